Background: an optimization exercise with open tools, aiming at a short achievable clock period and few clock cycles. Do not read the settings as production practice.
Function was checked by simulation only, so behaviour that the tests miss may differ from the original.
Order is by start time. A run may have started before the one above it ended, and the first run may already hold edits.
Some runs may be left out. An edit can pass the tests and still lose a function that they never use.

==> flow/design.v <==
`timescale 1ns/1ps
module AND_GATE( Input_1,
                 Input_2,
                 Result);
   parameter BubblesMask = 1;
   input  Input_1;
   input  Input_2;
   output Result;
   wire s_real_input_1;
   wire s_real_input_2;
   wire[1:0] s_signal_invert_mask;
   assign s_signal_invert_mask = BubblesMask;
   assign s_real_input_1 = (s_signal_invert_mask[0]) ? ~Input_1: Input_1;
   assign s_real_input_2 = (s_signal_invert_mask[1]) ? ~Input_2: Input_2;
   assign Result = s_real_input_1 &
                   s_real_input_2;
endmodule
`timescale 1ns/1ps
module AND_GATE_10_INPUTS( Input_1,
                           Input_10,
                           Input_2,
                           Input_3,
                           Input_4,
                           Input_5,
                           Input_6,
                           Input_7,
                           Input_8,
                           Input_9,
                           Result);
   parameter BubblesMask = 1;
   input  Input_1;
   input  Input_10;
   input  Input_2;
   input  Input_3;
   input  Input_4;
   input  Input_5;
   input  Input_6;
   input  Input_7;
   input  Input_8;
   input  Input_9;
   output Result;
   wire s_real_input_1;
   wire s_real_input_10;
   wire s_real_input_2;
   wire s_real_input_3;
   wire s_real_input_4;
   wire s_real_input_5;
   wire s_real_input_6;
   wire s_real_input_7;
   wire s_real_input_8;
   wire s_real_input_9;
   wire[9:0] s_signal_invert_mask;
   assign s_signal_invert_mask = BubblesMask;
   assign s_real_input_1 = (s_signal_invert_mask[0]) ? ~Input_1: Input_1;
   assign s_real_input_2 = (s_signal_invert_mask[1]) ? ~Input_2: Input_2;
   assign s_real_input_3 = (s_signal_invert_mask[2]) ? ~Input_3: Input_3;
   assign s_real_input_4 = (s_signal_invert_mask[3]) ? ~Input_4: Input_4;
   assign s_real_input_5 = (s_signal_invert_mask[4]) ? ~Input_5: Input_5;
   assign s_real_input_6 = (s_signal_invert_mask[5]) ? ~Input_6: Input_6;
   assign s_real_input_7 = (s_signal_invert_mask[6]) ? ~Input_7: Input_7;
   assign s_real_input_8 = (s_signal_invert_mask[7]) ? ~Input_8: Input_8;
   assign s_real_input_9 = (s_signal_invert_mask[8]) ? ~Input_9: Input_9;
   assign s_real_input_10 = (s_signal_invert_mask[9]) ? ~Input_10: Input_10;
   assign Result = s_real_input_1 &
                   s_real_input_2 &
                   s_real_input_3 &
                   s_real_input_4 &
                   s_real_input_5 &
                   s_real_input_6 &
                   s_real_input_7 &
                   s_real_input_8 &
                   s_real_input_9 &
                   s_real_input_10;
endmodule
`timescale 1ns/1ps
module AND_GATE_5_INPUTS( Input_1,
                          Input_2,
                          Input_3,
                          Input_4,
                          Input_5,
                          Result);
   parameter BubblesMask = 1;
   input  Input_1;
   input  Input_2;
   input  Input_3;
   input  Input_4;
   input  Input_5;
   output Result;
   wire s_real_input_1;
   wire s_real_input_2;
   wire s_real_input_3;
   wire s_real_input_4;
   wire s_real_input_5;
   wire[4:0] s_signal_invert_mask;
   assign s_signal_invert_mask = BubblesMask;
   assign s_real_input_1 = (s_signal_invert_mask[0]) ? ~Input_1: Input_1;
   assign s_real_input_2 = (s_signal_invert_mask[1]) ? ~Input_2: Input_2;
   assign s_real_input_3 = (s_signal_invert_mask[2]) ? ~Input_3: Input_3;
   assign s_real_input_4 = (s_signal_invert_mask[3]) ? ~Input_4: Input_4;
   assign s_real_input_5 = (s_signal_invert_mask[4]) ? ~Input_5: Input_5;
   assign Result = s_real_input_1 &
                   s_real_input_2 &
                   s_real_input_3 &
                   s_real_input_4 &
                   s_real_input_5;
endmodule
`timescale 1ns/1ps
module AND_GATE_6_INPUTS( Input_1,
                          Input_2,
                          Input_3,
                          Input_4,
                          Input_5,
                          Input_6,
                          Result);
   parameter BubblesMask = 1;
   input  Input_1;
   input  Input_2;
   input  Input_3;
   input  Input_4;
   input  Input_5;
   input  Input_6;
   output Result;
   wire s_real_input_1;
   wire s_real_input_2;
   wire s_real_input_3;
   wire s_real_input_4;
   wire s_real_input_5;
   wire s_real_input_6;
   wire[5:0] s_signal_invert_mask;
   assign s_signal_invert_mask = BubblesMask;
   assign s_real_input_1 = (s_signal_invert_mask[0]) ? ~Input_1: Input_1;
   assign s_real_input_2 = (s_signal_invert_mask[1]) ? ~Input_2: Input_2;
   assign s_real_input_3 = (s_signal_invert_mask[2]) ? ~Input_3: Input_3;
   assign s_real_input_4 = (s_signal_invert_mask[3]) ? ~Input_4: Input_4;
   assign s_real_input_5 = (s_signal_invert_mask[4]) ? ~Input_5: Input_5;
   assign s_real_input_6 = (s_signal_invert_mask[5]) ? ~Input_6: Input_6;
   assign Result = s_real_input_1 &
                   s_real_input_2 &
                   s_real_input_3 &
                   s_real_input_4 &
                   s_real_input_5 &
                   s_real_input_6;
endmodule
`timescale 1ns/1ps
module AND_GATE_7_INPUTS( Input_1,
                          Input_2,
                          Input_3,
                          Input_4,
                          Input_5,
                          Input_6,
                          Input_7,
                          Result);
   parameter BubblesMask = 1;
   input  Input_1;
   input  Input_2;
   input  Input_3;
   input  Input_4;
   input  Input_5;
   input  Input_6;
   input  Input_7;
   output Result;
   wire s_real_input_1;
   wire s_real_input_2;
   wire s_real_input_3;
   wire s_real_input_4;
   wire s_real_input_5;
   wire s_real_input_6;
   wire s_real_input_7;
   wire[6:0] s_signal_invert_mask;
   assign s_signal_invert_mask = BubblesMask;
   assign s_real_input_1 = (s_signal_invert_mask[0]) ? ~Input_1: Input_1;
   assign s_real_input_2 = (s_signal_invert_mask[1]) ? ~Input_2: Input_2;
   assign s_real_input_3 = (s_signal_invert_mask[2]) ? ~Input_3: Input_3;
   assign s_real_input_4 = (s_signal_invert_mask[3]) ? ~Input_4: Input_4;
   assign s_real_input_5 = (s_signal_invert_mask[4]) ? ~Input_5: Input_5;
   assign s_real_input_6 = (s_signal_invert_mask[5]) ? ~Input_6: Input_6;
   assign s_real_input_7 = (s_signal_invert_mask[6]) ? ~Input_7: Input_7;
   assign Result = s_real_input_1 &
                   s_real_input_2 &
                   s_real_input_3 &
                   s_real_input_4 &
                   s_real_input_5 &
                   s_real_input_6 &
                   s_real_input_7;
endmodule
`timescale 1ns/1ps
module AND_GATE_8_INPUTS( Input_1,
                          Input_2,
                          Input_3,
                          Input_4,
                          Input_5,
                          Input_6,
                          Input_7,
                          Input_8,
                          Result);
   parameter BubblesMask = 1;
   input  Input_1;
   input  Input_2;
   input  Input_3;
   input  Input_4;
   input  Input_5;
   input  Input_6;
   input  Input_7;
   input  Input_8;
   output Result;
   wire s_real_input_1;
   wire s_real_input_2;
   wire s_real_input_3;
   wire s_real_input_4;
   wire s_real_input_5;
   wire s_real_input_6;
   wire s_real_input_7;
   wire s_real_input_8;
   wire[7:0] s_signal_invert_mask;
   assign s_signal_invert_mask = BubblesMask;
   assign s_real_input_1 = (s_signal_invert_mask[0]) ? ~Input_1: Input_1;
   assign s_real_input_2 = (s_signal_invert_mask[1]) ? ~Input_2: Input_2;
   assign s_real_input_3 = (s_signal_invert_mask[2]) ? ~Input_3: Input_3;
   assign s_real_input_4 = (s_signal_invert_mask[3]) ? ~Input_4: Input_4;
   assign s_real_input_5 = (s_signal_invert_mask[4]) ? ~Input_5: Input_5;
   assign s_real_input_6 = (s_signal_invert_mask[5]) ? ~Input_6: Input_6;
   assign s_real_input_7 = (s_signal_invert_mask[6]) ? ~Input_7: Input_7;
   assign s_real_input_8 = (s_signal_invert_mask[7]) ? ~Input_8: Input_8;
   assign Result = s_real_input_1 &
                   s_real_input_2 &
                   s_real_input_3 &
                   s_real_input_4 &
                   s_real_input_5 &
                   s_real_input_6 &
                   s_real_input_7 &
                   s_real_input_8;
endmodule
`timescale 1ns/1ps
module AND_GATE_BUS( Input_1,
                     Input_2,
                     Result);
   parameter BubblesMask = 1;
   parameter NrOfBits = 1;
   input[NrOfBits-1:0]  Input_1;
   input[NrOfBits-1:0]  Input_2;
   output[NrOfBits-1:0] Result;
   wire[NrOfBits-1:0] s_real_input_1;
   wire[NrOfBits-1:0] s_real_input_2;
   wire[1:0] s_signal_invert_mask;
   assign s_signal_invert_mask = BubblesMask;
   assign s_real_input_1 = (s_signal_invert_mask[0]) ? ~Input_1: Input_1;
   assign s_real_input_2 = (s_signal_invert_mask[1]) ? ~Input_2: Input_2;
   assign Result = s_real_input_1 &
                   s_real_input_2;
endmodule
`timescale 1ns/1ps
module Adder( CarryIn,
              DataA,
              DataB,
              CarryOut,
              Result);
   parameter ExtendedBits = 1;
   parameter NrOfBits = 1;
   input  CarryIn;
   input[NrOfBits-1:0]  DataA;
   input[NrOfBits-1:0]  DataB;
   output CarryOut;
   output[NrOfBits-1:0] Result;
   wire[ExtendedBits-1:0] s_extended_dataA;
   wire[ExtendedBits-1:0] s_extended_dataB;
   wire[ExtendedBits-1:0] s_sum_result;
    assign   {CarryOut,Result} = DataA + DataB + CarryIn;
endmodule
`timescale 1ns/1ps
module Bit_Extender_12_32_SIGN( imm_in,
                                imm_out);
   input[11:0]  imm_in;
   output reg [31:0] imm_out;
	always @(*) begin
		imm_out = {{(20){imm_in[11]}}, imm_in};
	end
endmodule
`timescale 1ns/1ps
module Bit_Extender_20_32_SIGN( imm_in,
                                imm_out);
   input[19:0]  imm_in;
   output reg [31:0] imm_out;
	always @(*) begin
		imm_out = {{(12){imm_in[19]}}, imm_in};
	end
endmodule
`timescale 1ns/1ps
module Comparator( DataA,
                   DataB,
                   A_EQ_B,
                   A_GT_B,
                   A_LT_B);
   parameter TwosComplement = 1;
   parameter NrOfBits = 1;
   input[NrOfBits-1:0]  DataA;
   input[NrOfBits-1:0]  DataB;
   output A_EQ_B;
   output A_GT_B;
   output A_LT_B;
   wire s_signed_greater;
   wire s_signed_less;
   wire s_unsigned_greater;
   wire s_unsigned_less;
   assign s_signed_less      = ($signed(DataA) < $signed(DataB));
   assign s_unsigned_less    = (DataA < DataB);
   assign s_signed_greater   = ($signed(DataA) > $signed(DataB));
   assign s_unsigned_greater = (DataA > DataB);
   assign A_EQ_B = (DataA == DataB);
   assign A_GT_B = (TwosComplement==1) ? s_signed_greater : s_unsigned_greater;
   assign A_LT_B = (TwosComplement==1) ? s_signed_less : s_unsigned_less;
endmodule
`timescale 1ns/1ps
module Multiplexer_16( Enable,
                       MuxIn_0,
                       MuxIn_1,
                       MuxIn_10,
                       MuxIn_11,
                       MuxIn_12,
                       MuxIn_13,
                       MuxIn_14,
                       MuxIn_15,
                       MuxIn_2,
                       MuxIn_3,
                       MuxIn_4,
                       MuxIn_5,
                       MuxIn_6,
                       MuxIn_7,
                       MuxIn_8,
                       MuxIn_9,
                       Sel,
                       MuxOut);
   input  Enable;
   input  MuxIn_0;
   input  MuxIn_1;
   input  MuxIn_10;
   input  MuxIn_11;
   input  MuxIn_12;
   input  MuxIn_13;
   input  MuxIn_14;
   input  MuxIn_15;
   input  MuxIn_2;
   input  MuxIn_3;
   input  MuxIn_4;
   input  MuxIn_5;
   input  MuxIn_6;
   input  MuxIn_7;
   input  MuxIn_8;
   input  MuxIn_9;
   input[3:0]  Sel;
   output MuxOut;
   reg s_selected_vector;
   assign MuxOut = s_selected_vector;
   always @(*)
   begin
      if (~Enable) s_selected_vector <= 0;
      else case (Sel)
         4'b0000:
            s_selected_vector <= MuxIn_0;
         4'b0001:
            s_selected_vector <= MuxIn_1;
         4'b0010:
            s_selected_vector <= MuxIn_2;
         4'b0011:
            s_selected_vector <= MuxIn_3;
         4'b0100:
            s_selected_vector <= MuxIn_4;
         4'b0101:
            s_selected_vector <= MuxIn_5;
         4'b0110:
            s_selected_vector <= MuxIn_6;
         4'b0111:
            s_selected_vector <= MuxIn_7;
         4'b1000:
            s_selected_vector <= MuxIn_8;
         4'b1001:
            s_selected_vector <= MuxIn_9;
         4'b1010:
            s_selected_vector <= MuxIn_10;
         4'b1011:
            s_selected_vector <= MuxIn_11;
         4'b1100:
            s_selected_vector <= MuxIn_12;
         4'b1101:
            s_selected_vector <= MuxIn_13;
         4'b1110:
            s_selected_vector <= MuxIn_14;
         default:
            s_selected_vector <= MuxIn_15;
      endcase
   end
endmodule
`timescale 1ns/1ps
module Multiplexer_bus_16( Enable,
                           MuxIn_0,
                           MuxIn_1,
                           MuxIn_10,
                           MuxIn_11,
                           MuxIn_12,
                           MuxIn_13,
                           MuxIn_14,
                           MuxIn_15,
                           MuxIn_2,
                           MuxIn_3,
                           MuxIn_4,
                           MuxIn_5,
                           MuxIn_6,
                           MuxIn_7,
                           MuxIn_8,
                           MuxIn_9,
                           Sel,
                           MuxOut);
   parameter NrOfBits = 1;
   input  Enable;
   input[NrOfBits-1:0]  MuxIn_0;
   input[NrOfBits-1:0]  MuxIn_1;
   input[NrOfBits-1:0]  MuxIn_10;
   input[NrOfBits-1:0]  MuxIn_11;
   input[NrOfBits-1:0]  MuxIn_12;
   input[NrOfBits-1:0]  MuxIn_13;
   input[NrOfBits-1:0]  MuxIn_14;
   input[NrOfBits-1:0]  MuxIn_15;
   input[NrOfBits-1:0]  MuxIn_2;
   input[NrOfBits-1:0]  MuxIn_3;
   input[NrOfBits-1:0]  MuxIn_4;
   input[NrOfBits-1:0]  MuxIn_5;
   input[NrOfBits-1:0]  MuxIn_6;
   input[NrOfBits-1:0]  MuxIn_7;
   input[NrOfBits-1:0]  MuxIn_8;
   input[NrOfBits-1:0]  MuxIn_9;
   input[3:0]  Sel;
   output[NrOfBits-1:0] MuxOut;
   reg[NrOfBits-1:0] s_selected_vector;
   assign MuxOut = s_selected_vector;
   always @(*)
   begin
      if (~Enable) s_selected_vector <= 0;
      else case (Sel)
         4'b0000:
            s_selected_vector <= MuxIn_0;
         4'b0001:
            s_selected_vector <= MuxIn_1;
         4'b0010:
            s_selected_vector <= MuxIn_2;
         4'b0011:
            s_selected_vector <= MuxIn_3;
         4'b0100:
            s_selected_vector <= MuxIn_4;
         4'b0101:
            s_selected_vector <= MuxIn_5;
         4'b0110:
            s_selected_vector <= MuxIn_6;
         4'b0111:
            s_selected_vector <= MuxIn_7;
         4'b1000:
            s_selected_vector <= MuxIn_8;
         4'b1001:
            s_selected_vector <= MuxIn_9;
         4'b1010:
            s_selected_vector <= MuxIn_10;
         4'b1011:
            s_selected_vector <= MuxIn_11;
         4'b1100:
            s_selected_vector <= MuxIn_12;
         4'b1101:
            s_selected_vector <= MuxIn_13;
         4'b1110:
            s_selected_vector <= MuxIn_14;
         default:
            s_selected_vector <= MuxIn_15;
      endcase
   end
endmodule
`timescale 1ns/1ps
module Multiplexer_bus_2( Enable,
                          MuxIn_0,
                          MuxIn_1,
                          Sel,
                          MuxOut);
   parameter NrOfBits = 1;
   input  Enable;
   input[NrOfBits-1:0]  MuxIn_0;
   input[NrOfBits-1:0]  MuxIn_1;
   input  Sel;
   output[NrOfBits-1:0] MuxOut;
   reg[NrOfBits-1:0] s_selected_vector;
   assign MuxOut = s_selected_vector;
   always @(*)
   begin
      if (~Enable) s_selected_vector <= 0;
      else case (Sel)
         1'b0:
            s_selected_vector <= MuxIn_0;
         default:
            s_selected_vector <= MuxIn_1;
      endcase
   end
endmodule
`timescale 1ns/1ps
module Multiplexer_bus_4( Enable,
                          MuxIn_0,
                          MuxIn_1,
                          MuxIn_2,
                          MuxIn_3,
                          Sel,
                          MuxOut);
   parameter NrOfBits = 1;
   input  Enable;
   input[NrOfBits-1:0]  MuxIn_0;
   input[NrOfBits-1:0]  MuxIn_1;
   input[NrOfBits-1:0]  MuxIn_2;
   input[NrOfBits-1:0]  MuxIn_3;
   input[1:0]  Sel;
   output[NrOfBits-1:0] MuxOut;
   reg[NrOfBits-1:0] s_selected_vector;
   assign MuxOut = s_selected_vector;
   always @(*)
   begin
      if (~Enable) s_selected_vector <= 0;
      else case (Sel)
         2'b00:
            s_selected_vector <= MuxIn_0;
         2'b01:
            s_selected_vector <= MuxIn_1;
         2'b10:
            s_selected_vector <= MuxIn_2;
         default:
            s_selected_vector <= MuxIn_3;
      endcase
   end
endmodule
`timescale 1ns/1ps
module NOR_GATE_BUS( Input_1,
                     Input_2,
                     Result);
   parameter BubblesMask = 1;
   parameter NrOfBits = 1;
   input[NrOfBits-1:0]  Input_1;
   input[NrOfBits-1:0]  Input_2;
   output[NrOfBits-1:0] Result;
   wire[NrOfBits-1:0] s_real_input_1;
   wire[NrOfBits-1:0] s_real_input_2;
   wire[1:0] s_signal_invert_mask;
   assign s_signal_invert_mask = BubblesMask;
   assign s_real_input_1 = (s_signal_invert_mask[0]) ? ~Input_1: Input_1;
   assign s_real_input_2 = (s_signal_invert_mask[1]) ? ~Input_2: Input_2;
   assign Result = ~(s_real_input_1 |
                     s_real_input_2);
endmodule
`timescale 1ns/1ps
module NOT_GATE( Input_1,
                 Result);
   input  Input_1;
   output Result;
   assign Result = ~(Input_1);
endmodule
`timescale 1ns/1ps
module OR_GATE( Input_1,
                Input_2,
                Result);
   parameter BubblesMask = 1;
   input  Input_1;
   input  Input_2;
   output Result;
   wire s_real_input_1;
   wire s_real_input_2;
   wire[1:0] s_signal_invert_mask;
   assign s_signal_invert_mask = BubblesMask;
   assign s_real_input_1 = (s_signal_invert_mask[0]) ? ~Input_1: Input_1;
   assign s_real_input_2 = (s_signal_invert_mask[1]) ? ~Input_2: Input_2;
   assign Result = s_real_input_1 |
                   s_real_input_2;
endmodule
`timescale 1ns/1ps
module OR_GATE_11_INPUTS( Input_1,
                          Input_10,
                          Input_11,
                          Input_2,
                          Input_3,
                          Input_4,
                          Input_5,
                          Input_6,
                          Input_7,
                          Input_8,
                          Input_9,
                          Result);
   parameter BubblesMask = 1;
   input  Input_1;
   input  Input_10;
   input  Input_11;
   input  Input_2;
   input  Input_3;
   input  Input_4;
   input  Input_5;
   input  Input_6;
   input  Input_7;
   input  Input_8;
   input  Input_9;
   output Result;
   wire s_real_input_1;
   wire s_real_input_10;
   wire s_real_input_11;
   wire s_real_input_2;
   wire s_real_input_3;
   wire s_real_input_4;
   wire s_real_input_5;
   wire s_real_input_6;
   wire s_real_input_7;
   wire s_real_input_8;
   wire s_real_input_9;
   wire[10:0] s_signal_invert_mask;
   assign s_signal_invert_mask = BubblesMask;
   assign s_real_input_1 = (s_signal_invert_mask[0]) ? ~Input_1: Input_1;
   assign s_real_input_2 = (s_signal_invert_mask[1]) ? ~Input_2: Input_2;
   assign s_real_input_3 = (s_signal_invert_mask[2]) ? ~Input_3: Input_3;
   assign s_real_input_4 = (s_signal_invert_mask[3]) ? ~Input_4: Input_4;
   assign s_real_input_5 = (s_signal_invert_mask[4]) ? ~Input_5: Input_5;
   assign s_real_input_6 = (s_signal_invert_mask[5]) ? ~Input_6: Input_6;
   assign s_real_input_7 = (s_signal_invert_mask[6]) ? ~Input_7: Input_7;
   assign s_real_input_8 = (s_signal_invert_mask[7]) ? ~Input_8: Input_8;
   assign s_real_input_9 = (s_signal_invert_mask[8]) ? ~Input_9: Input_9;
   assign s_real_input_10 = (s_signal_invert_mask[9]) ? ~Input_10: Input_10;
   assign s_real_input_11 = (s_signal_invert_mask[10]) ? ~Input_11: Input_11;
   assign Result = s_real_input_1 |
                   s_real_input_2 |
                   s_real_input_3 |
                   s_real_input_4 |
                   s_real_input_5 |
                   s_real_input_6 |
                   s_real_input_7 |
                   s_real_input_8 |
                   s_real_input_9 |
                   s_real_input_10 |
                   s_real_input_11;
endmodule
`timescale 1ns/1ps
module OR_GATE_15_INPUTS( Input_1,
                          Input_10,
                          Input_11,
                          Input_12,
                          Input_13,
                          Input_14,
                          Input_15,
                          Input_2,
                          Input_3,
                          Input_4,
                          Input_5,
                          Input_6,
                          Input_7,
                          Input_8,
                          Input_9,
                          Result);
   parameter BubblesMask = 1;
   input  Input_1;
   input  Input_10;
   input  Input_11;
   input  Input_12;
   input  Input_13;
   input  Input_14;
   input  Input_15;
   input  Input_2;
   input  Input_3;
   input  Input_4;
   input  Input_5;
   input  Input_6;
   input  Input_7;
   input  Input_8;
   input  Input_9;
   output Result;
   wire s_real_input_1;
   wire s_real_input_10;
   wire s_real_input_11;
   wire s_real_input_12;
   wire s_real_input_13;
   wire s_real_input_14;
   wire s_real_input_15;
   wire s_real_input_2;
   wire s_real_input_3;
   wire s_real_input_4;
   wire s_real_input_5;
   wire s_real_input_6;
   wire s_real_input_7;
   wire s_real_input_8;
   wire s_real_input_9;
   wire[14:0] s_signal_invert_mask;
   assign s_signal_invert_mask = BubblesMask;
   assign s_real_input_1 = (s_signal_invert_mask[0]) ? ~Input_1: Input_1;
   assign s_real_input_2 = (s_signal_invert_mask[1]) ? ~Input_2: Input_2;
   assign s_real_input_3 = (s_signal_invert_mask[2]) ? ~Input_3: Input_3;
   assign s_real_input_4 = (s_signal_invert_mask[3]) ? ~Input_4: Input_4;
   assign s_real_input_5 = (s_signal_invert_mask[4]) ? ~Input_5: Input_5;
   assign s_real_input_6 = (s_signal_invert_mask[5]) ? ~Input_6: Input_6;
   assign s_real_input_7 = (s_signal_invert_mask[6]) ? ~Input_7: Input_7;
   assign s_real_input_8 = (s_signal_invert_mask[7]) ? ~Input_8: Input_8;
   assign s_real_input_9 = (s_signal_invert_mask[8]) ? ~Input_9: Input_9;
   assign s_real_input_10 = (s_signal_invert_mask[9]) ? ~Input_10: Input_10;
   assign s_real_input_11 = (s_signal_invert_mask[10]) ? ~Input_11: Input_11;
   assign s_real_input_12 = (s_signal_invert_mask[11]) ? ~Input_12: Input_12;
   assign s_real_input_13 = (s_signal_invert_mask[12]) ? ~Input_13: Input_13;
   assign s_real_input_14 = (s_signal_invert_mask[13]) ? ~Input_14: Input_14;
   assign s_real_input_15 = (s_signal_invert_mask[14]) ? ~Input_15: Input_15;
   assign Result = s_real_input_1 |
                   s_real_input_2 |
                   s_real_input_3 |
                   s_real_input_4 |
                   s_real_input_5 |
                   s_real_input_6 |
                   s_real_input_7 |
                   s_real_input_8 |
                   s_real_input_9 |
                   s_real_input_10 |
                   s_real_input_11 |
                   s_real_input_12 |
                   s_real_input_13 |
                   s_real_input_14 |
                   s_real_input_15;
endmodule
`timescale 1ns/1ps
module OR_GATE_20_INPUTS( Input_1,
                          Input_10,
                          Input_11,
                          Input_12,
                          Input_13,
                          Input_14,
                          Input_15,
                          Input_16,
                          Input_17,
                          Input_18,
                          Input_19,
                          Input_2,
                          Input_20,
                          Input_3,
                          Input_4,
                          Input_5,
                          Input_6,
                          Input_7,
                          Input_8,
                          Input_9,
                          Result);
   parameter BubblesMask = 1;
   input  Input_1;
   input  Input_10;
   input  Input_11;
   input  Input_12;
   input  Input_13;
   input  Input_14;
   input  Input_15;
   input  Input_16;
   input  Input_17;
   input  Input_18;
   input  Input_19;
   input  Input_2;
   input  Input_20;
   input  Input_3;
   input  Input_4;
   input  Input_5;
   input  Input_6;
   input  Input_7;
   input  Input_8;
   input  Input_9;
   output Result;
   wire s_real_input_1;
   wire s_real_input_10;
   wire s_real_input_11;
   wire s_real_input_12;
   wire s_real_input_13;
   wire s_real_input_14;
   wire s_real_input_15;
   wire s_real_input_16;
   wire s_real_input_17;
   wire s_real_input_18;
   wire s_real_input_19;
   wire s_real_input_2;
   wire s_real_input_20;
   wire s_real_input_3;
   wire s_real_input_4;
   wire s_real_input_5;
   wire s_real_input_6;
   wire s_real_input_7;
   wire s_real_input_8;
   wire s_real_input_9;
   wire[19:0] s_signal_invert_mask;
   assign s_signal_invert_mask = BubblesMask;
   assign s_real_input_1 = (s_signal_invert_mask[0]) ? ~Input_1: Input_1;
   assign s_real_input_2 = (s_signal_invert_mask[1]) ? ~Input_2: Input_2;
   assign s_real_input_3 = (s_signal_invert_mask[2]) ? ~Input_3: Input_3;
   assign s_real_input_4 = (s_signal_invert_mask[3]) ? ~Input_4: Input_4;
   assign s_real_input_5 = (s_signal_invert_mask[4]) ? ~Input_5: Input_5;
   assign s_real_input_6 = (s_signal_invert_mask[5]) ? ~Input_6: Input_6;
   assign s_real_input_7 = (s_signal_invert_mask[6]) ? ~Input_7: Input_7;
   assign s_real_input_8 = (s_signal_invert_mask[7]) ? ~Input_8: Input_8;
   assign s_real_input_9 = (s_signal_invert_mask[8]) ? ~Input_9: Input_9;
   assign s_real_input_10 = (s_signal_invert_mask[9]) ? ~Input_10: Input_10;
   assign s_real_input_11 = (s_signal_invert_mask[10]) ? ~Input_11: Input_11;
   assign s_real_input_12 = (s_signal_invert_mask[11]) ? ~Input_12: Input_12;
   assign s_real_input_13 = (s_signal_invert_mask[12]) ? ~Input_13: Input_13;
   assign s_real_input_14 = (s_signal_invert_mask[13]) ? ~Input_14: Input_14;
   assign s_real_input_15 = (s_signal_invert_mask[14]) ? ~Input_15: Input_15;
   assign s_real_input_16 = (s_signal_invert_mask[15]) ? ~Input_16: Input_16;
   assign s_real_input_17 = (s_signal_invert_mask[16]) ? ~Input_17: Input_17;
   assign s_real_input_18 = (s_signal_invert_mask[17]) ? ~Input_18: Input_18;
   assign s_real_input_19 = (s_signal_invert_mask[18]) ? ~Input_19: Input_19;
   assign s_real_input_20 = (s_signal_invert_mask[19]) ? ~Input_20: Input_20;
   assign Result = s_real_input_1 |
                   s_real_input_2 |
                   s_real_input_3 |
                   s_real_input_4 |
                   s_real_input_5 |
                   s_real_input_6 |
                   s_real_input_7 |
                   s_real_input_8 |
                   s_real_input_9 |
                   s_real_input_10 |
                   s_real_input_11 |
                   s_real_input_12 |
                   s_real_input_13 |
                   s_real_input_14 |
                   s_real_input_15 |
                   s_real_input_16 |
                   s_real_input_17 |
                   s_real_input_18 |
                   s_real_input_19 |
                   s_real_input_20;
endmodule
`timescale 1ns/1ps
module OR_GATE_8_INPUTS( Input_1,
                         Input_2,
                         Input_3,
                         Input_4,
                         Input_5,
                         Input_6,
                         Input_7,
                         Input_8,
                         Result);
   parameter BubblesMask = 1;
   input  Input_1;
   input  Input_2;
   input  Input_3;
   input  Input_4;
   input  Input_5;
   input  Input_6;
   input  Input_7;
   input  Input_8;
   output Result;
   wire s_real_input_1;
   wire s_real_input_2;
   wire s_real_input_3;
   wire s_real_input_4;
   wire s_real_input_5;
   wire s_real_input_6;
   wire s_real_input_7;
   wire s_real_input_8;
   wire[7:0] s_signal_invert_mask;
   assign s_signal_invert_mask = BubblesMask;
   assign s_real_input_1 = (s_signal_invert_mask[0]) ? ~Input_1: Input_1;
   assign s_real_input_2 = (s_signal_invert_mask[1]) ? ~Input_2: Input_2;
   assign s_real_input_3 = (s_signal_invert_mask[2]) ? ~Input_3: Input_3;
   assign s_real_input_4 = (s_signal_invert_mask[3]) ? ~Input_4: Input_4;
   assign s_real_input_5 = (s_signal_invert_mask[4]) ? ~Input_5: Input_5;
   assign s_real_input_6 = (s_signal_invert_mask[5]) ? ~Input_6: Input_6;
   assign s_real_input_7 = (s_signal_invert_mask[6]) ? ~Input_7: Input_7;
   assign s_real_input_8 = (s_signal_invert_mask[7]) ? ~Input_8: Input_8;
   assign Result = s_real_input_1 |
                   s_real_input_2 |
                   s_real_input_3 |
                   s_real_input_4 |
                   s_real_input_5 |
                   s_real_input_6 |
                   s_real_input_7 |
                   s_real_input_8;
endmodule
`timescale 1ns/1ps
module OR_GATE_9_INPUTS( Input_1,
                         Input_2,
                         Input_3,
                         Input_4,
                         Input_5,
                         Input_6,
                         Input_7,
                         Input_8,
                         Input_9,
                         Result);
   parameter BubblesMask = 1;
   input  Input_1;
   input  Input_2;
   input  Input_3;
   input  Input_4;
   input  Input_5;
   input  Input_6;
   input  Input_7;
   input  Input_8;
   input  Input_9;
   output Result;
   wire s_real_input_1;
   wire s_real_input_2;
   wire s_real_input_3;
   wire s_real_input_4;
   wire s_real_input_5;
   wire s_real_input_6;
   wire s_real_input_7;
   wire s_real_input_8;
   wire s_real_input_9;
   wire[8:0] s_signal_invert_mask;
   assign s_signal_invert_mask = BubblesMask;
   assign s_real_input_1 = (s_signal_invert_mask[0]) ? ~Input_1: Input_1;
   assign s_real_input_2 = (s_signal_invert_mask[1]) ? ~Input_2: Input_2;
   assign s_real_input_3 = (s_signal_invert_mask[2]) ? ~Input_3: Input_3;
   assign s_real_input_4 = (s_signal_invert_mask[3]) ? ~Input_4: Input_4;
   assign s_real_input_5 = (s_signal_invert_mask[4]) ? ~Input_5: Input_5;
   assign s_real_input_6 = (s_signal_invert_mask[5]) ? ~Input_6: Input_6;
   assign s_real_input_7 = (s_signal_invert_mask[6]) ? ~Input_7: Input_7;
   assign s_real_input_8 = (s_signal_invert_mask[7]) ? ~Input_8: Input_8;
   assign s_real_input_9 = (s_signal_invert_mask[8]) ? ~Input_9: Input_9;
   assign Result = s_real_input_1 |
                   s_real_input_2 |
                   s_real_input_3 |
                   s_real_input_4 |
                   s_real_input_5 |
                   s_real_input_6 |
                   s_real_input_7 |
                   s_real_input_8 |
                   s_real_input_9;
endmodule
`timescale 1ns/1ps
module OR_GATE_BUS( Input_1,
                    Input_2,
                    Result);
   parameter BubblesMask = 1;
   parameter NrOfBits = 1;
   input[NrOfBits-1:0]  Input_1;
   input[NrOfBits-1:0]  Input_2;
   output[NrOfBits-1:0] Result;
   wire[NrOfBits-1:0] s_real_input_1;
   wire[NrOfBits-1:0] s_real_input_2;
   wire[1:0] s_signal_invert_mask;
   assign s_signal_invert_mask = BubblesMask;
   assign s_real_input_1 = (s_signal_invert_mask[0]) ? ~Input_1: Input_1;
   assign s_real_input_2 = (s_signal_invert_mask[1]) ? ~Input_2: Input_2;
   assign Result = s_real_input_1 |
                   s_real_input_2;
endmodule
`timescale 1ns/1ps
module Priority_Encoder( enable,
                         input_vector,
                         Address,
                         EnableOut,
                         GroupSelect);
   parameter NrOfInputBits = 1;
   parameter NrOfSelectBits = 1;
   input  enable;
   input[NrOfInputBits-1:0]  input_vector;
   output[NrOfSelectBits-1:0] Address;
   output EnableOut;
   output GroupSelect;
   wire[4:0] s_address;
   wire s_in_is_zero;
   wire[32:0] v_select_1_vector;
   wire[15:0] v_select_2_vector;
   wire[7:0] v_select_3_vector;
   wire[3:0] v_select_4_vector;
   assign GroupSelect = ~s_in_is_zero&enable;
   assign EnableOut = s_in_is_zero&enable;
   assign Address = (~enable) ? 0 : s_address[NrOfSelectBits-1:0];
   assign s_in_is_zero = (input_vector == 0) ? 1'b1 : 1'b0;
   assign v_select_1_vector[32:NrOfInputBits] = 0;
   assign v_select_1_vector[NrOfInputBits-1:0] = input_vector;
   assign s_address[4] = (v_select_1_vector[31:16] == 0) ? 1'b0 : 1'b1;
   assign v_select_2_vector = (v_select_1_vector[31:16] == 0) ? v_select_1_vector[15:0] : v_select_1_vector[31:16];
   assign s_address[3] = (v_select_2_vector[15:8] == 0) ? 1'b0 : 1'b1;
   assign v_select_3_vector = (v_select_2_vector[15:8] == 0) ? v_select_2_vector[7:0] : v_select_2_vector[15:8];
   assign s_address[2] = (v_select_3_vector[7:4] == 0) ? 1'b0 : 1'b1;
   assign v_select_4_vector = (v_select_3_vector[7:4] == 0) ? v_select_3_vector[3:0] : v_select_2_vector[7:4];
   assign s_address[1] = (v_select_4_vector[3:2] == 0) ? 1'b0 : 1'b1;
   assign s_address[0] = (v_select_4_vector[3:2] == 0) ? v_select_4_vector[1] : v_select_4_vector[3];
endmodule
`timescale 1ns/1ps
module Shifter_32_bit( DataA,
                       ShiftAmount,
                       Result);
   parameter ShifterMode = 1;
   input[31:0]  DataA;
   input[4:0]  ShiftAmount;
   output reg [31:0] Result;
   always @* begin
       case(ShifterMode)
	       0: Result = DataA << ShiftAmount;
		   1: Result = DataA;
		   2: Result = DataA >> ShiftAmount;
		   3: Result = $signed(DataA) >>> ShiftAmount;
		   4: Result = DataA;
		   default: Result = DataA;
	   endcase
   end
endmodule
`timescale 1ns/1ps
module Subtractor( BorrowIn,
                   DataA,
                   DataB,
                   BorrowOut,
                   Result);
   parameter ExtendedBits = 1;
   parameter NrOfBits = 1;
   input  BorrowIn;
   input[NrOfBits-1:0]  DataA;
   input[NrOfBits-1:0]  DataB;
   output BorrowOut;
   output[NrOfBits-1:0] Result;
   wire s_carry;
   wire[ExtendedBits-1:0] s_extended_dataA;
   wire[ExtendedBits-1:0] s_extended_dataB;
   wire[NrOfBits-1:0] s_inverted_dataB;
   wire[ExtendedBits-1:0] s_sum_result;
   assign   {s_carry,Result} = DataA + ~(DataB) + ~(BorrowIn) + 2;
   assign   BorrowOut = ~s_carry;
endmodule
`timescale 1ns/1ps
module XOR_GATE_BUS( Input_1,
                     Input_2,
                     Result);
   parameter BubblesMask = 1;
   parameter NrOfBits = 1;
   input[NrOfBits-1:0]  Input_1;
   input[NrOfBits-1:0]  Input_2;
   output[NrOfBits-1:0] Result;
   wire[NrOfBits-1:0] s_real_input_1;
   wire[NrOfBits-1:0] s_real_input_2;
   wire[1:0] s_signal_invert_mask;
   assign s_signal_invert_mask = BubblesMask;
   assign s_real_input_1 = (s_signal_invert_mask[0]) ? ~Input_1: Input_1;
   assign s_real_input_2 = (s_signal_invert_mask[1]) ? ~Input_2: Input_2;
   genvar n;
   generate
      for (n = 0 ; n < NrOfBits ; n = n + 1)
         begin: gen_bit
            assign Result[n] = s_real_input_1[n]^
                               s_real_input_2[n];
         end
   endgenerate
endmodule
`timescale 1ns/1ps
module CPU( clk,
            rst,
            go,
            imem_addr,
            imem_rdata,
            dmem_addr,
            dmem_wdata,
            dmem_we,
            dmem_rdata,
            led,
            halted);
   input  clk;
   input  rst;
   input  go;
   input[31:0]  imem_rdata;
   input[31:0]  dmem_rdata;
   output[9:0]  imem_addr;
   output[9:0]  dmem_addr;
   output[31:0] dmem_wdata;
   output       dmem_we;
   output[31:0] led;
   output       halted;
   wire[4:0] s_LOGISIM_BUS_100;
   wire[4:0] s_LOGISIM_BUS_101;
   wire[31:0] s_LOGISIM_BUS_102;
   wire[31:0] s_LOGISIM_BUS_104;
   wire[31:0] s_LOGISIM_BUS_105;
   wire[31:0] s_LOGISIM_BUS_106;
   wire[31:0] s_LOGISIM_BUS_109;
   wire[31:0] s_LOGISIM_BUS_11;
   wire[3:0] s_LOGISIM_BUS_111;
   wire[11:0] s_LOGISIM_BUS_113;
   wire[31:0] s_LOGISIM_BUS_115;
   wire[4:0] s_LOGISIM_BUS_119;
   wire[4:0] s_LOGISIM_BUS_120;
   wire[31:0] s_LOGISIM_BUS_121;
   wire[31:0] s_LOGISIM_BUS_122;
   wire[2:0] s_LOGISIM_BUS_17;
   wire[31:0] s_LOGISIM_BUS_2;
   wire[7:0] s_LOGISIM_BUS_20;
   wire[31:0] s_LOGISIM_BUS_22;
   wire[3:0] s_LOGISIM_BUS_23;
   wire[6:0] s_LOGISIM_BUS_24;
   wire[7:0] s_LOGISIM_BUS_26;
   wire[31:0] s_LOGISIM_BUS_27;
   wire[15:0] s_LOGISIM_BUS_28;
   wire[31:0] s_LOGISIM_BUS_3;
   wire[4:0] s_LOGISIM_BUS_30;
   wire[11:0] s_LOGISIM_BUS_31;
   wire[31:0] s_LOGISIM_BUS_34;
   wire[31:0] s_LOGISIM_BUS_35;
   wire[4:0] s_LOGISIM_BUS_36;
   wire[1:0] s_LOGISIM_BUS_37;
   wire[31:0] s_LOGISIM_BUS_38;
   wire[31:0] s_LOGISIM_BUS_39;
   wire[31:0] s_LOGISIM_BUS_40;
   wire[31:0] s_LOGISIM_BUS_41;
   wire[31:0] s_LOGISIM_BUS_42;
   wire[31:0] s_LOGISIM_BUS_44;
   wire[19:0] s_LOGISIM_BUS_52;
   wire[31:0] s_LOGISIM_BUS_53;
   wire[4:0] s_LOGISIM_BUS_60;
   wire[9:0] s_LOGISIM_BUS_64;
   wire[5:0] s_LOGISIM_BUS_65;
   wire[7:0] s_LOGISIM_BUS_69;
   wire[31:0] s_LOGISIM_BUS_70;
   wire[31:0] s_LOGISIM_BUS_76;
   wire[31:0] s_LOGISIM_BUS_77;
   wire[4:0] s_LOGISIM_BUS_78;
   wire[31:0] s_LOGISIM_BUS_83;
   wire[4:0] s_LOGISIM_BUS_84;
   wire[31:0] s_LOGISIM_BUS_85;
   wire[31:0] s_LOGISIM_BUS_86;
   wire[31:0] s_LOGISIM_BUS_87;
   wire[11:0] s_LOGISIM_BUS_90;
   wire[31:0] s_LOGISIM_BUS_94;
   wire[15:0] s_LOGISIM_BUS_99;
   wire s_LOGISIM_NET_0;
   wire s_LOGISIM_NET_1;
   wire s_LOGISIM_NET_103;
   wire s_LOGISIM_NET_107;
   wire s_LOGISIM_NET_108;
   wire s_LOGISIM_NET_112;
   wire s_LOGISIM_NET_116;
   wire s_LOGISIM_NET_118;
   wire s_LOGISIM_NET_12;
   wire s_LOGISIM_NET_15;
   wire s_LOGISIM_NET_16;
   wire s_LOGISIM_NET_18;
   wire s_LOGISIM_NET_19;
   wire s_LOGISIM_NET_21;
   wire s_LOGISIM_NET_25;
   wire s_LOGISIM_NET_32;
   wire s_LOGISIM_NET_33;
   wire s_LOGISIM_NET_4;
   wire s_LOGISIM_NET_45;
   wire s_LOGISIM_NET_46;
   wire s_LOGISIM_NET_49;
   wire s_LOGISIM_NET_5;
   wire s_LOGISIM_NET_50;
   wire s_LOGISIM_NET_51;
   wire s_LOGISIM_NET_55;
   wire s_LOGISIM_NET_56;
   wire s_LOGISIM_NET_57;
   wire s_LOGISIM_NET_58;
   wire s_LOGISIM_NET_6;
   wire s_LOGISIM_NET_61;
   wire s_LOGISIM_NET_62;
   wire s_LOGISIM_NET_66;
   wire s_LOGISIM_NET_67;
   wire s_LOGISIM_NET_68;
   wire s_LOGISIM_NET_7;
   wire s_LOGISIM_NET_71;
   wire s_LOGISIM_NET_72;
   wire s_LOGISIM_NET_74;
   wire s_LOGISIM_NET_75;
   wire s_LOGISIM_NET_8;
   wire s_LOGISIM_NET_80;
   wire s_LOGISIM_NET_82;
   wire s_LOGISIM_NET_88;
   wire s_LOGISIM_NET_89;
   wire s_LOGISIM_NET_9;
   wire s_LOGISIM_NET_91;
   wire s_LOGISIM_NET_93;
   wire s_LOGISIM_NET_95;
   wire s_LOGISIM_NET_96;
   wire s_LOGISIM_NET_97;
   wire s_LOGISIM_NET_98;
   assign s_LOGISIM_BUS_17[0]                = s_LOGISIM_BUS_2[12];
   assign s_LOGISIM_BUS_30[0]                = s_LOGISIM_BUS_17[0];
   assign s_LOGISIM_BUS_17[1]                = s_LOGISIM_BUS_2[13];
   assign s_LOGISIM_BUS_30[1]                = s_LOGISIM_BUS_17[1];
   assign s_LOGISIM_BUS_17[2]                = s_LOGISIM_BUS_2[14];
   assign s_LOGISIM_BUS_30[2]                = s_LOGISIM_BUS_17[2];
   assign s_LOGISIM_NET_18                   = s_LOGISIM_BUS_2[25];
   assign s_LOGISIM_BUS_30[3]                = s_LOGISIM_NET_18;
   assign s_LOGISIM_NET_19                   = s_LOGISIM_BUS_2[30];
   assign s_LOGISIM_BUS_30[4]                = s_LOGISIM_NET_19;
   assign s_LOGISIM_BUS_20[0]                = s_LOGISIM_BUS_2[12];
   assign s_LOGISIM_BUS_52[11]               = s_LOGISIM_BUS_20[0];
   assign s_LOGISIM_BUS_20[1]                = s_LOGISIM_BUS_2[13];
   assign s_LOGISIM_BUS_52[12]               = s_LOGISIM_BUS_20[1];
   assign s_LOGISIM_BUS_20[2]                = s_LOGISIM_BUS_2[14];
   assign s_LOGISIM_BUS_52[13]               = s_LOGISIM_BUS_20[2];
   assign s_LOGISIM_BUS_20[3]                = s_LOGISIM_BUS_2[15];
   assign s_LOGISIM_BUS_52[14]               = s_LOGISIM_BUS_20[3];
   assign s_LOGISIM_BUS_20[4]                = s_LOGISIM_BUS_2[16];
   assign s_LOGISIM_BUS_52[15]               = s_LOGISIM_BUS_20[4];
   assign s_LOGISIM_BUS_20[5]                = s_LOGISIM_BUS_2[17];
   assign s_LOGISIM_BUS_52[16]               = s_LOGISIM_BUS_20[5];
   assign s_LOGISIM_BUS_20[6]                = s_LOGISIM_BUS_2[18];
   assign s_LOGISIM_BUS_52[17]               = s_LOGISIM_BUS_20[6];
   assign s_LOGISIM_BUS_20[7]                = s_LOGISIM_BUS_2[19];
   assign s_LOGISIM_BUS_52[18]               = s_LOGISIM_BUS_20[7];
   assign s_LOGISIM_BUS_24[0]                = s_LOGISIM_BUS_2[25];
   assign s_LOGISIM_BUS_31[5]                = s_LOGISIM_BUS_24[0];
   assign s_LOGISIM_BUS_24[1]                = s_LOGISIM_BUS_2[26];
   assign s_LOGISIM_BUS_31[6]                = s_LOGISIM_BUS_24[1];
   assign s_LOGISIM_BUS_24[2]                = s_LOGISIM_BUS_2[27];
   assign s_LOGISIM_BUS_31[7]                = s_LOGISIM_BUS_24[2];
   assign s_LOGISIM_BUS_24[3]                = s_LOGISIM_BUS_2[28];
   assign s_LOGISIM_BUS_31[8]                = s_LOGISIM_BUS_24[3];
   assign s_LOGISIM_BUS_24[4]                = s_LOGISIM_BUS_2[29];
   assign s_LOGISIM_BUS_31[9]                = s_LOGISIM_BUS_24[4];
   assign s_LOGISIM_BUS_24[5]                = s_LOGISIM_BUS_2[30];
   assign s_LOGISIM_BUS_31[10]               = s_LOGISIM_BUS_24[5];
   assign s_LOGISIM_BUS_24[6]                = s_LOGISIM_BUS_2[31];
   assign s_LOGISIM_BUS_31[11]               = s_LOGISIM_BUS_24[6];
   assign s_LOGISIM_NET_56                   = s_LOGISIM_BUS_2[7];
   assign s_LOGISIM_BUS_90[10]               = s_LOGISIM_NET_56;
   assign s_LOGISIM_BUS_64[0]                = s_LOGISIM_BUS_2[21];
   assign s_LOGISIM_BUS_52[0]                = s_LOGISIM_BUS_64[0];
   assign s_LOGISIM_BUS_64[1]                = s_LOGISIM_BUS_2[22];
   assign s_LOGISIM_BUS_52[1]                = s_LOGISIM_BUS_64[1];
   assign s_LOGISIM_BUS_64[2]                = s_LOGISIM_BUS_2[23];
   assign s_LOGISIM_BUS_52[2]                = s_LOGISIM_BUS_64[2];
   assign s_LOGISIM_BUS_64[3]                = s_LOGISIM_BUS_2[24];
   assign s_LOGISIM_BUS_52[3]                = s_LOGISIM_BUS_64[3];
   assign s_LOGISIM_BUS_64[4]                = s_LOGISIM_BUS_2[25];
   assign s_LOGISIM_BUS_52[4]                = s_LOGISIM_BUS_64[4];
   assign s_LOGISIM_BUS_64[5]                = s_LOGISIM_BUS_2[26];
   assign s_LOGISIM_BUS_52[5]                = s_LOGISIM_BUS_64[5];
   assign s_LOGISIM_BUS_64[6]                = s_LOGISIM_BUS_2[27];
   assign s_LOGISIM_BUS_52[6]                = s_LOGISIM_BUS_64[6];
   assign s_LOGISIM_BUS_64[7]                = s_LOGISIM_BUS_2[28];
   assign s_LOGISIM_BUS_52[7]                = s_LOGISIM_BUS_64[7];
   assign s_LOGISIM_BUS_64[8]                = s_LOGISIM_BUS_2[29];
   assign s_LOGISIM_BUS_52[8]                = s_LOGISIM_BUS_64[8];
   assign s_LOGISIM_BUS_64[9]                = s_LOGISIM_BUS_2[30];
   assign s_LOGISIM_BUS_52[9]                = s_LOGISIM_BUS_64[9];
   assign s_LOGISIM_BUS_65[0]                = s_LOGISIM_BUS_2[25];
   assign s_LOGISIM_BUS_90[4]                = s_LOGISIM_BUS_65[0];
   assign s_LOGISIM_BUS_65[1]                = s_LOGISIM_BUS_2[26];
   assign s_LOGISIM_BUS_90[5]                = s_LOGISIM_BUS_65[1];
   assign s_LOGISIM_BUS_65[2]                = s_LOGISIM_BUS_2[27];
   assign s_LOGISIM_BUS_90[6]                = s_LOGISIM_BUS_65[2];
   assign s_LOGISIM_BUS_65[3]                = s_LOGISIM_BUS_2[28];
   assign s_LOGISIM_BUS_90[7]                = s_LOGISIM_BUS_65[3];
   assign s_LOGISIM_BUS_65[4]                = s_LOGISIM_BUS_2[29];
   assign s_LOGISIM_BUS_90[8]                = s_LOGISIM_BUS_65[4];
   assign s_LOGISIM_BUS_65[5]                = s_LOGISIM_BUS_2[30];
   assign s_LOGISIM_BUS_90[9]                = s_LOGISIM_BUS_65[5];
   assign s_LOGISIM_NET_80                   = s_LOGISIM_BUS_2[31];
   assign s_LOGISIM_BUS_52[19]               = s_LOGISIM_NET_80;
   assign s_LOGISIM_NET_91                   = s_LOGISIM_BUS_2[31];
   assign s_LOGISIM_BUS_90[11]               = s_LOGISIM_NET_91;
   assign s_LOGISIM_NET_97                   = s_LOGISIM_BUS_2[20];
   assign s_LOGISIM_BUS_52[10]               = s_LOGISIM_NET_97;
   assign s_LOGISIM_BUS_101[0]               = s_LOGISIM_BUS_2[7];
   assign s_LOGISIM_BUS_31[0]                = s_LOGISIM_BUS_101[0];
   assign s_LOGISIM_BUS_101[1]               = s_LOGISIM_BUS_2[8];
   assign s_LOGISIM_BUS_31[1]                = s_LOGISIM_BUS_101[1];
   assign s_LOGISIM_BUS_101[2]               = s_LOGISIM_BUS_2[9];
   assign s_LOGISIM_BUS_31[2]                = s_LOGISIM_BUS_101[2];
   assign s_LOGISIM_BUS_101[3]               = s_LOGISIM_BUS_2[10];
   assign s_LOGISIM_BUS_31[3]                = s_LOGISIM_BUS_101[3];
   assign s_LOGISIM_BUS_101[4]               = s_LOGISIM_BUS_2[11];
   assign s_LOGISIM_BUS_31[4]                = s_LOGISIM_BUS_101[4];
   assign s_LOGISIM_BUS_111[0]               = s_LOGISIM_BUS_2[8];
   assign s_LOGISIM_BUS_90[0]                = s_LOGISIM_BUS_111[0];
   assign s_LOGISIM_BUS_111[1]               = s_LOGISIM_BUS_2[9];
   assign s_LOGISIM_BUS_90[1]                = s_LOGISIM_BUS_111[1];
   assign s_LOGISIM_BUS_111[2]               = s_LOGISIM_BUS_2[10];
   assign s_LOGISIM_BUS_90[2]                = s_LOGISIM_BUS_111[2];
   assign s_LOGISIM_BUS_111[3]               = s_LOGISIM_BUS_2[11];
   assign s_LOGISIM_BUS_90[3]                = s_LOGISIM_BUS_111[3];
   assign s_LOGISIM_NET_112                  = clk;
   assign s_LOGISIM_NET_107                  = rst;
   assign s_LOGISIM_NET_108                  = go;
   assign led                                = s_LOGISIM_BUS_122[31:0];
   assign halted                             = s_LOGISIM_NET_89;
   assign s_LOGISIM_BUS_53[31:0] = 32'd65535;
   assign s_LOGISIM_BUS_60[4:0] = 5'd10;
   assign s_LOGISIM_NET_62 = 1'd0;
   assign s_LOGISIM_NET_118 = 1'd1;
   assign s_LOGISIM_BUS_119[4:0] = 5'd17;
   assign s_LOGISIM_BUS_83[31:0] = 32'd4;
   assign s_LOGISIM_BUS_77[31:0] = 32'hfffffffe;
   assign s_LOGISIM_NET_61 = 1'd0;
   assign s_LOGISIM_NET_45 = 1'd0;
   assign s_LOGISIM_BUS_99[15:0] = 16'd0;
   assign s_LOGISIM_NET_5 = 1'd1;
   assign s_LOGISIM_NET_6 = 1'd1;
   assign s_LOGISIM_NET_33 = 1'd0;
   assign s_LOGISIM_BUS_100[4:0] = 5'd16;
   assign s_LOGISIM_NET_7 = 1'd0;
   assign s_LOGISIM_BUS_84[4:0] = 5'd1;
   assign s_LOGISIM_NET_4 = 1'd0;
   assign s_LOGISIM_BUS_105[31:0] = 32'd0;
   assign s_LOGISIM_BUS_35[31:0] = 32'd34;
   assign s_LOGISIM_NET_66 = 1'd1;
   assign s_LOGISIM_NET_1 = 1'd0;
   assign s_LOGISIM_BUS_36[4:0] = 5'd1;
   Priority_Encoder #(.NrOfInputBits(4),
                      .NrOfSelectBits(2))
      PRIENC_1 (.Address(s_LOGISIM_BUS_37[1:0]),
                .EnableOut(),
                .GroupSelect(),
                .enable(s_LOGISIM_NET_66),
                .input_vector({s_LOGISIM_NET_50,
                               s_LOGISIM_NET_25,
                               s_LOGISIM_NET_72,
                               s_LOGISIM_NET_5}));
   NOT_GATE      GATE_1 (.Input_1(s_LOGISIM_NET_89),
                         .Result(s_LOGISIM_NET_71));
   Bit_Extender_12_32_SIGN      BitExtender_1 (.imm_in(s_LOGISIM_BUS_90[11:0]),
                                               .imm_out(s_LOGISIM_BUS_106[31:0]));
   OR_GATE #(.BubblesMask(0))
      GATE_2 (.Input_1(s_LOGISIM_NET_25),
              .Input_2(s_LOGISIM_NET_50),
              .Result(s_LOGISIM_NET_68));
   Bit_Extender_20_32_SIGN      BitExtender_2 (.imm_in(s_LOGISIM_BUS_52[19:0]),
                                               .imm_out(s_LOGISIM_BUS_76[31:0]));
   AND_GATE #(.BubblesMask(0))
      GATE_3 (.Input_1(s_LOGISIM_NET_75),
              .Input_2(s_LOGISIM_NET_95),
              .Result(s_LOGISIM_NET_15));
   Adder #(.ExtendedBits(33),
           .NrOfBits(32))
      ADDER2C_1 (.CarryIn(s_LOGISIM_NET_61),
                 .CarryOut(),
                 .DataA(s_LOGISIM_BUS_109[31:0]),
                 .DataB(s_LOGISIM_BUS_83[31:0]),
                 .Result(s_LOGISIM_BUS_3[31:0]));
   OR_GATE #(.BubblesMask(0))
      GATE_4 (.Input_1(s_LOGISIM_NET_108),
              .Input_2(s_LOGISIM_NET_98),
              .Result(s_LOGISIM_NET_93));
   Multiplexer_bus_2 #(.NrOfBits(5))
      MUX_1 (.Enable(1'b1),
             .MuxIn_0(s_LOGISIM_BUS_2[19:15]),
             .MuxIn_1(s_LOGISIM_BUS_119[4:0]),
             .MuxOut(s_LOGISIM_BUS_78[4:0]),
             .Sel(s_LOGISIM_NET_32));
   OR_GATE #(.BubblesMask(0))
      GATE_5 (.Input_1(s_LOGISIM_NET_16),
              .Input_2(s_LOGISIM_NET_15),
              .Result(s_LOGISIM_NET_72));
   Multiplexer_bus_2 #(.NrOfBits(32))
      MUX_2 (.Enable(1'b1),
             .MuxIn_0(s_LOGISIM_BUS_105[31:0]),
             .MuxIn_1(s_LOGISIM_BUS_27[31:0]),
             .MuxOut(s_LOGISIM_BUS_38[31:0]),
             .Sel(s_LOGISIM_NET_96));
   AND_GATE_BUS #(.BubblesMask(0),
                  .NrOfBits(32))
      GATE_6 (.Input_1(s_LOGISIM_BUS_104[31:0]),
              .Input_2(s_LOGISIM_BUS_77[31:0]),
              .Result(s_LOGISIM_BUS_102[31:0]));
   REGISTER_FLIP_FLOP #(.ActiveLevel(1),
                        .NrOfBits(32))
      REGISTER_FILE_1 (.Clock(s_LOGISIM_NET_112),
                       .ClockEnable(s_LOGISIM_NET_96),
                       .D(s_LOGISIM_BUS_38[31:0]),
                       .Q(s_LOGISIM_BUS_122[31:0]),
                       .Reset(s_LOGISIM_NET_107),
                       .Tick(1'b1),
                       .cs(s_LOGISIM_NET_1),
                       .pre(s_LOGISIM_NET_1));
   Multiplexer_bus_2 #(.NrOfBits(32))
      MUX_3 (.Enable(1'b1),
             .MuxIn_0(s_LOGISIM_BUS_85[31:0]),
             .MuxIn_1(s_LOGISIM_BUS_34[31:0]),
             .MuxOut(s_LOGISIM_BUS_41[31:0]),
             .Sel(s_LOGISIM_NET_103));
   Comparator #(.NrOfBits(32),
                .TwosComplement(1))
      Comparator_1 (.A_EQ_B(s_LOGISIM_NET_9),
                    .A_GT_B(),
                    .A_LT_B(),
                    .DataA(s_LOGISIM_BUS_35[31:0]),
                    .DataB(s_LOGISIM_BUS_86[31:0]));
   OR_GATE #(.BubblesMask(0))
      GATE_7 (.Input_1(s_LOGISIM_NET_108),
              .Input_2(s_LOGISIM_NET_71),
              .Result(s_LOGISIM_NET_46));
   Multiplexer_bus_2 #(.NrOfBits(32))
      MUX_4 (.Enable(1'b1),
             .MuxIn_0(s_LOGISIM_BUS_104[31:0]),
             .MuxIn_1(s_LOGISIM_BUS_94[31:0]),
             .MuxOut(s_LOGISIM_BUS_85[31:0]),
             .Sel(s_LOGISIM_NET_74));
   Multiplexer_bus_4 #(.NrOfBits(32))
      MUX_5 (.Enable(1'b1),
             .MuxIn_0(s_LOGISIM_BUS_3[31:0]),
             .MuxIn_1(s_LOGISIM_BUS_40[31:0]),
             .MuxIn_2(s_LOGISIM_BUS_44[31:0]),
             .MuxIn_3(s_LOGISIM_BUS_102[31:0]),
             .MuxOut(s_LOGISIM_BUS_42[31:0]),
             .Sel(s_LOGISIM_BUS_37[1:0]));
   NOT_GATE      GATE_8 (.Input_1(s_LOGISIM_NET_12),
                         .Result(s_LOGISIM_NET_116));
   AND_GATE #(.BubblesMask(0))
      GATE_9 (.Input_1(s_LOGISIM_NET_12),
              .Input_2(s_LOGISIM_NET_49),
              .Result(s_LOGISIM_NET_0));
   Multiplexer_bus_2 #(.NrOfBits(12))
      MUX_6 (.Enable(1'b1),
             .MuxIn_0(s_LOGISIM_BUS_2[31:20]),
             .MuxIn_1(s_LOGISIM_BUS_31[11:0]),
             .MuxOut(s_LOGISIM_BUS_113[11:0]),
             .Sel(s_LOGISIM_NET_67));
   Adder #(.ExtendedBits(33),
           .NrOfBits(32))
      ADDER2C_2 (.CarryIn(s_LOGISIM_NET_62),
                 .CarryOut(),
                 .DataA(s_LOGISIM_BUS_22[31:0]),
                 .DataB(s_LOGISIM_BUS_109[31:0]),
                 .Result(s_LOGISIM_BUS_44[31:0]));
   Adder #(.ExtendedBits(33),
           .NrOfBits(32))
      ADDER2C_3 (.CarryIn(s_LOGISIM_NET_45),
                 .CarryOut(),
                 .DataA(s_LOGISIM_BUS_11[31:0]),
                 .DataB(s_LOGISIM_BUS_109[31:0]),
                 .Result(s_LOGISIM_BUS_40[31:0]));
   Multiplexer_bus_2 #(.NrOfBits(5))
      MUX_7 (.Enable(1'b1),
             .MuxIn_0(s_LOGISIM_BUS_2[24:20]),
             .MuxIn_1(s_LOGISIM_BUS_60[4:0]),
             .MuxOut(s_LOGISIM_BUS_120[4:0]),
             .Sel(s_LOGISIM_NET_32));
   assign dmem_addr                          = s_LOGISIM_BUS_104[11:2];
   assign dmem_wdata                         = s_LOGISIM_BUS_27[31:0];
   assign dmem_we                            = s_LOGISIM_NET_58;
   assign s_LOGISIM_BUS_94[31:0]             = dmem_rdata;
   Shifter_32_bit #(.ShifterMode(2))
      Shifter_1 (.DataA(s_LOGISIM_BUS_85[31:0]),
                 .Result(s_LOGISIM_BUS_70[31:0]),
                 .ShiftAmount(s_LOGISIM_BUS_100[4:0]));
   Shifter_32_bit #(.ShifterMode(0))
      Shifter_2 (.DataA(s_LOGISIM_BUS_76[31:0]),
                 .Result(s_LOGISIM_BUS_22[31:0]),
                 .ShiftAmount(s_LOGISIM_BUS_36[4:0]));
   AND_GATE #(.BubblesMask(0))
      GATE_10 (.Input_1(s_LOGISIM_NET_32),
               .Input_2(s_LOGISIM_NET_9),
               .Result(s_LOGISIM_NET_96));
   AND_GATE #(.BubblesMask(0))
      GATE_11 (.Input_1(s_LOGISIM_NET_32),
               .Input_2(s_LOGISIM_NET_21),
               .Result(s_LOGISIM_NET_89));
   Multiplexer_bus_2 #(.NrOfBits(32))
      MUX_8 (.Enable(1'b1),
             .MuxIn_0(s_LOGISIM_BUS_85[31:0]),
             .MuxIn_1(s_LOGISIM_BUS_70[31:0]),
             .MuxOut(s_LOGISIM_BUS_115[31:0]),
             .Sel(s_LOGISIM_BUS_104[1]));
   Shifter_32_bit #(.ShifterMode(0))
      Shifter_3 (.DataA(s_LOGISIM_BUS_106[31:0]),
                 .Result(s_LOGISIM_BUS_11[31:0]),
                 .ShiftAmount(s_LOGISIM_BUS_84[4:0]));
   AND_GATE_BUS #(.BubblesMask(0),
                  .NrOfBits(32))
      GATE_12 (.Input_1(s_LOGISIM_BUS_115[31:0]),
               .Input_2(s_LOGISIM_BUS_53[31:0]),
               .Result(s_LOGISIM_BUS_34[31:0]));
   assign imem_addr                          = s_LOGISIM_BUS_109[11:2];
   assign s_LOGISIM_BUS_2[31:0]              = imem_rdata;
   NOT_GATE      GATE_13 (.Input_1(s_LOGISIM_NET_89),
                          .Result(s_LOGISIM_NET_98));
   OR_GATE #(.BubblesMask(0))
      GATE_14 (.Input_1(s_LOGISIM_NET_0),
               .Input_2(s_LOGISIM_NET_88),
               .Result(s_LOGISIM_NET_16));
   AND_GATE #(.BubblesMask(0))
      GATE_15 (.Input_1(s_LOGISIM_NET_116),
               .Input_2(s_LOGISIM_NET_55),
               .Result(s_LOGISIM_NET_88));
   NOT_GATE      GATE_16 (.Input_1(s_LOGISIM_NET_8),
                          .Result(s_LOGISIM_NET_75));
   Multiplexer_bus_2 #(.NrOfBits(32))
      MUX_9 (.Enable(1'b1),
             .MuxIn_0(s_LOGISIM_BUS_41[31:0]),
             .MuxIn_1(s_LOGISIM_BUS_3[31:0]),
             .MuxOut(s_LOGISIM_BUS_121[31:0]),
             .Sel(s_LOGISIM_NET_68));
   NOT_GATE      GATE_17 (.Input_1(s_LOGISIM_NET_58),
                          .Result(s_LOGISIM_NET_82));
   Multiplexer_bus_2 #(.NrOfBits(32))
      MUX_10 (.Enable(1'b1),
              .MuxIn_0(s_LOGISIM_BUS_27[31:0]),
              .MuxIn_1(s_LOGISIM_BUS_39[31:0]),
              .MuxOut(s_LOGISIM_BUS_87[31:0]),
              .Sel(s_LOGISIM_NET_51));
   REGISTER_FLIP_FLOP_PC #(.ActiveLevel(1),
                           .NrOfBits(32))
      REGISTER_FILE_2 (.Clock(s_LOGISIM_NET_112),
                       .ClockEnable(s_LOGISIM_NET_93),
                       .D(s_LOGISIM_BUS_42[31:0]),
                       .Q(s_LOGISIM_BUS_109[31:0]),
                       .Reset(s_LOGISIM_NET_107),
                       .Tick(1'b1),
                       .cs(s_LOGISIM_NET_33),
                       .pre(s_LOGISIM_NET_33));
   Bit_Extender_12_32_SIGN      BitExtender_3 (.imm_in(s_LOGISIM_BUS_113[11:0]),
                                               .imm_out(s_LOGISIM_BUS_39[31:0]));
   NOT_GATE      GATE_18 (.Input_1(s_LOGISIM_NET_9),
                          .Result(s_LOGISIM_NET_21));
   controller      controller_1 (.ALU_OP(s_LOGISIM_BUS_23[3:0]),
                                 .ALU_SRC(s_LOGISIM_NET_51),
                                 .Beq(s_LOGISIM_NET_49),
                                 .Bne(s_LOGISIM_NET_55),
                                 .CSR(),
                                 .Funct(s_LOGISIM_BUS_30[4:0]),
                                 .IR21(s_LOGISIM_BUS_2[21]),
                                 .JAL(s_LOGISIM_NET_25),
                                 .Jalr(s_LOGISIM_NET_50),
                                 .MemToReg(s_LOGISIM_NET_74),
                                 .MemWrite(s_LOGISIM_NET_58),
                                 .OP(s_LOGISIM_BUS_2[6:2]),
                                 .RegWrite(s_LOGISIM_NET_8),
                                 .S_type(s_LOGISIM_NET_67),
                                 .ecall(s_LOGISIM_NET_32),
                                 .half(s_LOGISIM_NET_103),
                                 .uret(s_LOGISIM_NET_57));
   alu      alu_1 (.AluOP(s_LOGISIM_BUS_23[3:0]),
                   .Equal(s_LOGISIM_NET_12),
                   .LESS(s_LOGISIM_NET_95),
                   .NOTLESS(),
                   .Result(s_LOGISIM_BUS_104[31:0]),
                   .Result_2(),
                   .X(s_LOGISIM_BUS_86[31:0]),
                   .Y(s_LOGISIM_BUS_87[31:0]));
   regifile      regifile_1 (.Clk(s_LOGISIM_NET_112),
                             .Din(s_LOGISIM_BUS_121[31:0]),
                             .R1(s_LOGISIM_BUS_86[31:0]),
                             .R1Adr(s_LOGISIM_BUS_78[4:0]),
                             .R2(s_LOGISIM_BUS_27[31:0]),
                             .R2Adr(s_LOGISIM_BUS_120[4:0]),
                             .WAdr(s_LOGISIM_BUS_2[11:7]),
                             .WE(s_LOGISIM_NET_8));
endmodule
`timescale 1ns/1ps
module controller( Funct,
                   IR21,
                   OP,
                   ALU_OP,
                   ALU_SRC,
                   Beq,
                   Bne,
                   CSR,
                   JAL,
                   Jalr,
                   MemToReg,
                   MemWrite,
                   RegWrite,
                   S_type,
                   ecall,
                   half,
                   uret);
   input[4:0]  Funct;
   input  IR21;
   input[4:0]  OP;
   output[3:0] ALU_OP;
   output ALU_SRC;
   output Beq;
   output Bne;
   output CSR;
   output JAL;
   output Jalr;
   output MemToReg;
   output MemWrite;
   output RegWrite;
   output S_type;
   output ecall;
   output half;
   output uret;
   wire[3:0] s_LOGISIM_BUS_31;
   wire[4:0] s_LOGISIM_BUS_32;
   wire[4:0] s_LOGISIM_BUS_35;
   wire s_LOGISIM_NET_10;
   wire s_LOGISIM_NET_11;
   wire s_LOGISIM_NET_12;
   wire s_LOGISIM_NET_13;
   wire s_LOGISIM_NET_16;
   wire s_LOGISIM_NET_17;
   wire s_LOGISIM_NET_18;
   wire s_LOGISIM_NET_19;
   wire s_LOGISIM_NET_20;
   wire s_LOGISIM_NET_33;
   wire s_LOGISIM_NET_34;
   wire s_LOGISIM_NET_36;
   wire s_LOGISIM_NET_39;
   wire s_LOGISIM_NET_40;
   wire s_LOGISIM_NET_41;
   assign s_LOGISIM_BUS_35[4:0]              = OP;
   assign s_LOGISIM_BUS_32[4:0]              = Funct;
   assign s_LOGISIM_NET_39                   = IR21;
   assign MemWrite                           = s_LOGISIM_NET_17;
   assign ALU_SRC                            = s_LOGISIM_NET_19;
   assign ALU_OP                             = s_LOGISIM_BUS_31[3:0];
   assign S_type                             = s_LOGISIM_NET_11;
   assign RegWrite                           = s_LOGISIM_NET_34;
   assign MemToReg                           = s_LOGISIM_NET_41;
   assign ecall                              = s_LOGISIM_NET_13;
   assign Beq                                = s_LOGISIM_NET_40;
   assign half                               = s_LOGISIM_NET_20;
   assign Bne                                = s_LOGISIM_NET_18;
   assign CSR                                = s_LOGISIM_NET_10;
   assign Jalr                               = s_LOGISIM_NET_33;
   assign uret                               = s_LOGISIM_NET_36;
   assign JAL                                = s_LOGISIM_NET_16;
   AND_GATE #(.BubblesMask(1))
      GATE_1 (.Input_1(s_LOGISIM_NET_39),
              .Input_2(s_LOGISIM_NET_12),
              .Result(s_LOGISIM_NET_13));
   AND_GATE #(.BubblesMask(0))
      GATE_2 (.Input_1(s_LOGISIM_NET_39),
              .Input_2(s_LOGISIM_NET_12),
              .Result(s_LOGISIM_NET_36));
   controlcompute      controlcompute_1 (.F12(s_LOGISIM_BUS_32[0]),
                                         .F13(s_LOGISIM_BUS_32[1]),
                                         .F14(s_LOGISIM_BUS_32[2]),
                                         .F25(s_LOGISIM_BUS_32[3]),
                                         .F30(s_LOGISIM_BUS_32[4]),
                                         .OP2(s_LOGISIM_BUS_35[0]),
                                         .OP3(s_LOGISIM_BUS_35[1]),
                                         .OP4(s_LOGISIM_BUS_35[2]),
                                         .OP5(s_LOGISIM_BUS_35[3]),
                                         .OP6(s_LOGISIM_BUS_35[4]),
                                         .S0(s_LOGISIM_BUS_31[0]),
                                         .S1(s_LOGISIM_BUS_31[1]),
                                         .S2(s_LOGISIM_BUS_31[2]),
                                         .S3(s_LOGISIM_BUS_31[3]));
   controlsignal      controlsignal_1 (.ALU_SRC(s_LOGISIM_NET_19),
                                       .BEQ(s_LOGISIM_NET_40),
                                       .BNE(s_LOGISIM_NET_18),
                                       .CSR(s_LOGISIM_NET_10),
                                       .F12(s_LOGISIM_BUS_32[0]),
                                       .F13(s_LOGISIM_BUS_32[1]),
                                       .F14(s_LOGISIM_BUS_32[2]),
                                       .F25(s_LOGISIM_BUS_32[3]),
                                       .F30(s_LOGISIM_BUS_32[4]),
                                       .JAL(s_LOGISIM_NET_16),
                                       .JALR(s_LOGISIM_NET_33),
                                       .MemToReg(s_LOGISIM_NET_41),
                                       .MemWrite(s_LOGISIM_NET_17),
                                       .OP2(s_LOGISIM_BUS_35[0]),
                                       .OP3(s_LOGISIM_BUS_35[1]),
                                       .OP4(s_LOGISIM_BUS_35[2]),
                                       .OP5(s_LOGISIM_BUS_35[3]),
                                       .OP6(s_LOGISIM_BUS_35[4]),
                                       .RegWrite(s_LOGISIM_NET_34),
                                       .S_Type(s_LOGISIM_NET_11),
                                       .ecall(s_LOGISIM_NET_12),
                                       .half(s_LOGISIM_NET_20));
endmodule
`timescale 1ns/1ps
module controlsignal( F12,
                      F13,
                      F14,
                      F25,
                      F30,
                      OP2,
                      OP3,
                      OP4,
                      OP5,
                      OP6,
                      ALU_SRC,
                      BEQ,
                      BNE,
                      CSR,
                      JAL,
                      JALR,
                      MemToReg,
                      MemWrite,
                      RegWrite,
                      S_Type,
                      ecall,
                      half);
   input  F12;
   input  F13;
   input  F14;
   input  F25;
   input  F30;
   input  OP2;
   input  OP3;
   input  OP4;
   input  OP5;
   input  OP6;
   output ALU_SRC;
   output BEQ;
   output BNE;
   output CSR;
   output JAL;
   output JALR;
   output MemToReg;
   output MemWrite;
   output RegWrite;
   output S_Type;
   output ecall;
   output half;
   wire s_LOGISIM_NET_0;
   wire s_LOGISIM_NET_1;
   wire s_LOGISIM_NET_10;
   wire s_LOGISIM_NET_100;
   wire s_LOGISIM_NET_101;
   wire s_LOGISIM_NET_102;
   wire s_LOGISIM_NET_103;
   wire s_LOGISIM_NET_104;
   wire s_LOGISIM_NET_105;
   wire s_LOGISIM_NET_106;
   wire s_LOGISIM_NET_107;
   wire s_LOGISIM_NET_108;
   wire s_LOGISIM_NET_109;
   wire s_LOGISIM_NET_11;
   wire s_LOGISIM_NET_110;
   wire s_LOGISIM_NET_111;
   wire s_LOGISIM_NET_112;
   wire s_LOGISIM_NET_113;
   wire s_LOGISIM_NET_114;
   wire s_LOGISIM_NET_115;
   wire s_LOGISIM_NET_116;
   wire s_LOGISIM_NET_117;
   wire s_LOGISIM_NET_118;
   wire s_LOGISIM_NET_119;
   wire s_LOGISIM_NET_12;
   wire s_LOGISIM_NET_120;
   wire s_LOGISIM_NET_121;
   wire s_LOGISIM_NET_122;
   wire s_LOGISIM_NET_123;
   wire s_LOGISIM_NET_124;
   wire s_LOGISIM_NET_125;
   wire s_LOGISIM_NET_126;
   wire s_LOGISIM_NET_127;
   wire s_LOGISIM_NET_128;
   wire s_LOGISIM_NET_129;
   wire s_LOGISIM_NET_13;
   wire s_LOGISIM_NET_130;
   wire s_LOGISIM_NET_131;
   wire s_LOGISIM_NET_132;
   wire s_LOGISIM_NET_133;
   wire s_LOGISIM_NET_134;
   wire s_LOGISIM_NET_135;
   wire s_LOGISIM_NET_136;
   wire s_LOGISIM_NET_137;
   wire s_LOGISIM_NET_138;
   wire s_LOGISIM_NET_139;
   wire s_LOGISIM_NET_14;
   wire s_LOGISIM_NET_140;
   wire s_LOGISIM_NET_141;
   wire s_LOGISIM_NET_142;
   wire s_LOGISIM_NET_143;
   wire s_LOGISIM_NET_144;
   wire s_LOGISIM_NET_145;
   wire s_LOGISIM_NET_146;
   wire s_LOGISIM_NET_147;
   wire s_LOGISIM_NET_148;
   wire s_LOGISIM_NET_149;
   wire s_LOGISIM_NET_15;
   wire s_LOGISIM_NET_150;
   wire s_LOGISIM_NET_151;
   wire s_LOGISIM_NET_152;
   wire s_LOGISIM_NET_153;
   wire s_LOGISIM_NET_154;
   wire s_LOGISIM_NET_155;
   wire s_LOGISIM_NET_156;
   wire s_LOGISIM_NET_157;
   wire s_LOGISIM_NET_158;
   wire s_LOGISIM_NET_159;
   wire s_LOGISIM_NET_16;
   wire s_LOGISIM_NET_160;
   wire s_LOGISIM_NET_161;
   wire s_LOGISIM_NET_162;
   wire s_LOGISIM_NET_163;
   wire s_LOGISIM_NET_164;
   wire s_LOGISIM_NET_165;
   wire s_LOGISIM_NET_166;
   wire s_LOGISIM_NET_167;
   wire s_LOGISIM_NET_168;
   wire s_LOGISIM_NET_169;
   wire s_LOGISIM_NET_17;
   wire s_LOGISIM_NET_170;
   wire s_LOGISIM_NET_171;
   wire s_LOGISIM_NET_172;
   wire s_LOGISIM_NET_173;
   wire s_LOGISIM_NET_174;
   wire s_LOGISIM_NET_175;
   wire s_LOGISIM_NET_176;
   wire s_LOGISIM_NET_177;
   wire s_LOGISIM_NET_178;
   wire s_LOGISIM_NET_179;
   wire s_LOGISIM_NET_18;
   wire s_LOGISIM_NET_180;
   wire s_LOGISIM_NET_181;
   wire s_LOGISIM_NET_182;
   wire s_LOGISIM_NET_183;
   wire s_LOGISIM_NET_184;
   wire s_LOGISIM_NET_185;
   wire s_LOGISIM_NET_186;
   wire s_LOGISIM_NET_187;
   wire s_LOGISIM_NET_188;
   wire s_LOGISIM_NET_189;
   wire s_LOGISIM_NET_19;
   wire s_LOGISIM_NET_190;
   wire s_LOGISIM_NET_191;
   wire s_LOGISIM_NET_192;
   wire s_LOGISIM_NET_193;
   wire s_LOGISIM_NET_194;
   wire s_LOGISIM_NET_195;
   wire s_LOGISIM_NET_196;
   wire s_LOGISIM_NET_197;
   wire s_LOGISIM_NET_198;
   wire s_LOGISIM_NET_199;
   wire s_LOGISIM_NET_2;
   wire s_LOGISIM_NET_20;
   wire s_LOGISIM_NET_200;
   wire s_LOGISIM_NET_201;
   wire s_LOGISIM_NET_202;
   wire s_LOGISIM_NET_203;
   wire s_LOGISIM_NET_204;
   wire s_LOGISIM_NET_205;
   wire s_LOGISIM_NET_206;
   wire s_LOGISIM_NET_207;
   wire s_LOGISIM_NET_208;
   wire s_LOGISIM_NET_209;
   wire s_LOGISIM_NET_21;
   wire s_LOGISIM_NET_210;
   wire s_LOGISIM_NET_211;
   wire s_LOGISIM_NET_212;
   wire s_LOGISIM_NET_213;
   wire s_LOGISIM_NET_214;
   wire s_LOGISIM_NET_215;
   wire s_LOGISIM_NET_216;
   wire s_LOGISIM_NET_217;
   wire s_LOGISIM_NET_218;
   wire s_LOGISIM_NET_219;
   wire s_LOGISIM_NET_22;
   wire s_LOGISIM_NET_220;
   wire s_LOGISIM_NET_221;
   wire s_LOGISIM_NET_222;
   wire s_LOGISIM_NET_223;
   wire s_LOGISIM_NET_224;
   wire s_LOGISIM_NET_225;
   wire s_LOGISIM_NET_226;
   wire s_LOGISIM_NET_227;
   wire s_LOGISIM_NET_228;
   wire s_LOGISIM_NET_229;
   wire s_LOGISIM_NET_23;
   wire s_LOGISIM_NET_230;
   wire s_LOGISIM_NET_231;
   wire s_LOGISIM_NET_232;
   wire s_LOGISIM_NET_233;
   wire s_LOGISIM_NET_234;
   wire s_LOGISIM_NET_235;
   wire s_LOGISIM_NET_236;
   wire s_LOGISIM_NET_237;
   wire s_LOGISIM_NET_238;
   wire s_LOGISIM_NET_239;
   wire s_LOGISIM_NET_24;
   wire s_LOGISIM_NET_240;
   wire s_LOGISIM_NET_241;
   wire s_LOGISIM_NET_242;
   wire s_LOGISIM_NET_243;
   wire s_LOGISIM_NET_244;
   wire s_LOGISIM_NET_245;
   wire s_LOGISIM_NET_246;
   wire s_LOGISIM_NET_247;
   wire s_LOGISIM_NET_248;
   wire s_LOGISIM_NET_249;
   wire s_LOGISIM_NET_25;
   wire s_LOGISIM_NET_250;
   wire s_LOGISIM_NET_251;
   wire s_LOGISIM_NET_252;
   wire s_LOGISIM_NET_253;
   wire s_LOGISIM_NET_254;
   wire s_LOGISIM_NET_255;
   wire s_LOGISIM_NET_256;
   wire s_LOGISIM_NET_257;
   wire s_LOGISIM_NET_258;
   wire s_LOGISIM_NET_259;
   wire s_LOGISIM_NET_26;
   wire s_LOGISIM_NET_260;
   wire s_LOGISIM_NET_261;
   wire s_LOGISIM_NET_262;
   wire s_LOGISIM_NET_263;
   wire s_LOGISIM_NET_264;
   wire s_LOGISIM_NET_265;
   wire s_LOGISIM_NET_266;
   wire s_LOGISIM_NET_267;
   wire s_LOGISIM_NET_27;
   wire s_LOGISIM_NET_28;
   wire s_LOGISIM_NET_29;
   wire s_LOGISIM_NET_3;
   wire s_LOGISIM_NET_30;
   wire s_LOGISIM_NET_31;
   wire s_LOGISIM_NET_32;
   wire s_LOGISIM_NET_33;
   wire s_LOGISIM_NET_34;
   wire s_LOGISIM_NET_35;
   wire s_LOGISIM_NET_36;
   wire s_LOGISIM_NET_37;
   wire s_LOGISIM_NET_38;
   wire s_LOGISIM_NET_39;
   wire s_LOGISIM_NET_4;
   wire s_LOGISIM_NET_40;
   wire s_LOGISIM_NET_41;
   wire s_LOGISIM_NET_42;
   wire s_LOGISIM_NET_43;
   wire s_LOGISIM_NET_44;
   wire s_LOGISIM_NET_45;
   wire s_LOGISIM_NET_46;
   wire s_LOGISIM_NET_47;
   wire s_LOGISIM_NET_48;
   wire s_LOGISIM_NET_49;
   wire s_LOGISIM_NET_5;
   wire s_LOGISIM_NET_50;
   wire s_LOGISIM_NET_51;
   wire s_LOGISIM_NET_52;
   wire s_LOGISIM_NET_53;
   wire s_LOGISIM_NET_54;
   wire s_LOGISIM_NET_55;
   wire s_LOGISIM_NET_56;
   wire s_LOGISIM_NET_57;
   wire s_LOGISIM_NET_58;
   wire s_LOGISIM_NET_59;
   wire s_LOGISIM_NET_6;
   wire s_LOGISIM_NET_60;
   wire s_LOGISIM_NET_61;
   wire s_LOGISIM_NET_62;
   wire s_LOGISIM_NET_63;
   wire s_LOGISIM_NET_64;
   wire s_LOGISIM_NET_65;
   wire s_LOGISIM_NET_66;
   wire s_LOGISIM_NET_67;
   wire s_LOGISIM_NET_68;
   wire s_LOGISIM_NET_69;
   wire s_LOGISIM_NET_7;
   wire s_LOGISIM_NET_70;
   wire s_LOGISIM_NET_71;
   wire s_LOGISIM_NET_72;
   wire s_LOGISIM_NET_73;
   wire s_LOGISIM_NET_74;
   wire s_LOGISIM_NET_75;
   wire s_LOGISIM_NET_76;
   wire s_LOGISIM_NET_77;
   wire s_LOGISIM_NET_78;
   wire s_LOGISIM_NET_79;
   wire s_LOGISIM_NET_8;
   wire s_LOGISIM_NET_80;
   wire s_LOGISIM_NET_81;
   wire s_LOGISIM_NET_82;
   wire s_LOGISIM_NET_83;
   wire s_LOGISIM_NET_84;
   wire s_LOGISIM_NET_85;
   wire s_LOGISIM_NET_86;
   wire s_LOGISIM_NET_87;
   wire s_LOGISIM_NET_88;
   wire s_LOGISIM_NET_89;
   wire s_LOGISIM_NET_9;
   wire s_LOGISIM_NET_90;
   wire s_LOGISIM_NET_91;
   wire s_LOGISIM_NET_92;
   wire s_LOGISIM_NET_93;
   wire s_LOGISIM_NET_94;
   wire s_LOGISIM_NET_95;
   wire s_LOGISIM_NET_96;
   wire s_LOGISIM_NET_97;
   wire s_LOGISIM_NET_98;
   wire s_LOGISIM_NET_99;
   assign s_LOGISIM_NET_35                   = F30;
   assign s_LOGISIM_NET_1                    = OP3;
   assign s_LOGISIM_NET_13                   = F14;
   assign s_LOGISIM_NET_2                    = OP6;
   assign s_LOGISIM_NET_12                   = F12;
   assign s_LOGISIM_NET_28                   = F13;
   assign s_LOGISIM_NET_14                   = OP5;
   assign s_LOGISIM_NET_7                    = OP2;
   assign s_LOGISIM_NET_29                   = F25;
   assign s_LOGISIM_NET_18                   = OP4;
   assign RegWrite                           = s_LOGISIM_NET_250;
   assign half                               = s_LOGISIM_NET_251;
   assign MemWrite                           = s_LOGISIM_NET_122;
   assign ecall                              = s_LOGISIM_NET_260;
   assign JAL                                = s_LOGISIM_NET_266;
   assign JALR                               = s_LOGISIM_NET_113;
   assign S_Type                             = s_LOGISIM_NET_88;
   assign BEQ                                = s_LOGISIM_NET_137;
   assign BNE                                = s_LOGISIM_NET_226;
   assign CSR                                = s_LOGISIM_NET_223;
   assign ALU_SRC                            = s_LOGISIM_NET_143;
   assign MemToReg                           = s_LOGISIM_NET_198;
   AND_GATE_10_INPUTS #(.BubblesMask(0))
      GATE_1 (.Input_1(s_LOGISIM_NET_224),
              .Input_10(s_LOGISIM_NET_44),
              .Input_2(s_LOGISIM_NET_126),
              .Input_3(s_LOGISIM_NET_104),
              .Input_4(s_LOGISIM_NET_28),
              .Input_5(s_LOGISIM_NET_12),
              .Input_6(s_LOGISIM_NET_229),
              .Input_7(s_LOGISIM_NET_14),
              .Input_8(s_LOGISIM_NET_18),
              .Input_9(s_LOGISIM_NET_37),
              .Result(s_LOGISIM_NET_134));
   NOT_GATE      GATE_2 (.Input_1(s_LOGISIM_NET_14),
                         .Result(s_LOGISIM_NET_98));
   AND_GATE_10_INPUTS #(.BubblesMask(0))
      GATE_3 (.Input_1(s_LOGISIM_NET_35),
              .Input_10(s_LOGISIM_NET_147),
              .Input_2(s_LOGISIM_NET_105),
              .Input_3(s_LOGISIM_NET_13),
              .Input_4(s_LOGISIM_NET_70),
              .Input_5(s_LOGISIM_NET_12),
              .Input_6(s_LOGISIM_NET_218),
              .Input_7(s_LOGISIM_NET_115),
              .Input_8(s_LOGISIM_NET_18),
              .Input_9(s_LOGISIM_NET_84),
              .Result(s_LOGISIM_NET_82));
   NOT_GATE      GATE_4 (.Input_1(s_LOGISIM_NET_2),
                         .Result(s_LOGISIM_NET_218));
   NOT_GATE      GATE_5 (.Input_1(s_LOGISIM_NET_13),
                         .Result(s_LOGISIM_NET_75));
   NOT_GATE      GATE_6 (.Input_1(s_LOGISIM_NET_1),
                         .Result(s_LOGISIM_NET_19));
   AND_GATE_8_INPUTS #(.BubblesMask(0))
      GATE_7 (.Input_1(s_LOGISIM_NET_111),
              .Input_2(s_LOGISIM_NET_16),
              .Input_3(s_LOGISIM_NET_171),
              .Input_4(s_LOGISIM_NET_205),
              .Input_5(s_LOGISIM_NET_71),
              .Input_6(s_LOGISIM_NET_186),
              .Input_7(s_LOGISIM_NET_28),
              .Input_8(s_LOGISIM_NET_191),
              .Result(s_LOGISIM_NET_130));
   AND_GATE_8_INPUTS #(.BubblesMask(0))
      GATE_8 (.Input_1(s_LOGISIM_NET_162),
              .Input_2(s_LOGISIM_NET_28),
              .Input_3(s_LOGISIM_NET_125),
              .Input_4(s_LOGISIM_NET_164),
              .Input_5(s_LOGISIM_NET_5),
              .Input_6(s_LOGISIM_NET_140),
              .Input_7(s_LOGISIM_NET_141),
              .Input_8(s_LOGISIM_NET_150),
              .Result(s_LOGISIM_NET_121));
   NOT_GATE      GATE_9 (.Input_1(s_LOGISIM_NET_2),
                         .Result(s_LOGISIM_NET_45));
   NOT_GATE      GATE_10 (.Input_1(s_LOGISIM_NET_35),
                          .Result(s_LOGISIM_NET_80));
   NOT_GATE      GATE_11 (.Input_1(s_LOGISIM_NET_12),
                          .Result(s_LOGISIM_NET_263));
   NOT_GATE      GATE_12 (.Input_1(s_LOGISIM_NET_2),
                          .Result(s_LOGISIM_NET_229));
   NOT_GATE      GATE_13 (.Input_1(s_LOGISIM_NET_12),
                          .Result(s_LOGISIM_NET_179));
   NOT_GATE      GATE_14 (.Input_1(s_LOGISIM_NET_1),
                          .Result(s_LOGISIM_NET_91));
   NOT_GATE      GATE_15 (.Input_1(s_LOGISIM_NET_1),
                          .Result(s_LOGISIM_NET_234));
   NOT_GATE      GATE_16 (.Input_1(s_LOGISIM_NET_7),
                          .Result(s_LOGISIM_NET_127));
   OR_GATE #(.BubblesMask(0))
      GATE_17 (.Input_1(s_LOGISIM_NET_130),
               .Input_2(s_LOGISIM_NET_227),
               .Result(s_LOGISIM_NET_198));
   NOT_GATE      GATE_18 (.Input_1(s_LOGISIM_NET_1),
                          .Result(s_LOGISIM_NET_116));
   NOT_GATE      GATE_19 (.Input_1(s_LOGISIM_NET_13),
                          .Result(s_LOGISIM_NET_104));
   NOT_GATE      GATE_20 (.Input_1(s_LOGISIM_NET_7),
                          .Result(s_LOGISIM_NET_73));
   NOT_GATE      GATE_21 (.Input_1(s_LOGISIM_NET_29),
                          .Result(s_LOGISIM_NET_149));
   OR_GATE_8_INPUTS #(.BubblesMask(0))
      GATE_22 (.Input_1(s_LOGISIM_NET_123),
               .Input_2(s_LOGISIM_NET_101),
               .Input_3(s_LOGISIM_NET_157),
               .Input_4(s_LOGISIM_NET_118),
               .Input_5(s_LOGISIM_NET_51),
               .Input_6(s_LOGISIM_NET_159),
               .Input_7(s_LOGISIM_NET_221),
               .Input_8(s_LOGISIM_NET_230),
               .Result(s_LOGISIM_NET_143));
   NOT_GATE      GATE_23 (.Input_1(s_LOGISIM_NET_7),
                          .Result(s_LOGISIM_NET_61));
   NOT_GATE      GATE_24 (.Input_1(s_LOGISIM_NET_18),
                          .Result(s_LOGISIM_NET_254));
   NOT_GATE      GATE_25 (.Input_1(s_LOGISIM_NET_13),
                          .Result(s_LOGISIM_NET_39));
   NOT_GATE      GATE_26 (.Input_1(s_LOGISIM_NET_12),
                          .Result(s_LOGISIM_NET_125));
   NOT_GATE      GATE_27 (.Input_1(s_LOGISIM_NET_7),
                          .Result(s_LOGISIM_NET_150));
   NOT_GATE      GATE_28 (.Input_1(s_LOGISIM_NET_12),
                          .Result(s_LOGISIM_NET_180));
   NOT_GATE      GATE_29 (.Input_1(s_LOGISIM_NET_28),
                          .Result(s_LOGISIM_NET_188));
   NOT_GATE      GATE_30 (.Input_1(s_LOGISIM_NET_7),
                          .Result(s_LOGISIM_NET_94));
   NOT_GATE      GATE_31 (.Input_1(s_LOGISIM_NET_12),
                          .Result(s_LOGISIM_NET_187));
   NOT_GATE      GATE_32 (.Input_1(s_LOGISIM_NET_12),
                          .Result(s_LOGISIM_NET_66));
   NOT_GATE      GATE_33 (.Input_1(s_LOGISIM_NET_13),
                          .Result(s_LOGISIM_NET_245));
   NOT_GATE      GATE_34 (.Input_1(s_LOGISIM_NET_12),
                          .Result(s_LOGISIM_NET_62));
   NOT_GATE      GATE_35 (.Input_1(s_LOGISIM_NET_12),
                          .Result(s_LOGISIM_NET_237));
   NOT_GATE      GATE_36 (.Input_1(s_LOGISIM_NET_1),
                          .Result(s_LOGISIM_NET_216));
   NOT_GATE      GATE_37 (.Input_1(s_LOGISIM_NET_7),
                          .Result(s_LOGISIM_NET_41));
   NOT_GATE      GATE_38 (.Input_1(s_LOGISIM_NET_2),
                          .Result(s_LOGISIM_NET_38));
   NOT_GATE      GATE_39 (.Input_1(s_LOGISIM_NET_1),
                          .Result(s_LOGISIM_NET_65));
   AND_GATE_8_INPUTS #(.BubblesMask(0))
      GATE_40 (.Input_1(s_LOGISIM_NET_13),
               .Input_2(s_LOGISIM_NET_28),
               .Input_3(s_LOGISIM_NET_12),
               .Input_4(s_LOGISIM_NET_262),
               .Input_5(s_LOGISIM_NET_232),
               .Input_6(s_LOGISIM_NET_18),
               .Input_7(s_LOGISIM_NET_144),
               .Input_8(s_LOGISIM_NET_81),
               .Result(s_LOGISIM_NET_6));
   NOT_GATE      GATE_41 (.Input_1(s_LOGISIM_NET_18),
                          .Result(s_LOGISIM_NET_17));
   NOT_GATE      GATE_42 (.Input_1(s_LOGISIM_NET_14),
                          .Result(s_LOGISIM_NET_21));
   AND_GATE_6_INPUTS #(.BubblesMask(0))
      GATE_43 (.Input_1(s_LOGISIM_NET_102),
               .Input_2(s_LOGISIM_NET_106),
               .Input_3(s_LOGISIM_NET_18),
               .Input_4(s_LOGISIM_NET_231),
               .Input_5(s_LOGISIM_NET_185),
               .Input_6(s_LOGISIM_NET_114),
               .Result(s_LOGISIM_NET_157));
   NOT_GATE      GATE_44 (.Input_1(s_LOGISIM_NET_2),
                          .Result(s_LOGISIM_NET_214));
   NOT_GATE      GATE_45 (.Input_1(s_LOGISIM_NET_7),
                          .Result(s_LOGISIM_NET_96));
   NOT_GATE      GATE_46 (.Input_1(s_LOGISIM_NET_7),
                          .Result(s_LOGISIM_NET_152));
   NOT_GATE      GATE_47 (.Input_1(s_LOGISIM_NET_1),
                          .Result(s_LOGISIM_NET_87));
   NOT_GATE      GATE_48 (.Input_1(s_LOGISIM_NET_18),
                          .Result(s_LOGISIM_NET_240));
   AND_GATE_7_INPUTS #(.BubblesMask(0))
      GATE_49 (.Input_1(s_LOGISIM_NET_74),
               .Input_2(s_LOGISIM_NET_145),
               .Input_3(s_LOGISIM_NET_18),
               .Input_4(s_LOGISIM_NET_220),
               .Input_5(s_LOGISIM_NET_38),
               .Input_6(s_LOGISIM_NET_13),
               .Input_7(s_LOGISIM_NET_156),
               .Result(s_LOGISIM_NET_51));
   AND_GATE_7_INPUTS #(.BubblesMask(0))
      GATE_50 (.Input_1(s_LOGISIM_NET_61),
               .Input_2(s_LOGISIM_NET_202),
               .Input_3(s_LOGISIM_NET_17),
               .Input_4(s_LOGISIM_NET_256),
               .Input_5(s_LOGISIM_NET_173),
               .Input_6(s_LOGISIM_NET_28),
               .Input_7(s_LOGISIM_NET_23),
               .Result(s_LOGISIM_NET_123));
   AND_GATE_10_INPUTS #(.BubblesMask(0))
      GATE_51 (.Input_1(s_LOGISIM_NET_107),
               .Input_10(s_LOGISIM_NET_49),
               .Input_2(s_LOGISIM_NET_72),
               .Input_3(s_LOGISIM_NET_75),
               .Input_4(s_LOGISIM_NET_28),
               .Input_5(s_LOGISIM_NET_241),
               .Input_6(s_LOGISIM_NET_117),
               .Input_7(s_LOGISIM_NET_14),
               .Input_8(s_LOGISIM_NET_18),
               .Input_9(s_LOGISIM_NET_210),
               .Result(s_LOGISIM_NET_155));
   AND_GATE_8_INPUTS #(.BubblesMask(0))
      GATE_52 (.Input_1(s_LOGISIM_NET_189),
               .Input_2(s_LOGISIM_NET_56),
               .Input_3(s_LOGISIM_NET_18),
               .Input_4(s_LOGISIM_NET_193),
               .Input_5(s_LOGISIM_NET_54),
               .Input_6(s_LOGISIM_NET_170),
               .Input_7(s_LOGISIM_NET_172),
               .Input_8(s_LOGISIM_NET_182),
               .Result(s_LOGISIM_NET_118));
   NOT_GATE      GATE_53 (.Input_1(s_LOGISIM_NET_35),
                          .Result(s_LOGISIM_NET_181));
   NOT_GATE      GATE_54 (.Input_1(s_LOGISIM_NET_13),
                          .Result(s_LOGISIM_NET_95));
   NOT_GATE      GATE_55 (.Input_1(s_LOGISIM_NET_13),
                          .Result(s_LOGISIM_NET_204));
   NOT_GATE      GATE_56 (.Input_1(s_LOGISIM_NET_2),
                          .Result(s_LOGISIM_NET_117));
   NOT_GATE      GATE_57 (.Input_1(s_LOGISIM_NET_2),
                          .Result(s_LOGISIM_NET_225));
   NOT_GATE      GATE_58 (.Input_1(s_LOGISIM_NET_2),
                          .Result(s_LOGISIM_NET_31));
   NOT_GATE      GATE_59 (.Input_1(s_LOGISIM_NET_14),
                          .Result(s_LOGISIM_NET_153));
   NOT_GATE      GATE_60 (.Input_1(s_LOGISIM_NET_1),
                          .Result(s_LOGISIM_NET_146));
   NOT_GATE      GATE_61 (.Input_1(s_LOGISIM_NET_2),
                          .Result(s_LOGISIM_NET_83));
   NOT_GATE      GATE_62 (.Input_1(s_LOGISIM_NET_14),
                          .Result(s_LOGISIM_NET_165));
   NOT_GATE      GATE_63 (.Input_1(s_LOGISIM_NET_1),
                          .Result(s_LOGISIM_NET_141));
   NOT_GATE      GATE_64 (.Input_1(s_LOGISIM_NET_18),
                          .Result(s_LOGISIM_NET_252));
   NOT_GATE      GATE_65 (.Input_1(s_LOGISIM_NET_35),
                          .Result(s_LOGISIM_NET_93));
   AND_GATE_8_INPUTS #(.BubblesMask(0))
      GATE_66 (.Input_1(s_LOGISIM_NET_7),
               .Input_2(s_LOGISIM_NET_59),
               .Input_3(s_LOGISIM_NET_211),
               .Input_4(s_LOGISIM_NET_14),
               .Input_5(s_LOGISIM_NET_2),
               .Input_6(s_LOGISIM_NET_62),
               .Input_7(s_LOGISIM_NET_103),
               .Input_8(s_LOGISIM_NET_219),
               .Result(s_LOGISIM_NET_230));
   NOT_GATE      GATE_67 (.Input_1(s_LOGISIM_NET_2),
                          .Result(s_LOGISIM_NET_33));
   NOT_GATE      GATE_68 (.Input_1(s_LOGISIM_NET_28),
                          .Result(s_LOGISIM_NET_63));
   NOT_GATE      GATE_69 (.Input_1(s_LOGISIM_NET_2),
                          .Result(s_LOGISIM_NET_92));
   AND_GATE_10_INPUTS #(.BubblesMask(0))
      GATE_70 (.Input_1(s_LOGISIM_NET_32),
               .Input_10(s_LOGISIM_NET_167),
               .Input_2(s_LOGISIM_NET_183),
               .Input_3(s_LOGISIM_NET_13),
               .Input_4(s_LOGISIM_NET_243),
               .Input_5(s_LOGISIM_NET_12),
               .Input_6(s_LOGISIM_NET_45),
               .Input_7(s_LOGISIM_NET_153),
               .Input_8(s_LOGISIM_NET_18),
               .Input_9(s_LOGISIM_NET_228),
               .Result(s_LOGISIM_NET_26));
   NOT_GATE      GATE_71 (.Input_1(s_LOGISIM_NET_1),
                          .Result(s_LOGISIM_NET_128));
   NOT_GATE      GATE_72 (.Input_1(s_LOGISIM_NET_2),
                          .Result(s_LOGISIM_NET_163));
   NOT_GATE      GATE_73 (.Input_1(s_LOGISIM_NET_18),
                          .Result(s_LOGISIM_NET_248));
   AND_GATE_5_INPUTS #(.BubblesMask(0))
      GATE_74 (.Input_1(s_LOGISIM_NET_7),
               .Input_2(s_LOGISIM_NET_1),
               .Input_3(s_LOGISIM_NET_258),
               .Input_4(s_LOGISIM_NET_14),
               .Input_5(s_LOGISIM_NET_2),
               .Result(s_LOGISIM_NET_266));
   NOT_GATE      GATE_75 (.Input_1(s_LOGISIM_NET_1),
                          .Result(s_LOGISIM_NET_202));
   NOT_GATE      GATE_76 (.Input_1(s_LOGISIM_NET_28),
                          .Result(s_LOGISIM_NET_244));
   NOT_GATE      GATE_77 (.Input_1(s_LOGISIM_NET_7),
                          .Result(s_LOGISIM_NET_215));
   AND_GATE_8_INPUTS #(.BubblesMask(0))
      GATE_78 (.Input_1(s_LOGISIM_NET_41),
               .Input_2(s_LOGISIM_NET_216),
               .Input_3(s_LOGISIM_NET_55),
               .Input_4(s_LOGISIM_NET_48),
               .Input_5(s_LOGISIM_NET_11),
               .Input_6(s_LOGISIM_NET_12),
               .Input_7(s_LOGISIM_NET_15),
               .Input_8(s_LOGISIM_NET_13),
               .Result(s_LOGISIM_NET_101));
   NOT_GATE      GATE_79 (.Input_1(s_LOGISIM_NET_1),
                          .Result(s_LOGISIM_NET_210));
   NOT_GATE      GATE_80 (.Input_1(s_LOGISIM_NET_14),
                          .Result(s_LOGISIM_NET_259));
   NOT_GATE      GATE_81 (.Input_1(s_LOGISIM_NET_28),
                          .Result(s_LOGISIM_NET_79));
   AND_GATE_10_INPUTS #(.BubblesMask(0))
      GATE_82 (.Input_1(s_LOGISIM_NET_99),
               .Input_10(s_LOGISIM_NET_68),
               .Input_2(s_LOGISIM_NET_151),
               .Input_3(s_LOGISIM_NET_200),
               .Input_4(s_LOGISIM_NET_9),
               .Input_5(s_LOGISIM_NET_12),
               .Input_6(s_LOGISIM_NET_163),
               .Input_7(s_LOGISIM_NET_21),
               .Input_8(s_LOGISIM_NET_18),
               .Input_9(s_LOGISIM_NET_128),
               .Result(s_LOGISIM_NET_138));
   NOT_GATE      GATE_83 (.Input_1(s_LOGISIM_NET_1),
                          .Result(s_LOGISIM_NET_37));
   NOT_GATE      GATE_84 (.Input_1(s_LOGISIM_NET_29),
                          .Result(s_LOGISIM_NET_105));
   NOT_GATE      GATE_85 (.Input_1(s_LOGISIM_NET_14),
                          .Result(s_LOGISIM_NET_231));
   NOT_GATE      GATE_86 (.Input_1(s_LOGISIM_NET_1),
                          .Result(s_LOGISIM_NET_249));
   NOT_GATE      GATE_87 (.Input_1(s_LOGISIM_NET_2),
                          .Result(s_LOGISIM_NET_256));
   NOT_GATE      GATE_88 (.Input_1(s_LOGISIM_NET_7),
                          .Result(s_LOGISIM_NET_69));
   NOT_GATE      GATE_89 (.Input_1(s_LOGISIM_NET_1),
                          .Result(s_LOGISIM_NET_175));
   NOT_GATE      GATE_90 (.Input_1(s_LOGISIM_NET_14),
                          .Result(s_LOGISIM_NET_193));
   NOT_GATE      GATE_91 (.Input_1(s_LOGISIM_NET_7),
                          .Result(s_LOGISIM_NET_86));
   NOT_GATE      GATE_92 (.Input_1(s_LOGISIM_NET_1),
                          .Result(s_LOGISIM_NET_78));
   NOT_GATE      GATE_93 (.Input_1(s_LOGISIM_NET_12),
                          .Result(s_LOGISIM_NET_169));
   NOT_GATE      GATE_94 (.Input_1(s_LOGISIM_NET_12),
                          .Result(s_LOGISIM_NET_236));
   NOT_GATE      GATE_95 (.Input_1(s_LOGISIM_NET_2),
                          .Result(s_LOGISIM_NET_11));
   NOT_GATE      GATE_96 (.Input_1(s_LOGISIM_NET_1),
                          .Result(s_LOGISIM_NET_195));
   NOT_GATE      GATE_97 (.Input_1(s_LOGISIM_NET_2),
                          .Result(s_LOGISIM_NET_246));
   NOT_GATE      GATE_98 (.Input_1(s_LOGISIM_NET_7),
                          .Result(s_LOGISIM_NET_100));
   NOT_GATE      GATE_99 (.Input_1(s_LOGISIM_NET_29),
                          .Result(s_LOGISIM_NET_34));
   NOT_GATE      GATE_100 (.Input_1(s_LOGISIM_NET_2),
                           .Result(s_LOGISIM_NET_54));
   NOT_GATE      GATE_101 (.Input_1(s_LOGISIM_NET_18),
                           .Result(s_LOGISIM_NET_176));
   NOT_GATE      GATE_102 (.Input_1(s_LOGISIM_NET_7),
                           .Result(s_LOGISIM_NET_111));
   NOT_GATE      GATE_103 (.Input_1(s_LOGISIM_NET_28),
                           .Result(s_LOGISIM_NET_119));
   NOT_GATE      GATE_104 (.Input_1(s_LOGISIM_NET_1),
                           .Result(s_LOGISIM_NET_59));
   NOT_GATE      GATE_105 (.Input_1(s_LOGISIM_NET_1),
                           .Result(s_LOGISIM_NET_108));
   NOT_GATE      GATE_106 (.Input_1(s_LOGISIM_NET_7),
                           .Result(s_LOGISIM_NET_76));
   NOT_GATE      GATE_107 (.Input_1(s_LOGISIM_NET_1),
                           .Result(s_LOGISIM_NET_106));
   NOT_GATE      GATE_108 (.Input_1(s_LOGISIM_NET_12),
                           .Result(s_LOGISIM_NET_142));
   AND_GATE_8_INPUTS #(.BubblesMask(0))
      GATE_109 (.Input_1(s_LOGISIM_NET_13),
                .Input_2(s_LOGISIM_NET_28),
                .Input_3(s_LOGISIM_NET_237),
                .Input_4(s_LOGISIM_NET_246),
                .Input_5(s_LOGISIM_NET_194),
                .Input_6(s_LOGISIM_NET_18),
                .Input_7(s_LOGISIM_NET_65),
                .Input_8(s_LOGISIM_NET_242),
                .Result(s_LOGISIM_NET_239));
   NOT_GATE      GATE_110 (.Input_1(s_LOGISIM_NET_35),
                           .Result(s_LOGISIM_NET_32));
   NOT_GATE      GATE_111 (.Input_1(s_LOGISIM_NET_7),
                           .Result(s_LOGISIM_NET_43));
   NOT_GATE      GATE_112 (.Input_1(s_LOGISIM_NET_14),
                           .Result(s_LOGISIM_NET_194));
   NOT_GATE      GATE_113 (.Input_1(s_LOGISIM_NET_28),
                           .Result(s_LOGISIM_NET_15));
   NOT_GATE      GATE_114 (.Input_1(s_LOGISIM_NET_12),
                           .Result(s_LOGISIM_NET_173));
   AND_GATE_8_INPUTS #(.BubblesMask(0))
      GATE_115 (.Input_1(s_LOGISIM_NET_27),
                .Input_2(s_LOGISIM_NET_28),
                .Input_3(s_LOGISIM_NET_261),
                .Input_4(s_LOGISIM_NET_265),
                .Input_5(s_LOGISIM_NET_238),
                .Input_6(s_LOGISIM_NET_18),
                .Input_7(s_LOGISIM_NET_175),
                .Input_8(s_LOGISIM_NET_110),
                .Result(s_LOGISIM_NET_207));
   NOT_GATE      GATE_116 (.Input_1(s_LOGISIM_NET_7),
                           .Result(s_LOGISIM_NET_0));
   NOT_GATE      GATE_117 (.Input_1(s_LOGISIM_NET_2),
                           .Result(s_LOGISIM_NET_24));
   NOT_GATE      GATE_118 (.Input_1(s_LOGISIM_NET_35),
                           .Result(s_LOGISIM_NET_182));
   NOT_GATE      GATE_119 (.Input_1(s_LOGISIM_NET_14),
                           .Result(s_LOGISIM_NET_52));
   NOT_GATE      GATE_120 (.Input_1(s_LOGISIM_NET_1),
                           .Result(s_LOGISIM_NET_233));
   NOT_GATE      GATE_121 (.Input_1(s_LOGISIM_NET_18),
                           .Result(s_LOGISIM_NET_140));
   NOT_GATE      GATE_122 (.Input_1(s_LOGISIM_NET_2),
                           .Result(s_LOGISIM_NET_164));
   NOT_GATE      GATE_123 (.Input_1(s_LOGISIM_NET_29),
                           .Result(s_LOGISIM_NET_72));
   NOT_GATE      GATE_124 (.Input_1(s_LOGISIM_NET_2),
                           .Result(s_LOGISIM_NET_267));
   NOT_GATE      GATE_125 (.Input_1(s_LOGISIM_NET_35),
                           .Result(s_LOGISIM_NET_148));
   NOT_GATE      GATE_126 (.Input_1(s_LOGISIM_NET_18),
                           .Result(s_LOGISIM_NET_124));
   AND_GATE_8_INPUTS #(.BubblesMask(0))
      GATE_127 (.Input_1(s_LOGISIM_NET_13),
                .Input_2(s_LOGISIM_NET_213),
                .Input_3(s_LOGISIM_NET_12),
                .Input_4(s_LOGISIM_NET_267),
                .Input_5(s_LOGISIM_NET_247),
                .Input_6(s_LOGISIM_NET_176),
                .Input_7(s_LOGISIM_NET_203),
                .Input_8(s_LOGISIM_NET_127),
                .Result(s_LOGISIM_NET_40));
   AND_GATE_8_INPUTS #(.BubblesMask(0))
      GATE_128 (.Input_1(s_LOGISIM_NET_13),
                .Input_2(s_LOGISIM_NET_119),
                .Input_3(s_LOGISIM_NET_253),
                .Input_4(s_LOGISIM_NET_257),
                .Input_5(s_LOGISIM_NET_222),
                .Input_6(s_LOGISIM_NET_18),
                .Input_7(s_LOGISIM_NET_116),
                .Input_8(s_LOGISIM_NET_43),
                .Result(s_LOGISIM_NET_57));
   AND_GATE_8_INPUTS #(.BubblesMask(0))
      GATE_129 (.Input_1(s_LOGISIM_NET_86),
                .Input_2(s_LOGISIM_NET_133),
                .Input_3(s_LOGISIM_NET_254),
                .Input_4(s_LOGISIM_NET_259),
                .Input_5(s_LOGISIM_NET_225),
                .Input_6(s_LOGISIM_NET_12),
                .Input_7(s_LOGISIM_NET_129),
                .Input_8(s_LOGISIM_NET_13),
                .Result(s_LOGISIM_NET_227));
   NOT_GATE      GATE_130 (.Input_1(s_LOGISIM_NET_14),
                           .Result(s_LOGISIM_NET_5));
   AND_GATE_8_INPUTS #(.BubblesMask(0))
      GATE_131 (.Input_1(s_LOGISIM_NET_135),
                .Input_2(s_LOGISIM_NET_146),
                .Input_3(s_LOGISIM_NET_252),
                .Input_4(s_LOGISIM_NET_14),
                .Input_5(s_LOGISIM_NET_83),
                .Input_6(s_LOGISIM_NET_187),
                .Input_7(s_LOGISIM_NET_28),
                .Input_8(s_LOGISIM_NET_42),
                .Result(s_LOGISIM_NET_122));
   AND_GATE_7_INPUTS #(.BubblesMask(0))
      GATE_132 (.Input_1(s_LOGISIM_NET_76),
                .Input_2(s_LOGISIM_NET_233),
                .Input_3(s_LOGISIM_NET_18),
                .Input_4(s_LOGISIM_NET_14),
                .Input_5(s_LOGISIM_NET_2),
                .Input_6(s_LOGISIM_NET_28),
                .Input_7(s_LOGISIM_NET_13),
                .Result(s_LOGISIM_NET_223));
   NOT_GATE      GATE_133 (.Input_1(s_LOGISIM_NET_28),
                           .Result(s_LOGISIM_NET_129));
   NOT_GATE      GATE_134 (.Input_1(s_LOGISIM_NET_13),
                           .Result(s_LOGISIM_NET_64));
   NOT_GATE      GATE_135 (.Input_1(s_LOGISIM_NET_1),
                           .Result(s_LOGISIM_NET_145));
   NOT_GATE      GATE_136 (.Input_1(s_LOGISIM_NET_28),
                           .Result(s_LOGISIM_NET_139));
   NOT_GATE      GATE_137 (.Input_1(s_LOGISIM_NET_18),
                           .Result(s_LOGISIM_NET_55));
   NOT_GATE      GATE_138 (.Input_1(s_LOGISIM_NET_35),
                           .Result(s_LOGISIM_NET_99));
   NOT_GATE      GATE_139 (.Input_1(s_LOGISIM_NET_29),
                           .Result(s_LOGISIM_NET_172));
   NOT_GATE      GATE_140 (.Input_1(s_LOGISIM_NET_28),
                           .Result(s_LOGISIM_NET_103));
   NOT_GATE      GATE_141 (.Input_1(s_LOGISIM_NET_18),
                           .Result(s_LOGISIM_NET_184));
   NOT_GATE      GATE_142 (.Input_1(s_LOGISIM_NET_13),
                           .Result(s_LOGISIM_NET_53));
   NOT_GATE      GATE_143 (.Input_1(s_LOGISIM_NET_7),
                           .Result(s_LOGISIM_NET_147));
   NOT_GATE      GATE_144 (.Input_1(s_LOGISIM_NET_28),
                           .Result(s_LOGISIM_NET_70));
   NOT_GATE      GATE_145 (.Input_1(s_LOGISIM_NET_18),
                           .Result(s_LOGISIM_NET_171));
   NOT_GATE      GATE_146 (.Input_1(s_LOGISIM_NET_7),
                           .Result(s_LOGISIM_NET_81));
   NOT_GATE      GATE_147 (.Input_1(s_LOGISIM_NET_13),
                           .Result(s_LOGISIM_NET_209));
   NOT_GATE      GATE_148 (.Input_1(s_LOGISIM_NET_2),
                           .Result(s_LOGISIM_NET_265));
   NOT_GATE      GATE_149 (.Input_1(s_LOGISIM_NET_18),
                           .Result(s_LOGISIM_NET_36));
   NOT_GATE      GATE_150 (.Input_1(s_LOGISIM_NET_12),
                           .Result(s_LOGISIM_NET_186));
   NOT_GATE      GATE_151 (.Input_1(s_LOGISIM_NET_28),
                           .Result(s_LOGISIM_NET_50));
   NOT_GATE      GATE_152 (.Input_1(s_LOGISIM_NET_28),
                           .Result(s_LOGISIM_NET_132));
   AND_GATE_7_INPUTS #(.BubblesMask(0))
      GATE_153 (.Input_1(s_LOGISIM_NET_215),
                .Input_2(s_LOGISIM_NET_67),
                .Input_3(s_LOGISIM_NET_18),
                .Input_4(s_LOGISIM_NET_98),
                .Input_5(s_LOGISIM_NET_24),
                .Input_6(s_LOGISIM_NET_28),
                .Input_7(s_LOGISIM_NET_13),
                .Result(s_LOGISIM_NET_159));
   NOT_GATE      GATE_154 (.Input_1(s_LOGISIM_NET_2),
                           .Result(s_LOGISIM_NET_264));
   NOT_GATE      GATE_155 (.Input_1(s_LOGISIM_NET_14),
                           .Result(s_LOGISIM_NET_48));
   NOT_GATE      GATE_156 (.Input_1(s_LOGISIM_NET_1),
                           .Result(s_LOGISIM_NET_85));
   NOT_GATE      GATE_157 (.Input_1(s_LOGISIM_NET_12),
                           .Result(s_LOGISIM_NET_241));
   NOT_GATE      GATE_158 (.Input_1(s_LOGISIM_NET_14),
                           .Result(s_LOGISIM_NET_220));
   NOT_GATE      GATE_159 (.Input_1(s_LOGISIM_NET_7),
                           .Result(s_LOGISIM_NET_68));
   AND_GATE_8_INPUTS #(.BubblesMask(0))
      GATE_160 (.Input_1(s_LOGISIM_NET_47),
                .Input_2(s_LOGISIM_NET_234),
                .Input_3(s_LOGISIM_NET_36),
                .Input_4(s_LOGISIM_NET_14),
                .Input_5(s_LOGISIM_NET_2),
                .Input_6(s_LOGISIM_NET_12),
                .Input_7(s_LOGISIM_NET_50),
                .Input_8(s_LOGISIM_NET_53),
                .Result(s_LOGISIM_NET_226));
   AND_GATE_8_INPUTS #(.BubblesMask(0))
      GATE_161 (.Input_1(s_LOGISIM_NET_69),
                .Input_2(s_LOGISIM_NET_249),
                .Input_3(s_LOGISIM_NET_124),
                .Input_4(s_LOGISIM_NET_165),
                .Input_5(s_LOGISIM_NET_4),
                .Input_6(s_LOGISIM_NET_12),
                .Input_7(s_LOGISIM_NET_139),
                .Input_8(s_LOGISIM_NET_13),
                .Result(s_LOGISIM_NET_251));
   NOT_GATE      GATE_162 (.Input_1(s_LOGISIM_NET_28),
                           .Result(s_LOGISIM_NET_77));
   NOT_GATE      GATE_163 (.Input_1(s_LOGISIM_NET_29),
                           .Result(s_LOGISIM_NET_156));
   NOT_GATE      GATE_164 (.Input_1(s_LOGISIM_NET_1),
                           .Result(s_LOGISIM_NET_196));
   NOT_GATE      GATE_165 (.Input_1(s_LOGISIM_NET_7),
                           .Result(s_LOGISIM_NET_44));
   NOT_GATE      GATE_166 (.Input_1(s_LOGISIM_NET_7),
                           .Result(s_LOGISIM_NET_3));
   NOT_GATE      GATE_167 (.Input_1(s_LOGISIM_NET_18),
                           .Result(s_LOGISIM_NET_211));
   NOT_GATE      GATE_168 (.Input_1(s_LOGISIM_NET_7),
                           .Result(s_LOGISIM_NET_47));
   AND_GATE_10_INPUTS #(.BubblesMask(0))
      GATE_169 (.Input_1(s_LOGISIM_NET_35),
                .Input_10(s_LOGISIM_NET_94),
                .Input_2(s_LOGISIM_NET_174),
                .Input_3(s_LOGISIM_NET_235),
                .Input_4(s_LOGISIM_NET_79),
                .Input_5(s_LOGISIM_NET_179),
                .Input_6(s_LOGISIM_NET_31),
                .Input_7(s_LOGISIM_NET_14),
                .Input_8(s_LOGISIM_NET_18),
                .Input_9(s_LOGISIM_NET_87),
                .Result(s_LOGISIM_NET_60));
   NOT_GATE      GATE_170 (.Input_1(s_LOGISIM_NET_28),
                           .Result(s_LOGISIM_NET_212));
   NOT_GATE      GATE_171 (.Input_1(s_LOGISIM_NET_18),
                           .Result(s_LOGISIM_NET_258));
   AND_GATE_10_INPUTS #(.BubblesMask(0))
      GATE_172 (.Input_1(s_LOGISIM_NET_217),
                .Input_10(s_LOGISIM_NET_96),
                .Input_2(s_LOGISIM_NET_149),
                .Input_3(s_LOGISIM_NET_13),
                .Input_4(s_LOGISIM_NET_77),
                .Input_5(s_LOGISIM_NET_180),
                .Input_6(s_LOGISIM_NET_33),
                .Input_7(s_LOGISIM_NET_14),
                .Input_8(s_LOGISIM_NET_18),
                .Input_9(s_LOGISIM_NET_85),
                .Result(s_LOGISIM_NET_58));
   NOT_GATE      GATE_173 (.Input_1(s_LOGISIM_NET_14),
                           .Result(s_LOGISIM_NET_222));
   NOT_GATE      GATE_174 (.Input_1(s_LOGISIM_NET_28),
                           .Result(s_LOGISIM_NET_213));
   NOT_GATE      GATE_175 (.Input_1(s_LOGISIM_NET_7),
                           .Result(s_LOGISIM_NET_189));
   NOT_GATE      GATE_176 (.Input_1(s_LOGISIM_NET_29),
                           .Result(s_LOGISIM_NET_8));
   AND_GATE_10_INPUTS #(.BubblesMask(0))
      GATE_177 (.Input_1(s_LOGISIM_NET_80),
                .Input_10(s_LOGISIM_NET_0),
                .Input_2(s_LOGISIM_NET_120),
                .Input_3(s_LOGISIM_NET_39),
                .Input_4(s_LOGISIM_NET_188),
                .Input_5(s_LOGISIM_NET_236),
                .Input_6(s_LOGISIM_NET_92),
                .Input_7(s_LOGISIM_NET_14),
                .Input_8(s_LOGISIM_NET_18),
                .Input_9(s_LOGISIM_NET_196),
                .Result(s_LOGISIM_NET_25));
   NOT_GATE      GATE_178 (.Input_1(s_LOGISIM_NET_2),
                           .Result(s_LOGISIM_NET_257));
   NOT_GATE      GATE_179 (.Input_1(s_LOGISIM_NET_7),
                           .Result(s_LOGISIM_NET_166));
   NOT_GATE      GATE_180 (.Input_1(s_LOGISIM_NET_13),
                           .Result(s_LOGISIM_NET_162));
   NOT_GATE      GATE_181 (.Input_1(s_LOGISIM_NET_12),
                           .Result(s_LOGISIM_NET_253));
   AND_GATE_8_INPUTS #(.BubblesMask(0))
      GATE_182 (.Input_1(s_LOGISIM_NET_112),
                .Input_2(s_LOGISIM_NET_154),
                .Input_3(s_LOGISIM_NET_18),
                .Input_4(s_LOGISIM_NET_14),
                .Input_5(s_LOGISIM_NET_2),
                .Input_6(s_LOGISIM_NET_197),
                .Input_7(s_LOGISIM_NET_63),
                .Input_8(s_LOGISIM_NET_204),
                .Result(s_LOGISIM_NET_260));
   NOT_GATE      GATE_183 (.Input_1(s_LOGISIM_NET_1),
                           .Result(s_LOGISIM_NET_56));
   NOT_GATE      GATE_184 (.Input_1(s_LOGISIM_NET_14),
                           .Result(s_LOGISIM_NET_247));
   AND_GATE_8_INPUTS #(.BubblesMask(0))
      GATE_185 (.Input_1(s_LOGISIM_NET_209),
                .Input_2(s_LOGISIM_NET_212),
                .Input_3(s_LOGISIM_NET_66),
                .Input_4(s_LOGISIM_NET_2),
                .Input_5(s_LOGISIM_NET_14),
                .Input_6(s_LOGISIM_NET_22),
                .Input_7(s_LOGISIM_NET_201),
                .Input_8(s_LOGISIM_NET_7),
                .Result(s_LOGISIM_NET_190));
   NOT_GATE      GATE_186 (.Input_1(s_LOGISIM_NET_12),
                           .Result(s_LOGISIM_NET_199));
   NOT_GATE      GATE_187 (.Input_1(s_LOGISIM_NET_29),
                           .Result(s_LOGISIM_NET_120));
   AND_GATE_8_INPUTS #(.BubblesMask(0))
      GATE_188 (.Input_1(s_LOGISIM_NET_152),
                .Input_2(s_LOGISIM_NET_161),
                .Input_3(s_LOGISIM_NET_10),
                .Input_4(s_LOGISIM_NET_14),
                .Input_5(s_LOGISIM_NET_2),
                .Input_6(s_LOGISIM_NET_199),
                .Input_7(s_LOGISIM_NET_132),
                .Input_8(s_LOGISIM_NET_64),
                .Result(s_LOGISIM_NET_137));
   NOT_GATE      GATE_189 (.Input_1(s_LOGISIM_NET_28),
                           .Result(s_LOGISIM_NET_170));
   NOT_GATE      GATE_190 (.Input_1(s_LOGISIM_NET_1),
                           .Result(s_LOGISIM_NET_131));
   AND_GATE_8_INPUTS #(.BubblesMask(0))
      GATE_191 (.Input_1(s_LOGISIM_NET_100),
                .Input_2(s_LOGISIM_NET_108),
                .Input_3(s_LOGISIM_NET_240),
                .Input_4(s_LOGISIM_NET_14),
                .Input_5(s_LOGISIM_NET_30),
                .Input_6(s_LOGISIM_NET_142),
                .Input_7(s_LOGISIM_NET_28),
                .Input_8(s_LOGISIM_NET_245),
                .Result(s_LOGISIM_NET_88));
   NOT_GATE      GATE_192 (.Input_1(s_LOGISIM_NET_1),
                           .Result(s_LOGISIM_NET_203));
   NOT_GATE      GATE_193 (.Input_1(s_LOGISIM_NET_13),
                           .Result(s_LOGISIM_NET_20));
   AND_GATE_8_INPUTS #(.BubblesMask(0))
      GATE_194 (.Input_1(s_LOGISIM_NET_95),
                .Input_2(s_LOGISIM_NET_255),
                .Input_3(s_LOGISIM_NET_158),
                .Input_4(s_LOGISIM_NET_192),
                .Input_5(s_LOGISIM_NET_52),
                .Input_6(s_LOGISIM_NET_18),
                .Input_7(s_LOGISIM_NET_19),
                .Input_8(s_LOGISIM_NET_178),
                .Result(s_LOGISIM_NET_206));
   NOT_GATE      GATE_195 (.Input_1(s_LOGISIM_NET_29),
                           .Result(s_LOGISIM_NET_174));
   AND_GATE_10_INPUTS #(.BubblesMask(0))
      GATE_196 (.Input_1(s_LOGISIM_NET_181),
                .Input_10(s_LOGISIM_NET_166),
                .Input_2(s_LOGISIM_NET_89),
                .Input_3(s_LOGISIM_NET_13),
                .Input_4(s_LOGISIM_NET_28),
                .Input_5(s_LOGISIM_NET_263),
                .Input_6(s_LOGISIM_NET_214),
                .Input_7(s_LOGISIM_NET_14),
                .Input_8(s_LOGISIM_NET_18),
                .Input_9(s_LOGISIM_NET_91),
                .Result(s_LOGISIM_NET_168));
   AND_GATE_10_INPUTS #(.BubblesMask(0))
      GATE_197 (.Input_1(s_LOGISIM_NET_93),
                .Input_10(s_LOGISIM_NET_208),
                .Input_2(s_LOGISIM_NET_8),
                .Input_3(s_LOGISIM_NET_13),
                .Input_4(s_LOGISIM_NET_28),
                .Input_5(s_LOGISIM_NET_12),
                .Input_6(s_LOGISIM_NET_264),
                .Input_7(s_LOGISIM_NET_14),
                .Input_8(s_LOGISIM_NET_18),
                .Input_9(s_LOGISIM_NET_136),
                .Result(s_LOGISIM_NET_97));
   OR_GATE_20_INPUTS #(.BubblesMask(0))
      GATE_198 (.Input_1(s_LOGISIM_NET_25),
                .Input_10(s_LOGISIM_NET_57),
                .Input_11(s_LOGISIM_NET_207),
                .Input_12(s_LOGISIM_NET_138),
                .Input_13(s_LOGISIM_NET_26),
                .Input_14(s_LOGISIM_NET_82),
                .Input_15(s_LOGISIM_NET_121),
                .Input_16(s_LOGISIM_NET_160),
                .Input_17(s_LOGISIM_NET_190),
                .Input_18(s_LOGISIM_NET_177),
                .Input_19(s_LOGISIM_NET_58),
                .Input_2(s_LOGISIM_NET_60),
                .Input_20(s_LOGISIM_NET_40),
                .Input_3(s_LOGISIM_NET_97),
                .Input_4(s_LOGISIM_NET_168),
                .Input_5(s_LOGISIM_NET_155),
                .Input_6(s_LOGISIM_NET_134),
                .Input_7(s_LOGISIM_NET_206),
                .Input_8(s_LOGISIM_NET_6),
                .Input_9(s_LOGISIM_NET_239),
                .Result(s_LOGISIM_NET_250));
   NOT_GATE      GATE_199 (.Input_1(s_LOGISIM_NET_7),
                           .Result(s_LOGISIM_NET_74));
   NOT_GATE      GATE_200 (.Input_1(s_LOGISIM_NET_2),
                           .Result(s_LOGISIM_NET_4));
   NOT_GATE      GATE_201 (.Input_1(s_LOGISIM_NET_1),
                           .Result(s_LOGISIM_NET_201));
   NOT_GATE      GATE_202 (.Input_1(s_LOGISIM_NET_12),
                           .Result(s_LOGISIM_NET_261));
   NOT_GATE      GATE_203 (.Input_1(s_LOGISIM_NET_7),
                           .Result(s_LOGISIM_NET_242));
   NOT_GATE      GATE_204 (.Input_1(s_LOGISIM_NET_28),
                           .Result(s_LOGISIM_NET_109));
   NOT_GATE      GATE_205 (.Input_1(s_LOGISIM_NET_12),
                           .Result(s_LOGISIM_NET_158));
   NOT_GATE      GATE_206 (.Input_1(s_LOGISIM_NET_1),
                           .Result(s_LOGISIM_NET_16));
   NOT_GATE      GATE_207 (.Input_1(s_LOGISIM_NET_12),
                           .Result(s_LOGISIM_NET_197));
   AND_GATE_10_INPUTS #(.BubblesMask(0))
      GATE_208 (.Input_1(s_LOGISIM_NET_148),
                .Input_10(s_LOGISIM_NET_3),
                .Input_2(s_LOGISIM_NET_34),
                .Input_3(s_LOGISIM_NET_90),
                .Input_4(s_LOGISIM_NET_244),
                .Input_5(s_LOGISIM_NET_12),
                .Input_6(s_LOGISIM_NET_46),
                .Input_7(s_LOGISIM_NET_14),
                .Input_8(s_LOGISIM_NET_18),
                .Input_9(s_LOGISIM_NET_195),
                .Result(s_LOGISIM_NET_177));
   AND_GATE_5_INPUTS #(.BubblesMask(0))
      GATE_209 (.Input_1(s_LOGISIM_NET_2),
                .Input_2(s_LOGISIM_NET_14),
                .Input_3(s_LOGISIM_NET_184),
                .Input_4(s_LOGISIM_NET_1),
                .Input_5(s_LOGISIM_NET_7),
                .Result(s_LOGISIM_NET_160));
   AND_GATE_7_INPUTS #(.BubblesMask(0))
      GATE_210 (.Input_1(s_LOGISIM_NET_73),
                .Input_2(s_LOGISIM_NET_78),
                .Input_3(s_LOGISIM_NET_18),
                .Input_4(s_LOGISIM_NET_14),
                .Input_5(s_LOGISIM_NET_2),
                .Input_6(s_LOGISIM_NET_28),
                .Input_7(s_LOGISIM_NET_13),
                .Result(s_LOGISIM_NET_221));
   NOT_GATE      GATE_211 (.Input_1(s_LOGISIM_NET_7),
                           .Result(s_LOGISIM_NET_112));
   NOT_GATE      GATE_212 (.Input_1(s_LOGISIM_NET_2),
                           .Result(s_LOGISIM_NET_71));
   NOT_GATE      GATE_213 (.Input_1(s_LOGISIM_NET_28),
                           .Result(s_LOGISIM_NET_9));
   NOT_GATE      GATE_214 (.Input_1(s_LOGISIM_NET_7),
                           .Result(s_LOGISIM_NET_102));
   NOT_GATE      GATE_215 (.Input_1(s_LOGISIM_NET_13),
                           .Result(s_LOGISIM_NET_191));
   NOT_GATE      GATE_216 (.Input_1(s_LOGISIM_NET_12),
                           .Result(s_LOGISIM_NET_114));
   NOT_GATE      GATE_217 (.Input_1(s_LOGISIM_NET_2),
                           .Result(s_LOGISIM_NET_262));
   NOT_GATE      GATE_218 (.Input_1(s_LOGISIM_NET_7),
                           .Result(s_LOGISIM_NET_110));
   NOT_GATE      GATE_219 (.Input_1(s_LOGISIM_NET_7),
                           .Result(s_LOGISIM_NET_49));
   NOT_GATE      GATE_220 (.Input_1(s_LOGISIM_NET_1),
                           .Result(s_LOGISIM_NET_67));
   NOT_GATE      GATE_221 (.Input_1(s_LOGISIM_NET_28),
                           .Result(s_LOGISIM_NET_255));
   NOT_GATE      GATE_222 (.Input_1(s_LOGISIM_NET_1),
                           .Result(s_LOGISIM_NET_136));
   NOT_GATE      GATE_223 (.Input_1(s_LOGISIM_NET_29),
                           .Result(s_LOGISIM_NET_126));
   NOT_GATE      GATE_224 (.Input_1(s_LOGISIM_NET_7),
                           .Result(s_LOGISIM_NET_208));
   NOT_GATE      GATE_225 (.Input_1(s_LOGISIM_NET_18),
                           .Result(s_LOGISIM_NET_22));
   NOT_GATE      GATE_226 (.Input_1(s_LOGISIM_NET_1),
                           .Result(s_LOGISIM_NET_161));
   NOT_GATE      GATE_227 (.Input_1(s_LOGISIM_NET_13),
                           .Result(s_LOGISIM_NET_235));
   NOT_GATE      GATE_228 (.Input_1(s_LOGISIM_NET_13),
                           .Result(s_LOGISIM_NET_27));
   NOT_GATE      GATE_229 (.Input_1(s_LOGISIM_NET_28),
                           .Result(s_LOGISIM_NET_243));
   NOT_GATE      GATE_230 (.Input_1(s_LOGISIM_NET_35),
                           .Result(s_LOGISIM_NET_224));
   NOT_GATE      GATE_231 (.Input_1(s_LOGISIM_NET_13),
                           .Result(s_LOGISIM_NET_23));
   NOT_GATE      GATE_232 (.Input_1(s_LOGISIM_NET_13),
                           .Result(s_LOGISIM_NET_200));
   NOT_GATE      GATE_233 (.Input_1(s_LOGISIM_NET_7),
                           .Result(s_LOGISIM_NET_135));
   NOT_GATE      GATE_234 (.Input_1(s_LOGISIM_NET_35),
                           .Result(s_LOGISIM_NET_217));
   NOT_GATE      GATE_235 (.Input_1(s_LOGISIM_NET_29),
                           .Result(s_LOGISIM_NET_151));
   NOT_GATE      GATE_236 (.Input_1(s_LOGISIM_NET_1),
                           .Result(s_LOGISIM_NET_84));
   NOT_GATE      GATE_237 (.Input_1(s_LOGISIM_NET_14),
                           .Result(s_LOGISIM_NET_238));
   NOT_GATE      GATE_238 (.Input_1(s_LOGISIM_NET_18),
                           .Result(s_LOGISIM_NET_10));
   NOT_GATE      GATE_239 (.Input_1(s_LOGISIM_NET_1),
                           .Result(s_LOGISIM_NET_133));
   NOT_GATE      GATE_240 (.Input_1(s_LOGISIM_NET_1),
                           .Result(s_LOGISIM_NET_154));
   NOT_GATE      GATE_241 (.Input_1(s_LOGISIM_NET_14),
                           .Result(s_LOGISIM_NET_115));
   NOT_GATE      GATE_242 (.Input_1(s_LOGISIM_NET_14),
                           .Result(s_LOGISIM_NET_205));
   NOT_GATE      GATE_243 (.Input_1(s_LOGISIM_NET_35),
                           .Result(s_LOGISIM_NET_107));
   NOT_GATE      GATE_244 (.Input_1(s_LOGISIM_NET_1),
                           .Result(s_LOGISIM_NET_228));
   AND_GATE_8_INPUTS #(.BubblesMask(0))
      GATE_245 (.Input_1(s_LOGISIM_NET_7),
                .Input_2(s_LOGISIM_NET_131),
                .Input_3(s_LOGISIM_NET_248),
                .Input_4(s_LOGISIM_NET_14),
                .Input_5(s_LOGISIM_NET_2),
                .Input_6(s_LOGISIM_NET_169),
                .Input_7(s_LOGISIM_NET_109),
                .Input_8(s_LOGISIM_NET_20),
                .Result(s_LOGISIM_NET_113));
   NOT_GATE      GATE_246 (.Input_1(s_LOGISIM_NET_2),
                           .Result(s_LOGISIM_NET_30));
   NOT_GATE      GATE_247 (.Input_1(s_LOGISIM_NET_7),
                           .Result(s_LOGISIM_NET_178));
   NOT_GATE      GATE_248 (.Input_1(s_LOGISIM_NET_2),
                           .Result(s_LOGISIM_NET_185));
   NOT_GATE      GATE_249 (.Input_1(s_LOGISIM_NET_1),
                           .Result(s_LOGISIM_NET_144));
   NOT_GATE      GATE_250 (.Input_1(s_LOGISIM_NET_7),
                           .Result(s_LOGISIM_NET_167));
   NOT_GATE      GATE_251 (.Input_1(s_LOGISIM_NET_14),
                           .Result(s_LOGISIM_NET_232));
   NOT_GATE      GATE_252 (.Input_1(s_LOGISIM_NET_13),
                           .Result(s_LOGISIM_NET_42));
   NOT_GATE      GATE_253 (.Input_1(s_LOGISIM_NET_29),
                           .Result(s_LOGISIM_NET_183));
   NOT_GATE      GATE_254 (.Input_1(s_LOGISIM_NET_2),
                           .Result(s_LOGISIM_NET_192));
   NOT_GATE      GATE_255 (.Input_1(s_LOGISIM_NET_13),
                           .Result(s_LOGISIM_NET_219));
   NOT_GATE      GATE_256 (.Input_1(s_LOGISIM_NET_13),
                           .Result(s_LOGISIM_NET_90));
   NOT_GATE      GATE_257 (.Input_1(s_LOGISIM_NET_2),
                           .Result(s_LOGISIM_NET_46));
   NOT_GATE      GATE_258 (.Input_1(s_LOGISIM_NET_29),
                           .Result(s_LOGISIM_NET_89));
endmodule
`timescale 1ns/1ps
module controlcompute( F12,
                       F13,
                       F14,
                       F25,
                       F30,
                       OP2,
                       OP3,
                       OP4,
                       OP5,
                       OP6,
                       S0,
                       S1,
                       S2,
                       S3);
   input  F12;
   input  F13;
   input  F14;
   input  F25;
   input  F30;
   input  OP2;
   input  OP3;
   input  OP4;
   input  OP5;
   input  OP6;
   output S0;
   output S1;
   output S2;
   output S3;
   wire s_LOGISIM_NET_0;
   wire s_LOGISIM_NET_1;
   wire s_LOGISIM_NET_10;
   wire s_LOGISIM_NET_100;
   wire s_LOGISIM_NET_101;
   wire s_LOGISIM_NET_102;
   wire s_LOGISIM_NET_103;
   wire s_LOGISIM_NET_104;
   wire s_LOGISIM_NET_105;
   wire s_LOGISIM_NET_106;
   wire s_LOGISIM_NET_107;
   wire s_LOGISIM_NET_108;
   wire s_LOGISIM_NET_109;
   wire s_LOGISIM_NET_11;
   wire s_LOGISIM_NET_110;
   wire s_LOGISIM_NET_111;
   wire s_LOGISIM_NET_112;
   wire s_LOGISIM_NET_113;
   wire s_LOGISIM_NET_114;
   wire s_LOGISIM_NET_115;
   wire s_LOGISIM_NET_116;
   wire s_LOGISIM_NET_117;
   wire s_LOGISIM_NET_118;
   wire s_LOGISIM_NET_119;
   wire s_LOGISIM_NET_12;
   wire s_LOGISIM_NET_120;
   wire s_LOGISIM_NET_121;
   wire s_LOGISIM_NET_122;
   wire s_LOGISIM_NET_123;
   wire s_LOGISIM_NET_124;
   wire s_LOGISIM_NET_125;
   wire s_LOGISIM_NET_126;
   wire s_LOGISIM_NET_127;
   wire s_LOGISIM_NET_128;
   wire s_LOGISIM_NET_129;
   wire s_LOGISIM_NET_13;
   wire s_LOGISIM_NET_130;
   wire s_LOGISIM_NET_131;
   wire s_LOGISIM_NET_132;
   wire s_LOGISIM_NET_133;
   wire s_LOGISIM_NET_134;
   wire s_LOGISIM_NET_135;
   wire s_LOGISIM_NET_136;
   wire s_LOGISIM_NET_137;
   wire s_LOGISIM_NET_138;
   wire s_LOGISIM_NET_139;
   wire s_LOGISIM_NET_14;
   wire s_LOGISIM_NET_140;
   wire s_LOGISIM_NET_141;
   wire s_LOGISIM_NET_142;
   wire s_LOGISIM_NET_143;
   wire s_LOGISIM_NET_144;
   wire s_LOGISIM_NET_145;
   wire s_LOGISIM_NET_146;
   wire s_LOGISIM_NET_147;
   wire s_LOGISIM_NET_148;
   wire s_LOGISIM_NET_149;
   wire s_LOGISIM_NET_15;
   wire s_LOGISIM_NET_150;
   wire s_LOGISIM_NET_151;
   wire s_LOGISIM_NET_152;
   wire s_LOGISIM_NET_153;
   wire s_LOGISIM_NET_154;
   wire s_LOGISIM_NET_155;
   wire s_LOGISIM_NET_156;
   wire s_LOGISIM_NET_157;
   wire s_LOGISIM_NET_158;
   wire s_LOGISIM_NET_159;
   wire s_LOGISIM_NET_16;
   wire s_LOGISIM_NET_160;
   wire s_LOGISIM_NET_161;
   wire s_LOGISIM_NET_162;
   wire s_LOGISIM_NET_163;
   wire s_LOGISIM_NET_164;
   wire s_LOGISIM_NET_165;
   wire s_LOGISIM_NET_166;
   wire s_LOGISIM_NET_167;
   wire s_LOGISIM_NET_168;
   wire s_LOGISIM_NET_169;
   wire s_LOGISIM_NET_17;
   wire s_LOGISIM_NET_170;
   wire s_LOGISIM_NET_171;
   wire s_LOGISIM_NET_172;
   wire s_LOGISIM_NET_173;
   wire s_LOGISIM_NET_174;
   wire s_LOGISIM_NET_175;
   wire s_LOGISIM_NET_176;
   wire s_LOGISIM_NET_177;
   wire s_LOGISIM_NET_178;
   wire s_LOGISIM_NET_179;
   wire s_LOGISIM_NET_18;
   wire s_LOGISIM_NET_180;
   wire s_LOGISIM_NET_181;
   wire s_LOGISIM_NET_182;
   wire s_LOGISIM_NET_183;
   wire s_LOGISIM_NET_184;
   wire s_LOGISIM_NET_185;
   wire s_LOGISIM_NET_186;
   wire s_LOGISIM_NET_187;
   wire s_LOGISIM_NET_188;
   wire s_LOGISIM_NET_189;
   wire s_LOGISIM_NET_19;
   wire s_LOGISIM_NET_190;
   wire s_LOGISIM_NET_191;
   wire s_LOGISIM_NET_192;
   wire s_LOGISIM_NET_193;
   wire s_LOGISIM_NET_194;
   wire s_LOGISIM_NET_195;
   wire s_LOGISIM_NET_196;
   wire s_LOGISIM_NET_197;
   wire s_LOGISIM_NET_198;
   wire s_LOGISIM_NET_199;
   wire s_LOGISIM_NET_2;
   wire s_LOGISIM_NET_20;
   wire s_LOGISIM_NET_200;
   wire s_LOGISIM_NET_201;
   wire s_LOGISIM_NET_202;
   wire s_LOGISIM_NET_203;
   wire s_LOGISIM_NET_204;
   wire s_LOGISIM_NET_205;
   wire s_LOGISIM_NET_206;
   wire s_LOGISIM_NET_207;
   wire s_LOGISIM_NET_208;
   wire s_LOGISIM_NET_209;
   wire s_LOGISIM_NET_21;
   wire s_LOGISIM_NET_210;
   wire s_LOGISIM_NET_211;
   wire s_LOGISIM_NET_212;
   wire s_LOGISIM_NET_213;
   wire s_LOGISIM_NET_214;
   wire s_LOGISIM_NET_215;
   wire s_LOGISIM_NET_216;
   wire s_LOGISIM_NET_217;
   wire s_LOGISIM_NET_218;
   wire s_LOGISIM_NET_219;
   wire s_LOGISIM_NET_22;
   wire s_LOGISIM_NET_220;
   wire s_LOGISIM_NET_221;
   wire s_LOGISIM_NET_222;
   wire s_LOGISIM_NET_223;
   wire s_LOGISIM_NET_224;
   wire s_LOGISIM_NET_225;
   wire s_LOGISIM_NET_226;
   wire s_LOGISIM_NET_227;
   wire s_LOGISIM_NET_228;
   wire s_LOGISIM_NET_229;
   wire s_LOGISIM_NET_23;
   wire s_LOGISIM_NET_230;
   wire s_LOGISIM_NET_231;
   wire s_LOGISIM_NET_232;
   wire s_LOGISIM_NET_233;
   wire s_LOGISIM_NET_234;
   wire s_LOGISIM_NET_235;
   wire s_LOGISIM_NET_236;
   wire s_LOGISIM_NET_237;
   wire s_LOGISIM_NET_238;
   wire s_LOGISIM_NET_239;
   wire s_LOGISIM_NET_24;
   wire s_LOGISIM_NET_240;
   wire s_LOGISIM_NET_241;
   wire s_LOGISIM_NET_242;
   wire s_LOGISIM_NET_243;
   wire s_LOGISIM_NET_244;
   wire s_LOGISIM_NET_245;
   wire s_LOGISIM_NET_246;
   wire s_LOGISIM_NET_247;
   wire s_LOGISIM_NET_248;
   wire s_LOGISIM_NET_249;
   wire s_LOGISIM_NET_25;
   wire s_LOGISIM_NET_250;
   wire s_LOGISIM_NET_251;
   wire s_LOGISIM_NET_252;
   wire s_LOGISIM_NET_253;
   wire s_LOGISIM_NET_254;
   wire s_LOGISIM_NET_255;
   wire s_LOGISIM_NET_256;
   wire s_LOGISIM_NET_257;
   wire s_LOGISIM_NET_258;
   wire s_LOGISIM_NET_259;
   wire s_LOGISIM_NET_26;
   wire s_LOGISIM_NET_260;
   wire s_LOGISIM_NET_261;
   wire s_LOGISIM_NET_262;
   wire s_LOGISIM_NET_263;
   wire s_LOGISIM_NET_264;
   wire s_LOGISIM_NET_265;
   wire s_LOGISIM_NET_266;
   wire s_LOGISIM_NET_267;
   wire s_LOGISIM_NET_268;
   wire s_LOGISIM_NET_269;
   wire s_LOGISIM_NET_27;
   wire s_LOGISIM_NET_270;
   wire s_LOGISIM_NET_271;
   wire s_LOGISIM_NET_272;
   wire s_LOGISIM_NET_273;
   wire s_LOGISIM_NET_274;
   wire s_LOGISIM_NET_275;
   wire s_LOGISIM_NET_276;
   wire s_LOGISIM_NET_277;
   wire s_LOGISIM_NET_278;
   wire s_LOGISIM_NET_279;
   wire s_LOGISIM_NET_28;
   wire s_LOGISIM_NET_280;
   wire s_LOGISIM_NET_281;
   wire s_LOGISIM_NET_282;
   wire s_LOGISIM_NET_283;
   wire s_LOGISIM_NET_284;
   wire s_LOGISIM_NET_285;
   wire s_LOGISIM_NET_286;
   wire s_LOGISIM_NET_287;
   wire s_LOGISIM_NET_288;
   wire s_LOGISIM_NET_289;
   wire s_LOGISIM_NET_29;
   wire s_LOGISIM_NET_290;
   wire s_LOGISIM_NET_291;
   wire s_LOGISIM_NET_292;
   wire s_LOGISIM_NET_293;
   wire s_LOGISIM_NET_294;
   wire s_LOGISIM_NET_295;
   wire s_LOGISIM_NET_296;
   wire s_LOGISIM_NET_297;
   wire s_LOGISIM_NET_298;
   wire s_LOGISIM_NET_299;
   wire s_LOGISIM_NET_3;
   wire s_LOGISIM_NET_30;
   wire s_LOGISIM_NET_300;
   wire s_LOGISIM_NET_31;
   wire s_LOGISIM_NET_32;
   wire s_LOGISIM_NET_33;
   wire s_LOGISIM_NET_34;
   wire s_LOGISIM_NET_35;
   wire s_LOGISIM_NET_36;
   wire s_LOGISIM_NET_37;
   wire s_LOGISIM_NET_38;
   wire s_LOGISIM_NET_39;
   wire s_LOGISIM_NET_4;
   wire s_LOGISIM_NET_40;
   wire s_LOGISIM_NET_41;
   wire s_LOGISIM_NET_42;
   wire s_LOGISIM_NET_43;
   wire s_LOGISIM_NET_44;
   wire s_LOGISIM_NET_45;
   wire s_LOGISIM_NET_46;
   wire s_LOGISIM_NET_47;
   wire s_LOGISIM_NET_48;
   wire s_LOGISIM_NET_49;
   wire s_LOGISIM_NET_5;
   wire s_LOGISIM_NET_50;
   wire s_LOGISIM_NET_51;
   wire s_LOGISIM_NET_52;
   wire s_LOGISIM_NET_53;
   wire s_LOGISIM_NET_54;
   wire s_LOGISIM_NET_55;
   wire s_LOGISIM_NET_56;
   wire s_LOGISIM_NET_57;
   wire s_LOGISIM_NET_58;
   wire s_LOGISIM_NET_59;
   wire s_LOGISIM_NET_6;
   wire s_LOGISIM_NET_60;
   wire s_LOGISIM_NET_61;
   wire s_LOGISIM_NET_62;
   wire s_LOGISIM_NET_63;
   wire s_LOGISIM_NET_64;
   wire s_LOGISIM_NET_65;
   wire s_LOGISIM_NET_66;
   wire s_LOGISIM_NET_67;
   wire s_LOGISIM_NET_68;
   wire s_LOGISIM_NET_69;
   wire s_LOGISIM_NET_7;
   wire s_LOGISIM_NET_70;
   wire s_LOGISIM_NET_71;
   wire s_LOGISIM_NET_72;
   wire s_LOGISIM_NET_73;
   wire s_LOGISIM_NET_74;
   wire s_LOGISIM_NET_75;
   wire s_LOGISIM_NET_76;
   wire s_LOGISIM_NET_77;
   wire s_LOGISIM_NET_78;
   wire s_LOGISIM_NET_79;
   wire s_LOGISIM_NET_8;
   wire s_LOGISIM_NET_80;
   wire s_LOGISIM_NET_81;
   wire s_LOGISIM_NET_82;
   wire s_LOGISIM_NET_83;
   wire s_LOGISIM_NET_84;
   wire s_LOGISIM_NET_85;
   wire s_LOGISIM_NET_86;
   wire s_LOGISIM_NET_87;
   wire s_LOGISIM_NET_88;
   wire s_LOGISIM_NET_89;
   wire s_LOGISIM_NET_9;
   wire s_LOGISIM_NET_90;
   wire s_LOGISIM_NET_91;
   wire s_LOGISIM_NET_92;
   wire s_LOGISIM_NET_93;
   wire s_LOGISIM_NET_94;
   wire s_LOGISIM_NET_95;
   wire s_LOGISIM_NET_96;
   wire s_LOGISIM_NET_97;
   wire s_LOGISIM_NET_98;
   wire s_LOGISIM_NET_99;
   assign s_LOGISIM_NET_16                   = OP5;
   assign s_LOGISIM_NET_13                   = F12;
   assign s_LOGISIM_NET_6                    = F14;
   assign s_LOGISIM_NET_2                    = OP3;
   assign s_LOGISIM_NET_4                    = OP2;
   assign s_LOGISIM_NET_12                   = OP4;
   assign s_LOGISIM_NET_15                   = OP6;
   assign s_LOGISIM_NET_5                    = F30;
   assign s_LOGISIM_NET_20                   = F13;
   assign s_LOGISIM_NET_9                    = F25;
   assign S3                                 = s_LOGISIM_NET_291;
   assign S2                                 = s_LOGISIM_NET_219;
   assign S1                                 = s_LOGISIM_NET_285;
   assign S0                                 = s_LOGISIM_NET_234;
   NOT_GATE      GATE_1 (.Input_1(s_LOGISIM_NET_2),
                         .Result(s_LOGISIM_NET_122));
   NOT_GATE      GATE_2 (.Input_1(s_LOGISIM_NET_20),
                         .Result(s_LOGISIM_NET_135));
   NOT_GATE      GATE_3 (.Input_1(s_LOGISIM_NET_16),
                         .Result(s_LOGISIM_NET_276));
   NOT_GATE      GATE_4 (.Input_1(s_LOGISIM_NET_2),
                         .Result(s_LOGISIM_NET_77));
   AND_GATE_10_INPUTS #(.BubblesMask(0))
      GATE_5 (.Input_1(s_LOGISIM_NET_246),
              .Input_10(s_LOGISIM_NET_273),
              .Input_2(s_LOGISIM_NET_203),
              .Input_3(s_LOGISIM_NET_6),
              .Input_4(s_LOGISIM_NET_20),
              .Input_5(s_LOGISIM_NET_13),
              .Input_6(s_LOGISIM_NET_184),
              .Input_7(s_LOGISIM_NET_16),
              .Input_8(s_LOGISIM_NET_12),
              .Input_9(s_LOGISIM_NET_43),
              .Result(s_LOGISIM_NET_260));
   NOT_GATE      GATE_6 (.Input_1(s_LOGISIM_NET_6),
                         .Result(s_LOGISIM_NET_28));
   NOT_GATE      GATE_7 (.Input_1(s_LOGISIM_NET_12),
                         .Result(s_LOGISIM_NET_154));
   AND_GATE_8_INPUTS #(.BubblesMask(0))
      GATE_8 (.Input_1(s_LOGISIM_NET_150),
              .Input_2(s_LOGISIM_NET_193),
              .Input_3(s_LOGISIM_NET_46),
              .Input_4(s_LOGISIM_NET_73),
              .Input_5(s_LOGISIM_NET_276),
              .Input_6(s_LOGISIM_NET_12),
              .Input_7(s_LOGISIM_NET_221),
              .Input_8(s_LOGISIM_NET_59),
              .Result(s_LOGISIM_NET_100));
   NOT_GATE      GATE_9 (.Input_1(s_LOGISIM_NET_15),
                         .Result(s_LOGISIM_NET_0));
   NOT_GATE      GATE_10 (.Input_1(s_LOGISIM_NET_20),
                          .Result(s_LOGISIM_NET_228));
   NOT_GATE      GATE_11 (.Input_1(s_LOGISIM_NET_4),
                          .Result(s_LOGISIM_NET_41));
   NOT_GATE      GATE_12 (.Input_1(s_LOGISIM_NET_2),
                          .Result(s_LOGISIM_NET_54));
   NOT_GATE      GATE_13 (.Input_1(s_LOGISIM_NET_15),
                          .Result(s_LOGISIM_NET_136));
   NOT_GATE      GATE_14 (.Input_1(s_LOGISIM_NET_16),
                          .Result(s_LOGISIM_NET_83));
   NOT_GATE      GATE_15 (.Input_1(s_LOGISIM_NET_13),
                          .Result(s_LOGISIM_NET_178));
   NOT_GATE      GATE_16 (.Input_1(s_LOGISIM_NET_15),
                          .Result(s_LOGISIM_NET_251));
   NOT_GATE      GATE_17 (.Input_1(s_LOGISIM_NET_9),
                          .Result(s_LOGISIM_NET_74));
   NOT_GATE      GATE_18 (.Input_1(s_LOGISIM_NET_20),
                          .Result(s_LOGISIM_NET_96));
   NOT_GATE      GATE_19 (.Input_1(s_LOGISIM_NET_4),
                          .Result(s_LOGISIM_NET_67));
   NOT_GATE      GATE_20 (.Input_1(s_LOGISIM_NET_9),
                          .Result(s_LOGISIM_NET_261));
   NOT_GATE      GATE_21 (.Input_1(s_LOGISIM_NET_13),
                          .Result(s_LOGISIM_NET_226));
   NOT_GATE      GATE_22 (.Input_1(s_LOGISIM_NET_6),
                          .Result(s_LOGISIM_NET_150));
   NOT_GATE      GATE_23 (.Input_1(s_LOGISIM_NET_2),
                          .Result(s_LOGISIM_NET_101));
   NOT_GATE      GATE_24 (.Input_1(s_LOGISIM_NET_15),
                          .Result(s_LOGISIM_NET_271));
   NOT_GATE      GATE_25 (.Input_1(s_LOGISIM_NET_2),
                          .Result(s_LOGISIM_NET_8));
   NOT_GATE      GATE_26 (.Input_1(s_LOGISIM_NET_4),
                          .Result(s_LOGISIM_NET_84));
   NOT_GATE      GATE_27 (.Input_1(s_LOGISIM_NET_15),
                          .Result(s_LOGISIM_NET_282));
   NOT_GATE      GATE_28 (.Input_1(s_LOGISIM_NET_4),
                          .Result(s_LOGISIM_NET_22));
   AND_GATE_10_INPUTS #(.BubblesMask(0))
      GATE_29 (.Input_1(s_LOGISIM_NET_5),
               .Input_10(s_LOGISIM_NET_89),
               .Input_2(s_LOGISIM_NET_148),
               .Input_3(s_LOGISIM_NET_39),
               .Input_4(s_LOGISIM_NET_213),
               .Input_5(s_LOGISIM_NET_226),
               .Input_6(s_LOGISIM_NET_134),
               .Input_7(s_LOGISIM_NET_16),
               .Input_8(s_LOGISIM_NET_12),
               .Input_9(s_LOGISIM_NET_190),
               .Result(s_LOGISIM_NET_30));
   NOT_GATE      GATE_30 (.Input_1(s_LOGISIM_NET_2),
                          .Result(s_LOGISIM_NET_174));
   NOT_GATE      GATE_31 (.Input_1(s_LOGISIM_NET_15),
                          .Result(s_LOGISIM_NET_134));
   NOT_GATE      GATE_32 (.Input_1(s_LOGISIM_NET_20),
                          .Result(s_LOGISIM_NET_193));
   AND_GATE_8_INPUTS #(.BubblesMask(0))
      GATE_33 (.Input_1(s_LOGISIM_NET_182),
               .Input_2(s_LOGISIM_NET_20),
               .Input_3(s_LOGISIM_NET_145),
               .Input_4(s_LOGISIM_NET_167),
               .Input_5(s_LOGISIM_NET_83),
               .Input_6(s_LOGISIM_NET_153),
               .Input_7(s_LOGISIM_NET_289),
               .Input_8(s_LOGISIM_NET_41),
               .Result(s_LOGISIM_NET_123));
   NOT_GATE      GATE_34 (.Input_1(s_LOGISIM_NET_4),
                          .Result(s_LOGISIM_NET_250));
   NOT_GATE      GATE_35 (.Input_1(s_LOGISIM_NET_2),
                          .Result(s_LOGISIM_NET_126));
   NOT_GATE      GATE_36 (.Input_1(s_LOGISIM_NET_16),
                          .Result(s_LOGISIM_NET_239));
   NOT_GATE      GATE_37 (.Input_1(s_LOGISIM_NET_9),
                          .Result(s_LOGISIM_NET_164));
   NOT_GATE      GATE_38 (.Input_1(s_LOGISIM_NET_15),
                          .Result(s_LOGISIM_NET_196));
   AND_GATE_8_INPUTS #(.BubblesMask(0))
      GATE_39 (.Input_1(s_LOGISIM_NET_6),
               .Input_2(s_LOGISIM_NET_20),
               .Input_3(s_LOGISIM_NET_13),
               .Input_4(s_LOGISIM_NET_15),
               .Input_5(s_LOGISIM_NET_16),
               .Input_6(s_LOGISIM_NET_12),
               .Input_7(s_LOGISIM_NET_215),
               .Input_8(s_LOGISIM_NET_131),
               .Result(s_LOGISIM_NET_85));
   NOT_GATE      GATE_40 (.Input_1(s_LOGISIM_NET_5),
                          .Result(s_LOGISIM_NET_50));
   AND_GATE_8_INPUTS #(.BubblesMask(0))
      GATE_41 (.Input_1(s_LOGISIM_NET_6),
               .Input_2(s_LOGISIM_NET_119),
               .Input_3(s_LOGISIM_NET_13),
               .Input_4(s_LOGISIM_NET_196),
               .Input_5(s_LOGISIM_NET_115),
               .Input_6(s_LOGISIM_NET_180),
               .Input_7(s_LOGISIM_NET_29),
               .Input_8(s_LOGISIM_NET_84),
               .Result(s_LOGISIM_NET_243));
   NOT_GATE      GATE_42 (.Input_1(s_LOGISIM_NET_2),
                          .Result(s_LOGISIM_NET_29));
   NOT_GATE      GATE_43 (.Input_1(s_LOGISIM_NET_16),
                          .Result(s_LOGISIM_NET_115));
   NOT_GATE      GATE_44 (.Input_1(s_LOGISIM_NET_20),
                          .Result(s_LOGISIM_NET_79));
   NOT_GATE      GATE_45 (.Input_1(s_LOGISIM_NET_4),
                          .Result(s_LOGISIM_NET_116));
   NOT_GATE      GATE_46 (.Input_1(s_LOGISIM_NET_15),
                          .Result(s_LOGISIM_NET_156));
   NOT_GATE      GATE_47 (.Input_1(s_LOGISIM_NET_6),
                          .Result(s_LOGISIM_NET_42));
   NOT_GATE      GATE_48 (.Input_1(s_LOGISIM_NET_4),
                          .Result(s_LOGISIM_NET_268));
   NOT_GATE      GATE_49 (.Input_1(s_LOGISIM_NET_2),
                          .Result(s_LOGISIM_NET_190));
   NOT_GATE      GATE_50 (.Input_1(s_LOGISIM_NET_12),
                          .Result(s_LOGISIM_NET_253));
   NOT_GATE      GATE_51 (.Input_1(s_LOGISIM_NET_4),
                          .Result(s_LOGISIM_NET_34));
   NOT_GATE      GATE_52 (.Input_1(s_LOGISIM_NET_13),
                          .Result(s_LOGISIM_NET_145));
   NOT_GATE      GATE_53 (.Input_1(s_LOGISIM_NET_4),
                          .Result(s_LOGISIM_NET_205));
   NOT_GATE      GATE_54 (.Input_1(s_LOGISIM_NET_20),
                          .Result(s_LOGISIM_NET_119));
   NOT_GATE      GATE_55 (.Input_1(s_LOGISIM_NET_4),
                          .Result(s_LOGISIM_NET_127));
   NOT_GATE      GATE_56 (.Input_1(s_LOGISIM_NET_15),
                          .Result(s_LOGISIM_NET_267));
   NOT_GATE      GATE_57 (.Input_1(s_LOGISIM_NET_13),
                          .Result(s_LOGISIM_NET_207));
   NOT_GATE      GATE_58 (.Input_1(s_LOGISIM_NET_13),
                          .Result(s_LOGISIM_NET_280));
   NOT_GATE      GATE_59 (.Input_1(s_LOGISIM_NET_4),
                          .Result(s_LOGISIM_NET_62));
   AND_GATE_10_INPUTS #(.BubblesMask(0))
      GATE_60 (.Input_1(s_LOGISIM_NET_21),
               .Input_10(s_LOGISIM_NET_205),
               .Input_2(s_LOGISIM_NET_117),
               .Input_3(s_LOGISIM_NET_121),
               .Input_4(s_LOGISIM_NET_20),
               .Input_5(s_LOGISIM_NET_297),
               .Input_6(s_LOGISIM_NET_202),
               .Input_7(s_LOGISIM_NET_16),
               .Input_8(s_LOGISIM_NET_12),
               .Input_9(s_LOGISIM_NET_54),
               .Result(s_LOGISIM_NET_155));
   NOT_GATE      GATE_61 (.Input_1(s_LOGISIM_NET_6),
                          .Result(s_LOGISIM_NET_199));
   NOT_GATE      GATE_62 (.Input_1(s_LOGISIM_NET_20),
                          .Result(s_LOGISIM_NET_247));
   AND_GATE_10_INPUTS #(.BubblesMask(0))
      GATE_63 (.Input_1(s_LOGISIM_NET_165),
               .Input_10(s_LOGISIM_NET_37),
               .Input_2(s_LOGISIM_NET_249),
               .Input_3(s_LOGISIM_NET_6),
               .Input_4(s_LOGISIM_NET_247),
               .Input_5(s_LOGISIM_NET_259),
               .Input_6(s_LOGISIM_NET_172),
               .Input_7(s_LOGISIM_NET_16),
               .Input_8(s_LOGISIM_NET_12),
               .Input_9(s_LOGISIM_NET_217),
               .Result(s_LOGISIM_NET_26));
   NOT_GATE      GATE_64 (.Input_1(s_LOGISIM_NET_13),
                          .Result(s_LOGISIM_NET_53));
   NOT_GATE      GATE_65 (.Input_1(s_LOGISIM_NET_20),
                          .Result(s_LOGISIM_NET_225));
   NOT_GATE      GATE_66 (.Input_1(s_LOGISIM_NET_13),
                          .Result(s_LOGISIM_NET_224));
   AND_GATE_10_INPUTS #(.BubblesMask(0))
      GATE_67 (.Input_1(s_LOGISIM_NET_149),
               .Input_10(s_LOGISIM_NET_258),
               .Input_2(s_LOGISIM_NET_93),
               .Input_3(s_LOGISIM_NET_188),
               .Input_4(s_LOGISIM_NET_20),
               .Input_5(s_LOGISIM_NET_13),
               .Input_6(s_LOGISIM_NET_156),
               .Input_7(s_LOGISIM_NET_16),
               .Input_8(s_LOGISIM_NET_12),
               .Input_9(s_LOGISIM_NET_139),
               .Result(s_LOGISIM_NET_236));
   NOT_GATE      GATE_68 (.Input_1(s_LOGISIM_NET_6),
                          .Result(s_LOGISIM_NET_151));
   NOT_GATE      GATE_69 (.Input_1(s_LOGISIM_NET_9),
                          .Result(s_LOGISIM_NET_125));
   NOT_GATE      GATE_70 (.Input_1(s_LOGISIM_NET_13),
                          .Result(s_LOGISIM_NET_262));
   NOT_GATE      GATE_71 (.Input_1(s_LOGISIM_NET_15),
                          .Result(s_LOGISIM_NET_210));
   NOT_GATE      GATE_72 (.Input_1(s_LOGISIM_NET_2),
                          .Result(s_LOGISIM_NET_233));
   NOT_GATE      GATE_73 (.Input_1(s_LOGISIM_NET_2),
                          .Result(s_LOGISIM_NET_181));
   NOT_GATE      GATE_74 (.Input_1(s_LOGISIM_NET_5),
                          .Result(s_LOGISIM_NET_21));
   NOT_GATE      GATE_75 (.Input_1(s_LOGISIM_NET_6),
                          .Result(s_LOGISIM_NET_216));
   NOT_GATE      GATE_76 (.Input_1(s_LOGISIM_NET_9),
                          .Result(s_LOGISIM_NET_117));
   OR_GATE_9_INPUTS #(.BubblesMask(0))
      GATE_77 (.Input_1(s_LOGISIM_NET_87),
               .Input_2(s_LOGISIM_NET_152),
               .Input_3(s_LOGISIM_NET_236),
               .Input_4(s_LOGISIM_NET_186),
               .Input_5(s_LOGISIM_NET_286),
               .Input_6(s_LOGISIM_NET_99),
               .Input_7(s_LOGISIM_NET_177),
               .Input_8(s_LOGISIM_NET_7),
               .Input_9(s_LOGISIM_NET_283),
               .Result(s_LOGISIM_NET_291));
   NOT_GATE      GATE_78 (.Input_1(s_LOGISIM_NET_15),
                          .Result(s_LOGISIM_NET_160));
   NOT_GATE      GATE_79 (.Input_1(s_LOGISIM_NET_15),
                          .Result(s_LOGISIM_NET_140));
   NOT_GATE      GATE_80 (.Input_1(s_LOGISIM_NET_16),
                          .Result(s_LOGISIM_NET_275));
   NOT_GATE      GATE_81 (.Input_1(s_LOGISIM_NET_9),
                          .Result(s_LOGISIM_NET_61));
   NOT_GATE      GATE_82 (.Input_1(s_LOGISIM_NET_16),
                          .Result(s_LOGISIM_NET_118));
   NOT_GATE      GATE_83 (.Input_1(s_LOGISIM_NET_4),
                          .Result(s_LOGISIM_NET_89));
   NOT_GATE      GATE_84 (.Input_1(s_LOGISIM_NET_4),
                          .Result(s_LOGISIM_NET_49));
   NOT_GATE      GATE_85 (.Input_1(s_LOGISIM_NET_5),
                          .Result(s_LOGISIM_NET_48));
   NOT_GATE      GATE_86 (.Input_1(s_LOGISIM_NET_4),
                          .Result(s_LOGISIM_NET_76));
   OR_GATE_8_INPUTS #(.BubblesMask(0))
      GATE_87 (.Input_1(s_LOGISIM_NET_30),
               .Input_2(s_LOGISIM_NET_256),
               .Input_3(s_LOGISIM_NET_133),
               .Input_4(s_LOGISIM_NET_110),
               .Input_5(s_LOGISIM_NET_17),
               .Input_6(s_LOGISIM_NET_278),
               .Input_7(s_LOGISIM_NET_85),
               .Input_8(s_LOGISIM_NET_284),
               .Result(s_LOGISIM_NET_285));
   NOT_GATE      GATE_88 (.Input_1(s_LOGISIM_NET_20),
                          .Result(s_LOGISIM_NET_105));
   NOT_GATE      GATE_89 (.Input_1(s_LOGISIM_NET_13),
                          .Result(s_LOGISIM_NET_235));
   NOT_GATE      GATE_90 (.Input_1(s_LOGISIM_NET_9),
                          .Result(s_LOGISIM_NET_70));
   NOT_GATE      GATE_91 (.Input_1(s_LOGISIM_NET_5),
                          .Result(s_LOGISIM_NET_146));
   NOT_GATE      GATE_92 (.Input_1(s_LOGISIM_NET_2),
                          .Result(s_LOGISIM_NET_23));
   NOT_GATE      GATE_93 (.Input_1(s_LOGISIM_NET_4),
                          .Result(s_LOGISIM_NET_95));
   AND_GATE_8_INPUTS #(.BubblesMask(0))
      GATE_94 (.Input_1(s_LOGISIM_NET_199),
               .Input_2(s_LOGISIM_NET_105),
               .Input_3(s_LOGISIM_NET_224),
               .Input_4(s_LOGISIM_NET_245),
               .Input_5(s_LOGISIM_NET_179),
               .Input_6(s_LOGISIM_NET_12),
               .Input_7(s_LOGISIM_NET_102),
               .Input_8(s_LOGISIM_NET_62),
               .Result(s_LOGISIM_NET_78));
   AND_GATE_8_INPUTS #(.BubblesMask(0))
      GATE_95 (.Input_1(s_LOGISIM_NET_6),
               .Input_2(s_LOGISIM_NET_96),
               .Input_3(s_LOGISIM_NET_211),
               .Input_4(s_LOGISIM_NET_296),
               .Input_5(s_LOGISIM_NET_214),
               .Input_6(s_LOGISIM_NET_12),
               .Input_7(s_LOGISIM_NET_143),
               .Input_8(s_LOGISIM_NET_31),
               .Result(s_LOGISIM_NET_33));
   NOT_GATE      GATE_96 (.Input_1(s_LOGISIM_NET_13),
                          .Result(s_LOGISIM_NET_46));
   NOT_GATE      GATE_97 (.Input_1(s_LOGISIM_NET_2),
                          .Result(s_LOGISIM_NET_27));
   NOT_GATE      GATE_98 (.Input_1(s_LOGISIM_NET_5),
                          .Result(s_LOGISIM_NET_149));
   NOT_GATE      GATE_99 (.Input_1(s_LOGISIM_NET_9),
                          .Result(s_LOGISIM_NET_93));
   NOT_GATE      GATE_100 (.Input_1(s_LOGISIM_NET_2),
                           .Result(s_LOGISIM_NET_158));
   NOT_GATE      GATE_101 (.Input_1(s_LOGISIM_NET_15),
                           .Result(s_LOGISIM_NET_184));
   NOT_GATE      GATE_102 (.Input_1(s_LOGISIM_NET_13),
                           .Result(s_LOGISIM_NET_297));
   NOT_GATE      GATE_103 (.Input_1(s_LOGISIM_NET_2),
                           .Result(s_LOGISIM_NET_130));
   NOT_GATE      GATE_104 (.Input_1(s_LOGISIM_NET_4),
                           .Result(s_LOGISIM_NET_120));
   NOT_GATE      GATE_105 (.Input_1(s_LOGISIM_NET_13),
                           .Result(s_LOGISIM_NET_161));
   NOT_GATE      GATE_106 (.Input_1(s_LOGISIM_NET_6),
                           .Result(s_LOGISIM_NET_97));
   NOT_GATE      GATE_107 (.Input_1(s_LOGISIM_NET_15),
                           .Result(s_LOGISIM_NET_202));
   NOT_GATE      GATE_108 (.Input_1(s_LOGISIM_NET_6),
                           .Result(s_LOGISIM_NET_57));
   AND_GATE_8_INPUTS #(.BubblesMask(0))
      GATE_109 (.Input_1(s_LOGISIM_NET_6),
                .Input_2(s_LOGISIM_NET_20),
                .Input_3(s_LOGISIM_NET_183),
                .Input_4(s_LOGISIM_NET_293),
                .Input_5(s_LOGISIM_NET_185),
                .Input_6(s_LOGISIM_NET_12),
                .Input_7(s_LOGISIM_NET_109),
                .Input_8(s_LOGISIM_NET_254),
                .Result(s_LOGISIM_NET_186));
   NOT_GATE      GATE_110 (.Input_1(s_LOGISIM_NET_20),
                           .Result(s_LOGISIM_NET_82));
   NOT_GATE      GATE_111 (.Input_1(s_LOGISIM_NET_9),
                           .Result(s_LOGISIM_NET_141));
   NOT_GATE      GATE_112 (.Input_1(s_LOGISIM_NET_15),
                           .Result(s_LOGISIM_NET_167));
   NOT_GATE      GATE_113 (.Input_1(s_LOGISIM_NET_4),
                           .Result(s_LOGISIM_NET_1));
   NOT_GATE      GATE_114 (.Input_1(s_LOGISIM_NET_2),
                           .Result(s_LOGISIM_NET_212));
   NOT_GATE      GATE_115 (.Input_1(s_LOGISIM_NET_5),
                           .Result(s_LOGISIM_NET_206));
   AND_GATE_10_INPUTS #(.BubblesMask(0))
      GATE_116 (.Input_1(s_LOGISIM_NET_206),
                .Input_10(s_LOGISIM_NET_250),
                .Input_2(s_LOGISIM_NET_159),
                .Input_3(s_LOGISIM_NET_6),
                .Input_4(s_LOGISIM_NET_20),
                .Input_5(s_LOGISIM_NET_13),
                .Input_6(s_LOGISIM_NET_140),
                .Input_7(s_LOGISIM_NET_16),
                .Input_8(s_LOGISIM_NET_12),
                .Input_9(s_LOGISIM_NET_122),
                .Result(s_LOGISIM_NET_256));
   NOT_GATE      GATE_117 (.Input_1(s_LOGISIM_NET_12),
                           .Result(s_LOGISIM_NET_163));
   NOT_GATE      GATE_118 (.Input_1(s_LOGISIM_NET_9),
                           .Result(s_LOGISIM_NET_14));
   NOT_GATE      GATE_119 (.Input_1(s_LOGISIM_NET_6),
                           .Result(s_LOGISIM_NET_182));
   NOT_GATE      GATE_120 (.Input_1(s_LOGISIM_NET_9),
                           .Result(s_LOGISIM_NET_203));
   NOT_GATE      GATE_121 (.Input_1(s_LOGISIM_NET_4),
                           .Result(s_LOGISIM_NET_56));
   NOT_GATE      GATE_122 (.Input_1(s_LOGISIM_NET_20),
                           .Result(s_LOGISIM_NET_103));
   NOT_GATE      GATE_123 (.Input_1(s_LOGISIM_NET_12),
                           .Result(s_LOGISIM_NET_281));
   NOT_GATE      GATE_124 (.Input_1(s_LOGISIM_NET_9),
                           .Result(s_LOGISIM_NET_159));
   NOT_GATE      GATE_125 (.Input_1(s_LOGISIM_NET_13),
                           .Result(s_LOGISIM_NET_231));
   OR_GATE_11_INPUTS #(.BubblesMask(0))
      GATE_126 (.Input_1(s_LOGISIM_NET_35),
                .Input_10(s_LOGISIM_NET_51),
                .Input_11(s_LOGISIM_NET_129),
                .Input_2(s_LOGISIM_NET_240),
                .Input_3(s_LOGISIM_NET_64),
                .Input_4(s_LOGISIM_NET_288),
                .Input_5(s_LOGISIM_NET_78),
                .Input_6(s_LOGISIM_NET_60),
                .Input_7(s_LOGISIM_NET_123),
                .Input_8(s_LOGISIM_NET_168),
                .Input_9(s_LOGISIM_NET_269),
                .Result(s_LOGISIM_NET_219));
   NOT_GATE      GATE_127 (.Input_1(s_LOGISIM_NET_4),
                           .Result(s_LOGISIM_NET_274));
   AND_GATE_8_INPUTS #(.BubblesMask(0))
      GATE_128 (.Input_1(s_LOGISIM_NET_6),
                .Input_2(s_LOGISIM_NET_20),
                .Input_3(s_LOGISIM_NET_161),
                .Input_4(s_LOGISIM_NET_15),
                .Input_5(s_LOGISIM_NET_16),
                .Input_6(s_LOGISIM_NET_12),
                .Input_7(s_LOGISIM_NET_248),
                .Input_8(s_LOGISIM_NET_169),
                .Result(s_LOGISIM_NET_177));
   NOT_GATE      GATE_129 (.Input_1(s_LOGISIM_NET_15),
                           .Result(s_LOGISIM_NET_252));
   NOT_GATE      GATE_130 (.Input_1(s_LOGISIM_NET_16),
                           .Result(s_LOGISIM_NET_185));
   NOT_GATE      GATE_131 (.Input_1(s_LOGISIM_NET_15),
                           .Result(s_LOGISIM_NET_73));
   NOT_GATE      GATE_132 (.Input_1(s_LOGISIM_NET_4),
                           .Result(s_LOGISIM_NET_69));
   AND_GATE_8_INPUTS #(.BubblesMask(0))
      GATE_133 (.Input_1(s_LOGISIM_NET_6),
                .Input_2(s_LOGISIM_NET_191),
                .Input_3(s_LOGISIM_NET_66),
                .Input_4(s_LOGISIM_NET_15),
                .Input_5(s_LOGISIM_NET_16),
                .Input_6(s_LOGISIM_NET_266),
                .Input_7(s_LOGISIM_NET_23),
                .Input_8(s_LOGISIM_NET_116),
                .Result(s_LOGISIM_NET_284));
   AND_GATE_10_INPUTS #(.BubblesMask(0))
      GATE_134 (.Input_1(s_LOGISIM_NET_124),
                .Input_10(s_LOGISIM_NET_90),
                .Input_2(s_LOGISIM_NET_270),
                .Input_3(s_LOGISIM_NET_6),
                .Input_4(s_LOGISIM_NET_20),
                .Input_5(s_LOGISIM_NET_227),
                .Input_6(s_LOGISIM_NET_136),
                .Input_7(s_LOGISIM_NET_16),
                .Input_8(s_LOGISIM_NET_12),
                .Input_9(s_LOGISIM_NET_189),
                .Result(s_LOGISIM_NET_87));
   NOT_GATE      GATE_135 (.Input_1(s_LOGISIM_NET_4),
                           .Result(s_LOGISIM_NET_169));
   NOT_GATE      GATE_136 (.Input_1(s_LOGISIM_NET_4),
                           .Result(s_LOGISIM_NET_107));
   NOT_GATE      GATE_137 (.Input_1(s_LOGISIM_NET_4),
                           .Result(s_LOGISIM_NET_58));
   NOT_GATE      GATE_138 (.Input_1(s_LOGISIM_NET_13),
                           .Result(s_LOGISIM_NET_232));
   NOT_GATE      GATE_139 (.Input_1(s_LOGISIM_NET_5),
                           .Result(s_LOGISIM_NET_165));
   NOT_GATE      GATE_140 (.Input_1(s_LOGISIM_NET_15),
                           .Result(s_LOGISIM_NET_298));
   NOT_GATE      GATE_141 (.Input_1(s_LOGISIM_NET_13),
                           .Result(s_LOGISIM_NET_265));
   NOT_GATE      GATE_142 (.Input_1(s_LOGISIM_NET_2),
                           .Result(s_LOGISIM_NET_175));
   NOT_GATE      GATE_143 (.Input_1(s_LOGISIM_NET_9),
                           .Result(s_LOGISIM_NET_148));
   NOT_GATE      GATE_144 (.Input_1(s_LOGISIM_NET_6),
                           .Result(s_LOGISIM_NET_162));
   NOT_GATE      GATE_145 (.Input_1(s_LOGISIM_NET_20),
                           .Result(s_LOGISIM_NET_255));
   NOT_GATE      GATE_146 (.Input_1(s_LOGISIM_NET_15),
                           .Result(s_LOGISIM_NET_218));
   NOT_GATE      GATE_147 (.Input_1(s_LOGISIM_NET_6),
                           .Result(s_LOGISIM_NET_98));
   AND_GATE_10_INPUTS #(.BubblesMask(0))
      GATE_148 (.Input_1(s_LOGISIM_NET_204),
                .Input_10(s_LOGISIM_NET_95),
                .Input_2(s_LOGISIM_NET_70),
                .Input_3(s_LOGISIM_NET_6),
                .Input_4(s_LOGISIM_NET_24),
                .Input_5(s_LOGISIM_NET_280),
                .Input_6(s_LOGISIM_NET_210),
                .Input_7(s_LOGISIM_NET_16),
                .Input_8(s_LOGISIM_NET_12),
                .Input_9(s_LOGISIM_NET_257),
                .Result(s_LOGISIM_NET_7));
   NOT_GATE      GATE_149 (.Input_1(s_LOGISIM_NET_20),
                           .Result(s_LOGISIM_NET_132));
   NOT_GATE      GATE_150 (.Input_1(s_LOGISIM_NET_16),
                           .Result(s_LOGISIM_NET_187));
   NOT_GATE      GATE_151 (.Input_1(s_LOGISIM_NET_4),
                           .Result(s_LOGISIM_NET_80));
   NOT_GATE      GATE_152 (.Input_1(s_LOGISIM_NET_12),
                           .Result(s_LOGISIM_NET_266));
   NOT_GATE      GATE_153 (.Input_1(s_LOGISIM_NET_5),
                           .Result(s_LOGISIM_NET_104));
   NOT_GATE      GATE_154 (.Input_1(s_LOGISIM_NET_13),
                           .Result(s_LOGISIM_NET_106));
   NOT_GATE      GATE_155 (.Input_1(s_LOGISIM_NET_15),
                           .Result(s_LOGISIM_NET_294));
   NOT_GATE      GATE_156 (.Input_1(s_LOGISIM_NET_15),
                           .Result(s_LOGISIM_NET_55));
   NOT_GATE      GATE_157 (.Input_1(s_LOGISIM_NET_13),
                           .Result(s_LOGISIM_NET_211));
   NOT_GATE      GATE_158 (.Input_1(s_LOGISIM_NET_16),
                           .Result(s_LOGISIM_NET_3));
   NOT_GATE      GATE_159 (.Input_1(s_LOGISIM_NET_2),
                           .Result(s_LOGISIM_NET_173));
   AND_GATE_8_INPUTS #(.BubblesMask(0))
      GATE_160 (.Input_1(s_LOGISIM_NET_42),
                .Input_2(s_LOGISIM_NET_20),
                .Input_3(s_LOGISIM_NET_138),
                .Input_4(s_LOGISIM_NET_290),
                .Input_5(s_LOGISIM_NET_142),
                .Input_6(s_LOGISIM_NET_25),
                .Input_7(s_LOGISIM_NET_144),
                .Input_8(s_LOGISIM_NET_268),
                .Result(s_LOGISIM_NET_195));
   NOT_GATE      GATE_161 (.Input_1(s_LOGISIM_NET_15),
                           .Result(s_LOGISIM_NET_176));
   NOT_GATE      GATE_162 (.Input_1(s_LOGISIM_NET_2),
                           .Result(s_LOGISIM_NET_111));
   NOT_GATE      GATE_163 (.Input_1(s_LOGISIM_NET_6),
                           .Result(s_LOGISIM_NET_39));
   NOT_GATE      GATE_164 (.Input_1(s_LOGISIM_NET_13),
                           .Result(s_LOGISIM_NET_38));
   NOT_GATE      GATE_165 (.Input_1(s_LOGISIM_NET_20),
                           .Result(s_LOGISIM_NET_10));
   NOT_GATE      GATE_166 (.Input_1(s_LOGISIM_NET_4),
                           .Result(s_LOGISIM_NET_18));
   NOT_GATE      GATE_167 (.Input_1(s_LOGISIM_NET_2),
                           .Result(s_LOGISIM_NET_223));
   AND_GATE_8_INPUTS #(.BubblesMask(0))
      GATE_168 (.Input_1(s_LOGISIM_NET_11),
                .Input_2(s_LOGISIM_NET_20),
                .Input_3(s_LOGISIM_NET_235),
                .Input_4(s_LOGISIM_NET_298),
                .Input_5(s_LOGISIM_NET_239),
                .Input_6(s_LOGISIM_NET_12),
                .Input_7(s_LOGISIM_NET_173),
                .Input_8(s_LOGISIM_NET_68),
                .Result(s_LOGISIM_NET_99));
   NOT_GATE      GATE_169 (.Input_1(s_LOGISIM_NET_4),
                           .Result(s_LOGISIM_NET_258));
   NOT_GATE      GATE_170 (.Input_1(s_LOGISIM_NET_12),
                           .Result(s_LOGISIM_NET_63));
   NOT_GATE      GATE_171 (.Input_1(s_LOGISIM_NET_4),
                           .Result(s_LOGISIM_NET_71));
   NOT_GATE      GATE_172 (.Input_1(s_LOGISIM_NET_4),
                           .Result(s_LOGISIM_NET_131));
   NOT_GATE      GATE_173 (.Input_1(s_LOGISIM_NET_15),
                           .Result(s_LOGISIM_NET_290));
   AND_GATE_8_INPUTS #(.BubblesMask(0))
      GATE_174 (.Input_1(s_LOGISIM_NET_57),
                .Input_2(s_LOGISIM_NET_198),
                .Input_3(s_LOGISIM_NET_53),
                .Input_4(s_LOGISIM_NET_15),
                .Input_5(s_LOGISIM_NET_16),
                .Input_6(s_LOGISIM_NET_63),
                .Input_7(s_LOGISIM_NET_233),
                .Input_8(s_LOGISIM_NET_4),
                .Result(s_LOGISIM_NET_114));
   NOT_GATE      GATE_175 (.Input_1(s_LOGISIM_NET_16),
                           .Result(s_LOGISIM_NET_157));
   NOT_GATE      GATE_176 (.Input_1(s_LOGISIM_NET_16),
                           .Result(s_LOGISIM_NET_208));
   NOT_GATE      GATE_177 (.Input_1(s_LOGISIM_NET_15),
                           .Result(s_LOGISIM_NET_293));
   AND_GATE_8_INPUTS #(.BubblesMask(0))
      GATE_178 (.Input_1(s_LOGISIM_NET_6),
                .Input_2(s_LOGISIM_NET_20),
                .Input_3(s_LOGISIM_NET_13),
                .Input_4(s_LOGISIM_NET_200),
                .Input_5(s_LOGISIM_NET_128),
                .Input_6(s_LOGISIM_NET_12),
                .Input_7(s_LOGISIM_NET_36),
                .Input_8(s_LOGISIM_NET_194),
                .Result(s_LOGISIM_NET_222));
   NOT_GATE      GATE_179 (.Input_1(s_LOGISIM_NET_16),
                           .Result(s_LOGISIM_NET_128));
   NOT_GATE      GATE_180 (.Input_1(s_LOGISIM_NET_4),
                           .Result(s_LOGISIM_NET_197));
   AND_GATE_8_INPUTS #(.BubblesMask(0))
      GATE_181 (.Input_1(s_LOGISIM_NET_264),
                .Input_2(s_LOGISIM_NET_20),
                .Input_3(s_LOGISIM_NET_232),
                .Input_4(s_LOGISIM_NET_252),
                .Input_5(s_LOGISIM_NET_16),
                .Input_6(s_LOGISIM_NET_241),
                .Input_7(s_LOGISIM_NET_111),
                .Input_8(s_LOGISIM_NET_76),
                .Result(s_LOGISIM_NET_192));
   NOT_GATE      GATE_182 (.Input_1(s_LOGISIM_NET_2),
                           .Result(s_LOGISIM_NET_215));
   AND_GATE_10_INPUTS #(.BubblesMask(0))
      GATE_183 (.Input_1(s_LOGISIM_NET_50),
                .Input_10(s_LOGISIM_NET_274),
                .Input_2(s_LOGISIM_NET_141),
                .Input_3(s_LOGISIM_NET_216),
                .Input_4(s_LOGISIM_NET_82),
                .Input_5(s_LOGISIM_NET_106),
                .Input_6(s_LOGISIM_NET_0),
                .Input_7(s_LOGISIM_NET_16),
                .Input_8(s_LOGISIM_NET_12),
                .Input_9(s_LOGISIM_NET_44),
                .Result(s_LOGISIM_NET_35));
   AND_GATE_8_INPUTS #(.BubblesMask(0))
      GATE_184 (.Input_1(s_LOGISIM_NET_6),
                .Input_2(s_LOGISIM_NET_170),
                .Input_3(s_LOGISIM_NET_38),
                .Input_4(s_LOGISIM_NET_15),
                .Input_5(s_LOGISIM_NET_16),
                .Input_6(s_LOGISIM_NET_253),
                .Input_7(s_LOGISIM_NET_137),
                .Input_8(s_LOGISIM_NET_91),
                .Result(s_LOGISIM_NET_283));
   NOT_GATE      GATE_185 (.Input_1(s_LOGISIM_NET_4),
                           .Result(s_LOGISIM_NET_37));
   NOT_GATE      GATE_186 (.Input_1(s_LOGISIM_NET_2),
                           .Result(s_LOGISIM_NET_248));
   NOT_GATE      GATE_187 (.Input_1(s_LOGISIM_NET_16),
                           .Result(s_LOGISIM_NET_214));
   NOT_GATE      GATE_188 (.Input_1(s_LOGISIM_NET_2),
                           .Result(s_LOGISIM_NET_137));
   NOT_GATE      GATE_189 (.Input_1(s_LOGISIM_NET_2),
                           .Result(s_LOGISIM_NET_108));
   NOT_GATE      GATE_190 (.Input_1(s_LOGISIM_NET_4),
                           .Result(s_LOGISIM_NET_166));
   AND_GATE_8_INPUTS #(.BubblesMask(0))
      GATE_191 (.Input_1(s_LOGISIM_NET_6),
                .Input_2(s_LOGISIM_NET_20),
                .Input_3(s_LOGISIM_NET_13),
                .Input_4(s_LOGISIM_NET_15),
                .Input_5(s_LOGISIM_NET_16),
                .Input_6(s_LOGISIM_NET_12),
                .Input_7(s_LOGISIM_NET_209),
                .Input_8(s_LOGISIM_NET_120),
                .Result(s_LOGISIM_NET_201));
   NOT_GATE      GATE_192 (.Input_1(s_LOGISIM_NET_6),
                           .Result(s_LOGISIM_NET_121));
   AND_GATE_10_INPUTS #(.BubblesMask(0))
      GATE_193 (.Input_1(s_LOGISIM_NET_48),
                .Input_10(s_LOGISIM_NET_1),
                .Input_2(s_LOGISIM_NET_164),
                .Input_3(s_LOGISIM_NET_52),
                .Input_4(s_LOGISIM_NET_20),
                .Input_5(s_LOGISIM_NET_178),
                .Input_6(s_LOGISIM_NET_55),
                .Input_7(s_LOGISIM_NET_16),
                .Input_8(s_LOGISIM_NET_12),
                .Input_9(s_LOGISIM_NET_130),
                .Result(s_LOGISIM_NET_152));
   NOT_GATE      GATE_194 (.Input_1(s_LOGISIM_NET_4),
                           .Result(s_LOGISIM_NET_194));
   NOT_GATE      GATE_195 (.Input_1(s_LOGISIM_NET_13),
                           .Result(s_LOGISIM_NET_183));
   AND_GATE_10_INPUTS #(.BubblesMask(0))
      GATE_196 (.Input_1(s_LOGISIM_NET_5),
                .Input_10(s_LOGISIM_NET_237),
                .Input_2(s_LOGISIM_NET_74),
                .Input_3(s_LOGISIM_NET_162),
                .Input_4(s_LOGISIM_NET_225),
                .Input_5(s_LOGISIM_NET_32),
                .Input_6(s_LOGISIM_NET_229),
                .Input_7(s_LOGISIM_NET_16),
                .Input_8(s_LOGISIM_NET_12),
                .Input_9(s_LOGISIM_NET_101),
                .Result(s_LOGISIM_NET_240));
   NOT_GATE      GATE_197 (.Input_1(s_LOGISIM_NET_9),
                           .Result(s_LOGISIM_NET_230));
   NOT_GATE      GATE_198 (.Input_1(s_LOGISIM_NET_15),
                           .Result(s_LOGISIM_NET_229));
   NOT_GATE      GATE_199 (.Input_1(s_LOGISIM_NET_4),
                           .Result(s_LOGISIM_NET_68));
   NOT_GATE      GATE_200 (.Input_1(s_LOGISIM_NET_13),
                           .Result(s_LOGISIM_NET_66));
   OR_GATE_15_INPUTS #(.BubblesMask(0))
      GATE_201 (.Input_1(s_LOGISIM_NET_147),
                .Input_10(s_LOGISIM_NET_192),
                .Input_11(s_LOGISIM_NET_114),
                .Input_12(s_LOGISIM_NET_201),
                .Input_13(s_LOGISIM_NET_26),
                .Input_14(s_LOGISIM_NET_243),
                .Input_15(s_LOGISIM_NET_40),
                .Input_2(s_LOGISIM_NET_260),
                .Input_3(s_LOGISIM_NET_155),
                .Input_4(s_LOGISIM_NET_100),
                .Input_5(s_LOGISIM_NET_222),
                .Input_6(s_LOGISIM_NET_33),
                .Input_7(s_LOGISIM_NET_88),
                .Input_8(s_LOGISIM_NET_272),
                .Input_9(s_LOGISIM_NET_195),
                .Result(s_LOGISIM_NET_234));
   NOT_GATE      GATE_202 (.Input_1(s_LOGISIM_NET_2),
                           .Result(s_LOGISIM_NET_36));
   AND_GATE_10_INPUTS #(.BubblesMask(0))
      GATE_203 (.Input_1(s_LOGISIM_NET_19),
                .Input_10(s_LOGISIM_NET_166),
                .Input_2(s_LOGISIM_NET_61),
                .Input_3(s_LOGISIM_NET_65),
                .Input_4(s_LOGISIM_NET_20),
                .Input_5(s_LOGISIM_NET_295),
                .Input_6(s_LOGISIM_NET_160),
                .Input_7(s_LOGISIM_NET_16),
                .Input_8(s_LOGISIM_NET_12),
                .Input_9(s_LOGISIM_NET_158),
                .Result(s_LOGISIM_NET_133));
   NOT_GATE      GATE_204 (.Input_1(s_LOGISIM_NET_16),
                           .Result(s_LOGISIM_NET_142));
   NOT_GATE      GATE_205 (.Input_1(s_LOGISIM_NET_6),
                           .Result(s_LOGISIM_NET_11));
   AND_GATE_8_INPUTS #(.BubblesMask(0))
      GATE_206 (.Input_1(s_LOGISIM_NET_6),
                .Input_2(s_LOGISIM_NET_79),
                .Input_3(s_LOGISIM_NET_207),
                .Input_4(s_LOGISIM_NET_218),
                .Input_5(s_LOGISIM_NET_157),
                .Input_6(s_LOGISIM_NET_12),
                .Input_7(s_LOGISIM_NET_81),
                .Input_8(s_LOGISIM_NET_34),
                .Result(s_LOGISIM_NET_286));
   NOT_GATE      GATE_207 (.Input_1(s_LOGISIM_NET_2),
                           .Result(s_LOGISIM_NET_43));
   NOT_GATE      GATE_208 (.Input_1(s_LOGISIM_NET_4),
                           .Result(s_LOGISIM_NET_254));
   AND_GATE_8_INPUTS #(.BubblesMask(0))
      GATE_209 (.Input_1(s_LOGISIM_NET_6),
                .Input_2(s_LOGISIM_NET_132),
                .Input_3(s_LOGISIM_NET_262),
                .Input_4(s_LOGISIM_NET_15),
                .Input_5(s_LOGISIM_NET_16),
                .Input_6(s_LOGISIM_NET_154),
                .Input_7(s_LOGISIM_NET_175),
                .Input_8(s_LOGISIM_NET_69),
                .Result(s_LOGISIM_NET_40));
   NOT_GATE      GATE_210 (.Input_1(s_LOGISIM_NET_6),
                           .Result(s_LOGISIM_NET_86));
   NOT_GATE      GATE_211 (.Input_1(s_LOGISIM_NET_5),
                           .Result(s_LOGISIM_NET_246));
   NOT_GATE      GATE_212 (.Input_1(s_LOGISIM_NET_20),
                           .Result(s_LOGISIM_NET_170));
   NOT_GATE      GATE_213 (.Input_1(s_LOGISIM_NET_2),
                           .Result(s_LOGISIM_NET_139));
   NOT_GATE      GATE_214 (.Input_1(s_LOGISIM_NET_5),
                           .Result(s_LOGISIM_NET_45));
   NOT_GATE      GATE_215 (.Input_1(s_LOGISIM_NET_13),
                           .Result(s_LOGISIM_NET_244));
   AND_GATE_10_INPUTS #(.BubblesMask(0))
      GATE_216 (.Input_1(s_LOGISIM_NET_171),
                .Input_10(s_LOGISIM_NET_49),
                .Input_2(s_LOGISIM_NET_14),
                .Input_3(s_LOGISIM_NET_97),
                .Input_4(s_LOGISIM_NET_255),
                .Input_5(s_LOGISIM_NET_265),
                .Input_6(s_LOGISIM_NET_176),
                .Input_7(s_LOGISIM_NET_16),
                .Input_8(s_LOGISIM_NET_12),
                .Input_9(s_LOGISIM_NET_220),
                .Result(s_LOGISIM_NET_147));
   NOT_GATE      GATE_217 (.Input_1(s_LOGISIM_NET_5),
                           .Result(s_LOGISIM_NET_124));
   NOT_GATE      GATE_218 (.Input_1(s_LOGISIM_NET_15),
                           .Result(s_LOGISIM_NET_200));
   NOT_GATE      GATE_219 (.Input_1(s_LOGISIM_NET_2),
                           .Result(s_LOGISIM_NET_109));
   NOT_GATE      GATE_220 (.Input_1(s_LOGISIM_NET_5),
                           .Result(s_LOGISIM_NET_171));
   NOT_GATE      GATE_221 (.Input_1(s_LOGISIM_NET_2),
                           .Result(s_LOGISIM_NET_189));
   NOT_GATE      GATE_222 (.Input_1(s_LOGISIM_NET_6),
                           .Result(s_LOGISIM_NET_188));
   NOT_GATE      GATE_223 (.Input_1(s_LOGISIM_NET_4),
                           .Result(s_LOGISIM_NET_31));
   NOT_GATE      GATE_224 (.Input_1(s_LOGISIM_NET_15),
                           .Result(s_LOGISIM_NET_299));
   NOT_GATE      GATE_225 (.Input_1(s_LOGISIM_NET_13),
                           .Result(s_LOGISIM_NET_138));
   NOT_GATE      GATE_226 (.Input_1(s_LOGISIM_NET_6),
                           .Result(s_LOGISIM_NET_65));
   NOT_GATE      GATE_227 (.Input_1(s_LOGISIM_NET_2),
                           .Result(s_LOGISIM_NET_113));
   NOT_GATE      GATE_228 (.Input_1(s_LOGISIM_NET_6),
                           .Result(s_LOGISIM_NET_52));
   AND_GATE_8_INPUTS #(.BubblesMask(0))
      GATE_229 (.Input_1(s_LOGISIM_NET_6),
                .Input_2(s_LOGISIM_NET_20),
                .Input_3(s_LOGISIM_NET_13),
                .Input_4(s_LOGISIM_NET_15),
                .Input_5(s_LOGISIM_NET_16),
                .Input_6(s_LOGISIM_NET_12),
                .Input_7(s_LOGISIM_NET_126),
                .Input_8(s_LOGISIM_NET_127),
                .Result(s_LOGISIM_NET_51));
   NOT_GATE      GATE_230 (.Input_1(s_LOGISIM_NET_4),
                           .Result(s_LOGISIM_NET_273));
   NOT_GATE      GATE_231 (.Input_1(s_LOGISIM_NET_2),
                           .Result(s_LOGISIM_NET_221));
   NOT_GATE      GATE_232 (.Input_1(s_LOGISIM_NET_20),
                           .Result(s_LOGISIM_NET_213));
   NOT_GATE      GATE_233 (.Input_1(s_LOGISIM_NET_15),
                           .Result(s_LOGISIM_NET_72));
   NOT_GATE      GATE_234 (.Input_1(s_LOGISIM_NET_15),
                           .Result(s_LOGISIM_NET_245));
   NOT_GATE      GATE_235 (.Input_1(s_LOGISIM_NET_2),
                           .Result(s_LOGISIM_NET_289));
   AND_GATE_8_INPUTS #(.BubblesMask(0))
      GATE_236 (.Input_1(s_LOGISIM_NET_86),
                .Input_2(s_LOGISIM_NET_10),
                .Input_3(s_LOGISIM_NET_112),
                .Input_4(s_LOGISIM_NET_15),
                .Input_5(s_LOGISIM_NET_16),
                .Input_6(s_LOGISIM_NET_281),
                .Input_7(s_LOGISIM_NET_77),
                .Input_8(s_LOGISIM_NET_4),
                .Result(s_LOGISIM_NET_269));
   NOT_GATE      GATE_237 (.Input_1(s_LOGISIM_NET_16),
                           .Result(s_LOGISIM_NET_238));
   NOT_GATE      GATE_238 (.Input_1(s_LOGISIM_NET_2),
                           .Result(s_LOGISIM_NET_209));
   NOT_GATE      GATE_239 (.Input_1(s_LOGISIM_NET_13),
                           .Result(s_LOGISIM_NET_227));
   NOT_GATE      GATE_240 (.Input_1(s_LOGISIM_NET_9),
                           .Result(s_LOGISIM_NET_270));
   NOT_GATE      GATE_241 (.Input_1(s_LOGISIM_NET_13),
                           .Result(s_LOGISIM_NET_295));
   NOT_GATE      GATE_242 (.Input_1(s_LOGISIM_NET_15),
                           .Result(s_LOGISIM_NET_287));
   NOT_GATE      GATE_243 (.Input_1(s_LOGISIM_NET_2),
                           .Result(s_LOGISIM_NET_44));
   NOT_GATE      GATE_244 (.Input_1(s_LOGISIM_NET_2),
                           .Result(s_LOGISIM_NET_143));
   NOT_GATE      GATE_245 (.Input_1(s_LOGISIM_NET_13),
                           .Result(s_LOGISIM_NET_32));
   NOT_GATE      GATE_246 (.Input_1(s_LOGISIM_NET_4),
                           .Result(s_LOGISIM_NET_90));
   AND_GATE_8_INPUTS #(.BubblesMask(0))
      GATE_247 (.Input_1(s_LOGISIM_NET_98),
                .Input_2(s_LOGISIM_NET_20),
                .Input_3(s_LOGISIM_NET_47),
                .Input_4(s_LOGISIM_NET_72),
                .Input_5(s_LOGISIM_NET_275),
                .Input_6(s_LOGISIM_NET_12),
                .Input_7(s_LOGISIM_NET_223),
                .Input_8(s_LOGISIM_NET_58),
                .Result(s_LOGISIM_NET_17));
   NOT_GATE      GATE_248 (.Input_1(s_LOGISIM_NET_15),
                           .Result(s_LOGISIM_NET_172));
   AND_GATE_8_INPUTS #(.BubblesMask(0))
      GATE_249 (.Input_1(s_LOGISIM_NET_263),
                .Input_2(s_LOGISIM_NET_20),
                .Input_3(s_LOGISIM_NET_231),
                .Input_4(s_LOGISIM_NET_251),
                .Input_5(s_LOGISIM_NET_187),
                .Input_6(s_LOGISIM_NET_12),
                .Input_7(s_LOGISIM_NET_113),
                .Input_8(s_LOGISIM_NET_75),
                .Result(s_LOGISIM_NET_88));
   NOT_GATE      GATE_250 (.Input_1(s_LOGISIM_NET_9),
                           .Result(s_LOGISIM_NET_249));
   NOT_GATE      GATE_251 (.Input_1(s_LOGISIM_NET_15),
                           .Result(s_LOGISIM_NET_296));
   NOT_GATE      GATE_252 (.Input_1(s_LOGISIM_NET_6),
                           .Result(s_LOGISIM_NET_264));
   NOT_GATE      GATE_253 (.Input_1(s_LOGISIM_NET_16),
                           .Result(s_LOGISIM_NET_279));
   NOT_GATE      GATE_254 (.Input_1(s_LOGISIM_NET_4),
                           .Result(s_LOGISIM_NET_237));
   NOT_GATE      GATE_255 (.Input_1(s_LOGISIM_NET_15),
                           .Result(s_LOGISIM_NET_300));
   NOT_GATE      GATE_256 (.Input_1(s_LOGISIM_NET_2),
                           .Result(s_LOGISIM_NET_102));
   NOT_GATE      GATE_257 (.Input_1(s_LOGISIM_NET_2),
                           .Result(s_LOGISIM_NET_220));
   AND_GATE_10_INPUTS #(.BubblesMask(0))
      GATE_258 (.Input_1(s_LOGISIM_NET_146),
                .Input_10(s_LOGISIM_NET_18),
                .Input_2(s_LOGISIM_NET_261),
                .Input_3(s_LOGISIM_NET_6),
                .Input_4(s_LOGISIM_NET_228),
                .Input_5(s_LOGISIM_NET_13),
                .Input_6(s_LOGISIM_NET_282),
                .Input_7(s_LOGISIM_NET_208),
                .Input_8(s_LOGISIM_NET_12),
                .Input_9(s_LOGISIM_NET_212),
                .Result(s_LOGISIM_NET_278));
   NOT_GATE      GATE_259 (.Input_1(s_LOGISIM_NET_20),
                           .Result(s_LOGISIM_NET_191));
   NOT_GATE      GATE_260 (.Input_1(s_LOGISIM_NET_6),
                           .Result(s_LOGISIM_NET_263));
   AND_GATE_8_INPUTS #(.BubblesMask(0))
      GATE_261 (.Input_1(s_LOGISIM_NET_6),
                .Input_2(s_LOGISIM_NET_135),
                .Input_3(s_LOGISIM_NET_13),
                .Input_4(s_LOGISIM_NET_299),
                .Input_5(s_LOGISIM_NET_238),
                .Input_6(s_LOGISIM_NET_94),
                .Input_7(s_LOGISIM_NET_242),
                .Input_8(s_LOGISIM_NET_67),
                .Result(s_LOGISIM_NET_129));
   NOT_GATE      GATE_262 (.Input_1(s_LOGISIM_NET_4),
                           .Result(s_LOGISIM_NET_91));
   NOT_GATE      GATE_263 (.Input_1(s_LOGISIM_NET_5),
                           .Result(s_LOGISIM_NET_19));
   NOT_GATE      GATE_264 (.Input_1(s_LOGISIM_NET_2),
                           .Result(s_LOGISIM_NET_81));
   NOT_GATE      GATE_265 (.Input_1(s_LOGISIM_NET_13),
                           .Result(s_LOGISIM_NET_112));
   NOT_GATE      GATE_266 (.Input_1(s_LOGISIM_NET_2),
                           .Result(s_LOGISIM_NET_144));
   AND_GATE_10_INPUTS #(.BubblesMask(0))
      GATE_267 (.Input_1(s_LOGISIM_NET_104),
                .Input_10(s_LOGISIM_NET_22),
                .Input_2(s_LOGISIM_NET_230),
                .Input_3(s_LOGISIM_NET_151),
                .Input_4(s_LOGISIM_NET_20),
                .Input_5(s_LOGISIM_NET_13),
                .Input_6(s_LOGISIM_NET_271),
                .Input_7(s_LOGISIM_NET_16),
                .Input_8(s_LOGISIM_NET_12),
                .Input_9(s_LOGISIM_NET_174),
                .Result(s_LOGISIM_NET_288));
   NOT_GATE      GATE_268 (.Input_1(s_LOGISIM_NET_20),
                           .Result(s_LOGISIM_NET_198));
   NOT_GATE      GATE_269 (.Input_1(s_LOGISIM_NET_5),
                           .Result(s_LOGISIM_NET_204));
   NOT_GATE      GATE_270 (.Input_1(s_LOGISIM_NET_16),
                           .Result(s_LOGISIM_NET_179));
   NOT_GATE      GATE_271 (.Input_1(s_LOGISIM_NET_9),
                           .Result(s_LOGISIM_NET_92));
   NOT_GATE      GATE_272 (.Input_1(s_LOGISIM_NET_13),
                           .Result(s_LOGISIM_NET_47));
   NOT_GATE      GATE_273 (.Input_1(s_LOGISIM_NET_12),
                           .Result(s_LOGISIM_NET_153));
   NOT_GATE      GATE_274 (.Input_1(s_LOGISIM_NET_12),
                           .Result(s_LOGISIM_NET_180));
   NOT_GATE      GATE_275 (.Input_1(s_LOGISIM_NET_2),
                           .Result(s_LOGISIM_NET_257));
   NOT_GATE      GATE_276 (.Input_1(s_LOGISIM_NET_4),
                           .Result(s_LOGISIM_NET_59));
   NOT_GATE      GATE_277 (.Input_1(s_LOGISIM_NET_12),
                           .Result(s_LOGISIM_NET_241));
   AND_GATE_10_INPUTS #(.BubblesMask(0))
      GATE_278 (.Input_1(s_LOGISIM_NET_5),
                .Input_10(s_LOGISIM_NET_71),
                .Input_2(s_LOGISIM_NET_125),
                .Input_3(s_LOGISIM_NET_6),
                .Input_4(s_LOGISIM_NET_103),
                .Input_5(s_LOGISIM_NET_13),
                .Input_6(s_LOGISIM_NET_294),
                .Input_7(s_LOGISIM_NET_279),
                .Input_8(s_LOGISIM_NET_12),
                .Input_9(s_LOGISIM_NET_108),
                .Result(s_LOGISIM_NET_272));
   NOT_GATE      GATE_279 (.Input_1(s_LOGISIM_NET_20),
                           .Result(s_LOGISIM_NET_24));
   AND_GATE_10_INPUTS #(.BubblesMask(0))
      GATE_280 (.Input_1(s_LOGISIM_NET_45),
                .Input_10(s_LOGISIM_NET_56),
                .Input_2(s_LOGISIM_NET_92),
                .Input_3(s_LOGISIM_NET_6),
                .Input_4(s_LOGISIM_NET_20),
                .Input_5(s_LOGISIM_NET_13),
                .Input_6(s_LOGISIM_NET_292),
                .Input_7(s_LOGISIM_NET_16),
                .Input_8(s_LOGISIM_NET_12),
                .Input_9(s_LOGISIM_NET_277),
                .Result(s_LOGISIM_NET_64));
   NOT_GATE      GATE_281 (.Input_1(s_LOGISIM_NET_12),
                           .Result(s_LOGISIM_NET_94));
   NOT_GATE      GATE_282 (.Input_1(s_LOGISIM_NET_2),
                           .Result(s_LOGISIM_NET_242));
   NOT_GATE      GATE_283 (.Input_1(s_LOGISIM_NET_13),
                           .Result(s_LOGISIM_NET_259));
   NOT_GATE      GATE_284 (.Input_1(s_LOGISIM_NET_12),
                           .Result(s_LOGISIM_NET_25));
   NOT_GATE      GATE_285 (.Input_1(s_LOGISIM_NET_2),
                           .Result(s_LOGISIM_NET_217));
   NOT_GATE      GATE_286 (.Input_1(s_LOGISIM_NET_15),
                           .Result(s_LOGISIM_NET_292));
   AND_GATE_8_INPUTS #(.BubblesMask(0))
      GATE_287 (.Input_1(s_LOGISIM_NET_28),
                .Input_2(s_LOGISIM_NET_20),
                .Input_3(s_LOGISIM_NET_244),
                .Input_4(s_LOGISIM_NET_300),
                .Input_5(s_LOGISIM_NET_16),
                .Input_6(s_LOGISIM_NET_163),
                .Input_7(s_LOGISIM_NET_181),
                .Input_8(s_LOGISIM_NET_80),
                .Result(s_LOGISIM_NET_168));
   AND_GATE_8_INPUTS #(.BubblesMask(0))
      GATE_288 (.Input_1(s_LOGISIM_NET_6),
                .Input_2(s_LOGISIM_NET_20),
                .Input_3(s_LOGISIM_NET_13),
                .Input_4(s_LOGISIM_NET_287),
                .Input_5(s_LOGISIM_NET_118),
                .Input_6(s_LOGISIM_NET_12),
                .Input_7(s_LOGISIM_NET_27),
                .Input_8(s_LOGISIM_NET_197),
                .Result(s_LOGISIM_NET_60));
   AND_GATE_8_INPUTS #(.BubblesMask(0))
      GATE_289 (.Input_1(s_LOGISIM_NET_6),
                .Input_2(s_LOGISIM_NET_20),
                .Input_3(s_LOGISIM_NET_13),
                .Input_4(s_LOGISIM_NET_267),
                .Input_5(s_LOGISIM_NET_3),
                .Input_6(s_LOGISIM_NET_12),
                .Input_7(s_LOGISIM_NET_8),
                .Input_8(s_LOGISIM_NET_107),
                .Result(s_LOGISIM_NET_110));
   NOT_GATE      GATE_290 (.Input_1(s_LOGISIM_NET_4),
                           .Result(s_LOGISIM_NET_75));
   NOT_GATE      GATE_291 (.Input_1(s_LOGISIM_NET_2),
                           .Result(s_LOGISIM_NET_277));
endmodule
`timescale 1ns/1ps
module alu( AluOP,
            X,
            Y,
            Equal,
            LESS,
            NOTLESS,
            Result,
            Result_2);
   input[3:0]  AluOP;
   input[31:0]  X;
   input[31:0]  Y;
   output Equal;
   output LESS;
   output NOTLESS;
   output[31:0] Result;
   output[31:0] Result_2;
   wire[31:0] s_LOGISIM_BUS_0;
   wire[31:0] s_LOGISIM_BUS_1;
   wire[31:0] s_LOGISIM_BUS_10;
   wire[31:0] s_LOGISIM_BUS_11;
   wire[31:0] s_LOGISIM_BUS_12;
   wire[31:0] s_LOGISIM_BUS_13;
   wire[31:0] s_LOGISIM_BUS_16;
   wire[31:0] s_LOGISIM_BUS_17;
   wire[31:0] s_LOGISIM_BUS_18;
   wire[31:0] s_LOGISIM_BUS_2;
   wire[31:0] s_LOGISIM_BUS_20;
   wire[31:0] s_LOGISIM_BUS_24;
   wire[31:0] s_LOGISIM_BUS_26;
   wire[3:0] s_LOGISIM_BUS_27;
   wire[31:0] s_LOGISIM_BUS_6;
   wire[31:0] s_LOGISIM_BUS_7;
   wire[31:0] s_LOGISIM_BUS_8;
   wire[31:0] s_LOGISIM_BUS_9;
   wire s_LOGISIM_NET_15;
   wire s_LOGISIM_NET_22;
   wire s_LOGISIM_NET_23;
   wire s_LOGISIM_NET_25;
   wire s_LOGISIM_NET_3;
   assign s_LOGISIM_BUS_26[31:0]             = X;
   assign s_LOGISIM_BUS_24[31:0]             = Y;
   assign s_LOGISIM_BUS_27[3:0]              = AluOP;
   assign Result                             = s_LOGISIM_BUS_18[31:0];
   assign LESS                               = s_LOGISIM_NET_25;
   assign Equal                              = s_LOGISIM_NET_22;
   assign Result_2                           = s_LOGISIM_BUS_17[31:0];
   assign NOTLESS                            = s_LOGISIM_NET_23;
   assign s_LOGISIM_BUS_1[31:0] = 32'd0;
   assign s_LOGISIM_NET_3 = 1'd0;
   assign s_LOGISIM_BUS_16[31:1] = 31'd0;
   assign s_LOGISIM_BUS_2[31:0] = 32'd0;
   assign s_LOGISIM_NET_15 = 1'd0;
   assign s_LOGISIM_BUS_7[31:1] = 31'd0;
   Subtractor #(.ExtendedBits(33),
                .NrOfBits(32))
      SUBTRACTOR2C_1 (.BorrowIn(s_LOGISIM_NET_15),
                      .BorrowOut(),
                      .DataA(s_LOGISIM_BUS_26[31:0]),
                      .DataB(s_LOGISIM_BUS_24[31:0]),
                      .Result(s_LOGISIM_BUS_9[31:0]));
   NOR_GATE_BUS #(.BubblesMask(0),
                  .NrOfBits(32))
      GATE_1 (.Input_1(s_LOGISIM_BUS_26[31:0]),
              .Input_2(s_LOGISIM_BUS_24[31:0]),
              .Result(s_LOGISIM_BUS_13[31:0]));
   Adder #(.ExtendedBits(33),
           .NrOfBits(32))
      ADDER2C_1 (.CarryIn(s_LOGISIM_NET_15),
                 .CarryOut(),
                 .DataA(s_LOGISIM_BUS_26[31:0]),
                 .DataB(s_LOGISIM_BUS_24[31:0]),
                 .Result(s_LOGISIM_BUS_8[31:0]));
   OR_GATE_BUS #(.BubblesMask(0),
                 .NrOfBits(32))
      GATE_2 (.Input_1(s_LOGISIM_BUS_26[31:0]),
              .Input_2(s_LOGISIM_BUS_24[31:0]),
              .Result(s_LOGISIM_BUS_11[31:0]));
   Shifter_32_bit #(.ShifterMode(0))
      Shifter_1 (.DataA(s_LOGISIM_BUS_26[31:0]),
                 .Result(s_LOGISIM_BUS_20[31:0]),
                 .ShiftAmount(s_LOGISIM_BUS_24[4:0]));
   Multiplexer_16      MUX_1 (.Enable(1'b1),
                              .MuxIn_0(s_LOGISIM_NET_3),
                              .MuxIn_1(s_LOGISIM_NET_3),
                              .MuxIn_10(s_LOGISIM_NET_3),
                              .MuxIn_11(s_LOGISIM_BUS_7[0]),
                              .MuxIn_12(s_LOGISIM_BUS_16[0]),
                              .MuxIn_13(s_LOGISIM_NET_3),
                              .MuxIn_14(s_LOGISIM_NET_3),
                              .MuxIn_15(s_LOGISIM_NET_3),
                              .MuxIn_2(s_LOGISIM_NET_3),
                              .MuxIn_3(s_LOGISIM_NET_3),
                              .MuxIn_4(s_LOGISIM_NET_3),
                              .MuxIn_5(s_LOGISIM_NET_3),
                              .MuxIn_6(s_LOGISIM_NET_3),
                              .MuxIn_7(s_LOGISIM_NET_3),
                              .MuxIn_8(s_LOGISIM_NET_3),
                              .MuxIn_9(s_LOGISIM_NET_3),
                              .MuxOut(s_LOGISIM_NET_25),
                              .Sel(s_LOGISIM_BUS_27[3:0]));
   XOR_GATE_BUS #(.BubblesMask(0),
                  .NrOfBits(32))
      GATE_3 (.Input_1(s_LOGISIM_BUS_26[31:0]),
              .Input_2(s_LOGISIM_BUS_24[31:0]),
              .Result(s_LOGISIM_BUS_12[31:0]));
   Shifter_32_bit #(.ShifterMode(2))
      Shifter_2 (.DataA(s_LOGISIM_BUS_26[31:0]),
                 .Result(s_LOGISIM_BUS_0[31:0]),
                 .ShiftAmount(s_LOGISIM_BUS_24[4:0]));
   Comparator #(.NrOfBits(32),
                .TwosComplement(1))
      Comparator_1 (.A_EQ_B(s_LOGISIM_NET_22),
                    .A_GT_B(),
                    .A_LT_B(s_LOGISIM_BUS_7[0]),
                    .DataA(s_LOGISIM_BUS_26[31:0]),
                    .DataB(s_LOGISIM_BUS_24[31:0]));
   Multiplexer_bus_16 #(.NrOfBits(32))
      MUX_2 (.Enable(1'b1),
             .MuxIn_0(s_LOGISIM_BUS_1[31:0]),
             .MuxIn_1(s_LOGISIM_BUS_1[31:0]),
             .MuxIn_10(s_LOGISIM_BUS_1[31:0]),
             .MuxIn_11(s_LOGISIM_BUS_1[31:0]),
             .MuxIn_12(s_LOGISIM_BUS_1[31:0]),
             .MuxIn_13(s_LOGISIM_BUS_1[31:0]),
             .MuxIn_14(s_LOGISIM_BUS_1[31:0]),
             .MuxIn_15(s_LOGISIM_BUS_1[31:0]),
             .MuxIn_2(s_LOGISIM_BUS_1[31:0]),
             .MuxIn_3(s_LOGISIM_BUS_1[31:0]),
             .MuxIn_4(s_LOGISIM_BUS_1[31:0]),
             .MuxIn_5(s_LOGISIM_BUS_1[31:0]),
             .MuxIn_6(s_LOGISIM_BUS_1[31:0]),
             .MuxIn_7(s_LOGISIM_BUS_1[31:0]),
             .MuxIn_8(s_LOGISIM_BUS_1[31:0]),
             .MuxIn_9(s_LOGISIM_BUS_1[31:0]),
             .MuxOut(s_LOGISIM_BUS_17[31:0]),
             .Sel(s_LOGISIM_BUS_27[3:0]));
   Multiplexer_bus_16 #(.NrOfBits(32))
      MUX_3 (.Enable(1'b1),
             .MuxIn_0(s_LOGISIM_BUS_20[31:0]),
             .MuxIn_1(s_LOGISIM_BUS_10[31:0]),
             .MuxIn_10(s_LOGISIM_BUS_13[31:0]),
             .MuxIn_11(s_LOGISIM_BUS_7[31:0]),
             .MuxIn_12(s_LOGISIM_BUS_16[31:0]),
             .MuxIn_13(s_LOGISIM_BUS_2[31:0]),
             .MuxIn_14(s_LOGISIM_BUS_2[31:0]),
             .MuxIn_15(s_LOGISIM_BUS_2[31:0]),
             .MuxIn_2(s_LOGISIM_BUS_0[31:0]),
             .MuxIn_3(s_LOGISIM_BUS_2[31:0]),
             .MuxIn_4(s_LOGISIM_BUS_2[31:0]),
             .MuxIn_5(s_LOGISIM_BUS_8[31:0]),
             .MuxIn_6(s_LOGISIM_BUS_9[31:0]),
             .MuxIn_7(s_LOGISIM_BUS_6[31:0]),
             .MuxIn_8(s_LOGISIM_BUS_11[31:0]),
             .MuxIn_9(s_LOGISIM_BUS_12[31:0]),
             .MuxOut(s_LOGISIM_BUS_18[31:0]),
             .Sel(s_LOGISIM_BUS_27[3:0]));
   Comparator #(.NrOfBits(32),
                .TwosComplement(0))
      Comparator_2 (.A_EQ_B(),
                    .A_GT_B(),
                    .A_LT_B(s_LOGISIM_BUS_16[0]),
                    .DataA(s_LOGISIM_BUS_26[31:0]),
                    .DataB(s_LOGISIM_BUS_24[31:0]));
   Shifter_32_bit #(.ShifterMode(3))
      Shifter_3 (.DataA(s_LOGISIM_BUS_26[31:0]),
                 .Result(s_LOGISIM_BUS_10[31:0]),
                 .ShiftAmount(s_LOGISIM_BUS_24[4:0]));
   NOT_GATE      GATE_4 (.Input_1(s_LOGISIM_NET_25),
                         .Result(s_LOGISIM_NET_23));
   AND_GATE_BUS #(.BubblesMask(0),
                  .NrOfBits(32))
      GATE_5 (.Input_1(s_LOGISIM_BUS_26[31:0]),
              .Input_2(s_LOGISIM_BUS_24[31:0]),
              .Result(s_LOGISIM_BUS_6[31:0]));
endmodule
`timescale 1ns/1ps
module regifile( Clk,
                 Din,
                 LOGISIM_CLOCK_TREE_0,
                 R1Adr,
                 R2Adr,
                 WAdr,
                 WE,
                 R1,
                 R2);
   input  Clk;
   input[31:0]  Din;
   input[4:0]  LOGISIM_CLOCK_TREE_0;
   input[4:0]  R1Adr;
   input[4:0]  R2Adr;
   input[4:0]  WAdr;
   input  WE;
   output[31:0] R1;
   output[31:0] R2;
    reg [31:0]register[31:0];
    assign R1=register[R1Adr];
    assign R2=register[R2Adr];
    always@(negedge Clk)
    begin
        if(WE==1)
            register[WAdr]<=Din;
        register[0]<=0;
    end
endmodule
`timescale 1ns/1ps
module REGISTER_FLIP_FLOP( Clock,
                           ClockEnable,
                           D,
                           Reset,
                           Tick,
                           cs,
                           pre,
                           Q);
   parameter ActiveLevel = 1;
   parameter NrOfBits = 1;
   input  Clock;
   input  ClockEnable;
   input[NrOfBits-1:0]  D;
   input  Reset;
   input  Tick;
   input  cs;
   input  pre;
   output[NrOfBits-1:0] Q;
   reg[NrOfBits-1:0] s_state_reg;
   assign Q = s_state_reg;
   always @(posedge Clock or posedge Reset)
   begin
      if (Reset) s_state_reg <= 0;
      else if (ClockEnable&Tick) s_state_reg <= D;
   end
endmodule
`timescale 1ns/1ps
module REGISTER_FLIP_FLOP_PC( Clock,
                              ClockEnable,
                              D,
                              Reset,
                              Tick,
                              cs,
                              pre,
                              Q);
   parameter ActiveLevel = 1;
   parameter NrOfBits = 1;
   input  Clock;
   input  ClockEnable;
   input[NrOfBits-1:0]  D;
   input  Reset;
   input  Tick;
   input  cs;
   input  pre;
   output[NrOfBits-1:0] Q;
   reg[NrOfBits-1:0] s_state_reg;
   assign Q = s_state_reg;
   always @(posedge Clock or posedge Reset)
   begin
      if (Reset) s_state_reg <= 0;
      else if (ClockEnable&Tick) s_state_reg <= D;
   end
endmodule
==> flow/run.sh <==
#!/bin/bash
# synth_recipe.tcl (not shown) runs the flow's synth.tcl, then flattens the netlist and writes it again
# the make line also repeats each setting of config.mk as NAME=value (left out here)
make -C /OpenROAD-flow-scripts/flow DESIGN_CONFIG=/design/flow/config.mk WORK_HOME=/design/flow/orfs CLKGATE_MAP_FILE= SYNTH_SCRIPT=/design/flow/synth_recipe.tcl finish
==> flow/config.mk <==
export PLATFORM = sky130hd
export DESIGN_NAME = CPU
export DESIGN_NICKNAME = CPU
export VERILOG_FILES = /design/flow/design.v
export SDC_FILE = /design/flow/constraint.sdc
export NUM_CORES = 4
export LEC_CHECK = 0
export CAP_MARGIN = 20
export CORE_MARGIN = 2
export CORE_UTILIZATION = 40
export SLEW_MARGIN = 20
==> flow/constraint.sdc <==
create_clock -name core_clock -period 25.0 [get_ports {clk}]
set_input_delay 5.0000 -clock core_clock [delete_from_list [all_inputs] [get_ports {clk}]]
set_output_delay 5.0000 -clock core_clock [all_outputs]
set_load 0.01 [all_outputs]
==> results of run 1 <==
==> logic make-up after synthesis <==
| group | Yosys count | share of synthesized area |
|---|---|---|
| xor gates and xnor gates | 59 | 0.007922 |
| adders and majority gates | 136 | 0.02643 |
| muxes | 486 | 0.09498 |
| AOI/OAI and AO/OA | 1898 | 0.2060 |
| DFF | 1055 | 0.4808 |
| buffers and inverters | 679 | 0.04628 |
| and+or+nand+nor | 1872 | 0.1376 |
==> routing by layer <==
layer  track usage  routed length, um  share of wire
met3        0.1325              47510           0.14
met2        0.5670             142700           0.42
met4        0.2864              27740          0.082
met1        0.4841             120300           0.36
met5             0                105        0.00031
==> critical path: cells and delay by family <==
family	cells	cell delay [ns]
buf+inv	10	2.42
simple gates	7	2.00
fa+ha+maj	1	0.36
compound gates	12	2.63
==> cell type report <==
type / instances / area share
multi-input cells: 4451 / 0.3798
diodes: 12 / 0.0003624
well taps: 2175 / 0.03284
clock buffers: 121 / 0.03629
repair buffers: 941 / 0.1046
clock inverters: 1091 / 0.06116
inverters: 139 / 0.006357
flip-flops and latches: 1055 / 0.3786
==> synthesized netlist by cell type (56+ instances only) <==
cell type	instances
buf_2	124
o21ai_0	313
inv_1	129
o22ai_1	66
mux4_2	94
a21o_1	64
nand2_1	682
a31oi_1	105
mux2_2	96
edfxtp_1	992
mux2i_1	273
ha_1	133
o211ai_1	59
nor2_1	303
dfrtp_1	63
nand2b_1	76
a211oi_1	110
nand3_1	352
a221oi_1	91
a21oi_1	374
o221ai_1	171
nor3_1	105
clkbuf_1	293
buf_1	56
==> metrics by stage <==
step	area (sq um)	setup WS, ns
2_1_floorplan	65230	0.1993
3_3_place_gp	74720	-0.1593
3_5_place_dp	74720	-0.1668
4_1_cts	82790	0.5239
5_1_grt	82830	0.09118
6_report	82860	0.3645
==> final timing paths <==
check / startpoint / endpoint / slack (ns) / cells past startpoint
setup reg to reg: regifile_1.register[13][5]$_DFFE_NP_ / REGISTER_FILE_2.s_state_reg[15]$_DFFE_PP0P_ / 5.56 / 28
max in group asynchronous: rst / REGISTER_FILE_1.s_state_reg[8]$_DFFE_PP0P_ / 19.79 / 4
min in group asynchronous: rst / REGISTER_FILE_2.s_state_reg[6]$_DFFE_PP0P_ / 4.57 / 3
hold / removal: REGISTER_FILE_1.s_state_reg[0]$_DFFE_PP0P_ / REGISTER_FILE_1.s_state_reg[0]$_DFFE_PP0P_ / 0.49 / 1
hold reg to reg: REGISTER_FILE_1.s_state_reg[0]$_DFFE_PP0P_ / REGISTER_FILE_1.s_state_reg[0]$_DFFE_PP0P_ / 0.49 / 1
setup / recovery: imem_rdata[13] / regifile_1.register[2][28]$_DFFE_NP_ / 0.36 / 30
==> flow_metrics.tcl, run 1 <==
set metrics [dict create \
    drt_iter0_drc 11352 \
    ys_types 119 \
    vias 66774 \
    max_cap_viol_count 0 \
    rsz0062_at_grt "false" \
    stdcell_count 9985 \
    worstPathRequired_ns 12.93 \
    ys.flop_type "edfxtp_1" \
    multiInputGateArea_sq_um 31470 \
    syn_nets 6388 \
    grt_overflow 0 \
    crit_type "input pin to register" \
    slowest_delay_ns 0.82 \
    yosys_warnings 14 \
    core.rowCount 148 \
    nNetsFinal 7903 \
    postSynth.asyncResetShare 0.05972 \
    cp-start-kind "input pin" \
    finalSetupViolations 0 \
    dp_hpwl_um 227800 \
    antenna_found_initial 23 \
    hold_ws_ns 0.4853 \
    cts_resized 0 \
    worst_pin_slew_ns 1.383 \
    cpMostUsedCell "buf_12" \
    core_sq_um 162400 \
    vias_per_cell 6.687 \
    synth_edf_count 992 \
    cts_buffer_depth 3 \
    cts_sinks 1055 \
    initial_core_util 0.4017 \
    io_buffer_count 150 \
    post-cts-setup-buffer-count 0 \
    synth_area_leader_cell "edfxtp_1" \
    synthTopCellsByArea "edfxtp_1 46%, mux2i_1 4.2%, nand2_1 3.9%, mux4_2 3.2%, a21oi_1 2.9%" \
    netlist_area_sq_um 65230 \
    grt_pass1_wl_um 466200 \
    drt-total-wl_um 338300 \
    die_area_sq_um 166300 \
    grt_pass1_vias 64681 \
    finalHoldViolations 0 \
    tns_ns 0 \
    min_path_type "register to register" \
    ant_nets 0 \
    clock_latency_ns 0.81 \
    grt_max_degree 74 \
    cp.arrival_ns 12.56 \
    ys_ff_latch 1055 \
    place_inst 8761 \
    grt_usage 0.3911 \
    die_w_um 407.8 \
    clk_pin_slew_worst_paths_ns 0.07 \
    ys_seq_area_frac 0.4808 \
    cts_buffers 120 \
    drc 0 \
    critPathSlowestCell "nor2_4" \
    wire_per_inst_um 33.88 \
    avgSynthCellArea_sq_um 10.55 \
    fillCellCount 14669 \
    finClkSkew_ns 0.1207 \
    cts_root_buffer "clkbuf_16" \
    final_max_slew_viol_count 0 \
    end_kind "register" \
    drtPass1Iterations 9 \
    fin_util 0.5102 \
    cts_hold_buf 0 \
    final_common_cell "inv_1" \
    max_slew_margin 0.07100 \
    synth_top_area_frac 0.4567 \
    htree_levels 3 \
    ioPinCount 153 \
    final_cell_mix "1136 x inv_1, 992 x edfxtp_1, 694 x buf_4" \
    syn2layout_area_growth_pct 27.02 \
    cts_tree "yes" \
    drive_gt1_frac 0.1802 \
    die_h_um 407.8 \
    status "finished clean" \
    cp_max_fo 46 \
    regArea_sq_um 31370 \
    gp_congestion 1.084 \
    synth_cells 6185 \
    largest_register_ffs 992 \
]
Testbench counts, summed over its fixed seeds: cycles 39,453.
Power of run 1 is not shown: the default activity estimate is doubtful for this run.
==> run 2, diff against run 1 <==
==> flow/design.v (replaced) <==
`timescale 1ns/1ps
module CPU (clk, rst, go, imem_addr, imem_rdata, dmem_addr, dmem_wdata,
            dmem_we, dmem_rdata, led, halted);
   input         clk;
   input         rst;
   input         go;
   output [9:0]  imem_addr;
   input  [31:0] imem_rdata;
   output [9:0]  dmem_addr;
   output [31:0] dmem_wdata;
   output        dmem_we;
   input  [31:0] dmem_rdata;
   output [31:0] led;
   output        halted;
   reg  [31:0] pc_f;
   reg         x_valid;
   reg  [31:0] x_ir;
   reg  [31:0] x_pc;
   reg  [31:0] x_pc4;
   reg  [4:0]  m_rd;         
   reg  [31:0] m_res;
   reg         m_ld;
   reg         m_lhu;
   reg         m_a1;
   reg  [9:0]  dmem_addr_r;
   reg  [31:0] dmem_wdata_r;
   reg         dmem_we_r;
   reg  [4:0]  w_rd;
   reg  [31:0] w_alu;
   reg  [31:0] w_mem;
   reg         w_ld;
   reg         w_lhu;
   reg         w_a1;
   reg  [31:0] led_r;
   reg         halted_r;
   assign imem_addr  = pc_f[11:2];
   assign dmem_addr  = dmem_addr_r;
   assign dmem_wdata = dmem_wdata_r;
   assign dmem_we    = dmem_we_r;
   assign led        = led_r;
   assign halted     = halted_r;
   wire [31:0] w_half = {16'd0, w_a1 ? w_mem[31:16] : w_mem[15:0]};
   wire [31:0] w_val  = w_ld ? (w_lhu ? w_half : w_mem) : w_alu;
   wire [31:0] rf [0:31];
   assign rf[0] = 32'd0;
   genvar gi;
   generate
      for (gi = 1; gi < 32; gi = gi + 1) begin : gen_rf
         reg [31:0] r;
         always @(posedge clk)
            if (w_rd == gi) r <= w_val;
         assign rf[gi] = r;
      end
   endgenerate
   wire [6:0] opc  = x_ir[6:0];
   wire [4:0] rd   = x_ir[11:7];
   wire [2:0] f3   = x_ir[14:12];
   wire [4:0] rs1  = x_ir[19:15];
   wire [4:0] rs2  = x_ir[24:20];
   wire is_op   = (opc == 7'b0110011);
   wire is_opi  = (opc == 7'b0010011);
   wire is_ld   = (opc == 7'b0000011);
   wire is_st   = (opc == 7'b0100011);
   wire is_br   = (opc == 7'b1100011);
   wire is_jal  = (opc == 7'b1101111);
   wire is_jalr = (opc == 7'b1100111);
   wire is_sys  = (opc == 7'b1110011) && !x_ir[21];
   wire writes_rd = is_op | is_opi | is_ld | is_jal | is_jalr;
   wire uses_rs1  = is_op | is_opi | is_ld | is_st | is_br | is_jalr;
   wire uses_rs2  = is_op | is_st | is_br;
   wire [31:0] imm_i = {{20{x_ir[31]}}, x_ir[31:20]};
   wire [31:0] imm_s = {{20{x_ir[31]}}, x_ir[31:25], x_ir[11:7]};
   wire [31:0] imm_b = {{19{x_ir[31]}}, x_ir[31], x_ir[7], x_ir[30:25], x_ir[11:8], 1'b0};
   wire [31:0] imm_j = {{11{x_ir[31]}}, x_ir[31], x_ir[19:12], x_ir[20], x_ir[30:21], 1'b0};
   wire m_hit1 = (m_rd != 5'd0) && (m_rd == rs1);
   wire w_hit1 = (w_rd != 5'd0) && (w_rd == rs1);
   wire m_hit2 = (m_rd != 5'd0) && (m_rd == rs2);
   wire w_hit2 = (w_rd != 5'd0) && (w_rd == rs2);
   wire [31:0] opa = m_hit1 ? m_res : w_hit1 ? w_val : rf[rs1];
   wire [31:0] opb = m_hit2 ? m_res : w_hit2 ? w_val : rf[rs2];
   wire [31:0] a7 = (m_rd == 5'd17) ? m_res : (w_rd == 5'd17) ? w_val : rf[17];
   wire [31:0] a0 = (m_rd == 5'd10) ? m_res : (w_rd == 5'd10) ? w_val : rf[10];
   wire hazard = x_valid && m_ld && (m_rd != 5'd0) &&
                 ((uses_rs1 && m_rd == rs1) || (uses_rs2 && m_rd == rs2) ||
                  (is_sys && (m_rd == 5'd17 || m_rd == 5'd10)));
   wire stall  = hazard | halted_r;
   wire x_go   = x_valid & ~stall;
   wire [31:0] alu_b   = is_op ? opb : imm_i;
   wire        sub     = is_op & x_ir[30];
   wire [31:0] addsub  = sub ? (opa - alu_b) : (opa + alu_b);
   wire        lt_s    = ($signed(opa) < $signed(alu_b));
   wire        lt_u    = (opa < alu_b);
   wire [4:0]  shamt   = alu_b[4:0];
   wire [31:0] sll     = opa << shamt;
   wire [31:0] srx     = $signed({x_ir[30] & opa[31], opa}) >>> shamt;
   reg  [31:0] alu_res;
   always @(*) begin
      case (f3)
         3'd0: alu_res = addsub;
         3'd1: alu_res = sll;
         3'd2: alu_res = {31'd0, lt_s};
         3'd3: alu_res = {31'd0, lt_u};
         3'd4: alu_res = opa ^ alu_b;
         3'd5: alu_res = srx;
         3'd6: alu_res = opa | alu_b;
         default: alu_res = opa & alu_b;
      endcase
   end
   wire        eq      = (opa == opb);
   wire        blt     = ($signed(opa) < $signed(opb));
   wire        taken   = is_br & ((f3 == 3'd0) ? eq : (f3 == 3'd1) ? ~eq : blt);
   wire        quirk   = is_jalr && (rd == rs1) && (rd != 5'd0);
   wire [31:0] base    = quirk ? x_pc4 : opa;
   wire [31:0] sum     = base + (is_st ? imm_s : imm_i);
   wire [31:0] rel     = x_pc + (is_jal ? imm_j : imm_b);
   wire        redirect = x_go & (taken | is_jal | is_jalr);
   wire [31:0] target  = is_jalr ? {sum[31:1], 1'b0} : rel;
   wire        ecall_go = x_go & is_sys;
   wire        disp     = (a7 == 32'd34);
   always @(posedge clk or posedge rst) begin
      if (rst) begin
         pc_f    <= 32'd0;
         x_valid <= 1'b0;
      end else if (redirect) begin
         pc_f    <= target;
         x_valid <= 1'b0;
      end else if (!stall) begin
         pc_f    <= pc_f + 32'd4;
         x_valid <= 1'b1;
      end
   end
   always @(posedge clk) begin
      if (!stall) begin
         x_ir  <= imem_rdata;
         x_pc  <= pc_f;
         x_pc4 <= pc_f + 32'd4;
      end
   end
   always @(posedge clk or posedge rst) begin
      if (rst) begin
         m_rd      <= 5'd0;
         m_ld      <= 1'b0;
         dmem_we_r <= 1'b0;
         w_rd      <= 5'd0;
         w_ld      <= 1'b0;
         led_r     <= 32'd0;
         halted_r  <= 1'b0;
      end else begin
         m_rd      <= (x_go & writes_rd) ? rd : 5'd0;
         m_ld      <= x_go & is_ld;
         dmem_we_r <= x_go & is_st;
         w_rd      <= m_rd;
         w_ld      <= m_ld;
         if (ecall_go & disp)
            led_r <= a0;
         if (halted_r) begin
            if (go) halted_r <= 1'b0;
         end else if (ecall_go & ~disp)
            halted_r <= 1'b1;
      end
   end
   always @(posedge clk) begin
      m_res        <= (is_jal | is_jalr) ? x_pc4 : alu_res;
      m_lhu        <= (f3 == 3'd5);
      m_a1         <= sum[1];
      dmem_addr_r  <= sum[11:2];
      dmem_wdata_r <= opb;
      w_alu        <= m_res;
      w_mem        <= dmem_rdata;
      w_lhu        <= m_lhu;
      w_a1         <= m_a1;
   end
endmodule
==> run 2 against run 1 <==
Compared with the run above: still clean; hold slack worse by 0.15 ns; first-iteration DRC count up 28%; register-to-register slack better by 9.9 ns; setup slack better by 15 ns; via count down 4.1%; clock-buffer cell count up 50; global-route usage up 2.2 points; synthesized cell count up 1.6%; sequential cell count up 252; largest cell class is now registers.
==> flow_metrics.tcl, run 2 <==
set metrics [dict create \
    initial_core_util 0.4024 \
    ioPinCount 153 \
    syn_nets 6544 \
    cp_max_fo 25 \
    core.rowCount 152 \
    route.met2.wl_um 140200 \
    max_slew_margin 0.1183 \
    tns_ns 0 \
    ys_ff_latch 1307 \
    synth-simple-area-share 0.1340 \
    syn2layout_area_growth_pct 14.06 \
    r2r_setup_slack_ns 15.46 \
    synth_most_common_cell "edfxtp_1" \
    ys_seq_area_frac 0.5330 \
    synth_top_area_frac 0.4446 \
    synthXorXnorAreaFrac 0.01523 \
    vias 64043 \
    wire_per_inst_um 42.48 \
    cp-start-kind "register" \
    crit_type "register to register" \
    reg2reg_depth 23 \
    ys_types 110 \
    clk_pin_slew_worst_paths_ns 0.07 \
    core_sq_um 171500 \
    drtPass1Iterations 14 \
    synth_cells 6281 \
    largest_register_ffs 992 \
    antenna_found_initial 26 \
    grt_usage 0.4128 \
    vias_per_cell 7.281 \
    critPathSlowestCell "nor2_4" \
    gp_congestion 1.082 \
    ant_nets 0 \
    finalSetupViolations 0 \
    worstPathRequired_ns 25.76 \
    grt_max_degree 66 \
    cts_buffer_depth 3 \
    synth_top_family_by_area "compound AO/OA/AOI/OAI gates" \
    final_cell_mix "1022 x edfxtp_1, 715 x a22oi_1, 478 x nand2_1" \
    hold_ws_ns 0.3343 \
    die_area_sq_um 175900 \
    cts_root_buffer "clkbuf_16" \
    die_h_um 419.4 \
    topRoutingLayerUsed "met5" \
    min_path_type "register to register" \
    drc 0 \
    ys.flop_type "edfxtp_1" \
    cpMostUsedCell "a21oi_1" \
    cts_tree "yes" \
    grt_pass1_vias 59171 \
    cts_resized 0 \
    hold_start "m_lhu$_DFF_P_" \
    die_w_um 419.4 \
    cts_sinks 1307 \
    crit_chain "buf_4 > nand2b_1 > nor2_4 > buf_4 > a22oi_1 > and4_1 > a31oi_1 > o22ai_1 > o21a_1 > buf_4 > ha_1 > a21oi_1 > a21oi_1 > o21a_1 > o21ba_2 > o21ai_0 > a21oi_1 > o311ai_0 > a21oi_1 > o211ai_1 > a21oi_1 > or3_1 > nand3_1" \
    finClkSkew_ns 0.05198 \
    status "finished clean" \
    cp.arrival_ns 10.30 \
    largest-register "gen_rf.r" \
    yosys_warnings 1 \
    drive_gt1_frac 0.1139 \
    synth.area.mux_share 0.04499 \
    worst_pin_slew_ns 1.317 \
    max_cap_viol_count 0 \
    synth_area_leader_cell "edfxtp_1" \
    synthAdderAreaFrac 0.03596 \
    final_common_cell "edfxtp_1" \
    avgSynthCellArea_sq_um 10.99 \
    end_kind "register" \
    synth_top_cells_by_count "1022 x edfxtp_1, 715 x a22oi_1, 478 x nand2_1" \
    grt_pass1_wl_um 500200 \
    rsz0062_at_grt "false" \
    r2r_end "m_res[31]$_DFF_P_" \
    netlist_area_sq_um 69030 \
    drt_iter0_drc 14488 \
    min_period_ns 9.542 \
    dp_hpwl_um 237800 \
    clock_latency_ns 0.84 \
    cts_hold_buf 0 \
    postSynth.asyncResetShare 0.06044 \
    layout_setup_ws_ns 15.46 \
    final_max_slew_viol_count 0 \
    route.met3.wl_um 63830 \
    grt_overflow 0 \
    finalHoldViolations 0 \
    met1_length_um 137700 \
    worstHoldEndpoint "w_lhu$_DFF_P_" \
    slowest_delay_ns 0.93 \
    hold_depth 0 \
    io_buffer_count 152 \
    preCtsSetupSlack_ns 16.16 \
    drt-total-wl_um 373700 \
    fillCellCount 15887 \
    rr_startpoint "x_ir[21]$_DFFE_PN_" \
    synth-compound-area-share 0.1936 \
    nNetsFinal 6606 \
    post-cts-setup-buffer-count 0 \
    synth_edf_count 1022 \
    htree_levels 4 \
    synthTopCellsByArea "edfxtp_1 44%, a22oi_1 7.8%, dfxtp_1 6.0%, ha_1 3.5%, mux2i_1 3.3%" \
    cts_buffers 145 \
    max_freq_mhz 104.8 \
    fin_crit_sh 0.3817 \
]
run 2: cell types whose count changed after synthesis, sizes merged, moves of 90 or more:
cell	previous run	this run
a211oi	120	30
a22oi	43	715
and3	28	245
dfxtp	0	206
mux4	94	2
nand2	684	478
nand3	352	222
o221ai	171	24
run 2: cells by family (layout without fill, tap and decap cells):
logic type / Yosys count / count (layout)
flops: 1307 / 1307
compound gates: 1857 / 1857
buf+inv: 668 / 851
mux: 296 / 296
other cells: 0 / 22
fa+ha+maj: 196 / 196
xor+xnor: 120 / 120
simple gates: 1837 / 1837
run 2: area by class of cell:
cell class | instances | area (sq um) | area share
Clock buffer | 171 | 3870 | 0.04915
Clock inverter | 97 | 1080 | 0.01371
Multi-Input combinational cell | 4306 | 30010 | 0.3812
Timing Repair Buffer | 384 | 3283 | 0.04170
Tap cell | 2310 | 2890 | 0.03671
Antenna cell | 22 | 55.05 | 0.0006992
Sequential cell | 1307 | 36790 | 0.4673
Inverter | 199 | 752.0 | 0.009551
run 2: worst max-delay path by stage:
stage	startpoint	end	slack (ns)	cells past startpoint
final	x_ir[21]$_DFFE_PN_	m_res[31]$_DFF_P_	15.46	23
after global routing	x_ir[21]$_DFFE_PN_	m_res[31]$_DFF_P_	15.31	23
after CTS	x_ir[21]$_DFFE_PN_	m_res[0]$_DFF_P_	16.10	27
after detailed placement	x_ir[21]$_DFFE_PN_	m_res[0]$_DFF_P_	16.16	27
after global placement	x_ir[21]$_DFFE_PN_	m_res[0]$_DFF_P_	16.09	27
after floorplan	rst	dmem_we_r$_DFF_PP0_	17.98	1
run 2: worst max-delay path, delay by kind of cell (launching register included):
family | cells | cell delay, ns
compound gates | 14 | 5.27
fa+ha+maj | 1 | 0.38
buf+inv | 3 | 1.15
flops | 1 | 0.36
simple gates | 5 | 2.24
run 2: per-stage QoR:
| step | std cells | area (sq um) | util |
|---|---|---|---|
| 2_1_floorplan | 6281 | 69030 | - |
| 3_3_place_gp | 8504 | 73650 | 0.4294 |
| 3_5_place_dp | 8505 | 73680 | 0.4295 |
| 4_1_cts | 8773 | 78630 | 0.4584 |
| 5_1_grt | 8776 | 78690 | 0.4587 |
| 6_report | 8796 | 78740 | 0.4590 |
run 2: per-layer routing:
layer | vias up | track usage
met5 | - | 0.01139
met4 | 30 | 0.2636
met3 | 1714 | 0.1840
met2 | 6778 | 0.5363
met1 | 30963 | 0.5487
li1 | 24558 | -
Testbench counts for the RTL of run 2, summed over its fixed seeds: cycles 46,601.
Power of run 2 is not shown: the default activity estimate is doubtful for this run.
==> run 3, diff against run 2 <==
==> flow/design.v (replaced) <==
`timescale 1ns/1ps
module CPU (clk, rst, go, imem_addr, imem_rdata, dmem_addr, dmem_wdata,
            dmem_we, dmem_rdata, led, halted);
   input         clk;
   input         rst;
   input         go;
   output [9:0]  imem_addr;
   input  [31:0] imem_rdata;
   output [9:0]  dmem_addr;
   output [31:0] dmem_wdata;
   output        dmem_we;
   input  [31:0] dmem_rdata;
   output [31:0] led;
   output        halted;
   reg  [31:0] pc_f;
   reg         x_valid;
   reg  [31:0] x_ir;
   reg  [31:0] x_imm;        
   reg  [31:0] x_pc;
   reg  [31:0] x_pc4;
   reg         x_pred;       
   reg  [31:0] x_ptgt;       
   reg  [31:1] x_s1;         
   reg  [31:1] x_s2;
   reg         x_fm1, x_fw1, x_fm2, x_fw2;    
   reg         x_hz;         
   reg  [4:0]  x_rd;         
   reg         x_ld, x_st, x_jal, x_jalr, x_sys, x_link;
   reg         x_beq, x_bne, x_blt;
   reg         x_rr;         
   reg         x_sub;        
   reg         x_quirk;      
   reg         x_sel_add, x_sel_log, x_sel_shf, x_sel_lt;
   reg  [1:0]  x_log;        
   reg         x_ltu;
   reg         x_sra;
   reg         x_right;
   reg  [4:0]  m_rd;         
   reg  [31:0] m_add;
   reg  [31:0] m_log;
   reg  [31:0] m_shf;
   reg         m_lt;
   reg         m_sel_add, m_sel_log, m_sel_shf, m_sel_lt;
   reg         m_ld;
   reg         m_lhu;
   reg         m_a1;
   reg  [9:0]  dmem_addr_r;
   reg  [31:0] dmem_wdata_r;
   reg         dmem_we_r;
   reg  [4:0]  w_rd;
   reg  [31:0] w_alu;
   reg  [31:0] w_mem;
   reg         w_ld;
   reg         w_lhu;
   reg         w_a1;
   reg  [31:0] led_r;
   reg         halted_r;
   assign imem_addr  = pc_f[11:2];
   assign dmem_addr  = dmem_addr_r;
   assign dmem_wdata = dmem_wdata_r;
   assign dmem_we    = dmem_we_r;
   assign led        = led_r;
   assign halted     = halted_r;
   localparam NB = 16;
   reg  [NB-1:0] btb_v;
   reg  [5:0]    btb_tag [0:NB-1];
   reg  [9:0]    btb_tgt [0:NB-1];
   wire [3:0]    f_idx  = pc_f[5:2];
   wire          f_hit  = btb_v[f_idx] && (btb_tag[f_idx] == pc_f[11:6]);
   wire [31:0]   f_tgt  = {pc_f[31:12], btb_tgt[f_idx], 2'b00};
   wire [31:0]   f_pc4  = pc_f + 32'd4;
   wire [31:0] m_val  = ({32{m_sel_add}} & m_add) | ({32{m_sel_log}} & m_log) |
                        ({32{m_sel_shf}} & m_shf) | {31'd0, m_sel_lt & m_lt};
   wire [31:0] w_half = {16'd0, w_a1 ? w_mem[31:16] : w_mem[15:0]};
   wire [31:0] w_val  = w_ld ? (w_lhu ? w_half : w_mem) : w_alu;
   reg  [31:0] rf1, rf2;
   wire [31:0] rf [1:31];
   genvar gi;
   generate
      for (gi = 1; gi < 32; gi = gi + 1) begin : gen_rf
         reg [31:0] r;
         always @(posedge clk)
            if (w_rd == gi) r <= w_val;
         assign rf[gi] = r;
      end
   endgenerate
   integer k;
   always @(*) begin
      rf1 = 32'd0;
      rf2 = 32'd0;
      for (k = 1; k < 32; k = k + 1) begin
         rf1 = rf1 | ({32{x_s1[k]}} & rf[k]);
         rf2 = rf2 | ({32{x_s2[k]}} & rf[k]);
      end
   end
   wire [31:0] opa = x_fm1 ? m_val : x_fw1 ? w_val : rf1;
   wire [31:0] opb = x_fm2 ? m_val : x_fw2 ? w_val : rf2;
   wire stall  = (x_valid & x_hz) | (halted_r & ~go);
   wire x_go   = x_valid & ~stall;
   wire [31:0] alu_b   = x_rr ? opb : x_imm;
   wire [31:0] addsub;
   wire        carry;
   ks_add32 u_alu (.a(opa), .b(alu_b ^ {32{x_sub}}), .cin(x_sub), .s(addsub), .cout(carry));
   wire        lt_s    = (opa[31] ^ alu_b[31]) ? opa[31] : addsub[31];
   wire        lt_u    = ~carry;
   wire [4:0]  shamt   = alu_b[4:0];
   wire [31:0] sll     = opa << shamt;
   wire [31:0] srx     = $signed({x_sra & opa[31], opa}) >>> shamt;
   wire [31:0] logic_r = x_link ? x_pc4 :
                         (x_log == 2'd0) ? (opa ^ alu_b) :
                         (x_log == 2'd2) ? (opa | alu_b) : (opa & alu_b);
   wire        eq      = (opa == opb);
   wire        taken   = (x_beq & eq) | (x_bne & ~eq) | (x_blt & lt_s);
   wire [31:0] base    = x_quirk ? x_pc4 : opa;
   wire [31:0] sum;
   ks_add32 u_agu (.a(base), .b(x_imm), .cin(1'b0), .s(sum), .cout());
   wire [31:0] rel;
   ks_add32 u_rel (.a(x_pc), .b(x_imm), .cin(1'b0), .s(rel), .cout());
   wire        off4    = (x_imm == 32'd4);
   wire        jump    = (taken | x_jal) & ~off4;
   wire        pred_ok = (rel == x_ptgt);
   wire        redirect = x_go & (x_jalr | (x_pred ? ~(jump & pred_ok) : jump));
   wire [31:0] target  = x_jalr ? {sum[31:1], 1'b0} : jump ? rel : x_pc4;
   wire        btb_set = x_go & jump & ~x_pred;
   wire        btb_clr = x_go & x_pred & ~(jump & pred_ok);
   wire        ecall_go = x_go & x_sys;
   wire        disp     = (opa == 32'd34);
   wire [31:0] in     = imem_rdata;
   wire [6:0]  in_opc = in[6:0];
   wire [2:0]  in_f3  = in[14:12];
   wire        in_op  = (in_opc == 7'b0110011);
   wire        in_opi = (in_opc == 7'b0010011);
   wire        in_ld  = (in_opc == 7'b0000011);
   wire        in_st  = (in_opc == 7'b0100011);
   wire        in_br  = (in_opc == 7'b1100011);
   wire        in_jal = (in_opc == 7'b1101111);
   wire        in_jalr = (in_opc == 7'b1100111);
   wire        in_sys = (in_opc == 7'b1110011) && !in[21];
   wire        in_alu = in_op | in_opi;
   wire        in_u1  = in_op | in_opi | in_ld | in_st | in_br | in_jalr | in_sys;
   wire        in_u2  = in_op | in_st | in_br | in_sys;
   wire        in_wr  = in_op | in_opi | in_ld | in_jal | in_jalr;
   wire [4:0]  in_rd  = (in_wr && in[11:7] != 5'd0) ? in[11:7] : 5'd0;
   wire [4:0]  in_rs1 = in_sys ? 5'd17 : in[19:15];
   wire [4:0]  in_rs2 = in_sys ? 5'd10 : in[24:20];
   wire [31:0] in_imm = in_st  ? {{20{in[31]}}, in[31:25], in[11:7]} :
                        in_br  ? {{19{in[31]}}, in[31], in[7], in[30:25], in[11:8], 1'b0} :
                        in_jal ? {{11{in[31]}}, in[31], in[19:12], in[20], in[30:21], 1'b0} :
                                 {{20{in[31]}}, in[31:20]};
   wire [4:0]  nm_rd  = x_valid ? x_rd : 5'd0;
   always @(posedge clk or posedge rst) begin
      if (rst) begin
         pc_f    <= 32'd0;
         x_valid <= 1'b0;
      end else if (redirect) begin
         pc_f    <= target;
         x_valid <= 1'b0;
      end else if (!stall) begin
         pc_f    <= f_hit ? f_tgt : f_pc4;
         x_valid <= 1'b1;
      end
   end
   always @(posedge clk) begin
      if (!stall) begin
         x_ir      <= in;
         x_imm     <= in_imm;
         x_pc      <= pc_f;
         x_pc4     <= f_pc4;
         x_pred    <= f_hit;
         x_ptgt    <= f_tgt;
         for (k = 1; k < 32; k = k + 1) begin
            x_s1[k] <= (in_rs1 == k);
            x_s2[k] <= (in_rs2 == k);
         end
         x_rd      <= in_rd;
         x_ld      <= in_ld;
         x_st      <= in_st;
         x_jal     <= in_jal;
         x_jalr    <= in_jalr;
         x_sys     <= in_sys;
         x_link    <= in_jal | in_jalr;
         x_beq     <= in_br & (in_f3 == 3'd0);
         x_bne     <= in_br & (in_f3 == 3'd1);
         x_blt     <= in_br & (in_f3 == 3'd4);
         x_rr      <= in_op | in_br;
         x_sub     <= in_br | (in_op & in[30] & (in_f3 == 3'd0)) | (in_f3 == 3'd2) | (in_f3 == 3'd3);
         x_quirk   <= in_jalr & (in[11:7] == in[19:15]) & (in[11:7] != 5'd0);
         x_sel_add <= in_alu & (in_f3 == 3'd0);
         x_sel_shf <= in_alu & (in_f3 == 3'd1 || in_f3 == 3'd5);
         x_sel_lt  <= in_alu & (in_f3 == 3'd2 || in_f3 == 3'd3);
         x_sel_log <= (in_alu & (in_f3 == 3'd4 || in_f3 == 3'd6 || in_f3 == 3'd7)) | in_jal | in_jalr;
         x_log     <= {in_f3[1], in_f3[0]};
         x_ltu     <= in_f3[0];
         x_sra     <= in[30];
         x_right   <= in_f3[2];
         x_fm1     <= (nm_rd != 5'd0) && (nm_rd == in_rs1);
         x_fm2     <= (nm_rd != 5'd0) && (nm_rd == in_rs2);
         x_fw1     <= (m_rd != 5'd0) && (m_rd == in_rs1);
         x_fw2     <= (m_rd != 5'd0) && (m_rd == in_rs2);
         x_hz      <= x_valid && x_ld && (nm_rd != 5'd0) &&
                      ((in_u1 && nm_rd == in_rs1) || (in_u2 && nm_rd == in_rs2));
      end else begin
         x_fm1  <= 1'b0;
         x_fm2  <= 1'b0;
         x_fw1  <= x_fm1;
         x_fw2  <= x_fm2;
         x_hz   <= 1'b0;
      end
   end
   reg          u_set, u_clr;
   reg  [3:0]   u_idx;
   reg  [5:0]   u_tag;
   reg  [9:0]   u_tgt;
   always @(posedge clk or posedge rst) begin
      if (rst) begin
         u_set <= 1'b0;
         u_clr <= 1'b0;
         btb_v <= {NB{1'b0}};
      end else begin
         u_set <= btb_set;
         u_clr <= btb_clr;
         if (u_set)
            btb_v[u_idx] <= 1'b1;
         else if (u_clr)
            btb_v[u_idx] <= 1'b0;
      end
   end
   always @(posedge clk) begin
      u_idx <= x_pc[5:2];
      u_tag <= x_pc[11:6];
      u_tgt <= rel[11:2];
      if (u_set) begin
         btb_tag[u_idx] <= u_tag;
         btb_tgt[u_idx] <= u_tgt;
      end
   end
   always @(posedge clk or posedge rst) begin
      if (rst) begin
         m_rd      <= 5'd0;
         m_ld      <= 1'b0;
         dmem_we_r <= 1'b0;
         w_rd      <= 5'd0;
         w_ld      <= 1'b0;
         led_r     <= 32'd0;
         halted_r  <= 1'b0;
      end else begin
         m_rd      <= x_go ? x_rd : 5'd0;
         m_ld      <= x_go & x_ld;
         dmem_we_r <= x_go & x_st;
         w_rd      <= m_rd;
         w_ld      <= m_ld;
         if (ecall_go & disp)
            led_r <= opb;
         halted_r  <= (halted_r & ~go) | (ecall_go & ~disp);
      end
   end
   always @(posedge clk) begin
      m_add        <= addsub;
      m_log        <= logic_r;
      m_shf        <= x_right ? srx : sll;
      m_lt         <= x_ltu ? lt_u : lt_s;
      m_sel_add    <= x_sel_add;
      m_sel_log    <= x_sel_log;
      m_sel_shf    <= x_sel_shf;
      m_sel_lt     <= x_sel_lt;
      m_lhu        <= (x_ir[14:12] == 3'd5);
      m_a1         <= sum[1];
      dmem_addr_r  <= sum[11:2];
      dmem_wdata_r <= opb;
      w_alu        <= m_val;
      w_mem        <= dmem_rdata;
      w_lhu        <= m_lhu;
      w_a1         <= m_a1;
   end
endmodule
module ks_add32 (a, b, cin, s, cout);
   input  [31:0] a;
   input  [31:0] b;
   input         cin;
   output [31:0] s;
   output        cout;
   wire [31:0] p0 = a ^ b;
   wire [31:0] g [0:5];
   wire [31:0] p [0:5];
   assign g[0] = {a[31:1] & b[31:1], (a[0] & b[0]) | (p0[0] & cin)};
   assign p[0] = p0;
   genvar l, i;
   generate
      for (l = 1; l <= 5; l = l + 1) begin : lvl
         for (i = 0; i < 32; i = i + 1) begin : bt
            if (i >= (1 << (l - 1))) begin : op
               assign g[l][i] = g[l-1][i] | (p[l-1][i] & g[l-1][i - (1 << (l - 1))]);
               assign p[l][i] = p[l-1][i] & p[l-1][i - (1 << (l - 1))];
            end else begin : pass
               assign g[l][i] = g[l-1][i];
               assign p[l][i] = p[l-1][i];
            end
         end
      end
   endgenerate
   assign s    = p0 ^ {g[5][30:0], cin};
   assign cout = g[5][31];
endmodule
==> flow/flow/run.sh (new file) <==
#!/bin/bash
# The standard layout, with timing repair aimed at a much shorter period than
# the 25 ns the design is signed off at (the constraints are unchanged; only
# repair_timing's setup margin is raised), and with the resizer free to pick
# cells of any footprint.
set -euo pipefail
cd "$(dirname "$0")/.."
export SETUP_SLACK_MARGIN=19
bash standard.sh MATCH_CELL_FOOTPRINT=0 finish > standard_flow.log 2>&1
==> flow/standard.sh (new file) <==
#!/bin/bash
# synth_recipe.tcl (not shown) runs the flow's synth.tcl, then flattens the netlist and writes it again
# the make line also repeats each setting of config.mk as NAME=value (left out here)
make -C /OpenROAD-flow-scripts/flow DESIGN_CONFIG=/design/flow/config.mk WORK_HOME=/design/flow/orfs CLKGATE_MAP_FILE= SYNTH_SCRIPT=/design/flow/synth_recipe.tcl "${@:-finish}"
removed: flow/run.sh
==> run 3 against run 2 <==
Compared with the run above: still clean on timing, DRC and antenna; hold slack worse by 0.0090 ns; area after synthesis rose by 19%; via count is 10% higher; clock-buffer cell count up 54; design area rose by 28%; final cell count is 13% higher; maximum frequency rose by 47%; die area grew 19%; critical path depth shrank 22; utilization increased by 3.6 points; non-clock buffer count increased by 365; critical endpoint is now imem_addr[0].
==> flow_metrics.tcl, run 3 <==
set metrics [dict create \
    clock_latency_ns 0.87 \
    critPathSlowestCell "dfrtp_4" \
    rsz0062_at_grt "true" \
    synth_most_common_cell "edfxtp_1" \
    ys_types 103 \
    htree_levels 4 \
    synth_cells 6567 \
    grt_max_degree 68 \
    finalSetupViolations 0 \
    grt_pass1_wl_um 523700 \
    cts_tree "yes" \
    crit_buf_inv 1 \
    drt-total-wl_um 389300 \
    core_sq_um 204400 \
    drt_iter0_drc 14824 \
    die_w_um 457.1 \
    dp_hpwl_um 227300 \
    core.rowCount 166 \
    grt_usage 0.3568 \
    hold_depth 0 \
    clk_pin_slew_worst_paths_ns 0.06 \
    cp_max_fo 2 \
    nNetsFinal 7330 \
    cts_buffers 184 \
    postSynth.asyncResetShare 0.05508 \
    synth_top_area_frac 0.5222 \
    max_cap_viol_count 0 \
    finalHoldViolations 0 \
    slowest_delay_ns 0.54 \
    synth_area_leader_cell "edfxtp_1" \
    worstPathRequired_ns 20.00 \
    avgSynthCellArea_sq_um 12.50 \
    antenna_found_initial 20 \
    drc 0 \
    final_cell_mix "1428 x edfxtp_1, 400 x buf_4, 398 x a22oi_1" \
    synthTopCellsByArea "edfxtp_1 52%, dfxtp_1 5.8%, a22oi_1 3.7%, a221oi_1 3.5%, a22o_1 3.4%" \
    max_slew_margin 0.2419 \
    vias_per_cell 7.084 \
    cp_top_family "flip-flops" \
    min_period_ns 6.511 \
    synth_edf_count 1428 \
    cts_hold_buf 0 \
    cp.depth 1 \
    crit_chain "buf_6" \
    cp.arrival_ns 1.51 \
    r2r_setup_slack_ns 18.70 \
    status "finished clean" \
    yosys_warnings 2 \
    ys_ff_latch 1761 \
    worst_pin_slew_ns 1.130 \
    cts_root_buffer "clkbuf_16" \
    ant_nets 0 \
    crit_type "register to output port" \
    initial_core_util 0.4018 \
    die_area_sq_um 208900 \
    final_max_slew_viol_count 0 \
    grt_overflow 0 \
    cts_sinks 1761 \
    ys_seq_area_frac 0.6093 \
    drive_gt1_frac 0.2246 \
    io_buffer_count 152 \
    syn_nets 6799 \
    final_common_cell "edfxtp_1" \
    ioPinCount 153 \
    drtPass1Iterations 12 \
    finClkSkew_ns 0.1285 \
    min_path_type "register to register" \
    cts_buffer_depth 3 \
    synth_top_cells_by_count "1428 x edfxtp_1, 402 x a22oi_1, 394 x nor2_1" \
    fin_crit_sh 0.2605 \
    grt_pass1_vias 65552 \
    tns_ns 0 \
    ys.flop_type "edfxtp_1" \
    vias 70534 \
    wire_per_inst_um 39.09 \
    die_h_um 457.1 \
    largest-register "gen_rf.r" \
    syn2layout_area_growth_pct 23.13 \
    reg2reg_depth 31 \
    gp_congestion 0.9914 \
    end_kind "output port" \
    cp-start-kind "register" \
    max_freq_mhz 153.6 \
    largest_register_ffs 992 \
    netlist_area_sq_um 82110 \
]
==> run 3: changes by cell type in the layout (fill, tap and decap cells not counted), sizes merged, moves of 105 or more <==
cell           previous run  this run
clkdlybuf4s50           152        47
edfxtp                 1022      1428
a221oi                   39       328
and3                    245        21
a22o                     28       318
buf                     232       640
a22oi                   715       404
==> run 3: final timing paths <==
path	from	end
max	pc_f[2]$_DFFE_PP0P_	imem_addr[0]
min	m_lhu$_DFF_P_	w_lhu$_DFF_P_
max reg2reg	x_s2[28]$_DFFE_PN_	pc_f[9]$_DFFE_PP0P_
min reg2reg	m_lhu$_DFF_P_	w_lhu$_DFF_P_
max in group asynchronous	rst	led_r[17]$_DFFE_PP0P_
min in group asynchronous	rst	asynchronous set/reset pin
==> run 3: cell type report <==
cell class,instances,area (sq um)
antenna,17,42.54
clock buffer,225,4942
clock inverter,115,1513
fill,17579,103300
inverter,202,885.9
multi-input combinational,4180,32280
sequential,1761,50110
tap,2688,3363
timing repair buffer,749,7855
timing repair inverter,20,118.9
==> run 3: cell families (layout without fill, tap and decap cells) <==
logic type	Yosys count	count (layout)	synth area share
AND/OR/NAND/NOR	1427	1429	0.08244
XOR/XNOR	237	237	0.02580
multiplexers	280	281	0.04163
AO/OA/AOI/OAI	2066	2068	0.1853
flip-flops	1761	1761	0.6093
adder cells (fa/ha/maj)	165	165	0.02542
other	0	17	0
buffers and inverters	631	1311	0.03012
==> run 3: repair_timing <==
action / 4_1_cts / 5_1_grt
endpoints found under the setup margin: 489 / 180
gates cloned: 40 / 9
pin swaps: 81 / 122
gates resized for setup: 895 / 281
buffers inserted: 213 / 108
==> run 3: through the flow <==
step	hold slack [ns]	setup slack (ns)	utilization	cells	instance area [sq um]
2_1_floorplan	0.3096	18.21	-	6567	82510
3_3_place_gp	0.3130	16.22	0.4293	9226	87740
3_5_place_dp	0.3138	16.18	0.4295	9228	87780
4_1_cts	0.3267	18.45	0.4837	9821	98850
5_1_grt	0.3365	18.46	0.4945	9941	101100
6_report	0.3254	18.49	0.4947	9957	101100
==> run 3: layer usage <==
layer | track usage | wire (um) | up-vias | share of wire
met5 | 0 | 195 | - | 0.00050
met4 | 0.2407 | 36960 | 16 | 0.095
met3 | 0.1566 | 65680 | 2135 | 0.17
met2 | 0.4915 | 152400 | 7208 | 0.39
met1 | 0.4493 | 134000 | 34052 | 0.34
li1 | - | - | 27123 | -
Testbench counts for the RTL of run 3, summed over its fixed seeds: cycles 42,774.
Power of run 3 is not shown: the default activity estimate is doubtful for this run.
==> run 4, diff against run 3 <==
--- a/flow/design.v
+++ b/flow/design.v
@@ -20,4 +20,4 @@
    reg  [31:0] x_pc4;
-   reg         x_pred;       
-   reg  [31:0] x_ptgt;       
+   reg  [31:0] x_pnext;      
+   reg         x_pbtb;       
    reg  [31:1] x_s1;         
@@ -118,9 +118,10 @@
    ks_add32 u_rel (.a(x_pc), .b(x_imm), .cin(1'b0), .s(rel), .cout());
-   wire        off4    = (x_imm == 32'd4);
-   wire        jump    = (taken | x_jal) & ~off4;
-   wire        pred_ok = (rel == x_ptgt);
-   wire        redirect = x_go & (x_jalr | (x_pred ? ~(jump & pred_ok) : jump));
+   wire        jump    = taken | x_jal;
+   wire        ok_rel  = (rel == x_pnext);
+   wire        ok_seq  = (x_pc4 == x_pnext);
+   wire        mis     = jump ? ~ok_rel : ~ok_seq;
+   wire        redirect = x_go & (x_jalr | mis);
    wire [31:0] target  = x_jalr ? {sum[31:1], 1'b0} : jump ? rel : x_pc4;
-   wire        btb_set = x_go & jump & ~x_pred;
-   wire        btb_clr = x_go & x_pred & ~(jump & pred_ok);
+   wire        btb_set = x_go & taken & ~x_imm[31] & mis;
+   wire        btb_clr = x_go & x_pbtb & mis;
    wire        ecall_go = x_go & x_sys;
@@ -149,2 +150,8 @@
                                  {{20{in[31]}}, in[31:20]};
+   wire        f_stat = (in_opc == 7'b1101111) | ((in_opc == 7'b1100011) & in[31]);
+   wire [31:0] f_off  = in[3] ? {{11{in[31]}}, in[31], in[19:12], in[20], in[30:21], 1'b0}
+                              : {{19{in[31]}}, in[31], in[7], in[30:25], in[11:8], 1'b0};
+   wire [31:0] f_star;
+   ks_add32 u_fst (.a(pc_f), .b(f_off), .cin(1'b0), .s(f_star), .cout());
+   wire [31:0] f_next = f_stat ? f_star : f_hit ? f_tgt : f_pc4;
    wire [4:0]  nm_rd  = x_valid ? x_rd : 5'd0;
@@ -158,3 +165,3 @@
       end else if (!stall) begin
-         pc_f    <= f_hit ? f_tgt : f_pc4;
+         pc_f    <= f_next;
          x_valid <= 1'b1;
@@ -168,4 +175,4 @@
          x_pc4     <= f_pc4;
-         x_pred    <= f_hit;
-         x_ptgt    <= f_tgt;
+         x_pnext   <= f_next;
+         x_pbtb    <= ~f_stat & f_hit;
          for (k = 1; k < 32; k = k + 1) begin
==> run 4 against run 3 <==
Compared with the run above: die area up 3.1%; register-to-register slack got worse by 0.67 ns; via count up 1.6%; hold slack gained 0.016 ns; synthesized cell count grew 2.4%; setup slack worse by 1.2 ns; maximum frequency shrank 16%; sequential cell count increased by 22; clock skew is 0.0083 ns lower; clock-buffer cell count grew 13; area after synthesis is 3.1% higher.
==> flow_metrics.tcl, run 4 <==
set metrics [dict create \
    die_h_um 464.1 \
    grt_pass1_vias 66881 \
    antenna_found_initial 27 \
    ant_nets 0 \
    finalSetupViolations 0 \
    hold_start "m_a1$_DFF_P_" \
    postSynth.asyncResetShare 0.05440 \
    cp_max_fo 6 \
    grt_max_degree 67 \
    status "finished clean" \
    worst_pin_slew_ns 1.239 \
    rr_startpoint "x_s1[20]$_DFFE_PN_" \
    synth_area_leader_cell "edfxtp_1" \
    cts_tree "yes" \
    netlist_area_sq_um 84670 \
    die_area_sq_um 215400 \
    nNetsFinal 7513 \
    synth_most_common_cell "edfxtp_1" \
    max_slew_margin 0.1678 \
    synth_edf_count 1450 \
    preCtsSetupSlack_ns 14.85 \
    ys.flop_type "edfxtp_1" \
    crit_type "input pin to register" \
    gp_congestion 1.005 \
    layout_setup_ws_ns 17.28 \
    synthTopCellsByArea "edfxtp_1 51%, dfxtp_1 5.6%, a22oi_1 3.7%, a221oi_1 3.2%, a22o_1 3.2%" \
    ys_seq_area_frac 0.5987 \
    dp_hpwl_um 230900 \
    clk_pin_slew_worst_paths_ns 0.06 \
    synth_top_area_frac 0.5143 \
    rsz0062_at_grt "true" \
    startpoint "imem_rdata[3]" \
    initial_core_util 0.4032 \
    r2r_setup_slack_ns 18.03 \
    drc 0 \
    avgSynthCellArea_sq_um 12.59 \
    cp-start-kind "input pin" \
    ys_ff_latch 1783 \
    io_buffer_count 152 \
    drive_gt1_frac 0.2064 \
    final_common_cell "edfxtp_1" \
    synth_top_cells_by_count "1450 x edfxtp_1, 478 x nand2_1, 416 x a22oi_1" \
    cts_buffers 186 \
    max_freq_mhz 129.5 \
    min_period_ns 7.725 \
    vias 71649 \
    clock_latency_ns 0.90 \
    hold_depth 0 \
    yosys_warnings 2 \
    worstPathRequired_ns 25.75 \
    drt-total-wl_um 394700 \
    die_w_um 464.1 \
    drtPass1Iterations 13 \
    grt_usage 0.3527 \
    fin_crit_sh 0.3090 \
    core.rowCount 168 \
    tns_ns 0 \
    reg2reg_depth 26 \
    end_kind "register" \
    cts_sinks 1783 \
    largest_register_ffs 992 \
    synth_cells 6725 \
    fillCellCount 18062 \
    largest-register "gen_rf.r" \
    finalHoldViolations 0 \
    final_cell_mix "1450 x edfxtp_1, 468 x nand2_1, 417 x buf_4" \
    core_sq_um 210000 \
    cts_root_buffer "clkbuf_16" \
    wire_per_inst_um 38.60 \
    min_path_type "register to register" \
    cp.arrival_ns 8.48 \
    grt_overflow 0 \
    finClkSkew_ns 0.1202 \
    vias_per_cell 7.006 \
    max_cap_viol_count 0 \
    grt_pass1_wl_um 533400 \
    syn_nets 6988 \
    final_max_slew_viol_count 0 \
    cts_buffer_depth 3 \
    ys_types 97 \
    ioPinCount 153 \
    drt_iter0_drc 14536 \
    syn2layout_area_growth_pct 21.08 \
    htree_levels 4 \
]
## run 4: cell count changes after synthesis, moves of 36 or more
| cell | previous run | this run |
|---|---|---|
| mux4_2 | 41 | 87 |
| nor2_1 | 394 | 358 |
| nand2_1 | 390 | 478 |
| buf_2 | 54 | 99 |
| xnor2_1 | 161 | 198 |
| clkbuf_1 | 290 | 212 |
## run 4: stage by stage
| stage | area (sq um) | util | cells | hold WS, ns |
|---|---|---|---|---|
| 2_1_floorplan | 85010 | - | 6725 | 0.3096 |
| 3_3_place_gp | 90580 | 0.4314 | 9544 | 0.3333 |
| 3_5_place_dp | 90590 | 0.4314 | 9544 | 0.3253 |
| 4_1_cts | 100800 | 0.4800 | 10112 | 0.3367 |
| 5_1_grt | 102500 | 0.4880 | 10213 | 0.3545 |
| 6_report | 102500 | 0.4882 | 10227 | 0.3413 |
## run 4: cell type report
class	instances	area, sq um	area share
sequential	1783	50750	0.4951
multi-input combinational	4327	33400	0.3258
timing repair buffer	742	7666	0.07478
clock buffer	238	4994	0.04871
tap	2805	3510	0.03423
clock inverter	107	1267	0.01236
inverter	207	860.8	0.008397
antenna	15	37.54	0.0003661
timing repair inverter	3	33.78	0.0003295
## run 4: path summary, 6_finish.rpt
check,end
max,pc_f[31]$_DFFE_PP0P_
min reg2reg,w_a1$_DFF_P_
min,w_a1$_DFF_P_
max in group asynchronous,pc_f[2]$_DFFE_PP0P_
max reg2reg,pc_f[30]$_DFFE_PP0P_
min in group asynchronous,pc_f[5]$_DFFE_PP0P_
## run 4: layer usage
layer  GRT usage  wire [um]
met5    0.003119        566
met4      0.2245      33390
met3      0.1526      67570
met2      0.4788     154700
met1      0.4563     138500
## run 4: logic make-up (layout without fill, tap and decap cells)
| group | after synthesis | count (layout) | share of synthesized area |
|---|---|---|---|
| buffers and inverters | 619 | 1297 | 0.02953 |
| adder cells (fa/ha/maj) | 196 | 196 | 0.02932 |
| AND/OR/NAND/NOR | 1466 | 1469 | 0.08137 |
| flip-flops | 1783 | 1783 | 0.5987 |
| XOR/XNOR | 305 | 305 | 0.03171 |
| AO/OA/AOI/OAI | 2001 | 2002 | 0.1720 |
| multiplexers | 355 | 355 | 0.05731 |
| other | 0 | 15 | 0 |
## run 4: worst max-delay path, cell delays in order
cell and delay (ns):
buf_16 0.12, buf_6 0.12, mux2i_4 0.17, buf_4 0.15, fa_2 0.41, nor2b_4 0.17, o31ai_4 0.09, a211oi_2 0.26
o211ai_1 0.14, buf_4 0.17, a311oi_4 0.35, o21bai_2 0.14, a31oi_2 0.18, a211o_1 0.17, a21oi_2 0.06, xnor2_2 0.14
o31ai_2 0.26, nand3_1 0.14, o221ai_2 0.20, a21oi_2 0.04
## run 4: repair_timing
item                       4_1_cts  5_1_grt
gates cloned                    32        3
hold buffers                     0        0
gates resized for setup        798      200
setup buffers                  191       97
pin swaps                       81       95
setup endpoints to repair      554      226
Testbench counts for the RTL of run 4, summed over its fixed seeds: cycles 41,672.
Power of run 4 is not shown: the default activity estimate is doubtful for this run.
==> run 5, diff against run 4 <==
--- a/flow/design.v
+++ b/flow/design.v
@@ -14,3 +14,41 @@
    output        halted;
+   function [32:0] ks32;
+      input [31:0] a;
+      input [31:0] b;
+      input        cin;
+      reg   [31:0] p0, g, p, gn, pn;
+      integer      l, i;
+      begin
+         p0 = a ^ b;
+         g  = a & b;
+         g[0] = g[0] | (p0[0] & cin);
+         p  = p0;
+         for (l = 0; l < 5; l = l + 1) begin
+            for (i = 0; i < 32; i = i + 1) begin
+               if (i >= (1 << l)) begin
+                  gn[i] = g[i] | (p[i] & g[i - (1 << l)]);
+                  pn[i] = p[i] & p[i - (1 << l)];
+               end else begin
+                  gn[i] = g[i];
+                  pn[i] = p[i];
+               end
+            end
+            g = gn;
+            p = pn;
+         end
+         ks32 = {g[31], p0 ^ {g[30:0], cin}};
+      end
+   endfunction
+   function [31:0] ks32s;
+      input [31:0] a;
+      input [31:0] b;
+      input        cin;
+      reg   [32:0] r;
+      begin
+         r = ks32(a, b, cin);
+         ks32s = r[31:0];
+      end
+   endfunction
    reg  [31:0] pc_f;
+   reg  [11:0] last_link;
    reg         x_valid;
@@ -102,3 +140,3 @@
    wire        carry;
-   ks_add32 u_alu (.a(opa), .b(alu_b ^ {32{x_sub}}), .cin(x_sub), .s(addsub), .cout(carry));
+   assign {carry, addsub} = ks32(opa, alu_b ^ {32{x_sub}}, x_sub);
    wire        lt_s    = (opa[31] ^ alu_b[31]) ? opa[31] : addsub[31];
@@ -115,5 +153,5 @@
    wire [31:0] sum;
-   ks_add32 u_agu (.a(base), .b(x_imm), .cin(1'b0), .s(sum), .cout());
+   assign sum = ks32s(base, x_imm, 1'b0);
    wire [31:0] rel;
-   ks_add32 u_rel (.a(x_pc), .b(x_imm), .cin(1'b0), .s(rel), .cout());
+   assign rel = ks32s(x_pc, x_imm, 1'b0);
    wire        jump    = taken | x_jal;
@@ -122,3 +160,9 @@
    wire        mis     = jump ? ~ok_rel : ~ok_seq;
-   wire        redirect = x_go & (x_jalr | mis);
+   wire [31:0] jd0, jd1;
+   assign jd0 = ks32s(x_pnext, ~x_imm, 1'b1);
+   assign jd1 = ks32s({x_pnext[31:1], 1'b1}, ~x_imm, 1'b1);
+   wire        ok_jq   = (x_pc4 == jd0) | (x_pc4 == jd1);
+   wire        ok_jr   = (opa == jd0) | (opa == jd1);
+   wire        ok_j    = x_quirk ? ok_jq : ok_jr;
+   wire        redirect = x_go & (x_jalr ? ~ok_j : mis);
    wire [31:0] target  = x_jalr ? {sum[31:1], 1'b0} : jump ? rel : x_pc4;
@@ -138,6 +182,7 @@
    wire        in_jalr = (in_opc == 7'b1100111);
-   wire        in_sys = (in_opc == 7'b1110011) && !in[21];
+   wire        in_sys = in[6] & in[4] & !in[21];
+   wire        in_ctl = in[6] & ~in[4];
    wire        in_alu = in_op | in_opi;
-   wire        in_u1  = in_op | in_opi | in_ld | in_st | in_br | in_jalr | in_sys;
-   wire        in_u2  = in_op | in_st | in_br | in_sys;
+   wire        in_u1  = ~in[3];
+   wire        in_u2  = in[5] & ~in[2];
    wire        in_wr  = in_op | in_opi | in_ld | in_jal | in_jalr;
@@ -150,10 +195,25 @@
                                  {{20{in[31]}}, in[31:20]};
-   wire        f_stat = (in_opc == 7'b1101111) | ((in_opc == 7'b1100011) & in[31]);
+   wire        f_stat = in_ctl & (in[3] | (~in[2] & in[31]));
    wire [31:0] f_off  = in[3] ? {{11{in[31]}}, in[31], in[19:12], in[20], in[30:21], 1'b0}
                               : {{19{in[31]}}, in[31], in[7], in[30:25], in[11:8], 1'b0};
-   wire [31:0] f_star;
-   ks_add32 u_fst (.a(pc_f), .b(f_off), .cin(1'b0), .s(f_star), .cout());
-   wire [31:0] f_next = f_stat ? f_star : f_hit ? f_tgt : f_pc4;
+   wire [11:0] f_star;
+   ks_add12 u_fst (.a(pc_f[11:0]), .b(f_off[11:0]), .s(f_star));
+   wire        f_jalr = in_ctl & ~in[3] & in[2];
+   wire        f_qk   = (in[11:7] == in[19:15]) & (in[11:7] != 5'd0);
+   wire [31:0] f_immi = {{20{in[31]}}, in[31:20]};
+   wire [11:0] f_jq, f_jl;
+   ks_add12 u_fjq (.a(f_pc4[11:0]), .b(f_immi[11:0]), .s(f_jq));
+   ks_add12 u_fjl (.a(last_link), .b(f_immi[11:0]), .s(f_jl));
+   wire [11:0] f_jt   = f_qk ? {f_jq[11:1], 1'b0} : {f_jl[11:1], 1'b0};
+   wire [31:0] f_next = f_stat ? {pc_f[31:12], f_star} :
+                        f_jalr ? {pc_f[31:12], f_jt} :
+                        f_hit  ? f_tgt : f_pc4;
    wire [4:0]  nm_rd  = x_valid ? x_rd : 5'd0;
    always @(posedge clk or posedge rst) begin
+      if (rst)
+         last_link <= 12'd0;
+      else if (!stall && (in_opc == 7'b1101111 || f_jalr) && in[11:7] != 5'd0)
+         last_link <= f_pc4[11:0];
+   end
+   always @(posedge clk or posedge rst) begin
       if (rst) begin
@@ -282,12 +342,10 @@
 endmodule
-module ks_add32 (a, b, cin, s, cout);
-   input  [31:0] a;
-   input  [31:0] b;
-   input         cin;
-   output [31:0] s;
-   output        cout;
-   wire [31:0] p0 = a ^ b;
-   wire [31:0] g [0:5];
-   wire [31:0] p [0:5];
-   assign g[0] = {a[31:1] & b[31:1], (a[0] & b[0]) | (p0[0] & cin)};
+module ks_add12 (a, b, s);
+   input  [11:0] a;
+   input  [11:0] b;
+   output [11:0] s;
+   wire [11:0] p0 = a ^ b;
+   wire [11:0] g [0:4];
+   wire [11:0] p [0:4];
+   assign g[0] = a & b;
    assign p[0] = p0;
@@ -295,4 +353,4 @@
    generate
-      for (l = 1; l <= 5; l = l + 1) begin : lvl
-         for (i = 0; i < 32; i = i + 1) begin : bt
+      for (l = 1; l <= 4; l = l + 1) begin : lvl
+         for (i = 0; i < 12; i = i + 1) begin : bt
             if (i >= (1 << (l - 1))) begin : op
@@ -307,4 +365,3 @@
    endgenerate
-   assign s    = p0 ^ {g[5][30:0], cin};
-   assign cout = g[5][31];
+   assign s = p0 ^ {g[4][10:0], 1'b0};
 endmodule
--- a/flow/config.mk
+++ b/flow/config.mk
@@ -11 +11,2 @@
 export SLEW_MARGIN = 20
+export SYNTH_HIERARCHICAL = 1
==> run 5 against run 4 <==
Compared with the run above: still clean on timing, DRC and antenna; via count is 8.1% higher; first-iteration DRC count increased by 2.0%; sequential share of layout area fell by 2.9 points.
==> flow_metrics.tcl, run 5 <==
set metrics [dict create \
    worst_pin_slew_ns 1.343 \
    rr_startpoint "x_fw2$_DFF_P_" \
    crit_buf_inv 1 \
    hold_start "m_lhu$_DFF_P_" \
    min_path_type "register to register" \
    cp-start-kind "input pin" \
    cp.arrival_ns 7.28 \
    status "finished clean" \
    cpMostUsedCell "a21oi_1" \
    io_buffer_count 152 \
    finalHoldViolations 0 \
    cp_top_family "compound AO/OA/AOI/OAI gates" \
    fin_crit_sh 0.2630 \
    hold_depth 0 \
    clk_pin_slew_worst_paths_ns 0.06 \
    dp_hpwl_um 262400 \
    crit_type "input pin to register" \
    stdcell_count 11253 \
    grt_usage 0.3625 \
    r2r_end "pc_f[4]$_DFFE_PP0P_" \
    finalSetupViolations 0 \
    drc 0 \
    vias_per_cell 6.881 \
    final_common_cell "edfxtp_1" \
    drt-total-wl_um 439200 \
    cts_tree "yes" \
    critPathSlowestCell "ha_1" \
    max_freq_mhz 152.1 \
    slowest_delay_ns 0.38 \
    max_slew_margin 0.1027 \
    drive_gt1_frac 0.2015 \
    die_h_um 477.0 \
    grt_pass1_vias 70878 \
    end_kind "register" \
    final_max_slew_viol_count 0 \
    die_w_um 477.0 \
    clock_latency_ns 0.90 \
    htree_levels 4 \
    syn_nets 7855 \
    final_cell_mix "1450 x edfxtp_1, 569 x nand2_1, 443 x buf_4" \
    cts_buffer_depth 3 \
    cts_sinks 1795 \
    syn2layout_area_growth_pct 22.44 \
    wire_per_inst_um 39.03 \
    largest-register "gen_rf.r" \
    antenna_found_initial 24 \
    cts_hold_buf 0 \
    synth_cells 7554 \
    min_period_ns 6.574 \
    yosys_warnings 8 \
    worstPathRequired_ns 25.71 \
    ioPinCount 153 \
    core.rowCount 173 \
    r2r_setup_slack_ns 18.93 \
    cts_buffers 191 \
    worstHoldEndpoint "w_lhu$_DFF_P_" \
    initial_core_util 0.4025 \
    die_area_sq_um 227500 \
    tns_ns 0 \
    crit_chain "clkbuf_2 > ha_1 > a21o_1 > a21oi_1 > nand4_1 > a21oi_1 > xnor2_1 > mux2i_1 > nor2_1 > a21oi_1 > a21oi_1 > nor3b_1 > a221o_1" \
    drtPass1Iterations 14 \
    grt_overflow 0 \
    place_inst 10484 \
    cp.depth 13 \
    cts_root_buffer "clkbuf_16" \
    core_sq_um 222300 \
    avgSynthCellArea_sq_um 11.85 \
    grt_pass1_wl_um 579500 \
    gp_congestion 0.9949 \
    nNetsFinal 8392 \
    largest_register_ffs 992 \
    reg2reg_depth 26 \
    vias 77429 \
    cp_max_fo 5 \
    fillCellCount 19515 \
    finClkSkew_ns 0.1072 \
    drt_iter0_drc 14821 \
    ant_nets 0 \
    max_cap_viol_count 0 \
    grt_max_degree 88 \
    rsz0062_at_grt "true" \
    netlist_area_sq_um 89480 \
]
==> run 5: how the worst max path moves through the flow <==
stage                          start              endpoint  slack (ns)
2_1_floorplan          imem_rdata[3]  pc_f[11]$_DFFE_PP0P_       17.82
3_3_place_gp          imem_rdata[20]  pc_f[10]$_DFFE_PP0P_       16.31
3_5_place_dp          imem_rdata[20]  pc_f[10]$_DFFE_PP0P_       16.32
4_1_cts        led_r[17]$_DFFE_PP0P_               led[17]       18.45
5_1_grt               imem_rdata[21]   pc_f[9]$_DFFE_PP0P_       18.33
6_report              imem_rdata[27]  pc_f[10]$_DFFE_PP0P_       18.43
==> run 5: layout make-up <==
type                       instances  area [sq um]  share of cell area
clock buffer                     248          5166             0.04715
clock inverter                   111          1326             0.01211
tap                             2975          3722             0.03398
multi-input combinational       5040         38440              0.3509
timing repair inverter             4         32.53           0.0002969
timing repair buffer             804          8712             0.07952
inverter                         255          1039            0.009479
sequential                      1795         51070              0.4661
antenna                           21         52.55           0.0004797
==> run 5: timing repair <==
item	CTS	global route
hold endpoints to repair	0	0
pin swaps	76	118
buffers inserted	134	208
gates resized for setup	867	392
gates cloned	19	27
setup endpoints to repair	481	224
==> run 5: layer usage <==
metal  share of wire  global-route usage
met1            0.36              0.4812
met2            0.40              0.5087
met3            0.16              0.1254
met4           0.083              0.2148
met5         0.00034                   0
==> run 5: worst reg2reg max path, delay by kind of cell, from the launching register on <==
family,cells,cell delay [ns]
AO/OA/AOI/OAI,12,2.39
buffers and inverters,7,1.46
flip-flops,1,0.61
multiplexers,2,0.53
AND/OR/NAND/NOR,3,0.42
adder cells (fa/ha/maj),1,0.39
XOR/XNOR,1,0.12
==> run 5: stage by stage <==
| stage | hold WS (ns) | worst slack (ns) | util | instance area [sq um] |
|---|---|---|---|---|
| finish | 0.3115 | 18.43 | 0.4928 | 109600 |
| global route | 0.3308 | 18.33 | 0.4927 | 109500 |
| CTS | 0.3256 | 18.45 | 0.4740 | 105400 |
| detailed placement | 0.3147 | 16.32 | 0.4301 | 95610 |
| global placement | 0.3131 | 16.31 | 0.4300 | 95580 |
| floorplan | 0.3096 | 17.82 | - | 89980 |
Testbench counts for the RTL of run 5, summed over its fixed seeds: cycles 40,710.
Power of run 5 is not shown: the default activity estimate is doubtful for this run.
==> run 6, diff against run 5 <==
--- a/flow/design.v
+++ b/flow/design.v
@@ -52,3 +52,2 @@
    reg  [31:0] pc_f;
-   reg  [11:0] last_link;
    reg         x_valid;
@@ -160,9 +159,3 @@
    wire        mis     = jump ? ~ok_rel : ~ok_seq;
-   wire [31:0] jd0, jd1;
-   assign jd0 = ks32s(x_pnext, ~x_imm, 1'b1);
-   assign jd1 = ks32s({x_pnext[31:1], 1'b1}, ~x_imm, 1'b1);
-   wire        ok_jq   = (x_pc4 == jd0) | (x_pc4 == jd1);
-   wire        ok_jr   = (opa == jd0) | (opa == jd1);
-   wire        ok_j    = x_quirk ? ok_jq : ok_jr;
-   wire        redirect = x_go & (x_jalr ? ~ok_j : mis);
+   wire        redirect = x_go & (x_jalr | mis);
    wire [31:0] target  = x_jalr ? {sum[31:1], 1'b0} : jump ? rel : x_pc4;
@@ -200,11 +193,3 @@
    ks_add12 u_fst (.a(pc_f[11:0]), .b(f_off[11:0]), .s(f_star));
-   wire        f_jalr = in_ctl & ~in[3] & in[2];
-   wire        f_qk   = (in[11:7] == in[19:15]) & (in[11:7] != 5'd0);
-   wire [31:0] f_immi = {{20{in[31]}}, in[31:20]};
-   wire [11:0] f_jq, f_jl;
-   ks_add12 u_fjq (.a(f_pc4[11:0]), .b(f_immi[11:0]), .s(f_jq));
-   ks_add12 u_fjl (.a(last_link), .b(f_immi[11:0]), .s(f_jl));
-   wire [11:0] f_jt   = f_qk ? {f_jq[11:1], 1'b0} : {f_jl[11:1], 1'b0};
    wire [31:0] f_next = f_stat ? {pc_f[31:12], f_star} :
-                        f_jalr ? {pc_f[31:12], f_jt} :
                         f_hit  ? f_tgt : f_pc4;
@@ -212,8 +197,2 @@
    always @(posedge clk or posedge rst) begin
-      if (rst)
-         last_link <= 12'd0;
-      else if (!stall && (in_opc == 7'b1101111 || f_jalr) && in[11:7] != 5'd0)
-         last_link <= f_pc4[11:0];
-   end
-   always @(posedge clk or posedge rst) begin
       if (rst) begin
==> run 6 against run 5 <==
Compared with the run above: still clean; clock skew shrank 0.033 ns; area after synthesis decreased by 5.5%; wire length shrank 9.1%; sequential share of layout area grew 2.7 points; sequential cell count decreased by 12; register-to-register slack got worse by 0.31 ns; via count is 9.0% lower; die area down 5.4%; first-iteration DRC count decreased by 4.0%; design area fell by 6.1%; highest routed layer unchanged.
==> flow_metrics.tcl, run 6 <==
set metrics [dict create \
    status "finished clean" \
    synthAdderAreaFrac 0.02654 \
    clk_pin_slew_worst_paths_ns 0.07 \
    fillCellCount 18053 \
    grt_pass1_wl_um 533900 \
    cp.arrival_ns 1.55 \
    cts_tree "yes" \
    min_period_ns 6.551 \
    end_kind "output port" \
    die_w_um 463.9 \
    finClkSkew_ns 0.07390 \
    syn2layout_area_growth_pct 21.64 \
    drc 0 \
    synth_top_family_by_area "compound AO/OA/AOI/OAI gates" \
    cts_sinks 1783 \
    ioPinCount 153 \
    gp_congestion 1.006 \
    tns_ns 0 \
    fin_util 0.4900 \
    syn_nets 6825 \
    vias 70464 \
    drt-total-wl_um 399100 \
    largest_register_ffs 992 \
    cts_buffers 187 \
    max_cap_viol_count 0 \
    fin_crit_sh 0.2620 \
    max_freq_mhz 152.7 \
    synthTopCellsByArea "edfxtp_1 51%, dfxtp_1 5.6%, a221oi_1 3.3%, a22oi_1 3.3%, a22o_1 3.3%" \
    cp-start-kind "register" \
    core.rowCount 168 \
    synth.area.mux_share 0.06482 \
    place_area_sq_um 90600 \
    synthXorXnorAreaFrac 0.03424 \
    synth_top_cells_by_count "1450 x edfxtp_1, 396 x nand2_1, 372 x a22oi_1" \
    ys_seq_area_frac 0.5993 \
    grt_usage 0.3546 \
    clock_latency_ns 0.90 \
    ys_ff_latch 1783 \
    worst_pin_slew_ns 1.199 \
    ys_types 105 \
    cts_hold_buf 0 \
    die_area_sq_um 215200 \
    cp_max_fo 2 \
    post-route-cell-area_sq_um 102900 \
    worstPathRequired_ns 20.00 \
    crit_chain "buf_12 > buf_6" \
    vias_per_cell 7.013 \
    synth_area_leader_cell "edfxtp_1" \
    nNetsFinal 7316 \
    crit_type "register to output port" \
    final_cell_mix "1450 x edfxtp_1, 375 x nand2_1, 369 x a22oi_1" \
    grt_max_degree 90 \
    avgSynthCellArea_sq_um 12.85 \
    core_sq_um 210000 \
    final_common_cell "edfxtp_1" \
    cts_buffer_depth 3 \
    finalHoldViolations 0 \
    ant_nets 0 \
    yosys_warnings 8 \
    netlist_area_sq_um 84580 \
    grt_overflow 0 \
    synth_top_area_frac 0.5148 \
    cts_root_buffer "clkbuf_16" \
    postSynth.asyncResetShare 0.05440 \
    grt_pass1_vias 65503 \
    drive_gt1_frac 0.2272 \
    slowest_delay_ns 0.42 \
    synth_most_common_cell "edfxtp_1" \
    largest-register "gen_rf.r" \
    io_buffer_count 152 \
    wire_per_inst_um 39.72 \
    min_path_type "register to register" \
    critPathSlowestCell "dfrtp_2" \
    htree_levels 4 \
    synth-simple-area-share 0.07642 \
    initial_core_util 0.4028 \
    synth_cells 6581 \
    drt_iter0_drc 14221 \
    synth-compound-area-share 0.1689 \
    antenna_found_initial 29 \
    max_slew_margin 0.1900 \
    final_max_slew_viol_count 0 \
    synth_edf_count 1450 \
    drtPass1Iterations 13 \
    finalSetupViolations 0 \
    rsz0062_at_grt "true" \
    dp_hpwl_um 239400 \
    die_h_um 463.9 \
    ys.flop_type "edfxtp_1" \
]
[run 6: cell types whose count changed in the layout (fill, tap and decap cells not counted), sizes merged, moves of 36 or more]
| cell | before | now |
|---|---|---|
| o21ai | 303 | 147 |
| ha | 227 | 173 |
| inv | 255 | 214 |
| xnor2 | 304 | 176 |
| a21oi | 442 | 336 |
| a22oi | 440 | 372 |
| nand2 | 597 | 396 |
| nor2 | 442 | 318 |
| buf | 704 | 603 |
| mux2 | 55 | 129 |
| mux4 | 50 | 86 |
| mux2i | 250 | 209 |
[run 6: final timing paths]
check                               startpoint               endpoint  slack [ns]  cells past startpoint
max reg2reg                 x_s1[10]$_DFFE_PN_   pc_f[24]$_DFFE_PP0P_       18.62                     26
max in group asynchronous                  rst  led_r[10]$_DFFE_PP0P_       19.14                      3
min reg2reg                      m_lhu$_DFF_P_          w_lhu$_DFF_P_        0.31                      0
min                              m_lhu$_DFF_P_          w_lhu$_DFF_P_        0.31                      0
min in group asynchronous                  rst    pc_f[5]$_DFFE_PP0P_        4.68                      2
max                        pc_f[4]$_DFFE_PP0P_           imem_addr[2]       18.45                      2
[run 6: worst max-delay path: cells and delay by family (launching register included)]
kind / cells / cell delay (ns)
flip-flops: 1 / 0.42
buffers and inverters: 2 / 0.26
[run 6: final cells by class]
cell class	count	area, sq um	share of cell area
flip-flops and latches	1783	50770	0.4935
multi-input cells	4167	33890	0.3294
repair buffers	709	7689	0.07473
clock buffers	233	4967	0.04828
well taps	2805	3510	0.03411
clock inverters	115	1107	0.01076
inverters	213	873.3	0.008488
repair inverters	11	55.05	0.0005351
diodes	11	27.53	0.0002675
[run 6: Yosys stat by module (local to each module, per instance)]
module / area (sq um) / cells inside
CPU: 84060 / 6516
ks_add12: 525.5 / 65
[run 6: timing repair]
action | in CTS | in global routing
cloned | 37 | 9
buffers inserted | 179 | 102
gates resized for setup | 890 | 232
pin swaps | 82 | 87
endpoints found under the setup margin | 510 | 144
[run 6: layer usage]
| layer | global-route usage | wire length [um] | vias to the layer above |
|---|---|---|---|
| li1 | - | - | 27117 |
| met1 | 0.4658 | 141200 | 34348 |
| met2 | 0.4857 | 156300 | 7062 |
| met3 | 0.1454 | 67700 | 1917 |
| met4 | 0.2126 | 33590 | 20 |
| met5 | 0.005793 | 307 | - |
[run 6: cell families after synthesis]
family / after synthesis
AOI/OAI and AO/OA: 1900
DFF: 1783
and+or+nand+nor: 1335
buffers and inverters: 638
muxes: 421
xor gates and xnor gates: 326
adders and majority gates: 177
other: 1
[run 6: through the flow]
step	hold WS (ns)	cells	setup slack, ns
final	0.3058	10047	18.45
after global routing	0.3250	10038	18.42
after CTS	0.2986	9924	18.42
after detailed placement	0.3147	9360	16.30
after global placement	0.3132	9359	16.20
after floorplan	0.3096	6581	15.85
Testbench counts for the RTL of run 6, summed over its fixed seeds: cycles 41,672.
Power of run 6 is not shown: the default activity estimate is doubtful for this run.
==> run 7, diff against run 6 <==
--- a/flow/design.v
+++ b/flow/design.v
@@ -52,2 +52,3 @@
    reg  [31:0] pc_f;
+   reg  [11:2] last_link;
    reg         x_valid;
@@ -159,3 +160,9 @@
    wire        mis     = jump ? ~ok_rel : ~ok_seq;
-   wire        redirect = x_go & (x_jalr | mis);
+   wire [31:0] jd0, jd1;
+   assign jd0 = ks32s(x_pnext, ~x_imm, 1'b1);
+   assign jd1 = ks32s({x_pnext[31:1], 1'b1}, ~x_imm, 1'b1);
+   wire        ok_jq   = (x_pc4 == jd0) | (x_pc4 == jd1);
+   wire        ok_jr   = (opa == jd0) | (opa == jd1);
+   wire        ok_j    = x_quirk ? ok_jq : ok_jr;
+   wire        redirect = x_go & (x_jalr ? ~ok_j : mis);
    wire [31:0] target  = x_jalr ? {sum[31:1], 1'b0} : jump ? rel : x_pc4;
@@ -189,7 +196,17 @@
    wire        f_stat = in_ctl & (in[3] | (~in[2] & in[31]));
-   wire [31:0] f_off  = in[3] ? {{11{in[31]}}, in[31], in[19:12], in[20], in[30:21], 1'b0}
-                              : {{19{in[31]}}, in[31], in[7], in[30:25], in[11:8], 1'b0};
-   wire [11:0] f_star;
-   ks_add12 u_fst (.a(pc_f[11:0]), .b(f_off[11:0]), .s(f_star));
-   wire [31:0] f_next = f_stat ? {pc_f[31:12], f_star} :
+   wire [11:2] f_offj = {in[20], in[30:22]};
+   wire [11:2] f_offb = {in[7], in[30:25], in[11:9]};
+   wire [11:2] f_sj, f_sb;
+   ks_add10 u_fsj (.a(pc_f[11:2]), .b(f_offj), .s(f_sj));
+   ks_add10 u_fsb (.a(pc_f[11:2]), .b(f_offb), .s(f_sb));
+   wire [11:2] f_star = in[3] ? f_sj : f_sb;
+   wire        f_jalr = in_ctl & ~in[3] & in[2];
+   wire        f_qk   = (in[11:7] == in[19:15]) & (in[11:7] != 5'd0);
+   wire [31:0] f_immi = {{20{in[31]}}, in[31:20]};
+   wire [11:2] f_jq, f_jl;
+   ks_add10 u_fjq (.a(f_pc4[11:2]), .b(f_immi[11:2]), .s(f_jq));
+   ks_add10 u_fjl (.a(last_link), .b(f_immi[11:2]), .s(f_jl));
+   wire [11:2] f_jt   = f_qk ? f_jq : f_jl;
+   wire [31:0] f_next = f_stat ? {pc_f[31:12], f_star, 2'b00} :
+                        f_jalr ? {pc_f[31:12], f_jt, 2'b00} :
                         f_hit  ? f_tgt : f_pc4;
@@ -197,2 +214,8 @@
    always @(posedge clk or posedge rst) begin
+      if (rst)
+         last_link <= 10'd0;
+      else if (!stall && (in_opc == 7'b1101111 || f_jalr) && in[11:7] != 5'd0)
+         last_link <= f_pc4[11:2];
+   end
+   always @(posedge clk or posedge rst) begin
       if (rst) begin
@@ -321,9 +344,9 @@
 endmodule
-module ks_add12 (a, b, s);
-   input  [11:0] a;
-   input  [11:0] b;
-   output [11:0] s;
-   wire [11:0] p0 = a ^ b;
-   wire [11:0] g [0:4];
-   wire [11:0] p [0:4];
+module ks_add10 (a, b, s);
+   input  [9:0] a;
+   input  [9:0] b;
+   output [9:0] s;
+   wire [9:0] p0 = a ^ b;
+   wire [9:0] g [0:4];
+   wire [9:0] p [0:4];
    assign g[0] = a & b;
@@ -333,3 +356,3 @@
       for (l = 1; l <= 4; l = l + 1) begin : lvl
-         for (i = 0; i < 12; i = i + 1) begin : bt
+         for (i = 0; i < 10; i = i + 1) begin : bt
             if (i >= (1 << (l - 1))) begin : op
@@ -344,3 +367,3 @@
    endgenerate
-   assign s = p0 ^ {g[4][10:0], 1'b0};
+   assign s = p0 ^ {g[4][8:0], 1'b0};
 endmodule
==> run 7 against run 6 <==
Compared with the run above: still clean on timing, DRC and antenna; utilization down 0.91 points; sequential share of layout area down 2.8 points; clock-buffer cell count increased by 4; synthesized cell count increased by 19%; critical path type is now register to register; highest routed layer unchanged.
==> flow_metrics.tcl, run 7 <==
set metrics [dict create \
    fin_crit_sh 0.2624 \
    grt_pass1_vias 74164 \
    initial_core_util 0.4032 \
    r2r_end "pc_f[25]$_DFFE_PP0P_" \
    grt_overflow 0 \
    die_h_um 483.3 \
    drt-total-wl_um 440100 \
    grt_max_degree 78 \
    nNetsFinal 8537 \
    ioPinCount 153 \
    critPathSlowestCell "and4bb_2" \
    synth_top_area_frac 0.4737 \
    cp_max_fo 20 \
    core.rowCount 175 \
    min_path_type "register to register" \
    final_cell_mix "1450 x edfxtp_1, 526 x nand2_1, 464 x a22oi_1" \
    ys_seq_area_frac 0.5543 \
    netlist_area_sq_um 91910 \
    cts_hold_buf 0 \
    finalHoldViolations 0 \
    cts_sinks 1793 \
    core_sq_um 227900 \
    synth_area_leader_cell "edfxtp_1" \
    crit_buf_inv 5 \
    ys_ff_latch 1793 \
    postSynth.asyncResetShare 0.05968 \
    yosys_warnings 8 \
    largest-register "gen_rf.r" \
    min_period_ns 6.559 \
    drc 0 \
    reg2reg_depth 19 \
    antenna_found_initial 27 \
    cts_buffers 188 \
    rsz0062_at_grt "true" \
    clock_latency_ns 0.91 \
    max_cap_viol_count 0 \
    max_freq_mhz 152.5 \
    cp.depth 19 \
    finalSetupViolations 0 \
    die_area_sq_um 233600 \
    grt_pass1_wl_um 592800 \
    topRoutingLayerUsed "met5" \
    clk_pin_slew_worst_paths_ns 0.06 \
    drive_gt1_frac 0.1898 \
    cp.arrival_ns 7.29 \
    crit_type "register to register" \
    worst_pin_slew_ns 1.236 \
    rr_startpoint "x_s1[22]$_DFFE_PN_" \
    regArea_sq_um 51010 \
    multiInputGateArea_sq_um 40500 \
    vias_per_cell 6.972 \
    cp-endpoint "pc_f[25]$_DFFE_PP0P_" \
    vias 79635 \
    slowest_delay_ns 0.56 \
    final_common_cell "edfxtp_1" \
    drtPass1Iterations 12 \
    die_w_um 483.3 \
    crit_chain "buf_4 > buf_6 > a22o_1 > a221oi_1 > nand3_1 > o31a_1 > a21o_1 > clkinvlp_4 > a21oi_1 > a31oi_1 > and4bb_2 > nand4_1 > and3_2 > a311o_1 > buf_4 > a21o_4 > buf_12 > a221o_1 > a31oi_1" \
    ys.flop_type "edfxtp_1" \
    startpoint "x_s1[22]$_DFFE_PN_" \
    ant_nets 0 \
    end_kind "register" \
    max_slew_margin 0.1742 \
    place_area_sq_um 98040 \
    synth_edf_count 1450 \
    syn2layout_area_growth_pct 19.25 \
    grt_usage 0.3588 \
    cp_top_family "compound AO/OA/AOI/OAI gates" \
    cp-start-kind "register" \
    route.met3.wl_um 72550 \
    htree_levels 4 \
    syn_nets 8143 \
    synth_most_common_cell "edfxtp_1" \
    r2r_setup_slack_ns 18.44 \
    io_buffer_count 152 \
    fillCellCount 20044 \
    gp_congestion 1.014 \
    drt_iter0_drc 15635 \
    synth_top_cells_by_count "1450 x edfxtp_1, 555 x nand2_1, 465 x a22oi_1" \
    met1_length_um 159200 \
    cts_buffer_depth 3 \
    dp_hpwl_um 273000 \
    final_max_slew_viol_count 0 \
    avgSynthCellArea_sq_um 11.73 \
    cts_tree "yes" \
    worstPathRequired_ns 25.73 \
    post-route-cell-area_sq_um 109600 \
    status "finished clean" \
    finClkSkew_ns 0.1087 \
    tns_ns 0 \
    route.met2.wl_um 172800 \
    ys_types 110 \
    synthTopCellsByArea "edfxtp_1 47%, dfxtp_1 5.1%, a22oi_1 3.8%, ha_1 3.1%, dfrtp_1 2.9%" \
    wire_per_inst_um 38.53 \
    cts_root_buffer "clkbuf_16" \
    largest_register_ffs 992 \
    synth_cells 7838 \
]
run 7: cell types whose count changed in the layout (fill, tap and decap cells not counted), sizes merged, moves of 94 or more:
cell   before  now
o21ai     147  290
a21oi     336  430
nand2     396  559
nor2      318  466
a22oi     372  467
xnor2     176  275
run 7: metrics by stage:
stage / std cells / hold slack, ns / setup slack, ns / utilization
floorplan: 7838 / 0.3096 / 18.15 / -
global route: 11411 / 0.3558 / 18.43 / 0.4807
finish: 11422 / 0.3353 / 18.44 / 0.4808
detailed placement: 10762 / 0.3319 / 15.96 / 0.4301
global placement: 10761 / 0.3311 / 16.07 / 0.4300
CTS: 11252 / 0.3394 / 18.43 / 0.4674
run 7: modules after synthesis (local to each module, per instance):
module | copies in the design | cells inside
CPU | 1 | 7634
ks_add10 | 4 | 51
run 7: layer usage:
metal,vias to the layer above,track usage
met5,-,0.01041
met4,22,0.2201
met3,1876,0.1403
met2,7516,0.4885
met1,38840,0.4748
li1,31381,-
run 7: cell type report:
| class | instances | area share |
|---|---|---|
| Antenna cell | 15 | 0.0003425 |
| Clock buffer | 237 | 0.04574 |
| Clock inverter | 119 | 0.01146 |
| Inverter | 275 | 0.01051 |
| Multi-Input combinational cell | 5286 | 0.3695 |
| Sequential cell | 1793 | 0.4654 |
| Tap cell | 3009 | 0.03435 |
| Timing Repair Buffer | 678 | 0.06202 |
| Timing Repair inverter | 10 | 0.0006279 |
run 7: cell families after synthesis:
kind of cell,Yosys count,synth area share
DFF,1793,0.5543
AOI/OAI and AO/OA,2367,0.1878
adders and majority gates,238,0.03305
and+or+nand+nor,1850,0.09697
buffers and inverters,765,0.03413
xor gates and xnor gates,464,0.04698
muxes,361,0.04676
run 7: worst min path at each step:
stage	startpoint	end	slack, ns	depth (start not counted)
3_5_place_dp	x_sel_log$_DFFE_PN_	m_sel_log$_DFF_P_	0.33	0
3_3_place_gp	x_sel_log$_DFFE_PN_	m_sel_log$_DFF_P_	0.33	0
5_1_grt	x_sel_log$_DFFE_PN_	m_sel_log$_DFF_P_	0.36	0
2_1_floorplan	m_a1$_DFF_P_	w_a1$_DFF_P_	0.31	0
4_1_cts	x_sel_log$_DFFE_PN_	m_sel_log$_DFF_P_	0.34	0
6_report	x_sel_log$_DFFE_PN_	m_sel_log$_DFF_P_	0.34	0
run 7: timing repair:
action                     CTS  global route
buffers inserted           117           144
setup endpoints to repair  491           199
resized for setup          686           427
pin swaps                   64            93
gates cloned                17            10
Testbench counts for the RTL of run 7, summed over its fixed seeds: cycles 40,710.
Power of run 7 is not shown: the default activity estimate is doubtful for this run.
==> run 8, diff against run 7 <==
--- a/flow/flow/run.sh
+++ b/flow/flow/run.sh
@@ -7,3 +7,3 @@
 cd "$(dirname "$0")/.."
-export SETUP_SLACK_MARGIN=19
+export SETUP_SLACK_MARGIN=19.4
 bash standard.sh MATCH_CELL_FOOTPRINT=0 finish > standard_flow.log 2>&1
==> run 8 against run 7 <==
Compared with the run above: maximum frequency increased by 0.24%; critical path type is now register to output port; hold slack improved by 0.015 ns; area after synthesis unchanged; via count increased by 1.9%; largest cell class unchanged; design area increased by 1.6%; final cell count increased by 0.88%.
==> flow_metrics.tcl, run 8 <==
set metrics [dict create \
    max_freq_mhz 152.8 \
    cts_buffer_depth 3 \
    max_cap_viol_count 0 \
    core.rowCount 175 \
    synthAdderAreaFrac 0.03305 \
    final_common_cell "edfxtp_1" \
    nNetsFinal 8627 \
    largest_register_ffs 992 \
    synth_area_leader_cell "edfxtp_1" \
    cts_sinks 1793 \
    end_kind "output port" \
    synth_most_common_cell "edfxtp_1" \
    yosys_warnings 8 \
    final_cell_mix "1450 x edfxtp_1, 518 x nand2_1, 463 x a22oi_1" \
    synth_edf_count 1450 \
    hold_ws_ns 0.3507 \
    cts_hold_buf 0 \
    initial_core_util 0.4032 \
    min_period_ns 6.543 \
    drt-total-wl_um 452000 \
    synth_top_area_frac 0.4737 \
    cp_max_fo 2 \
    ant_nets 0 \
    drtPass1Iterations 13 \
    netlist_area_sq_um 91910 \
    syn2layout_area_growth_pct 21.19 \
    finClkSkew_ns 0.09578 \
    grt_max_degree 82 \
    ioPinCount 153 \
    io_buffer_count 152 \
    worst_pin_slew_ns 1.177 \
    min_path_type "register to register" \
    final_max_slew_viol_count 0 \
    largest-register "gen_rf.r" \
    synth_cells 7838 \
    crit_chain "buf_6" \
    synthXorXnorAreaFrac 0.04698 \
    die_h_um 483.3 \
    fin_crit_sh 0.2617 \
    post-route-cell-area_sq_um 111400 \
    slowest_delay_ns 0.52 \
    place_area_sq_um 98190 \
    gp_congestion 1.016 \
    synth-simple-area-share 0.09697 \
    finalHoldViolations 0 \
    grt_pass1_wl_um 606200 \
    crit_buf_inv 1 \
    cp.arrival_ns 1.54 \
    vias 81150 \
    postSynth.asyncResetShare 0.05968 \
    clock_latency_ns 0.93 \
    drive_gt1_frac 0.2049 \
    die_w_um 483.3 \
    wire_per_inst_um 39.23 \
    ys.flop_type "edfxtp_1" \
    grt_usage 0.3693 \
    cp-start-kind "register" \
    crit_type "register to output port" \
    synth_top_family_by_area "compound AO/OA/AOI/OAI gates" \
    rsz0062_at_grt "true" \
    vias_per_cell 7.043 \
    antenna_found_initial 24 \
    status "finished clean" \
    worstPathRequired_ns 20.00 \
    drt_iter0_drc 14758 \
    synthTopCellsByArea "edfxtp_1 47%, dfxtp_1 5.1%, a22oi_1 3.8%, ha_1 3.1%, dfrtp_1 2.9%" \
    synth_top_cells_by_count "1450 x edfxtp_1, 555 x nand2_1, 465 x a22oi_1" \
    ys_seq_area_frac 0.5543 \
    clk_pin_slew_worst_paths_ns 0.06 \
    ys_types 110 \
    core_sq_um 227900 \
    avgSynthCellArea_sq_um 11.73 \
    max_slew_margin 0.2154 \
    htree_levels 4 \
    syn_nets 8143 \
    cts_tree "yes" \
    finalSetupViolations 0 \
    grt_pass1_vias 74912 \
    die_area_sq_um 233600 \
    synth.area.mux_share 0.04676 \
    fillCellCount 20016 \
    drc 0 \
    cts_buffers 190 \
    synth-compound-area-share 0.1878 \
    cts_root_buffer "clkbuf_16" \
    tns_ns 0 \
    critPathSlowestCell "dfrtp_4" \
    ys_ff_latch 1793 \
    grt_overflow 0 \
    dp_hpwl_um 273200 \
    cp_top_family "flip-flops" \
]
run 8: worst paths after layout:
kind	start	end	slack, ns	cells past startpoint
setup / recovery	pc_f[3]$_DFFE_PP0P_	imem_addr[1]	18.46	1
hold / removal	x_sel_log$_DFFE_PN_	m_sel_log$_DFF_P_	0.35	0
setup reg to reg	x_s1[21]$_DFFE_PN_	pc_f[18]$_DFFE_PP0P_	18.66	18
hold reg to reg	x_sel_log$_DFFE_PN_	m_sel_log$_DFF_P_	0.35	0
max in group asynchronous	rst	asynchronous set/reset pin	19.54	4
min in group asynchronous	rst	last_link[2]$_DFFE_PP0P_	4.63	3
run 8: cell type report:
type | instances | area, sq um | share of cell area
multi-input cells | 5289 | 40970 | 0.3678
flip-flops and latches | 1793 | 51000 | 0.4579
repair buffers | 764 | 7998 | 0.07180
clock inverters | 106 | 1224 | 0.01099
diodes | 30 | 75.07 | 0.0006740
well taps | 3009 | 3765 | 0.03380
repair inverters | 9 | 63.81 | 0.0005729
inverters | 275 | 1130 | 0.01014
clock buffers | 247 | 5164 | 0.04636
run 8: Yosys stat by module (local to each module, per instance):
module / copies in the design / area (sq um)
ks_add10: 4 / 437.9
CPU: 1 / 90160
run 8: layer usage:
layer | global-route usage | share of wire | vias up
li1 | - | - | 31559
met1 | 0.4849 | 0.36 | 39605
met2 | 0.5044 | 0.39 | 7936
met3 | 0.1545 | 0.17 | 2029
met4 | 0.2173 | 0.082 | 21
met5 | 0.009186 | 0.0011 | -
run 8: logic make-up (layout without fill, tap and decap cells):
kind of cell,after synthesis,in the layout
flops,1793,1793
other cells,0,30
xor+xnor,464,464
fa+ha+maj,238,238
simple gates,1850,1858
buf+inv,765,1401
compound gates,2367,2368
mux,361,361
run 8: stage by stage:
step | utilization | instances | setup WS [ns]
2_1_floorplan | - | 7838 | 18.15
3_3_place_gp | 0.4307 | 10769 | 16.24
4_1_cts | 0.4794 | 11383 | 18.45
3_5_place_dp | 0.4308 | 10771 | 16.17
5_1_grt | 0.4884 | 11496 | 18.43
6_report | 0.4887 | 11522 | 18.46
run 8: timing repair:
item	4_1_cts	5_1_grt
endpoints found under the setup margin	587	246
gates cloned	33	8
buffers inserted	226	101
resized for setup	1017	253
pin swaps	132	105
Power of run 8 is not shown: the default activity estimate is doubtful for this run.

==> static timing again, ports no longer ideal <==
How much do the figures lean on ideal ports? The routed layouts below were timed once more, with nothing changed but the port constraints. Step 1 assumes that a clkbuf_16 drives the clock port and a buf_2 every other input. Step 2 also shifts input and output timing later by t, the mid clock arrival at the registers, as if the neighbouring blocks saw the same clock. a / b / c = ideal ports / drivers / drivers and shift; a / b = the first two.
run	t (ns)	setup WS [ns]	worst register clock-pin slew, ns
run 2	0.902	15.458 / 15.458 / 15.458	0.07 / 0.07
run 3	0.899	18.489 / 18.406 / 17.949	0.07 / 0.07
run 4	0.932	17.275 / 17.307 / 16.374	0.07 / 0.07
run 5	0.943	18.426 / 18.368 / 17.425	0.07 / 0.07
run 6	0.957	18.449 / 18.352 / 17.545	0.07 / 0.07
run 7	0.944	18.441 / 18.368 / 17.607	0.07 / 0.07
run 8	0.958	18.457 / 18.377 / 17.650	0.07 / 0.07
After both steps setup and hold are still met in every run listed. For run 5, which loses most, drivers alone change the setup slack by -0.058 ns; drivers and shift together by -1.001 ns.
